Source: an optimization exercise on an open RTL-to-GDS flow (aim: small area). Production flows keep margins and buffers that such runs may drop.
RTL that was checked went through simulation tests only; none was proved equivalent to the original.
Order is by start time. A run may have started before the one above it ended, and the first run may already hold edits.
Not every run is shown, and edits may drop behaviour that the tests do not exercise.
Only the layout flow was run in runs 1 to 3, 6 to 9, 11, 13 and 23; the RTL was not checked for function there.

--- flow/design.v ---
module mini_fir_mac (
    input             clk,
    input             rst_n,
    input      [ 7:0] i_data,
    input      [ 7:0] i_coeff,
    input      [18:0] i_prev,
    output reg [18:0] o_next    
);
localparam MPY_BITS = 8+8;
localparam ACCU_BITS = MPY_BITS + 3;
wire [MPY_BITS-1:0] mult;
wire [ACCU_BITS-1:0] adder;
assign mult  = i_data * i_coeff;
assign adder = i_prev + {{(ACCU_BITS-MPY_BITS){1'b0}}, mult[MPY_BITS-1:0]};
always @(posedge clk or negedge rst_n) begin
    if(~rst_n) 
        o_next <= 'd0;
    else
        o_next <= adder;
end
endmodule
module mini_fir_dp (
    input        clk,
    input        rst_n,
    input  [7:0] i_coeff_00,
    input  [7:0] i_coeff_01,
    input  [7:0] i_coeff_02,
    input  [7:0] i_coeff_03,
    input  [7:0] i_coeff_04,
    input  [7:0] i_coeff_05,
    input  [7:0] i_coeff_06,
    input  [7:0] i_din,
    output reg [7:0] o_dout
);
wire [18:0] tmp_00;
wire [18:0] tmp_01;
wire [18:0] tmp_02;
wire [18:0] tmp_03;
wire [18:0] tmp_04;
wire [18:0] tmp_05;
wire [18:0] tmp_06;
mini_fir_mac u_mac_00 (.clk (clk), .rst_n (rst_n), .i_data ( i_din), .i_coeff(i_coeff_00), .i_prev( 19'd0), .o_next(tmp_00));
mini_fir_mac u_mac_01 (.clk (clk), .rst_n (rst_n), .i_data ( i_din), .i_coeff(i_coeff_01), .i_prev(tmp_00), .o_next(tmp_01));
mini_fir_mac u_mac_02 (.clk (clk), .rst_n (rst_n), .i_data ( i_din), .i_coeff(i_coeff_02), .i_prev(tmp_01), .o_next(tmp_02));
mini_fir_mac u_mac_03 (.clk (clk), .rst_n (rst_n), .i_data ( i_din), .i_coeff(i_coeff_03), .i_prev(tmp_02), .o_next(tmp_03));
mini_fir_mac u_mac_04 (.clk (clk), .rst_n (rst_n), .i_data ( i_din), .i_coeff(i_coeff_04), .i_prev(tmp_03), .o_next(tmp_04));
mini_fir_mac u_mac_05 (.clk (clk), .rst_n (rst_n), .i_data ( i_din), .i_coeff(i_coeff_05), .i_prev(tmp_04), .o_next(tmp_05));
mini_fir_mac u_mac_06 (.clk (clk), .rst_n (rst_n), .i_data ( i_din), .i_coeff(i_coeff_06), .i_prev(tmp_05), .o_next(tmp_06));
wire [10:0] shift_nbits = tmp_06>>8;
wire [7:0]  clip_out = (|shift_nbits[10:8]) ? 8'hff : shift_nbits[7:0];
always @(posedge clk or negedge rst_n) begin
    if(~rst_n) begin
        o_dout <= 'd0;
    end
    else begin
        o_dout <= clip_out;
    end
end
endmodule
module mini_fir_ctrl (    
    input        clk,
    input        rst_n,
    input  [3:0] i_addr,
    input  [7:0] i_data_wr,
    input        i_wr,
    input        i_rd,
    output     [7:0] o_data_rd,
    output reg [7:0] o_fir_ctrl,
    output reg [7:0] o_coeff_00,
    output reg [7:0] o_coeff_01,
    output reg [7:0] o_coeff_02,
    output reg [7:0] o_coeff_03,
    output reg [7:0] o_coeff_04,
    output reg [7:0] o_coeff_05,
    output reg [7:0] o_coeff_06
);
localparam COEFF_00_ID = 4'h0;
localparam COEFF_01_ID = 4'h1;
localparam COEFF_02_ID = 4'h2;
localparam COEFF_03_ID = 4'h3;
localparam COEFF_04_ID = 4'h4;
localparam COEFF_05_ID = 4'h5;
localparam COEFF_06_ID = 4'h6;
localparam FIR_CTRL_ID = 4'hf;
always @(posedge clk or negedge rst_n) begin
    if(~rst_n) begin        
        o_coeff_00 <= 8'h00;
        o_coeff_01 <= 8'h00;
        o_coeff_02 <= 8'h00;
        o_coeff_03 <= 8'h00;
        o_coeff_04 <= 8'h00;
        o_coeff_05 <= 8'h00;
        o_coeff_06 <= 8'h00;
        o_fir_ctrl <= 8'h00;
    end
    else if(i_wr) begin
        case(i_addr[3:0])            
            COEFF_00_ID: o_coeff_00 <= i_data_wr; 
            COEFF_01_ID: o_coeff_01 <= i_data_wr; 
            COEFF_02_ID: o_coeff_02 <= i_data_wr; 
            COEFF_03_ID: o_coeff_03 <= i_data_wr; 
            COEFF_04_ID: o_coeff_04 <= i_data_wr; 
            COEFF_05_ID: o_coeff_05 <= i_data_wr; 
            COEFF_06_ID: o_coeff_06 <= i_data_wr; 
            FIR_CTRL_ID: o_fir_ctrl <= i_data_wr; 
            default ;
        endcase
    end
end
reg [7:0] reg_out_mux;
always @* begin
    case(i_addr[3:0])            
        COEFF_00_ID: reg_out_mux = o_coeff_00; 
        COEFF_01_ID: reg_out_mux = o_coeff_01; 
        COEFF_02_ID: reg_out_mux = o_coeff_02; 
        COEFF_03_ID: reg_out_mux = o_coeff_03; 
        COEFF_04_ID: reg_out_mux = o_coeff_04; 
        COEFF_05_ID: reg_out_mux = o_coeff_05; 
        COEFF_06_ID: reg_out_mux = o_coeff_06; 
        FIR_CTRL_ID: reg_out_mux = o_fir_ctrl;    
            default: reg_out_mux = 8'd0;     
    endcase
end
assign o_data_rd = i_rd ? reg_out_mux : 8'd0;
endmodule
module mini_fir #(
    parameter NUM = 1
)(    
    input        clk,
    input        rst_n,
    input  [3:0] i_addr,
    input  [7:0] i_data_wr,
    input        i_wr,
    input        i_rd,
    output [7:0] o_data_rd,
    input  [7:0] i_din,
    output reg [7:0] o_dout
);
wire [7:0] fir_ctrl;
wire [7:0] coeff_00;
wire [7:0] coeff_01;
wire [7:0] coeff_02;
wire [7:0] coeff_03;
wire [7:0] coeff_04;
wire [7:0] coeff_05;
wire [7:0] coeff_06;
wire fir_enable;
assign fir_enable = fir_ctrl[0];
wire [8*(NUM+1)-1 :0] fir_temp;
genvar i;
mini_fir_ctrl u_fir_ctrl (    
    .clk         ( clk        ),
    .rst_n       ( rst_n      ),
    .i_addr      ( i_addr     ),
    .i_data_wr   ( i_data_wr  ),
    .i_wr        ( i_wr       ),
    .i_rd        ( i_rd       ),
    .o_data_rd   ( o_data_rd  ),
    .o_fir_ctrl  (   fir_ctrl ),
    .o_coeff_00  (   coeff_00 ),
    .o_coeff_01  (   coeff_01 ),
    .o_coeff_02  (   coeff_02 ),
    .o_coeff_03  (   coeff_03 ),
    .o_coeff_04  (   coeff_04 ),
    .o_coeff_05  (   coeff_05 ),
    .o_coeff_06  (   coeff_06 )
);
assign fir_temp[7:0] = i_din;
generate
for(i=0; i< NUM; i=i+1) begin: loop_fir_dp
    mini_fir_dp u_fir_dp(
        .clk         ( clk        ),
        .rst_n       ( rst_n      ),
        .i_coeff_00  (   coeff_00 ),
        .i_coeff_01  (   coeff_01 ),
        .i_coeff_02  (   coeff_02 ),
        .i_coeff_03  (   coeff_03 ),
        .i_coeff_04  (   coeff_04 ),
        .i_coeff_05  (   coeff_05 ),
        .i_coeff_06  (   coeff_06 ),
        .i_din       ( fir_temp[    i*8+:8] ),
        .o_dout      ( fir_temp[(i+1)*8+:8] )
    );
    end
endgenerate
always @(posedge clk or negedge rst_n) begin
    if(~rst_n) begin
        o_dout <= 'd0;
    end
    else if(fir_enable) begin
        o_dout <= fir_temp[8*NUM+:8];
    end
    else begin
        o_dout <= i_din;
    end
end
endmodule
--- flow/run.sh ---
#!/bin/bash
# synth_recipe.tcl (not shown) runs the flow's synth.tcl, then flattens the netlist and writes it again
# the make line also repeats each setting of config.mk as NAME=value (left out here)
make -C /OpenROAD-flow-scripts/flow DESIGN_CONFIG=/design/flow/config.mk WORK_HOME=/design/flow/orfs CLKGATE_MAP_FILE= SYNTH_SCRIPT=/design/flow/synth_recipe.tcl finish
--- flow/constraint.sdc ---
create_clock -name core_clock -period 5.5 [get_ports {clk}]
set_input_delay 1.1000 -clock core_clock [delete_from_list [all_inputs] [get_ports {clk}]]
set_output_delay 1.1000 -clock core_clock [all_outputs]
set_load 0.01 [all_outputs]
--- flow/config.mk ---
export PLATFORM = sky130hd
export DESIGN_NAME = mini_fir
export DESIGN_NICKNAME = mini_fir
export VERILOG_FILES = /design/flow/design.v
export SDC_FILE = /design/flow/constraint.sdc
export NUM_CORES = 4
export LEC_CHECK = 0
export CAP_MARGIN = 20
export CORE_MARGIN = 2
export CORE_UTILIZATION = 40
export SLEW_MARGIN = 20
==> impl_metrics.prom, run 1 <==
# TYPE chip_impl_metric gauge
chip_impl_metric{name="post_drt_wl_per_cell",unit="um"} 16.11
chip_impl_metric{name="globalRouteOverflowTotal",unit=""} 0
chip_impl_info{name="start_kind",value="input pin"} 1
chip_impl_metric{name="drt_first_iter_violations",unit=""} 854
chip_impl_metric{name="detail_route.drc_violations",unit=""} 0
chip_impl_metric{name="setup-violations-final",unit=""} 0
chip_impl_metric{name="syn_to_final_growth",unit="%"} 12.11
chip_impl_metric{name="num-fill-cells",unit=""} 5751
chip_impl_metric{name="post-route-min-period",unit="ps"} 5310
chip_impl_metric{name="ant_nets",unit=""} 0
chip_impl_metric{name="gp_routability_congestion",unit=""} 0.8464
chip_impl_metric{name="syn-instance-count",unit=""} 2553
chip_impl_info{name="cp-end-kind",value="flip-flop"} 1
chip_impl_metric{name="core",unit="sq um"} 60130
chip_impl_metric{name="initial_utilization",unit="%"} 40.37
chip_impl_metric{name="critPathMaxFanout",unit=""} 14
chip_impl_info{name="cts_tree",value="built"} 1
chip_impl_metric{name="post_synthesis_async_set_or_reset_flop_share",unit="%"} 100.0
chip_impl_metric{name="clk_transition_reported_paths",unit="ps"} 80
chip_impl_metric{name="port_buffers",unit=""} 39
chip_impl_metric{name="cts_buffers",unit=""} 17
chip_impl_info{name="layout.cells.most_common",value="inv_1"} 1
chip_impl_info{name="crit_type",value="input pin to flip-flop"} 1
chip_impl_metric{name="regToRegSetupSlack",unit="ps"} 820
chip_impl_metric{name="place_hpwl",unit="um"} 44940
chip_impl_info{name="critical_path.reg2reg.endpoint",value="loop_fir_dp[0].u_fir_dp.u_mac_05.o_next[18]$_DFF_PN0_"} 1
chip_impl_metric{name="worst_slew_pin_slew",unit="ps"} 1138
chip_impl_metric{name="cts-root-to-sink-buffers",unit=""} 2
chip_impl_metric{name="hold_viol_final",unit=""} 0
chip_impl_metric{name="netlist-cell-type-count",unit=""} 64
chip_impl_metric{name="first_global_vias",unit=""} 18490
chip_impl_info{name="final_cell_mix",value="inv_1 (636), fa_1 (336), ha_1 (272), and2_1 (263), nand2_1 (210)"} 1
chip_impl_metric{name="postSynthRegisterBits",unit=""} 199
chip_impl_info{name="worst_setup_path_endpoint",value="loop_fir_dp[0].u_fir_dp.u_mac_01.o_next[16]$_DFF_PN0_"} 1
chip_impl_metric{name="grt_first_pass_wirelength",unit="um"} 95720
chip_impl_metric{name="rows",unit=""} 90
chip_impl_metric{name="num_io_pins",unit=""} 40
chip_impl_info{name="rsz_0062_raised_after_global_routing",value="false"} 1
chip_impl_metric{name="worst_ep_arrival_time",unit="ps"} 5690
chip_impl_metric{name="max_freq",unit="MHz"} 188.3
chip_impl_metric{name="tns",unit="ps"} 0
chip_impl_metric{name="htreeDepth",unit=""} 4
chip_impl_metric{name="num-nets-final",unit=""} 3309
chip_impl_metric{name="gr-usage-all-layers",unit="%"} 19.36
chip_impl_metric{name="hold_buffers",unit=""} 0
chip_impl_metric{name="postCtsSetupBuffers",unit=""} 0
chip_impl_metric{name="design.die.area",unit="sq um"} 62680
chip_impl_metric{name="routed_wl",unit="um"} 55970
chip_impl_metric{name="ys_seq_area_share",unit="%"} 20.51
chip_impl_metric{name="antenna_found_initial",unit=""} 1
chip_impl_metric{name="final_max_slew_viol_count",unit=""} 0
chip_impl_metric{name="cts.sink_count",unit=""} 199
chip_impl_info{name="synth_ff_type",value="dfrtp_1"} 1
chip_impl_info{name="r2r-start",value="u_fir_ctrl.o_coeff_05[2]$_DFFE_PN0P_"} 1
chip_impl_metric{name="post_route_cells_drive_above_1_share",unit="%"} 11.08
chip_impl_metric{name="largest_net_degree_at_the_start_of_global_routing",unit=""} 171
chip_impl_metric{name="maxCapViolCount",unit=""} 0
chip_impl_metric{name="clock-skew-final",unit="ps"} 12.67
chip_impl_info{name="status",value="finished clean"} 1
chip_impl_info{name="worst_hold_path_type",value="flip-flop to flip-flop"} 1
chip_impl_metric{name="route.vias.total",unit=""} 16930
chip_impl_metric{name="worst_r2r_path_depth",unit=""} 17
chip_impl_info{name="clock-root-buffer",value="clkbuf_16"} 1
chip_impl_metric{name="die_h",unit="um"} 250.4
chip_impl_metric{name="drt_pass1_iterations",unit=""} 7
chip_impl_metric{name="syn_avg_cell_area",unit="sq um"} 9.509
chip_impl_metric{name="total_number_of_yosys_warnings",unit=""} 4
chip_impl_metric{name="cts_repair_resize_count",unit=""} 0
chip_impl_info{name="crit_path_from",value="i_din[3]"} 1
chip_impl_metric{name="worst_ep_required_time",unit="ps"} 5880
chip_impl_metric{name="floorplan.die.width",unit="um"} 250.4
chip_impl_metric{name="period_share",unit="%"} 96.55
chip_impl_metric{name="mappedNetlistArea",unit="sq um"} 24280
chip_impl_metric{name="synth_edf_count",unit=""} 0
chip_impl_metric{name="vias_per_cell",unit=""} 4.873
chip_impl_metric{name="insertion_delay",unit="ps"} 500
chip_impl_metric{name="worst_relative_slew_slack",unit="%"} 24.12
==> cells in the mapped netlist, drive strengths merged (26+ instances only) <==
master	number	share of area [%]
a21oi	72	1.5
and2	263	6.8
clkbuf	98	1.5
dfrtp	199	21
fa	336	28
ha	272	14
inv	636	9.8
mux2	74	3.4
nand2	210	3.2
nor2	45	0.70
o21a	26	0.80
o21ai	40	0.82
xnor2	64	2.3
==> worst min-delay path by stage <==
stage | slack [ps] | from | depth (start not counted) | end
CTS | 430 | loop_fir_dp[0].u_fir_dp.u_mac_06.o_next[11]$_DFF_PN0_ | 1 | loop_fir_dp[0].u_fir_dp.o_dout[3]$_DFF_PN0_
floorplan | 410 | loop_fir_dp[0].u_fir_dp.u_mac_06.o_next[8]$_DFF_PN0_ | 1 | loop_fir_dp[0].u_fir_dp.o_dout[0]$_DFF_PN0_
global placement | 410 | loop_fir_dp[0].u_fir_dp.u_mac_06.o_next[13]$_DFF_PN0_ | 1 | loop_fir_dp[0].u_fir_dp.o_dout[5]$_DFF_PN0_
global route | 450 | loop_fir_dp[0].u_fir_dp.u_mac_06.o_next[11]$_DFF_PN0_ | 1 | loop_fir_dp[0].u_fir_dp.o_dout[3]$_DFF_PN0_
detailed placement | 410 | loop_fir_dp[0].u_fir_dp.u_mac_06.o_next[11]$_DFF_PN0_ | 1 | loop_fir_dp[0].u_fir_dp.o_dout[3]$_DFF_PN0_
finish | 430 | loop_fir_dp[0].u_fir_dp.u_mac_06.o_next[11]$_DFF_PN0_ | 1 | loop_fir_dp[0].u_fir_dp.o_dout[3]$_DFF_PN0_
==> per-layer routing <==
layer	GRT usage (%)	part of all wire, %
met3	2.941	3.8
met4	5.133	1.9
met2	31.71	47
met5	0	0
met1	26.84	48
==> cell type report <==
cell class | count | area, sq um | share of cell area, %
Tap cell | 782 | 978.4 | 3.595
Antenna cell | 3 | 7.507 | 0.02758
Clock inverter | 13 | 136.4 | 0.5011
Multi-Input combinational cell | 1612 | 16500 | 60.62
Clock buffer | 19 | 442.9 | 1.627
Sequential cell | 199 | 4980 | 18.30
Timing Repair Buffer | 211 | 1787 | 6.565
Inverter | 636 | 2387 | 8.771
==> cells by family (layout without fill, tap and decap cells) <==
logic type / after synthesis / in the layout / synth area share, %
fa+ha+maj: 608 / 608 / 41.73
flops: 199 / 199 / 20.51
buf+inv: 742 / 879 / 11.53
xor+xnor: 81 / 81 / 2.922
simple gates: 609 / 609 / 13.10
other cells: 0 / 3 / 0
compound gates: 229 / 229 / 6.226
mux: 85 / 85 / 3.989
==> stage by stage <==
stage / worst slack (ps) / hold slack [ps] / util [%] / cell area (sq um) / instances
floorplan: 62.31 / 408.4 / - / 24280 / 2553
global placement: -245.3 / 410.2 / 44.27 / 26620 / 3439
global route: 5.838 / 452.1 / 45.25 / 27210 / 3473
CTS: 251.3 / 432.3 / 45.24 / 27200 / 3472
finish: 189.8 / 430.1 / 45.26 / 27220 / 3475
detailed placement: -238.9 / 414.8 / 44.28 / 26630 / 3440
==> registers in the layout, indices dropped and copies added, names as in the netlist, 11 cells and up <==
name / count
loop_fir_dp.u_fir_dp.u_mac_00.o_next: 16
loop_fir_dp.u_fir_dp.u_mac_03.o_next: 19
loop_fir_dp.u_fir_dp.u_mac_04.o_next: 19
loop_fir_dp.u_fir_dp.u_mac_02.o_next: 18
loop_fir_dp.u_fir_dp.u_mac_01.o_next: 17
loop_fir_dp.u_fir_dp.u_mac_05.o_next: 19
loop_fir_dp.u_fir_dp.u_mac_06.o_next: 11
==> worst max-delay path: stages <==
cell and delay [ps]:
buf_2 410, buf_12 220, buf_12 120, and2_1 150
fa_1 460, fa_1 460, fa_1 490, inv_1 50
fa_1 510, inv_1 50, ha_1 290, and2_1 180
a221oi_1 360, a31oi_1 170, a21o_1 210, a21oi_1 160
xor2_1 280
Power of run 1 is not shown: the default activity estimate is doubtful for this run.
==> run 2: changes to the inputs <==
==> flow/design.v (replaced) <==
module mini_fir_mac (
    input  [7:0]  i_c0, i_c1, i_c2, i_c3, i_c4, i_c5, i_c6,
    input  [7:0]  i_x0, i_x1, i_x2, i_x3, i_x4, i_x5, i_x6,
    output [18:0] o_sum
);
assign o_sum = i_c0 * i_x0 + i_c1 * i_x1 + i_c2 * i_x2 + i_c3 * i_x3
             + i_c4 * i_x4 + i_c5 * i_x5 + i_c6 * i_x6;
endmodule
module mini_fir_dp (
    input        clk,
    input  [7:0] i_coeff_00,
    input  [7:0] i_coeff_01,
    input  [7:0] i_coeff_02,
    input  [7:0] i_coeff_03,
    input  [7:0] i_coeff_04,
    input  [7:0] i_coeff_05,
    input  [7:0] i_coeff_06,
    input  [7:0] i_din,
    output reg [7:0] o_dout
);
reg [55:0] x_d;
always @(posedge clk)
    x_d <= {x_d[47:0], i_din};
wire [18:0] sum;
mini_fir_mac u_mac (
    .i_c0(i_coeff_00), .i_c1(i_coeff_01), .i_c2(i_coeff_02), .i_c3(i_coeff_03),
    .i_c4(i_coeff_04), .i_c5(i_coeff_05), .i_c6(i_coeff_06),
    .i_x0(x_d[55:48]), .i_x1(x_d[47:40]), .i_x2(x_d[39:32]), .i_x3(x_d[31:24]),
    .i_x4(x_d[23:16]), .i_x5(x_d[15:8]), .i_x6(x_d[7:0]),
    .o_sum(sum)
);
always @(posedge clk)
    o_dout <= (|sum[18:16]) ? 8'hff : sum[15:8];
endmodule
module mini_fir_ctrl (
    input        clk,
    input        rst_n,
    input  [3:0] i_addr,
    input  [7:0] i_data_wr,
    input        i_wr,
    input        i_rd,
    output     [7:0] o_data_rd,
    output reg [7:0] o_fir_ctrl,
    output reg [7:0] o_coeff_00,
    output reg [7:0] o_coeff_01,
    output reg [7:0] o_coeff_02,
    output reg [7:0] o_coeff_03,
    output reg [7:0] o_coeff_04,
    output reg [7:0] o_coeff_05,
    output reg [7:0] o_coeff_06
);
always @(posedge clk or negedge rst_n) begin
    if (~rst_n) begin
        o_coeff_00 <= 8'h00;
        o_coeff_01 <= 8'h00;
        o_coeff_02 <= 8'h00;
        o_coeff_03 <= 8'h00;
        o_coeff_04 <= 8'h00;
        o_coeff_05 <= 8'h00;
        o_coeff_06 <= 8'h00;
        o_fir_ctrl <= 8'h00;
    end else if (i_wr) begin
        case (i_addr)
            4'h0: o_coeff_00 <= i_data_wr;
            4'h1: o_coeff_01 <= i_data_wr;
            4'h2: o_coeff_02 <= i_data_wr;
            4'h3: o_coeff_03 <= i_data_wr;
            4'h4: o_coeff_04 <= i_data_wr;
            4'h5: o_coeff_05 <= i_data_wr;
            4'h6: o_coeff_06 <= i_data_wr;
            4'hf: o_fir_ctrl <= i_data_wr;
            default: ;
        endcase
    end
end
reg [7:0] reg_out_mux;
always @* begin
    case (i_addr)
        4'h0: reg_out_mux = o_coeff_00;
        4'h1: reg_out_mux = o_coeff_01;
        4'h2: reg_out_mux = o_coeff_02;
        4'h3: reg_out_mux = o_coeff_03;
        4'h4: reg_out_mux = o_coeff_04;
        4'h5: reg_out_mux = o_coeff_05;
        4'h6: reg_out_mux = o_coeff_06;
        4'hf: reg_out_mux = o_fir_ctrl;
        default: reg_out_mux = 8'd0;
    endcase
end
assign o_data_rd = i_rd ? reg_out_mux : 8'd0;
endmodule
module mini_fir #(
    parameter NUM = 1
)(
    input        clk,
    input        rst_n,
    input  [3:0] i_addr,
    input  [7:0] i_data_wr,
    input        i_wr,
    input        i_rd,
    output [7:0] o_data_rd,
    input  [7:0] i_din,
    output reg [7:0] o_dout
);
wire [7:0] fir_ctrl;
wire [7:0] coeff_00, coeff_01, coeff_02, coeff_03, coeff_04, coeff_05, coeff_06;
wire [7:0] fir_out;
mini_fir_ctrl u_fir_ctrl (
    .clk        (clk),
    .rst_n      (rst_n),
    .i_addr     (i_addr),
    .i_data_wr  (i_data_wr),
    .i_wr       (i_wr),
    .i_rd       (i_rd),
    .o_data_rd  (o_data_rd),
    .o_fir_ctrl (fir_ctrl),
    .o_coeff_00 (coeff_00),
    .o_coeff_01 (coeff_01),
    .o_coeff_02 (coeff_02),
    .o_coeff_03 (coeff_03),
    .o_coeff_04 (coeff_04),
    .o_coeff_05 (coeff_05),
    .o_coeff_06 (coeff_06)
);
mini_fir_dp u_fir_dp (
    .clk        (clk),
    .i_coeff_00 (coeff_00),
    .i_coeff_01 (coeff_01),
    .i_coeff_02 (coeff_02),
    .i_coeff_03 (coeff_03),
    .i_coeff_04 (coeff_04),
    .i_coeff_05 (coeff_05),
    .i_coeff_06 (coeff_06),
    .i_din      (i_din),
    .o_dout     (fir_out)
);
always @(posedge clk or negedge rst_n) begin
    if (~rst_n)
        o_dout <= 8'd0;
    else if (fir_ctrl[0])
        o_dout <= fir_out;
    else
        o_dout <= i_din;
end
endmodule
==> impl_metrics.prom, run 2 <==
# TYPE chip_impl_metric gauge
chip_impl_info{name="status",value="complete, but fails checks"} 1
chip_impl_info{name="so.violations",value="setup timing"} 1
chip_impl_info{name="top_register",value="u_fir_dp.x_d"} 1
chip_impl_metric{name="ys_seq_area_share",unit="%"} 15.08
chip_impl_info{name="synth_top_family_by_area",value="adder cells"} 1
chip_impl_metric{name="num_io_pins",unit=""} 40
chip_impl_info{name="timing.critical_path.mode_cell",value="fa_1"} 1
chip_impl_metric{name="post-route-min-period",unit="ps"} 9173
chip_impl_metric{name="worst_relative_slew_slack",unit="%"} 46.06
chip_impl_metric{name="total_number_of_yosys_warnings",unit=""} 3
chip_impl_metric{name="syn_to_final_growth",unit="%"} 18.57
chip_impl_metric{name="yosys.area_share.xor_xnor",unit="%"} 1.010
chip_impl_metric{name="ant_nets",unit=""} 0
chip_impl_metric{name="cts_buffers",unit=""} 17
chip_impl_metric{name="compound_gate_portion_of_the_synthesized_area",unit="%"} 3.371
chip_impl_info{name="final_cell_mix",value="inv_1 (471), fa_1 (392), and2_1 (249), buf_4 (238), nand2_1 (203)"} 1
chip_impl_metric{name="routed_wl",unit="um"} 58610
chip_impl_info{name="synth_most_common_cell",value="inv_1"} 1
chip_impl_metric{name="mappedNetlistArea",unit="sq um"} 20450
chip_impl_metric{name="worst_ep_arrival_time",unit="ps"} 9530
chip_impl_metric{name="timing.hold.ws",unit="ps"} 472.4
chip_impl_metric{name="die_h",unit="um"} 230.1
chip_impl_metric{name="syn-instance-count",unit=""} 2020
chip_impl_info{name="clock-root-buffer",value="clkbuf_16"} 1
chip_impl_metric{name="cts-root-to-sink-buffers",unit=""} 2
chip_impl_info{name="cp-end-kind",value="flip-flop"} 1
chip_impl_metric{name="drt_pass1_iterations",unit=""} 6
chip_impl_info{name="worst_hold_path_type",value="flip-flop to flip-flop"} 1
chip_impl_metric{name="floorplan.die.width",unit="um"} 230.1
chip_impl_metric{name="rows",unit=""} 82
chip_impl_info{name="cpLargestDelayFamily",value="adder cells"} 1
chip_impl_metric{name="gr-usage-all-layers",unit="%"} 23.77
chip_impl_metric{name="insertion_delay",unit="ps"} 490
chip_impl_info{name="layout.cells.most_common",value="inv_1"} 1
chip_impl_metric{name="final_max_slew_viol_count",unit=""} 0
chip_impl_metric{name="netlist.area_leader.share",unit="%"} 39.26
chip_impl_metric{name="first_global_vias",unit=""} 15930
chip_impl_metric{name="post_drt_wl_per_cell",unit="um"} 19.89
chip_impl_metric{name="max_ffs_per_register",unit=""} 56
chip_impl_metric{name="largest_net_degree_at_the_start_of_global_routing",unit=""} 39
chip_impl_info{name="synth_ff_type",value="dfrtp_1"} 1
chip_impl_metric{name="cts.sink_count",unit=""} 136
chip_impl_metric{name="place_hpwl",unit="um"} 50430
chip_impl_info{name="rsz_0062_raised_after_global_routing",value="true"} 1
chip_impl_info{name="crit_type",value="flip-flop to flip-flop"} 1
chip_impl_metric{name="detail_route.drc_violations",unit=""} 0
chip_impl_metric{name="antenna_cells",unit=""} 0
chip_impl_metric{name="critPathMaxStageDelay",unit="ps"} 530
chip_impl_metric{name="period_share",unit="%"} 166.8
chip_impl_metric{name="multi_input_area",unit="sq um"} 15670
chip_impl_metric{name="setup-violations-final",unit=""} 8
chip_impl_metric{name="max_freq",unit="MHz"} 109.0
chip_impl_metric{name="worst_ep_required_time",unit="ps"} 5860
chip_impl_metric{name="hold_buffers",unit=""} 0
chip_impl_metric{name="worst_slew_pin_slew",unit="ps"} 806.6
chip_impl_metric{name="core",unit="sq um"} 50270
chip_impl_metric{name="globalRouteOverflowTotal",unit=""} 0
chip_impl_metric{name="num-nets-final",unit=""} 2898
chip_impl_metric{name="area.sequential",unit="sq um"} 3097
chip_impl_metric{name="gp_routability_congestion",unit=""} 0.9239
chip_impl_metric{name="route.vias.total",unit=""} 14420
chip_impl_metric{name="maxCapViolCount",unit=""} 0
chip_impl_metric{name="post_synthesis_async_set_or_reset_flop_share",unit="%"} 52.94
chip_impl_metric{name="grt_first_pass_wirelength",unit="um"} 94180
chip_impl_metric{name="clock-skew-final",unit="ps"} 10.53
chip_impl_metric{name="num-fill-cells",unit=""} 4694
chip_impl_metric{name="post_route_cells_drive_above_1_share",unit="%"} 19.31
chip_impl_metric{name="clk_transition_reported_paths",unit="ps"} 70
chip_impl_info{name="synth_top_area_cell",value="fa_1"} 1
chip_impl_info{name="cell_at_the_slowest_stage_of_the_critical_path",value="fa_2"} 1
chip_impl_metric{name="syn_avg_cell_area",unit="sq um"} 10.12
chip_impl_metric{name="critPathMaxFanout",unit=""} 8
chip_impl_info{name="cts_tree",value="built"} 1
chip_impl_metric{name="port_buffers",unit=""} 39
chip_impl_metric{name="htreeDepth",unit=""} 4
chip_impl_metric{name="hold_viol_final",unit=""} 0
chip_impl_metric{name="design.die.area",unit="sq um"} 52950
chip_impl_metric{name="fin_ws",unit="ps"} -3673
chip_impl_metric{name="synthSimpleGateAreaFrac",unit="%"} 14.02
chip_impl_metric{name="initial_utilization",unit="%"} 40.67
chip_impl_metric{name="cp_num_buf_inv",unit=""} 7
chip_impl_metric{name="drt_first_iter_violations",unit=""} 1007
chip_impl_info{name="netlist_top_cells_count",value="inv_1 (480), fa_1 (401), and2_1 (251), ha_1 (212), nand2_1 (207)"} 1
chip_impl_metric{name="vias_per_cell",unit=""} 4.895
chip_impl_metric{name="netlist-cell-type-count",unit=""} 72
chip_impl_metric{name="postSynthRegisterBits",unit=""} 136
chip_impl_metric{name="synthMuxAreaShare",unit="%"} 4.283
chip_impl_metric{name="synth_edf_count",unit=""} 0
chip_impl_info{name="start_kind",value="flip-flop"} 1
chip_impl_metric{name="synthAdderAreaFrac",unit="%"} 52.23
chip_impl_info{name="synthTopCellsByArea",value="fa_1 (39%), ha_1 (13%), dfrtp_1 (8.8%)"} 1
chip_impl_metric{name="antenna_found_initial",unit=""} 3
==> run 2: cell count changes after synthesis, moves of 12 or more <==
cell / delta
a21o_1: -14
a21oi_1: -49
and2_1: -12
clkbuf_1: -47
dfrtp_1: -127
dfxtp_1: +64
fa_1: +65
ha_1: -60
inv_1: -156
nand2b_1: -12
nor2_1: -21
o21a_1: -25
o21ai_0: -26
xnor2_1: -51
==> run 2: area by class of cell <==
class	count	area share, %
clock buffers	21	1.899
flip-flops and latches	136	12.77
repair buffers	281	9.315
multi-input cells	1345	64.65
clock inverters	11	0.4696
well taps	672	3.468
inverters	480	7.431
==> run 2: layer usage <==
metal	share of wire [%]	GRT usage, %
met5	0	0
met4	3.4	8.931
met1	45	32.85
met2	47	37.85
met3	4.6	3.509
==> run 2: kinds of logic (layout without fill, tap and decap cells) <==
family                   count (synthesis)  in the layout
adder cells (fa/ha/maj)                613            613
AND/OR/NAND/NOR                        543            543
buffers and inverters                  539            793
flip-flops                             136            136
AO/OA/AOI/OAI                           90             90
multiplexers                            78             78
XOR/XNOR                                21             21
==> run 2: repair_timing <==
action	4_1_cts	5_1_grt
buffers inserted	0	5
gates resized for setup	14	31
setup endpoints to repair	8	8
pin swaps	5	34
==> run 2: path summary, 6_finish.rpt <==
| kind | start | depth (start not counted) | slack (ps) | to |
|---|---|---|---|---|
| setup / recovery | u_fir_ctrl.o_coeff_00[4]$_DFFE_PN0P_ | 32 | -3670 | u_fir_dp.o_dout[6]$_SDFF_PP1_ |
| hold / removal | u_fir_dp.o_dout[2]$_SDFF_PP1_ | 1 | 470 | o_dout[2]$_DFF_PN0_ |
| setup reg to reg | u_fir_ctrl.o_coeff_00[4]$_DFFE_PN0P_ | 32 | -3670 | u_fir_dp.o_dout[6]$_SDFF_PP1_ |
| hold reg to reg | u_fir_dp.o_dout[2]$_SDFF_PP1_ | 1 | 470 | o_dout[2]$_DFF_PN0_ |
| max in group asynchronous | rst_n | 2 | 3820 | u_fir_ctrl.o_fir_ctrl[1]$_DFFE_PN0P_ |
| min in group asynchronous | rst_n | 1 | 630 | u_fir_ctrl.o_coeff_03[1]$_DFFE_PN0P_ |
==> run 2: through the flow <==
step / instance area [sq um] / util [%] / setup TNS [ps] / std cells / setup WS [ps]
after floorplan: 20660 / - / -25070 / 2020 / -3141
after global placement: 23460 / 46.66 / -28840 / 2909 / -3612
after detailed placement: 23460 / 46.66 / -29480 / 2909 / -3711
after CTS: 24100 / 47.93 / -29190 / 2941 / -3676
after global routing: 24250 / 48.23 / -31820 / 2946 / -3984
final: 24250 / 48.23 / -29250 / 2946 / -3673
==> run 2: worst reg2reg max path: cells and delay by family, from the launching register on <==
kind / cells / cell delay, ps
flops: 1 / 440
compound gates: 3 / 510
fa+ha+maj: 14 / 6560
simple gates: 6 / 890
xor+xnor: 2 / 310
buf+inv: 7 / 330
Power of run 2 is not shown: default switching activity piles up to over one toggle a cycle in this logic, so the estimate is an artifact.
==> run 3: changes to the inputs <==
--- a/flow/design.v
+++ b/flow/design.v
@@ -1,10 +1,1024 @@
 module mini_fir_mac (
-    input  [7:0]  i_c0, i_c1, i_c2, i_c3, i_c4, i_c5, i_c6,
-    input  [7:0]  i_x0, i_x1, i_x2, i_x3, i_x4, i_x5, i_x6,
-    output [18:0] o_sum
+    input [7:0] i_c0, input [7:0] i_c1, input [7:0] i_c2, input [7:0] i_c3, input [7:0] i_c4, input [7:0] i_c5, input [7:0] i_c6,
+    input [7:0] i_x0, input [7:0] i_x1, input [7:0] i_x2, input [7:0] i_x3, input [7:0] i_x4, input [7:0] i_x5, input [7:0] i_x6,
+    output [10:0] o_sum
 );
-assign o_sum = i_c0 * i_x0 + i_c1 * i_x1 + i_c2 * i_x2 + i_c3 * i_x3
-             + i_c4 * i_x4 + i_c5 * i_x5 + i_c6 * i_x6;
+wire p0_0_0, p0_0_1, p0_0_2, p0_0_3, p0_0_4, p0_0_5, p0_0_6, p0_0_7, p0_1_0, p0_1_1, p0_1_2, p0_1_3;
+wire p0_1_4, p0_1_5, p0_1_6, p0_1_7, p0_2_0, p0_2_1, p0_2_2, p0_2_3, p0_2_4, p0_2_5, p0_2_6, p0_2_7;
+wire p0_3_0, p0_3_1, p0_3_2, p0_3_3, p0_3_4, p0_3_5, p0_3_6, p0_3_7, p0_4_0, p0_4_1, p0_4_2, p0_4_3;
+wire p0_4_4, p0_4_5, p0_4_6, p0_4_7, p0_5_0, p0_5_1, p0_5_2, p0_5_3, p0_5_4, p0_5_5, p0_5_6, p0_5_7;
+wire p0_6_0, p0_6_1, p0_6_2, p0_6_3, p0_6_4, p0_6_5, p0_6_6, p0_6_7, p0_7_0, p0_7_1, p0_7_2, p0_7_3;
+wire p0_7_4, p0_7_5, p0_7_6, p0_7_7, p1_0_0, p1_0_1, p1_0_2, p1_0_3, p1_0_4, p1_0_5, p1_0_6, p1_0_7;
+wire p1_1_0, p1_1_1, p1_1_2, p1_1_3, p1_1_4, p1_1_5, p1_1_6, p1_1_7, p1_2_0, p1_2_1, p1_2_2, p1_2_3;
+wire p1_2_4, p1_2_5, p1_2_6, p1_2_7, p1_3_0, p1_3_1, p1_3_2, p1_3_3, p1_3_4, p1_3_5, p1_3_6, p1_3_7;
+wire p1_4_0, p1_4_1, p1_4_2, p1_4_3, p1_4_4, p1_4_5, p1_4_6, p1_4_7, p1_5_0, p1_5_1, p1_5_2, p1_5_3;
+wire p1_5_4, p1_5_5, p1_5_6, p1_5_7, p1_6_0, p1_6_1, p1_6_2, p1_6_3, p1_6_4, p1_6_5, p1_6_6, p1_6_7;
+wire p1_7_0, p1_7_1, p1_7_2, p1_7_3, p1_7_4, p1_7_5, p1_7_6, p1_7_7, p2_0_0, p2_0_1, p2_0_2, p2_0_3;
+wire p2_0_4, p2_0_5, p2_0_6, p2_0_7, p2_1_0, p2_1_1, p2_1_2, p2_1_3, p2_1_4, p2_1_5, p2_1_6, p2_1_7;
+wire p2_2_0, p2_2_1, p2_2_2, p2_2_3, p2_2_4, p2_2_5, p2_2_6, p2_2_7, p2_3_0, p2_3_1, p2_3_2, p2_3_3;
+wire p2_3_4, p2_3_5, p2_3_6, p2_3_7, p2_4_0, p2_4_1, p2_4_2, p2_4_3, p2_4_4, p2_4_5, p2_4_6, p2_4_7;
+wire p2_5_0, p2_5_1, p2_5_2, p2_5_3, p2_5_4, p2_5_5, p2_5_6, p2_5_7, p2_6_0, p2_6_1, p2_6_2, p2_6_3;
+wire p2_6_4, p2_6_5, p2_6_6, p2_6_7, p2_7_0, p2_7_1, p2_7_2, p2_7_3, p2_7_4, p2_7_5, p2_7_6, p2_7_7;
+wire p3_0_0, p3_0_1, p3_0_2, p3_0_3, p3_0_4, p3_0_5, p3_0_6, p3_0_7, p3_1_0, p3_1_1, p3_1_2, p3_1_3;
+wire p3_1_4, p3_1_5, p3_1_6, p3_1_7, p3_2_0, p3_2_1, p3_2_2, p3_2_3, p3_2_4, p3_2_5, p3_2_6, p3_2_7;
+wire p3_3_0, p3_3_1, p3_3_2, p3_3_3, p3_3_4, p3_3_5, p3_3_6, p3_3_7, p3_4_0, p3_4_1, p3_4_2, p3_4_3;
+wire p3_4_4, p3_4_5, p3_4_6, p3_4_7, p3_5_0, p3_5_1, p3_5_2, p3_5_3, p3_5_4, p3_5_5, p3_5_6, p3_5_7;
+wire p3_6_0, p3_6_1, p3_6_2, p3_6_3, p3_6_4, p3_6_5, p3_6_6, p3_6_7, p3_7_0, p3_7_1, p3_7_2, p3_7_3;
+wire p3_7_4, p3_7_5, p3_7_6, p3_7_7, p4_0_0, p4_0_1, p4_0_2, p4_0_3, p4_0_4, p4_0_5, p4_0_6, p4_0_7;
+wire p4_1_0, p4_1_1, p4_1_2, p4_1_3, p4_1_4, p4_1_5, p4_1_6, p4_1_7, p4_2_0, p4_2_1, p4_2_2, p4_2_3;
+wire p4_2_4, p4_2_5, p4_2_6, p4_2_7, p4_3_0, p4_3_1, p4_3_2, p4_3_3, p4_3_4, p4_3_5, p4_3_6, p4_3_7;
+wire p4_4_0, p4_4_1, p4_4_2, p4_4_3, p4_4_4, p4_4_5, p4_4_6, p4_4_7, p4_5_0, p4_5_1, p4_5_2, p4_5_3;
+wire p4_5_4, p4_5_5, p4_5_6, p4_5_7, p4_6_0, p4_6_1, p4_6_2, p4_6_3, p4_6_4, p4_6_5, p4_6_6, p4_6_7;
+wire p4_7_0, p4_7_1, p4_7_2, p4_7_3, p4_7_4, p4_7_5, p4_7_6, p4_7_7, p5_0_0, p5_0_1, p5_0_2, p5_0_3;
+wire p5_0_4, p5_0_5, p5_0_6, p5_0_7, p5_1_0, p5_1_1, p5_1_2, p5_1_3, p5_1_4, p5_1_5, p5_1_6, p5_1_7;
+wire p5_2_0, p5_2_1, p5_2_2, p5_2_3, p5_2_4, p5_2_5, p5_2_6, p5_2_7, p5_3_0, p5_3_1, p5_3_2, p5_3_3;
+wire p5_3_4, p5_3_5, p5_3_6, p5_3_7, p5_4_0, p5_4_1, p5_4_2, p5_4_3, p5_4_4, p5_4_5, p5_4_6, p5_4_7;
+wire p5_5_0, p5_5_1, p5_5_2, p5_5_3, p5_5_4, p5_5_5, p5_5_6, p5_5_7, p5_6_0, p5_6_1, p5_6_2, p5_6_3;
+wire p5_6_4, p5_6_5, p5_6_6, p5_6_7, p5_7_0, p5_7_1, p5_7_2, p5_7_3, p5_7_4, p5_7_5, p5_7_6, p5_7_7;
+wire p6_0_0, p6_0_1, p6_0_2, p6_0_3, p6_0_4, p6_0_5, p6_0_6, p6_0_7, p6_1_0, p6_1_1, p6_1_2, p6_1_3;
+wire p6_1_4, p6_1_5, p6_1_6, p6_1_7, p6_2_0, p6_2_1, p6_2_2, p6_2_3, p6_2_4, p6_2_5, p6_2_6, p6_2_7;
+wire p6_3_0, p6_3_1, p6_3_2, p6_3_3, p6_3_4, p6_3_5, p6_3_6, p6_3_7, p6_4_0, p6_4_1, p6_4_2, p6_4_3;
+wire p6_4_4, p6_4_5, p6_4_6, p6_4_7, p6_5_0, p6_5_1, p6_5_2, p6_5_3, p6_5_4, p6_5_5, p6_5_6, p6_5_7;
+wire p6_6_0, p6_6_1, p6_6_2, p6_6_3, p6_6_4, p6_6_5, p6_6_6, p6_6_7, p6_7_0, p6_7_1, p6_7_2, p6_7_3;
+wire p6_7_4, p6_7_5, p6_7_6, p6_7_7, fs0, fc0, fs1, fc1, fs2, fc2, hs0, hc0;
+wire fs3, fc3, fs4, fc4, fs5, fc5, fs6, fc6, fs7, fc7, fs8, fc8;
+wire fs9, fc9, fs10, fc10, fs11, fc11, fs12, fc12, fs13, fc13, fs14, fc14;
+wire fs15, fc15, fs16, fc16, fs17, fc17, fs18, fc18, fs19, fc19, fs20, fc20;
+wire fs21, fc21, fs22, fc22, fs23, fc23, fs24, fc24, fs25, fc25, fs26, fc26;
+wire hs1, hc1, fs27, fc27, fs28, fc28, fs29, fc29, fs30, fc30, fs31, fc31;
+wire fs32, fc32, fs33, fc33, fs34, fc34, fs35, fc35, fs36, fc36, fs37, fc37;
+wire fs38, fc38, fs39, fc39, fs40, fc40, fs41, fc41, fs42, fc42, fs43, fc43;
+wire fs44, fc44, fs45, fc45, fs46, fc46, hs2, hc2, fs47, fc47, fs48, fc48;
+wire fs49, fc49, fs50, fc50, fs51, fc51, fs52, fc52, fs53, fc53, fs54, fc54;
+wire fs55, fc55, fs56, fc56, fs57, fc57, fs58, fc58, fs59, fc59, fs60, fc60;
+wire fs61, fc61, fs62, fc62, fs63, fc63, fs64, fc64, fs65, fc65, fs66, fc66;
+wire fs67, fc67, fs68, fc68, fs69, fc69, fs70, fc70, fs71, fc71, fs72, fc72;
+wire hs3, hc3, fs73, fc73, fs74, fc74, fs75, fc75, fs76, fc76, fs77, fc77;
+wire fs78, fc78, fs79, fc79, fs80, fc80, fs81, fc81, fs82, fc82, fs83, fc83;
+wire fs84, fc84, fs85, fc85, fs86, fc86, fs87, fc87, fs88, fc88, fs89, fc89;
+wire fs90, fc90, fs91, fc91, fs92, fc92, fs93, fc93, fs94, fc94, fs95, fc95;
+wire fs96, fc96, fs97, fc97, fs98, fc98, hs4, hc4, fs99, fc99, fs100, fc100;
+wire fs101, fc101, fs102, fc102, fs103, fc103, fs104, fc104, hs5, hc5, fs105, fc105;
+wire fs106, fc106, fs107, fc107, fs108, fc108, fs109, fc109, fs110, fc110, fs111, fc111;
+wire fs112, fc112, fs113, fc113, fs114, fc114, fs115, fc115, fs116, fc116, fs117, fc117;
+wire fs118, fc118, fs119, fc119, fs120, fc120, fs121, fc121, fs122, fc122, fs123, fc123;
+wire fs124, fc124, fs125, fc125, fs126, fc126, fs127, fc127, fs128, fc128, fs129, fc129;
+wire fs130, fc130, fs131, fc131, fs132, fc132, fs133, fc133, hs6, hc6, fs134, fc134;
+wire fs135, fc135, fs136, fc136, fs137, fc137, fs138, fc138, fs139, fc139, fs140, fc140;
+wire fs141, fc141, fs142, fc142, fs143, fc143, fs144, fc144, fs145, fc145, fs146, fc146;
+wire fs147, fc147, fs148, fc148, fs149, fc149, fs150, fc150, fs151, fc151, fs152, fc152;
+wire fs153, fc153, fs154, fc154, fs155, fc155, fs156, fc156, fs157, fc157, fs158, fc158;
+wire fs159, fc159, fs160, fc160, fs161, fc161, fs162, fc162, fs163, fc163, fs164, fc164;
+wire fs165, fc165, fs166, fc166, fs167, fc167, fs168, fc168, fs169, fc169, fs170, fc170;
+wire fs171, fc171, fs172, fc172, fs173, fc173, fs174, fc174, fs175, fc175, fs176, fc176;
+wire fs177, fc177, fs178, fc178, fs179, fc179, fs180, fc180, fs181, fc181, fs182, fc182;
+wire fs183, fc183, fs184, fc184, fs185, fc185, fs186, fc186, fs187, fc187, fs188, fc188;
+wire fs189, fc189, hs7, hc7, fs190, fc190, fs191, fc191, fs192, fc192, hs8, hc8;
+wire fs193, fc193, fs194, fc194, fs195, fc195, fs196, fc196, fs197, fc197, fs198, fc198;
+wire fs199, fc199, fs200, fc200, fs201, fc201, fs202, fc202, hs9, hc9, fs203, fc203;
+wire fs204, fc204, fs205, fc205, fs206, fc206, fs207, fc207, fs208, fc208, fs209, fc209;
+wire fs210, fc210, fs211, fc211, fs212, fc212, fs213, fc213, fs214, fc214, fs215, fc215;
+wire fs216, fc216, fs217, fc217, fs218, fc218, fs219, fc219, fs220, fc220, fs221, fc221;
+wire fs222, fc222, fs223, fc223, fs224, fc224, fs225, fc225, fs226, fc226, fs227, fc227;
+wire fs228, fc228, fs229, fc229, fs230, fc230, fs231, fc231, fs232, fc232, fs233, fc233;
+wire fs234, fc234, fs235, fc235, fs236, fc236, fs237, fc237, fs238, fc238, fs239, fc239;
+wire fs240, fc240, fs241, fc241, fs242, fc242, fs243, fc243, fs244, fc244, fs245, fc245;
+wire fs246, fc246, fs247, fc247, fs248, fc248, fs249, fc249, fs250, fc250, fs251, fc251;
+wire fs252, fc252, fs253, fc253, fs254, fc254, fs255, fc255, fs256, fc256, fs257, fc257;
+wire fs258, fc258, fs259, fc259, fs260, fc260, fs261, fc261, fs262, fc262, fs263, fc263;
+wire fs264, fc264, fs265, fc265, hs10, hc10, fs266, fc266, fs267, fc267, fs268, fc268;
+wire fs269, fc269, fs270, fc270, fs271, fc271, fs272, fc272, fs273, fc273, fs274, fc274;
+wire fs275, fc275, fs276, fc276, fs277, fc277, fs278, fc278, fs279, fc279, fs280, fc280;
+wire fs281, fc281, fs282, fc282, fs283, fc283, fs284, fc284, fs285, fc285, fs286, fc286;
+wire fs287, fc287, fs288, fc288, fs289, fc289, fs290, fc290, fs291, fc291, fs292, fc292;
+wire fs293, fc293, fs294, fc294, fs295, fc295, fs296, fc296, fs297, fc297, fs298, fc298;
+wire fs299, fc299, fs300, fc300, fs301, fc301, fs302, fc302, fs303, fc303, fs304, fc304;
+wire fs305, fc305, fs306, fc306, fs307, fc307, fs308, fc308, fs309, fc309, hs11, hc11;
+wire fs310, fc310, fs311, fc311, fs312, fc312, fs313, fc313, hs12, hc12, fs314, fc314;
+wire fs315, fc315, fs316, fc316, fs317, fc317, fs318, fc318, fs319, fc319, fs320, fc320;
+wire fs321, fc321, fs322, fc322, fs323, fc323, fs324, fc324, fs325, fc325, fs326, fc326;
+wire fs327, fc327, fs328, fc328, fs329, fc329, fs330, fc330, fs331, fc331, fs332, fc332;
+wire fs333, fc333, fs334, fc334, fs335, fc335, fs336, fc336, fs337, fc337, fs338, fc338;
+wire fs339, fc339, fs340, fc340, fs341, fc341, fs342, fc342, fs343, fc343, fs344, fc344;
+wire fs345, fc345, fs346, fc346, fs347, fc347, fs348, fc348, fs349, fc349, fs350, fc350;
+wire fs351, fc351, fs352, fc352, hs13, hc13, fs353, fc353, fs354, fc354, fs355, fc355;
+wire fs356, fc356, fs357, fc357, fs358, fc358, fs359, fc359, fs360, fc360, fs361, fc361;
+wire fs362, fc362, fs363, fc363, fs364, fc364, fs365, fc365, fs366, fc366, fs367, fc367;
+wire fs368, fc368, fs369, fc369, fs370, fc370, fs371, fc371, fs372, fc372, fs373, fc373;
+wire fs374, fc374, fs375, fc375, fs376, fc376, fs377, fc377, fs378, fc378, fs379, fc379;
+wire fs380, fc380, hs14, hc14, fs381, fc381, fs382, fc382, fs383, fc383, fs384, fc384;
+wire fs385, fc385, fs386, fc386, fs387, fc387, fs388, fc388, fs389, fc389, fs390, fc390;
+wire fs391, fc391, fs392, fc392, fs393, fc393, fs394, fc394, fs395, fc395, hs15, hc15;
+wire hs16, hc16, fs396, fc396, fs397, fc397, fs398, fc398, fs399, fc399, fs400, fc400;
+wire fs401, fc401, fs402, fc402, fs403, fc403, fs404, fc404, fs405, fc405, fs406, fc406;
+wire fs407, fc407, fs408, fc408, fs409, fc409, fs410, fc410, fs411, fc411, mh17, mc412;
+wire mc413, mc414, mc415, mc416, mc417, mc418, fs419, fc419, fs420, fc420, fs421, fc421;
+wire fs422, fc422, fs423, fc423, fs424, fc424, fs425, fc425, fs426, fc426, fs427, fc427;
+wire fs428, fc428;
+assign p0_0_0 = ~(i_c0[0] & i_x0[0]);
+assign p0_0_1 = ~(i_c0[0] & i_x0[1]);
+assign p0_0_2 = ~(i_c0[0] & i_x0[2]);
+assign p0_0_3 = ~(i_c0[0] & i_x0[3]);
+assign p0_0_4 = ~(i_c0[0] & i_x0[4]);
+assign p0_0_5 = ~(i_c0[0] & i_x0[5]);
+assign p0_0_6 = ~(i_c0[0] & i_x0[6]);
+assign p0_0_7 = ~(i_c0[0] & i_x0[7]);
+assign p0_1_0 = ~(i_c0[1] & i_x0[0]);
+assign p0_1_1 = ~(i_c0[1] & i_x0[1]);
+assign p0_1_2 = ~(i_c0[1] & i_x0[2]);
+assign p0_1_3 = ~(i_c0[1] & i_x0[3]);
+assign p0_1_4 = ~(i_c0[1] & i_x0[4]);
+assign p0_1_5 = ~(i_c0[1] & i_x0[5]);
+assign p0_1_6 = ~(i_c0[1] & i_x0[6]);
+assign p0_1_7 = ~(i_c0[1] & i_x0[7]);
+assign p0_2_0 = ~(i_c0[2] & i_x0[0]);
+assign p0_2_1 = ~(i_c0[2] & i_x0[1]);
+assign p0_2_2 = ~(i_c0[2] & i_x0[2]);
+assign p0_2_3 = ~(i_c0[2] & i_x0[3]);
+assign p0_2_4 = ~(i_c0[2] & i_x0[4]);
+assign p0_2_5 = ~(i_c0[2] & i_x0[5]);
+assign p0_2_6 = ~(i_c0[2] & i_x0[6]);
+assign p0_2_7 = ~(i_c0[2] & i_x0[7]);
+assign p0_3_0 = ~(i_c0[3] & i_x0[0]);
+assign p0_3_1 = ~(i_c0[3] & i_x0[1]);
+assign p0_3_2 = ~(i_c0[3] & i_x0[2]);
+assign p0_3_3 = ~(i_c0[3] & i_x0[3]);
+assign p0_3_4 = ~(i_c0[3] & i_x0[4]);
+assign p0_3_5 = ~(i_c0[3] & i_x0[5]);
+assign p0_3_6 = ~(i_c0[3] & i_x0[6]);
+assign p0_3_7 = ~(i_c0[3] & i_x0[7]);
+assign p0_4_0 = ~(i_c0[4] & i_x0[0]);
+assign p0_4_1 = ~(i_c0[4] & i_x0[1]);
+assign p0_4_2 = ~(i_c0[4] & i_x0[2]);
+assign p0_4_3 = ~(i_c0[4] & i_x0[3]);
+assign p0_4_4 = ~(i_c0[4] & i_x0[4]);
+assign p0_4_5 = ~(i_c0[4] & i_x0[5]);
+assign p0_4_6 = ~(i_c0[4] & i_x0[6]);
+assign p0_4_7 = ~(i_c0[4] & i_x0[7]);
+assign p0_5_0 = ~(i_c0[5] & i_x0[0]);
+assign p0_5_1 = ~(i_c0[5] & i_x0[1]);
+assign p0_5_2 = ~(i_c0[5] & i_x0[2]);
+assign p0_5_3 = ~(i_c0[5] & i_x0[3]);
+assign p0_5_4 = ~(i_c0[5] & i_x0[4]);
+assign p0_5_5 = ~(i_c0[5] & i_x0[5]);
+assign p0_5_6 = ~(i_c0[5] & i_x0[6]);
+assign p0_5_7 = ~(i_c0[5] & i_x0[7]);
+assign p0_6_0 = ~(i_c0[6] & i_x0[0]);
+assign p0_6_1 = ~(i_c0[6] & i_x0[1]);
+assign p0_6_2 = ~(i_c0[6] & i_x0[2]);
+assign p0_6_3 = ~(i_c0[6] & i_x0[3]);
+assign p0_6_4 = ~(i_c0[6] & i_x0[4]);
+assign p0_6_5 = ~(i_c0[6] & i_x0[5]);
+assign p0_6_6 = ~(i_c0[6] & i_x0[6]);
+assign p0_6_7 = ~(i_c0[6] & i_x0[7]);
+assign p0_7_0 = ~(i_c0[7] & i_x0[0]);
+assign p0_7_1 = ~(i_c0[7] & i_x0[1]);
+assign p0_7_2 = ~(i_c0[7] & i_x0[2]);
+assign p0_7_3 = ~(i_c0[7] & i_x0[3]);
+assign p0_7_4 = ~(i_c0[7] & i_x0[4]);
+assign p0_7_5 = ~(i_c0[7] & i_x0[5]);
+assign p0_7_6 = ~(i_c0[7] & i_x0[6]);
+assign p0_7_7 = ~(i_c0[7] & i_x0[7]);
+assign p1_0_0 = ~(i_c1[0] & i_x1[0]);
+assign p1_0_1 = ~(i_c1[0] & i_x1[1]);
+assign p1_0_2 = ~(i_c1[0] & i_x1[2]);
+assign p1_0_3 = ~(i_c1[0] & i_x1[3]);
+assign p1_0_4 = ~(i_c1[0] & i_x1[4]);
+assign p1_0_5 = ~(i_c1[0] & i_x1[5]);
+assign p1_0_6 = ~(i_c1[0] & i_x1[6]);
+assign p1_0_7 = ~(i_c1[0] & i_x1[7]);
+assign p1_1_0 = ~(i_c1[1] & i_x1[0]);
+assign p1_1_1 = ~(i_c1[1] & i_x1[1]);
+assign p1_1_2 = ~(i_c1[1] & i_x1[2]);
+assign p1_1_3 = ~(i_c1[1] & i_x1[3]);
+assign p1_1_4 = ~(i_c1[1] & i_x1[4]);
+assign p1_1_5 = ~(i_c1[1] & i_x1[5]);
+assign p1_1_6 = ~(i_c1[1] & i_x1[6]);
+assign p1_1_7 = ~(i_c1[1] & i_x1[7]);
+assign p1_2_0 = ~(i_c1[2] & i_x1[0]);
+assign p1_2_1 = ~(i_c1[2] & i_x1[1]);
+assign p1_2_2 = ~(i_c1[2] & i_x1[2]);
+assign p1_2_3 = ~(i_c1[2] & i_x1[3]);
+assign p1_2_4 = ~(i_c1[2] & i_x1[4]);
+assign p1_2_5 = ~(i_c1[2] & i_x1[5]);
+assign p1_2_6 = ~(i_c1[2] & i_x1[6]);
+assign p1_2_7 = ~(i_c1[2] & i_x1[7]);
+assign p1_3_0 = ~(i_c1[3] & i_x1[0]);
+assign p1_3_1 = ~(i_c1[3] & i_x1[1]);
+assign p1_3_2 = ~(i_c1[3] & i_x1[2]);
+assign p1_3_3 = ~(i_c1[3] & i_x1[3]);
+assign p1_3_4 = ~(i_c1[3] & i_x1[4]);
+assign p1_3_5 = ~(i_c1[3] & i_x1[5]);
+assign p1_3_6 = ~(i_c1[3] & i_x1[6]);
+assign p1_3_7 = ~(i_c1[3] & i_x1[7]);
+assign p1_4_0 = ~(i_c1[4] & i_x1[0]);
+assign p1_4_1 = ~(i_c1[4] & i_x1[1]);
+assign p1_4_2 = ~(i_c1[4] & i_x1[2]);
+assign p1_4_3 = ~(i_c1[4] & i_x1[3]);
+assign p1_4_4 = ~(i_c1[4] & i_x1[4]);
+assign p1_4_5 = ~(i_c1[4] & i_x1[5]);
+assign p1_4_6 = ~(i_c1[4] & i_x1[6]);
+assign p1_4_7 = ~(i_c1[4] & i_x1[7]);
+assign p1_5_0 = ~(i_c1[5] & i_x1[0]);
+assign p1_5_1 = ~(i_c1[5] & i_x1[1]);
+assign p1_5_2 = ~(i_c1[5] & i_x1[2]);
+assign p1_5_3 = ~(i_c1[5] & i_x1[3]);
+assign p1_5_4 = ~(i_c1[5] & i_x1[4]);
+assign p1_5_5 = ~(i_c1[5] & i_x1[5]);
+assign p1_5_6 = ~(i_c1[5] & i_x1[6]);
+assign p1_5_7 = ~(i_c1[5] & i_x1[7]);
+assign p1_6_0 = ~(i_c1[6] & i_x1[0]);
+assign p1_6_1 = ~(i_c1[6] & i_x1[1]);
+assign p1_6_2 = ~(i_c1[6] & i_x1[2]);
+assign p1_6_3 = ~(i_c1[6] & i_x1[3]);
+assign p1_6_4 = ~(i_c1[6] & i_x1[4]);
+assign p1_6_5 = ~(i_c1[6] & i_x1[5]);
+assign p1_6_6 = ~(i_c1[6] & i_x1[6]);
+assign p1_6_7 = ~(i_c1[6] & i_x1[7]);
+assign p1_7_0 = ~(i_c1[7] & i_x1[0]);
+assign p1_7_1 = ~(i_c1[7] & i_x1[1]);
+assign p1_7_2 = ~(i_c1[7] & i_x1[2]);
+assign p1_7_3 = ~(i_c1[7] & i_x1[3]);
+assign p1_7_4 = ~(i_c1[7] & i_x1[4]);
+assign p1_7_5 = ~(i_c1[7] & i_x1[5]);
+assign p1_7_6 = ~(i_c1[7] & i_x1[6]);
+assign p1_7_7 = ~(i_c1[7] & i_x1[7]);
+assign p2_0_0 = ~(i_c2[0] & i_x2[0]);
+assign p2_0_1 = ~(i_c2[0] & i_x2[1]);
+assign p2_0_2 = ~(i_c2[0] & i_x2[2]);
+assign p2_0_3 = ~(i_c2[0] & i_x2[3]);
+assign p2_0_4 = ~(i_c2[0] & i_x2[4]);
+assign p2_0_5 = ~(i_c2[0] & i_x2[5]);
+assign p2_0_6 = ~(i_c2[0] & i_x2[6]);
+assign p2_0_7 = ~(i_c2[0] & i_x2[7]);
+assign p2_1_0 = ~(i_c2[1] & i_x2[0]);
+assign p2_1_1 = ~(i_c2[1] & i_x2[1]);
+assign p2_1_2 = ~(i_c2[1] & i_x2[2]);
+assign p2_1_3 = ~(i_c2[1] & i_x2[3]);
+assign p2_1_4 = ~(i_c2[1] & i_x2[4]);
+assign p2_1_5 = ~(i_c2[1] & i_x2[5]);
+assign p2_1_6 = ~(i_c2[1] & i_x2[6]);
+assign p2_1_7 = ~(i_c2[1] & i_x2[7]);
+assign p2_2_0 = ~(i_c2[2] & i_x2[0]);
+assign p2_2_1 = ~(i_c2[2] & i_x2[1]);
+assign p2_2_2 = ~(i_c2[2] & i_x2[2]);
+assign p2_2_3 = ~(i_c2[2] & i_x2[3]);
+assign p2_2_4 = ~(i_c2[2] & i_x2[4]);
+assign p2_2_5 = ~(i_c2[2] & i_x2[5]);
+assign p2_2_6 = ~(i_c2[2] & i_x2[6]);
+assign p2_2_7 = ~(i_c2[2] & i_x2[7]);
+assign p2_3_0 = ~(i_c2[3] & i_x2[0]);
+assign p2_3_1 = ~(i_c2[3] & i_x2[1]);
+assign p2_3_2 = ~(i_c2[3] & i_x2[2]);
+assign p2_3_3 = ~(i_c2[3] & i_x2[3]);
+assign p2_3_4 = ~(i_c2[3] & i_x2[4]);
+assign p2_3_5 = ~(i_c2[3] & i_x2[5]);
+assign p2_3_6 = ~(i_c2[3] & i_x2[6]);
+assign p2_3_7 = ~(i_c2[3] & i_x2[7]);
+assign p2_4_0 = ~(i_c2[4] & i_x2[0]);
+assign p2_4_1 = ~(i_c2[4] & i_x2[1]);
+assign p2_4_2 = ~(i_c2[4] & i_x2[2]);
+assign p2_4_3 = ~(i_c2[4] & i_x2[3]);
+assign p2_4_4 = ~(i_c2[4] & i_x2[4]);
+assign p2_4_5 = ~(i_c2[4] & i_x2[5]);
+assign p2_4_6 = ~(i_c2[4] & i_x2[6]);
+assign p2_4_7 = ~(i_c2[4] & i_x2[7]);
+assign p2_5_0 = ~(i_c2[5] & i_x2[0]);
+assign p2_5_1 = ~(i_c2[5] & i_x2[1]);
+assign p2_5_2 = ~(i_c2[5] & i_x2[2]);
+assign p2_5_3 = ~(i_c2[5] & i_x2[3]);
+assign p2_5_4 = ~(i_c2[5] & i_x2[4]);
+assign p2_5_5 = ~(i_c2[5] & i_x2[5]);
+assign p2_5_6 = ~(i_c2[5] & i_x2[6]);
+assign p2_5_7 = ~(i_c2[5] & i_x2[7]);
+assign p2_6_0 = ~(i_c2[6] & i_x2[0]);
+assign p2_6_1 = ~(i_c2[6] & i_x2[1]);
+assign p2_6_2 = ~(i_c2[6] & i_x2[2]);
+assign p2_6_3 = ~(i_c2[6] & i_x2[3]);
+assign p2_6_4 = ~(i_c2[6] & i_x2[4]);
+assign p2_6_5 = ~(i_c2[6] & i_x2[5]);
+assign p2_6_6 = ~(i_c2[6] & i_x2[6]);
+assign p2_6_7 = ~(i_c2[6] & i_x2[7]);
+assign p2_7_0 = ~(i_c2[7] & i_x2[0]);
+assign p2_7_1 = ~(i_c2[7] & i_x2[1]);
+assign p2_7_2 = ~(i_c2[7] & i_x2[2]);
+assign p2_7_3 = ~(i_c2[7] & i_x2[3]);
+assign p2_7_4 = ~(i_c2[7] & i_x2[4]);
+assign p2_7_5 = ~(i_c2[7] & i_x2[5]);
+assign p2_7_6 = ~(i_c2[7] & i_x2[6]);
+assign p2_7_7 = ~(i_c2[7] & i_x2[7]);
+assign p3_0_0 = ~(i_c3[0] & i_x3[0]);
+assign p3_0_1 = ~(i_c3[0] & i_x3[1]);
+assign p3_0_2 = ~(i_c3[0] & i_x3[2]);
+assign p3_0_3 = ~(i_c3[0] & i_x3[3]);
+assign p3_0_4 = ~(i_c3[0] & i_x3[4]);
+assign p3_0_5 = ~(i_c3[0] & i_x3[5]);
+assign p3_0_6 = ~(i_c3[0] & i_x3[6]);
+assign p3_0_7 = ~(i_c3[0] & i_x3[7]);
+assign p3_1_0 = ~(i_c3[1] & i_x3[0]);
+assign p3_1_1 = ~(i_c3[1] & i_x3[1]);
+assign p3_1_2 = ~(i_c3[1] & i_x3[2]);
+assign p3_1_3 = ~(i_c3[1] & i_x3[3]);
+assign p3_1_4 = ~(i_c3[1] & i_x3[4]);
+assign p3_1_5 = ~(i_c3[1] & i_x3[5]);
+assign p3_1_6 = ~(i_c3[1] & i_x3[6]);
+assign p3_1_7 = ~(i_c3[1] & i_x3[7]);
+assign p3_2_0 = ~(i_c3[2] & i_x3[0]);
+assign p3_2_1 = ~(i_c3[2] & i_x3[1]);
+assign p3_2_2 = ~(i_c3[2] & i_x3[2]);
+assign p3_2_3 = ~(i_c3[2] & i_x3[3]);
+assign p3_2_4 = ~(i_c3[2] & i_x3[4]);
+assign p3_2_5 = ~(i_c3[2] & i_x3[5]);
+assign p3_2_6 = ~(i_c3[2] & i_x3[6]);
+assign p3_2_7 = ~(i_c3[2] & i_x3[7]);
+assign p3_3_0 = ~(i_c3[3] & i_x3[0]);
+assign p3_3_1 = ~(i_c3[3] & i_x3[1]);
+assign p3_3_2 = ~(i_c3[3] & i_x3[2]);
+assign p3_3_3 = ~(i_c3[3] & i_x3[3]);
+assign p3_3_4 = ~(i_c3[3] & i_x3[4]);
+assign p3_3_5 = ~(i_c3[3] & i_x3[5]);
+assign p3_3_6 = ~(i_c3[3] & i_x3[6]);
+assign p3_3_7 = ~(i_c3[3] & i_x3[7]);
+assign p3_4_0 = ~(i_c3[4] & i_x3[0]);
+assign p3_4_1 = ~(i_c3[4] & i_x3[1]);
+assign p3_4_2 = ~(i_c3[4] & i_x3[2]);
+assign p3_4_3 = ~(i_c3[4] & i_x3[3]);
+assign p3_4_4 = ~(i_c3[4] & i_x3[4]);
+assign p3_4_5 = ~(i_c3[4] & i_x3[5]);
+assign p3_4_6 = ~(i_c3[4] & i_x3[6]);
+assign p3_4_7 = ~(i_c3[4] & i_x3[7]);
+assign p3_5_0 = ~(i_c3[5] & i_x3[0]);
+assign p3_5_1 = ~(i_c3[5] & i_x3[1]);
+assign p3_5_2 = ~(i_c3[5] & i_x3[2]);
+assign p3_5_3 = ~(i_c3[5] & i_x3[3]);
+assign p3_5_4 = ~(i_c3[5] & i_x3[4]);
+assign p3_5_5 = ~(i_c3[5] & i_x3[5]);
+assign p3_5_6 = ~(i_c3[5] & i_x3[6]);
+assign p3_5_7 = ~(i_c3[5] & i_x3[7]);
+assign p3_6_0 = ~(i_c3[6] & i_x3[0]);
+assign p3_6_1 = ~(i_c3[6] & i_x3[1]);
+assign p3_6_2 = ~(i_c3[6] & i_x3[2]);
+assign p3_6_3 = ~(i_c3[6] & i_x3[3]);
+assign p3_6_4 = ~(i_c3[6] & i_x3[4]);
+assign p3_6_5 = ~(i_c3[6] & i_x3[5]);
+assign p3_6_6 = ~(i_c3[6] & i_x3[6]);
+assign p3_6_7 = ~(i_c3[6] & i_x3[7]);
+assign p3_7_0 = ~(i_c3[7] & i_x3[0]);
+assign p3_7_1 = ~(i_c3[7] & i_x3[1]);
+assign p3_7_2 = ~(i_c3[7] & i_x3[2]);
+assign p3_7_3 = ~(i_c3[7] & i_x3[3]);
+assign p3_7_4 = ~(i_c3[7] & i_x3[4]);
+assign p3_7_5 = ~(i_c3[7] & i_x3[5]);
+assign p3_7_6 = ~(i_c3[7] & i_x3[6]);
+assign p3_7_7 = ~(i_c3[7] & i_x3[7]);
+assign p4_0_0 = ~(i_c4[0] & i_x4[0]);
+assign p4_0_1 = ~(i_c4[0] & i_x4[1]);
+assign p4_0_2 = ~(i_c4[0] & i_x4[2]);
+assign p4_0_3 = ~(i_c4[0] & i_x4[3]);
+assign p4_0_4 = ~(i_c4[0] & i_x4[4]);
+assign p4_0_5 = ~(i_c4[0] & i_x4[5]);
+assign p4_0_6 = ~(i_c4[0] & i_x4[6]);
+assign p4_0_7 = ~(i_c4[0] & i_x4[7]);
+assign p4_1_0 = ~(i_c4[1] & i_x4[0]);
+assign p4_1_1 = ~(i_c4[1] & i_x4[1]);
+assign p4_1_2 = ~(i_c4[1] & i_x4[2]);
+assign p4_1_3 = ~(i_c4[1] & i_x4[3]);
+assign p4_1_4 = ~(i_c4[1] & i_x4[4]);
+assign p4_1_5 = ~(i_c4[1] & i_x4[5]);
+assign p4_1_6 = ~(i_c4[1] & i_x4[6]);
+assign p4_1_7 = ~(i_c4[1] & i_x4[7]);
+assign p4_2_0 = ~(i_c4[2] & i_x4[0]);
+assign p4_2_1 = ~(i_c4[2] & i_x4[1]);
+assign p4_2_2 = ~(i_c4[2] & i_x4[2]);
+assign p4_2_3 = ~(i_c4[2] & i_x4[3]);
+assign p4_2_4 = ~(i_c4[2] & i_x4[4]);
+assign p4_2_5 = ~(i_c4[2] & i_x4[5]);
+assign p4_2_6 = ~(i_c4[2] & i_x4[6]);
+assign p4_2_7 = ~(i_c4[2] & i_x4[7]);
+assign p4_3_0 = ~(i_c4[3] & i_x4[0]);
+assign p4_3_1 = ~(i_c4[3] & i_x4[1]);
+assign p4_3_2 = ~(i_c4[3] & i_x4[2]);
+assign p4_3_3 = ~(i_c4[3] & i_x4[3]);
+assign p4_3_4 = ~(i_c4[3] & i_x4[4]);
+assign p4_3_5 = ~(i_c4[3] & i_x4[5]);
+assign p4_3_6 = ~(i_c4[3] & i_x4[6]);
+assign p4_3_7 = ~(i_c4[3] & i_x4[7]);
+assign p4_4_0 = ~(i_c4[4] & i_x4[0]);
+assign p4_4_1 = ~(i_c4[4] & i_x4[1]);
+assign p4_4_2 = ~(i_c4[4] & i_x4[2]);
+assign p4_4_3 = ~(i_c4[4] & i_x4[3]);
+assign p4_4_4 = ~(i_c4[4] & i_x4[4]);
+assign p4_4_5 = ~(i_c4[4] & i_x4[5]);
+assign p4_4_6 = ~(i_c4[4] & i_x4[6]);
+assign p4_4_7 = ~(i_c4[4] & i_x4[7]);
+assign p4_5_0 = ~(i_c4[5] & i_x4[0]);
+assign p4_5_1 = ~(i_c4[5] & i_x4[1]);
+assign p4_5_2 = ~(i_c4[5] & i_x4[2]);
+assign p4_5_3 = ~(i_c4[5] & i_x4[3]);
+assign p4_5_4 = ~(i_c4[5] & i_x4[4]);
+assign p4_5_5 = ~(i_c4[5] & i_x4[5]);
+assign p4_5_6 = ~(i_c4[5] & i_x4[6]);
+assign p4_5_7 = ~(i_c4[5] & i_x4[7]);
+assign p4_6_0 = ~(i_c4[6] & i_x4[0]);
+assign p4_6_1 = ~(i_c4[6] & i_x4[1]);
+assign p4_6_2 = ~(i_c4[6] & i_x4[2]);
+assign p4_6_3 = ~(i_c4[6] & i_x4[3]);
+assign p4_6_4 = ~(i_c4[6] & i_x4[4]);
+assign p4_6_5 = ~(i_c4[6] & i_x4[5]);
+assign p4_6_6 = ~(i_c4[6] & i_x4[6]);
+assign p4_6_7 = ~(i_c4[6] & i_x4[7]);
+assign p4_7_0 = ~(i_c4[7] & i_x4[0]);
+assign p4_7_1 = ~(i_c4[7] & i_x4[1]);
+assign p4_7_2 = ~(i_c4[7] & i_x4[2]);
+assign p4_7_3 = ~(i_c4[7] & i_x4[3]);
+assign p4_7_4 = ~(i_c4[7] & i_x4[4]);
+assign p4_7_5 = ~(i_c4[7] & i_x4[5]);
+assign p4_7_6 = ~(i_c4[7] & i_x4[6]);
+assign p4_7_7 = ~(i_c4[7] & i_x4[7]);
+assign p5_0_0 = ~(i_c5[0] & i_x5[0]);
+assign p5_0_1 = ~(i_c5[0] & i_x5[1]);
+assign p5_0_2 = ~(i_c5[0] & i_x5[2]);
+assign p5_0_3 = ~(i_c5[0] & i_x5[3]);
+assign p5_0_4 = ~(i_c5[0] & i_x5[4]);
+assign p5_0_5 = ~(i_c5[0] & i_x5[5]);
+assign p5_0_6 = ~(i_c5[0] & i_x5[6]);
+assign p5_0_7 = ~(i_c5[0] & i_x5[7]);
+assign p5_1_0 = ~(i_c5[1] & i_x5[0]);
+assign p5_1_1 = ~(i_c5[1] & i_x5[1]);
+assign p5_1_2 = ~(i_c5[1] & i_x5[2]);
+assign p5_1_3 = ~(i_c5[1] & i_x5[3]);
+assign p5_1_4 = ~(i_c5[1] & i_x5[4]);
+assign p5_1_5 = ~(i_c5[1] & i_x5[5]);
+assign p5_1_6 = ~(i_c5[1] & i_x5[6]);
+assign p5_1_7 = ~(i_c5[1] & i_x5[7]);
+assign p5_2_0 = ~(i_c5[2] & i_x5[0]);
+assign p5_2_1 = ~(i_c5[2] & i_x5[1]);
+assign p5_2_2 = ~(i_c5[2] & i_x5[2]);
+assign p5_2_3 = ~(i_c5[2] & i_x5[3]);
+assign p5_2_4 = ~(i_c5[2] & i_x5[4]);
+assign p5_2_5 = ~(i_c5[2] & i_x5[5]);
+assign p5_2_6 = ~(i_c5[2] & i_x5[6]);
+assign p5_2_7 = ~(i_c5[2] & i_x5[7]);
+assign p5_3_0 = ~(i_c5[3] & i_x5[0]);
+assign p5_3_1 = ~(i_c5[3] & i_x5[1]);
+assign p5_3_2 = ~(i_c5[3] & i_x5[2]);
+assign p5_3_3 = ~(i_c5[3] & i_x5[3]);
+assign p5_3_4 = ~(i_c5[3] & i_x5[4]);
+assign p5_3_5 = ~(i_c5[3] & i_x5[5]);
+assign p5_3_6 = ~(i_c5[3] & i_x5[6]);
+assign p5_3_7 = ~(i_c5[3] & i_x5[7]);
+assign p5_4_0 = ~(i_c5[4] & i_x5[0]);
+assign p5_4_1 = ~(i_c5[4] & i_x5[1]);
+assign p5_4_2 = ~(i_c5[4] & i_x5[2]);
+assign p5_4_3 = ~(i_c5[4] & i_x5[3]);
+assign p5_4_4 = ~(i_c5[4] & i_x5[4]);
+assign p5_4_5 = ~(i_c5[4] & i_x5[5]);
+assign p5_4_6 = ~(i_c5[4] & i_x5[6]);
+assign p5_4_7 = ~(i_c5[4] & i_x5[7]);
+assign p5_5_0 = ~(i_c5[5] & i_x5[0]);
+assign p5_5_1 = ~(i_c5[5] & i_x5[1]);
+assign p5_5_2 = ~(i_c5[5] & i_x5[2]);
+assign p5_5_3 = ~(i_c5[5] & i_x5[3]);
+assign p5_5_4 = ~(i_c5[5] & i_x5[4]);
+assign p5_5_5 = ~(i_c5[5] & i_x5[5]);
+assign p5_5_6 = ~(i_c5[5] & i_x5[6]);
+assign p5_5_7 = ~(i_c5[5] & i_x5[7]);
+assign p5_6_0 = ~(i_c5[6] & i_x5[0]);
+assign p5_6_1 = ~(i_c5[6] & i_x5[1]);
+assign p5_6_2 = ~(i_c5[6] & i_x5[2]);
+assign p5_6_3 = ~(i_c5[6] & i_x5[3]);
+assign p5_6_4 = ~(i_c5[6] & i_x5[4]);
+assign p5_6_5 = ~(i_c5[6] & i_x5[5]);
+assign p5_6_6 = ~(i_c5[6] & i_x5[6]);
+assign p5_6_7 = ~(i_c5[6] & i_x5[7]);
+assign p5_7_0 = ~(i_c5[7] & i_x5[0]);
+assign p5_7_1 = ~(i_c5[7] & i_x5[1]);
+assign p5_7_2 = ~(i_c5[7] & i_x5[2]);
+assign p5_7_3 = ~(i_c5[7] & i_x5[3]);
+assign p5_7_4 = ~(i_c5[7] & i_x5[4]);
+assign p5_7_5 = ~(i_c5[7] & i_x5[5]);
+assign p5_7_6 = ~(i_c5[7] & i_x5[6]);
+assign p5_7_7 = ~(i_c5[7] & i_x5[7]);
+assign p6_0_0 = ~(i_c6[0] & i_x6[0]);
+assign p6_0_1 = ~(i_c6[0] & i_x6[1]);
+assign p6_0_2 = ~(i_c6[0] & i_x6[2]);
+assign p6_0_3 = ~(i_c6[0] & i_x6[3]);
+assign p6_0_4 = ~(i_c6[0] & i_x6[4]);
+assign p6_0_5 = ~(i_c6[0] & i_x6[5]);
+assign p6_0_6 = ~(i_c6[0] & i_x6[6]);
+assign p6_0_7 = ~(i_c6[0] & i_x6[7]);
+assign p6_1_0 = ~(i_c6[1] & i_x6[0]);
+assign p6_1_1 = ~(i_c6[1] & i_x6[1]);
+assign p6_1_2 = ~(i_c6[1] & i_x6[2]);
+assign p6_1_3 = ~(i_c6[1] & i_x6[3]);
+assign p6_1_4 = ~(i_c6[1] & i_x6[4]);
+assign p6_1_5 = ~(i_c6[1] & i_x6[5]);
+assign p6_1_6 = ~(i_c6[1] & i_x6[6]);
+assign p6_1_7 = ~(i_c6[1] & i_x6[7]);
+assign p6_2_0 = ~(i_c6[2] & i_x6[0]);
+assign p6_2_1 = ~(i_c6[2] & i_x6[1]);
+assign p6_2_2 = ~(i_c6[2] & i_x6[2]);
+assign p6_2_3 = ~(i_c6[2] & i_x6[3]);
+assign p6_2_4 = ~(i_c6[2] & i_x6[4]);
+assign p6_2_5 = ~(i_c6[2] & i_x6[5]);
+assign p6_2_6 = ~(i_c6[2] & i_x6[6]);
+assign p6_2_7 = ~(i_c6[2] & i_x6[7]);
+assign p6_3_0 = ~(i_c6[3] & i_x6[0]);
+assign p6_3_1 = ~(i_c6[3] & i_x6[1]);
+assign p6_3_2 = ~(i_c6[3] & i_x6[2]);
+assign p6_3_3 = ~(i_c6[3] & i_x6[3]);
+assign p6_3_4 = ~(i_c6[3] & i_x6[4]);
+assign p6_3_5 = ~(i_c6[3] & i_x6[5]);
+assign p6_3_6 = ~(i_c6[3] & i_x6[6]);
+assign p6_3_7 = ~(i_c6[3] & i_x6[7]);
+assign p6_4_0 = ~(i_c6[4] & i_x6[0]);
+assign p6_4_1 = ~(i_c6[4] & i_x6[1]);
+assign p6_4_2 = ~(i_c6[4] & i_x6[2]);
+assign p6_4_3 = ~(i_c6[4] & i_x6[3]);
+assign p6_4_4 = ~(i_c6[4] & i_x6[4]);
+assign p6_4_5 = ~(i_c6[4] & i_x6[5]);
+assign p6_4_6 = ~(i_c6[4] & i_x6[6]);
+assign p6_4_7 = ~(i_c6[4] & i_x6[7]);
+assign p6_5_0 = ~(i_c6[5] & i_x6[0]);
+assign p6_5_1 = ~(i_c6[5] & i_x6[1]);
+assign p6_5_2 = ~(i_c6[5] & i_x6[2]);
+assign p6_5_3 = ~(i_c6[5] & i_x6[3]);
+assign p6_5_4 = ~(i_c6[5] & i_x6[4]);
+assign p6_5_5 = ~(i_c6[5] & i_x6[5]);
+assign p6_5_6 = ~(i_c6[5] & i_x6[6]);
+assign p6_5_7 = ~(i_c6[5] & i_x6[7]);
+assign p6_6_0 = ~(i_c6[6] & i_x6[0]);
+assign p6_6_1 = ~(i_c6[6] & i_x6[1]);
+assign p6_6_2 = ~(i_c6[6] & i_x6[2]);
+assign p6_6_3 = ~(i_c6[6] & i_x6[3]);
+assign p6_6_4 = ~(i_c6[6] & i_x6[4]);
+assign p6_6_5 = ~(i_c6[6] & i_x6[5]);
+assign p6_6_6 = ~(i_c6[6] & i_x6[6]);
+assign p6_6_7 = ~(i_c6[6] & i_x6[7]);
+assign p6_7_0 = ~(i_c6[7] & i_x6[0]);
+assign p6_7_1 = ~(i_c6[7] & i_x6[1]);
+assign p6_7_2 = ~(i_c6[7] & i_x6[2]);
+assign p6_7_3 = ~(i_c6[7] & i_x6[3]);
+assign p6_7_4 = ~(i_c6[7] & i_x6[4]);
+assign p6_7_5 = ~(i_c6[7] & i_x6[5]);
+assign p6_7_6 = ~(i_c6[7] & i_x6[6]);
+assign p6_7_7 = ~(i_c6[7] & i_x6[7]);
+mini_fir_fa u_fa0 (.a(p0_0_6), .b(p0_1_5), .c(p0_2_4), .s(fs0), .co(fc0));
+mini_fir_fa u_fa1 (.a(p0_3_3), .b(p0_4_2), .c(p0_5_1), .s(fs1), .co(fc1));
+mini_fir_fa u_fa2 (.a(p0_6_0), .b(p1_0_6), .c(p1_1_5), .s(fs2), .co(fc2));
+mini_fir_iha u_ha0 (.a(p1_2_4), .b(p1_3_3), .s(hs0), .co(hc0));
+mini_fir_fa u_fa3 (.a(p0_0_7), .b(p0_1_6), .c(p0_2_5), .s(fs3), .co(fc3));
+mini_fir_fa u_fa4 (.a(p0_3_4), .b(p0_4_3), .c(p0_5_2), .s(fs4), .co(fc4));
+mini_fir_fa u_fa5 (.a(p0_6_1), .b(p0_7_0), .c(p1_0_7), .s(fs5), .co(fc5));
+mini_fir_fa u_fa6 (.a(p1_1_6), .b(p1_2_5), .c(p1_3_4), .s(fs6), .co(fc6));
+mini_fir_fa u_fa7 (.a(p1_4_3), .b(p1_5_2), .c(p1_6_1), .s(fs7), .co(fc7));
+mini_fir_fa u_fa8 (.a(p1_7_0), .b(p2_0_7), .c(p2_1_6), .s(fs8), .co(fc8));
+mini_fir_fa u_fa9 (.a(p2_2_5), .b(p2_3_4), .c(p2_4_3), .s(fs9), .co(fc9));
+mini_fir_fa u_fa10 (.a(p2_5_2), .b(p2_6_1), .c(p2_7_0), .s(fs10), .co(fc10));
+mini_fir_fa u_fa11 (.a(p3_0_7), .b(p3_1_6), .c(p3_2_5), .s(fs11), .co(fc11));
+mini_fir_fa u_fa12 (.a(p0_1_7), .b(p0_2_6), .c(p0_3_5), .s(fs12), .co(fc12));
+mini_fir_fa u_fa13 (.a(p0_4_4), .b(p0_5_3), .c(p0_6_2), .s(fs13), .co(fc13));
+mini_fir_fa u_fa14 (.a(p0_7_1), .b(p1_1_7), .c(p1_2_6), .s(fs14), .co(fc14));
+mini_fir_fa u_fa15 (.a(p1_3_5), .b(p1_4_4), .c(p1_5_3), .s(fs15), .co(fc15));
+mini_fir_fa u_fa16 (.a(p1_6_2), .b(p1_7_1), .c(p2_1_7), .s(fs16), .co(fc16));
+mini_fir_fa u_fa17 (.a(p2_2_6), .b(p2_3_5), .c(p2_4_4), .s(fs17), .co(fc17));
+mini_fir_fa u_fa18 (.a(p2_5_3), .b(p2_6_2), .c(p2_7_1), .s(fs18), .co(fc18));
+mini_fir_fa u_fa19 (.a(p3_1_7), .b(p3_2_6), .c(p3_3_5), .s(fs19), .co(fc19));
+mini_fir_fa u_fa20 (.a(p0_2_7), .b(p0_3_6), .c(p0_4_5), .s(fs20), .co(fc20));
+mini_fir_fa u_fa21 (.a(p0_5_4), .b(p0_6_3), .c(p0_7_2), .s(fs21), .co(fc21));
+mini_fir_fa u_fa22 (.a(p1_2_7), .b(p1_3_6), .c(p1_4_5), .s(fs22), .co(fc22));
+mini_fir_fa u_fa23 (.a(p1_5_4), .b(p1_6_3), .c(p1_7_2), .s(fs23), .co(fc23));
+mini_fir_fa u_fa24 (.a(p0_0_4), .b(p0_1_3), .c(p0_2_2), .s(fs24), .co(fc24));
+mini_fir_fa u_fa25 (.a(p0_3_1), .b(p0_4_0), .c(p1_0_4), .s(fs25), .co(fc25));
+mini_fir_fa u_fa26 (.a(p1_1_3), .b(p1_2_2), .c(p1_3_1), .s(fs26), .co(fc26));
+mini_fir_iha u_ha1 (.a(p1_4_0), .b(p2_0_4), .s(hs1), .co(hc1));
+mini_fir_fa u_fa27 (.a(p0_0_5), .b(p0_1_4), .c(p0_2_3), .s(fs27), .co(fc27));
+mini_fir_fa u_fa28 (.a(p0_3_2), .b(p0_4_1), .c(p0_5_0), .s(fs28), .co(fc28));
+mini_fir_fa u_fa29 (.a(p1_0_5), .b(p1_1_4), .c(p1_2_3), .s(fs29), .co(fc29));
+mini_fir_fa u_fa30 (.a(p1_3_2), .b(p1_4_1), .c(p1_5_0), .s(fs30), .co(fc30));
+mini_fir_fa u_fa31 (.a(p2_0_5), .b(p2_1_4), .c(p2_2_3), .s(fs31), .co(fc31));
+mini_fir_fa u_fa32 (.a(p2_3_2), .b(p2_4_1), .c(p2_5_0), .s(fs32), .co(fc32));
+mini_fir_fa u_fa33 (.a(p3_0_5), .b(p3_1_4), .c(p3_2_3), .s(fs33), .co(fc33));
+mini_fir_fa u_fa34 (.a(p3_3_2), .b(p3_4_1), .c(p3_5_0), .s(fs34), .co(fc34));
+mini_fir_fa u_fa35 (.a(p4_0_5), .b(p4_1_4), .c(p4_2_3), .s(fs35), .co(fc35));
+mini_fir_fa u_fa36 (.a(p1_4_2), .b(p1_5_1), .c(p1_6_0), .s(fs36), .co(fc36));
+mini_fir_fa u_fa37 (.a(p2_0_6), .b(p2_1_5), .c(p2_2_4), .s(fs37), .co(fc37));
+mini_fir_fa u_fa38 (.a(p2_3_3), .b(p2_4_2), .c(p2_5_1), .s(fs38), .co(fc38));
+mini_fir_fa u_fa39 (.a(p2_6_0), .b(p3_0_6), .c(p3_1_5), .s(fs39), .co(fc39));
+mini_fir_fa u_fa40 (.a(p3_2_4), .b(p3_3_3), .c(p3_4_2), .s(fs40), .co(fc40));
+mini_fir_fa u_fa41 (.a(p3_5_1), .b(p3_6_0), .c(p4_0_6), .s(fs41), .co(fc41));
+mini_fir_fa u_fa42 (.a(p4_1_5), .b(p4_2_4), .c(p4_3_3), .s(fs42), .co(fc42));
+mini_fir_fa u_fa43 (.a(p4_4_2), .b(p4_5_1), .c(p4_6_0), .s(fs43), .co(fc43));
+mini_fir_fa u_fa44 (.a(p5_0_6), .b(p5_1_5), .c(p5_2_4), .s(fs44), .co(fc44));
+mini_fir_fa u_fa45 (.a(p5_3_3), .b(p5_4_2), .c(p5_5_1), .s(fs45), .co(fc45));
+mini_fir_fa u_fa46 (.a(p5_6_0), .b(p6_0_6), .c(p6_1_5), .s(fs46), .co(fc46));
+mini_fir_iha u_ha2 (.a(p6_2_4), .b(p6_3_3), .s(hs2), .co(hc2));
+mini_fir_fa u_fa47 (.a(p3_3_4), .b(p3_4_3), .c(p3_5_2), .s(fs47), .co(fc47));
+mini_fir_fa u_fa48 (.a(p3_6_1), .b(p3_7_0), .c(p4_0_7), .s(fs48), .co(fc48));
+mini_fir_fa u_fa49 (.a(p4_1_6), .b(p4_2_5), .c(p4_3_4), .s(fs49), .co(fc49));
+mini_fir_fa u_fa50 (.a(p4_4_3), .b(p4_5_2), .c(p4_6_1), .s(fs50), .co(fc50));
+mini_fir_fa u_fa51 (.a(p4_7_0), .b(p5_0_7), .c(p5_1_6), .s(fs51), .co(fc51));
+mini_fir_fa u_fa52 (.a(p5_2_5), .b(p5_3_4), .c(p5_4_3), .s(fs52), .co(fc52));
+mini_fir_fa u_fa53 (.a(p5_5_2), .b(p5_6_1), .c(p5_7_0), .s(fs53), .co(fc53));
+mini_fir_fa u_fa54 (.a(p6_0_7), .b(p6_1_6), .c(p6_2_5), .s(fs54), .co(fc54));
+mini_fir_fa u_fa55 (.a(p6_3_4), .b(p6_4_3), .c(p6_5_2), .s(fs55), .co(fc55));
+mini_fir_fa u_fa56 (.a(p6_6_1), .b(p6_7_0), .c(hc0), .s(fs56), .co(fc56));
+mini_fir_fa u_fa57 (.a(fc0), .b(fc1), .c(fc2), .s(fs57), .co(fc57));
+mini_fir_fa u_fa58 (.a(fs10), .b(fs11), .c(fs3), .s(fs58), .co(fc58));
+mini_fir_fa u_fa59 (.a(fs4), .b(fs5), .c(fs6), .s(fs59), .co(fc59));
+mini_fir_fa u_fa60 (.a(p3_4_4), .b(p3_5_3), .c(p3_6_2), .s(fs60), .co(fc60));
+mini_fir_fa u_fa61 (.a(p3_7_1), .b(p4_1_7), .c(p4_2_6), .s(fs61), .co(fc61));
+mini_fir_fa u_fa62 (.a(p4_3_5), .b(p4_4_4), .c(p4_5_3), .s(fs62), .co(fc62));
+mini_fir_fa u_fa63 (.a(p4_6_2), .b(p4_7_1), .c(p5_1_7), .s(fs63), .co(fc63));
+mini_fir_fa u_fa64 (.a(p5_2_6), .b(p5_3_5), .c(p5_4_4), .s(fs64), .co(fc64));
+mini_fir_fa u_fa65 (.a(p5_5_3), .b(p5_6_2), .c(p5_7_1), .s(fs65), .co(fc65));
+mini_fir_fa u_fa66 (.a(p6_1_7), .b(p6_2_6), .c(p6_3_5), .s(fs66), .co(fc66));
+mini_fir_fa u_fa67 (.a(p6_4_4), .b(p6_5_3), .c(p6_6_2), .s(fs67), .co(fc67));
+mini_fir_fa u_fa68 (.a(p6_7_1), .b(fc10), .c(fc11), .s(fs68), .co(fc68));
+mini_fir_fa u_fa69 (.a(fc3), .b(fc4), .c(fc5), .s(fs69), .co(fc69));
+mini_fir_fa u_fa70 (.a(fc6), .b(fc7), .c(fc8), .s(fs70), .co(fc70));
+mini_fir_fa u_fa71 (.a(fc9), .b(fs12), .c(fs13), .s(fs71), .co(fc71));
+mini_fir_fa u_fa72 (.a(fs14), .b(fs15), .c(fs16), .s(fs72), .co(fc72));
+mini_fir_iha u_ha3 (.a(fs17), .b(fs18), .s(hs3), .co(hc3));
+mini_fir_fa u_fa73 (.a(p2_2_7), .b(p2_3_6), .c(p2_4_5), .s(fs73), .co(fc73));
+mini_fir_fa u_fa74 (.a(p2_5_4), .b(p2_6_3), .c(p2_7_2), .s(fs74), .co(fc74));
+mini_fir_fa u_fa75 (.a(p3_2_7), .b(p3_3_6), .c(p3_4_5), .s(fs75), .co(fc75));
+mini_fir_fa u_fa76 (.a(p3_5_4), .b(p3_6_3), .c(p3_7_2), .s(fs76), .co(fc76));
+mini_fir_fa u_fa77 (.a(p4_2_7), .b(p4_3_6), .c(p4_4_5), .s(fs77), .co(fc77));
+mini_fir_fa u_fa78 (.a(p4_5_4), .b(p4_6_3), .c(p4_7_2), .s(fs78), .co(fc78));
+mini_fir_fa u_fa79 (.a(p5_2_7), .b(p5_3_6), .c(p5_4_5), .s(fs79), .co(fc79));
+mini_fir_fa u_fa80 (.a(p5_5_4), .b(p5_6_3), .c(p5_7_2), .s(fs80), .co(fc80));
+mini_fir_fa u_fa81 (.a(p6_2_7), .b(p6_3_6), .c(p6_4_5), .s(fs81), .co(fc81));
+mini_fir_fa u_fa82 (.a(p6_5_4), .b(p6_6_3), .c(p6_7_2), .s(fs82), .co(fc82));
+mini_fir_fa u_fa83 (.a(fc12), .b(fc13), .c(fc14), .s(fs83), .co(fc83));
+mini_fir_fa u_fa84 (.a(fc15), .b(fc16), .c(fc17), .s(fs84), .co(fc84));
+mini_fir_fa u_fa85 (.a(fc18), .b(fc19), .c(fs20), .s(fs85), .co(fc85));
+mini_fir_fa u_fa86 (.a(fs21), .b(fs22), .c(fs23), .s(fs86), .co(fc86));
+mini_fir_fa u_fa87 (.a(p0_3_7), .b(p0_4_6), .c(p0_5_5), .s(fs87), .co(fc87));
+mini_fir_fa u_fa88 (.a(p0_6_4), .b(p0_7_3), .c(p1_3_7), .s(fs88), .co(fc88));
+mini_fir_fa u_fa89 (.a(p1_4_6), .b(p1_5_5), .c(p1_6_4), .s(fs89), .co(fc89));
+mini_fir_fa u_fa90 (.a(p1_7_3), .b(p2_3_7), .c(p2_4_6), .s(fs90), .co(fc90));
+mini_fir_fa u_fa91 (.a(p2_5_5), .b(p2_6_4), .c(p2_7_3), .s(fs91), .co(fc91));
+mini_fir_fa u_fa92 (.a(p3_3_7), .b(p3_4_6), .c(p3_5_5), .s(fs92), .co(fc92));
+mini_fir_fa u_fa93 (.a(p3_6_4), .b(p3_7_3), .c(p4_3_7), .s(fs93), .co(fc93));
+mini_fir_fa u_fa94 (.a(p4_4_6), .b(p4_5_5), .c(p4_6_4), .s(fs94), .co(fc94));
+mini_fir_fa u_fa95 (.a(p4_7_3), .b(p5_3_7), .c(p5_4_6), .s(fs95), .co(fc95));
+mini_fir_fa u_fa96 (.a(p5_5_5), .b(p5_6_4), .c(p5_7_3), .s(fs96), .co(fc96));
+mini_fir_fa u_fa97 (.a(p6_3_7), .b(p6_4_6), .c(p6_5_5), .s(fs97), .co(fc97));
+mini_fir_fa u_fa98 (.a(p6_6_4), .b(p6_7_3), .c(fc20), .s(fs98), .co(fc98));
+mini_fir_iha u_ha4 (.a(fc21), .b(fc22), .s(hs4), .co(hc4));
+mini_fir_fa u_fa99 (.a(p0_4_7), .b(p0_5_6), .c(p0_6_5), .s(fs99), .co(fc99));
+mini_fir_fa u_fa100 (.a(p0_7_4), .b(p1_4_7), .c(p1_5_6), .s(fs100), .co(fc100));
+mini_fir_fa u_fa101 (.a(p1_6_5), .b(p1_7_4), .c(p2_4_7), .s(fs101), .co(fc101));
+mini_fir_fa u_fa102 (.a(p2_5_6), .b(p2_6_5), .c(p2_7_4), .s(fs102), .co(fc102));
+mini_fir_fa u_fa103 (.a(p3_4_7), .b(p3_5_6), .c(p3_6_5), .s(fs103), .co(fc103));
+mini_fir_fa u_fa104 (.a(p3_7_4), .b(p4_4_7), .c(p4_5_6), .s(fs104), .co(fc104));
+mini_fir_iha u_ha5 (.a(p4_6_5), .b(p4_7_4), .s(hs5), .co(hc5));
+mini_fir_fa u_fa105 (.a(p0_0_2), .b(p0_1_1), .c(p0_2_0), .s(fs105), .co(fc105));
+mini_fir_fa u_fa106 (.a(p0_0_3), .b(p0_1_2), .c(p0_2_1), .s(fs106), .co(fc106));
+mini_fir_fa u_fa107 (.a(p0_3_0), .b(p1_0_3), .c(p1_1_2), .s(fs107), .co(fc107));
+mini_fir_fa u_fa108 (.a(p1_2_1), .b(p1_3_0), .c(p2_0_3), .s(fs108), .co(fc108));
+mini_fir_fa u_fa109 (.a(p2_1_2), .b(p2_2_1), .c(p2_3_0), .s(fs109), .co(fc109));
+mini_fir_fa u_fa110 (.a(p3_0_3), .b(p3_1_2), .c(p3_2_1), .s(fs110), .co(fc110));
+mini_fir_fa u_fa111 (.a(p2_1_3), .b(p2_2_2), .c(p2_3_1), .s(fs111), .co(fc111));
+mini_fir_fa u_fa112 (.a(p2_4_0), .b(p3_0_4), .c(p3_1_3), .s(fs112), .co(fc112));
+mini_fir_fa u_fa113 (.a(p3_2_2), .b(p3_3_1), .c(p3_4_0), .s(fs113), .co(fc113));
+mini_fir_fa u_fa114 (.a(p4_0_4), .b(p4_1_3), .c(p4_2_2), .s(fs114), .co(fc114));
+mini_fir_fa u_fa115 (.a(p4_3_1), .b(p4_4_0), .c(p5_0_4), .s(fs115), .co(fc115));
+mini_fir_fa u_fa116 (.a(p5_1_3), .b(p5_2_2), .c(p5_3_1), .s(fs116), .co(fc116));
+mini_fir_fa u_fa117 (.a(p5_4_0), .b(p6_0_4), .c(p6_1_3), .s(fs117), .co(fc117));
+mini_fir_fa u_fa118 (.a(p4_3_2), .b(p4_4_1), .c(p4_5_0), .s(fs118), .co(fc118));
+mini_fir_fa u_fa119 (.a(p5_0_5), .b(p5_1_4), .c(p5_2_3), .s(fs119), .co(fc119));
+mini_fir_fa u_fa120 (.a(p5_3_2), .b(p5_4_1), .c(p5_5_0), .s(fs120), .co(fc120));
+mini_fir_fa u_fa121 (.a(p6_0_5), .b(p6_1_4), .c(p6_2_3), .s(fs121), .co(fc121));
+mini_fir_fa u_fa122 (.a(p6_3_2), .b(p6_4_1), .c(p6_5_0), .s(fs122), .co(fc122));
+mini_fir_fa u_fa123 (.a(hc1), .b(fc24), .c(fc25), .s(fs123), .co(fc123));
+mini_fir_fa u_fa124 (.a(fc26), .b(fs27), .c(fs28), .s(fs124), .co(fc124));
+mini_fir_fa u_fa125 (.a(fs29), .b(fs30), .c(fs31), .s(fs125), .co(fc125));
+mini_fir_fa u_fa126 (.a(p6_4_2), .b(p6_5_1), .c(p6_6_0), .s(fs126), .co(fc126));
+mini_fir_fa u_fa127 (.a(hs0), .b(hs2), .c(fc27), .s(fs127), .co(fc127));
+mini_fir_fa u_fa128 (.a(fc28), .b(fc29), .c(fc30), .s(fs128), .co(fc128));
+mini_fir_fa u_fa129 (.a(fc31), .b(fc32), .c(fc33), .s(fs129), .co(fc129));
+mini_fir_fa u_fa130 (.a(fc34), .b(fc35), .c(fs0), .s(fs130), .co(fc130));
+mini_fir_fa u_fa131 (.a(fs1), .b(fs2), .c(fs36), .s(fs131), .co(fc131));
+mini_fir_fa u_fa132 (.a(fs37), .b(fs38), .c(fs39), .s(fs132), .co(fc132));
+mini_fir_fa u_fa133 (.a(fs40), .b(fs41), .c(fs42), .s(fs133), .co(fc133));
+mini_fir_iha u_ha6 (.a(fs43), .b(fs44), .s(hs6), .co(hc6));
+mini_fir_fa u_fa134 (.a(hc2), .b(fc36), .c(fc37), .s(fs134), .co(fc134));
+mini_fir_fa u_fa135 (.a(fc38), .b(fc39), .c(fc40), .s(fs135), .co(fc135));
+mini_fir_fa u_fa136 (.a(fc41), .b(fc42), .c(fc43), .s(fs136), .co(fc136));
+mini_fir_fa u_fa137 (.a(fc44), .b(fc45), .c(fc46), .s(fs137), .co(fc137));
+mini_fir_fa u_fa138 (.a(fs47), .b(fs48), .c(fs49), .s(fs138), .co(fc138));
+mini_fir_fa u_fa139 (.a(fs50), .b(fs51), .c(fs52), .s(fs139), .co(fc139));
+mini_fir_fa u_fa140 (.a(fs53), .b(fs54), .c(fs55), .s(fs140), .co(fc140));
+mini_fir_fa u_fa141 (.a(fs7), .b(fs8), .c(fs9), .s(fs141), .co(fc141));
+mini_fir_fa u_fa142 (.a(fs56), .b(fs57), .c(fs58), .s(fs142), .co(fc142));
+mini_fir_fa u_fa143 (.a(fc47), .b(fc48), .c(fc49), .s(fs143), .co(fc143));
+mini_fir_fa u_fa144 (.a(fc50), .b(fc51), .c(fc52), .s(fs144), .co(fc144));
+mini_fir_fa u_fa145 (.a(fc53), .b(fc54), .c(fc55), .s(fs145), .co(fc145));
+mini_fir_fa u_fa146 (.a(fs19), .b(fs60), .c(fs61), .s(fs146), .co(fc146));
+mini_fir_fa u_fa147 (.a(fs62), .b(fs63), .c(fs64), .s(fs147), .co(fc147));
+mini_fir_fa u_fa148 (.a(fs65), .b(fs66), .c(fs67), .s(fs148), .co(fc148));
+mini_fir_fa u_fa149 (.a(fc56), .b(hs3), .c(fc57), .s(fs149), .co(fc149));
+mini_fir_fa u_fa150 (.a(fc58), .b(fc59), .c(fs68), .s(fs150), .co(fc150));
+mini_fir_fa u_fa151 (.a(fs69), .b(fs70), .c(fs71), .s(fs151), .co(fc151));
+mini_fir_fa u_fa152 (.a(fc60), .b(fc61), .c(fc62), .s(fs152), .co(fc152));
+mini_fir_fa u_fa153 (.a(fc63), .b(fc64), .c(fc65), .s(fs153), .co(fc153));
+mini_fir_fa u_fa154 (.a(fc66), .b(fc67), .c(fs73), .s(fs154), .co(fc154));
+mini_fir_fa u_fa155 (.a(fs74), .b(fs75), .c(fs76), .s(fs155), .co(fc155));
+mini_fir_fa u_fa156 (.a(fs77), .b(fs78), .c(fs79), .s(fs156), .co(fc156));
+mini_fir_fa u_fa157 (.a(fs80), .b(fs81), .c(fs82), .s(fs157), .co(fc157));
+mini_fir_fa u_fa158 (.a(hc3), .b(fc68), .c(fc69), .s(fs158), .co(fc158));
+mini_fir_fa u_fa159 (.a(fc70), .b(fc71), .c(fc72), .s(fs159), .co(fc159));
+mini_fir_fa u_fa160 (.a(fs83), .b(fs84), .c(fs85), .s(fs160), .co(fc160));
+mini_fir_fa u_fa161 (.a(fc23), .b(fc73), .c(fc74), .s(fs161), .co(fc161));
+mini_fir_fa u_fa162 (.a(fc75), .b(fc76), .c(fc77), .s(fs162), .co(fc162));
+mini_fir_fa u_fa163 (.a(fc78), .b(fc79), .c(fc80), .s(fs163), .co(fc163));
+mini_fir_fa u_fa164 (.a(fc81), .b(fc82), .c(fs87), .s(fs164), .co(fc164));
+mini_fir_fa u_fa165 (.a(fs88), .b(fs89), .c(fs90), .s(fs165), .co(fc165));
+mini_fir_fa u_fa166 (.a(fs91), .b(fs92), .c(fs93), .s(fs166), .co(fc166));
+mini_fir_fa u_fa167 (.a(fs94), .b(fs95), .c(fs96), .s(fs167), .co(fc167));
+mini_fir_fa u_fa168 (.a(fs97), .b(hs4), .c(fc83), .s(fs168), .co(fc168));
+mini_fir_fa u_fa169 (.a(fc84), .b(fc85), .c(fc86), .s(fs169), .co(fc169));
+mini_fir_fa u_fa170 (.a(p5_4_7), .b(p5_5_6), .c(p5_6_5), .s(fs170), .co(fc170));
+mini_fir_fa u_fa171 (.a(p5_7_4), .b(p6_4_7), .c(p6_5_6), .s(fs171), .co(fc171));
+mini_fir_fa u_fa172 (.a(p6_6_5), .b(p6_7_4), .c(hs5), .s(fs172), .co(fc172));
+mini_fir_fa u_fa173 (.a(fc87), .b(fc88), .c(fc89), .s(fs173), .co(fc173));
+mini_fir_fa u_fa174 (.a(fc90), .b(fc91), .c(fc92), .s(fs174), .co(fc174));
+mini_fir_fa u_fa175 (.a(fc93), .b(fc94), .c(fc95), .s(fs175), .co(fc175));
+mini_fir_fa u_fa176 (.a(fc96), .b(fc97), .c(fs100), .s(fs176), .co(fc176));
+mini_fir_fa u_fa177 (.a(fs101), .b(fs102), .c(fs103), .s(fs177), .co(fc177));
+mini_fir_fa u_fa178 (.a(fs104), .b(fs99), .c(hc4), .s(fs178), .co(fc178));
+mini_fir_fa u_fa179 (.a(p0_5_7), .b(p0_6_6), .c(p0_7_5), .s(fs179), .co(fc179));
+mini_fir_fa u_fa180 (.a(p1_5_7), .b(p1_6_6), .c(p1_7_5), .s(fs180), .co(fc180));
+mini_fir_fa u_fa181 (.a(p2_5_7), .b(p2_6_6), .c(p2_7_5), .s(fs181), .co(fc181));
+mini_fir_fa u_fa182 (.a(p3_5_7), .b(p3_6_6), .c(p3_7_5), .s(fs182), .co(fc182));
+mini_fir_fa u_fa183 (.a(p4_5_7), .b(p4_6_6), .c(p4_7_5), .s(fs183), .co(fc183));
+mini_fir_fa u_fa184 (.a(p5_5_7), .b(p5_6_6), .c(p5_7_5), .s(fs184), .co(fc184));
+mini_fir_fa u_fa185 (.a(p6_5_7), .b(p6_6_6), .c(p6_7_5), .s(fs185), .co(fc185));
+mini_fir_fa u_fa186 (.a(hc5), .b(fc100), .c(fc101), .s(fs186), .co(fc186));
+mini_fir_fa u_fa187 (.a(fc102), .b(fc103), .c(fc104), .s(fs187), .co(fc187));
+mini_fir_fa u_fa188 (.a(p0_6_7), .b(p0_7_6), .c(p1_6_7), .s(fs188), .co(fc188));
+mini_fir_fa u_fa189 (.a(p1_7_6), .b(p2_6_7), .c(p2_7_6), .s(fs189), .co(fc189));
+mini_fir_iha u_ha7 (.a(p0_0_1), .b(p0_1_0), .s(hs7), .co(hc7));
+mini_fir_fa u_fa190 (.a(p1_0_2), .b(p1_1_1), .c(p1_2_0), .s(fs190), .co(fc190));
+mini_fir_fa u_fa191 (.a(p2_0_2), .b(p2_1_1), .c(p2_2_0), .s(fs191), .co(fc191));
+mini_fir_fa u_fa192 (.a(p3_0_2), .b(p3_1_1), .c(p3_2_0), .s(fs192), .co(fc192));
+mini_fir_iha u_ha8 (.a(p4_0_2), .b(p4_1_1), .s(hs8), .co(hc8));
+mini_fir_fa u_fa193 (.a(p3_3_0), .b(p4_0_3), .c(p4_1_2), .s(fs193), .co(fc193));
+mini_fir_fa u_fa194 (.a(p4_2_1), .b(p4_3_0), .c(p5_0_3), .s(fs194), .co(fc194));
+mini_fir_fa u_fa195 (.a(p5_1_2), .b(p5_2_1), .c(p5_3_0), .s(fs195), .co(fc195));
+mini_fir_fa u_fa196 (.a(p6_0_3), .b(p6_1_2), .c(p6_2_1), .s(fs196), .co(fc196));
+mini_fir_fa u_fa197 (.a(p6_3_0), .b(fc105), .c(fs106), .s(fs197), .co(fc197));
+mini_fir_fa u_fa198 (.a(p6_2_2), .b(p6_3_1), .c(p6_4_0), .s(fs198), .co(fc198));
+mini_fir_fa u_fa199 (.a(hs1), .b(fc106), .c(fc107), .s(fs199), .co(fc199));
+mini_fir_fa u_fa200 (.a(fc108), .b(fc109), .c(fc110), .s(fs200), .co(fc200));
+mini_fir_fa u_fa201 (.a(fs111), .b(fs112), .c(fs113), .s(fs201), .co(fc201));
+mini_fir_fa u_fa202 (.a(fs114), .b(fs115), .c(fs116), .s(fs202), .co(fc202));
+mini_fir_iha u_ha9 (.a(fs117), .b(fs24), .s(hs9), .co(hc9));
+mini_fir_fa u_fa203 (.a(fc111), .b(fc112), .c(fc113), .s(fs203), .co(fc203));
+mini_fir_fa u_fa204 (.a(fc114), .b(fc115), .c(fc116), .s(fs204), .co(fc204));
+mini_fir_fa u_fa205 (.a(fc117), .b(fs118), .c(fs119), .s(fs205), .co(fc205));
+mini_fir_fa u_fa206 (.a(fs120), .b(fs121), .c(fs122), .s(fs206), .co(fc206));
+mini_fir_fa u_fa207 (.a(fs32), .b(fs33), .c(fs34), .s(fs207), .co(fc207));
+mini_fir_fa u_fa208 (.a(fs35), .b(fs123), .c(fs124), .s(fs208), .co(fc208));
+mini_fir_fa u_fa209 (.a(fc118), .b(fc119), .c(fc120), .s(fs209), .co(fc209));
+mini_fir_fa u_fa210 (.a(fc121), .b(fc122), .c(fs126), .s(fs210), .co(fc210));
+mini_fir_fa u_fa211 (.a(fs45), .b(fs46), .c(hs6), .s(fs211), .co(fc211));
+mini_fir_fa u_fa212 (.a(fc123), .b(fc124), .c(fc125), .s(fs212), .co(fc212));
+mini_fir_fa u_fa213 (.a(fs127), .b(fs128), .c(fs129), .s(fs213), .co(fc213));
+mini_fir_fa u_fa214 (.a(fs130), .b(fs131), .c(fs132), .s(fs214), .co(fc214));
+mini_fir_fa u_fa215 (.a(fc126), .b(hc6), .c(fc127), .s(fs215), .co(fc215));
+mini_fir_fa u_fa216 (.a(fc128), .b(fc129), .c(fc130), .s(fs216), .co(fc216));
+mini_fir_fa u_fa217 (.a(fc131), .b(fc132), .c(fc133), .s(fs217), .co(fc217));
+mini_fir_fa u_fa218 (.a(fs134), .b(fs135), .c(fs136), .s(fs218), .co(fc218));
+mini_fir_fa u_fa219 (.a(fs137), .b(fs138), .c(fs139), .s(fs219), .co(fc219));
+mini_fir_fa u_fa220 (.a(fs140), .b(fs141), .c(fs59), .s(fs220), .co(fc220));
+mini_fir_fa u_fa221 (.a(fc134), .b(fc135), .c(fc136), .s(fs221), .co(fc221));
+mini_fir_fa u_fa222 (.a(fc137), .b(fc138), .c(fc139), .s(fs222), .co(fc222));
+mini_fir_fa u_fa223 (.a(fc140), .b(fc141), .c(fs143), .s(fs223), .co(fc223));
+mini_fir_fa u_fa224 (.a(fs144), .b(fs145), .c(fs146), .s(fs224), .co(fc224));
+mini_fir_fa u_fa225 (.a(fs147), .b(fs148), .c(fs72), .s(fs225), .co(fc225));
+mini_fir_fa u_fa226 (.a(fc142), .b(fs149), .c(fs150), .s(fs226), .co(fc226));
+mini_fir_fa u_fa227 (.a(fc143), .b(fc144), .c(fc145), .s(fs227), .co(fc227));
+mini_fir_fa u_fa228 (.a(fc146), .b(fc147), .c(fc148), .s(fs228), .co(fc228));
+mini_fir_fa u_fa229 (.a(fs152), .b(fs153), .c(fs154), .s(fs229), .co(fc229));
+mini_fir_fa u_fa230 (.a(fs155), .b(fs156), .c(fs157), .s(fs230), .co(fc230));
+mini_fir_fa u_fa231 (.a(fs86), .b(fc149), .c(fc150), .s(fs231), .co(fc231));
+mini_fir_fa u_fa232 (.a(fc151), .b(fs158), .c(fs159), .s(fs232), .co(fc232));
+mini_fir_fa u_fa233 (.a(fc152), .b(fc153), .c(fc154), .s(fs233), .co(fc233));
+mini_fir_fa u_fa234 (.a(fc155), .b(fc156), .c(fc157), .s(fs234), .co(fc234));
+mini_fir_fa u_fa235 (.a(fs161), .b(fs162), .c(fs163), .s(fs235), .co(fc235));
+mini_fir_fa u_fa236 (.a(fs164), .b(fs165), .c(fs166), .s(fs236), .co(fc236));
+mini_fir_fa u_fa237 (.a(fs167), .b(fs98), .c(fc158), .s(fs237), .co(fc237));
+mini_fir_fa u_fa238 (.a(fc159), .b(fc160), .c(fs168), .s(fs238), .co(fc238));
+mini_fir_fa u_fa239 (.a(fs170), .b(fs171), .c(fs172), .s(fs239), .co(fc239));
+mini_fir_fa u_fa240 (.a(fc161), .b(fc162), .c(fc163), .s(fs240), .co(fc240));
+mini_fir_fa u_fa241 (.a(fc164), .b(fc165), .c(fc166), .s(fs241), .co(fc241));
+mini_fir_fa u_fa242 (.a(fc167), .b(fc98), .c(fs173), .s(fs242), .co(fc242));
+mini_fir_fa u_fa243 (.a(fs174), .b(fs175), .c(fs176), .s(fs243), .co(fc243));
+mini_fir_fa u_fa244 (.a(fs177), .b(fs178), .c(fc168), .s(fs244), .co(fc244));
+mini_fir_fa u_fa245 (.a(fc170), .b(fc171), .c(fc99), .s(fs245), .co(fc245));
+mini_fir_fa u_fa246 (.a(fs179), .b(fs180), .c(fs181), .s(fs246), .co(fc246));
+mini_fir_fa u_fa247 (.a(fs182), .b(fs183), .c(fs184), .s(fs247), .co(fc247));
+mini_fir_fa u_fa248 (.a(fs185), .b(fc172), .c(fc173), .s(fs248), .co(fc248));
+mini_fir_fa u_fa249 (.a(fc174), .b(fc175), .c(fc176), .s(fs249), .co(fc249));
+mini_fir_fa u_fa250 (.a(fc177), .b(fs186), .c(fs187), .s(fs250), .co(fc250));
+mini_fir_fa u_fa251 (.a(p3_6_7), .b(p3_7_6), .c(p4_6_7), .s(fs251), .co(fc251));
+mini_fir_fa u_fa252 (.a(p4_7_6), .b(p5_6_7), .c(p5_7_6), .s(fs252), .co(fc252));
+mini_fir_fa u_fa253 (.a(p6_6_7), .b(p6_7_6), .c(fc179), .s(fs253), .co(fc253));
+mini_fir_fa u_fa254 (.a(fc180), .b(fc181), .c(fc182), .s(fs254), .co(fc254));
+mini_fir_fa u_fa255 (.a(fc183), .b(fc184), .c(fc185), .s(fs255), .co(fc255));
+mini_fir_fa u_fa256 (.a(fs188), .b(fs189), .c(fc186), .s(fs256), .co(fc256));
+mini_fir_fa u_fa257 (.a(p0_7_7), .b(p1_7_7), .c(p2_7_7), .s(fs257), .co(fc257));
+mini_fir_fa u_fa258 (.a(p1_0_1), .b(p1_1_0), .c(p2_0_1), .s(fs258), .co(fc258));
+mini_fir_fa u_fa259 (.a(p2_1_0), .b(p3_0_1), .c(p3_1_0), .s(fs259), .co(fc259));
+mini_fir_fa u_fa260 (.a(p4_2_0), .b(p5_0_2), .c(p5_1_1), .s(fs260), .co(fc260));
+mini_fir_fa u_fa261 (.a(p5_2_0), .b(p6_0_2), .c(p6_1_1), .s(fs261), .co(fc261));
+mini_fir_fa u_fa262 (.a(p6_2_0), .b(hc7), .c(hs8), .s(fs262), .co(fc262));
+mini_fir_fa u_fa263 (.a(hc8), .b(fc190), .c(fc191), .s(fs263), .co(fc263));
+mini_fir_fa u_fa264 (.a(fc192), .b(fs107), .c(fs108), .s(fs264), .co(fc264));
+mini_fir_fa u_fa265 (.a(fs109), .b(fs110), .c(fs193), .s(fs265), .co(fc265));
+mini_fir_iha u_ha10 (.a(fs194), .b(fs195), .s(hs10), .co(hc10));
+mini_fir_fa u_fa266 (.a(fc193), .b(fc194), .c(fc195), .s(fs266), .co(fc266));
+mini_fir_fa u_fa267 (.a(fc196), .b(fs198), .c(fs25), .s(fs267), .co(fc267));
+mini_fir_fa u_fa268 (.a(fs26), .b(hs9), .c(fc197), .s(fs268), .co(fc268));
+mini_fir_fa u_fa269 (.a(fs199), .b(fs200), .c(fs201), .s(fs269), .co(fc269));
+mini_fir_fa u_fa270 (.a(fc198), .b(hc9), .c(fc199), .s(fs270), .co(fc270));
+mini_fir_fa u_fa271 (.a(fc200), .b(fc201), .c(fc202), .s(fs271), .co(fc271));
+mini_fir_fa u_fa272 (.a(fs125), .b(fs203), .c(fs204), .s(fs272), .co(fc272));
+mini_fir_fa u_fa273 (.a(fs205), .b(fs206), .c(fs207), .s(fs273), .co(fc273));
+mini_fir_fa u_fa274 (.a(fc203), .b(fc204), .c(fc205), .s(fs274), .co(fc274));
+mini_fir_fa u_fa275 (.a(fc206), .b(fc207), .c(fs133), .s(fs275), .co(fc275));
+mini_fir_fa u_fa276 (.a(fs209), .b(fs210), .c(fs211), .s(fs276), .co(fc276));
+mini_fir_fa u_fa277 (.a(fc208), .b(fs212), .c(fs213), .s(fs277), .co(fc277));
+mini_fir_fa u_fa278 (.a(fc209), .b(fc210), .c(fc211), .s(fs278), .co(fc278));
+mini_fir_fa u_fa279 (.a(fc212), .b(fc213), .c(fc214), .s(fs279), .co(fc279));
+mini_fir_fa u_fa280 (.a(fs142), .b(fs215), .c(fs216), .s(fs280), .co(fc280));
+mini_fir_fa u_fa281 (.a(fs217), .b(fs218), .c(fs219), .s(fs281), .co(fc281));
+mini_fir_fa u_fa282 (.a(fc215), .b(fc216), .c(fc217), .s(fs282), .co(fc282));
+mini_fir_fa u_fa283 (.a(fc218), .b(fc219), .c(fc220), .s(fs283), .co(fc283));
+mini_fir_fa u_fa284 (.a(fs151), .b(fs221), .c(fs222), .s(fs284), .co(fc284));
+mini_fir_fa u_fa285 (.a(fs223), .b(fs224), .c(fs225), .s(fs285), .co(fc285));
+mini_fir_fa u_fa286 (.a(fc221), .b(fc222), .c(fc223), .s(fs286), .co(fc286));
+mini_fir_fa u_fa287 (.a(fc224), .b(fc225), .c(fs160), .s(fs287), .co(fc287));
+mini_fir_fa u_fa288 (.a(fs227), .b(fs228), .c(fs229), .s(fs288), .co(fc288));
+mini_fir_fa u_fa289 (.a(fs230), .b(fc226), .c(fs231), .s(fs289), .co(fc289));
+mini_fir_fa u_fa290 (.a(fc227), .b(fc228), .c(fc229), .s(fs290), .co(fc290));
+mini_fir_fa u_fa291 (.a(fc230), .b(fs169), .c(fs233), .s(fs291), .co(fc291));
+mini_fir_fa u_fa292 (.a(fs234), .b(fs235), .c(fs236), .s(fs292), .co(fc292));
+mini_fir_fa u_fa293 (.a(fc231), .b(fc232), .c(fs237), .s(fs293), .co(fc293));
+mini_fir_fa u_fa294 (.a(fs239), .b(fc169), .c(fc233), .s(fs294), .co(fc294));
+mini_fir_fa u_fa295 (.a(fc234), .b(fc235), .c(fc236), .s(fs295), .co(fc295));
+mini_fir_fa u_fa296 (.a(fs240), .b(fs241), .c(fs242), .s(fs296), .co(fc296));
+mini_fir_fa u_fa297 (.a(fs243), .b(fc237), .c(fc238), .s(fs297), .co(fc297));
+mini_fir_fa u_fa298 (.a(fs245), .b(fs246), .c(fs247), .s(fs298), .co(fc298));
+mini_fir_fa u_fa299 (.a(fc178), .b(fc239), .c(fc240), .s(fs299), .co(fc299));
+mini_fir_fa u_fa300 (.a(fc241), .b(fc242), .c(fc243), .s(fs300), .co(fc300));
+mini_fir_fa u_fa301 (.a(fs248), .b(fs249), .c(fs250), .s(fs301), .co(fc301));
+mini_fir_fa u_fa302 (.a(fs251), .b(fs252), .c(fc187), .s(fs302), .co(fc302));
+mini_fir_fa u_fa303 (.a(fc245), .b(fc246), .c(fc247), .s(fs303), .co(fc303));
+mini_fir_fa u_fa304 (.a(fs253), .b(fs254), .c(fs255), .s(fs304), .co(fc304));
+mini_fir_fa u_fa305 (.a(fc248), .b(fc249), .c(fc250), .s(fs305), .co(fc305));
+mini_fir_fa u_fa306 (.a(p3_7_7), .b(p4_7_7), .c(p5_7_7), .s(fs306), .co(fc306));
+mini_fir_fa u_fa307 (.a(p6_7_7), .b(fc188), .c(fc189), .s(fs307), .co(fc307));
+mini_fir_fa u_fa308 (.a(fc251), .b(fc252), .c(fs257), .s(fs308), .co(fc308));
+mini_fir_fa u_fa309 (.a(fc253), .b(fc254), .c(fc255), .s(fs309), .co(fc309));
+mini_fir_iha u_ha11 (.a(p0_0_0), .b(p1_0_0), .s(hs11), .co(hc11));
+mini_fir_fa u_fa310 (.a(p4_0_1), .b(p4_1_0), .c(p5_0_1), .s(fs310), .co(fc310));
+mini_fir_fa u_fa311 (.a(p5_1_0), .b(p6_0_1), .c(p6_1_0), .s(fs311), .co(fc311));
+mini_fir_fa u_fa312 (.a(fc258), .b(fc259), .c(fs105), .s(fs312), .co(fc312));
+mini_fir_fa u_fa313 (.a(fs190), .b(fs191), .c(fs192), .s(fs313), .co(fc313));
+mini_fir_iha u_ha12 (.a(fs260), .b(fs261), .s(hs12), .co(hc12));
+mini_fir_fa u_fa314 (.a(fc260), .b(fc261), .c(fs196), .s(fs314), .co(fc314));
+mini_fir_fa u_fa315 (.a(fc262), .b(hs10), .c(fs197), .s(fs315), .co(fc315));
+mini_fir_fa u_fa316 (.a(fs263), .b(fs264), .c(fs265), .s(fs316), .co(fc316));
+mini_fir_fa u_fa317 (.a(hc10), .b(fc263), .c(fc264), .s(fs317), .co(fc317));
+mini_fir_fa u_fa318 (.a(fc265), .b(fs202), .c(fs266), .s(fs318), .co(fc318));
+mini_fir_fa u_fa319 (.a(fs267), .b(fs268), .c(fs269), .s(fs319), .co(fc319));
+mini_fir_fa u_fa320 (.a(fc266), .b(fc267), .c(fc268), .s(fs320), .co(fc320));
+mini_fir_fa u_fa321 (.a(fc269), .b(fs208), .c(fs270), .s(fs321), .co(fc321));
+mini_fir_fa u_fa322 (.a(fs271), .b(fs272), .c(fs273), .s(fs322), .co(fc322));
+mini_fir_fa u_fa323 (.a(fc270), .b(fc271), .c(fc272), .s(fs323), .co(fc323));
+mini_fir_fa u_fa324 (.a(fc273), .b(fs214), .c(fs274), .s(fs324), .co(fc324));
+mini_fir_fa u_fa325 (.a(fs275), .b(fs276), .c(fs277), .s(fs325), .co(fc325));
+mini_fir_fa u_fa326 (.a(fc274), .b(fc275), .c(fs220), .s(fs326), .co(fc326));
+mini_fir_fa u_fa327 (.a(fc276), .b(fs278), .c(fc277), .s(fs327), .co(fc327));
+mini_fir_fa u_fa328 (.a(fs279), .b(fs280), .c(fs281), .s(fs328), .co(fc328));
+mini_fir_fa u_fa329 (.a(fc278), .b(fc279), .c(fc280), .s(fs329), .co(fc329));
+mini_fir_fa u_fa330 (.a(fc281), .b(fs226), .c(fs282), .s(fs330), .co(fc330));
+mini_fir_fa u_fa331 (.a(fs283), .b(fs284), .c(fs285), .s(fs331), .co(fc331));
+mini_fir_fa u_fa332 (.a(fc282), .b(fc283), .c(fc284), .s(fs332), .co(fc332));
+mini_fir_fa u_fa333 (.a(fc285), .b(fs232), .c(fs286), .s(fs333), .co(fc333));
+mini_fir_fa u_fa334 (.a(fs287), .b(fs288), .c(fs289), .s(fs334), .co(fc334));
+mini_fir_fa u_fa335 (.a(fc286), .b(fc287), .c(fc288), .s(fs335), .co(fc335));
+mini_fir_fa u_fa336 (.a(fs238), .b(fs290), .c(fs291), .s(fs336), .co(fc336));
+mini_fir_fa u_fa337 (.a(fs292), .b(fc289), .c(fs293), .s(fs337), .co(fc337));
+mini_fir_fa u_fa338 (.a(fc290), .b(fc291), .c(fc292), .s(fs338), .co(fc338));
+mini_fir_fa u_fa339 (.a(fs244), .b(fs294), .c(fs295), .s(fs339), .co(fc339));
+mini_fir_fa u_fa340 (.a(fs296), .b(fc293), .c(fs297), .s(fs340), .co(fc340));
+mini_fir_fa u_fa341 (.a(fs298), .b(fc244), .c(fc294), .s(fs341), .co(fc341));
+mini_fir_fa u_fa342 (.a(fc295), .b(fc296), .c(fs299), .s(fs342), .co(fc342));
+mini_fir_fa u_fa343 (.a(fs300), .b(fs301), .c(fc297), .s(fs343), .co(fc343));
+mini_fir_fa u_fa344 (.a(fc298), .b(fs256), .c(fs302), .s(fs344), .co(fc344));
+mini_fir_fa u_fa345 (.a(fs303), .b(fs304), .c(fc299), .s(fs345), .co(fc345));
+mini_fir_fa u_fa346 (.a(fc300), .b(fc301), .c(fs305), .s(fs346), .co(fc346));
+mini_fir_fa u_fa347 (.a(fs306), .b(fs307), .c(fs308), .s(fs347), .co(fc347));
+mini_fir_fa u_fa348 (.a(fc256), .b(fc302), .c(fc303), .s(fs348), .co(fc348));
+mini_fir_fa u_fa349 (.a(fc304), .b(fs309), .c(fc305), .s(fs349), .co(fc349));
+mini_fir_fa u_fa350 (.a(fc257), .b(fc306), .c(fc307), .s(fs350), .co(fc350));
+mini_fir_fa u_fa351 (.a(p2_0_0), .b(p3_0_0), .c(p4_0_0), .s(fs351), .co(fc351));
+mini_fir_fa u_fa352 (.a(hc11), .b(hs7), .c(fs258), .s(fs352), .co(fc352));
+mini_fir_iha u_ha13 (.a(fs259), .b(fs310), .s(hs13), .co(hc13));
+mini_fir_fa u_fa353 (.a(fc310), .b(fc311), .c(fs262), .s(fs353), .co(fc353));
+mini_fir_fa u_fa354 (.a(hs12), .b(fs312), .c(fs313), .s(fs354), .co(fc354));
+mini_fir_fa u_fa355 (.a(hc12), .b(fc312), .c(fc313), .s(fs355), .co(fc355));
+mini_fir_fa u_fa356 (.a(fs314), .b(fs315), .c(fs316), .s(fs356), .co(fc356));
+mini_fir_fa u_fa357 (.a(fc314), .b(fc315), .c(fc316), .s(fs357), .co(fc357));
+mini_fir_fa u_fa358 (.a(fs317), .b(fs318), .c(fs319), .s(fs358), .co(fc358));
+mini_fir_fa u_fa359 (.a(fc317), .b(fc318), .c(fc319), .s(fs359), .co(fc359));
+mini_fir_fa u_fa360 (.a(fs320), .b(fs321), .c(fs322), .s(fs360), .co(fc360));
+mini_fir_fa u_fa361 (.a(fc320), .b(fc321), .c(fc322), .s(fs361), .co(fc361));
+mini_fir_fa u_fa362 (.a(fs323), .b(fs324), .c(fs325), .s(fs362), .co(fc362));
+mini_fir_fa u_fa363 (.a(fc323), .b(fc324), .c(fs326), .s(fs363), .co(fc363));
+mini_fir_fa u_fa364 (.a(fc325), .b(fs327), .c(fs328), .s(fs364), .co(fc364));
+mini_fir_fa u_fa365 (.a(fc326), .b(fc327), .c(fc328), .s(fs365), .co(fc365));
+mini_fir_fa u_fa366 (.a(fs329), .b(fs330), .c(fs331), .s(fs366), .co(fc366));
+mini_fir_fa u_fa367 (.a(fc329), .b(fc330), .c(fc331), .s(fs367), .co(fc367));
+mini_fir_fa u_fa368 (.a(fs332), .b(fs333), .c(fs334), .s(fs368), .co(fc368));
+mini_fir_fa u_fa369 (.a(fc332), .b(fc333), .c(fs335), .s(fs369), .co(fc369));
+mini_fir_fa u_fa370 (.a(fs336), .b(fc334), .c(fs337), .s(fs370), .co(fc370));
+mini_fir_fa u_fa371 (.a(fc335), .b(fc336), .c(fs338), .s(fs371), .co(fc371));
+mini_fir_fa u_fa372 (.a(fs339), .b(fc337), .c(fs340), .s(fs372), .co(fc372));
+mini_fir_fa u_fa373 (.a(fc338), .b(fc339), .c(fs341), .s(fs373), .co(fc373));
+mini_fir_fa u_fa374 (.a(fs342), .b(fc340), .c(fs343), .s(fs374), .co(fc374));
+mini_fir_fa u_fa375 (.a(fs344), .b(fc341), .c(fc342), .s(fs375), .co(fc375));
+mini_fir_fa u_fa376 (.a(fs345), .b(fs346), .c(fc343), .s(fs376), .co(fc376));
+mini_fir_fa u_fa377 (.a(fs347), .b(fc344), .c(fs348), .s(fs377), .co(fc377));
+mini_fir_fa u_fa378 (.a(fc345), .b(fc346), .c(fs349), .s(fs378), .co(fc378));
+mini_fir_fa u_fa379 (.a(fc308), .b(fc309), .c(fc347), .s(fs379), .co(fc379));
+mini_fir_fa u_fa380 (.a(fs350), .b(fc348), .c(fc349), .s(fs380), .co(fc380));
+mini_fir_iha u_ha14 (.a(p5_0_0), .b(p6_0_0), .s(hs14), .co(hc14));
+mini_fir_fa u_fa381 (.a(fc351), .b(fs311), .c(hs13), .s(fs381), .co(fc381));
+mini_fir_fa u_fa382 (.a(hc13), .b(fc352), .c(fs353), .s(fs382), .co(fc382));
+mini_fir_fa u_fa383 (.a(fc353), .b(fc354), .c(fs355), .s(fs383), .co(fc383));
+mini_fir_fa u_fa384 (.a(fc355), .b(fc356), .c(fs357), .s(fs384), .co(fc384));
+mini_fir_fa u_fa385 (.a(fc357), .b(fc358), .c(fs359), .s(fs385), .co(fc385));
+mini_fir_fa u_fa386 (.a(fc359), .b(fc360), .c(fs361), .s(fs386), .co(fc386));
+mini_fir_fa u_fa387 (.a(fc361), .b(fs363), .c(fc362), .s(fs387), .co(fc387));
+mini_fir_fa u_fa388 (.a(fc363), .b(fc364), .c(fs365), .s(fs388), .co(fc388));
+mini_fir_fa u_fa389 (.a(fc365), .b(fc366), .c(fs367), .s(fs389), .co(fc389));
+mini_fir_fa u_fa390 (.a(fc367), .b(fs369), .c(fc368), .s(fs390), .co(fc390));
+mini_fir_fa u_fa391 (.a(fc369), .b(fs371), .c(fc370), .s(fs391), .co(fc391));
+mini_fir_fa u_fa392 (.a(fc371), .b(fs373), .c(fc372), .s(fs392), .co(fc392));
+mini_fir_fa u_fa393 (.a(fc373), .b(fs375), .c(fc374), .s(fs393), .co(fc393));
+mini_fir_fa u_fa394 (.a(fs377), .b(fc375), .c(fs378), .s(fs394), .co(fc394));
+mini_fir_fa u_fa395 (.a(fs379), .b(fc377), .c(fc378), .s(fs395), .co(fc395));
+mini_fir_iha u_ha15 (.a(fc350), .b(fc379), .s(hs15), .co(hc15));
+mini_fir_iha u_ha16 (.a(hs11), .b(hs14), .s(hs16), .co(hc16));
+mini_fir_fa u_fa396 (.a(hc14), .b(fs352), .c(fs381), .s(fs396), .co(fc396));
+mini_fir_fa u_fa397 (.a(fc381), .b(fs354), .c(fs382), .s(fs397), .co(fc397));
+mini_fir_fa u_fa398 (.a(fc382), .b(fs356), .c(fs383), .s(fs398), .co(fc398));
+mini_fir_fa u_fa399 (.a(fc383), .b(fs358), .c(fs384), .s(fs399), .co(fc399));
+mini_fir_fa u_fa400 (.a(fc384), .b(fs360), .c(fs385), .s(fs400), .co(fc400));
+mini_fir_fa u_fa401 (.a(fc385), .b(fs362), .c(fs386), .s(fs401), .co(fc401));
+mini_fir_fa u_fa402 (.a(fc386), .b(fs364), .c(fs387), .s(fs402), .co(fc402));
+mini_fir_fa u_fa403 (.a(fs366), .b(fc387), .c(fs388), .s(fs403), .co(fc403));
+mini_fir_fa u_fa404 (.a(fc388), .b(fs368), .c(fs389), .s(fs404), .co(fc404));
+mini_fir_fa u_fa405 (.a(fc389), .b(fs370), .c(fs390), .s(fs405), .co(fc405));
+mini_fir_fa u_fa406 (.a(fs372), .b(fc390), .c(fs391), .s(fs406), .co(fc406));
+mini_fir_fa u_fa407 (.a(fs374), .b(fc391), .c(fs392), .s(fs407), .co(fc407));
+mini_fir_fa u_fa408 (.a(fs376), .b(fc392), .c(fs393), .s(fs408), .co(fc408));
+mini_fir_fa u_fa409 (.a(fc376), .b(fs394), .c(fc393), .s(fs409), .co(fc409));
+mini_fir_fa u_fa410 (.a(fs380), .b(fc394), .c(fs395), .s(fs410), .co(fc410));
+mini_fir_fa u_fa411 (.a(hs15), .b(fc380), .c(fc395), .s(fs411), .co(fc411));
+assign mh17 = hs16 | fs351;
+assign mc412 = (hc16 & fs396) | (mh17 & (hc16 | fs396));
+assign mc413 = (fc396 & fs397) | (mc412 & (fc396 | fs397));
+assign mc414 = (fc397 & fs398) | (mc413 & (fc397 | fs398));
+assign mc415 = (fc398 & fs399) | (mc414 & (fc398 | fs399));
+assign mc416 = (fc399 & fs400) | (mc415 & (fc399 | fs400));
+assign mc417 = (fc400 & fs401) | (mc416 & (fc400 | fs401));
+assign mc418 = (fc401 & fs402) | (mc417 & (fc401 | fs402));
+mini_fir_fa u_fa419 (.a(fc402), .b(fs403), .c(mc418), .s(fs419), .co(fc419));
+mini_fir_fa u_fa420 (.a(fc403), .b(fs404), .c(fc419), .s(fs420), .co(fc420));
+mini_fir_fa u_fa421 (.a(fc404), .b(fs405), .c(fc420), .s(fs421), .co(fc421));
+mini_fir_fa u_fa422 (.a(fc405), .b(fs406), .c(fc421), .s(fs422), .co(fc422));
+mini_fir_fa u_fa423 (.a(fc406), .b(fs407), .c(fc422), .s(fs423), .co(fc423));
+mini_fir_fa u_fa424 (.a(fc407), .b(fs408), .c(fc423), .s(fs424), .co(fc424));
+mini_fir_fa u_fa425 (.a(fc408), .b(fs409), .c(fc424), .s(fs425), .co(fc425));
+mini_fir_fa u_fa426 (.a(fc409), .b(fs410), .c(fc425), .s(fs426), .co(fc426));
+mini_fir_fa u_fa427 (.a(fc410), .b(fs411), .c(fc426), .s(fs427), .co(fc427));
+mini_fir_fa u_fa428 (.a(fc411), .b(hc15), .c(fc427), .s(fs428), .co(fc428));
+assign o_sum = ~{fc428, fs428, fs427, fs426, fs425, fs424, fs423, fs422, fs421, fs420, fs419};
+endmodule
+module mini_fir_fa (input a, input b, input c, output s, output co);
+assign s  = a ^ b ^ c;
+assign co = (a & b) | (c & (a ^ b));
+endmodule
+module mini_fir_iha (input a, input b, output s, output co);
+assign s  = ~(a ^ b);
+assign co = a | b;
 endmodule
 module mini_fir_dp (
     input        clk,
@@ -21,7 +1035,7 @@
 reg [55:0] x_d;
 always @(posedge clk)
     x_d <= {x_d[47:0], i_din};
-wire [18:0] sum;
+wire [10:0] sum;
 mini_fir_mac u_mac (
     .i_c0(i_coeff_00), .i_c1(i_coeff_01), .i_c2(i_coeff_02), .i_c3(i_coeff_03),
     .i_c4(i_coeff_04), .i_c5(i_coeff_05), .i_c6(i_coeff_06),
@@ -30,7 +1044,7 @@
     .o_sum(sum)
 );
 always @(posedge clk)
-    o_dout <= (|sum[18:16]) ? 8'hff : sum[15:8];
+    o_dout <= (|sum[10:8]) ? 8'hff : sum[7:0];
 endmodule
 module mini_fir_ctrl (
     input        clk,
--- a/flow/config.mk
+++ b/flow/config.mk
@@ -5,7 +5,9 @@
 export SDC_FILE = /design/flow/constraint.sdc
 export NUM_CORES = 4
 export LEC_CHECK = 0
+export ABC_AREA = 1
 export CAP_MARGIN = 20
 export CORE_MARGIN = 2
 export CORE_UTILIZATION = 40
 export SLEW_MARGIN = 20
+export SYNTH_HIERARCHICAL = 1
==> impl_metrics.prom, run 3 <==
# TYPE chip_impl_metric gauge
chip_impl_metric{name="final_max_slew_viol_count",unit=""} 0
chip_impl_metric{name="syn_avg_cell_area",unit="sq um"} 9.983
chip_impl_metric{name="cts-root-to-sink-buffers",unit=""} 2
chip_impl_info{name="timing.critical_path.mode_cell",value="fa_2"} 1
chip_impl_metric{name="clock-skew-final",unit="ps"} 11.19
chip_impl_info{name="cts_tree",value="built"} 1
chip_impl_metric{name="syn_to_final_growth",unit="%"} 16.98
chip_impl_info{name="r2r-start",value="u_fir_ctrl.o_coeff_06[3]$_DFFE_PN0P_"} 1
chip_impl_metric{name="die_h",unit="um"} 202.8
chip_impl_metric{name="insertion_delay",unit="ps"} 450
chip_impl_metric{name="gr-usage-all-layers",unit="%"} 26.89
chip_impl_metric{name="post-route-min-period",unit="ps"} 8753
chip_impl_metric{name="post_route_cells_drive_above_1_share",unit="%"} 16.74
chip_impl_info{name="so.violations",value="setup timing"} 1
chip_impl_metric{name="synth_edf_count",unit=""} 0
chip_impl_metric{name="hold_path_depth",unit=""} 2
chip_impl_metric{name="drt_first_iter_violations",unit=""} 1113
chip_impl_metric{name="cts.sink_count",unit=""} 136
chip_impl_info{name="synthTopCellsByArea",value="fa_1 (53%), nand2_1 (14%), dfrtp_1 (11%)"} 1
chip_impl_info{name="layout.cells.most_common",value="nand2_1"} 1
chip_impl_info{name="clock-root-buffer",value="clkbuf_16"} 1
chip_impl_metric{name="port_buffers",unit=""} 39
chip_impl_metric{name="ant_nets",unit=""} 0
chip_impl_info{name="final_cell_mix",value="nand2_1 (587), fa_1 (395), buf_4 (171), inv_1 (105)"} 1
chip_impl_metric{name="mappedNetlistArea",unit="sq um"} 15800
chip_impl_metric{name="period_share",unit="%"} 159.1
chip_impl_metric{name="worst_slew_pin_slew",unit="ps"} 804.4
chip_impl_info{name="synth_top_area_cell",value="fa_1"} 1
chip_impl_metric{name="route.vias.total",unit=""} 11530
chip_impl_metric{name="postSynthRegisterBits",unit=""} 136
chip_impl_metric{name="netlist.area_leader.share",unit="%"} 53.46
chip_impl_metric{name="ys_seq_area_share",unit="%"} 19.51
chip_impl_metric{name="num-fill-cells",unit=""} 3610
chip_impl_info{name="critical_path.reg2reg.endpoint",value="u_fir_dp.o_dout[3]$_SDFF_PP1_"} 1
chip_impl_metric{name="grt_first_pass_wirelength",unit="um"} 79180
chip_impl_metric{name="num_io_pins",unit=""} 40
chip_impl_metric{name="gp_routability_congestion",unit=""} 0.9765
chip_impl_metric{name="regToRegSetupSlack",unit="ps"} -3250
chip_impl_metric{name="post_drt_wl_per_cell",unit="um"} 23.12
chip_impl_metric{name="maxCapViolCount",unit=""} 0
chip_impl_metric{name="num-nets-final",unit=""} 2158
chip_impl_metric{name="largest_net_degree_at_the_start_of_global_routing",unit=""} 51
chip_impl_metric{name="post_synthesis_async_set_or_reset_flop_share",unit="%"} 52.94
chip_impl_info{name="cp-end-kind",value="flip-flop"} 1
chip_impl_metric{name="globalRouteOverflowTotal",unit=""} 0
chip_impl_metric{name="worst_relative_slew_slack",unit="%"} 46.37
chip_impl_metric{name="design.die.area",unit="sq um"} 41110
chip_impl_metric{name="clk_transition_reported_paths",unit="ps"} 60
chip_impl_metric{name="total_number_of_yosys_warnings",unit=""} 9
chip_impl_metric{name="max_ffs_per_register",unit=""} 56
chip_impl_metric{name="area.sequential",unit="sq um"} 3103
chip_impl_metric{name="critPathMaxFanout",unit=""} 9
chip_impl_info{name="start_kind",value="flip-flop"} 1
chip_impl_metric{name="stdcell_area",unit="sq um"} 18490
chip_impl_metric{name="cts_buffers",unit=""} 17
chip_impl_metric{name="initial_utilization",unit="%"} 40.70
chip_impl_metric{name="worst_r2r_path_depth",unit=""} 25
chip_impl_info{name="hold_start",value="u_fir_dp.o_dout[7]$_SDFF_PP1_"} 1
chip_impl_metric{name="max_freq",unit="MHz"} 114.3
chip_impl_info{name="netlist_top_cells_count",value="nand2_1 (594), fa_1 (422), clkbuf_1 (113), inv_1 (108), dfrtp_1 (72)"} 1
chip_impl_metric{name="antenna_cells",unit=""} 0
chip_impl_metric{name="core",unit="sq um"} 38830
chip_impl_metric{name="dpl-instance-area",unit="sq um"} 17790
chip_impl_metric{name="first_global_vias",unit=""} 12670
chip_impl_metric{name="vias_per_cell",unit=""} 5.181
chip_impl_info{name="crit_type",value="flip-flop to flip-flop"} 1
chip_impl_metric{name="detail_route.drc_violations",unit=""} 0
chip_impl_metric{name="setup-violations-final",unit=""} 8
chip_impl_info{name="cell_at_the_slowest_stage_of_the_critical_path",value="fa_1"} 1
chip_impl_metric{name="drt_pass1_iterations",unit=""} 5
chip_impl_info{name="synth_most_common_cell",value="nand2_1"} 1
chip_impl_metric{name="htreeDepth",unit=""} 4
chip_impl_info{name="synth_ff_type",value="dfrtp_1"} 1
chip_impl_metric{name="tns",unit="ps"} -25930
chip_impl_metric{name="netlist-cell-type-count",unit=""} 23
chip_impl_metric{name="routed_wl",unit="um"} 51470
chip_impl_info{name="min_delay_worst_endpoint",value="o_dout[7]$_DFF_PN0_"} 1
chip_impl_metric{name="syn-instance-count",unit=""} 1583
chip_impl_metric{name="antenna_found_initial",unit=""} 0
chip_impl_info{name="status",value="complete, but fails checks"} 1
chip_impl_metric{name="hold_viol_final",unit=""} 0
chip_impl_metric{name="floorplan.die.width",unit="um"} 202.8
chip_impl_info{name="worst_hold_path_type",value="flip-flop to flip-flop"} 1
chip_impl_metric{name="rows",unit=""} 72
chip_impl_metric{name="worst_ep_arrival_time",unit="ps"} 9080
chip_impl_info{name="top_register",value="u_fir_dp.x_d"} 1
chip_impl_metric{name="place_hpwl",unit="um"} 43600
chip_impl_metric{name="multi_input_area",unit="sq um"} 11910
chip_impl_metric{name="fin_ws",unit="ps"} -3253
chip_impl_metric{name="critPathMaxStageDelay",unit="ps"} 640
chip_impl_info{name="rsz_0062_raised_after_global_routing",value="true"} 1
chip_impl_metric{name="worst_ep_required_time",unit="ps"} 5830
-- run 3: final cells by class --
class | instances | share of cell area [%]
Inverter | 110 | 2.234
Clock inverter | 13 | 0.6565
Multi-Input combinational cell | 1207 | 64.43
Tap cell | 518 | 3.506
Sequential cell | 136 | 16.79
Clock buffer | 19 | 2.396
Timing Repair Buffer | 223 | 9.997
-- run 3: per-layer routing --
metal,up-vias,GRT usage [%],wire (um)
met2,519,42.82,24740
li1,4937,-,-
met5,-,0,0
met4,0,11.44,2285
met3,99,4.799,3672
met1,5978,36.47,20780
-- run 3: cell families after synthesis --
kind of cell,synth area share [%]
adder cells (fa/ha/maj),54.81
buffers and inverters,5.883
flip-flops,19.51
AND/OR/NAND/NOR,17.40
AO/OA/AOI/OAI,2.399
-- run 3: worst max-delay path by stage --
stage | from | to | slack, ps | cells past startpoint
after floorplan | u_fir_ctrl.o_coeff_02[0]$_DFFE_PN0P_ | u_fir_dp.o_dout[1]$_SDFF_PP1_ | -2950 | 26
after CTS | u_fir_ctrl.o_coeff_00[4]$_DFFE_PN0P_ | u_fir_dp.o_dout[1]$_SDFF_PP1_ | -3260 | 25
after global placement | u_fir_ctrl.o_coeff_06[2]$_DFFE_PN0P_ | u_fir_dp.o_dout[1]$_SDFF_PP1_ | -3250 | 27
after detailed placement | u_fir_ctrl.o_coeff_00[0]$_DFFE_PN0P_ | u_fir_dp.o_dout[1]$_SDFF_PP1_ | -3350 | 23
final | u_fir_ctrl.o_coeff_06[3]$_DFFE_PN0P_ | u_fir_dp.o_dout[3]$_SDFF_PP1_ | -3250 | 25
after global routing | u_fir_ctrl.o_coeff_02[5]$_DFFE_PN0P_ | u_fir_dp.o_dout[4]$_SDFF_PP1_ | -3450 | 25
-- run 3: worst max-delay path: cells and delay by family (launching register included) --
| family | cells | cell delay [ps] |
|---|---|---|
| adders and majority gates | 17 | 7220 |
| buffers and inverters | 2 | 230 |
| DFF | 1 | 380 |
| and+or+nand+nor | 6 | 770 |
-- run 3: timing repair --
action	4_1_cts	5_1_grt
hold buffers	0	0
pin swaps	6	12
setup buffers	2	1
endpoints found under the setup margin	8	8
gates resized for setup	22	22
-- run 3: per-module statistics from Yosys (local to each module, per instance) --
| module | flops+latches | cells | copies in the design | area, sq um |
|---|---|---|---|---|
| mini_fir_ctrl | 64 | 358 | 1 | 2940 |
| mini_fir_mac | 0 | 602 | 1 | 2275 |
| mini_fir_dp | 64 | 82 | 1 | 1366 |
| mini_fir | 8 | 34 | 1 | 305.3 |
| mini_fir_iha | 0 | 5 | 17 | 27.53 |
| mini_fir_fa | 0 | 1 | 422 | 20.02 |
-- run 3: through the flow --
stage | util, % | hold slack, ps | cells | setup slack [ps]
4_1_cts | 47.46 | 426.3 | 2225 | -3262
3_3_place_gp | 45.81 | 415.8 | 2191 | -3254
2_1_floorplan | - | 329.0 | 1583 | -2949
6_report | 47.61 | 424.6 | 2226 | -3253
3_5_place_dp | 45.81 | 415.7 | 2191 | -3352
5_1_grt | 47.61 | 470.1 | 2226 | -3454
Power of run 3 is left out for the same reason.
==> run 4: changes to the inputs <==
--- a/flow/design.v
+++ b/flow/design.v
@@ -1,7 +1,9 @@
 module mini_fir_mac (
     input [7:0] i_c0, input [7:0] i_c1, input [7:0] i_c2, input [7:0] i_c3, input [7:0] i_c4, input [7:0] i_c5, input [7:0] i_c6,
     input [7:0] i_x0, input [7:0] i_x1, input [7:0] i_x2, input [7:0] i_x3, input [7:0] i_x4, input [7:0] i_x5, input [7:0] i_x6,
-    output [10:0] o_sum
+    output [9:0] o_a_n,
+    output [9:0] o_b_n,
+    output o_c_n
 );
 wire p0_0_0, p0_0_1, p0_0_2, p0_0_3, p0_0_4, p0_0_5, p0_0_6, p0_0_7, p0_1_0, p0_1_1, p0_1_2, p0_1_3;
 wire p0_1_4, p0_1_5, p0_1_6, p0_1_7, p0_2_0, p0_2_1, p0_2_2, p0_2_3, p0_2_4, p0_2_5, p0_2_6, p0_2_7;
@@ -111,10 +113,8 @@
 wire fs391, fc391, fs392, fc392, fs393, fc393, fs394, fc394, fs395, fc395, hs15, hc15;
 wire hs16, hc16, fs396, fc396, fs397, fc397, fs398, fc398, fs399, fc399, fs400, fc400;
 wire fs401, fc401, fs402, fc402, fs403, fc403, fs404, fc404, fs405, fc405, fs406, fc406;
-wire fs407, fc407, fs408, fc408, fs409, fc409, fs410, fc410, fs411, fc411, mh17, mc412;
-wire mc413, mc414, mc415, mc416, mc417, mc418, fs419, fc419, fs420, fc420, fs421, fc421;
-wire fs422, fc422, fs423, fc423, fs424, fc424, fs425, fc425, fs426, fc426, fs427, fc427;
-wire fs428, fc428;
+wire fs407, fc407, fs408, fc408, fs409, fc409, fs410, fc410, fs411, fc411, mc0, mc1;
+wire mc2, mc3, mc4, mc5, mc6, mc7;
 assign p0_0_0 = ~(i_c0[0] & i_x0[0]);
 assign p0_0_1 = ~(i_c0[0] & i_x0[1]);
 assign p0_0_2 = ~(i_c0[0] & i_x0[2]);
@@ -992,25 +992,34 @@
 mini_fir_fa u_fa409 (.a(fc376), .b(fs394), .c(fc393), .s(fs409), .co(fc409));
 mini_fir_fa u_fa410 (.a(fs380), .b(fc394), .c(fs395), .s(fs410), .co(fc410));
 mini_fir_fa u_fa411 (.a(hs15), .b(fc380), .c(fc395), .s(fs411), .co(fc411));
-assign mh17 = hs16 | fs351;
-assign mc412 = (hc16 & fs396) | (mh17 & (hc16 | fs396));
-assign mc413 = (fc396 & fs397) | (mc412 & (fc396 | fs397));
-assign mc414 = (fc397 & fs398) | (mc413 & (fc397 | fs398));
-assign mc415 = (fc398 & fs399) | (mc414 & (fc398 | fs399));
-assign mc416 = (fc399 & fs400) | (mc415 & (fc399 | fs400));
-assign mc417 = (fc400 & fs401) | (mc416 & (fc400 | fs401));
-assign mc418 = (fc401 & fs402) | (mc417 & (fc401 | fs402));
-mini_fir_fa u_fa419 (.a(fc402), .b(fs403), .c(mc418), .s(fs419), .co(fc419));
-mini_fir_fa u_fa420 (.a(fc403), .b(fs404), .c(fc419), .s(fs420), .co(fc420));
-mini_fir_fa u_fa421 (.a(fc404), .b(fs405), .c(fc420), .s(fs421), .co(fc421));
-mini_fir_fa u_fa422 (.a(fc405), .b(fs406), .c(fc421), .s(fs422), .co(fc422));
-mini_fir_fa u_fa423 (.a(fc406), .b(fs407), .c(fc422), .s(fs423), .co(fc423));
-mini_fir_fa u_fa424 (.a(fc407), .b(fs408), .c(fc423), .s(fs424), .co(fc424));
-mini_fir_fa u_fa425 (.a(fc408), .b(fs409), .c(fc424), .s(fs425), .co(fc425));
-mini_fir_fa u_fa426 (.a(fc409), .b(fs410), .c(fc425), .s(fs426), .co(fc426));
-mini_fir_fa u_fa427 (.a(fc410), .b(fs411), .c(fc426), .s(fs427), .co(fc427));
-mini_fir_fa u_fa428 (.a(fc411), .b(hc15), .c(fc427), .s(fs428), .co(fc428));
-assign o_sum = ~{fc428, fs428, fs427, fs426, fs425, fs424, fs423, fs422, fs421, fs420, fs419};
+assign mc0 = hs16 | fs351;
+assign mc1 = (hc16 & fs396) | (mc0 & (hc16 | fs396));
+assign mc2 = (fc396 & fs397) | (mc1 & (fc396 | fs397));
+assign mc3 = (fc397 & fs398) | (mc2 & (fc397 | fs398));
+assign mc4 = (fc398 & fs399) | (mc3 & (fc398 | fs399));
+assign mc5 = (fc399 & fs400) | (mc4 & (fc399 | fs400));
+assign mc6 = (fc400 & fs401) | (mc5 & (fc400 | fs401));
+assign mc7 = (fc401 & fs402) | (mc6 & (fc401 | fs402));
+assign o_a_n = {fc411, fc410, fc409, fc408, fc407, fc406, fc405, fc404, fc403, fc402};
+assign o_b_n = {hc15, fs411, fs410, fs409, fs408, fs407, fs406, fs405, fs404, fs403};
+assign o_c_n = mc7;
+endmodule
+module mini_fir_cpa (
+    input  [9:0] i_a_n,
+    input  [9:0] i_b_n,
+    input         i_c_n,
+    output [10:0] o_sum
+);
+wire [10:0] c_n;
+wire [9:0] s_n;
+assign c_n[0] = i_c_n;
+genvar i;
+generate
+    for (i = 0; i < 10; i = i + 1) begin : g_rip
+        mini_fir_fa u_fa (.a(i_a_n[i]), .b(i_b_n[i]), .c(c_n[i]), .s(s_n[i]), .co(c_n[i+1]));
+    end
+endgenerate
+assign o_sum = ~{c_n[10], s_n};
 endmodule
 module mini_fir_fa (input a, input b, input c, output s, output co);
 assign s  = a ^ b ^ c;
@@ -1030,21 +1039,30 @@
     input  [7:0] i_coeff_05,
     input  [7:0] i_coeff_06,
     input  [7:0] i_din,
-    output reg [7:0] o_dout
+    output [7:0] o_dout
 );
 reg [55:0] x_d;
 always @(posedge clk)
     x_d <= {x_d[47:0], i_din};
-wire [10:0] sum;
+wire [9:0] a_n, b_n;
+wire       c_n;
 mini_fir_mac u_mac (
     .i_c0(i_coeff_00), .i_c1(i_coeff_01), .i_c2(i_coeff_02), .i_c3(i_coeff_03),
     .i_c4(i_coeff_04), .i_c5(i_coeff_05), .i_c6(i_coeff_06),
     .i_x0(x_d[55:48]), .i_x1(x_d[47:40]), .i_x2(x_d[39:32]), .i_x3(x_d[31:24]),
     .i_x4(x_d[23:16]), .i_x5(x_d[15:8]), .i_x6(x_d[7:0]),
-    .o_sum(sum)
+    .o_a_n(a_n), .o_b_n(b_n), .o_c_n(c_n)
 );
-always @(posedge clk)
-    o_dout <= (|sum[10:8]) ? 8'hff : sum[7:0];
+reg [9:0] sa_n, sb_n;
+reg       sc_n;
+always @(posedge clk) begin
+    sa_n <= a_n;
+    sb_n <= b_n;
+    sc_n <= c_n;
+end
+wire [10:0] sum;
+mini_fir_cpa u_cpa (.i_a_n(sa_n), .i_b_n(sb_n), .i_c_n(sc_n), .o_sum(sum));
+assign o_dout = (|sum[10:8]) ? 8'hff : sum[7:0];
 endmodule
 module mini_fir_ctrl (
     input        clk,
==> impl_metrics.prom, run 4 <==
# TYPE chip_impl_metric gauge
chip_impl_info{name="rsz_0062_raised_after_global_routing",value="false"} 1
chip_impl_metric{name="syn-instance-count",unit=""} 1619
chip_impl_info{name="crit_type",value="flip-flop to flip-flop"} 1
chip_impl_metric{name="cp_num_buf_inv",unit=""} 0
chip_impl_metric{name="period_share",unit="%"} 94.62
chip_impl_metric{name="fin_ws",unit="ps"} 296.1
chip_impl_info{name="critical_path.reg2reg.endpoint",value="u_fir_dp.sb_n[3]$_DFF_P_"} 1
chip_impl_info{name="synth_most_common_cell",value="nand2_1"} 1
chip_impl_metric{name="ys_seq_area_share",unit="%"} 20.61
chip_impl_metric{name="port_buffers",unit=""} 39
chip_impl_metric{name="setup-violations-final",unit=""} 0
chip_impl_metric{name="worst_ep_required_time",unit="ps"} 5800
chip_impl_metric{name="cts_buffers",unit=""} 17
chip_impl_metric{name="routed_wl",unit="um"} 52010
chip_impl_metric{name="grt_first_pass_wirelength",unit="um"} 79060
chip_impl_info{name="status",value="finished clean"} 1
chip_impl_metric{name="post_drt_wl_per_cell",unit="um"} 23.97
chip_impl_metric{name="htreeDepth",unit=""} 4
chip_impl_metric{name="core",unit="sq um"} 39910
chip_impl_metric{name="ant_nets",unit=""} 0
chip_impl_info{name="worst_hold_path_type",value="flip-flop to flip-flop"} 1
chip_impl_info{name="start_kind",value="flip-flop"} 1
chip_impl_metric{name="gp_routability_congestion",unit=""} 0.9738
chip_impl_info{name="timing.critical_path.mode_cell",value="fa_1"} 1
chip_impl_metric{name="syn_avg_cell_area",unit="sq um"} 10.02
chip_impl_metric{name="first_global_vias",unit=""} 12550
chip_impl_metric{name="num-nets-final",unit=""} 2095
chip_impl_metric{name="tns",unit="ps"} 0
chip_impl_metric{name="antenna_found_initial",unit=""} 1
chip_impl_info{name="cell_at_the_slowest_stage_of_the_critical_path",value="fa_1"} 1
chip_impl_info{name="clock-root-buffer",value="clkbuf_16"} 1
chip_impl_metric{name="cts_repair_resize_count",unit=""} 0
chip_impl_metric{name="total_number_of_yosys_warnings",unit=""} 9
chip_impl_metric{name="clock-skew-final",unit="ps"} 16.42
chip_impl_metric{name="post-route-min-period",unit="ps"} 5204
chip_impl_metric{name="hold_buffers",unit=""} 0
chip_impl_info{name="netlist_top_cells_count",value="nand2_1 (595), fa_1 (422), clkbuf_1 (113), inv_1 (111), dfxtp_1 (77)"} 1
chip_impl_metric{name="synth_edf_count",unit=""} 0
chip_impl_info{name="final_cell_mix",value="nand2_1 (595), fa_1 (422), inv_1 (111), buf_4 (105), dfxtp_1 (77)"} 1
chip_impl_info{name="cts_tree",value="built"} 1
chip_impl_info{name="layout.cells.most_common",value="nand2_1"} 1
chip_impl_metric{name="regToRegSetupSlack",unit="ps"} 300
chip_impl_metric{name="insertion_delay",unit="ps"} 430
chip_impl_info{name="hold_start",value="u_fir_dp.x_d[12]$_DFF_P_"} 1
chip_impl_metric{name="worst_ep_arrival_time",unit="ps"} 5510
chip_impl_info{name="layout_top_registers",value="u_fir_dp.x_d x56, u_fir_dp.sa_n x10, u_fir_dp.sb_n x10"} 1
chip_impl_info{name="cpLargestDelayFamily",value="adder cells"} 1
chip_impl_metric{name="vias_per_cell",unit=""} 5.242
chip_impl_metric{name="postSynthRegisterBits",unit=""} 149
chip_impl_info{name="cp-end-kind",value="flip-flop"} 1
chip_impl_metric{name="worst_slew_pin_slew",unit="ps"} 797.5
chip_impl_metric{name="hold_viol_final",unit=""} 0
chip_impl_metric{name="pre_cts_slack",unit="ps"} 295.1
chip_impl_metric{name="num_io_pins",unit=""} 40
chip_impl_info{name="top_register",value="u_fir_dp.x_d"} 1
chip_impl_metric{name="drt_pass1_iterations",unit=""} 8
chip_impl_metric{name="maxCapViolCount",unit=""} 0
chip_impl_metric{name="worst_r2r_path_depth",unit=""} 10
chip_impl_info{name="r2r-start",value="u_fir_ctrl.o_coeff_00[3]$_DFFE_PN0P_"} 1
chip_impl_metric{name="detail_route.drc_violations",unit=""} 0
chip_impl_info{name="min_delay_worst_endpoint",value="u_fir_dp.x_d[20]$_DFF_P_"} 1
chip_impl_info{name="synthTopCellsByArea",value="fa_1 (52%), nand2_1 (14%), dfrtp_1 (11%)"} 1
chip_impl_metric{name="clk_transition_reported_paths",unit="ps"} 70
chip_impl_metric{name="final_max_slew_viol_count",unit=""} 0
chip_impl_metric{name="syn_to_final_growth",unit="%"} 10.65
chip_impl_metric{name="route.vias.total",unit=""} 11380
chip_impl_metric{name="cts.sink_count",unit=""} 149
chip_impl_metric{name="mappedNetlistArea",unit="sq um"} 16220
chip_impl_info{name="synth_top_area_cell",value="fa_1"} 1
chip_impl_metric{name="post_route_cells_drive_above_1_share",unit="%"} 8.936
chip_impl_metric{name="initial_utilization",unit="%"} 40.64
chip_impl_metric{name="largest_net_degree_at_the_start_of_global_routing",unit=""} 73
chip_impl_metric{name="cts-root-to-sink-buffers",unit=""} 2
chip_impl_info{name="synth_ff_type",value="dfxtp_1"} 1
chip_impl_metric{name="floorplan.die.width",unit="um"} 205.4
chip_impl_metric{name="post_synthesis_async_set_or_reset_flop_share",unit="%"} 48.32
chip_impl_metric{name="globalRouteOverflowTotal",unit=""} 0
chip_impl_metric{name="drt_first_iter_violations",unit=""} 993
chip_impl_metric{name="hold_path_depth",unit=""} 0
chip_impl_metric{name="antenna_cells",unit=""} 0
chip_impl_metric{name="design.die.area",unit="sq um"} 42170
chip_impl_metric{name="die_h",unit="um"} 205.4
chip_impl_metric{name="worst_relative_slew_slack",unit="%"} 46.78
chip_impl_metric{name="critPathMaxFanout",unit=""} 10
chip_impl_metric{name="place_hpwl",unit="um"} 44400
chip_impl_metric{name="max_freq",unit="MHz"} 192.2
chip_impl_info{name="critical_path.cell_chain",value="nand2_1 -> fa_1 -> fa_1 -> fa_1 -> fa_1 -> fa_1 -> fa_1 -> fa_1 -> fa_1 -> fa_1"} 1
chip_impl_metric{name="critPathMaxStageDelay",unit="ps"} 590
chip_impl_metric{name="gr-usage-all-layers",unit="%"} 26.44
chip_impl_metric{name="rows",unit=""} 73
chip_impl_metric{name="max_ffs_per_register",unit=""} 56
chip_impl_metric{name="netlist.area_leader.share",unit="%"} 52.09
chip_impl_metric{name="postCtsSetupBuffers",unit=""} 0
chip_impl_metric{name="netlist-cell-type-count",unit=""} 22
==> run 4: worst max-delay path by stage <==
stage	startpoint	to	slack (ps)	depth (start not counted)
final	u_fir_ctrl.o_coeff_00[3]$_DFFE_PN0P_	u_fir_dp.sb_n[3]$_DFF_P_	300	10
after global routing	u_fir_ctrl.o_coeff_02[2]$_DFFE_PN0P_	u_fir_dp.sb_n[3]$_DFF_P_	140	10
after CTS	u_fir_dp.sc_n$_DFF_P_	o_dout[2]$_DFF_PN0_	290	15
after detailed placement	u_fir_dp.sc_n$_DFF_P_	o_dout[2]$_DFF_PN0_	300	15
after global placement	u_fir_dp.sc_n$_DFF_P_	o_dout[0]$_DFF_PN0_	350	15
after floorplan	u_fir_ctrl.o_coeff_00[0]$_DFFE_PN0P_	u_fir_dp.sb_n[3]$_DFF_P_	510	12
==> run 4: logic make-up (layout without fill, tap and decap cells) <==
| family | after synthesis | in the layout | share of synthesized area, % |
|---|---|---|---|
| AO/OA/AOI/OAI | 77 | 77 | 2.399 |
| AND/OR/NAND/NOR | 691 | 691 | 16.86 |
| buffers and inverters | 263 | 289 | 6.727 |
| adder cells (fa/ha/maj) | 439 | 439 | 53.40 |
| flip-flops | 149 | 149 | 20.61 |
==> run 4: layer usage <==
layer  share of wire [%]  wire length (um)  vias to the layer above  GRT usage (%)
li1                    -                 -                     4822              -
met3                 7.4              3861                      144          5.432
met1                  39             20070                     5874          33.95
met4                 7.5              3880                        2          16.86
met5               0.035                18                        -              0
met2                  46             24170                      534          41.05
==> run 4: per-module statistics from Yosys, one instance, submodules excluded <==
module	times used	flip-flops and latches
mini_fir_mac	1	0
mini_fir_ctrl	1	64
mini_fir	1	8
mini_fir_fa	422	0
mini_fir_dp	1	77
mini_fir_cpa	1	0
mini_fir_iha	17	0
==> run 4: through the flow <==
stage	hold WS (ps)	instance area (sq um)	util, %	instances
floorplan	329.0	16220	-	1619
global placement	427.6	17390	43.56	2138
detailed placement	426.3	17390	43.56	2138
CTS	442.6	17940	44.95	2170
global route	457.3	17950	44.96	2170
finish	450.9	17950	44.96	2170
==> run 4: final cells by class <==
type                       count  area (sq um)
multi-input combinational   1207         11790
clock inverter                12         120.1
tap                          525         656.9
sequential                   149          3343
clock buffer                  20         436.7
timing repair buffer         144          1180
inverter                     113         424.2
fill                        3759         21970
==> run 4: worst register-to-register path: stages, from the launching register on <==
cell and delay [ps]:
dfrtp_1 580, nand2_1 160, fa_1 480, fa_1 540, fa_1 480, fa_1 490
fa_1 590, fa_1 440, fa_1 390, fa_1 520, fa_1 410
Power of run 4 is not shown: the default activity estimate is doubtful for this run.
==> run 5: changes to the inputs <==
--- a/flow/config.mk
+++ b/flow/config.mk
@@ -8,6 +8,7 @@
 export ABC_AREA = 1
 export CAP_MARGIN = 20
 export CORE_MARGIN = 2
-export CORE_UTILIZATION = 40
+export CORE_UTILIZATION = 65
+export GPL_TIMING_DRIVEN = 0
 export SLEW_MARGIN = 20
 export SYNTH_HIERARCHICAL = 1
==> impl_metrics.prom, run 5 <==
# TYPE chip_impl_metric gauge
chip_impl_metric{name="worst_slew_pin_slew",unit="ps"} 881.4
chip_impl_metric{name="routed_wl",unit="um"} 48690
chip_impl_info{name="status",value="finished clean"} 1
chip_impl_metric{name="die_h",unit="um"} 162.0
chip_impl_info{name="synthTopCellsByArea",value="fa_1 (52%), nand2_1 (14%), dfrtp_1 (11%)"} 1
chip_impl_metric{name="ys_seq_area_share",unit="%"} 20.61
chip_impl_metric{name="cts_buffers",unit=""} 17
chip_impl_metric{name="worst_ep_arrival_time",unit="ps"} 5750
chip_impl_info{name="cpLargestDelayFamily",value="adder cells"} 1
chip_impl_metric{name="mappedNetlistArea",unit="sq um"} 16220
chip_impl_metric{name="total_number_of_yosys_warnings",unit=""} 9
chip_impl_info{name="critical_path.cell_chain",value="buf_1 -> nand2_1 -> fa_1 -> inv_1 -> ha_1 -> inv_1 -> fa_1 -> fa_1 -> fa_1 -> fa_1 -> fa_1 -> fa_1 -> fa_1 -> buf_4"} 1
chip_impl_metric{name="vias_per_cell",unit=""} 6.017
chip_impl_info{name="start_kind",value="flip-flop"} 1
chip_impl_metric{name="drt_pass1_iterations",unit=""} 6
chip_impl_metric{name="worst_relative_slew_slack",unit="%"} 41.24
chip_impl_metric{name="floorplan.die.width",unit="um"} 162.0
chip_impl_metric{name="critPathMaxFanout",unit=""} 8
chip_impl_info{name="globalRoute.busiestLayer",value="met2"} 1
chip_impl_metric{name="ant_nets",unit=""} 0
chip_impl_metric{name="max_freq",unit="MHz"} 184.6
chip_impl_metric{name="detail_route.drc_violations",unit=""} 0
chip_impl_metric{name="setup-violations-final",unit=""} 0
chip_impl_info{name="crit_type",value="flip-flop to flip-flop"} 1
chip_impl_info{name="layout_top_registers",value="u_fir_dp.x_d x56, u_fir_dp.sa_n x10, u_fir_dp.sb_n x10"} 1
chip_impl_metric{name="syn_avg_cell_area",unit="sq um"} 10.02
chip_impl_metric{name="clk_transition_reported_paths",unit="ps"} 80
chip_impl_metric{name="post_synthesis_async_set_or_reset_flop_share",unit="%"} 48.32
chip_impl_metric{name="first_global_vias",unit=""} 13340
chip_impl_metric{name="gp_routability_congestion",unit=""} 1.000
chip_impl_info{name="final_cell_mix",value="nand2_1 (595), fa_1 (422), inv_1 (111), dfxtp_1 (77), dfrtp_1 (71)"} 1
chip_impl_metric{name="gr-usage-met3",unit="%"} 10.60
chip_impl_metric{name="gr-usage-met2",unit="%"} 61.43
chip_impl_metric{name="post_route_cells_drive_above_1_share",unit="%"} 6.341
chip_impl_metric{name="initial_utilization",unit="%"} 66.50
chip_impl_info{name="rsz_0062_raised_after_global_routing",value="false"} 1
chip_impl_metric{name="grtUsageMet1",unit="%"} 52.43
chip_impl_metric{name="cts-root-to-sink-buffers",unit=""} 2
chip_impl_metric{name="dpl-instance-area",unit="sq um"} 17030
chip_impl_metric{name="htreeDepth",unit=""} 4
chip_impl_metric{name="syn-instance-count",unit=""} 1619
chip_impl_info{name="top_register",value="u_fir_dp.x_d"} 1
chip_impl_metric{name="period_share",unit="%"} 98.49
chip_impl_metric{name="post-route-min-period",unit="ps"} 5417
chip_impl_metric{name="cts.sink_count",unit=""} 149
chip_impl_info{name="cts_tree",value="built"} 1
chip_impl_metric{name="critPathMaxStageDelay",unit="ps"} 620
chip_impl_metric{name="drt_first_iter_violations",unit=""} 1411
chip_impl_metric{name="worst_ep_required_time",unit="ps"} 5840
chip_impl_metric{name="route.vias.total",unit=""} 11910
chip_impl_metric{name="postCtsSetupBuffers",unit=""} 0
chip_impl_metric{name="antenna_cells",unit=""} 0
chip_impl_metric{name="gr-usage-all-layers",unit="%"} 40.14
chip_impl_metric{name="insertion_delay",unit="ps"} 450
chip_impl_info{name="timing.critical_path.mode_cell",value="fa_1"} 1
chip_impl_metric{name="netlist-cell-type-count",unit=""} 22
chip_impl_info{name="worst_hold_path_type",value="flip-flop to flip-flop"} 1
chip_impl_info{name="synth_top_area_cell",value="fa_1"} 1
chip_impl_metric{name="core",unit="sq um"} 24390
chip_impl_metric{name="num-nets-final",unit=""} 2106
chip_impl_metric{name="max_ffs_per_register",unit=""} 56
chip_impl_metric{name="syn_to_final_growth",unit="%"} 8.223
chip_impl_info{name="layout.cells.most_common",value="nand2_1"} 1
chip_impl_metric{name="cp_num_buf_inv",unit=""} 4
chip_impl_metric{name="clock-skew-final",unit="ps"} 19.50
chip_impl_info{name="clock-root-buffer",value="clkbuf_16"} 1
chip_impl_metric{name="port_buffers",unit=""} 38
chip_impl_metric{name="place_hpwl",unit="um"} 39370
chip_impl_info{name="netlist_top_cells_count",value="nand2_1 (595), fa_1 (422), clkbuf_1 (113), inv_1 (111), dfxtp_1 (77)"} 1
chip_impl_metric{name="postSynthRegisterBits",unit=""} 149
chip_impl_metric{name="design.die.area",unit="sq um"} 26230
chip_impl_metric{name="maxCapViolCount",unit=""} 0
chip_impl_metric{name="final_max_slew_viol_count",unit=""} 0
chip_impl_info{name="synth_ff_type",value="dfxtp_1"} 1
chip_impl_metric{name="hold_viol_final",unit=""} 0
chip_impl_metric{name="netlist.area_leader.share",unit="%"} 52.09
chip_impl_info{name="synth_most_common_cell",value="nand2_1"} 1
chip_impl_metric{name="rows",unit=""} 57
chip_impl_info{name="cp-end-kind",value="flip-flop"} 1
chip_impl_info{name="cell_at_the_slowest_stage_of_the_critical_path",value="fa_1"} 1
chip_impl_metric{name="hold_buffers",unit=""} 0
chip_impl_metric{name="antenna_found_initial",unit=""} 0
chip_impl_metric{name="synth_edf_count",unit=""} 0
chip_impl_metric{name="globalRouteOverflowTotal",unit=""} 0
chip_impl_metric{name="stdcell_area",unit="sq um"} 17550
chip_impl_metric{name="num_io_pins",unit=""} 40
chip_impl_metric{name="largest_net_degree_at_the_start_of_global_routing",unit=""} 48
chip_impl_metric{name="grt_first_pass_wirelength",unit="um"} 75490
chip_impl_metric{name="post_drt_wl_per_cell",unit="um"} 24.59
==> run 5: cell counts after synthesis <==
No cell type changed its count.
==> run 5: per-stage QoR <==
| step | setup slack [ps] | TNS [ps] | cells | utilization, % | hold WS, ps |
|---|---|---|---|---|---|
| 3_3_place_gp | 17.26 | 0 | 1981 | 69.72 | 332.2 |
| 2_1_floorplan | 506.8 | 0 | 1619 | - | 329.0 |
| 4_1_cts | 4.172 | 0 | 2003 | 72.24 | 348.2 |
| 5_1_grt | 2.822 | 0 | 1980 | 71.97 | 358.3 |
| 3_5_place_dp | -82.99 | -167.7 | 1982 | 69.82 | 335.7 |
| 6_report | 82.96 | 0 | 1980 | 71.97 | 346.2 |
==> run 5: kinds of logic (layout without fill, tap and decap cells) <==
logic type,after synthesis,count (layout),share of synthesized area [%]
AOI/OAI and AO/OA,77,77,2.399
adders and majority gates,439,439,53.40
buffers and inverters,263,300,6.727
DFF,149,149,20.61
and+or+nand+nor,691,691,16.86
==> run 5: worst paths after layout <==
kind | depth (start not counted) | startpoint | slack (ps) | to
min in group asynchronous | 1 | rst_n | 580 | o_dout[4]$_DFF_PN0_
max in group asynchronous | 2 | rst_n | 4310 | u_fir_ctrl.o_coeff_01[4]$_DFFE_PN0P_
min reg2reg | 0 | u_fir_dp.x_d[14]$_DFF_P_ | 350 | u_fir_dp.x_d[22]$_DFF_P_
min | 0 | u_fir_dp.x_d[14]$_DFF_P_ | 350 | u_fir_dp.x_d[22]$_DFF_P_
max reg2reg | 14 | u_fir_dp.x_d[38]$_DFF_P_ | 80 | u_fir_dp.sb_n[3]$_DFF_P_
max | 14 | u_fir_dp.x_d[38]$_DFF_P_ | 80 | u_fir_dp.sb_n[3]$_DFF_P_
==> run 5: layer usage <==
| metal | vias to the layer above | wire [um] |
|---|---|---|
| met4 | 0 | 3465 |
| met3 | 204 | 5338 |
| met1 | 6057 | 17250 |
| met2 | 809 | 22640 |
| li1 | 4844 | - |
| met5 | - | 0 |
==> run 5: cell type report <==
class	instances	area [sq um]
flip-flops and latches	149	3344
clock inverters	15	193.9
plain buffers	116	569.3
inverters	113	424.2
fillers	1892	6838
repair buffers	39	405.4
multi-input cells	1207	11790
well taps	324	405.4
clock buffers	17	425.4
==> run 5: repair_timing <==
item | CTS | global route
resized for setup | 9 | 33
pin swaps | 0 | 0
endpoints found under the setup margin | 4 | 9
==> run 5: Yosys stat by module, one instance, submodules excluded <==
module | flops+latches | cell area [sq um] | times used | cells
mini_fir_dp | 77 | 1627 | 1 | 95
mini_fir_fa | 0 | 20.02 | 422 | 1
mini_fir_cpa | 0 | 41.29 | 1 | 11
mini_fir | 8 | 305.3 | 1 | 34
mini_fir_iha | 0 | 27.53 | 17 | 5
mini_fir_mac | 0 | 2390 | 1 | 614
mini_fir_ctrl | 64 | 2940 | 1 | 358
Power of run 5 is not shown: default switching activity piles up to over one toggle a cycle in this logic, so the estimate is an artifact.
==> run 6: changes to the inputs <==
==> flow/design.v (replaced) <==
module mini_fir_mac (
    input [7:0] i_c0, input [7:0] i_c1, input [7:0] i_c2, input [7:0] i_c3, input [7:0] i_c4, input [7:0] i_c5, input [7:0] i_c6,
    input [7:0] i_x0, input [7:0] i_x1, input [7:0] i_x2, input [7:0] i_x3, input [7:0] i_x4, input [7:0] i_x5, input [7:0] i_x6,
    output [9:0] o_a_n,
    output [9:0] o_b_n,
    output o_c_n
);
wire p0_0_0, p0_0_1, p0_0_2, p0_0_3, p0_0_4, p0_0_5, p0_0_6, p0_0_7, p0_1_0, p0_1_1, p0_1_2, p0_1_3;
wire p0_1_4, p0_1_5, p0_1_6, p0_1_7, p0_2_0, p0_2_1, p0_2_2, p0_2_3, p0_2_4, p0_2_5, p0_2_6, p0_2_7;
wire p0_3_0, p0_3_1, p0_3_2, p0_3_3, p0_3_4, p0_3_5, p0_3_6, p0_3_7, p0_4_0, p0_4_1, p0_4_2, p0_4_3;
wire p0_4_4, p0_4_5, p0_4_6, p0_4_7, p0_5_0, p0_5_1, p0_5_2, p0_5_3, p0_5_4, p0_5_5, p0_5_6, p0_5_7;
wire p0_6_0, p0_6_1, p0_6_2, p0_6_3, p0_6_4, p0_6_5, p0_6_6, p0_6_7, p0_7_0, p0_7_1, p0_7_2, p0_7_3;
wire p0_7_4, p0_7_5, p0_7_6, p0_7_7, p1_0_0, p1_0_1, p1_0_2, p1_0_3, p1_0_4, p1_0_5, p1_0_6, p1_0_7;
wire p1_1_0, p1_1_1, p1_1_2, p1_1_3, p1_1_4, p1_1_5, p1_1_6, p1_1_7, p1_2_0, p1_2_1, p1_2_2, p1_2_3;
wire p1_2_4, p1_2_5, p1_2_6, p1_2_7, p1_3_0, p1_3_1, p1_3_2, p1_3_3, p1_3_4, p1_3_5, p1_3_6, p1_3_7;
wire p1_4_0, p1_4_1, p1_4_2, p1_4_3, p1_4_4, p1_4_5, p1_4_6, p1_4_7, p1_5_0, p1_5_1, p1_5_2, p1_5_3;
wire p1_5_4, p1_5_5, p1_5_6, p1_5_7, p1_6_0, p1_6_1, p1_6_2, p1_6_3, p1_6_4, p1_6_5, p1_6_6, p1_6_7;
wire p1_7_0, p1_7_1, p1_7_2, p1_7_3, p1_7_4, p1_7_5, p1_7_6, p1_7_7, p2_0_0, p2_0_1, p2_0_2, p2_0_3;
wire p2_0_4, p2_0_5, p2_0_6, p2_0_7, p2_1_0, p2_1_1, p2_1_2, p2_1_3, p2_1_4, p2_1_5, p2_1_6, p2_1_7;
wire p2_2_0, p2_2_1, p2_2_2, p2_2_3, p2_2_4, p2_2_5, p2_2_6, p2_2_7, p2_3_0, p2_3_1, p2_3_2, p2_3_3;
wire p2_3_4, p2_3_5, p2_3_6, p2_3_7, p2_4_0, p2_4_1, p2_4_2, p2_4_3, p2_4_4, p2_4_5, p2_4_6, p2_4_7;
wire p2_5_0, p2_5_1, p2_5_2, p2_5_3, p2_5_4, p2_5_5, p2_5_6, p2_5_7, p2_6_0, p2_6_1, p2_6_2, p2_6_3;
wire p2_6_4, p2_6_5, p2_6_6, p2_6_7, p2_7_0, p2_7_1, p2_7_2, p2_7_3, p2_7_4, p2_7_5, p2_7_6, p2_7_7;
wire p3_0_0, p3_0_1, p3_0_2, p3_0_3, p3_0_4, p3_0_5, p3_0_6, p3_0_7, p3_1_0, p3_1_1, p3_1_2, p3_1_3;
wire p3_1_4, p3_1_5, p3_1_6, p3_1_7, p3_2_0, p3_2_1, p3_2_2, p3_2_3, p3_2_4, p3_2_5, p3_2_6, p3_2_7;
wire p3_3_0, p3_3_1, p3_3_2, p3_3_3, p3_3_4, p3_3_5, p3_3_6, p3_3_7, p3_4_0, p3_4_1, p3_4_2, p3_4_3;
wire p3_4_4, p3_4_5, p3_4_6, p3_4_7, p3_5_0, p3_5_1, p3_5_2, p3_5_3, p3_5_4, p3_5_5, p3_5_6, p3_5_7;
wire p3_6_0, p3_6_1, p3_6_2, p3_6_3, p3_6_4, p3_6_5, p3_6_6, p3_6_7, p3_7_0, p3_7_1, p3_7_2, p3_7_3;
wire p3_7_4, p3_7_5, p3_7_6, p3_7_7, p4_0_0, p4_0_1, p4_0_2, p4_0_3, p4_0_4, p4_0_5, p4_0_6, p4_0_7;
wire p4_1_0, p4_1_1, p4_1_2, p4_1_3, p4_1_4, p4_1_5, p4_1_6, p4_1_7, p4_2_0, p4_2_1, p4_2_2, p4_2_3;
wire p4_2_4, p4_2_5, p4_2_6, p4_2_7, p4_3_0, p4_3_1, p4_3_2, p4_3_3, p4_3_4, p4_3_5, p4_3_6, p4_3_7;
wire p4_4_0, p4_4_1, p4_4_2, p4_4_3, p4_4_4, p4_4_5, p4_4_6, p4_4_7, p4_5_0, p4_5_1, p4_5_2, p4_5_3;
wire p4_5_4, p4_5_5, p4_5_6, p4_5_7, p4_6_0, p4_6_1, p4_6_2, p4_6_3, p4_6_4, p4_6_5, p4_6_6, p4_6_7;
wire p4_7_0, p4_7_1, p4_7_2, p4_7_3, p4_7_4, p4_7_5, p4_7_6, p4_7_7, p5_0_0, p5_0_1, p5_0_2, p5_0_3;
wire p5_0_4, p5_0_5, p5_0_6, p5_0_7, p5_1_0, p5_1_1, p5_1_2, p5_1_3, p5_1_4, p5_1_5, p5_1_6, p5_1_7;
wire p5_2_0, p5_2_1, p5_2_2, p5_2_3, p5_2_4, p5_2_5, p5_2_6, p5_2_7, p5_3_0, p5_3_1, p5_3_2, p5_3_3;
wire p5_3_4, p5_3_5, p5_3_6, p5_3_7, p5_4_0, p5_4_1, p5_4_2, p5_4_3, p5_4_4, p5_4_5, p5_4_6, p5_4_7;
wire p5_5_0, p5_5_1, p5_5_2, p5_5_3, p5_5_4, p5_5_5, p5_5_6, p5_5_7, p5_6_0, p5_6_1, p5_6_2, p5_6_3;
wire p5_6_4, p5_6_5, p5_6_6, p5_6_7, p5_7_0, p5_7_1, p5_7_2, p5_7_3, p5_7_4, p5_7_5, p5_7_6, p5_7_7;
wire p6_0_0, p6_0_1, p6_0_2, p6_0_3, p6_0_4, p6_0_5, p6_0_6, p6_0_7, p6_1_0, p6_1_1, p6_1_2, p6_1_3;
wire p6_1_4, p6_1_5, p6_1_6, p6_1_7, p6_2_0, p6_2_1, p6_2_2, p6_2_3, p6_2_4, p6_2_5, p6_2_6, p6_2_7;
wire p6_3_0, p6_3_1, p6_3_2, p6_3_3, p6_3_4, p6_3_5, p6_3_6, p6_3_7, p6_4_0, p6_4_1, p6_4_2, p6_4_3;
wire p6_4_4, p6_4_5, p6_4_6, p6_4_7, p6_5_0, p6_5_1, p6_5_2, p6_5_3, p6_5_4, p6_5_5, p6_5_6, p6_5_7;
wire p6_6_0, p6_6_1, p6_6_2, p6_6_3, p6_6_4, p6_6_5, p6_6_6, p6_6_7, p6_7_0, p6_7_1, p6_7_2, p6_7_3;
wire p6_7_4, p6_7_5, p6_7_6, p6_7_7, fs0, fc0, fs1, fc1, fs2, fc2, fs3, fc3;
wire fs4, fc4, fs5, fc5, fs6, fc6, fs7, fc7, fs8, fc8, fs9, fc9;
wire fs10, fc10, fs11, fc11, fs12, fc12, fs13, fc13, fs14, fc14, fs15, fc15;
wire fs16, fc16, fs17, fc17, fs18, fc18, fs19, fc19, fs20, fc20, fs21, fc21;
wire fs22, fc22, fs23, fc23, fs24, fc24, fs25, fc25, fs26, fc26, fs27, fc27;
wire fs28, fc28, fs29, fc29, fs30, fc30, fs31, fc31, fs32, fc32, fs33, fc33;
wire fs34, fc34, fs35, fc35, fs36, fc36, fs37, fc37, fs38, fc38, fs39, fc39;
wire fs40, fc40, fs41, fc41, fs42, fc42, fs43, fc43, fs44, fc44, fs45, fc45;
wire fs46, fc46, fs47, fc47, fs48, fc48, fs49, fc49, fs50, fc50, fs51, fc51;
wire fs52, fc52, fs53, fc53, fs54, fc54, fs55, fc55, fs56, fc56, fs57, fc57;
wire fs58, fc58, fs59, fc59, fs60, fc60, fs61, fc61, fs62, fc62, fs63, fc63;
wire fs64, fc64, fs65, fc65, fs66, fc66, fs67, fc67, fs68, fc68, fs69, fc69;
wire fs70, fc70, fs71, fc71, fs72, fc72, fs73, fc73, fs74, fc74, fs75, fc75;
wire fs76, fc76, fs77, fc77, fs78, fc78, fs79, fc79, fs80, fc80, fs81, fc81;
wire fs82, fc82, fs83, fc83, fs84, fc84, fs85, fc85, fs86, fc86, fs87, fc87;
wire fs88, fc88, fs89, fc89, fs90, fc90, fs91, fc91, fs92, fc92, fs93, fc93;
wire fs94, fc94, fs95, fc95, fs96, fc96, fs97, fc97, fs98, fc98, fs99, fc99;
wire fs100, fc100, fs101, fc101, fs102, fc102, fs103, fc103, fs104, fc104, fs105, fc105;
wire fs106, fc106, fs107, fc107, fs108, fc108, fs109, fc109, fs110, fc110, fs111, fc111;
wire fs112, fc112, fs113, fc113, fs114, fc114, fs115, fc115, fs116, fc116, fs117, fc117;
wire fs118, fc118, fs119, fc119, fs120, fc120, fs121, fc121, fs122, fc122, fs123, fc123;
wire fs124, fc124, fs125, fc125, fs126, fc126, fs127, fc127, fs128, fc128, fs129, fc129;
wire fs130, fc130, fs131, fc131, fs132, fc132, fs133, fc133, fs134, fc134, fs135, fc135;
wire fs136, fc136, fs137, fc137, fs138, fc138, fs139, fc139, fs140, fc140, fs141, fc141;
wire fs142, fc142, fs143, fc143, fs144, fc144, fs145, fc145, fs146, fc146, fs147, fc147;
wire fs148, fc148, fs149, fc149, fs150, fc150, fs151, fc151, fs152, fc152, fs153, fc153;
wire fs154, fc154, fs155, fc155, fs156, fc156, fs157, fc157, fs158, fc158, fs159, fc159;
wire fs160, fc160, fs161, fc161, fs162, fc162, fs163, fc163, fs164, fc164, fs165, fc165;
wire fs166, fc166, fs167, fc167, fs168, fc168, fs169, fc169, fs170, fc170, fs171, fc171;
wire fs172, fc172, fs173, fc173, fs174, fc174, fs175, fc175, fs176, fc176, fs177, fc177;
wire fs178, fc178, fs179, fc179, fs180, fc180, fs181, fc181, fs182, fc182, fs183, fc183;
wire fs184, fc184, fs185, fc185, fs186, fc186, fs187, fc187, fs188, fc188, fs189, fc189;
wire fs190, fc190, fs191, fc191, fs192, fc192, fs193, fc193, fs194, fc194, fs195, fc195;
wire fs196, fc196, fs197, fc197, fs198, fc198, fs199, fc199, fs200, fc200, fs201, fc201;
wire fs202, fc202, fs203, fc203, fs204, fc204, fs205, fc205, fs206, fc206, fs207, fc207;
wire fs208, fc208, fs209, fc209, fs210, fc210, fs211, fc211, fs212, fc212, fs213, fc213;
wire fs214, fc214, fs215, fc215, fs216, fc216, fs217, fc217, fs218, fc218, fs219, fc219;
wire fs220, fc220, fs221, fc221, fs222, fc222, fs223, fc223, fs224, fc224, fs225, fc225;
wire fs226, fc226, fs227, fc227, fs228, fc228, fs229, fc229, fs230, fc230, fs231, fc231;
wire fs232, fc232, fs233, fc233, fs234, fc234, fs235, fc235, fs236, fc236, fs237, fc237;
wire fs238, fc238, fs239, fc239, fs240, fc240, fs241, fc241, fs242, fc242, fs243, fc243;
wire fs244, fc244, fs245, fc245, fs246, fc246, fs247, fc247, fs248, fc248, fs249, fc249;
wire fs250, fc250, fs251, fc251, fs252, fc252, fs253, fc253, fs254, fc254, fs255, fc255;
wire fs256, fc256, fs257, fc257, fs258, fc258, fs259, fc259, fs260, fc260, fs261, fc261;
wire fs262, fc262, fs263, fc263, fs264, fc264, fs265, fc265, fs266, fc266, fs267, fc267;
wire fs268, fc268, fs269, fc269, fs270, fc270, fs271, fc271, fs272, fc272, fs273, fc273;
wire fs274, fc274, fs275, fc275, fs276, fc276, fs277, fc277, fs278, fc278, fs279, fc279;
wire fs280, fc280, fs281, fc281, fs282, fc282, fs283, fc283, fs284, fc284, fs285, fc285;
wire fs286, fc286, fs287, fc287, fs288, fc288, fs289, fc289, fs290, fc290, fs291, fc291;
wire fs292, fc292, fs293, fc293, fs294, fc294, fs295, fc295, fs296, fc296, fs297, fc297;
wire fs298, fc298, fs299, fc299, fs300, fc300, fs301, fc301, fs302, fc302, fs303, fc303;
wire fs304, fc304, fs305, fc305, fs306, fc306, fs307, fc307, fs308, fc308, fs309, fc309;
wire fs310, fc310, fs311, fc311, fs312, fc312, fs313, fc313, fs314, fc314, fs315, fc315;
wire fs316, fc316, fs317, fc317, fs318, fc318, fs319, fc319, fs320, fc320, fs321, fc321;
wire fs322, fc322, fs323, fc323, fs324, fc324, fs325, fc325, fs326, fc326, fs327, fc327;
wire fs328, fc328, fs329, fc329, fs330, fc330, hs0, hc0, fs331, fc331, fs332, fc332;
wire hs1, hc1, fs333, fc333, fs334, fc334, hs2, hc2, fs335, fc335, fs336, fc336;
wire hs3, hc3, fs337, fc337, fs338, fc338, fs339, fc339, fs340, fc340, fs341, fc341;
wire hs4, hc4, fs342, fc342, fs343, fc343, hs5, hc5, fs344, fc344, fs345, fc345;
wire fs346, fc346, fs347, fc347, fs348, fc348, fs349, fc349, fs350, fc350, fs351, fc351;
wire fs352, fc352, fs353, fc353, fs354, fc354, fs355, fc355, fs356, fc356, fs357, fc357;
wire fs358, fc358, fs359, fc359, fs360, fc360, hs6, hc6, fs361, fc361, fs362, fc362;
wire fs363, fc363, fs364, fc364, fs365, fc365, fs366, fc366, fs367, fc367, fs368, fc368;
wire fs369, fc369, fs370, fc370, fs371, fc371, fs372, fc372, fs373, fc373, fs374, fc374;
wire fs375, fc375, fs376, fc376, fs377, fc377, fs378, fc378, fs379, fc379, fs380, fc380;
wire fs381, fc381, fs382, fc382, fs383, fc383, fs384, fc384, fs385, fc385, fs386, fc386;
wire fs387, fc387, fs388, fc388, fs389, fc389, fs390, fc390, fs391, fc391, fs392, fc392;
wire fs393, fc393, fs394, fc394, fs395, fc395, fs396, fc396, fs397, fc397, fs398, fc398;
wire fs399, fc399, hs7, hc7, hs8, hc8, fs400, fc400, fs401, fc401, fs402, fc402;
wire fs403, fc403, fs404, fc404, fs405, fc405, fs406, fc406, fs407, fc407, fs408, fc408;
wire fs409, fc409, fs410, fc410, fs411, fc411, fs412, fc412, hs9, hc9, mc0, mc1;
wire mc2, mc3, mc4, mc5, mc6;
assign p0_0_0 = ~(i_c0[0] & i_x0[0]);
assign p0_0_1 = ~(i_c0[0] & i_x0[1]);
assign p0_0_2 = ~(i_c0[0] & i_x0[2]);
assign p0_0_3 = ~(i_c0[0] & i_x0[3]);
assign p0_0_4 = ~(i_c0[0] & i_x0[4]);
assign p0_0_5 = ~(i_c0[0] & i_x0[5]);
assign p0_0_6 = ~(i_c0[0] & i_x0[6]);
assign p0_0_7 = ~(i_c0[0] & i_x0[7]);
assign p0_1_0 = ~(i_c0[1] & i_x0[0]);
assign p0_1_1 = ~(i_c0[1] & i_x0[1]);
assign p0_1_2 = ~(i_c0[1] & i_x0[2]);
assign p0_1_3 = ~(i_c0[1] & i_x0[3]);
assign p0_1_4 = ~(i_c0[1] & i_x0[4]);
assign p0_1_5 = ~(i_c0[1] & i_x0[5]);
assign p0_1_6 = ~(i_c0[1] & i_x0[6]);
assign p0_1_7 = ~(i_c0[1] & i_x0[7]);
assign p0_2_0 = ~(i_c0[2] & i_x0[0]);
assign p0_2_1 = ~(i_c0[2] & i_x0[1]);
assign p0_2_2 = ~(i_c0[2] & i_x0[2]);
assign p0_2_3 = ~(i_c0[2] & i_x0[3]);
assign p0_2_4 = ~(i_c0[2] & i_x0[4]);
assign p0_2_5 = ~(i_c0[2] & i_x0[5]);
assign p0_2_6 = ~(i_c0[2] & i_x0[6]);
assign p0_2_7 = ~(i_c0[2] & i_x0[7]);
assign p0_3_0 = ~(i_c0[3] & i_x0[0]);
assign p0_3_1 = ~(i_c0[3] & i_x0[1]);
assign p0_3_2 = ~(i_c0[3] & i_x0[2]);
assign p0_3_3 = ~(i_c0[3] & i_x0[3]);
assign p0_3_4 = ~(i_c0[3] & i_x0[4]);
assign p0_3_5 = ~(i_c0[3] & i_x0[5]);
assign p0_3_6 = ~(i_c0[3] & i_x0[6]);
assign p0_3_7 = ~(i_c0[3] & i_x0[7]);
assign p0_4_0 = ~(i_c0[4] & i_x0[0]);
assign p0_4_1 = ~(i_c0[4] & i_x0[1]);
assign p0_4_2 = ~(i_c0[4] & i_x0[2]);
assign p0_4_3 = ~(i_c0[4] & i_x0[3]);
assign p0_4_4 = ~(i_c0[4] & i_x0[4]);
assign p0_4_5 = ~(i_c0[4] & i_x0[5]);
assign p0_4_6 = ~(i_c0[4] & i_x0[6]);
assign p0_4_7 = ~(i_c0[4] & i_x0[7]);
assign p0_5_0 = ~(i_c0[5] & i_x0[0]);
assign p0_5_1 = ~(i_c0[5] & i_x0[1]);
assign p0_5_2 = ~(i_c0[5] & i_x0[2]);
assign p0_5_3 = ~(i_c0[5] & i_x0[3]);
assign p0_5_4 = ~(i_c0[5] & i_x0[4]);
assign p0_5_5 = ~(i_c0[5] & i_x0[5]);
assign p0_5_6 = ~(i_c0[5] & i_x0[6]);
assign p0_5_7 = ~(i_c0[5] & i_x0[7]);
assign p0_6_0 = ~(i_c0[6] & i_x0[0]);
assign p0_6_1 = ~(i_c0[6] & i_x0[1]);
assign p0_6_2 = ~(i_c0[6] & i_x0[2]);
assign p0_6_3 = ~(i_c0[6] & i_x0[3]);
assign p0_6_4 = ~(i_c0[6] & i_x0[4]);
assign p0_6_5 = ~(i_c0[6] & i_x0[5]);
assign p0_6_6 = ~(i_c0[6] & i_x0[6]);
assign p0_6_7 = ~(i_c0[6] & i_x0[7]);
assign p0_7_0 = ~(i_c0[7] & i_x0[0]);
assign p0_7_1 = ~(i_c0[7] & i_x0[1]);
assign p0_7_2 = ~(i_c0[7] & i_x0[2]);
assign p0_7_3 = ~(i_c0[7] & i_x0[3]);
assign p0_7_4 = ~(i_c0[7] & i_x0[4]);
assign p0_7_5 = ~(i_c0[7] & i_x0[5]);
assign p0_7_6 = ~(i_c0[7] & i_x0[6]);
assign p0_7_7 = ~(i_c0[7] & i_x0[7]);
assign p1_0_0 = ~(i_c1[0] & i_x1[0]);
assign p1_0_1 = ~(i_c1[0] & i_x1[1]);
assign p1_0_2 = ~(i_c1[0] & i_x1[2]);
assign p1_0_3 = ~(i_c1[0] & i_x1[3]);
assign p1_0_4 = ~(i_c1[0] & i_x1[4]);
assign p1_0_5 = ~(i_c1[0] & i_x1[5]);
assign p1_0_6 = ~(i_c1[0] & i_x1[6]);
assign p1_0_7 = ~(i_c1[0] & i_x1[7]);
assign p1_1_0 = ~(i_c1[1] & i_x1[0]);
assign p1_1_1 = ~(i_c1[1] & i_x1[1]);
assign p1_1_2 = ~(i_c1[1] & i_x1[2]);
assign p1_1_3 = ~(i_c1[1] & i_x1[3]);
assign p1_1_4 = ~(i_c1[1] & i_x1[4]);
assign p1_1_5 = ~(i_c1[1] & i_x1[5]);
assign p1_1_6 = ~(i_c1[1] & i_x1[6]);
assign p1_1_7 = ~(i_c1[1] & i_x1[7]);
assign p1_2_0 = ~(i_c1[2] & i_x1[0]);
assign p1_2_1 = ~(i_c1[2] & i_x1[1]);
assign p1_2_2 = ~(i_c1[2] & i_x1[2]);
assign p1_2_3 = ~(i_c1[2] & i_x1[3]);
assign p1_2_4 = ~(i_c1[2] & i_x1[4]);
assign p1_2_5 = ~(i_c1[2] & i_x1[5]);
assign p1_2_6 = ~(i_c1[2] & i_x1[6]);
assign p1_2_7 = ~(i_c1[2] & i_x1[7]);
assign p1_3_0 = ~(i_c1[3] & i_x1[0]);
assign p1_3_1 = ~(i_c1[3] & i_x1[1]);
assign p1_3_2 = ~(i_c1[3] & i_x1[2]);
assign p1_3_3 = ~(i_c1[3] & i_x1[3]);
assign p1_3_4 = ~(i_c1[3] & i_x1[4]);
assign p1_3_5 = ~(i_c1[3] & i_x1[5]);
assign p1_3_6 = ~(i_c1[3] & i_x1[6]);
assign p1_3_7 = ~(i_c1[3] & i_x1[7]);
assign p1_4_0 = ~(i_c1[4] & i_x1[0]);
assign p1_4_1 = ~(i_c1[4] & i_x1[1]);
assign p1_4_2 = ~(i_c1[4] & i_x1[2]);
assign p1_4_3 = ~(i_c1[4] & i_x1[3]);
assign p1_4_4 = ~(i_c1[4] & i_x1[4]);
assign p1_4_5 = ~(i_c1[4] & i_x1[5]);
assign p1_4_6 = ~(i_c1[4] & i_x1[6]);
assign p1_4_7 = ~(i_c1[4] & i_x1[7]);
assign p1_5_0 = ~(i_c1[5] & i_x1[0]);
assign p1_5_1 = ~(i_c1[5] & i_x1[1]);
assign p1_5_2 = ~(i_c1[5] & i_x1[2]);
assign p1_5_3 = ~(i_c1[5] & i_x1[3]);
assign p1_5_4 = ~(i_c1[5] & i_x1[4]);
assign p1_5_5 = ~(i_c1[5] & i_x1[5]);
assign p1_5_6 = ~(i_c1[5] & i_x1[6]);
assign p1_5_7 = ~(i_c1[5] & i_x1[7]);
assign p1_6_0 = ~(i_c1[6] & i_x1[0]);
assign p1_6_1 = ~(i_c1[6] & i_x1[1]);
assign p1_6_2 = ~(i_c1[6] & i_x1[2]);
assign p1_6_3 = ~(i_c1[6] & i_x1[3]);
assign p1_6_4 = ~(i_c1[6] & i_x1[4]);
assign p1_6_5 = ~(i_c1[6] & i_x1[5]);
assign p1_6_6 = ~(i_c1[6] & i_x1[6]);
assign p1_6_7 = ~(i_c1[6] & i_x1[7]);
assign p1_7_0 = ~(i_c1[7] & i_x1[0]);
assign p1_7_1 = ~(i_c1[7] & i_x1[1]);
assign p1_7_2 = ~(i_c1[7] & i_x1[2]);
assign p1_7_3 = ~(i_c1[7] & i_x1[3]);
assign p1_7_4 = ~(i_c1[7] & i_x1[4]);
assign p1_7_5 = ~(i_c1[7] & i_x1[5]);
assign p1_7_6 = ~(i_c1[7] & i_x1[6]);
assign p1_7_7 = ~(i_c1[7] & i_x1[7]);
assign p2_0_0 = ~(i_c2[0] & i_x2[0]);
assign p2_0_1 = ~(i_c2[0] & i_x2[1]);
assign p2_0_2 = ~(i_c2[0] & i_x2[2]);
assign p2_0_3 = ~(i_c2[0] & i_x2[3]);
assign p2_0_4 = ~(i_c2[0] & i_x2[4]);
assign p2_0_5 = ~(i_c2[0] & i_x2[5]);
assign p2_0_6 = ~(i_c2[0] & i_x2[6]);
assign p2_0_7 = ~(i_c2[0] & i_x2[7]);
assign p2_1_0 = ~(i_c2[1] & i_x2[0]);
assign p2_1_1 = ~(i_c2[1] & i_x2[1]);
assign p2_1_2 = ~(i_c2[1] & i_x2[2]);
assign p2_1_3 = ~(i_c2[1] & i_x2[3]);
assign p2_1_4 = ~(i_c2[1] & i_x2[4]);
assign p2_1_5 = ~(i_c2[1] & i_x2[5]);
assign p2_1_6 = ~(i_c2[1] & i_x2[6]);
assign p2_1_7 = ~(i_c2[1] & i_x2[7]);
assign p2_2_0 = ~(i_c2[2] & i_x2[0]);
assign p2_2_1 = ~(i_c2[2] & i_x2[1]);
assign p2_2_2 = ~(i_c2[2] & i_x2[2]);
assign p2_2_3 = ~(i_c2[2] & i_x2[3]);
assign p2_2_4 = ~(i_c2[2] & i_x2[4]);
assign p2_2_5 = ~(i_c2[2] & i_x2[5]);
assign p2_2_6 = ~(i_c2[2] & i_x2[6]);
assign p2_2_7 = ~(i_c2[2] & i_x2[7]);
assign p2_3_0 = ~(i_c2[3] & i_x2[0]);
assign p2_3_1 = ~(i_c2[3] & i_x2[1]);
assign p2_3_2 = ~(i_c2[3] & i_x2[2]);
assign p2_3_3 = ~(i_c2[3] & i_x2[3]);
assign p2_3_4 = ~(i_c2[3] & i_x2[4]);
assign p2_3_5 = ~(i_c2[3] & i_x2[5]);
assign p2_3_6 = ~(i_c2[3] & i_x2[6]);
assign p2_3_7 = ~(i_c2[3] & i_x2[7]);
assign p2_4_0 = ~(i_c2[4] & i_x2[0]);
assign p2_4_1 = ~(i_c2[4] & i_x2[1]);
assign p2_4_2 = ~(i_c2[4] & i_x2[2]);
assign p2_4_3 = ~(i_c2[4] & i_x2[3]);
assign p2_4_4 = ~(i_c2[4] & i_x2[4]);
assign p2_4_5 = ~(i_c2[4] & i_x2[5]);
assign p2_4_6 = ~(i_c2[4] & i_x2[6]);
assign p2_4_7 = ~(i_c2[4] & i_x2[7]);
assign p2_5_0 = ~(i_c2[5] & i_x2[0]);
assign p2_5_1 = ~(i_c2[5] & i_x2[1]);
assign p2_5_2 = ~(i_c2[5] & i_x2[2]);
assign p2_5_3 = ~(i_c2[5] & i_x2[3]);
assign p2_5_4 = ~(i_c2[5] & i_x2[4]);
assign p2_5_5 = ~(i_c2[5] & i_x2[5]);
assign p2_5_6 = ~(i_c2[5] & i_x2[6]);
assign p2_5_7 = ~(i_c2[5] & i_x2[7]);
assign p2_6_0 = ~(i_c2[6] & i_x2[0]);
assign p2_6_1 = ~(i_c2[6] & i_x2[1]);
assign p2_6_2 = ~(i_c2[6] & i_x2[2]);
assign p2_6_3 = ~(i_c2[6] & i_x2[3]);
assign p2_6_4 = ~(i_c2[6] & i_x2[4]);
assign p2_6_5 = ~(i_c2[6] & i_x2[5]);
assign p2_6_6 = ~(i_c2[6] & i_x2[6]);
assign p2_6_7 = ~(i_c2[6] & i_x2[7]);
assign p2_7_0 = ~(i_c2[7] & i_x2[0]);
assign p2_7_1 = ~(i_c2[7] & i_x2[1]);
assign p2_7_2 = ~(i_c2[7] & i_x2[2]);
assign p2_7_3 = ~(i_c2[7] & i_x2[3]);
assign p2_7_4 = ~(i_c2[7] & i_x2[4]);
assign p2_7_5 = ~(i_c2[7] & i_x2[5]);
assign p2_7_6 = ~(i_c2[7] & i_x2[6]);
assign p2_7_7 = ~(i_c2[7] & i_x2[7]);
assign p3_0_0 = ~(i_c3[0] & i_x3[0]);
assign p3_0_1 = ~(i_c3[0] & i_x3[1]);
assign p3_0_2 = ~(i_c3[0] & i_x3[2]);
assign p3_0_3 = ~(i_c3[0] & i_x3[3]);
assign p3_0_4 = ~(i_c3[0] & i_x3[4]);
assign p3_0_5 = ~(i_c3[0] & i_x3[5]);
assign p3_0_6 = ~(i_c3[0] & i_x3[6]);
assign p3_0_7 = ~(i_c3[0] & i_x3[7]);
assign p3_1_0 = ~(i_c3[1] & i_x3[0]);
assign p3_1_1 = ~(i_c3[1] & i_x3[1]);
assign p3_1_2 = ~(i_c3[1] & i_x3[2]);
assign p3_1_3 = ~(i_c3[1] & i_x3[3]);
assign p3_1_4 = ~(i_c3[1] & i_x3[4]);
assign p3_1_5 = ~(i_c3[1] & i_x3[5]);
assign p3_1_6 = ~(i_c3[1] & i_x3[6]);
assign p3_1_7 = ~(i_c3[1] & i_x3[7]);
assign p3_2_0 = ~(i_c3[2] & i_x3[0]);
assign p3_2_1 = ~(i_c3[2] & i_x3[1]);
assign p3_2_2 = ~(i_c3[2] & i_x3[2]);
assign p3_2_3 = ~(i_c3[2] & i_x3[3]);
assign p3_2_4 = ~(i_c3[2] & i_x3[4]);
assign p3_2_5 = ~(i_c3[2] & i_x3[5]);
assign p3_2_6 = ~(i_c3[2] & i_x3[6]);
assign p3_2_7 = ~(i_c3[2] & i_x3[7]);
assign p3_3_0 = ~(i_c3[3] & i_x3[0]);
assign p3_3_1 = ~(i_c3[3] & i_x3[1]);
assign p3_3_2 = ~(i_c3[3] & i_x3[2]);
assign p3_3_3 = ~(i_c3[3] & i_x3[3]);
assign p3_3_4 = ~(i_c3[3] & i_x3[4]);
assign p3_3_5 = ~(i_c3[3] & i_x3[5]);
assign p3_3_6 = ~(i_c3[3] & i_x3[6]);
assign p3_3_7 = ~(i_c3[3] & i_x3[7]);
assign p3_4_0 = ~(i_c3[4] & i_x3[0]);
assign p3_4_1 = ~(i_c3[4] & i_x3[1]);
assign p3_4_2 = ~(i_c3[4] & i_x3[2]);
assign p3_4_3 = ~(i_c3[4] & i_x3[3]);
assign p3_4_4 = ~(i_c3[4] & i_x3[4]);
assign p3_4_5 = ~(i_c3[4] & i_x3[5]);
assign p3_4_6 = ~(i_c3[4] & i_x3[6]);
assign p3_4_7 = ~(i_c3[4] & i_x3[7]);
assign p3_5_0 = ~(i_c3[5] & i_x3[0]);
assign p3_5_1 = ~(i_c3[5] & i_x3[1]);
assign p3_5_2 = ~(i_c3[5] & i_x3[2]);
assign p3_5_3 = ~(i_c3[5] & i_x3[3]);
assign p3_5_4 = ~(i_c3[5] & i_x3[4]);
assign p3_5_5 = ~(i_c3[5] & i_x3[5]);
assign p3_5_6 = ~(i_c3[5] & i_x3[6]);
assign p3_5_7 = ~(i_c3[5] & i_x3[7]);
assign p3_6_0 = ~(i_c3[6] & i_x3[0]);
assign p3_6_1 = ~(i_c3[6] & i_x3[1]);
assign p3_6_2 = ~(i_c3[6] & i_x3[2]);
assign p3_6_3 = ~(i_c3[6] & i_x3[3]);
assign p3_6_4 = ~(i_c3[6] & i_x3[4]);
assign p3_6_5 = ~(i_c3[6] & i_x3[5]);
assign p3_6_6 = ~(i_c3[6] & i_x3[6]);
assign p3_6_7 = ~(i_c3[6] & i_x3[7]);
assign p3_7_0 = ~(i_c3[7] & i_x3[0]);
assign p3_7_1 = ~(i_c3[7] & i_x3[1]);
assign p3_7_2 = ~(i_c3[7] & i_x3[2]);
assign p3_7_3 = ~(i_c3[7] & i_x3[3]);
assign p3_7_4 = ~(i_c3[7] & i_x3[4]);
assign p3_7_5 = ~(i_c3[7] & i_x3[5]);
assign p3_7_6 = ~(i_c3[7] & i_x3[6]);
assign p3_7_7 = ~(i_c3[7] & i_x3[7]);
assign p4_0_0 = ~(i_c4[0] & i_x4[0]);
assign p4_0_1 = ~(i_c4[0] & i_x4[1]);
assign p4_0_2 = ~(i_c4[0] & i_x4[2]);
assign p4_0_3 = ~(i_c4[0] & i_x4[3]);
assign p4_0_4 = ~(i_c4[0] & i_x4[4]);
assign p4_0_5 = ~(i_c4[0] & i_x4[5]);
assign p4_0_6 = ~(i_c4[0] & i_x4[6]);
assign p4_0_7 = ~(i_c4[0] & i_x4[7]);
assign p4_1_0 = ~(i_c4[1] & i_x4[0]);
assign p4_1_1 = ~(i_c4[1] & i_x4[1]);
assign p4_1_2 = ~(i_c4[1] & i_x4[2]);
assign p4_1_3 = ~(i_c4[1] & i_x4[3]);
assign p4_1_4 = ~(i_c4[1] & i_x4[4]);
assign p4_1_5 = ~(i_c4[1] & i_x4[5]);
assign p4_1_6 = ~(i_c4[1] & i_x4[6]);
assign p4_1_7 = ~(i_c4[1] & i_x4[7]);
assign p4_2_0 = ~(i_c4[2] & i_x4[0]);
assign p4_2_1 = ~(i_c4[2] & i_x4[1]);
assign p4_2_2 = ~(i_c4[2] & i_x4[2]);
assign p4_2_3 = ~(i_c4[2] & i_x4[3]);
assign p4_2_4 = ~(i_c4[2] & i_x4[4]);
assign p4_2_5 = ~(i_c4[2] & i_x4[5]);
assign p4_2_6 = ~(i_c4[2] & i_x4[6]);
assign p4_2_7 = ~(i_c4[2] & i_x4[7]);
assign p4_3_0 = ~(i_c4[3] & i_x4[0]);
assign p4_3_1 = ~(i_c4[3] & i_x4[1]);
assign p4_3_2 = ~(i_c4[3] & i_x4[2]);
assign p4_3_3 = ~(i_c4[3] & i_x4[3]);
assign p4_3_4 = ~(i_c4[3] & i_x4[4]);
assign p4_3_5 = ~(i_c4[3] & i_x4[5]);
assign p4_3_6 = ~(i_c4[3] & i_x4[6]);
assign p4_3_7 = ~(i_c4[3] & i_x4[7]);
assign p4_4_0 = ~(i_c4[4] & i_x4[0]);
assign p4_4_1 = ~(i_c4[4] & i_x4[1]);
assign p4_4_2 = ~(i_c4[4] & i_x4[2]);
assign p4_4_3 = ~(i_c4[4] & i_x4[3]);
assign p4_4_4 = ~(i_c4[4] & i_x4[4]);
assign p4_4_5 = ~(i_c4[4] & i_x4[5]);
assign p4_4_6 = ~(i_c4[4] & i_x4[6]);
assign p4_4_7 = ~(i_c4[4] & i_x4[7]);
assign p4_5_0 = ~(i_c4[5] & i_x4[0]);
assign p4_5_1 = ~(i_c4[5] & i_x4[1]);
assign p4_5_2 = ~(i_c4[5] & i_x4[2]);
assign p4_5_3 = ~(i_c4[5] & i_x4[3]);
assign p4_5_4 = ~(i_c4[5] & i_x4[4]);
assign p4_5_5 = ~(i_c4[5] & i_x4[5]);
assign p4_5_6 = ~(i_c4[5] & i_x4[6]);
assign p4_5_7 = ~(i_c4[5] & i_x4[7]);
assign p4_6_0 = ~(i_c4[6] & i_x4[0]);
assign p4_6_1 = ~(i_c4[6] & i_x4[1]);
assign p4_6_2 = ~(i_c4[6] & i_x4[2]);
assign p4_6_3 = ~(i_c4[6] & i_x4[3]);
assign p4_6_4 = ~(i_c4[6] & i_x4[4]);
assign p4_6_5 = ~(i_c4[6] & i_x4[5]);
assign p4_6_6 = ~(i_c4[6] & i_x4[6]);
assign p4_6_7 = ~(i_c4[6] & i_x4[7]);
assign p4_7_0 = ~(i_c4[7] & i_x4[0]);
assign p4_7_1 = ~(i_c4[7] & i_x4[1]);
assign p4_7_2 = ~(i_c4[7] & i_x4[2]);
assign p4_7_3 = ~(i_c4[7] & i_x4[3]);
assign p4_7_4 = ~(i_c4[7] & i_x4[4]);
assign p4_7_5 = ~(i_c4[7] & i_x4[5]);
assign p4_7_6 = ~(i_c4[7] & i_x4[6]);
assign p4_7_7 = ~(i_c4[7] & i_x4[7]);
assign p5_0_0 = ~(i_c5[0] & i_x5[0]);
assign p5_0_1 = ~(i_c5[0] & i_x5[1]);
assign p5_0_2 = ~(i_c5[0] & i_x5[2]);
assign p5_0_3 = ~(i_c5[0] & i_x5[3]);
assign p5_0_4 = ~(i_c5[0] & i_x5[4]);
assign p5_0_5 = ~(i_c5[0] & i_x5[5]);
assign p5_0_6 = ~(i_c5[0] & i_x5[6]);
assign p5_0_7 = ~(i_c5[0] & i_x5[7]);
assign p5_1_0 = ~(i_c5[1] & i_x5[0]);
assign p5_1_1 = ~(i_c5[1] & i_x5[1]);
assign p5_1_2 = ~(i_c5[1] & i_x5[2]);
assign p5_1_3 = ~(i_c5[1] & i_x5[3]);
assign p5_1_4 = ~(i_c5[1] & i_x5[4]);
assign p5_1_5 = ~(i_c5[1] & i_x5[5]);
assign p5_1_6 = ~(i_c5[1] & i_x5[6]);
assign p5_1_7 = ~(i_c5[1] & i_x5[7]);
assign p5_2_0 = ~(i_c5[2] & i_x5[0]);
assign p5_2_1 = ~(i_c5[2] & i_x5[1]);
assign p5_2_2 = ~(i_c5[2] & i_x5[2]);
assign p5_2_3 = ~(i_c5[2] & i_x5[3]);
assign p5_2_4 = ~(i_c5[2] & i_x5[4]);
assign p5_2_5 = ~(i_c5[2] & i_x5[5]);
assign p5_2_6 = ~(i_c5[2] & i_x5[6]);
assign p5_2_7 = ~(i_c5[2] & i_x5[7]);
assign p5_3_0 = ~(i_c5[3] & i_x5[0]);
assign p5_3_1 = ~(i_c5[3] & i_x5[1]);
assign p5_3_2 = ~(i_c5[3] & i_x5[2]);
assign p5_3_3 = ~(i_c5[3] & i_x5[3]);
assign p5_3_4 = ~(i_c5[3] & i_x5[4]);
assign p5_3_5 = ~(i_c5[3] & i_x5[5]);
assign p5_3_6 = ~(i_c5[3] & i_x5[6]);
assign p5_3_7 = ~(i_c5[3] & i_x5[7]);
assign p5_4_0 = ~(i_c5[4] & i_x5[0]);
assign p5_4_1 = ~(i_c5[4] & i_x5[1]);
assign p5_4_2 = ~(i_c5[4] & i_x5[2]);
assign p5_4_3 = ~(i_c5[4] & i_x5[3]);
assign p5_4_4 = ~(i_c5[4] & i_x5[4]);
assign p5_4_5 = ~(i_c5[4] & i_x5[5]);
assign p5_4_6 = ~(i_c5[4] & i_x5[6]);
assign p5_4_7 = ~(i_c5[4] & i_x5[7]);
assign p5_5_0 = ~(i_c5[5] & i_x5[0]);
assign p5_5_1 = ~(i_c5[5] & i_x5[1]);
assign p5_5_2 = ~(i_c5[5] & i_x5[2]);
assign p5_5_3 = ~(i_c5[5] & i_x5[3]);
assign p5_5_4 = ~(i_c5[5] & i_x5[4]);
assign p5_5_5 = ~(i_c5[5] & i_x5[5]);
assign p5_5_6 = ~(i_c5[5] & i_x5[6]);
assign p5_5_7 = ~(i_c5[5] & i_x5[7]);
assign p5_6_0 = ~(i_c5[6] & i_x5[0]);
assign p5_6_1 = ~(i_c5[6] & i_x5[1]);
assign p5_6_2 = ~(i_c5[6] & i_x5[2]);
assign p5_6_3 = ~(i_c5[6] & i_x5[3]);
assign p5_6_4 = ~(i_c5[6] & i_x5[4]);
assign p5_6_5 = ~(i_c5[6] & i_x5[5]);
assign p5_6_6 = ~(i_c5[6] & i_x5[6]);
assign p5_6_7 = ~(i_c5[6] & i_x5[7]);
assign p5_7_0 = ~(i_c5[7] & i_x5[0]);
assign p5_7_1 = ~(i_c5[7] & i_x5[1]);
assign p5_7_2 = ~(i_c5[7] & i_x5[2]);
assign p5_7_3 = ~(i_c5[7] & i_x5[3]);
assign p5_7_4 = ~(i_c5[7] & i_x5[4]);
assign p5_7_5 = ~(i_c5[7] & i_x5[5]);
assign p5_7_6 = ~(i_c5[7] & i_x5[6]);
assign p5_7_7 = ~(i_c5[7] & i_x5[7]);
assign p6_0_0 = ~(i_c6[0] & i_x6[0]);
assign p6_0_1 = ~(i_c6[0] & i_x6[1]);
assign p6_0_2 = ~(i_c6[0] & i_x6[2]);
assign p6_0_3 = ~(i_c6[0] & i_x6[3]);
assign p6_0_4 = ~(i_c6[0] & i_x6[4]);
assign p6_0_5 = ~(i_c6[0] & i_x6[5]);
assign p6_0_6 = ~(i_c6[0] & i_x6[6]);
assign p6_0_7 = ~(i_c6[0] & i_x6[7]);
assign p6_1_0 = ~(i_c6[1] & i_x6[0]);
assign p6_1_1 = ~(i_c6[1] & i_x6[1]);
assign p6_1_2 = ~(i_c6[1] & i_x6[2]);
assign p6_1_3 = ~(i_c6[1] & i_x6[3]);
assign p6_1_4 = ~(i_c6[1] & i_x6[4]);
assign p6_1_5 = ~(i_c6[1] & i_x6[5]);
assign p6_1_6 = ~(i_c6[1] & i_x6[6]);
assign p6_1_7 = ~(i_c6[1] & i_x6[7]);
assign p6_2_0 = ~(i_c6[2] & i_x6[0]);
assign p6_2_1 = ~(i_c6[2] & i_x6[1]);
assign p6_2_2 = ~(i_c6[2] & i_x6[2]);
assign p6_2_3 = ~(i_c6[2] & i_x6[3]);
assign p6_2_4 = ~(i_c6[2] & i_x6[4]);
assign p6_2_5 = ~(i_c6[2] & i_x6[5]);
assign p6_2_6 = ~(i_c6[2] & i_x6[6]);
assign p6_2_7 = ~(i_c6[2] & i_x6[7]);
assign p6_3_0 = ~(i_c6[3] & i_x6[0]);
assign p6_3_1 = ~(i_c6[3] & i_x6[1]);
assign p6_3_2 = ~(i_c6[3] & i_x6[2]);
assign p6_3_3 = ~(i_c6[3] & i_x6[3]);
assign p6_3_4 = ~(i_c6[3] & i_x6[4]);
assign p6_3_5 = ~(i_c6[3] & i_x6[5]);
assign p6_3_6 = ~(i_c6[3] & i_x6[6]);
assign p6_3_7 = ~(i_c6[3] & i_x6[7]);
assign p6_4_0 = ~(i_c6[4] & i_x6[0]);
assign p6_4_1 = ~(i_c6[4] & i_x6[1]);
assign p6_4_2 = ~(i_c6[4] & i_x6[2]);
assign p6_4_3 = ~(i_c6[4] & i_x6[3]);
assign p6_4_4 = ~(i_c6[4] & i_x6[4]);
assign p6_4_5 = ~(i_c6[4] & i_x6[5]);
assign p6_4_6 = ~(i_c6[4] & i_x6[6]);
assign p6_4_7 = ~(i_c6[4] & i_x6[7]);
assign p6_5_0 = ~(i_c6[5] & i_x6[0]);
assign p6_5_1 = ~(i_c6[5] & i_x6[1]);
assign p6_5_2 = ~(i_c6[5] & i_x6[2]);
assign p6_5_3 = ~(i_c6[5] & i_x6[3]);
assign p6_5_4 = ~(i_c6[5] & i_x6[4]);
assign p6_5_5 = ~(i_c6[5] & i_x6[5]);
assign p6_5_6 = ~(i_c6[5] & i_x6[6]);
assign p6_5_7 = ~(i_c6[5] & i_x6[7]);
assign p6_6_0 = ~(i_c6[6] & i_x6[0]);
assign p6_6_1 = ~(i_c6[6] & i_x6[1]);
assign p6_6_2 = ~(i_c6[6] & i_x6[2]);
assign p6_6_3 = ~(i_c6[6] & i_x6[3]);
assign p6_6_4 = ~(i_c6[6] & i_x6[4]);
assign p6_6_5 = ~(i_c6[6] & i_x6[5]);
assign p6_6_6 = ~(i_c6[6] & i_x6[6]);
assign p6_6_7 = ~(i_c6[6] & i_x6[7]);
assign p6_7_0 = ~(i_c6[7] & i_x6[0]);
assign p6_7_1 = ~(i_c6[7] & i_x6[1]);
assign p6_7_2 = ~(i_c6[7] & i_x6[2]);
assign p6_7_3 = ~(i_c6[7] & i_x6[3]);
assign p6_7_4 = ~(i_c6[7] & i_x6[4]);
assign p6_7_5 = ~(i_c6[7] & i_x6[5]);
assign p6_7_6 = ~(i_c6[7] & i_x6[6]);
assign p6_7_7 = ~(i_c6[7] & i_x6[7]);
mini_fir_fa u_fa0 (.a(p0_0_6), .b(p0_1_5), .c(p0_2_4), .s(fs0), .co(fc0));
mini_fir_fa u_fa1 (.a(p0_3_3), .b(p0_4_2), .c(p0_5_1), .s(fs1), .co(fc1));
mini_fir_fa u_fa2 (.a(p0_6_0), .b(p1_0_6), .c(p1_1_5), .s(fs2), .co(fc2));
mini_fir_fa u_fa3 (.a(p1_2_4), .b(p1_3_3), .c(p1_4_2), .s(fs3), .co(fc3));
mini_fir_fa u_fa4 (.a(p0_0_7), .b(p0_1_6), .c(p0_2_5), .s(fs4), .co(fc4));
mini_fir_fa u_fa5 (.a(p0_3_4), .b(p0_4_3), .c(p0_5_2), .s(fs5), .co(fc5));
mini_fir_fa u_fa6 (.a(p0_6_1), .b(p0_7_0), .c(p1_0_7), .s(fs6), .co(fc6));
mini_fir_fa u_fa7 (.a(p1_1_6), .b(p1_2_5), .c(p1_3_4), .s(fs7), .co(fc7));
mini_fir_fa u_fa8 (.a(p1_4_3), .b(p1_5_2), .c(p1_6_1), .s(fs8), .co(fc8));
mini_fir_fa u_fa9 (.a(p1_7_0), .b(p2_0_7), .c(p2_1_6), .s(fs9), .co(fc9));
mini_fir_fa u_fa10 (.a(p2_2_5), .b(p2_3_4), .c(p2_4_3), .s(fs10), .co(fc10));
mini_fir_fa u_fa11 (.a(p2_5_2), .b(p2_6_1), .c(p2_7_0), .s(fs11), .co(fc11));
mini_fir_fa u_fa12 (.a(p3_0_7), .b(p3_1_6), .c(p3_2_5), .s(fs12), .co(fc12));
mini_fir_fa u_fa13 (.a(p0_1_7), .b(p0_2_6), .c(p0_3_5), .s(fs13), .co(fc13));
mini_fir_fa u_fa14 (.a(p0_4_4), .b(p0_5_3), .c(p0_6_2), .s(fs14), .co(fc14));
mini_fir_fa u_fa15 (.a(p0_7_1), .b(p1_1_7), .c(p1_2_6), .s(fs15), .co(fc15));
mini_fir_fa u_fa16 (.a(p1_3_5), .b(p1_4_4), .c(p1_5_3), .s(fs16), .co(fc16));
mini_fir_fa u_fa17 (.a(p1_6_2), .b(p1_7_1), .c(p2_1_7), .s(fs17), .co(fc17));
mini_fir_fa u_fa18 (.a(p2_2_6), .b(p2_3_5), .c(p2_4_4), .s(fs18), .co(fc18));
mini_fir_fa u_fa19 (.a(p2_5_3), .b(p2_6_2), .c(p2_7_1), .s(fs19), .co(fc19));
mini_fir_fa u_fa20 (.a(p3_1_7), .b(p3_2_6), .c(p3_3_5), .s(fs20), .co(fc20));
mini_fir_fa u_fa21 (.a(p0_2_7), .b(p0_3_6), .c(p0_4_5), .s(fs21), .co(fc21));
mini_fir_fa u_fa22 (.a(p0_5_4), .b(p0_6_3), .c(p0_7_2), .s(fs22), .co(fc22));
mini_fir_fa u_fa23 (.a(p1_2_7), .b(p1_3_6), .c(p1_4_5), .s(fs23), .co(fc23));
mini_fir_fa u_fa24 (.a(p1_5_4), .b(p1_6_3), .c(p1_7_2), .s(fs24), .co(fc24));
mini_fir_fa u_fa25 (.a(p0_0_4), .b(p0_1_3), .c(p0_2_2), .s(fs25), .co(fc25));
mini_fir_fa u_fa26 (.a(p0_3_1), .b(p0_4_0), .c(p1_0_4), .s(fs26), .co(fc26));
mini_fir_fa u_fa27 (.a(p1_1_3), .b(p1_2_2), .c(p1_3_1), .s(fs27), .co(fc27));
mini_fir_fa u_fa28 (.a(p1_4_0), .b(p2_0_4), .c(p2_1_3), .s(fs28), .co(fc28));
mini_fir_fa u_fa29 (.a(p0_0_5), .b(p0_1_4), .c(p0_2_3), .s(fs29), .co(fc29));
mini_fir_fa u_fa30 (.a(p0_3_2), .b(p0_4_1), .c(p0_5_0), .s(fs30), .co(fc30));
mini_fir_fa u_fa31 (.a(p1_0_5), .b(p1_1_4), .c(p1_2_3), .s(fs31), .co(fc31));
mini_fir_fa u_fa32 (.a(p1_3_2), .b(p1_4_1), .c(p1_5_0), .s(fs32), .co(fc32));
mini_fir_fa u_fa33 (.a(p2_0_5), .b(p2_1_4), .c(p2_2_3), .s(fs33), .co(fc33));
mini_fir_fa u_fa34 (.a(p2_3_2), .b(p2_4_1), .c(p2_5_0), .s(fs34), .co(fc34));
mini_fir_fa u_fa35 (.a(p3_0_5), .b(p3_1_4), .c(p3_2_3), .s(fs35), .co(fc35));
mini_fir_fa u_fa36 (.a(p3_3_2), .b(p3_4_1), .c(p3_5_0), .s(fs36), .co(fc36));
mini_fir_fa u_fa37 (.a(p4_0_5), .b(p4_1_4), .c(p4_2_3), .s(fs37), .co(fc37));
mini_fir_fa u_fa38 (.a(p1_5_1), .b(p1_6_0), .c(p2_0_6), .s(fs38), .co(fc38));
mini_fir_fa u_fa39 (.a(p2_1_5), .b(p2_2_4), .c(p2_3_3), .s(fs39), .co(fc39));
mini_fir_fa u_fa40 (.a(p2_4_2), .b(p2_5_1), .c(p2_6_0), .s(fs40), .co(fc40));
mini_fir_fa u_fa41 (.a(p3_0_6), .b(p3_1_5), .c(p3_2_4), .s(fs41), .co(fc41));
mini_fir_fa u_fa42 (.a(p3_3_3), .b(p3_4_2), .c(p3_5_1), .s(fs42), .co(fc42));
mini_fir_fa u_fa43 (.a(p3_6_0), .b(p4_0_6), .c(p4_1_5), .s(fs43), .co(fc43));
mini_fir_fa u_fa44 (.a(p4_2_4), .b(p4_3_3), .c(p4_4_2), .s(fs44), .co(fc44));
mini_fir_fa u_fa45 (.a(p4_5_1), .b(p4_6_0), .c(p5_0_6), .s(fs45), .co(fc45));
mini_fir_fa u_fa46 (.a(p5_1_5), .b(p5_2_4), .c(p5_3_3), .s(fs46), .co(fc46));
mini_fir_fa u_fa47 (.a(p5_4_2), .b(p5_5_1), .c(p5_6_0), .s(fs47), .co(fc47));
mini_fir_fa u_fa48 (.a(p6_0_6), .b(p6_1_5), .c(p6_2_4), .s(fs48), .co(fc48));
mini_fir_fa u_fa49 (.a(p3_3_4), .b(p3_4_3), .c(p3_5_2), .s(fs49), .co(fc49));
mini_fir_fa u_fa50 (.a(p3_6_1), .b(p3_7_0), .c(p4_0_7), .s(fs50), .co(fc50));
mini_fir_fa u_fa51 (.a(p4_1_6), .b(p4_2_5), .c(p4_3_4), .s(fs51), .co(fc51));
mini_fir_fa u_fa52 (.a(p4_4_3), .b(p4_5_2), .c(p4_6_1), .s(fs52), .co(fc52));
mini_fir_fa u_fa53 (.a(p4_7_0), .b(p5_0_7), .c(p5_1_6), .s(fs53), .co(fc53));
mini_fir_fa u_fa54 (.a(p5_2_5), .b(p5_3_4), .c(p5_4_3), .s(fs54), .co(fc54));
mini_fir_fa u_fa55 (.a(p5_5_2), .b(p5_6_1), .c(p5_7_0), .s(fs55), .co(fc55));
mini_fir_fa u_fa56 (.a(p6_0_7), .b(p6_1_6), .c(p6_2_5), .s(fs56), .co(fc56));
mini_fir_fa u_fa57 (.a(p6_3_4), .b(p6_4_3), .c(p6_5_2), .s(fs57), .co(fc57));
mini_fir_fa u_fa58 (.a(p6_6_1), .b(p6_7_0), .c(fc0), .s(fs58), .co(fc58));
mini_fir_fa u_fa59 (.a(fc1), .b(fc2), .c(fc3), .s(fs59), .co(fc59));
mini_fir_fa u_fa60 (.a(fs10), .b(fs11), .c(fs12), .s(fs60), .co(fc60));
mini_fir_fa u_fa61 (.a(fs4), .b(fs5), .c(fs6), .s(fs61), .co(fc61));
mini_fir_fa u_fa62 (.a(p3_4_4), .b(p3_5_3), .c(p3_6_2), .s(fs62), .co(fc62));
mini_fir_fa u_fa63 (.a(p3_7_1), .b(p4_1_7), .c(p4_2_6), .s(fs63), .co(fc63));
mini_fir_fa u_fa64 (.a(p4_3_5), .b(p4_4_4), .c(p4_5_3), .s(fs64), .co(fc64));
mini_fir_fa u_fa65 (.a(p4_6_2), .b(p4_7_1), .c(p5_1_7), .s(fs65), .co(fc65));
mini_fir_fa u_fa66 (.a(p5_2_6), .b(p5_3_5), .c(p5_4_4), .s(fs66), .co(fc66));
mini_fir_fa u_fa67 (.a(p5_5_3), .b(p5_6_2), .c(p5_7_1), .s(fs67), .co(fc67));
mini_fir_fa u_fa68 (.a(p6_1_7), .b(p6_2_6), .c(p6_3_5), .s(fs68), .co(fc68));
mini_fir_fa u_fa69 (.a(p6_4_4), .b(p6_5_3), .c(p6_6_2), .s(fs69), .co(fc69));
mini_fir_fa u_fa70 (.a(p6_7_1), .b(fc10), .c(fc11), .s(fs70), .co(fc70));
mini_fir_fa u_fa71 (.a(fc12), .b(fc4), .c(fc5), .s(fs71), .co(fc71));
mini_fir_fa u_fa72 (.a(fc6), .b(fc7), .c(fc8), .s(fs72), .co(fc72));
mini_fir_fa u_fa73 (.a(fc9), .b(fs13), .c(fs14), .s(fs73), .co(fc73));
mini_fir_fa u_fa74 (.a(fs15), .b(fs16), .c(fs17), .s(fs74), .co(fc74));
mini_fir_fa u_fa75 (.a(fs18), .b(fs19), .c(fs20), .s(fs75), .co(fc75));
mini_fir_fa u_fa76 (.a(p2_2_7), .b(p2_3_6), .c(p2_4_5), .s(fs76), .co(fc76));
mini_fir_fa u_fa77 (.a(p2_5_4), .b(p2_6_3), .c(p2_7_2), .s(fs77), .co(fc77));
mini_fir_fa u_fa78 (.a(p3_2_7), .b(p3_3_6), .c(p3_4_5), .s(fs78), .co(fc78));
mini_fir_fa u_fa79 (.a(p3_5_4), .b(p3_6_3), .c(p3_7_2), .s(fs79), .co(fc79));
mini_fir_fa u_fa80 (.a(p4_2_7), .b(p4_3_6), .c(p4_4_5), .s(fs80), .co(fc80));
mini_fir_fa u_fa81 (.a(p4_5_4), .b(p4_6_3), .c(p4_7_2), .s(fs81), .co(fc81));
mini_fir_fa u_fa82 (.a(p5_2_7), .b(p5_3_6), .c(p5_4_5), .s(fs82), .co(fc82));
mini_fir_fa u_fa83 (.a(p5_5_4), .b(p5_6_3), .c(p5_7_2), .s(fs83), .co(fc83));
mini_fir_fa u_fa84 (.a(p6_2_7), .b(p6_3_6), .c(p6_4_5), .s(fs84), .co(fc84));
mini_fir_fa u_fa85 (.a(p6_5_4), .b(p6_6_3), .c(p6_7_2), .s(fs85), .co(fc85));
mini_fir_fa u_fa86 (.a(fc13), .b(fc14), .c(fc15), .s(fs86), .co(fc86));
mini_fir_fa u_fa87 (.a(fc16), .b(fc17), .c(fc18), .s(fs87), .co(fc87));
mini_fir_fa u_fa88 (.a(fc19), .b(fc20), .c(fs21), .s(fs88), .co(fc88));
mini_fir_fa u_fa89 (.a(fs22), .b(fs23), .c(fs24), .s(fs89), .co(fc89));
mini_fir_fa u_fa90 (.a(p0_3_7), .b(p0_4_6), .c(p0_5_5), .s(fs90), .co(fc90));
mini_fir_fa u_fa91 (.a(p0_6_4), .b(p0_7_3), .c(p1_3_7), .s(fs91), .co(fc91));
mini_fir_fa u_fa92 (.a(p1_4_6), .b(p1_5_5), .c(p1_6_4), .s(fs92), .co(fc92));
mini_fir_fa u_fa93 (.a(p1_7_3), .b(p2_3_7), .c(p2_4_6), .s(fs93), .co(fc93));
mini_fir_fa u_fa94 (.a(p2_5_5), .b(p2_6_4), .c(p2_7_3), .s(fs94), .co(fc94));
mini_fir_fa u_fa95 (.a(p3_3_7), .b(p3_4_6), .c(p3_5_5), .s(fs95), .co(fc95));
mini_fir_fa u_fa96 (.a(p3_6_4), .b(p3_7_3), .c(p4_3_7), .s(fs96), .co(fc96));
mini_fir_fa u_fa97 (.a(p4_4_6), .b(p4_5_5), .c(p4_6_4), .s(fs97), .co(fc97));
mini_fir_fa u_fa98 (.a(p4_7_3), .b(p5_3_7), .c(p5_4_6), .s(fs98), .co(fc98));
mini_fir_fa u_fa99 (.a(p5_5_5), .b(p5_6_4), .c(p5_7_3), .s(fs99), .co(fc99));
mini_fir_fa u_fa100 (.a(p6_3_7), .b(p6_4_6), .c(p6_5_5), .s(fs100), .co(fc100));
mini_fir_fa u_fa101 (.a(p6_6_4), .b(p6_7_3), .c(fc21), .s(fs101), .co(fc101));
mini_fir_fa u_fa102 (.a(fc22), .b(fc23), .c(fc24), .s(fs102), .co(fc102));
mini_fir_fa u_fa103 (.a(p0_4_7), .b(p0_5_6), .c(p0_6_5), .s(fs103), .co(fc103));
mini_fir_fa u_fa104 (.a(p0_7_4), .b(p1_4_7), .c(p1_5_6), .s(fs104), .co(fc104));
mini_fir_fa u_fa105 (.a(p1_6_5), .b(p1_7_4), .c(p2_4_7), .s(fs105), .co(fc105));
mini_fir_fa u_fa106 (.a(p2_5_6), .b(p2_6_5), .c(p2_7_4), .s(fs106), .co(fc106));
mini_fir_fa u_fa107 (.a(p3_4_7), .b(p3_5_6), .c(p3_6_5), .s(fs107), .co(fc107));
mini_fir_fa u_fa108 (.a(p3_7_4), .b(p4_4_7), .c(p4_5_6), .s(fs108), .co(fc108));
mini_fir_fa u_fa109 (.a(p4_6_5), .b(p4_7_4), .c(p5_4_7), .s(fs109), .co(fc109));
mini_fir_fa u_fa110 (.a(p0_0_2), .b(p0_1_1), .c(p0_2_0), .s(fs110), .co(fc110));
mini_fir_fa u_fa111 (.a(p0_0_3), .b(p0_1_2), .c(p0_2_1), .s(fs111), .co(fc111));
mini_fir_fa u_fa112 (.a(p0_3_0), .b(p1_0_3), .c(p1_1_2), .s(fs112), .co(fc112));
mini_fir_fa u_fa113 (.a(p1_2_1), .b(p1_3_0), .c(p2_0_3), .s(fs113), .co(fc113));
mini_fir_fa u_fa114 (.a(p2_1_2), .b(p2_2_1), .c(p2_3_0), .s(fs114), .co(fc114));
mini_fir_fa u_fa115 (.a(p3_0_3), .b(p3_1_2), .c(p3_2_1), .s(fs115), .co(fc115));
mini_fir_fa u_fa116 (.a(p2_2_2), .b(p2_3_1), .c(p2_4_0), .s(fs116), .co(fc116));
mini_fir_fa u_fa117 (.a(p3_0_4), .b(p3_1_3), .c(p3_2_2), .s(fs117), .co(fc117));
mini_fir_fa u_fa118 (.a(p3_3_1), .b(p3_4_0), .c(p4_0_4), .s(fs118), .co(fc118));
mini_fir_fa u_fa119 (.a(p4_1_3), .b(p4_2_2), .c(p4_3_1), .s(fs119), .co(fc119));
mini_fir_fa u_fa120 (.a(p4_4_0), .b(p5_0_4), .c(p5_1_3), .s(fs120), .co(fc120));
mini_fir_fa u_fa121 (.a(p5_2_2), .b(p5_3_1), .c(p5_4_0), .s(fs121), .co(fc121));
mini_fir_fa u_fa122 (.a(p6_0_4), .b(p6_1_3), .c(p6_2_2), .s(fs122), .co(fc122));
mini_fir_fa u_fa123 (.a(p4_3_2), .b(p4_4_1), .c(p4_5_0), .s(fs123), .co(fc123));
mini_fir_fa u_fa124 (.a(p5_0_5), .b(p5_1_4), .c(p5_2_3), .s(fs124), .co(fc124));
mini_fir_fa u_fa125 (.a(p5_3_2), .b(p5_4_1), .c(p5_5_0), .s(fs125), .co(fc125));
mini_fir_fa u_fa126 (.a(p6_0_5), .b(p6_1_4), .c(p6_2_3), .s(fs126), .co(fc126));
mini_fir_fa u_fa127 (.a(p6_3_2), .b(p6_4_1), .c(p6_5_0), .s(fs127), .co(fc127));
mini_fir_fa u_fa128 (.a(fc25), .b(fc26), .c(fc27), .s(fs128), .co(fc128));
mini_fir_fa u_fa129 (.a(fc28), .b(fs29), .c(fs30), .s(fs129), .co(fc129));
mini_fir_fa u_fa130 (.a(fs31), .b(fs32), .c(fs33), .s(fs130), .co(fc130));
mini_fir_fa u_fa131 (.a(p6_3_3), .b(p6_4_2), .c(p6_5_1), .s(fs131), .co(fc131));
mini_fir_fa u_fa132 (.a(p6_6_0), .b(fc29), .c(fc30), .s(fs132), .co(fc132));
mini_fir_fa u_fa133 (.a(fc31), .b(fc32), .c(fc33), .s(fs133), .co(fc133));
mini_fir_fa u_fa134 (.a(fc34), .b(fc35), .c(fc36), .s(fs134), .co(fc134));
mini_fir_fa u_fa135 (.a(fc37), .b(fs0), .c(fs1), .s(fs135), .co(fc135));
mini_fir_fa u_fa136 (.a(fs2), .b(fs3), .c(fs38), .s(fs136), .co(fc136));
mini_fir_fa u_fa137 (.a(fs39), .b(fs40), .c(fs41), .s(fs137), .co(fc137));
mini_fir_fa u_fa138 (.a(fs42), .b(fs43), .c(fs44), .s(fs138), .co(fc138));
mini_fir_fa u_fa139 (.a(fs45), .b(fs46), .c(fs47), .s(fs139), .co(fc139));
mini_fir_fa u_fa140 (.a(fc38), .b(fc39), .c(fc40), .s(fs140), .co(fc140));
mini_fir_fa u_fa141 (.a(fc41), .b(fc42), .c(fc43), .s(fs141), .co(fc141));
mini_fir_fa u_fa142 (.a(fc44), .b(fc45), .c(fc46), .s(fs142), .co(fc142));
mini_fir_fa u_fa143 (.a(fc47), .b(fc48), .c(fs49), .s(fs143), .co(fc143));
mini_fir_fa u_fa144 (.a(fs50), .b(fs51), .c(fs52), .s(fs144), .co(fc144));
mini_fir_fa u_fa145 (.a(fs53), .b(fs54), .c(fs55), .s(fs145), .co(fc145));
mini_fir_fa u_fa146 (.a(fs56), .b(fs57), .c(fs7), .s(fs146), .co(fc146));
mini_fir_fa u_fa147 (.a(fs8), .b(fs9), .c(fs58), .s(fs147), .co(fc147));
mini_fir_fa u_fa148 (.a(fs59), .b(fs60), .c(fs61), .s(fs148), .co(fc148));
mini_fir_fa u_fa149 (.a(fc49), .b(fc50), .c(fc51), .s(fs149), .co(fc149));
mini_fir_fa u_fa150 (.a(fc52), .b(fc53), .c(fc54), .s(fs150), .co(fc150));
mini_fir_fa u_fa151 (.a(fc55), .b(fc56), .c(fc57), .s(fs151), .co(fc151));
mini_fir_fa u_fa152 (.a(fs62), .b(fs63), .c(fs64), .s(fs152), .co(fc152));
mini_fir_fa u_fa153 (.a(fs65), .b(fs66), .c(fs67), .s(fs153), .co(fc153));
mini_fir_fa u_fa154 (.a(fs68), .b(fs69), .c(fc58), .s(fs154), .co(fc154));
mini_fir_fa u_fa155 (.a(fc59), .b(fc60), .c(fc61), .s(fs155), .co(fc155));
mini_fir_fa u_fa156 (.a(fs70), .b(fs71), .c(fs72), .s(fs156), .co(fc156));
mini_fir_fa u_fa157 (.a(fs73), .b(fs74), .c(fs75), .s(fs157), .co(fc157));
mini_fir_fa u_fa158 (.a(fc62), .b(fc63), .c(fc64), .s(fs158), .co(fc158));
mini_fir_fa u_fa159 (.a(fc65), .b(fc66), .c(fc67), .s(fs159), .co(fc159));
mini_fir_fa u_fa160 (.a(fc68), .b(fc69), .c(fs76), .s(fs160), .co(fc160));
mini_fir_fa u_fa161 (.a(fs77), .b(fs78), .c(fs79), .s(fs161), .co(fc161));
mini_fir_fa u_fa162 (.a(fs80), .b(fs81), .c(fs82), .s(fs162), .co(fc162));
mini_fir_fa u_fa163 (.a(fs83), .b(fs84), .c(fs85), .s(fs163), .co(fc163));
mini_fir_fa u_fa164 (.a(fc70), .b(fc71), .c(fc72), .s(fs164), .co(fc164));
mini_fir_fa u_fa165 (.a(fc73), .b(fc74), .c(fc75), .s(fs165), .co(fc165));
mini_fir_fa u_fa166 (.a(fs86), .b(fs87), .c(fs88), .s(fs166), .co(fc166));
mini_fir_fa u_fa167 (.a(fc76), .b(fc77), .c(fc78), .s(fs167), .co(fc167));
mini_fir_fa u_fa168 (.a(fc79), .b(fc80), .c(fc81), .s(fs168), .co(fc168));
mini_fir_fa u_fa169 (.a(fc82), .b(fc83), .c(fc84), .s(fs169), .co(fc169));
mini_fir_fa u_fa170 (.a(fc85), .b(fs100), .c(fs90), .s(fs170), .co(fc170));
mini_fir_fa u_fa171 (.a(fs91), .b(fs92), .c(fs93), .s(fs171), .co(fc171));
mini_fir_fa u_fa172 (.a(fs94), .b(fs95), .c(fs96), .s(fs172), .co(fc172));
mini_fir_fa u_fa173 (.a(fs97), .b(fs98), .c(fs99), .s(fs173), .co(fc173));
mini_fir_fa u_fa174 (.a(fc86), .b(fc87), .c(fc88), .s(fs174), .co(fc174));
mini_fir_fa u_fa175 (.a(fc89), .b(fs101), .c(fs102), .s(fs175), .co(fc175));
mini_fir_fa u_fa176 (.a(p5_5_6), .b(p5_6_5), .c(p5_7_4), .s(fs176), .co(fc176));
mini_fir_fa u_fa177 (.a(p6_4_7), .b(p6_5_6), .c(p6_6_5), .s(fs177), .co(fc177));
mini_fir_fa u_fa178 (.a(p6_7_4), .b(fc100), .c(fc90), .s(fs178), .co(fc178));
mini_fir_fa u_fa179 (.a(fc91), .b(fc92), .c(fc93), .s(fs179), .co(fc179));
mini_fir_fa u_fa180 (.a(fc94), .b(fc95), .c(fc96), .s(fs180), .co(fc180));
mini_fir_fa u_fa181 (.a(fc97), .b(fc98), .c(fc99), .s(fs181), .co(fc181));
mini_fir_fa u_fa182 (.a(fs103), .b(fs104), .c(fs105), .s(fs182), .co(fc182));
mini_fir_fa u_fa183 (.a(fs106), .b(fs107), .c(fs108), .s(fs183), .co(fc183));
mini_fir_fa u_fa184 (.a(fs109), .b(fc101), .c(fc102), .s(fs184), .co(fc184));
mini_fir_fa u_fa185 (.a(p0_5_7), .b(p0_6_6), .c(p0_7_5), .s(fs185), .co(fc185));
mini_fir_fa u_fa186 (.a(p1_5_7), .b(p1_6_6), .c(p1_7_5), .s(fs186), .co(fc186));
mini_fir_fa u_fa187 (.a(p2_5_7), .b(p2_6_6), .c(p2_7_5), .s(fs187), .co(fc187));
mini_fir_fa u_fa188 (.a(p3_5_7), .b(p3_6_6), .c(p3_7_5), .s(fs188), .co(fc188));
mini_fir_fa u_fa189 (.a(p4_5_7), .b(p4_6_6), .c(p4_7_5), .s(fs189), .co(fc189));
mini_fir_fa u_fa190 (.a(p5_5_7), .b(p5_6_6), .c(p5_7_5), .s(fs190), .co(fc190));
mini_fir_fa u_fa191 (.a(p6_5_7), .b(p6_6_6), .c(p6_7_5), .s(fs191), .co(fc191));
mini_fir_fa u_fa192 (.a(fc103), .b(fc104), .c(fc105), .s(fs192), .co(fc192));
mini_fir_fa u_fa193 (.a(fc106), .b(fc107), .c(fc108), .s(fs193), .co(fc193));
mini_fir_fa u_fa194 (.a(p0_6_7), .b(p0_7_6), .c(p1_6_7), .s(fs194), .co(fc194));
mini_fir_fa u_fa195 (.a(p1_7_6), .b(p2_6_7), .c(p2_7_6), .s(fs195), .co(fc195));
mini_fir_fa u_fa196 (.a(p0_0_1), .b(p0_1_0), .c(p1_0_1), .s(fs196), .co(fc196));
mini_fir_fa u_fa197 (.a(p1_0_2), .b(p1_1_1), .c(p1_2_0), .s(fs197), .co(fc197));
mini_fir_fa u_fa198 (.a(p2_0_2), .b(p2_1_1), .c(p2_2_0), .s(fs198), .co(fc198));
mini_fir_fa u_fa199 (.a(p3_0_2), .b(p3_1_1), .c(p3_2_0), .s(fs199), .co(fc199));
mini_fir_fa u_fa200 (.a(p4_0_2), .b(p4_1_1), .c(p4_2_0), .s(fs200), .co(fc200));
mini_fir_fa u_fa201 (.a(p3_3_0), .b(p4_0_3), .c(p4_1_2), .s(fs201), .co(fc201));
mini_fir_fa u_fa202 (.a(p4_2_1), .b(p4_3_0), .c(p5_0_3), .s(fs202), .co(fc202));
mini_fir_fa u_fa203 (.a(p5_1_2), .b(p5_2_1), .c(p5_3_0), .s(fs203), .co(fc203));
mini_fir_fa u_fa204 (.a(p6_0_3), .b(p6_1_2), .c(p6_2_1), .s(fs204), .co(fc204));
mini_fir_fa u_fa205 (.a(p6_3_0), .b(fc110), .c(fs111), .s(fs205), .co(fc205));
mini_fir_fa u_fa206 (.a(p6_3_1), .b(p6_4_0), .c(fc111), .s(fs206), .co(fc206));
mini_fir_fa u_fa207 (.a(fc112), .b(fc113), .c(fc114), .s(fs207), .co(fc207));
mini_fir_fa u_fa208 (.a(fc115), .b(fs116), .c(fs117), .s(fs208), .co(fc208));
mini_fir_fa u_fa209 (.a(fs118), .b(fs119), .c(fs120), .s(fs209), .co(fc209));
mini_fir_fa u_fa210 (.a(fs121), .b(fs122), .c(fs25), .s(fs210), .co(fc210));
mini_fir_fa u_fa211 (.a(fc116), .b(fc117), .c(fc118), .s(fs211), .co(fc211));
mini_fir_fa u_fa212 (.a(fc119), .b(fc120), .c(fc121), .s(fs212), .co(fc212));
mini_fir_fa u_fa213 (.a(fc122), .b(fs123), .c(fs124), .s(fs213), .co(fc213));
mini_fir_fa u_fa214 (.a(fs125), .b(fs126), .c(fs127), .s(fs214), .co(fc214));
mini_fir_fa u_fa215 (.a(fs34), .b(fs35), .c(fs36), .s(fs215), .co(fc215));
mini_fir_fa u_fa216 (.a(fs37), .b(fs128), .c(fs129), .s(fs216), .co(fc216));
mini_fir_fa u_fa217 (.a(fc123), .b(fc124), .c(fc125), .s(fs217), .co(fc217));
mini_fir_fa u_fa218 (.a(fc126), .b(fc127), .c(fs131), .s(fs218), .co(fc218));
mini_fir_fa u_fa219 (.a(fs48), .b(fc128), .c(fc129), .s(fs219), .co(fc219));
mini_fir_fa u_fa220 (.a(fc130), .b(fs132), .c(fs133), .s(fs220), .co(fc220));
mini_fir_fa u_fa221 (.a(fs134), .b(fs135), .c(fs136), .s(fs221), .co(fc221));
mini_fir_fa u_fa222 (.a(fs137), .b(fs138), .c(fs139), .s(fs222), .co(fc222));
mini_fir_fa u_fa223 (.a(fc131), .b(fc132), .c(fc133), .s(fs223), .co(fc223));
mini_fir_fa u_fa224 (.a(fc134), .b(fc135), .c(fc136), .s(fs224), .co(fc224));
mini_fir_fa u_fa225 (.a(fc137), .b(fc138), .c(fc139), .s(fs225), .co(fc225));
mini_fir_fa u_fa226 (.a(fs140), .b(fs141), .c(fs142), .s(fs226), .co(fc226));
mini_fir_fa u_fa227 (.a(fs143), .b(fs144), .c(fs145), .s(fs227), .co(fc227));
mini_fir_fa u_fa228 (.a(fs146), .b(fs147), .c(fs148), .s(fs228), .co(fc228));
mini_fir_fa u_fa229 (.a(fc140), .b(fc141), .c(fc142), .s(fs229), .co(fc229));
mini_fir_fa u_fa230 (.a(fc143), .b(fc144), .c(fc145), .s(fs230), .co(fc230));
mini_fir_fa u_fa231 (.a(fc146), .b(fs149), .c(fs150), .s(fs231), .co(fc231));
mini_fir_fa u_fa232 (.a(fs151), .b(fs152), .c(fs153), .s(fs232), .co(fc232));
mini_fir_fa u_fa233 (.a(fc147), .b(fc148), .c(fs154), .s(fs233), .co(fc233));
mini_fir_fa u_fa234 (.a(fs155), .b(fs156), .c(fs157), .s(fs234), .co(fc234));
mini_fir_fa u_fa235 (.a(fc149), .b(fc150), .c(fc151), .s(fs235), .co(fc235));
mini_fir_fa u_fa236 (.a(fc152), .b(fc153), .c(fs158), .s(fs236), .co(fc236));
mini_fir_fa u_fa237 (.a(fs159), .b(fs160), .c(fs161), .s(fs237), .co(fc237));
mini_fir_fa u_fa238 (.a(fs162), .b(fs163), .c(fs89), .s(fs238), .co(fc238));
mini_fir_fa u_fa239 (.a(fc154), .b(fc155), .c(fc156), .s(fs239), .co(fc239));
mini_fir_fa u_fa240 (.a(fc157), .b(fs164), .c(fs165), .s(fs240), .co(fc240));
mini_fir_fa u_fa241 (.a(fc158), .b(fc159), .c(fc160), .s(fs241), .co(fc241));
mini_fir_fa u_fa242 (.a(fc161), .b(fc162), .c(fc163), .s(fs242), .co(fc242));
mini_fir_fa u_fa243 (.a(fs167), .b(fs168), .c(fs169), .s(fs243), .co(fc243));
mini_fir_fa u_fa244 (.a(fs170), .b(fs171), .c(fs172), .s(fs244), .co(fc244));
mini_fir_fa u_fa245 (.a(fs173), .b(fc164), .c(fc165), .s(fs245), .co(fc245));
mini_fir_fa u_fa246 (.a(fc166), .b(fs174), .c(fs175), .s(fs246), .co(fc246));
mini_fir_fa u_fa247 (.a(fs176), .b(fs177), .c(fc167), .s(fs247), .co(fc247));
mini_fir_fa u_fa248 (.a(fc168), .b(fc169), .c(fc170), .s(fs248), .co(fc248));
mini_fir_fa u_fa249 (.a(fc171), .b(fc172), .c(fc173), .s(fs249), .co(fc249));
mini_fir_fa u_fa250 (.a(fs178), .b(fs179), .c(fs180), .s(fs250), .co(fc250));
mini_fir_fa u_fa251 (.a(fs181), .b(fs182), .c(fs183), .s(fs251), .co(fc251));
mini_fir_fa u_fa252 (.a(fc174), .b(fc175), .c(fs184), .s(fs252), .co(fc252));
mini_fir_fa u_fa253 (.a(fc109), .b(fc176), .c(fc177), .s(fs253), .co(fc253));
mini_fir_fa u_fa254 (.a(fs185), .b(fs186), .c(fs187), .s(fs254), .co(fc254));
mini_fir_fa u_fa255 (.a(fs188), .b(fs189), .c(fs190), .s(fs255), .co(fc255));
mini_fir_fa u_fa256 (.a(fs191), .b(fc178), .c(fc179), .s(fs256), .co(fc256));
mini_fir_fa u_fa257 (.a(fc180), .b(fc181), .c(fc182), .s(fs257), .co(fc257));
mini_fir_fa u_fa258 (.a(fc183), .b(fs192), .c(fs193), .s(fs258), .co(fc258));
mini_fir_fa u_fa259 (.a(p3_6_7), .b(p3_7_6), .c(p4_6_7), .s(fs259), .co(fc259));
mini_fir_fa u_fa260 (.a(p4_7_6), .b(p5_6_7), .c(p5_7_6), .s(fs260), .co(fc260));
mini_fir_fa u_fa261 (.a(p6_6_7), .b(p6_7_6), .c(fc185), .s(fs261), .co(fc261));
mini_fir_fa u_fa262 (.a(fc186), .b(fc187), .c(fc188), .s(fs262), .co(fc262));
mini_fir_fa u_fa263 (.a(fc189), .b(fc190), .c(fc191), .s(fs263), .co(fc263));
mini_fir_fa u_fa264 (.a(fs194), .b(fs195), .c(fc192), .s(fs264), .co(fc264));
mini_fir_fa u_fa265 (.a(p0_7_7), .b(p1_7_7), .c(p2_7_7), .s(fs265), .co(fc265));
mini_fir_fa u_fa266 (.a(p1_1_0), .b(p2_0_1), .c(p2_1_0), .s(fs266), .co(fc266));
mini_fir_fa u_fa267 (.a(p3_0_1), .b(p3_1_0), .c(p4_0_1), .s(fs267), .co(fc267));
mini_fir_fa u_fa268 (.a(p5_0_2), .b(p5_1_1), .c(p5_2_0), .s(fs268), .co(fc268));
mini_fir_fa u_fa269 (.a(p6_0_2), .b(p6_1_1), .c(p6_2_0), .s(fs269), .co(fc269));
mini_fir_fa u_fa270 (.a(fc196), .b(fs110), .c(fs197), .s(fs270), .co(fc270));
mini_fir_fa u_fa271 (.a(fc197), .b(fc198), .c(fc199), .s(fs271), .co(fc271));
mini_fir_fa u_fa272 (.a(fc200), .b(fs112), .c(fs113), .s(fs272), .co(fc272));
mini_fir_fa u_fa273 (.a(fs114), .b(fs115), .c(fs201), .s(fs273), .co(fc273));
mini_fir_fa u_fa274 (.a(fs202), .b(fs203), .c(fs204), .s(fs274), .co(fc274));
mini_fir_fa u_fa275 (.a(fc201), .b(fc202), .c(fc203), .s(fs275), .co(fc275));
mini_fir_fa u_fa276 (.a(fc204), .b(fs26), .c(fs27), .s(fs276), .co(fc276));
mini_fir_fa u_fa277 (.a(fs28), .b(fc205), .c(fs206), .s(fs277), .co(fc277));
mini_fir_fa u_fa278 (.a(fs207), .b(fs208), .c(fs209), .s(fs278), .co(fc278));
mini_fir_fa u_fa279 (.a(fc206), .b(fc207), .c(fc208), .s(fs279), .co(fc279));
mini_fir_fa u_fa280 (.a(fc209), .b(fc210), .c(fs130), .s(fs280), .co(fc280));
mini_fir_fa u_fa281 (.a(fs211), .b(fs212), .c(fs213), .s(fs281), .co(fc281));
mini_fir_fa u_fa282 (.a(fs214), .b(fs215), .c(fs216), .s(fs282), .co(fc282));
mini_fir_fa u_fa283 (.a(fc211), .b(fc212), .c(fc213), .s(fs283), .co(fc283));
mini_fir_fa u_fa284 (.a(fc214), .b(fc215), .c(fs217), .s(fs284), .co(fc284));
mini_fir_fa u_fa285 (.a(fs218), .b(fc216), .c(fs219), .s(fs285), .co(fc285));
mini_fir_fa u_fa286 (.a(fs220), .b(fs221), .c(fs222), .s(fs286), .co(fc286));
mini_fir_fa u_fa287 (.a(fc217), .b(fc218), .c(fc219), .s(fs287), .co(fc287));
mini_fir_fa u_fa288 (.a(fc220), .b(fc221), .c(fc222), .s(fs288), .co(fc288));
mini_fir_fa u_fa289 (.a(fs223), .b(fs224), .c(fs225), .s(fs289), .co(fc289));
mini_fir_fa u_fa290 (.a(fs226), .b(fs227), .c(fs228), .s(fs290), .co(fc290));
mini_fir_fa u_fa291 (.a(fc223), .b(fc224), .c(fc225), .s(fs291), .co(fc291));
mini_fir_fa u_fa292 (.a(fc226), .b(fc227), .c(fs229), .s(fs292), .co(fc292));
mini_fir_fa u_fa293 (.a(fs230), .b(fs231), .c(fs232), .s(fs293), .co(fc293));
mini_fir_fa u_fa294 (.a(fc228), .b(fs233), .c(fs234), .s(fs294), .co(fc294));
mini_fir_fa u_fa295 (.a(fc229), .b(fc230), .c(fc231), .s(fs295), .co(fc295));
mini_fir_fa u_fa296 (.a(fc232), .b(fs166), .c(fs235), .s(fs296), .co(fc296));
mini_fir_fa u_fa297 (.a(fs236), .b(fs237), .c(fs238), .s(fs297), .co(fc297));
mini_fir_fa u_fa298 (.a(fc233), .b(fc234), .c(fs239), .s(fs298), .co(fc298));
mini_fir_fa u_fa299 (.a(fc235), .b(fc236), .c(fc237), .s(fs299), .co(fc299));
mini_fir_fa u_fa300 (.a(fc238), .b(fs241), .c(fs242), .s(fs300), .co(fc300));
mini_fir_fa u_fa301 (.a(fs243), .b(fs244), .c(fc239), .s(fs301), .co(fc301));
mini_fir_fa u_fa302 (.a(fc240), .b(fs245), .c(fs246), .s(fs302), .co(fc302));
mini_fir_fa u_fa303 (.a(fc241), .b(fc242), .c(fc243), .s(fs303), .co(fc303));
mini_fir_fa u_fa304 (.a(fc244), .b(fs247), .c(fs248), .s(fs304), .co(fc304));
mini_fir_fa u_fa305 (.a(fs249), .b(fs250), .c(fs251), .s(fs305), .co(fc305));
mini_fir_fa u_fa306 (.a(fc245), .b(fc246), .c(fs252), .s(fs306), .co(fc306));
mini_fir_fa u_fa307 (.a(fs253), .b(fs254), .c(fs255), .s(fs307), .co(fc307));
mini_fir_fa u_fa308 (.a(fc184), .b(fc247), .c(fc248), .s(fs308), .co(fc308));
mini_fir_fa u_fa309 (.a(fc249), .b(fc250), .c(fc251), .s(fs309), .co(fc309));
mini_fir_fa u_fa310 (.a(fs256), .b(fs257), .c(fs258), .s(fs310), .co(fc310));
mini_fir_fa u_fa311 (.a(fs259), .b(fs260), .c(fc193), .s(fs311), .co(fc311));
mini_fir_fa u_fa312 (.a(fc253), .b(fc254), .c(fc255), .s(fs312), .co(fc312));
mini_fir_fa u_fa313 (.a(fs261), .b(fs262), .c(fs263), .s(fs313), .co(fc313));
mini_fir_fa u_fa314 (.a(fc256), .b(fc257), .c(fc258), .s(fs314), .co(fc314));
mini_fir_fa u_fa315 (.a(p3_7_7), .b(p4_7_7), .c(p5_7_7), .s(fs315), .co(fc315));
mini_fir_fa u_fa316 (.a(p6_7_7), .b(fc194), .c(fc195), .s(fs316), .co(fc316));
mini_fir_fa u_fa317 (.a(fc259), .b(fc260), .c(fs265), .s(fs317), .co(fc317));
mini_fir_fa u_fa318 (.a(fc261), .b(fc262), .c(fc263), .s(fs318), .co(fc318));
mini_fir_fa u_fa319 (.a(p0_0_0), .b(p1_0_0), .c(p2_0_0), .s(fs319), .co(fc319));
mini_fir_fa u_fa320 (.a(p4_1_0), .b(p5_0_1), .c(p5_1_0), .s(fs320), .co(fc320));
mini_fir_fa u_fa321 (.a(p6_0_1), .b(p6_1_0), .c(fs196), .s(fs321), .co(fc321));
mini_fir_fa u_fa322 (.a(fc266), .b(fc267), .c(fs198), .s(fs322), .co(fc322));
mini_fir_fa u_fa323 (.a(fs199), .b(fs200), .c(fs268), .s(fs323), .co(fc323));
mini_fir_fa u_fa324 (.a(fc268), .b(fc269), .c(fc270), .s(fs324), .co(fc324));
mini_fir_fa u_fa325 (.a(fs205), .b(fs271), .c(fs272), .s(fs325), .co(fc325));
mini_fir_fa u_fa326 (.a(fc271), .b(fc272), .c(fc273), .s(fs326), .co(fc326));
mini_fir_fa u_fa327 (.a(fc274), .b(fs210), .c(fs275), .s(fs327), .co(fc327));
mini_fir_fa u_fa328 (.a(fs276), .b(fs277), .c(fs278), .s(fs328), .co(fc328));
mini_fir_fa u_fa329 (.a(fc275), .b(fc276), .c(fc277), .s(fs329), .co(fc329));
mini_fir_fa u_fa330 (.a(fc278), .b(fs279), .c(fs280), .s(fs330), .co(fc330));
mini_fir_iha u_ha0 (.a(fs281), .b(fs282), .s(hs0), .co(hc0));
mini_fir_fa u_fa331 (.a(fc279), .b(fc280), .c(fc281), .s(fs331), .co(fc331));
mini_fir_fa u_fa332 (.a(fs283), .b(fs284), .c(fc282), .s(fs332), .co(fc332));
mini_fir_iha u_ha1 (.a(fs285), .b(fs286), .s(hs1), .co(hc1));
mini_fir_fa u_fa333 (.a(fc283), .b(fc284), .c(fc285), .s(fs333), .co(fc333));
mini_fir_fa u_fa334 (.a(fc286), .b(fs287), .c(fs288), .s(fs334), .co(fc334));
mini_fir_iha u_ha2 (.a(fs289), .b(fs290), .s(hs2), .co(hc2));
mini_fir_fa u_fa335 (.a(fc287), .b(fc288), .c(fc289), .s(fs335), .co(fc335));
mini_fir_fa u_fa336 (.a(fs291), .b(fs292), .c(fs293), .s(fs336), .co(fc336));
mini_fir_iha u_ha3 (.a(fc290), .b(fs294), .s(hs3), .co(hc3));
mini_fir_fa u_fa337 (.a(fc291), .b(fc292), .c(fc293), .s(fs337), .co(fc337));
mini_fir_fa u_fa338 (.a(fs240), .b(fs295), .c(fs296), .s(fs338), .co(fc338));
mini_fir_fa u_fa339 (.a(fs297), .b(fc294), .c(fs298), .s(fs339), .co(fc339));
mini_fir_fa u_fa340 (.a(fc295), .b(fc296), .c(fc297), .s(fs340), .co(fc340));
mini_fir_fa u_fa341 (.a(fs299), .b(fs300), .c(fc298), .s(fs341), .co(fc341));
mini_fir_iha u_ha4 (.a(fs301), .b(fs302), .s(hs4), .co(hc4));
mini_fir_fa u_fa342 (.a(fc299), .b(fc300), .c(fs303), .s(fs342), .co(fc342));
mini_fir_fa u_fa343 (.a(fs304), .b(fs305), .c(fc301), .s(fs343), .co(fc343));
mini_fir_iha u_ha5 (.a(fc302), .b(fs306), .s(hs5), .co(hc5));
mini_fir_fa u_fa344 (.a(fs307), .b(fc252), .c(fc303), .s(fs344), .co(fc344));
mini_fir_fa u_fa345 (.a(fc304), .b(fc305), .c(fs308), .s(fs345), .co(fc345));
mini_fir_fa u_fa346 (.a(fs309), .b(fs310), .c(fc306), .s(fs346), .co(fc346));
mini_fir_fa u_fa347 (.a(fc307), .b(fs264), .c(fs311), .s(fs347), .co(fc347));
mini_fir_fa u_fa348 (.a(fs312), .b(fs313), .c(fc308), .s(fs348), .co(fc348));
mini_fir_fa u_fa349 (.a(fc309), .b(fc310), .c(fs314), .s(fs349), .co(fc349));
mini_fir_fa u_fa350 (.a(fs315), .b(fs316), .c(fs317), .s(fs350), .co(fc350));
mini_fir_fa u_fa351 (.a(fc264), .b(fc311), .c(fc312), .s(fs351), .co(fc351));
mini_fir_fa u_fa352 (.a(fc313), .b(fs318), .c(fc314), .s(fs352), .co(fc352));
mini_fir_fa u_fa353 (.a(fc265), .b(fc315), .c(fc316), .s(fs353), .co(fc353));
mini_fir_fa u_fa354 (.a(p3_0_0), .b(p4_0_0), .c(p5_0_0), .s(fs354), .co(fc354));
mini_fir_fa u_fa355 (.a(fc319), .b(fs266), .c(fs267), .s(fs355), .co(fc355));
mini_fir_fa u_fa356 (.a(fc320), .b(fs269), .c(fc321), .s(fs356), .co(fc356));
mini_fir_fa u_fa357 (.a(fs270), .b(fs322), .c(fs323), .s(fs357), .co(fc357));
mini_fir_fa u_fa358 (.a(fc322), .b(fc323), .c(fs273), .s(fs358), .co(fc358));
mini_fir_fa u_fa359 (.a(fs274), .b(fs324), .c(fs325), .s(fs359), .co(fc359));
mini_fir_fa u_fa360 (.a(fc324), .b(fc325), .c(fs326), .s(fs360), .co(fc360));
mini_fir_iha u_ha6 (.a(fs327), .b(fs328), .s(hs6), .co(hc6));
mini_fir_fa u_fa361 (.a(fc326), .b(fc327), .c(fc328), .s(fs361), .co(fc361));
mini_fir_fa u_fa362 (.a(fs329), .b(fs330), .c(hs0), .s(fs362), .co(fc362));
mini_fir_fa u_fa363 (.a(fc329), .b(fc330), .c(fs331), .s(fs363), .co(fc363));
mini_fir_fa u_fa364 (.a(hc0), .b(hs1), .c(fs332), .s(fs364), .co(fc364));
mini_fir_fa u_fa365 (.a(fc331), .b(hc1), .c(fc332), .s(fs365), .co(fc365));
mini_fir_fa u_fa366 (.a(fs333), .b(fs334), .c(hs2), .s(fs366), .co(fc366));
mini_fir_fa u_fa367 (.a(fc333), .b(fc334), .c(fs335), .s(fs367), .co(fc367));
mini_fir_fa u_fa368 (.a(fs336), .b(hc2), .c(hs3), .s(fs368), .co(fc368));
mini_fir_fa u_fa369 (.a(fc335), .b(fc336), .c(fs337), .s(fs369), .co(fc369));
mini_fir_fa u_fa370 (.a(fs338), .b(hc3), .c(fs339), .s(fs370), .co(fc370));
mini_fir_fa u_fa371 (.a(fc337), .b(fc338), .c(fs340), .s(fs371), .co(fc371));
mini_fir_fa u_fa372 (.a(hs4), .b(fc339), .c(fs341), .s(fs372), .co(fc372));
mini_fir_fa u_fa373 (.a(fc340), .b(fs342), .c(hc4), .s(fs373), .co(fc373));
mini_fir_fa u_fa374 (.a(hs5), .b(fc341), .c(fs343), .s(fs374), .co(fc374));
mini_fir_fa u_fa375 (.a(fc342), .b(fs344), .c(fs345), .s(fs375), .co(fc375));
mini_fir_fa u_fa376 (.a(hc5), .b(fc343), .c(fs346), .s(fs376), .co(fc376));
mini_fir_fa u_fa377 (.a(fs347), .b(fc344), .c(fc345), .s(fs377), .co(fc377));
mini_fir_fa u_fa378 (.a(fs348), .b(fs349), .c(fc346), .s(fs378), .co(fc378));
mini_fir_fa u_fa379 (.a(fs350), .b(fc347), .c(fs351), .s(fs379), .co(fc379));
mini_fir_fa u_fa380 (.a(fc348), .b(fc349), .c(fs352), .s(fs380), .co(fc380));
mini_fir_fa u_fa381 (.a(fc317), .b(fc318), .c(fc350), .s(fs381), .co(fc381));
mini_fir_fa u_fa382 (.a(fs353), .b(fc351), .c(fc352), .s(fs382), .co(fc382));
mini_fir_fa u_fa383 (.a(fc354), .b(fs320), .c(fs321), .s(fs383), .co(fc383));
mini_fir_fa u_fa384 (.a(fc355), .b(fs356), .c(fs357), .s(fs384), .co(fc384));
mini_fir_fa u_fa385 (.a(fc356), .b(fc357), .c(fs358), .s(fs385), .co(fc385));
mini_fir_fa u_fa386 (.a(fc358), .b(fc359), .c(fs360), .s(fs386), .co(fc386));
mini_fir_fa u_fa387 (.a(fc360), .b(hc6), .c(fs361), .s(fs387), .co(fc387));
mini_fir_fa u_fa388 (.a(fc361), .b(fs363), .c(fc362), .s(fs388), .co(fc388));
mini_fir_fa u_fa389 (.a(fc363), .b(fc364), .c(fs365), .s(fs389), .co(fc389));
mini_fir_fa u_fa390 (.a(fc365), .b(fs367), .c(fc366), .s(fs390), .co(fc390));
mini_fir_fa u_fa391 (.a(fc367), .b(fs369), .c(fc368), .s(fs391), .co(fc391));
mini_fir_fa u_fa392 (.a(fc369), .b(fs371), .c(fc370), .s(fs392), .co(fc392));
mini_fir_fa u_fa393 (.a(fc371), .b(fs373), .c(fc372), .s(fs393), .co(fc393));
mini_fir_fa u_fa394 (.a(fs375), .b(fc373), .c(fc374), .s(fs394), .co(fc394));
mini_fir_fa u_fa395 (.a(fc375), .b(fs377), .c(fc376), .s(fs395), .co(fc395));
mini_fir_fa u_fa396 (.a(fs379), .b(fc377), .c(fs380), .s(fs396), .co(fc396));
mini_fir_fa u_fa397 (.a(fs381), .b(fc379), .c(fc380), .s(fs397), .co(fc397));
mini_fir_fa u_fa398 (.a(fc353), .b(fc381), .c(fc382), .s(fs398), .co(fc398));
mini_fir_fa u_fa399 (.a(p6_0_0), .b(fs319), .c(fs354), .s(fs399), .co(fc399));
mini_fir_iha u_ha7 (.a(fs355), .b(fs383), .s(hs7), .co(hc7));
mini_fir_iha u_ha8 (.a(fc383), .b(fs384), .s(hs8), .co(hc8));
mini_fir_fa u_fa400 (.a(fc384), .b(fs359), .c(fs385), .s(fs400), .co(fc400));
mini_fir_fa u_fa401 (.a(fc385), .b(hs6), .c(fs386), .s(fs401), .co(fc401));
mini_fir_fa u_fa402 (.a(fc386), .b(fs362), .c(fs387), .s(fs402), .co(fc402));
mini_fir_fa u_fa403 (.a(fc387), .b(fs364), .c(fs388), .s(fs403), .co(fc403));
mini_fir_fa u_fa404 (.a(fc388), .b(fs366), .c(fs389), .s(fs404), .co(fc404));
mini_fir_fa u_fa405 (.a(fs368), .b(fc389), .c(fs390), .s(fs405), .co(fc405));
mini_fir_fa u_fa406 (.a(fs370), .b(fc390), .c(fs391), .s(fs406), .co(fc406));
mini_fir_fa u_fa407 (.a(fs372), .b(fc391), .c(fs392), .s(fs407), .co(fc407));
mini_fir_fa u_fa408 (.a(fs374), .b(fc392), .c(fs393), .s(fs408), .co(fc408));
mini_fir_fa u_fa409 (.a(fs376), .b(fc393), .c(fs394), .s(fs409), .co(fc409));
mini_fir_fa u_fa410 (.a(fs378), .b(fc394), .c(fs395), .s(fs410), .co(fc410));
mini_fir_fa u_fa411 (.a(fc378), .b(fs396), .c(fc395), .s(fs411), .co(fc411));
mini_fir_fa u_fa412 (.a(fs382), .b(fc396), .c(fs397), .s(fs412), .co(fc412));
mini_fir_iha u_ha9 (.a(fc397), .b(fs398), .s(hs9), .co(hc9));
assign mc0 = fc399 | hs7;
assign mc1 = (hc7 & hs8) | (mc0 & (hc7 | hs8));
assign mc2 = (hc8 & fs400) | (mc1 & (hc8 | fs400));
assign mc3 = (fc400 & fs401) | (mc2 & (fc400 | fs401));
assign mc4 = (fc401 & fs402) | (mc3 & (fc401 | fs402));
assign mc5 = (fc402 & fs403) | (mc4 & (fc402 | fs403));
assign mc6 = (fc403 & fs404) | (mc5 & (fc403 | fs404));
assign o_a_n = {hc9, fc412, fc411, fc410, fc409, fc408, fc407, fc406, fc405, fc404};
assign o_b_n = {fc398, hs9, fs412, fs411, fs410, fs409, fs408, fs407, fs406, fs405};
assign o_c_n = mc6;
endmodule
module mini_fir_cpa (
    input  [9:0] i_a_n,
    input  [9:0] i_b_n,
    input         i_c_n,
    output [10:0] o_sum
);
wire [10:0] c_n;
wire [9:0] s_n;
assign c_n[0] = i_c_n;
genvar i;
generate
    for (i = 0; i < 10; i = i + 1) begin : g_rip
        mini_fir_fa u_fa (.a(i_a_n[i]), .b(i_b_n[i]), .c(c_n[i]), .s(s_n[i]), .co(c_n[i+1]));
    end
endgenerate
assign o_sum = ~{c_n[10], s_n};
endmodule
module mini_fir_fa (input a, input b, input c, output s, output co);
assign s  = a ^ b ^ c;
assign co = (a & b) | (c & (a ^ b));
endmodule
module mini_fir_iha (input a, input b, output s, output co);
mini_fir_xnor2 u_s (.a(a), .b(b), .y(s));
mini_fir_or2 u_co (.a(a), .b(b), .y(co));
endmodule
module mini_fir_xnor2 (input a, input b, output y);
assign y = ~(a ^ b);
endmodule
module mini_fir_or2 (input a, input b, output y);
assign y = a | b;
endmodule
module mini_fir_dp (
    input        clk,
    input  [7:0] i_coeff_00,
    input  [7:0] i_coeff_01,
    input  [7:0] i_coeff_02,
    input  [7:0] i_coeff_03,
    input  [7:0] i_coeff_04,
    input  [7:0] i_coeff_05,
    input  [7:0] i_coeff_06,
    input  [7:0] i_din,
    output [7:0] o_dout
);
reg [55:0] x_d;
always @(posedge clk)
    x_d <= {x_d[47:0], i_din};
wire [9:0] a_n, b_n;
wire       c_n;
mini_fir_mac u_mac (
    .i_c0(i_coeff_00), .i_c1(i_coeff_01), .i_c2(i_coeff_02), .i_c3(i_coeff_03),
    .i_c4(i_coeff_04), .i_c5(i_coeff_05), .i_c6(i_coeff_06),
    .i_x0(x_d[55:48]), .i_x1(x_d[47:40]), .i_x2(x_d[39:32]), .i_x3(x_d[31:24]),
    .i_x4(x_d[23:16]), .i_x5(x_d[15:8]), .i_x6(x_d[7:0]),
    .o_a_n(a_n), .o_b_n(b_n), .o_c_n(c_n)
);
reg [9:0] sa_n, sb_n;
reg       sc_n;
always @(posedge clk) begin
    sa_n <= a_n;
    sb_n <= b_n;
    sc_n <= c_n;
end
wire [10:0] sum;
mini_fir_cpa u_cpa (.i_a_n(sa_n), .i_b_n(sb_n), .i_c_n(sc_n), .o_sum(sum));
assign o_dout = (|sum[10:8]) ? 8'hff : sum[7:0];
endmodule
module mini_fir_ctrl (
    input        clk,
    input        rst_n,
    input  [3:0] i_addr,
    input  [7:0] i_data_wr,
    input        i_wr,
    input        i_rd,
    output     [7:0] o_data_rd,
    output reg [7:0] o_fir_ctrl,
    output reg [7:0] o_coeff_00,
    output reg [7:0] o_coeff_01,
    output reg [7:0] o_coeff_02,
    output reg [7:0] o_coeff_03,
    output reg [7:0] o_coeff_04,
    output reg [7:0] o_coeff_05,
    output reg [7:0] o_coeff_06
);
always @(posedge clk or negedge rst_n) begin
    if (~rst_n) begin
        o_coeff_00 <= 8'h00;
        o_coeff_01 <= 8'h00;
        o_coeff_02 <= 8'h00;
        o_coeff_03 <= 8'h00;
        o_coeff_04 <= 8'h00;
        o_coeff_05 <= 8'h00;
        o_coeff_06 <= 8'h00;
        o_fir_ctrl <= 8'h00;
    end else if (i_wr) begin
        case (i_addr)
            4'h0: o_coeff_00 <= i_data_wr;
            4'h1: o_coeff_01 <= i_data_wr;
            4'h2: o_coeff_02 <= i_data_wr;
            4'h3: o_coeff_03 <= i_data_wr;
            4'h4: o_coeff_04 <= i_data_wr;
            4'h5: o_coeff_05 <= i_data_wr;
            4'h6: o_coeff_06 <= i_data_wr;
            4'hf: o_fir_ctrl <= i_data_wr;
            default: ;
        endcase
    end
end
reg [7:0] reg_out_mux;
always @* begin
    case (i_addr)
        4'h0: reg_out_mux = o_coeff_00;
        4'h1: reg_out_mux = o_coeff_01;
        4'h2: reg_out_mux = o_coeff_02;
        4'h3: reg_out_mux = o_coeff_03;
        4'h4: reg_out_mux = o_coeff_04;
        4'h5: reg_out_mux = o_coeff_05;
        4'h6: reg_out_mux = o_coeff_06;
        4'hf: reg_out_mux = o_fir_ctrl;
        default: reg_out_mux = 8'd0;
    endcase
end
assign o_data_rd = i_rd ? reg_out_mux : 8'd0;
endmodule
module mini_fir #(
    parameter NUM = 1
)(
    input        clk,
    input        rst_n,
    input  [3:0] i_addr,
    input  [7:0] i_data_wr,
    input        i_wr,
    input        i_rd,
    output [7:0] o_data_rd,
    input  [7:0] i_din,
    output reg [7:0] o_dout
);
wire [7:0] fir_ctrl;
wire [7:0] coeff_00, coeff_01, coeff_02, coeff_03, coeff_04, coeff_05, coeff_06;
wire [7:0] fir_out;
mini_fir_ctrl u_fir_ctrl (
    .clk        (clk),
    .rst_n      (rst_n),
    .i_addr     (i_addr),
    .i_data_wr  (i_data_wr),
    .i_wr       (i_wr),
    .i_rd       (i_rd),
    .o_data_rd  (o_data_rd),
    .o_fir_ctrl (fir_ctrl),
    .o_coeff_00 (coeff_00),
    .o_coeff_01 (coeff_01),
    .o_coeff_02 (coeff_02),
    .o_coeff_03 (coeff_03),
    .o_coeff_04 (coeff_04),
    .o_coeff_05 (coeff_05),
    .o_coeff_06 (coeff_06)
);
mini_fir_dp u_fir_dp (
    .clk        (clk),
    .i_coeff_00 (coeff_00),
    .i_coeff_01 (coeff_01),
    .i_coeff_02 (coeff_02),
    .i_coeff_03 (coeff_03),
    .i_coeff_04 (coeff_04),
    .i_coeff_05 (coeff_05),
    .i_coeff_06 (coeff_06),
    .i_din      (i_din),
    .o_dout     (fir_out)
);
always @(posedge clk or negedge rst_n) begin
    if (~rst_n)
        o_dout <= 8'd0;
    else if (fir_ctrl[0])
        o_dout <= fir_out;
    else
        o_dout <= i_din;
end
endmodule
--- a/flow/config.mk
+++ b/flow/config.mk
@@ -9,6 +9,7 @@
 export CAP_MARGIN = 20
 export CORE_MARGIN = 2
 export CORE_UTILIZATION = 65
+export CTS_BUF_LIST = sky130_fd_sc_hd__clkbuf_4 sky130_fd_sc_hd__clkbuf_16
 export GPL_TIMING_DRIVEN = 0
 export SLEW_MARGIN = 20
 export SYNTH_HIERARCHICAL = 1
==> impl_metrics.prom, run 6 <==
# TYPE chip_impl_metric gauge
chip_impl_info{name="worst_hold_path_type",value="flip-flop to flip-flop"} 1
chip_impl_metric{name="dpl-instance-area",unit="sq um"} 16840
chip_impl_info{name="layout_top_registers",value="u_fir_dp.x_d x56, u_fir_dp.sa_n x10, u_fir_dp.sb_n x10"} 1
chip_impl_metric{name="num_io_pins",unit=""} 40
chip_impl_metric{name="drt_pass1_iterations",unit=""} 8
chip_impl_info{name="clock-root-buffer",value="clkbuf_16"} 1
chip_impl_info{name="top_register",value="u_fir_dp.x_d"} 1
chip_impl_metric{name="clk_transition_reported_paths",unit="ps"} 90
chip_impl_info{name="min_delay_worst_endpoint",value="u_fir_dp.x_d[26]$_DFF_P_"} 1
chip_impl_metric{name="hold_viol_final",unit=""} 0
chip_impl_info{name="r2r-start",value="u_fir_ctrl.o_coeff_02[6]$_DFFE_PN0P_"} 1
chip_impl_metric{name="worst_r2r_path_depth",unit=""} 11
chip_impl_metric{name="port_buffers",unit=""} 38
chip_impl_info{name="cpLargestDelayFamily",value="adder cells"} 1
chip_impl_info{name="synth_most_common_cell",value="nand2_1"} 1
chip_impl_info{name="cts_tree",value="built"} 1
chip_impl_metric{name="vias_per_cell",unit=""} 6.126
chip_impl_metric{name="max_ffs_per_register",unit=""} 56
chip_impl_metric{name="initial_utilization",unit="%"} 66.14
chip_impl_info{name="critical_path.cell_chain",value="nand2_1 -> fa_1 -> fa_1 -> fa_1 -> fa_1 -> fa_1 -> fa_1 -> fa_1 -> fa_1 -> fa_1 -> buf_4"} 1
chip_impl_metric{name="floorplan.die.width",unit="um"} 161.1
chip_impl_metric{name="postCtsSetupBuffers",unit=""} 0
chip_impl_metric{name="routed_wl",unit="um"} 48270
chip_impl_metric{name="synth_edf_count",unit=""} 0
chip_impl_metric{name="period_share",unit="%"} 97.99
chip_impl_metric{name="cts_buffers",unit=""} 17
chip_impl_metric{name="timing.hold.ws",unit="ps"} 350.0
chip_impl_metric{name="mappedNetlistArea",unit="sq um"} 16040
chip_impl_metric{name="hold_buffers",unit=""} 0
chip_impl_metric{name="antenna_cells",unit=""} 0
chip_impl_info{name="start_kind",value="flip-flop"} 1
chip_impl_metric{name="place_hpwl",unit="um"} 38950
chip_impl_metric{name="design.die.area",unit="sq um"} 25950
chip_impl_info{name="netlist_top_cells_count",value="nand2_1 (631), fa_1 (423), clkbuf_1 (113), dfxtp_1 (77), inv_1 (76)"} 1
chip_impl_metric{name="worst_slew_pin_slew",unit="ps"} 837.1
chip_impl_metric{name="final_max_slew_viol_count",unit=""} 0
chip_impl_metric{name="detail_route.drc_violations",unit=""} 0
chip_impl_info{name="crit_type",value="flip-flop to flip-flop"} 1
chip_impl_metric{name="core",unit="sq um"} 24250
chip_impl_metric{name="post_route_cells_drive_above_1_share",unit="%"} 7.711
chip_impl_metric{name="globalRouteOverflowTotal",unit=""} 0
chip_impl_metric{name="num-nets-final",unit=""} 2055
chip_impl_metric{name="total_number_of_yosys_warnings",unit=""} 9
chip_impl_metric{name="netlist.area_leader.share",unit="%"} 52.80
chip_impl_metric{name="cp_num_buf_inv",unit=""} 1
chip_impl_info{name="status",value="finished clean"} 1
chip_impl_metric{name="cts-root-to-sink-buffers",unit=""} 2
chip_impl_metric{name="route.vias.total",unit=""} 11920
chip_impl_metric{name="ant_nets",unit=""} 0
chip_impl_info{name="cp-end-kind",value="flip-flop"} 1
chip_impl_metric{name="syn-instance-count",unit=""} 1607
chip_impl_metric{name="largest_net_degree_at_the_start_of_global_routing",unit=""} 44
chip_impl_metric{name="maxCapViolCount",unit=""} 0
chip_impl_metric{name="netlist-cell-type-count",unit=""} 21
chip_impl_metric{name="critPathMaxStageDelay",unit="ps"} 670
chip_impl_metric{name="setup-violations-final",unit=""} 0
chip_impl_metric{name="cts_repair_resize_count",unit=""} 1
chip_impl_info{name="hold_start",value="u_fir_dp.x_d[18]$_DFF_P_"} 1
chip_impl_metric{name="gp_routability_congestion",unit=""} 0.9806
chip_impl_metric{name="post_synthesis_async_set_or_reset_flop_share",unit="%"} 48.32
chip_impl_metric{name="htreeDepth",unit=""} 4
chip_impl_metric{name="gr-usage-all-layers",unit="%"} 40.05
chip_impl_metric{name="die_h",unit="um"} 161.1
chip_impl_info{name="timing.critical_path.mode_cell",value="fa_1"} 1
chip_impl_info{name="synth_ff_type",value="dfxtp_1"} 1
chip_impl_metric{name="hold_path_depth",unit=""} 0
chip_impl_metric{name="stdcell_area",unit="sq um"} 17300
chip_impl_metric{name="post-route-min-period",unit="ps"} 5389
chip_impl_metric{name="max_freq",unit="MHz"} 185.6
chip_impl_metric{name="first_global_vias",unit=""} 13240
chip_impl_info{name="synth_top_area_cell",value="fa_1"} 1
chip_impl_info{name="critical_path.reg2reg.endpoint",value="u_fir_dp.sb_n[2]$_DFF_P_"} 1
chip_impl_metric{name="critPathMaxFanout",unit=""} 10
chip_impl_metric{name="clock-skew-final",unit="ps"} 15.26
chip_impl_metric{name="rows",unit=""} 57
chip_impl_metric{name="regToRegSetupSlack",unit="ps"} 110
chip_impl_info{name="cell_at_the_slowest_stage_of_the_critical_path",value="dfrtp_1"} 1
chip_impl_metric{name="ys_seq_area_share",unit="%"} 20.85
chip_impl_metric{name="worst_relative_slew_slack",unit="%"} 44.20
chip_impl_metric{name="post_drt_wl_per_cell",unit="um"} 24.82
chip_impl_metric{name="syn_avg_cell_area",unit="sq um"} 9.980
chip_impl_info{name="synthTopCellsByArea",value="fa_1 (53%), nand2_1 (15%), dfrtp_1 (11%)"} 1
chip_impl_metric{name="syn_to_final_growth",unit="%"} 7.887
chip_impl_metric{name="worst_ep_required_time",unit="ps"} 5850
chip_impl_metric{name="grt_first_pass_wirelength",unit="um"} 75270
chip_impl_metric{name="postSynthRegisterBits",unit=""} 149
chip_impl_info{name="final_cell_mix",value="nand2_1 (631), fa_1 (423), dfxtp_1 (77), inv_1 (76), nand3_1 (67)"} 1
chip_impl_info{name="layout.cells.most_common",value="nand2_1"} 1
chip_impl_metric{name="drt_first_iter_violations",unit=""} 1504
chip_impl_metric{name="worst_ep_arrival_time",unit="ps"} 5740
chip_impl_metric{name="post_layout_utilization_of_the_core",unit="%"} 71.36
chip_impl_metric{name="insertion_delay",unit="ps"} 450
chip_impl_metric{name="antenna_found_initial",unit=""} 0
chip_impl_metric{name="cts.sink_count",unit=""} 149
-- run 6: cell count changes after synthesis, sizes merged --
cell,before,now
fa,422,423
o21ai,66,65
or2,0,1
nand2,595,631
o22a,1,0
ha,17,0
inv,112,77
nor2,25,29
-- run 6: logic make-up (layout without fill, tap and decap cells) --
group	after synthesis	in the layout	share of synthesized area (%)
flip-flops	149	149	20.85
buffers and inverters	228	242	5.984
AO/OA/AOI/OAI	75	75	2.340
adder cells (fa/ha/maj)	423	423	52.80
AND/OR/NAND/NOR	732	732	18.03
-- run 6: final cells by class --
| class | count | area (sq um) |
|---|---|---|
| sequential | 149 | 3358 |
| fill | 1871 | 6945 |
| clock buffer | 17 | 425.4 |
| multi-input combinational | 1230 | 11740 |
| inverter | 78 | 292.8 |
| timing repair buffer | 39 | 397.9 |
| buffer | 93 | 494.2 |
| tap | 324 | 405.4 |
| clock inverter | 15 | 193.9 |
-- run 6: routing by layer --
layer	GRT usage, %	vias to the layer above	wire length [um]
li1	-	4779	-
met1	53.42	6018	17020
met2	61.65	885	22490
met3	8.988	234	5365
met4	23.30	0	3398
met5	0	-	0
-- run 6: Yosys stat by module (local to each module, per instance), excerpt --
module          cell area, sq um  flops+latches  cells inside
mini_fir_cpa               41.29              0            11
mini_fir_fa                20.02              0             1
mini_fir_dp                 1627             77            95
mini_fir_xnor2             18.77              0             5
mini_fir_mac                2356              0           606
mini_fir_or2               11.26              0             3
mini_fir                   305.3              8            34
mini_fir_ctrl               2940             64           358
-- run 6: worst max path at each step --
stage | start | end | slack, ps | cells past startpoint
final | u_fir_ctrl.o_coeff_02[6]$_DFFE_PN0P_ | u_fir_dp.sb_n[2]$_DFF_P_ | 110 | 11
after global routing | u_fir_ctrl.o_coeff_00[6]$_DFFE_PN0P_ | u_fir_dp.sb_n[2]$_DFF_P_ | -1 | 11
after CTS | u_fir_ctrl.o_coeff_05[1]$_DFFE_PN0P_ | u_fir_dp.sc_n$_DFF_P_ | 1 | 16
after detailed placement | u_fir_ctrl.o_coeff_00[5]$_DFFE_PN0P_ | u_fir_dp.sb_n[2]$_DFF_P_ | -50 | 12
after global placement | u_fir_ctrl.o_coeff_00[7]$_DFFE_PN0P_ | u_fir_dp.sb_n[2]$_DFF_P_ | 7 | 12
after floorplan | u_fir_ctrl.o_coeff_00[1]$_DFFE_PN0P_ | u_fir_dp.sb_n[2]$_DFF_P_ | 460 | 12
-- run 6: through the flow --
step	worst slack, ps	TNS (ps)	std cells
2_1_floorplan	461.2	0	1607
3_3_place_gp	6.568	0	1969
3_5_place_dp	-54.73	-106.7	1970
4_1_cts	1.040	0	1991
5_1_grt	-1.169	-1.169	1945
6_report	110.8	0	1945
-- run 6: worst reg2reg max path, delay by kind of cell (launching register included) --
family / cells / cell delay (ps)
adder cells (fa/ha/maj): 9 / 4330
buffers and inverters: 1 / 140
flip-flops: 1 / 670
AND/OR/NAND/NOR: 1 / 180
Power of run 6 is left out for the same reason.
==> run 7: changes to the inputs <==
--- a/flow/config.mk
+++ b/flow/config.mk
@@ -9,7 +9,7 @@
 export CAP_MARGIN = 20
 export CORE_MARGIN = 2
 export CORE_UTILIZATION = 65
-export CTS_BUF_LIST = sky130_fd_sc_hd__clkbuf_4 sky130_fd_sc_hd__clkbuf_16
+export CTS_BUF_LIST = sky130_fd_sc_hd__clkbuf_8
 export GPL_TIMING_DRIVEN = 0
 export SLEW_MARGIN = 20
 export SYNTH_HIERARCHICAL = 1
==> impl_metrics.prom, run 7 <==
# TYPE chip_impl_metric gauge
chip_impl_metric{name="globalRouteOverflowTotal",unit=""} 0
chip_impl_metric{name="postCtsSetupBuffers",unit=""} 0
chip_impl_metric{name="setup-violations-final",unit=""} 0
chip_impl_info{name="top_register",value="u_fir_dp.x_d"} 1
chip_impl_info{name="timing.critical_path.mode_cell",value="fa_1"} 1
chip_impl_metric{name="clock-skew-final",unit="ps"} 29.98
chip_impl_metric{name="total_number_of_yosys_warnings",unit=""} 9
chip_impl_metric{name="period_share",unit="%"} 97.82
chip_impl_metric{name="critPathMaxFanout",unit=""} 8
chip_impl_info{name="r2r-start",value="u_fir_ctrl.o_coeff_06[6]$_DFFE_PN0P_"} 1
chip_impl_metric{name="route.vias.total",unit=""} 11830
chip_impl_metric{name="drt_first_iter_violations",unit=""} 1390
chip_impl_info{name="clock-root-buffer",value="clkbuf_8"} 1
chip_impl_metric{name="instances_no_fill",unit=""} 1949
chip_impl_metric{name="worst_ep_arrival_time",unit="ps"} 5800
chip_impl_info{name="netlist_top_cells_count",value="nand2_1 (631), fa_1 (423), clkbuf_1 (113), dfxtp_1 (77), inv_1 (76)"} 1
chip_impl_metric{name="clk_transition_reported_paths",unit="ps"} 130
chip_impl_info{name="worst_hold_path_type",value="flip-flop to flip-flop"} 1
chip_impl_metric{name="first_global_vias",unit=""} 13110
chip_impl_metric{name="place_hpwl",unit="um"} 38950
chip_impl_metric{name="detail_route.drc_violations",unit=""} 0
chip_impl_info{name="critical_path.cell_chain",value="clkbuf_1 -> nand2_1 -> fa_1 -> fa_1 -> fa_1 -> fa_1 -> fa_1 -> fa_1 -> fa_1 -> fa_1 -> buf_4"} 1
chip_impl_info{name="layout.cells.most_common",value="nand2_1"} 1
chip_impl_metric{name="ant_nets",unit=""} 0
chip_impl_info{name="cts_tree",value="built"} 1
chip_impl_info{name="crit_path_from",value="u_fir_ctrl.o_coeff_06[6]$_DFFE_PN0P_"} 1
chip_impl_metric{name="core",unit="sq um"} 24250
chip_impl_metric{name="syn-instance-count",unit=""} 1607
chip_impl_metric{name="maxCapViolCount",unit=""} 0
chip_impl_info{name="critical_path.reg2reg.endpoint",value="u_fir_dp.sb_n[2]$_DFF_P_"} 1
chip_impl_metric{name="vias_per_cell",unit=""} 6.071
chip_impl_metric{name="post_drt_wl_per_cell",unit="um"} 24.40
chip_impl_metric{name="final_max_slew_viol_count",unit=""} 0
chip_impl_info{name="cell_at_the_slowest_stage_of_the_critical_path",value="clkbuf_1"} 1
chip_impl_metric{name="hold_viol_final",unit=""} 0
chip_impl_metric{name="grt_first_pass_wirelength",unit="um"} 74620
chip_impl_metric{name="drt_pass1_iterations",unit=""} 9
chip_impl_metric{name="post_synthesis_async_set_or_reset_flop_share",unit="%"} 48.32
chip_impl_metric{name="syn_to_final_growth",unit="%"} 6.749
chip_impl_info{name="synthTopCellsByArea",value="fa_1 (53%), nand2_1 (15%), dfrtp_1 (11%)"} 1
chip_impl_metric{name="fin_ws",unit="ps"} 119.9
chip_impl_metric{name="place.detailed.instances",unit=""} 1970
chip_impl_metric{name="worst_relative_slew_slack",unit="%"} 44.53
chip_impl_metric{name="num-fill-cells",unit=""} 1892
chip_impl_metric{name="worst_ep_required_time",unit="ps"} 5920
chip_impl_metric{name="ys_seq_area_share",unit="%"} 20.85
chip_impl_metric{name="die_h",unit="um"} 161.1
chip_impl_metric{name="hold_buffers",unit=""} 0
chip_impl_metric{name="floorplan.die.width",unit="um"} 161.1
chip_impl_metric{name="rows",unit=""} 57
chip_impl_metric{name="antenna_found_initial",unit=""} 1
chip_impl_info{name="rsz_0062_raised_after_global_routing",value="true"} 1
chip_impl_info{name="worst_setup_path_endpoint",value="u_fir_dp.sb_n[2]$_DFF_P_"} 1
chip_impl_info{name="cp-end-kind",value="flip-flop"} 1
chip_impl_metric{name="max_ffs_per_register",unit=""} 56
chip_impl_metric{name="regToRegSetupSlack",unit="ps"} 120
chip_impl_metric{name="netlist-cell-type-count",unit=""} 21
chip_impl_info{name="synth_most_common_cell",value="nand2_1"} 1
chip_impl_metric{name="cts.sink_count",unit=""} 149
chip_impl_metric{name="critPathMaxStageDelay",unit="ps"} 640
chip_impl_metric{name="gr-usage-all-layers",unit="%"} 39.63
chip_impl_metric{name="max_freq",unit="MHz"} 185.9
chip_impl_metric{name="cts_buffers",unit=""} 17
chip_impl_info{name="status",value="finished clean"} 1
chip_impl_metric{name="netlist.area_leader.share",unit="%"} 52.80
chip_impl_metric{name="mappedNetlistArea",unit="sq um"} 16040
chip_impl_metric{name="initial_utilization",unit="%"} 66.14
chip_impl_info{name="synth_top_area_cell",value="fa_1"} 1
chip_impl_metric{name="antenna_cells",unit=""} 0
chip_impl_info{name="layout_top_registers",value="u_fir_dp.x_d x56, u_fir_dp.sa_n x10, u_fir_dp.sb_n x10"} 1
chip_impl_metric{name="num_io_pins",unit=""} 40
chip_impl_metric{name="postSynthRegisterBits",unit=""} 149
chip_impl_metric{name="pre_cts_slack",unit="ps"} -54.73
chip_impl_metric{name="syn_avg_cell_area",unit="sq um"} 9.980
chip_impl_metric{name="largest_net_degree_at_the_start_of_global_routing",unit=""} 44
chip_impl_metric{name="num-nets-final",unit=""} 2059
chip_impl_metric{name="htreeDepth",unit=""} 4
chip_impl_metric{name="routed_wl",unit="um"} 47550
chip_impl_metric{name="design.die.area",unit="sq um"} 25950
chip_impl_info{name="start_kind",value="flip-flop"} 1
chip_impl_metric{name="worst_r2r_path_depth",unit=""} 11
chip_impl_info{name="synth_ff_type",value="dfxtp_1"} 1
chip_impl_metric{name="synth_edf_count",unit=""} 0
chip_impl_info{name="final_cell_mix",value="nand2_1 (631), fa_1 (423), dfxtp_1 (77), inv_1 (76), nand3_1 (67)"} 1
chip_impl_metric{name="insertion_delay",unit="ps"} 500
chip_impl_metric{name="worst_slew_pin_slew",unit="ps"} 832.1
chip_impl_metric{name="cts-root-to-sink-buffers",unit=""} 2
chip_impl_metric{name="gp_routability_congestion",unit=""} 0.9806
chip_impl_info{name="crit_type",value="flip-flop to flip-flop"} 1
chip_impl_metric{name="post-route-min-period",unit="ps"} 5380
chip_impl_metric{name="post_route_cells_drive_above_1_share",unit="%"} 7.385
chip_impl_metric{name="port_buffers",unit=""} 38
[run 7: changes by cell type in the layout (fill, tap and decap cells not counted), sizes merged]
| cell | delta |
|---|---|
| clkbuf | +5 |
| buf | -1 |
[run 7: routing by layer]
layer / global-route usage [%] / share of wire [%] / vias to the layer above
met3: 9.605 / 11 / 198
met1: 52.62 / 35 / 6018
met5: 0 / 0 / -
met2: 61.88 / 47 / 834
li1: - / - / 4782
met4: 20.62 / 6.3 / 0
[run 7: worst max-delay path: cells and delay by family, from the launching register on]
| kind | cells | cell delay, ps |
|---|---|---|
| buf+inv | 2 | 780 |
| flops | 1 | 400 |
| fa+ha+maj | 8 | 3950 |
| simple gates | 1 | 190 |
[run 7: worst min path at each step]
| stage | from | slack [ps] | cells after the start | end |
|---|---|---|---|---|
| finish | u_fir_dp.x_d[18]$_DFF_P_ | 350 | 0 | u_fir_dp.x_d[26]$_DFF_P_ |
| global route | u_fir_dp.x_d[40]$_DFF_P_ | 360 | 0 | u_fir_dp.x_d[48]$_DFF_P_ |
| CTS | u_fir_dp.x_d[18]$_DFF_P_ | 350 | 0 | u_fir_dp.x_d[26]$_DFF_P_ |
| detailed placement | u_fir_dp.x_d[12]$_DFF_P_ | 340 | 0 | u_fir_dp.x_d[20]$_DFF_P_ |
| global placement | u_fir_dp.x_d[42]$_DFF_P_ | 330 | 0 | u_fir_dp.x_d[50]$_DFF_P_ |
| floorplan | u_fir_dp.x_d[2]$_DFF_P_ | 330 | 0 | u_fir_dp.x_d[10]$_DFF_P_ |
[run 7: layout make-up]
cell class                      instances  area [sq um]  share of cell area [%]
Buffer                                 97         509.2                   2.974
Sequential cell                       149          3352                   19.58
Clock buffer                           17         234.0                   1.367
Inverter                               78         292.8                   1.710
Multi-Input combinational cell       1230         11740                   68.54
Timing Repair Buffer                   39         397.9                   2.324
Tap cell                              324         405.4                   2.368
Clock inverter                         15         193.9                   1.133
[run 7: kinds of logic after synthesis]
logic type | after synthesis | synth area share [%]
buffers and inverters | 228 | 5.984
AO/OA/AOI/OAI | 75 | 2.340
adder cells (fa/ha/maj) | 423 | 52.80
flip-flops | 149 | 20.85
AND/OR/NAND/NOR | 732 | 18.03
[run 7: stage by stage]
stage	cell area [sq um]	util, %	hold WS (ps)	setup TNS (ps)
6_report	17120	70.60	350.6	0
5_1_grt	17120	70.60	360.7	-19.62
2_1_floorplan	16040	-	329.0	0
4_1_cts	17240	71.09	354.8	0
3_3_place_gp	16820	69.38	331.7	0
3_5_place_dp	16840	69.45	335.5	-106.7
[run 7: modules after synthesis (local to each module, per instance), a selection]
module,copies in the design,flip-flops and latches,cells,cell area [sq um]
mini_fir_or2,10,0,3,11.26
mini_fir_mac,1,0,606,2356
mini_fir_ctrl,1,64,358,2940
mini_fir_cpa,1,0,11,41.29
mini_fir_dp,1,77,95,1627
mini_fir,1,8,34,305.3
mini_fir_xnor2,10,0,5,18.77
mini_fir_fa,423,0,1,20.02
[run 7: what timing repair did]
action	4_1_cts	5_1_grt
pin swaps	0	0
resized for setup	3	65
setup endpoints to repair	4	10
Power of run 7 is left out for the same reason.
==> run 8: changes to the inputs <==
--- a/flow/config.mk
+++ b/flow/config.mk
@@ -10,6 +10,7 @@
 export CORE_MARGIN = 2
 export CORE_UTILIZATION = 65
 export CTS_BUF_LIST = sky130_fd_sc_hd__clkbuf_8
+export CTS_CLUSTER_SIZE = 10
 export GPL_TIMING_DRIVEN = 0
 export SLEW_MARGIN = 20
 export SYNTH_HIERARCHICAL = 1
==> impl_metrics.prom, run 8 <==
# TYPE chip_impl_metric gauge
chip_impl_info{name="status",value="finished clean"} 1
chip_impl_metric{name="synthAdderAreaFrac",unit="%"} 52.80
chip_impl_info{name="synth_top_area_cell",value="fa_1"} 1
chip_impl_metric{name="largest_net_degree_at_the_start_of_global_routing",unit=""} 44
chip_impl_metric{name="place.detailed.instances",unit=""} 1970
chip_impl_metric{name="postSynthRegisterBits",unit=""} 149
chip_impl_metric{name="htreeDepth",unit=""} 4
chip_impl_metric{name="syn_avg_cell_area",unit="sq um"} 9.980
chip_impl_metric{name="fin_ws",unit="ps"} 119.9
chip_impl_info{name="clock-root-buffer",value="clkbuf_8"} 1
chip_impl_metric{name="grtUsageMet1",unit="%"} 52.62
chip_impl_metric{name="worst_r2r_path_depth",unit=""} 11
chip_impl_metric{name="design.die.area",unit="sq um"} 25950
chip_impl_metric{name="gp_routability_congestion",unit=""} 0.9806
chip_impl_info{name="synth_ff_type",value="dfxtp_1"} 1
chip_impl_metric{name="netlist-cell-type-count",unit=""} 21
chip_impl_metric{name="post_synthesis_async_set_or_reset_flop_share",unit="%"} 48.32
chip_impl_metric{name="critPathMaxFanout",unit=""} 8
chip_impl_metric{name="ant_nets",unit=""} 0
chip_impl_info{name="netlist_top_cells_count",value="nand2_1 (631), fa_1 (423), clkbuf_1 (113), dfxtp_1 (77), inv_1 (76)"} 1
chip_impl_metric{name="clk_transition_reported_paths",unit="ps"} 130
chip_impl_metric{name="yosys.area_share.xor_xnor",unit="%"} 0
chip_impl_metric{name="die_h",unit="um"} 161.1
chip_impl_info{name="layout.cells.most_common",value="nand2_1"} 1
chip_impl_info{name="cp-end-kind",value="flip-flop"} 1
chip_impl_metric{name="hold_viol_final",unit=""} 0
chip_impl_metric{name="max_freq",unit="MHz"} 185.9
chip_impl_info{name="critical_path.reg2reg.endpoint",value="u_fir_dp.sb_n[2]$_DFF_P_"} 1
chip_impl_metric{name="num-nets-final",unit=""} 2059
chip_impl_info{name="timing.critical_path.mode_cell",value="fa_1"} 1
chip_impl_metric{name="port_buffers",unit=""} 38
chip_impl_metric{name="detail_route.drc_violations",unit=""} 0
chip_impl_metric{name="total_number_of_yosys_warnings",unit=""} 9
chip_impl_metric{name="ys_seq_area_share",unit="%"} 20.85
chip_impl_metric{name="clock-skew-final",unit="ps"} 29.98
chip_impl_metric{name="core",unit="sq um"} 24250
chip_impl_metric{name="post-route-min-period",unit="ps"} 5380
chip_impl_metric{name="drt_pass1_iterations",unit=""} 9
chip_impl_metric{name="cts.sink_count",unit=""} 149
chip_impl_info{name="synth_most_common_cell",value="nand2_1"} 1
chip_impl_info{name="synth_top_family_by_area",value="adder cells"} 1
chip_impl_metric{name="drt_first_iter_violations",unit=""} 1390
chip_impl_metric{name="critPathMaxStageDelay",unit="ps"} 640
chip_impl_metric{name="worst_ep_arrival_time",unit="ps"} 5800
chip_impl_metric{name="pre_cts_slack",unit="ps"} -54.73
chip_impl_metric{name="post_drt_wl_per_cell",unit="um"} 24.40
chip_impl_metric{name="hold_path_depth",unit=""} 0
chip_impl_info{name="top_register",value="u_fir_dp.x_d"} 1
chip_impl_metric{name="vias_per_cell",unit=""} 6.071
chip_impl_info{name="cell_at_the_slowest_stage_of_the_critical_path",value="clkbuf_1"} 1
chip_impl_metric{name="worst_relative_slew_slack",unit="%"} 44.53
chip_impl_metric{name="post_route_cells_drive_above_1_share",unit="%"} 7.385
chip_impl_metric{name="regToRegSetupSlack",unit="ps"} 120
chip_impl_metric{name="num-fill-cells",unit=""} 1892
chip_impl_metric{name="worst_ep_required_time",unit="ps"} 5920
chip_impl_metric{name="cts-root-to-sink-buffers",unit=""} 2
chip_impl_metric{name="synthSimpleGateAreaFrac",unit="%"} 18.03
chip_impl_info{name="start_kind",value="flip-flop"} 1
chip_impl_info{name="min_delay_worst_endpoint",value="u_fir_dp.x_d[26]$_DFF_P_"} 1
chip_impl_info{name="cts_tree",value="built"} 1
chip_impl_metric{name="first_global_vias",unit=""} 13110
chip_impl_info{name="hold_start",value="u_fir_dp.x_d[18]$_DFF_P_"} 1
chip_impl_metric{name="netlist.area_leader.share",unit="%"} 52.80
chip_impl_metric{name="maxCapViolCount",unit=""} 0
chip_impl_info{name="globalRoute.busiestLayer",value="met2"} 1
chip_impl_metric{name="setup-violations-final",unit=""} 0
chip_impl_metric{name="mappedNetlistArea",unit="sq um"} 16040
chip_impl_info{name="layout_top_registers",value="u_fir_dp.x_d x56, u_fir_dp.sa_n x10, u_fir_dp.sb_n x10"} 1
chip_impl_info{name="critical_path.cell_chain",value="clkbuf_1 -> nand2_1 -> fa_1 -> fa_1 -> fa_1 -> fa_1 -> fa_1 -> fa_1 -> fa_1 -> fa_1 -> buf_4"} 1
chip_impl_metric{name="num_io_pins",unit=""} 40
chip_impl_info{name="rsz_0062_raised_after_global_routing",value="true"} 1
chip_impl_metric{name="floorplan.die.width",unit="um"} 161.1
chip_impl_metric{name="synth_edf_count",unit=""} 0
chip_impl_metric{name="syn_to_final_growth",unit="%"} 6.749
chip_impl_metric{name="rows",unit=""} 57
chip_impl_metric{name="antenna_cells",unit=""} 0
chip_impl_metric{name="final_max_slew_viol_count",unit=""} 0
chip_impl_metric{name="gr-usage-met2",unit="%"} 61.88
chip_impl_metric{name="gr-usage-met3",unit="%"} 9.605
chip_impl_metric{name="globalRouteOverflowTotal",unit=""} 0
chip_impl_metric{name="syn-instance-count",unit=""} 1607
chip_impl_info{name="worst_hold_path_type",value="flip-flop to flip-flop"} 1
chip_impl_info{name="crit_type",value="flip-flop to flip-flop"} 1
chip_impl_metric{name="antenna_found_initial",unit=""} 1
chip_impl_info{name="r2r-start",value="u_fir_ctrl.o_coeff_06[6]$_DFFE_PN0P_"} 1
chip_impl_metric{name="synthMuxAreaShare",unit="%"} 0
chip_impl_metric{name="grt_first_pass_wirelength",unit="um"} 74620
chip_impl_metric{name="initial_utilization",unit="%"} 66.14
chip_impl_metric{name="route.vias.total",unit=""} 11830
chip_impl_metric{name="cts_buffers",unit=""} 17
chip_impl_metric{name="insertion_delay",unit="ps"} 500
chip_impl_metric{name="instances_no_fill",unit=""} 1949
chip_impl_metric{name="worst_slew_pin_slew",unit="ps"} 832.1
chip_impl_metric{name="postCtsSetupBuffers",unit=""} 0
chip_impl_metric{name="cts_repair_resize_count",unit=""} 3
chip_impl_metric{name="period_share",unit="%"} 97.82
chip_impl_metric{name="compound_gate_portion_of_the_synthesized_area",unit="%"} 2.340
chip_impl_metric{name="routed_wl",unit="um"} 47550
chip_impl_metric{name="place_hpwl",unit="um"} 38950
chip_impl_metric{name="max_ffs_per_register",unit=""} 56
chip_impl_metric{name="hold_buffers",unit=""} 0
chip_impl_info{name="final_cell_mix",value="nand2_1 (631), fa_1 (423), dfxtp_1 (77), inv_1 (76), nand3_1 (67)"} 1
chip_impl_metric{name="gr-usage-all-layers",unit="%"} 39.63
chip_impl_info{name="synthTopCellsByArea",value="fa_1 (53%), nand2_1 (15%), dfrtp_1 (11%)"} 1
-- run 8: critical path: cells and delay by family (launching register included) --
family | cells | cell delay (ps)
adders and majority gates | 8 | 3950
buffers and inverters | 2 | 780
DFF | 1 | 400
and+or+nand+nor | 1 | 190
-- run 8: area by class of cell --
cell class                 instances  area [sq um]  area share [%]
clock inverter                    15         193.9           1.133
buffer                            97         509.2           2.974
tap                              324         405.4           2.368
timing repair buffer              39         397.9           2.324
multi-input combinational       1230         11740           68.54
inverter                          78         292.8           1.710
clock buffer                      17         234.0           1.367
sequential                       149          3352           19.58
-- run 8: how the worst max path moves through the flow --
stage / startpoint / to / cells past startpoint / slack (ps)
floorplan: u_fir_ctrl.o_coeff_00[1]$_DFFE_PN0P_ / u_fir_dp.sb_n[2]$_DFF_P_ / 12 / 460
global placement: u_fir_ctrl.o_coeff_00[7]$_DFFE_PN0P_ / u_fir_dp.sb_n[2]$_DFF_P_ / 12 / 7
detailed placement: u_fir_ctrl.o_coeff_00[5]$_DFFE_PN0P_ / u_fir_dp.sb_n[2]$_DFF_P_ / 12 / -50
CTS: u_fir_dp.x_d[24]$_DFF_P_ / u_fir_dp.sc_n$_DFF_P_ / 16 / 1
global route: u_fir_dp.x_d[14]$_DFF_P_ / u_fir_dp.sc_n$_DFF_P_ / 16 / -20
finish: u_fir_ctrl.o_coeff_06[6]$_DFFE_PN0P_ / u_fir_dp.sb_n[2]$_DFF_P_ / 11 / 120
-- run 8: layer usage --
layer  up-vias  routed length (um)
met4         0                3011
met1      6018               16810
met3       198                5326
met5         -                   0
met2       834               22410
li1       4782                   -
-- run 8: through the flow --
step	TNS [ps]	cell area (sq um)	hold slack, ps	utilization (%)
after floorplan	0	16040	329.0	-
after global placement	0	16820	331.7	69.38
after detailed placement	-106.7	16840	335.5	69.45
after CTS	0	17240	354.8	71.09
after global routing	-19.62	17120	360.7	70.60
final	0	17120	350.6	70.60
-- run 8: cell families after synthesis --
| logic type | count (synthesis) |
|---|---|
| compound gates | 75 |
| fa+ha+maj | 423 |
| simple gates | 732 |
| flops | 149 |
| buf+inv | 228 |
-- run 8: per-module statistics from Yosys, one instance, submodules excluded, a selection --
module	copies in the design	cells
mini_fir_mac	1	606
mini_fir_xnor2	10	5
mini_fir_ctrl	1	358
mini_fir_or2	10	3
mini_fir	1	34
mini_fir_cpa	1	11
mini_fir_dp	1	95
mini_fir_fa	423	1
Power of run 8 is left out for the same reason.
==> run 9: changes to the inputs <==
--- a/flow/design.v
+++ b/flow/design.v
@@ -893,25 +893,25 @@
 mini_fir_fa u_fa328 (.a(fs276), .b(fs277), .c(fs278), .s(fs328), .co(fc328));
 mini_fir_fa u_fa329 (.a(fc275), .b(fc276), .c(fc277), .s(fs329), .co(fc329));
 mini_fir_fa u_fa330 (.a(fc278), .b(fs279), .c(fs280), .s(fs330), .co(fc330));
-mini_fir_iha u_ha0 (.a(fs281), .b(fs282), .s(hs0), .co(hc0));
+mini_fir_fa u_ha0 (.a(fs281), .b(fs282), .c(1'b1), .s(hs0), .co(hc0));
 mini_fir_fa u_fa331 (.a(fc279), .b(fc280), .c(fc281), .s(fs331), .co(fc331));
 mini_fir_fa u_fa332 (.a(fs283), .b(fs284), .c(fc282), .s(fs332), .co(fc332));
-mini_fir_iha u_ha1 (.a(fs285), .b(fs286), .s(hs1), .co(hc1));
+mini_fir_fa u_ha1 (.a(fs285), .b(fs286), .c(1'b1), .s(hs1), .co(hc1));
 mini_fir_fa u_fa333 (.a(fc283), .b(fc284), .c(fc285), .s(fs333), .co(fc333));
 mini_fir_fa u_fa334 (.a(fc286), .b(fs287), .c(fs288), .s(fs334), .co(fc334));
-mini_fir_iha u_ha2 (.a(fs289), .b(fs290), .s(hs2), .co(hc2));
+mini_fir_fa u_ha2 (.a(fs289), .b(fs290), .c(1'b1), .s(hs2), .co(hc2));
 mini_fir_fa u_fa335 (.a(fc287), .b(fc288), .c(fc289), .s(fs335), .co(fc335));
 mini_fir_fa u_fa336 (.a(fs291), .b(fs292), .c(fs293), .s(fs336), .co(fc336));
-mini_fir_iha u_ha3 (.a(fc290), .b(fs294), .s(hs3), .co(hc3));
+mini_fir_fa u_ha3 (.a(fc290), .b(fs294), .c(1'b1), .s(hs3), .co(hc3));
 mini_fir_fa u_fa337 (.a(fc291), .b(fc292), .c(fc293), .s(fs337), .co(fc337));
 mini_fir_fa u_fa338 (.a(fs240), .b(fs295), .c(fs296), .s(fs338), .co(fc338));
 mini_fir_fa u_fa339 (.a(fs297), .b(fc294), .c(fs298), .s(fs339), .co(fc339));
 mini_fir_fa u_fa340 (.a(fc295), .b(fc296), .c(fc297), .s(fs340), .co(fc340));
 mini_fir_fa u_fa341 (.a(fs299), .b(fs300), .c(fc298), .s(fs341), .co(fc341));
-mini_fir_iha u_ha4 (.a(fs301), .b(fs302), .s(hs4), .co(hc4));
+mini_fir_fa u_ha4 (.a(fs301), .b(fs302), .c(1'b1), .s(hs4), .co(hc4));
 mini_fir_fa u_fa342 (.a(fc299), .b(fc300), .c(fs303), .s(fs342), .co(fc342));
 mini_fir_fa u_fa343 (.a(fs304), .b(fs305), .c(fc301), .s(fs343), .co(fc343));
-mini_fir_iha u_ha5 (.a(fc302), .b(fs306), .s(hs5), .co(hc5));
+mini_fir_fa u_ha5 (.a(fc302), .b(fs306), .c(1'b1), .s(hs5), .co(hc5));
 mini_fir_fa u_fa344 (.a(fs307), .b(fc252), .c(fc303), .s(fs344), .co(fc344));
 mini_fir_fa u_fa345 (.a(fc304), .b(fc305), .c(fs308), .s(fs345), .co(fc345));
 mini_fir_fa u_fa346 (.a(fs309), .b(fs310), .c(fc306), .s(fs346), .co(fc346));
@@ -929,7 +929,7 @@
 mini_fir_fa u_fa358 (.a(fc322), .b(fc323), .c(fs273), .s(fs358), .co(fc358));
 mini_fir_fa u_fa359 (.a(fs274), .b(fs324), .c(fs325), .s(fs359), .co(fc359));
 mini_fir_fa u_fa360 (.a(fc324), .b(fc325), .c(fs326), .s(fs360), .co(fc360));
-mini_fir_iha u_ha6 (.a(fs327), .b(fs328), .s(hs6), .co(hc6));
+mini_fir_fa u_ha6 (.a(fs327), .b(fs328), .c(1'b1), .s(hs6), .co(hc6));
 mini_fir_fa u_fa361 (.a(fc326), .b(fc327), .c(fc328), .s(fs361), .co(fc361));
 mini_fir_fa u_fa362 (.a(fs329), .b(fs330), .c(hs0), .s(fs362), .co(fc362));
 mini_fir_fa u_fa363 (.a(fc329), .b(fc330), .c(fs331), .s(fs363), .co(fc363));
@@ -969,8 +969,8 @@
 mini_fir_fa u_fa397 (.a(fs381), .b(fc379), .c(fc380), .s(fs397), .co(fc397));
 mini_fir_fa u_fa398 (.a(fc353), .b(fc381), .c(fc382), .s(fs398), .co(fc398));
 mini_fir_fa u_fa399 (.a(p6_0_0), .b(fs319), .c(fs354), .s(fs399), .co(fc399));
-mini_fir_iha u_ha7 (.a(fs355), .b(fs383), .s(hs7), .co(hc7));
-mini_fir_iha u_ha8 (.a(fc383), .b(fs384), .s(hs8), .co(hc8));
+mini_fir_fa u_ha7 (.a(fs355), .b(fs383), .c(1'b1), .s(hs7), .co(hc7));
+mini_fir_fa u_ha8 (.a(fc383), .b(fs384), .c(1'b1), .s(hs8), .co(hc8));
 mini_fir_fa u_fa400 (.a(fc384), .b(fs359), .c(fs385), .s(fs400), .co(fc400));
 mini_fir_fa u_fa401 (.a(fc385), .b(hs6), .c(fs386), .s(fs401), .co(fc401));
 mini_fir_fa u_fa402 (.a(fc386), .b(fs362), .c(fs387), .s(fs402), .co(fc402));
@@ -984,7 +984,7 @@
 mini_fir_fa u_fa410 (.a(fs378), .b(fc394), .c(fs395), .s(fs410), .co(fc410));
 mini_fir_fa u_fa411 (.a(fc378), .b(fs396), .c(fc395), .s(fs411), .co(fc411));
 mini_fir_fa u_fa412 (.a(fs382), .b(fc396), .c(fs397), .s(fs412), .co(fc412));
-mini_fir_iha u_ha9 (.a(fc397), .b(fs398), .s(hs9), .co(hc9));
+mini_fir_fa u_ha9 (.a(fc397), .b(fs398), .c(1'b1), .s(hs9), .co(hc9));
 assign mc0 = fc399 | hs7;
 assign mc1 = (hc7 & hs8) | (mc0 & (hc7 | hs8));
 assign mc2 = (hc8 & fs400) | (mc1 & (hc8 | fs400));
--- a/flow/config.mk
+++ b/flow/config.mk
@@ -10,7 +10,7 @@
 export CORE_MARGIN = 2
 export CORE_UTILIZATION = 65
 export CTS_BUF_LIST = sky130_fd_sc_hd__clkbuf_8
-export CTS_CLUSTER_SIZE = 10
+export CTS_CLUSTER_DIAMETER = 30
 export GPL_TIMING_DRIVEN = 0
 export SLEW_MARGIN = 20
 export SYNTH_HIERARCHICAL = 1
==> impl_metrics.prom, run 9 <==
# TYPE chip_impl_metric gauge
chip_impl_info{name="clock-root-buffer",value="clkbuf_8"} 1
chip_impl_metric{name="syn_to_final_growth",unit="%"} 7.966
chip_impl_metric{name="detail_route.drc_violations",unit=""} 0
chip_impl_metric{name="post_synthesis_async_set_or_reset_flop_share",unit="%"} 48.32
chip_impl_metric{name="num-nets-final",unit=""} 2016
chip_impl_info{name="netlist_top_cells_count",value="nand2_1 (591), fa_1 (433), clkbuf_1 (113), dfxtp_1 (77), dfrtp_1 (72)"} 1
chip_impl_metric{name="post_route_cells_drive_above_1_share",unit="%"} 11.26
chip_impl_metric{name="syn_avg_cell_area",unit="sq um"} 10.37
chip_impl_metric{name="insertion_delay",unit="ps"} 490
chip_impl_info{name="top_register",value="u_fir_dp.x_d"} 1
chip_impl_metric{name="synth_edf_count",unit=""} 0
chip_impl_metric{name="place_hpwl",unit="um"} 38960
chip_impl_metric{name="first_global_vias",unit=""} 12620
chip_impl_metric{name="clk_transition_reported_paths",unit="ps"} 100
chip_impl_metric{name="post_layout_utilization_of_the_core",unit="%"} 71.19
chip_impl_metric{name="vias_per_cell",unit=""} 6.066
chip_impl_metric{name="grtUsageMet1",unit="%"} 53.92
chip_impl_info{name="layout_top_registers",value="u_fir_dp.x_d x56, u_fir_dp.sa_n x10, u_fir_dp.sb_n x10"} 1
chip_impl_metric{name="total_number_of_yosys_warnings",unit=""} 9
chip_impl_metric{name="floorplan.die.width",unit="um"} 160.6
chip_impl_metric{name="netlist-cell-type-count",unit=""} 22
chip_impl_metric{name="setup-violations-final",unit=""} 0
chip_impl_metric{name="worst_ep_required_time",unit="ps"} 5910
chip_impl_metric{name="period_share",unit="%"} 98.49
chip_impl_metric{name="worst_slew_pin_slew",unit="ps"} 838.6
chip_impl_metric{name="gr-usage-met2",unit="%"} 61.70
chip_impl_info{name="synth_ff_type",value="dfxtp_1"} 1
chip_impl_metric{name="pre_cts_slack",unit="ps"} -462.9
chip_impl_metric{name="fin_ws",unit="ps"} 83.19
chip_impl_metric{name="htreeDepth",unit=""} 4
chip_impl_metric{name="post_drt_wl_per_cell",unit="um"} 25.40
chip_impl_metric{name="gp_routability_congestion",unit=""} 0.9793
chip_impl_metric{name="drt_pass1_iterations",unit=""} 5
chip_impl_metric{name="gr-usage-all-layers",unit="%"} 40.21
chip_impl_metric{name="routed_wl",unit="um"} 48160
chip_impl_metric{name="worst_ep_arrival_time",unit="ps"} 5830
chip_impl_metric{name="gr-usage-met3",unit="%"} 10.23
chip_impl_metric{name="largest_net_degree_at_the_start_of_global_routing",unit=""} 54
chip_impl_metric{name="final_max_slew_viol_count",unit=""} 0
chip_impl_info{name="final_cell_mix",value="nand2_1 (591), fa_1 (430), dfxtp_1 (73), nand3_1 (67), o21ai_0 (64)"} 1
chip_impl_info{name="status",value="finished clean"} 1
chip_impl_info{name="cp-end-kind",value="flip-flop"} 1
chip_impl_metric{name="maxCapViolCount",unit=""} 0
chip_impl_metric{name="port_buffers",unit=""} 38
chip_impl_metric{name="core",unit="sq um"} 24180
chip_impl_metric{name="cts-root-to-sink-buffers",unit=""} 2
chip_impl_info{name="cts_tree",value="built"} 1
chip_impl_info{name="worst_hold_path_type",value="flip-flop to flip-flop"} 1
chip_impl_metric{name="critPathMaxFanout",unit=""} 10
chip_impl_metric{name="cts.sink_count",unit=""} 149
chip_impl_metric{name="antenna_found_initial",unit=""} 0
chip_impl_metric{name="die_h",unit="um"} 160.6
chip_impl_metric{name="hold_viol_final",unit=""} 0
chip_impl_metric{name="clock-skew-final",unit="ps"} 21.12
chip_impl_metric{name="max_freq",unit="MHz"} 184.6
chip_impl_metric{name="initial_utilization",unit="%"} 65.94
chip_impl_info{name="start_kind",value="flip-flop"} 1
chip_impl_metric{name="grt_first_pass_wirelength",unit="um"} 74740
chip_impl_metric{name="rows",unit=""} 57
chip_impl_metric{name="ant_nets",unit=""} 0
chip_impl_metric{name="max_ffs_per_register",unit=""} 56
chip_impl_metric{name="syn-instance-count",unit=""} 1538
chip_impl_info{name="globalRoute.busiestLayer",value="met2"} 1
chip_impl_metric{name="mappedNetlistArea",unit="sq um"} 15940
chip_impl_metric{name="num-fill-cells",unit=""} 1818
chip_impl_info{name="synthTopCellsByArea",value="fa_1 (54%), nand2_1 (14%), dfrtp_1 (11%)"} 1
chip_impl_info{name="crit_type",value="flip-flop to flip-flop"} 1
chip_impl_metric{name="hold_buffers",unit=""} 0
chip_impl_metric{name="netlist.area_leader.share",unit="%"} 54.38
chip_impl_info{name="layout.cells.most_common",value="nand2_1"} 1
chip_impl_info{name="synth_top_area_cell",value="fa_1"} 1
chip_impl_metric{name="antenna_cells",unit=""} 0
chip_impl_metric{name="post-route-min-period",unit="ps"} 5417
chip_impl_metric{name="drt_first_iter_violations",unit=""} 1364
chip_impl_metric{name="num_io_pins",unit=""} 40
chip_impl_metric{name="design.die.area",unit="sq um"} 25790
chip_impl_metric{name="hold_path_depth",unit=""} 0
chip_impl_metric{name="postSynthRegisterBits",unit=""} 149
chip_impl_metric{name="cts_buffers",unit=""} 17
chip_impl_metric{name="ys_seq_area_share",unit="%"} 20.97
chip_impl_metric{name="globalRouteOverflowTotal",unit=""} 0
chip_impl_info{name="synth_most_common_cell",value="nand2_1"} 1
chip_impl_metric{name="worst_relative_slew_slack",unit="%"} 44.09
chip_impl_metric{name="worst_r2r_path_depth",unit=""} 13
chip_impl_metric{name="route.vias.total",unit=""} 11500
## run 9: cell count changes in the layout (fill, tap and decap cells not counted), moves of 13 or more
cell	before	now
buf_4	23	37
clkbuf_1	29	16
dfrtp_1	65	35
dfrtp_2	7	37
inv_1	76	36
nand2_1	631	591
## run 9: path summary, 6_finish.rpt
| check | from | end | slack [ps] |
|---|---|---|---|
| hold reg to reg | u_fir_dp.x_d[16]$_DFF_P_ | u_fir_dp.x_d[24]$_DFF_P_ | 350 |
| min in group asynchronous | rst_n | o_dout[6]$_DFF_PN0_ | 500 |
| setup reg to reg | u_fir_ctrl.o_coeff_04[3]$_DFFE_PN0P_ | u_fir_dp.sc_n$_DFF_P_ | 80 |
| hold / removal | u_fir_dp.x_d[16]$_DFF_P_ | u_fir_dp.x_d[24]$_DFF_P_ | 350 |
| max in group asynchronous | rst_n | u_fir_ctrl.o_coeff_01[1]$_DFFE_PN0P_ | 4370 |
| setup / recovery | u_fir_ctrl.o_coeff_04[3]$_DFFE_PN0P_ | u_fir_dp.sc_n$_DFF_P_ | 80 |
## run 9: worst max-delay path, stage by stage, from the launching register on
cell and delay [ps]:
dfrtp_1 780, nand2_1 170, fa_1 550, fa_1 430
fa_1 540, fa_1 440, fa_1 510, fa_1 430
fa_1 480, fa_2 590, nand2_1 70, o21ai_0 90
inv_1 100, a21oi_4 160
## run 9: layer usage
metal  vias up  part of all wire [%]  wire length (um)
li1       4639                     -                 -
met1      5827                    36             17260
met2       832                    47             22600
met3       204                    11              5411
met4         0                   6.0              2889
met5         -                     0                 0
## run 9: modules after synthesis (local to each module, per instance)
module,cells,times used
mini_fir_ctrl,358,1
mini_fir_mac,607,1
mini_fir_dp,95,1
mini_fir,34,1
mini_fir_cpa,11,1
mini_fir_fa,1,433
## run 9: per-stage QoR
step / cell area (sq um) / instances / TNS [ps] / hold slack, ps
4_1_cts: 17040 / 1886 / 0 / 339.4
3_3_place_gp: 16760 / 1909 / -1477 / 332.1
2_1_floorplan: 15980 / 1547 / 0 / 329.0
3_5_place_dp: 16790 / 1910 / -2160 / 334.0
5_1_grt: 17210 / 1896 / -17.33 / 354.6
6_report: 17210 / 1896 / 0 / 348.9
## run 9: timing repair
action                                  in CTS  in global routing
resized for setup                           44                 75
pin swaps                                    0                  1
setup buffers                                0                 14
endpoints found under the setup margin      13                  8
## run 9: kinds of logic (layout without fill, tap and decap cells)
group	after synthesis	count (layout)	synth area share (%)
adder cells (fa/ha/maj)	433	433	54.38
buffers and inverters	188	213	5.078
AO/OA/AOI/OAI	75	75	2.355
other	1	10	0.02352
flip-flops	149	149	20.97
AND/OR/NAND/NOR	692	692	17.20
## run 9: cell type report
cell class	count	area, sq um	area share, %
Sequential cell	149	3395	19.72
Timing Repair Buffer	53	510.5	2.966
Clock inverter	14	152.6	0.8869
Clock buffer	18	247.7	1.439
Tap cell	324	405.4	2.355
Inverter	38	142.6	0.8287
Multi-Input combinational cell	1210	11840	68.80
Buffer	90	516.7	3.002
Power of run 9 is left out for the same reason.
==> run 10: changes to the inputs <==
--- a/flow/design.v
+++ b/flow/design.v
@@ -112,8 +112,9 @@
 wire fs393, fc393, fs394, fc394, fs395, fc395, fs396, fc396, fs397, fc397, fs398, fc398;
 wire fs399, fc399, hs7, hc7, hs8, hc8, fs400, fc400, fs401, fc401, fs402, fc402;
 wire fs403, fc403, fs404, fc404, fs405, fc405, fs406, fc406, fs407, fc407, fs408, fc408;
-wire fs409, fc409, fs410, fc410, fs411, fc411, fs412, fc412, hs9, hc9, mc0, mc1;
-wire mc2, mc3, mc4, mc5, mc6;
+wire fs409, fc409, fs410, fc410, fs411, fc411, fs412, fc412, hs9, hc9, lg0, lp0;
+wire lg1, lp1, lg2, lp2, lg3, lp3, lg4, lp4, lg5, lp5, lg6, lp6;
+wire lg7, lp7, lc1, lc2, lc3, lc4, lgg, lpp, lcout_n;
 assign p0_0_0 = ~(i_c0[0] & i_x0[0]);
 assign p0_0_1 = ~(i_c0[0] & i_x0[1]);
 assign p0_0_2 = ~(i_c0[0] & i_x0[2]);
@@ -985,16 +986,32 @@
 mini_fir_fa u_fa411 (.a(fc378), .b(fs396), .c(fc395), .s(fs411), .co(fc411));
 mini_fir_fa u_fa412 (.a(fs382), .b(fc396), .c(fs397), .s(fs412), .co(fc412));
 mini_fir_fa u_ha9 (.a(fc397), .b(fs398), .c(1'b1), .s(hs9), .co(hc9));
-assign mc0 = fc399 | hs7;
-assign mc1 = (hc7 & hs8) | (mc0 & (hc7 | hs8));
-assign mc2 = (hc8 & fs400) | (mc1 & (hc8 | fs400));
-assign mc3 = (fc400 & fs401) | (mc2 & (fc400 | fs401));
-assign mc4 = (fc401 & fs402) | (mc3 & (fc401 | fs402));
-assign mc5 = (fc402 & fs403) | (mc4 & (fc402 | fs403));
-assign mc6 = (fc403 & fs404) | (mc5 & (fc403 | fs404));
+assign lg0 = 1'b0;
+assign lp0 = ~fs399;
+assign lg1 = (~fc399 & ~hs7);
+assign lp1 = (~fc399 | ~hs7);
+assign lg2 = (~hc7 & ~hs8);
+assign lp2 = (~hc7 | ~hs8);
+assign lg3 = (~hc8 & ~fs400);
+assign lp3 = (~hc8 | ~fs400);
+assign lg4 = (~fc400 & ~fs401);
+assign lp4 = (~fc400 | ~fs401);
+assign lg5 = (~fc401 & ~fs402);
+assign lp5 = (~fc401 | ~fs402);
+assign lg6 = (~fc402 & ~fs403);
+assign lp6 = (~fc402 | ~fs403);
+assign lg7 = (~fc403 & ~fs404);
+assign lp7 = (~fc403 | ~fs404);
+assign lc1 = lg0;
+assign lc2 = lg1 | (lp1 & lc1);
+assign lc3 = lg2 | (lp2 & lc2);
+assign lc4 = lg3 | (lp3 & lc3);
+assign lgg = (lg4 & lp5 & lp6 & lp7) | (lg5 & lp6 & lp7) | (lg6 & lp7) | (lg7);
+assign lpp = lp4 & lp5 & lp6 & lp7;
+assign lcout_n = ~(lgg | (lpp & lc4));
 assign o_a_n = {hc9, fc412, fc411, fc410, fc409, fc408, fc407, fc406, fc405, fc404};
 assign o_b_n = {fc398, hs9, fs412, fs411, fs410, fs409, fs408, fs407, fs406, fs405};
-assign o_c_n = mc6;
+assign o_c_n = lcout_n;
 endmodule
 module mini_fir_cpa (
     input  [9:0] i_a_n,
==> impl_metrics.prom, run 10 <==
# TYPE chip_impl_metric gauge
chip_impl_metric{name="max_freq",unit="MHz"} 184.7
chip_impl_metric{name="worst_relative_slew_slack",unit="%"} 45.29
chip_impl_metric{name="first_global_vias",unit=""} 12700
chip_impl_info{name="cell_at_the_slowest_stage_of_the_critical_path",value="fa_1"} 1
chip_impl_metric{name="stdcell_area",unit="sq um"} 17210
chip_impl_metric{name="compound_gate_portion_of_the_synthesized_area",unit="%"} 2.289
chip_impl_info{name="cts_tree",value="built"} 1
chip_impl_metric{name="rows",unit=""} 57
chip_impl_info{name="critical_path.cell_chain",value="nand2_1 -> fa_1 -> fa_1 -> fa_1 -> fa_1 -> fa_1 -> fa_1 -> fa_1 -> fa_1 -> nand2_1 -> nand2_1 -> inv_1 -> nand2_1 -> nand2_1 -> nor2_4"} 1
chip_impl_metric{name="cts.sink_count",unit=""} 149
chip_impl_metric{name="post_synthesis_async_set_or_reset_flop_share",unit="%"} 48.32
chip_impl_info{name="worst_hold_path_type",value="flip-flop to flip-flop"} 1
chip_impl_metric{name="dpl-instance-area",unit="sq um"} 16800
chip_impl_metric{name="mappedNetlistArea",unit="sq um"} 15960
chip_impl_metric{name="routed_wl",unit="um"} 48870
chip_impl_metric{name="gp_routability_congestion",unit=""} 0.9924
chip_impl_metric{name="design.die.area",unit="sq um"} 25830
chip_impl_metric{name="num-nets-final",unit=""} 2015
chip_impl_metric{name="netlist.area_leader.share",unit="%"} 54.30
chip_impl_metric{name="yosys.area_share.xor_xnor",unit="%"} 0
chip_impl_info{name="layout_top_registers",value="u_fir_dp.x_d x56, u_fir_dp.sa_n x10, u_fir_dp.sb_n x10"} 1
chip_impl_metric{name="critPathMaxFanout",unit=""} 10
chip_impl_metric{name="timing.hold.ws",unit="ps"} 332.3
chip_impl_metric{name="drt_pass1_iterations",unit=""} 7
chip_impl_metric{name="globalRouteOverflowTotal",unit=""} 0
chip_impl_info{name="layout.cells.most_common",value="nand2_1"} 1
chip_impl_metric{name="period_share",unit="%"} 98.42
chip_impl_info{name="start_kind",value="flip-flop"} 1
chip_impl_metric{name="setup-violations-final",unit=""} 0
chip_impl_info{name="synth_top_area_cell",value="fa_1"} 1
chip_impl_info{name="cpLargestDelayFamily",value="adder cells"} 1
chip_impl_metric{name="grt_first_pass_wirelength",unit="um"} 75360
chip_impl_metric{name="antenna_found_initial",unit=""} 0
chip_impl_metric{name="total_number_of_yosys_warnings",unit=""} 9
chip_impl_metric{name="synth_edf_count",unit=""} 0
chip_impl_metric{name="maxCapViolCount",unit=""} 0
chip_impl_metric{name="hold_viol_final",unit=""} 0
chip_impl_info{name="netlist_top_cells_count",value="nand2_1 (595), fa_1 (433), clkbuf_1 (114), dfxtp_1 (77), dfrtp_1 (72)"} 1
chip_impl_metric{name="detail_route.drc_violations",unit=""} 0
chip_impl_metric{name="post_route_cells_drive_above_1_share",unit="%"} 11.46
chip_impl_metric{name="largest_net_degree_at_the_start_of_global_routing",unit=""} 44
chip_impl_metric{name="ant_nets",unit=""} 0
chip_impl_metric{name="cts-root-to-sink-buffers",unit=""} 2
chip_impl_metric{name="syn-instance-count",unit=""} 1543
chip_impl_metric{name="netlist-cell-type-count",unit=""} 24
chip_impl_metric{name="drt_first_iter_violations",unit=""} 1337
chip_impl_metric{name="post-route-min-period",unit="ps"} 5413
chip_impl_info{name="synth_ff_type",value="dfxtp_1"} 1
chip_impl_info{name="final_cell_mix",value="nand2_1 (595), fa_1 (433), dfxtp_1 (68), nand3_1 (67), o21ai_0 (63)"} 1
chip_impl_info{name="synth_most_common_cell",value="nand2_1"} 1
chip_impl_metric{name="num-fill-cells",unit=""} 1850
chip_impl_metric{name="die_h",unit="um"} 160.7
chip_impl_metric{name="critPathMaxStageDelay",unit="ps"} 610
chip_impl_metric{name="gr-usage-all-layers",unit="%"} 40.62
chip_impl_metric{name="syn_to_final_growth",unit="%"} 7.791
chip_impl_metric{name="cp_num_buf_inv",unit=""} 1
chip_impl_info{name="cp-end-kind",value="flip-flop"} 1
chip_impl_info{name="timing.critical_path.mode_cell",value="fa_1"} 1
chip_impl_info{name="synth_top_family_by_area",value="adder cells"} 1
chip_impl_metric{name="num_io_pins",unit=""} 40
chip_impl_metric{name="vias_per_cell",unit=""} 6.140
chip_impl_metric{name="floorplan.die.width",unit="um"} 160.7
chip_impl_metric{name="port_buffers",unit=""} 38
chip_impl_metric{name="synthMuxAreaShare",unit="%"} 0
chip_impl_metric{name="max_ffs_per_register",unit=""} 56
chip_impl_info{name="status",value="finished clean"} 1
chip_impl_metric{name="cts_buffers",unit=""} 17
chip_impl_metric{name="place_hpwl",unit="um"} 38790
chip_impl_metric{name="worst_ep_arrival_time",unit="ps"} 5820
chip_impl_metric{name="pre_cts_slack",unit="ps"} -432.4
chip_impl_info{name="rsz_0062_raised_after_global_routing",value="false"} 1
chip_impl_metric{name="fin_ws",unit="ps"} 86.88
chip_impl_metric{name="insertion_delay",unit="ps"} 490
chip_impl_metric{name="core",unit="sq um"} 24250
chip_impl_metric{name="postSynthRegisterBits",unit=""} 149
chip_impl_info{name="synthTopCellsByArea",value="fa_1 (54%), nand2_1 (14%), dfrtp_1 (11%)"} 1
chip_impl_metric{name="htreeDepth",unit=""} 4
chip_impl_info{name="clock-root-buffer",value="clkbuf_8"} 1
chip_impl_metric{name="post_drt_wl_per_cell",unit="um"} 25.79
chip_impl_metric{name="worst_ep_required_time",unit="ps"} 5910
chip_impl_metric{name="synthAdderAreaFrac",unit="%"} 54.30
chip_impl_metric{name="initial_utilization",unit="%"} 65.83
chip_impl_metric{name="clock-skew-final",unit="ps"} 22.49
chip_impl_metric{name="worst_slew_pin_slew",unit="ps"} 820.6
chip_impl_metric{name="final_max_slew_viol_count",unit=""} 0
chip_impl_metric{name="ys_seq_area_share",unit="%"} 20.94
chip_impl_metric{name="syn_avg_cell_area",unit="sq um"} 10.35
chip_impl_metric{name="route.vias.total",unit=""} 11640
chip_impl_metric{name="synthSimpleGateAreaFrac",unit="%"} 17.32
chip_impl_info{name="crit_type",value="flip-flop to flip-flop"} 1
chip_impl_metric{name="clk_transition_reported_paths",unit="ps"} 120
chip_impl_info{name="top_register",value="u_fir_dp.x_d"} 1
chip_impl_metric{name="tns",unit="ps"} 0
chip_impl_metric{name="antenna_cells",unit=""} 0
-- run 10: worst paths after layout --
path | startpoint | to | slack (ps) | depth (start not counted)
max | u_fir_ctrl.o_coeff_00[6]$_DFFE_PN0P_ | u_fir_dp.sc_n$_DFF_P_ | 90 | 15
min | u_fir_dp.x_d[40]$_DFF_P_ | u_fir_dp.x_d[48]$_DFF_P_ | 330 | 0
max reg2reg | u_fir_ctrl.o_coeff_00[6]$_DFFE_PN0P_ | u_fir_dp.sc_n$_DFF_P_ | 90 | 15
min reg2reg | u_fir_dp.x_d[40]$_DFF_P_ | u_fir_dp.x_d[48]$_DFF_P_ | 330 | 0
max in group asynchronous | rst_n | u_fir_ctrl.o_coeff_00[1]$_DFFE_PN0P_ | 4300 | 2
min in group asynchronous | rst_n | o_dout[6]$_DFF_PN0_ | 550 | 1
-- run 10: layout make-up --
cell class	instances	area [sq um]	area share (%)
well taps	324	405.4	2.356
repair buffers	45	455.4	2.647
inverters	40	150.1	0.8726
flip-flops and latches	149	3415	19.84
clock buffers	17	234.0	1.360
plain buffers	92	521.8	3.032
clock inverters	15	177.7	1.033
multi-input cells	1213	11850	68.86
-- run 10: logic make-up (layout without fill, tap and decap cells) --
family	Yosys count	after routing
AND/OR/NAND/NOR	697	697
adder cells (fa/ha/maj)	433	433
buffers and inverters	190	209
flip-flops	149	149
AO/OA/AOI/OAI	73	73
other	1	10
-- run 10: what timing repair did --
| item | 4_1_cts | 5_1_grt |
|---|---|---|
| hold buffers | 0 | 0 |
| setup buffers | 0 | 6 |
| setup endpoints to repair | 14 | 10 |
| resized for setup | 73 | 51 |
| gates cloned | 0 | 0 |
-- run 10: worst register-to-register path, cell delays in order, from the launching register on --
cell     delay (ps)
dfrtp_2         550
nand2_1         140
fa_1            610
fa_1            460
fa_1            480
fa_1            560
fa_1            450
fa_1            580
fa_1            460
fa_1            590
nand2_1         100
nand2_1          70
inv_1            40
nand2_1          50
nand2_1          80
nor2_4          150
-- run 10: per-layer routing --
| layer | wire length, um | global-route usage, % | share of wire (%) |
|---|---|---|---|
| met3 | 5747 | 12.27 | 12 |
| met5 | 0 | 0 | 0 |
| met1 | 17410 | 52.93 | 36 |
| met2 | 22750 | 63.21 | 47 |
| met4 | 2969 | 20.21 | 6.1 |
-- run 10: stage by stage --
step | cells | utilization [%]
6_report | 1895 | 70.96
2_1_floorplan | 1552 | -
3_5_place_dp | 1915 | 69.28
4_1_cts | 1889 | 70.50
5_1_grt | 1895 | 70.96
3_3_place_gp | 1914 | 69.21
-- run 10: modules after synthesis, one instance, submodules excluded --
module | cell area, sq um | flops+latches | times used | cells inside
mini_fir_ctrl | 2940 | 64 | 1 | 358
mini_fir_mac | 2381 | 0 | 1 | 612
mini_fir_dp | 1627 | 77 | 1 | 95
mini_fir | 305.3 | 8 | 1 | 34
mini_fir_cpa | 41.29 | 0 | 1 | 11
mini_fir_fa | 20.02 | 0 | 433 | 1
Power of run 10 is left out for the same reason.
==> run 11: changes to the inputs <==
--- a/flow/design.v
+++ b/flow/design.v
@@ -109,12 +109,10 @@
 wire fs375, fc375, fs376, fc376, fs377, fc377, fs378, fc378, fs379, fc379, fs380, fc380;
 wire fs381, fc381, fs382, fc382, fs383, fc383, fs384, fc384, fs385, fc385, fs386, fc386;
 wire fs387, fc387, fs388, fc388, fs389, fc389, fs390, fc390, fs391, fc391, fs392, fc392;
-wire fs393, fc393, fs394, fc394, fs395, fc395, fs396, fc396, fs397, fc397, fs398, fc398;
-wire fs399, fc399, hs7, hc7, hs8, hc8, fs400, fc400, fs401, fc401, fs402, fc402;
-wire fs403, fc403, fs404, fc404, fs405, fc405, fs406, fc406, fs407, fc407, fs408, fc408;
-wire fs409, fc409, fs410, fc410, fs411, fc411, fs412, fc412, hs9, hc9, lg0, lp0;
-wire lg1, lp1, lg2, lp2, lg3, lp3, lg4, lp4, lg5, lp5, lg6, lp6;
-wire lg7, lp7, lc1, lc2, lc3, lc4, lgg, lpp, lcout_n;
+wire fs393, fc393, fs394, fc394, fs395, fc395, fs396, fc396, fs397, fc397, fs398, fs399;
+wire fc399, hs7, hc7, hs8, hc8, fs400, fc400, fs401, fc401, fs402, fc402, fs403;
+wire fc403, fs404, lg0, lp0, lg1, lp1, lg2, lp2, lg3, lp3, lg4, lp4;
+wire lg5, lp5, lg6, lp6, lg7, lp7, lc1, lc2, lc3, lc4, lgg, lpp;
 assign p0_0_0 = ~(i_c0[0] & i_x0[0]);
 assign p0_0_1 = ~(i_c0[0] & i_x0[1]);
 assign p0_0_2 = ~(i_c0[0] & i_x0[2]);
@@ -968,7 +966,7 @@
 mini_fir_fa u_fa395 (.a(fc375), .b(fs377), .c(fc376), .s(fs395), .co(fc395));
 mini_fir_fa u_fa396 (.a(fs379), .b(fc377), .c(fs380), .s(fs396), .co(fc396));
 mini_fir_fa u_fa397 (.a(fs381), .b(fc379), .c(fc380), .s(fs397), .co(fc397));
-mini_fir_fa u_fa398 (.a(fc353), .b(fc381), .c(fc382), .s(fs398), .co(fc398));
+mini_fir_fa u_fa398 (.a(fc353), .b(fc381), .c(fc382), .s(fs398), .co(o_b_n[9]));
 mini_fir_fa u_fa399 (.a(p6_0_0), .b(fs319), .c(fs354), .s(fs399), .co(fc399));
 mini_fir_fa u_ha7 (.a(fs355), .b(fs383), .c(1'b1), .s(hs7), .co(hc7));
 mini_fir_fa u_ha8 (.a(fc383), .b(fs384), .c(1'b1), .s(hs8), .co(hc8));
@@ -976,16 +974,16 @@
 mini_fir_fa u_fa401 (.a(fc385), .b(hs6), .c(fs386), .s(fs401), .co(fc401));
 mini_fir_fa u_fa402 (.a(fc386), .b(fs362), .c(fs387), .s(fs402), .co(fc402));
 mini_fir_fa u_fa403 (.a(fc387), .b(fs364), .c(fs388), .s(fs403), .co(fc403));
-mini_fir_fa u_fa404 (.a(fc388), .b(fs366), .c(fs389), .s(fs404), .co(fc404));
-mini_fir_fa u_fa405 (.a(fs368), .b(fc389), .c(fs390), .s(fs405), .co(fc405));
-mini_fir_fa u_fa406 (.a(fs370), .b(fc390), .c(fs391), .s(fs406), .co(fc406));
-mini_fir_fa u_fa407 (.a(fs372), .b(fc391), .c(fs392), .s(fs407), .co(fc407));
-mini_fir_fa u_fa408 (.a(fs374), .b(fc392), .c(fs393), .s(fs408), .co(fc408));
-mini_fir_fa u_fa409 (.a(fs376), .b(fc393), .c(fs394), .s(fs409), .co(fc409));
-mini_fir_fa u_fa410 (.a(fs378), .b(fc394), .c(fs395), .s(fs410), .co(fc410));
-mini_fir_fa u_fa411 (.a(fc378), .b(fs396), .c(fc395), .s(fs411), .co(fc411));
-mini_fir_fa u_fa412 (.a(fs382), .b(fc396), .c(fs397), .s(fs412), .co(fc412));
-mini_fir_fa u_ha9 (.a(fc397), .b(fs398), .c(1'b1), .s(hs9), .co(hc9));
+mini_fir_fa u_fa404 (.a(fc388), .b(fs366), .c(fs389), .s(fs404), .co(o_a_n[0]));
+mini_fir_fa u_fa405 (.a(fs368), .b(fc389), .c(fs390), .s(o_b_n[0]), .co(o_a_n[1]));
+mini_fir_fa u_fa406 (.a(fs370), .b(fc390), .c(fs391), .s(o_b_n[1]), .co(o_a_n[2]));
+mini_fir_fa u_fa407 (.a(fs372), .b(fc391), .c(fs392), .s(o_b_n[2]), .co(o_a_n[3]));
+mini_fir_fa u_fa408 (.a(fs374), .b(fc392), .c(fs393), .s(o_b_n[3]), .co(o_a_n[4]));
+mini_fir_fa u_fa409 (.a(fs376), .b(fc393), .c(fs394), .s(o_b_n[4]), .co(o_a_n[5]));
+mini_fir_fa u_fa410 (.a(fs378), .b(fc394), .c(fs395), .s(o_b_n[5]), .co(o_a_n[6]));
+mini_fir_fa u_fa411 (.a(fc378), .b(fs396), .c(fc395), .s(o_b_n[6]), .co(o_a_n[7]));
+mini_fir_fa u_fa412 (.a(fs382), .b(fc396), .c(fs397), .s(o_b_n[7]), .co(o_a_n[8]));
+mini_fir_fa u_ha9 (.a(fc397), .b(fs398), .c(1'b1), .s(o_b_n[8]), .co(o_a_n[9]));
 assign lg0 = 1'b0;
 assign lp0 = ~fs399;
 assign lg1 = (~fc399 & ~hs7);
@@ -1008,10 +1006,7 @@
 assign lc4 = lg3 | (lp3 & lc3);
 assign lgg = (lg4 & lp5 & lp6 & lp7) | (lg5 & lp6 & lp7) | (lg6 & lp7) | (lg7);
 assign lpp = lp4 & lp5 & lp6 & lp7;
-assign lcout_n = ~(lgg | (lpp & lc4));
-assign o_a_n = {hc9, fc412, fc411, fc410, fc409, fc408, fc407, fc406, fc405, fc404};
-assign o_b_n = {fc398, hs9, fs412, fs411, fs410, fs409, fs408, fs407, fs406, fs405};
-assign o_c_n = lcout_n;
+assign o_c_n = ~(lgg | (lpp & lc4));
 endmodule
 module mini_fir_cpa (
     input  [9:0] i_a_n,
==> flow/flow/run.sh (new file) <==
#!/bin/bash
# The standard layout, except that the port buffers are the smallest buffer
# (sky130_fd_sc_hd__buf_1) instead of ORFS's default choice.
set -euo pipefail
bash standard.sh "BUFFER_PORTS_ARGS=-buffer_cell sky130_fd_sc_hd__buf_1" finish > standard.log 2>&1
==> flow/standard.sh (new file) <==
#!/bin/bash
# synth_recipe.tcl (not shown) runs the flow's synth.tcl, then flattens the netlist and writes it again
# the make line also repeats each setting of config.mk as NAME=value (left out here)
make -C /OpenROAD-flow-scripts/flow DESIGN_CONFIG=/design/flow/config.mk WORK_HOME=/design/flow/orfs CLKGATE_MAP_FILE= SYNTH_SCRIPT=/design/flow/synth_recipe.tcl "${@:-finish}"
removed: flow/run.sh
==> impl_metrics.prom, run 11 <==
# TYPE chip_impl_metric gauge
chip_impl_metric{name="max_ffs_per_register",unit=""} 56
chip_impl_metric{name="first_global_vias",unit=""} 12810
chip_impl_metric{name="gp_routability_congestion",unit=""} 0.9839
chip_impl_metric{name="post-route-min-period",unit="ps"} 5361
chip_impl_metric{name="cts-root-to-sink-buffers",unit=""} 2
chip_impl_metric{name="worst_r2r_path_depth",unit=""} 14
chip_impl_metric{name="post_drt_wl_per_cell",unit="um"} 25.69
chip_impl_info{name="r2r-start",value="u_fir_dp.x_d[21]$_DFF_P_"} 1
chip_impl_metric{name="cts.sink_count",unit=""} 149
chip_impl_metric{name="detail_route.drc_violations",unit=""} 0
chip_impl_metric{name="drt_pass1_iterations",unit=""} 6
chip_impl_info{name="critical_path.cell_chain",value="buf_4 -> nand2_1 -> fa_1 -> fa_1 -> fa_1 -> fa_1 -> fa_1 -> fa_1 -> fa_1 -> fa_2 -> nand2_1 -> nand4_1 -> a21oi_1 -> nor2_4"} 1
chip_impl_metric{name="worst_ep_arrival_time",unit="ps"} 5730
chip_impl_metric{name="mappedNetlistArea",unit="sq um"} 15810
chip_impl_info{name="synthTopCellsByArea",value="fa_1 (55%), nand2_1 (14%), dfrtp_1 (11%)"} 1
chip_impl_info{name="rsz_0062_raised_after_global_routing",value="false"} 1
chip_impl_metric{name="critPathMaxFanout",unit=""} 8
chip_impl_metric{name="initial_utilization",unit="%"} 65.60
chip_impl_metric{name="cp_num_buf_inv",unit=""} 1
chip_impl_info{name="cp-end-kind",value="flip-flop"} 1
chip_impl_info{name="layout.cells.most_common",value="nand2_1"} 1
chip_impl_metric{name="multi_input_area",unit="sq um"} 11860
chip_impl_info{name="layout_top_registers",value="u_fir_dp.x_d x56, u_fir_dp.sa_n x10, u_fir_dp.sb_n x10"} 1
chip_impl_info{name="critical_path.reg2reg.endpoint",value="u_fir_dp.sc_n$_DFF_P_"} 1
chip_impl_metric{name="setup-violations-final",unit=""} 0
chip_impl_metric{name="netlist-cell-type-count",unit=""} 24
chip_impl_metric{name="drt_first_iter_violations",unit=""} 1518
chip_impl_info{name="crit_path_from",value="u_fir_dp.x_d[21]$_DFF_P_"} 1
chip_impl_metric{name="regToRegSetupSlack",unit="ps"} 140
chip_impl_metric{name="syn-instance-count",unit=""} 1523
chip_impl_metric{name="ys_seq_area_share",unit="%"} 21.14
chip_impl_metric{name="tns",unit="ps"} 0
chip_impl_info{name="worst_setup_path_endpoint",value="u_fir_dp.sc_n$_DFF_P_"} 1
chip_impl_info{name="synth_most_common_cell",value="nand2_1"} 1
chip_impl_metric{name="area.sequential",unit="sq um"} 3433
chip_impl_metric{name="gr-usage-all-layers",unit="%"} 40.59
chip_impl_metric{name="worst_ep_required_time",unit="ps"} 5870
chip_impl_info{name="clock-root-buffer",value="clkbuf_8"} 1
chip_impl_metric{name="post_route_cells_drive_above_1_share",unit="%"} 12.52
chip_impl_metric{name="antenna_cells",unit=""} 0
chip_impl_metric{name="port_buffers",unit=""} 38
chip_impl_metric{name="max_freq",unit="MHz"} 186.5
chip_impl_info{name="final_cell_mix",value="nand2_1 (593), fa_1 (430), nand3_1 (67), dfxtp_1 (65), o21ai_0 (63)"} 1
chip_impl_metric{name="route.vias.total",unit=""} 11730
chip_impl_info{name="cts_tree",value="built"} 1
chip_impl_metric{name="maxCapViolCount",unit=""} 0
chip_impl_metric{name="synth_edf_count",unit=""} 0
chip_impl_info{name="cell_at_the_slowest_stage_of_the_critical_path",value="fa_1"} 1
chip_impl_metric{name="rows",unit=""} 57
chip_impl_metric{name="ant_nets",unit=""} 0
chip_impl_metric{name="num_io_pins",unit=""} 40
chip_impl_metric{name="worst_slew_pin_slew",unit="ps"} 783.7
chip_impl_metric{name="worstSetupPathDepth",unit=""} 14
chip_impl_metric{name="insertion_delay",unit="ps"} 500
chip_impl_info{name="status",value="finished clean"} 1
chip_impl_metric{name="floorplan.die.width",unit="um"} 160.0
chip_impl_info{name="synth_ff_type",value="dfxtp_1"} 1
chip_impl_metric{name="syn_avg_cell_area",unit="sq um"} 10.38
chip_impl_metric{name="postSynthRegisterBits",unit=""} 149
chip_impl_metric{name="total_number_of_yosys_warnings",unit=""} 9
chip_impl_metric{name="grt_first_pass_wirelength",unit="um"} 74990
chip_impl_info{name="top_register",value="u_fir_dp.x_d"} 1
chip_impl_metric{name="routed_wl",unit="um"} 48730
chip_impl_info{name="netlist_top_cells_count",value="nand2_1 (595), fa_1 (433), clkbuf_1 (114), dfxtp_1 (77), dfrtp_1 (72)"} 1
chip_impl_metric{name="fin_ws",unit="ps"} 138.8
chip_impl_metric{name="antenna_found_initial",unit=""} 0
chip_impl_metric{name="period_share",unit="%"} 97.48
chip_impl_info{name="timing.critical_path.mode_cell",value="fa_1"} 1
chip_impl_metric{name="place_hpwl",unit="um"} 39070
chip_impl_metric{name="clock-skew-final",unit="ps"} 24.41
chip_impl_metric{name="final_max_slew_viol_count",unit=""} 0
chip_impl_info{name="synth_top_area_cell",value="fa_1"} 1
chip_impl_metric{name="hold_buffers",unit=""} 0
chip_impl_metric{name="num-fill-cells",unit=""} 1902
chip_impl_metric{name="hold_viol_final",unit=""} 0
chip_impl_metric{name="largest_net_degree_at_the_start_of_global_routing",unit=""} 28
chip_impl_info{name="start_kind",value="flip-flop"} 1
chip_impl_info{name="crit_type",value="flip-flop to flip-flop"} 1
chip_impl_metric{name="netlist.area_leader.share",unit="%"} 54.82
chip_impl_info{name="cpLargestDelayFamily",value="adder cells"} 1
chip_impl_metric{name="cts_buffers",unit=""} 17
chip_impl_metric{name="worst_relative_slew_slack",unit="%"} 47.75
chip_impl_metric{name="htreeDepth",unit=""} 4
chip_impl_metric{name="critPathMaxStageDelay",unit="ps"} 580
chip_impl_metric{name="globalRouteOverflowTotal",unit=""} 0
chip_impl_metric{name="die_h",unit="um"} 160.0
chip_impl_metric{name="num-nets-final",unit=""} 2017
chip_impl_metric{name="design.die.area",unit="sq um"} 25590
chip_impl_metric{name="vias_per_cell",unit=""} 6.183
chip_impl_metric{name="post_synthesis_async_set_or_reset_flop_share",unit="%"} 48.32
chip_impl_info{name="worst_hold_path_type",value="flip-flop to flip-flop"} 1
chip_impl_metric{name="core",unit="sq um"} 24110
chip_impl_metric{name="pre_cts_slack",unit="ps"} -487.1
chip_impl_metric{name="syn_to_final_growth",unit="%"} 8.427
chip_impl_metric{name="clk_transition_reported_paths",unit="ps"} 120
## run 11: Yosys stat by module (local to each module, per instance)
module	times used	area (sq um)	cells inside
mini_fir_ctrl	1	2940	358
mini_fir_mac	1	2231	592
mini_fir_dp	1	1627	95
mini_fir	1	305.3	34
mini_fir_cpa	1	41.29	11
mini_fir_fa	433	20.02	1
## run 11: area by class of cell
| cell class | instances | area share (%) |
|---|---|---|
| plain buffers | 69 | 2.379 |
| clock buffers | 17 | 1.365 |
| clock inverters | 15 | 1.219 |
| inverters | 40 | 0.8757 |
| multi-input cells | 1213 | 69.15 |
| flip-flops and latches | 149 | 20.02 |
| well taps | 324 | 2.364 |
| repair buffers | 70 | 2.620 |
## run 11: cells by family (layout without fill, tap and decap cells)
kind of cell	Yosys count	in the layout	share of synthesized area [%]
simple gates	697	697	17.49
other cells	1	10	0.02372
flops	149	149	21.14
compound gates	73	73	2.310
fa+ha+maj	433	433	54.82
buf+inv	170	211	4.217
## run 11: metrics by stage
step | cells | instance area (sq um) | utilization, % | hold WS, ps
2_1_floorplan | 1532 | 15850 | - | 329.0
3_3_place_gp | 1894 | 16390 | 68.01 | 329.6
3_5_place_dp | 1897 | 16470 | 68.33 | 337.7
4_1_cts | 1871 | 16790 | 69.65 | 347.8
5_1_grt | 1897 | 17150 | 71.13 | 352.7
6_report | 1897 | 17150 | 71.13 | 345.7
## run 11: layer usage
metal / up-vias / global-route usage (%) / wire [um]
met5: - / 0 / 0
met4: 0 / 22.15 / 3024
met3: 220 / 12.44 / 5517
met2: 838 / 63.56 / 23040
met1: 6034 / 51.48 / 17150
li1: 4637 / - / -
## run 11: worst reg2reg max path: stages, from the launching register on
cell     delay, ps
dfxtp_1        410
buf_4          210
nand2_1        140
fa_1           500
fa_1           580
fa_1           450
fa_1           550
fa_1           450
fa_1           430
fa_1           540
fa_2           470
nand2_1        110
nand4_1         90
a21oi_1        230
nor2_4          80
## run 11: worst min-delay path by stage
stage / from / end / slack [ps] / depth (start not counted)
floorplan: u_fir_dp.x_d[2]$_DFF_P_ / u_fir_dp.x_d[10]$_DFF_P_ / 330 / 0
global placement: u_fir_dp.x_d[45]$_DFF_P_ / u_fir_dp.x_d[53]$_DFF_P_ / 330 / 0
detailed placement: u_fir_dp.x_d[11]$_DFF_P_ / u_fir_dp.x_d[19]$_DFF_P_ / 340 / 0
CTS: u_fir_dp.x_d[11]$_DFF_P_ / u_fir_dp.x_d[19]$_DFF_P_ / 350 / 0
global route: u_fir_dp.x_d[14]$_DFF_P_ / u_fir_dp.x_d[22]$_DFF_P_ / 350 / 0
finish: u_fir_dp.x_d[14]$_DFF_P_ / u_fir_dp.x_d[22]$_DFF_P_ / 350 / 0
## run 11: what timing repair did
action | 4_1_cts | 5_1_grt
resized for setup | 67 | 109
setup buffers | 0 | 29
setup endpoints to repair | 9 | 3
pin swaps | 0 | 1
Power of run 11 is left out for the same reason.
==> run 12: changes to the inputs <==
==> flow/design.v: back to that of run 10 <==
==> impl_metrics.prom, run 12 <==
# TYPE chip_impl_metric gauge
chip_impl_metric{name="worst_ep_required_time",unit="ps"} 5870
chip_impl_metric{name="rows",unit=""} 57
chip_impl_info{name="top_register",value="u_fir_dp.x_d"} 1
chip_impl_info{name="netlist_top_cells_count",value="nand2_1 (595), fa_1 (433), clkbuf_1 (114), dfxtp_1 (77), dfrtp_1 (72)"} 1
chip_impl_metric{name="tns",unit="ps"} 0
chip_impl_metric{name="insertion_delay",unit="ps"} 480
chip_impl_metric{name="globalRouteOverflowTotal",unit=""} 0
chip_impl_metric{name="ant_nets",unit=""} 0
chip_impl_metric{name="worst_slew_pin_slew",unit="ps"} 818.2
chip_impl_metric{name="syn_to_final_growth",unit="%"} 6.592
chip_impl_metric{name="design.die.area",unit="sq um"} 25830
chip_impl_info{name="synth_top_area_cell",value="fa_1"} 1
chip_impl_metric{name="hold_viol_final",unit=""} 0
chip_impl_metric{name="detail_route.drc_violations",unit=""} 0
chip_impl_metric{name="cts.sink_count",unit=""} 149
chip_impl_metric{name="first_global_vias",unit=""} 12930
chip_impl_metric{name="max_ffs_per_register",unit=""} 56
chip_impl_info{name="start_kind",value="flip-flop"} 1
chip_impl_metric{name="syn_avg_cell_area",unit="sq um"} 10.35
chip_impl_info{name="r2r-start",value="u_fir_ctrl.o_coeff_06[5]$_DFFE_PN0P_"} 1
chip_impl_metric{name="post_layout_utilization_of_the_core",unit="%"} 70.17
chip_impl_metric{name="critPathMaxFanout",unit=""} 8
chip_impl_metric{name="routed_wl",unit="um"} 47990
chip_impl_metric{name="port_buffers",unit=""} 38
chip_impl_metric{name="worst_r2r_path_depth",unit=""} 11
chip_impl_metric{name="hold_buffers",unit=""} 0
chip_impl_info{name="crit_type",value="flip-flop to flip-flop"} 1
chip_impl_metric{name="core",unit="sq um"} 24250
chip_impl_info{name="layout_top_registers",value="u_fir_dp.x_d x56, u_fir_dp.sa_n x10, u_fir_dp.sb_n x10"} 1
chip_impl_metric{name="antenna_cells",unit=""} 0
chip_impl_metric{name="floorplan.die.width",unit="um"} 160.7
chip_impl_metric{name="die_h",unit="um"} 160.7
chip_impl_metric{name="num_io_pins",unit=""} 40
chip_impl_metric{name="cts_buffers",unit=""} 17
chip_impl_metric{name="mappedNetlistArea",unit="sq um"} 15960
chip_impl_metric{name="post-route-min-period",unit="ps"} 5393
chip_impl_metric{name="route.vias.total",unit=""} 11610
chip_impl_metric{name="ys_seq_area_share",unit="%"} 20.94
chip_impl_metric{name="gp_routability_congestion",unit=""} 0.9929
chip_impl_metric{name="max_freq",unit="MHz"} 185.4
chip_impl_metric{name="vias_per_cell",unit=""} 6.121
chip_impl_metric{name="post_route_cells_drive_above_1_share",unit="%"} 11.70
chip_impl_metric{name="clock-skew-final",unit="ps"} 20.31
chip_impl_metric{name="clk_transition_reported_paths",unit="ps"} 100
chip_impl_metric{name="total_number_of_yosys_warnings",unit=""} 9
chip_impl_metric{name="post_synthesis_async_set_or_reset_flop_share",unit="%"} 48.32
chip_impl_metric{name="period_share",unit="%"} 98.05
chip_impl_info{name="synth_ff_type",value="dfxtp_1"} 1
chip_impl_metric{name="initial_utilization",unit="%"} 65.83
chip_impl_info{name="worst_hold_path_type",value="flip-flop to flip-flop"} 1
chip_impl_metric{name="num-nets-final",unit=""} 2016
chip_impl_metric{name="worst_ep_arrival_time",unit="ps"} 5760
chip_impl_info{name="cp-end-kind",value="flip-flop"} 1
chip_impl_metric{name="final_max_slew_viol_count",unit=""} 0
chip_impl_metric{name="largest_net_degree_at_the_start_of_global_routing",unit=""} 28
chip_impl_metric{name="gr-usage-all-layers",unit="%"} 40.45
chip_impl_metric{name="netlist.area_leader.share",unit="%"} 54.30
chip_impl_metric{name="synth_edf_count",unit=""} 0
chip_impl_metric{name="drt_first_iter_violations",unit=""} 1280
chip_impl_metric{name="postSynthRegisterBits",unit=""} 149
chip_impl_metric{name="setup-violations-final",unit=""} 0
chip_impl_metric{name="regToRegSetupSlack",unit="ps"} 110
chip_impl_metric{name="netlist-cell-type-count",unit=""} 24
chip_impl_metric{name="worst_relative_slew_slack",unit="%"} 45.45
chip_impl_metric{name="drt_pass1_iterations",unit=""} 6
chip_impl_metric{name="hold_path_depth",unit=""} 0
chip_impl_metric{name="maxCapViolCount",unit=""} 0
chip_impl_info{name="min_delay_worst_endpoint",value="u_fir_dp.x_d[50]$_DFF_P_"} 1
chip_impl_metric{name="antenna_found_initial",unit=""} 0
chip_impl_metric{name="grt_first_pass_wirelength",unit="um"} 75350
chip_impl_info{name="synth_most_common_cell",value="nand2_1"} 1
chip_impl_metric{name="post_drt_wl_per_cell",unit="um"} 25.31
chip_impl_info{name="hold_start",value="u_fir_dp.x_d[42]$_DFF_P_"} 1
chip_impl_info{name="final_cell_mix",value="nand2_1 (595), fa_1 (432), dfxtp_1 (68), nand3_1 (67), o21ai_0 (63)"} 1
chip_impl_info{name="status",value="finished clean"} 1
chip_impl_metric{name="syn-instance-count",unit=""} 1543
chip_impl_info{name="critical_path.reg2reg.endpoint",value="u_fir_dp.sb_n[3]$_DFF_P_"} 1
chip_impl_info{name="clock-root-buffer",value="clkbuf_8"} 1
chip_impl_metric{name="place_hpwl",unit="um"} 38660
chip_impl_info{name="layout.cells.most_common",value="nand2_1"} 1
chip_impl_metric{name="cts-root-to-sink-buffers",unit=""} 2
chip_impl_info{name="synthTopCellsByArea",value="fa_1 (54%), nand2_1 (14%), dfrtp_1 (11%)"} 1
chip_impl_metric{name="htreeDepth",unit=""} 4
chip_impl_info{name="cts_tree",value="built"} 1
[run 12: how the worst max path moves through the flow]
stage / startpoint / endpoint / slack (ps) / cells after the start
floorplan: u_fir_ctrl.o_coeff_00[1]$_DFFE_PN0P_ / u_fir_dp.sb_n[3]$_DFF_P_ / 330 / 12
global placement: u_fir_ctrl.o_coeff_02[2]$_DFFE_PN0P_ / u_fir_dp.sc_n$_DFF_P_ / -460 / 16
detailed placement: u_fir_ctrl.o_coeff_02[2]$_DFFE_PN0P_ / u_fir_dp.sc_n$_DFF_P_ / -510 / 16
CTS: u_fir_ctrl.o_coeff_03[2]$_DFFE_PN0P_ / u_fir_dp.sc_n$_DFF_P_ / 0.8 / 15
global route: u_fir_dp.x_d[25]$_DFF_P_ / u_fir_dp.sc_n$_DFF_P_ / -1 / 16
finish: u_fir_ctrl.o_coeff_06[5]$_DFFE_PN0P_ / u_fir_dp.sb_n[3]$_DFF_P_ / 110 / 11
[run 12: critical path: stages, from the launching register on]
cell and delay, ps:
dfrtp_1 430, clkbuf_1 540, nand2_1 180, fa_1 500, fa_1 530, fa_1 610, fa_1 470, fa_1 530
fa_1 440, fa_1 510, fa_1 410, buf_4 140
[run 12: logic make-up after synthesis]
| group | synth area share, % |
|---|---|
| AND/OR/NAND/NOR | 17.32 |
| flip-flops | 20.94 |
| buffers and inverters | 5.118 |
| adder cells (fa/ha/maj) | 54.30 |
| other | 0.02349 |
| AO/OA/AOI/OAI | 2.289 |
[run 12: cell type report]
cell class                      count  area, sq um
Clock inverter                     15        165.2
Sequential cell                   149         3421
Tap cell                          324        405.4
Inverter                           40        150.1
Multi-Input combinational cell   1213        11850
Clock buffer                       17        234.0
Timing Repair Buffer               47        264.0
Fill cell                        1874         7233
Buffer                             91        525.5
[run 12: per-layer routing]
layer / global-route usage [%] / share of wire [%]
met5: 0 / 0
met4: 21.19 / 6.3
met3: 13.38 / 12
met2: 61.78 / 46
met1: 52.51 / 36
[run 12: timing repair]
action | in CTS | in global routing
gates resized for setup | 51 | 92
endpoints found under the hold margin | 0 | 0
pin swaps | 0 | 2
buffers inserted | 0 | 6
endpoints found under the setup margin | 14 | 13
[run 12: metrics by stage]
| stage | cells | setup slack (ps) | hold WS (ps) | cell area [sq um] |
|---|---|---|---|---|
| after floorplan | 1552 | 328.3 | 329.0 | 16000 |
| after global placement | 1914 | -455.4 | 330.7 | 16540 |
| after detailed placement | 1917 | -511.6 | 334.0 | 16620 |
| after CTS | 1896 | 0.7860 | 347.8 | 16890 |
| after global routing | 1896 | -1.448 | 354.2 | 17020 |
| final | 1896 | 107.1 | 339.0 | 17020 |
[run 12: Yosys stat by module (local to each module, per instance)]
module / copies in the design / flip-flops and latches / cell area [sq um]
mini_fir: 1 / 8 / 305.3
mini_fir_ctrl: 1 / 64 / 2940
mini_fir_cpa: 1 / 0 / 41.29
mini_fir_mac: 1 / 0 / 2381
mini_fir_fa: 433 / 0 / 20.02
mini_fir_dp: 1 / 77 / 1627
Power of run 12 is left out for the same reason.
==> run 13: too many edits to list; what changed since run 12 <==
flow/design.v: 1192 -> 1190 lines; modules unchanged: 8
  mini_fir_mac: edited, 1015 -> 1010 lines, shown in part
  mini_fir_pp: new, 3 lines
==> module mini_fir_mac as of run 13, first 21 of 1010 lines <==
module mini_fir_mac (
    input [7:0] i_c0, input [7:0] i_c1, input [7:0] i_c2, input [7:0] i_c3, input [7:0] i_c4, input [7:0] i_c5, input [7:0] i_c6,
    input [7:0] i_x0, input [7:0] i_x1, input [7:0] i_x2, input [7:0] i_x3, input [7:0] i_x4, input [7:0] i_x5, input [7:0] i_x6,
    output [9:0] o_a_n,
    output [9:0] o_b_n,
    output o_c_n
);
wire p0_0_0, p0_0_1, p0_0_2, p0_0_3, p0_0_4, p0_0_5, p0_0_6, p0_0_7, p0_1_0, p0_1_1, p0_1_2, p0_1_3;
wire p0_1_4, p0_1_5, p0_1_6, p0_1_7, p0_2_0, p0_2_1, p0_2_2, p0_2_3, p0_2_4, p0_2_5, p0_2_6, p0_2_7;
wire p0_3_0, p0_3_1, p0_3_2, p0_3_3, p0_3_4, p0_3_5, p0_3_6, p0_3_7, p0_4_0, p0_4_1, p0_4_2, p0_4_3;
wire p0_4_4, p0_4_5, p0_4_6, p0_4_7, p0_5_0, p0_5_1, p0_5_2, p0_5_3, p0_5_4, p0_5_5, p0_5_6, p0_5_7;
wire p0_6_0, p0_6_1, p0_6_2, p0_6_3, p0_6_4, p0_6_5, p0_6_6, p0_6_7, p0_7_0, p0_7_1, p0_7_2, p0_7_3;
wire p0_7_4, p0_7_5, p0_7_6, p0_7_7, p1_0_0, p1_0_1, p1_0_2, p1_0_3, p1_0_4, p1_0_5, p1_0_6, p1_0_7;
wire p1_1_0, p1_1_1, p1_1_2, p1_1_3, p1_1_4, p1_1_5, p1_1_6, p1_1_7, p1_2_0, p1_2_1, p1_2_2, p1_2_3;
wire p1_2_4, p1_2_5, p1_2_6, p1_2_7, p1_3_0, p1_3_1, p1_3_2, p1_3_3, p1_3_4, p1_3_5, p1_3_6, p1_3_7;
wire p1_4_0, p1_4_1, p1_4_2, p1_4_3, p1_4_4, p1_4_5, p1_4_6, p1_4_7, p1_5_0, p1_5_1, p1_5_2, p1_5_3;
wire p1_5_4, p1_5_5, p1_5_6, p1_5_7, p1_6_0, p1_6_1, p1_6_2, p1_6_3, p1_6_4, p1_6_5, p1_6_6, p1_6_7;
wire p1_7_0, p1_7_1, p1_7_2, p1_7_3, p1_7_4, p1_7_5, p1_7_6, p1_7_7, p2_0_0, p2_0_1, p2_0_2, p2_0_3;
wire p2_0_4, p2_0_5, p2_0_6, p2_0_7, p2_1_0, p2_1_1, p2_1_2, p2_1_3, p2_1_4, p2_1_5, p2_1_6, p2_1_7;
wire p2_2_0, p2_2_1, p2_2_2, p2_2_3, p2_2_4, p2_2_5, p2_2_6, p2_2_7, p2_3_0, p2_3_1, p2_3_2, p2_3_3;
wire p2_3_4, p2_3_5, p2_3_6, p2_3_7, p2_4_0, p2_4_1, p2_4_2, p2_4_3, p2_4_4, p2_4_5, p2_4_6, p2_4_7;
==> module mini_fir_pp as of run 13 <==
module mini_fir_pp (input a, input b, output y);
assign y = ~(a & b);
endmodule
==> impl_metrics.prom, run 13 <==
# TYPE chip_impl_metric gauge
chip_impl_metric{name="mappedNetlistArea",unit="sq um"} 15390
chip_impl_metric{name="worstSetupPathDepth",unit=""} 15
chip_impl_info{name="worst_hold_path_type",value="flip-flop to flip-flop"} 1
chip_impl_metric{name="post_route_cells_drive_above_1_share",unit="%"} 12.96
chip_impl_metric{name="instances_no_fill",unit=""} 1863
chip_impl_info{name="cell_at_the_slowest_stage_of_the_critical_path",value="fa_2"} 1
chip_impl_metric{name="worst_slew_pin_slew",unit="ps"} 774.2
chip_impl_metric{name="post_synthesis_async_set_or_reset_flop_share",unit="%"} 48.32
chip_impl_info{name="cp-end-kind",value="flip-flop"} 1
chip_impl_metric{name="postSynthRegisterBits",unit=""} 149
chip_impl_info{name="crit_path_from",value="u_fir_dp.x_d[33]$_DFF_P_"} 1
chip_impl_info{name="top_register",value="u_fir_dp.x_d"} 1
chip_impl_info{name="cpLargestDelayFamily",value="adder cells"} 1
chip_impl_info{name="synthTopCellsByArea",value="fa_1 (56%), nand2_1 (15%), dfrtp_1 (12%)"} 1
chip_impl_metric{name="critPathMaxFanout",unit=""} 9
chip_impl_metric{name="gr-usage-all-layers",unit="%"} 43.08
chip_impl_metric{name="worst_r2r_path_depth",unit=""} 15
chip_impl_metric{name="syn_avg_cell_area",unit="sq um"} 10.91
chip_impl_metric{name="setup-violations-final",unit=""} 0
chip_impl_metric{name="num_io_pins",unit=""} 40
chip_impl_metric{name="cp_num_buf_inv",unit=""} 1
chip_impl_metric{name="max_freq",unit="MHz"} 184.9
chip_impl_info{name="crit_type",value="flip-flop to flip-flop"} 1
chip_impl_info{name="layout_top_registers",value="u_fir_dp.x_d x56, u_fir_dp.sa_n x10, u_fir_dp.sb_n x10"} 1
chip_impl_info{name="r2r-start",value="u_fir_dp.x_d[33]$_DFF_P_"} 1
chip_impl_metric{name="core",unit="sq um"} 23330
chip_impl_metric{name="yosys.area_share.xor_xnor",unit="%"} 0
chip_impl_metric{name="cts-root-to-sink-buffers",unit=""} 2
chip_impl_metric{name="maxCapViolCount",unit=""} 0
chip_impl_metric{name="die_h",unit="um"} 157.9
chip_impl_metric{name="ys_seq_area_share",unit="%"} 21.72
chip_impl_metric{name="globalRouteOverflowTotal",unit=""} 0
chip_impl_metric{name="num-nets-final",unit=""} 1987
chip_impl_metric{name="hold_buffers",unit=""} 0
chip_impl_metric{name="critPathMaxStageDelay",unit="ps"} 650
chip_impl_metric{name="synthMuxAreaShare",unit="%"} 0
chip_impl_metric{name="ant_nets",unit=""} 0
chip_impl_metric{name="worst_relative_slew_slack",unit="%"} 48.38
chip_impl_metric{name="vias_per_cell",unit=""} 6.262
chip_impl_metric{name="period_share",unit="%"} 98.32
chip_impl_metric{name="worst_ep_arrival_time",unit="ps"} 5820
chip_impl_info{name="synth_ff_type",value="dfxtp_1"} 1
chip_impl_info{name="synth_top_family_by_area",value="adder cells"} 1
chip_impl_metric{name="drt_pass1_iterations",unit=""} 7
chip_impl_info{name="start_kind",value="flip-flop"} 1
chip_impl_metric{name="max_ffs_per_register",unit=""} 56
chip_impl_metric{name="place_hpwl",unit="um"} 37340
chip_impl_info{name="final_cell_mix",value="nand2_1 (594), fa_1 (431), nand3_1 (67), o21ai_0 (63), buf_4 (50)"} 1
chip_impl_metric{name="floorplan.die.width",unit="um"} 157.9
chip_impl_info{name="rsz_0062_raised_after_global_routing",value="true"} 1
chip_impl_metric{name="insertion_delay",unit="ps"} 480
chip_impl_metric{name="antenna_found_initial",unit=""} 1
chip_impl_metric{name="clk_transition_reported_paths",unit="ps"} 120
chip_impl_info{name="cts_tree",value="built"} 1
chip_impl_metric{name="synthAdderAreaFrac",unit="%"} 56.32
chip_impl_metric{name="initial_utilization",unit="%"} 65.97
chip_impl_metric{name="largest_net_degree_at_the_start_of_global_routing",unit=""} 29
chip_impl_metric{name="post_drt_wl_per_cell",unit="um"} 26.96
chip_impl_metric{name="cts.sink_count",unit=""} 149
chip_impl_metric{name="gp_routability_congestion",unit=""} 0.9910
chip_impl_metric{name="route.vias.total",unit=""} 11670
chip_impl_metric{name="regToRegSetupSlack",unit="ps"} 90
chip_impl_metric{name="netlist-cell-type-count",unit=""} 23
chip_impl_metric{name="design.die.area",unit="sq um"} 24930
chip_impl_metric{name="post-route-min-period",unit="ps"} 5408
chip_impl_metric{name="routed_wl",unit="um"} 50230
chip_impl_info{name="worst_setup_path_endpoint",value="u_fir_dp.sc_n$_DFF_P_"} 1
chip_impl_metric{name="drt_first_iter_violations",unit=""} 1415
chip_impl_metric{name="total_number_of_yosys_warnings",unit=""} 9
chip_impl_metric{name="cts_buffers",unit=""} 17
chip_impl_info{name="synth_most_common_cell",value="nand2_1"} 1
chip_impl_metric{name="hold_viol_final",unit=""} 0
chip_impl_metric{name="syn-instance-count",unit=""} 1411
chip_impl_metric{name="syn_to_final_growth",unit="%"} 10.37
chip_impl_metric{name="netlist.area_leader.share",unit="%"} 56.32
chip_impl_metric{name="synthSimpleGateAreaFrac",unit="%"} 17.96
chip_impl_info{name="synth_top_area_cell",value="fa_1"} 1
chip_impl_info{name="timing.critical_path.mode_cell",value="fa_1"} 1
chip_impl_metric{name="grt_first_pass_wirelength",unit="um"} 74300
chip_impl_metric{name="synth_edf_count",unit=""} 0
chip_impl_info{name="critical_path.cell_chain",value="nand2_1 -> fa_1 -> fa_1 -> fa_1 -> fa_2 -> fa_1 -> fa_1 -> fa_1 -> fa_2 -> nand2_1 -> nand2_1 -> inv_1 -> nand2_1 -> nand2_1 -> nor2_4"} 1
chip_impl_info{name="layout.cells.most_common",value="nand2_1"} 1
chip_impl_metric{name="clock-skew-final",unit="ps"} 17.81
chip_impl_info{name="critical_path.reg2reg.endpoint",value="u_fir_dp.sc_n$_DFF_P_"} 1
chip_impl_metric{name="worst_ep_required_time",unit="ps"} 5910
chip_impl_metric{name="port_buffers",unit=""} 38
chip_impl_info{name="hold_start",value="u_fir_dp.x_d[41]$_DFF_P_"} 1
chip_impl_info{name="status",value="finished clean"} 1
chip_impl_metric{name="first_global_vias",unit=""} 12440
chip_impl_metric{name="compound_gate_portion_of_the_synthesized_area",unit="%"} 2.374
chip_impl_metric{name="htreeDepth",unit=""} 4
chip_impl_metric{name="final_max_slew_viol_count",unit=""} 0
chip_impl_info{name="clock-root-buffer",value="clkbuf_8"} 1
chip_impl_metric{name="place.detailed.instances",unit=""} 1779
chip_impl_info{name="netlist_top_cells_count",value="nand2_1 (595), fa_1 (433), dfxtp_1 (77), dfrtp_1 (72), nand3_1 (67)"} 1
chip_impl_metric{name="detail_route.drc_violations",unit=""} 0
chip_impl_metric{name="rows",unit=""} 56
run 13: logic make-up (layout without fill, tap and decap cells):
family | Yosys count | after routing
compound gates | 73 | 73
fa+ha+maj | 433 | 433
other cells | 1 | 11
buf+inv | 58 | 181
flops | 149 | 149
simple gates | 697 | 697
run 13: per-layer routing:
| layer | GRT usage (%) | up-vias | part of all wire (%) |
|---|---|---|---|
| met5 | 0 | - | 0 |
| met4 | 24.16 | 0 | 6.4 |
| met3 | 15.90 | 211 | 14 |
| met2 | 60.70 | 920 | 44 |
| met1 | 58.52 | 5956 | 35 |
| li1 | - | 4579 | - |
run 13: cell type report:
type | instances | area, sq um
clock buffers | 17 | 234.0
well taps | 319 | 399.1
inverters | 40 | 150.1
repair buffers | 91 | 596.8
diodes | 1 | 2.502
multi-input cells | 1213 | 11860
clock inverters | 15 | 193.9
plain buffers | 18 | 96.34
fillers | 1688 | 6344
flip-flops and latches | 149 | 3461
run 13: how the worst min path moves through the flow:
stage | slack (ps) | to | cells after the start
after global placement | 470 | u_fir_ctrl.o_fir_ctrl[3]$_DFFE_PN0P_ | 2
after floorplan | 420 | u_fir_dp.x_d[10]$_DFF_P_ | 0
final | 430 | u_fir_dp.x_d[49]$_DFF_P_ | 0
after global routing | 440 | u_fir_dp.x_d[49]$_DFF_P_ | 0
after detailed placement | 480 | u_fir_ctrl.o_fir_ctrl[3]$_DFFE_PN0P_ | 2
after CTS | 460 | u_fir_dp.x_d[39]$_DFF_P_ | 0
run 13: timing repair:
action	in CTS	in global routing
resized for setup	42	52
setup buffers	17	34
setup endpoints to repair	1	2
pin swaps	0	1
run 13: modules after synthesis, one instance, submodules excluded:
module | times used | flops+latches
mini_fir_ctrl | 1 | 64
mini_fir_dp | 1 | 77
mini_fir_pp | 448 | 0
mini_fir_fa | 433 | 0
mini_fir | 1 | 8
mini_fir_cpa | 1 | 0
mini_fir_mac | 1 | 0
run 13: through the flow:
step	setup TNS (ps)	setup slack, ps	instance area [sq um]	utilization [%]	hold WS, ps
after global placement	-141.3	-141.3	15970	68.44	466.4
after global routing	0	10.28	16990	72.81	435.3
final	0	92.13	16990	72.81	433.6
after floorplan	0	626.7	15430	-	423.6
after detailed placement	-197.8	-197.8	16020	68.65	478.4
after CTS	0	3.152	16640	71.31	464.7
Power of run 13 is left out for the same reason.
==> run 14: changes to the inputs <==
--- a/flow/design.v
+++ b/flow/design.v
@@ -1094,6 +1094,36 @@
     output reg [7:0] o_coeff_05,
     output reg [7:0] o_coeff_06
 );
+wire [7:0] hit;
+assign hit[0] = (i_addr == 4'h0);
+assign hit[1] = (i_addr == 4'h1);
+assign hit[2] = (i_addr == 4'h2);
+assign hit[3] = (i_addr == 4'h3);
+assign hit[4] = (i_addr == 4'h4);
+assign hit[5] = (i_addr == 4'h5);
+assign hit[6] = (i_addr == 4'h6);
+assign hit[7] = (i_addr == 4'hf);
+wire [7:0] we_n = ~({8{i_wr}} & hit);
+wire [7:0] rd   = {8{i_rd}} & hit;
+wire [7:0] d_n  = ~i_data_wr;
+wire [63:0] q = {o_fir_ctrl, o_coeff_06, o_coeff_05, o_coeff_04,
+                 o_coeff_03, o_coeff_02, o_coeff_01, o_coeff_00};
+wire [63:0] nxt;
+genvar k, b;
+generate
+    for (k = 0; k < 8; k = k + 1) begin : g_reg
+        for (b = 0; b < 8; b = b + 1) begin : g_bit
+            mini_fir_hold u_hold (.d_n(d_n[b]), .we_n(we_n[k]), .q(q[8*k+b]), .y(nxt[8*k+b]));
+        end
+    end
+    for (b = 0; b < 8; b = b + 1) begin : g_rd
+        mini_fir_rdbit u_rd (
+            .sel(rd),
+            .d({q[56+b], q[48+b], q[40+b], q[32+b], q[24+b], q[16+b], q[8+b], q[b]}),
+            .y(o_data_rd[b])
+        );
+    end
+endgenerate
 always @(posedge clk or negedge rst_n) begin
     if (~rst_n) begin
         o_coeff_00 <= 8'h00;
@@ -1104,35 +1134,28 @@
         o_coeff_05 <= 8'h00;
         o_coeff_06 <= 8'h00;
         o_fir_ctrl <= 8'h00;
-    end else if (i_wr) begin
-        case (i_addr)
-            4'h0: o_coeff_00 <= i_data_wr;
-            4'h1: o_coeff_01 <= i_data_wr;
-            4'h2: o_coeff_02 <= i_data_wr;
-            4'h3: o_coeff_03 <= i_data_wr;
-            4'h4: o_coeff_04 <= i_data_wr;
-            4'h5: o_coeff_05 <= i_data_wr;
-            4'h6: o_coeff_06 <= i_data_wr;
-            4'hf: o_fir_ctrl <= i_data_wr;
-            default: ;
-        endcase
+    end else begin
+        {o_fir_ctrl, o_coeff_06, o_coeff_05, o_coeff_04,
+         o_coeff_03, o_coeff_02, o_coeff_01, o_coeff_00} <= nxt;
     end
 end
-reg [7:0] reg_out_mux;
-always @* begin
-    case (i_addr)
-        4'h0: reg_out_mux = o_coeff_00;
-        4'h1: reg_out_mux = o_coeff_01;
-        4'h2: reg_out_mux = o_coeff_02;
-        4'h3: reg_out_mux = o_coeff_03;
-        4'h4: reg_out_mux = o_coeff_04;
-        4'h5: reg_out_mux = o_coeff_05;
-        4'h6: reg_out_mux = o_coeff_06;
-        4'hf: reg_out_mux = o_fir_ctrl;
-        default: reg_out_mux = 8'd0;
-    endcase
-end
-assign o_data_rd = i_rd ? reg_out_mux : 8'd0;
+endmodule
+module mini_fir_hold (input d_n, input we_n, input q, output y);
+assign y = ~((d_n | we_n) & ~(we_n & q));
+endmodule
+module mini_fir_rdbit (input [7:0] sel, input [7:0] d, output y);
+wire [3:0] t_n;
+mini_fir_aoi22 u_t0 (.a(sel[0]), .b(d[0]), .c(sel[1]), .d(d[1]), .y(t_n[0]));
+mini_fir_aoi22 u_t1 (.a(sel[2]), .b(d[2]), .c(sel[3]), .d(d[3]), .y(t_n[1]));
+mini_fir_aoi22 u_t2 (.a(sel[4]), .b(d[4]), .c(sel[5]), .d(d[5]), .y(t_n[2]));
+mini_fir_aoi22 u_t3 (.a(sel[6]), .b(d[6]), .c(sel[7]), .d(d[7]), .y(t_n[3]));
+mini_fir_nand4 u_or (.a(t_n[0]), .b(t_n[1]), .c(t_n[2]), .d(t_n[3]), .y(y));
+endmodule
+module mini_fir_aoi22 (input a, input b, input c, input d, output y);
+assign y = ~((a & b) | (c & d));
+endmodule
+module mini_fir_nand4 (input a, input b, input c, input d, output y);
+assign y = ~(a & b & c & d);
 endmodule
 module mini_fir #(
     parameter NUM = 1
==> impl_metrics.prom, run 14 <==
# TYPE chip_impl_metric gauge
chip_impl_info{name="status",value="finished clean"} 1
chip_impl_metric{name="max_ffs_per_register",unit=""} 56
chip_impl_info{name="synth_most_common_cell",value="nand2_1"} 1
chip_impl_metric{name="place.detailed.instances",unit=""} 1825
chip_impl_metric{name="critPathMaxFanout",unit=""} 10
chip_impl_metric{name="period_share",unit="%"} 98.65
chip_impl_info{name="synth_ff_type",value="dfxtp_1"} 1
chip_impl_metric{name="syn_to_final_growth",unit="%"} 10.17
chip_impl_metric{name="area.sequential",unit="sq um"} 3468
chip_impl_metric{name="ant_nets",unit=""} 0
chip_impl_info{name="clock-root-buffer",value="clkbuf_8"} 1
chip_impl_metric{name="netlist.area_leader.share",unit="%"} 56.13
chip_impl_metric{name="design.die.area",unit="sq um"} 25010
chip_impl_metric{name="gr-usage-all-layers",unit="%"} 40.39
chip_impl_metric{name="hold_path_depth",unit=""} 0
chip_impl_metric{name="worst_relative_slew_slack",unit="%"} 32.48
chip_impl_metric{name="instances_no_fill",unit=""} 1909
chip_impl_metric{name="routed_wl",unit="um"} 46970
chip_impl_info{name="layout_top_registers",value="u_fir_dp.x_d x56, u_fir_dp.sa_n x10, u_fir_dp.sb_n x10"} 1
chip_impl_metric{name="total_number_of_yosys_warnings",unit=""} 9
chip_impl_metric{name="post_synthesis_async_set_or_reset_flop_share",unit="%"} 48.32
chip_impl_metric{name="maxCapViolCount",unit=""} 0
chip_impl_metric{name="synth_edf_count",unit=""} 0
chip_impl_metric{name="ys_seq_area_share",unit="%"} 21.65
chip_impl_metric{name="post-route-min-period",unit="ps"} 5426
chip_impl_metric{name="post_route_cells_drive_above_1_share",unit="%"} 11.64
chip_impl_metric{name="worst_r2r_path_depth",unit=""} 15
chip_impl_metric{name="die_h",unit="um"} 158.1
chip_impl_metric{name="htreeDepth",unit=""} 4
chip_impl_metric{name="core",unit="sq um"} 23400
chip_impl_metric{name="tns",unit="ps"} 0
chip_impl_metric{name="setup-violations-final",unit=""} 0
chip_impl_metric{name="netlist-cell-type-count",unit=""} 19
chip_impl_metric{name="cts.sink_count",unit=""} 149
chip_impl_metric{name="globalRouteOverflowTotal",unit=""} 0
chip_impl_metric{name="initial_utilization",unit="%"} 65.99
chip_impl_metric{name="drt_pass1_iterations",unit=""} 5
chip_impl_metric{name="worst_ep_arrival_time",unit="ps"} 5840
chip_impl_metric{name="place_hpwl",unit="um"} 35860
chip_impl_metric{name="clock-skew-final",unit="ps"} 30.44
chip_impl_metric{name="num-fill-cells",unit=""} 1787
chip_impl_metric{name="antenna_found_initial",unit=""} 1
chip_impl_metric{name="vias_per_cell",unit=""} 6.009
chip_impl_metric{name="floorplan.die.width",unit="um"} 158.1
chip_impl_metric{name="max_freq",unit="MHz"} 184.3
chip_impl_metric{name="regToRegSetupSlack",unit="ps"} 70
chip_impl_metric{name="post_drt_wl_per_cell",unit="um"} 24.61
chip_impl_info{name="hold_start",value="u_fir_dp.x_d[40]$_DFF_P_"} 1
chip_impl_metric{name="port_buffers",unit=""} 38
chip_impl_metric{name="pre_cts_slack",unit="ps"} -191.1
chip_impl_metric{name="worst_ep_required_time",unit="ps"} 5920
chip_impl_metric{name="largest_net_degree_at_the_start_of_global_routing",unit=""} 30
chip_impl_metric{name="mappedNetlistArea",unit="sq um"} 15440
chip_impl_metric{name="fin_ws",unit="ps"} 74.46
chip_impl_info{name="layout.cells.most_common",value="nand2_1"} 1
chip_impl_metric{name="drt_first_iter_violations",unit=""} 1126
chip_impl_info{name="crit_type",value="flip-flop to flip-flop"} 1
chip_impl_metric{name="postSynthRegisterBits",unit=""} 149
chip_impl_info{name="critical_path.reg2reg.endpoint",value="u_fir_dp.sc_n$_DFF_P_"} 1
chip_impl_metric{name="multi_input_area",unit="sq um"} 11810
chip_impl_metric{name="rows",unit=""} 56
chip_impl_info{name="rsz_0062_raised_after_global_routing",value="true"} 1
chip_impl_info{name="start_kind",value="flip-flop"} 1
chip_impl_info{name="netlist_top_cells_count",value="nand2_1 (681), fa_1 (433), inv_1 (86), dfxtp_1 (77), dfrtp_1 (72)"} 1
chip_impl_info{name="cp-end-kind",value="flip-flop"} 1
chip_impl_info{name="cts_tree",value="built"} 1
chip_impl_info{name="min_delay_worst_endpoint",value="u_fir_dp.x_d[48]$_DFF_P_"} 1
chip_impl_metric{name="detail_route.drc_violations",unit=""} 0
chip_impl_info{name="top_register",value="u_fir_dp.x_d"} 1
chip_impl_info{name="synthTopCellsByArea",value="fa_1 (56%), nand2_1 (17%), dfrtp_1 (12%)"} 1
chip_impl_metric{name="num-nets-final",unit=""} 2033
chip_impl_metric{name="final_max_slew_viol_count",unit=""} 0
chip_impl_metric{name="route.vias.total",unit=""} 11470
chip_impl_info{name="final_cell_mix",value="nand2_1 (678), fa_1 (431), inv_1 (86), o21ai_1 (64), buf_4 (42)"} 1
chip_impl_metric{name="timing.hold.ws",unit="ps"} 441.0
chip_impl_info{name="synth_top_area_cell",value="fa_1"} 1
chip_impl_info{name="r2r-start",value="u_fir_ctrl.o_coeff_03[2]$_DFF_PN0_"} 1
chip_impl_metric{name="insertion_delay",unit="ps"} 490
chip_impl_metric{name="grt_first_pass_wirelength",unit="um"} 70500
chip_impl_metric{name="hold_viol_final",unit=""} 0
chip_impl_metric{name="hold_buffers",unit=""} 0
chip_impl_metric{name="syn_avg_cell_area",unit="sq um"} 10.60
chip_impl_metric{name="num_io_pins",unit=""} 40
chip_impl_metric{name="worst_slew_pin_slew",unit="ps"} 1005
chip_impl_metric{name="clk_transition_reported_paths",unit="ps"} 120
chip_impl_metric{name="gp_routability_congestion",unit=""} 1.000
chip_impl_metric{name="cts-root-to-sink-buffers",unit=""} 2
chip_impl_metric{name="first_global_vias",unit=""} 12080
chip_impl_metric{name="syn-instance-count",unit=""} 1457
chip_impl_info{name="worst_hold_path_type",value="flip-flop to flip-flop"} 1
chip_impl_metric{name="cts_buffers",unit=""} 17
==> run 14: changes by cell type in the layout (fill, tap and decap cells not counted), sizes merged <==
cell,delta
nor3,+1
nand3,-56
clkinv,-3
nor2,-10
nand4,+1
nand2,+86
inv,+51
buf,-16
a21oi,-8
==> run 14: metal layers <==
metal  vias up  track usage, %  routed length [um]
li1       4648               -                   -
met3       230           11.69                5555
met5         -               0                   0
met2       792           61.01               21490
met1      5802           52.71               16530
met4         0           24.02                3390
==> run 14: cells by family (layout without fill, tap and decap cells) <==
kind of cell,Yosys count,after routing,share of synthesized area [%]
adders and majority gates,433,433,56.13
buffers and inverters,90,213,2.236
AOI/OAI and AO/OA,65,65,2.107
DFF,149,149,21.65
and+or+nand+nor,719,719,17.85
other,1,11,0.02428
==> run 14: timing repair <==
action | in CTS | in global routing
pin swaps | 0 | 8
endpoints found under the setup margin | 1 | 1
buffers inserted | 0 | 51
resized for setup | 45 | 54
cloned | 0 | 0
==> run 14: metrics by stage <==
step / cell area (sq um) / utilization [%]
floorplan: 15480 / -
global placement: 16020 / 68.45
detailed placement: 16070 / 68.65
CTS: 16550 / 70.71
global route: 17010 / 72.69
finish: 17010 / 72.70
==> run 14: final cells by class <==
type	count	area share (%)
antenna	1	0.01471
buffer	2	0.08825
clock buffer	17	1.375
clock inverter	15	1.111
inverter	88	1.942
multi-input combinational	1227	69.41
sequential	149	20.39
tap	319	2.346
timing repair buffer	91	3.332
==> run 14: how the worst max path moves through the flow <==
stage | start | endpoint | slack, ps
finish | u_fir_ctrl.o_coeff_03[2]$_DFF_PN0_ | u_fir_dp.sc_n$_DFF_P_ | 70
global route | u_fir_ctrl.o_coeff_02[4]$_DFF_PN0_ | u_fir_dp.sc_n$_DFF_P_ | -120
CTS | u_fir_ctrl.o_coeff_02[5]$_DFF_PN0_ | u_fir_dp.sc_n$_DFF_P_ | 40
detailed placement | u_fir_ctrl.o_coeff_02[2]$_DFF_PN0_ | u_fir_dp.sc_n$_DFF_P_ | -190
global placement | u_fir_ctrl.o_coeff_02[2]$_DFF_PN0_ | u_fir_dp.sc_n$_DFF_P_ | -140
floorplan | u_fir_ctrl.o_coeff_02[2]$_DFF_PN0_ | u_fir_dp.sc_n$_DFF_P_ | 630
==> run 14: worst max-delay path: stages (launching register included) <==
cell and delay, ps:
dfrtp_2 590, nand2_1 120, fa_1 510, fa_1 430
fa_1 490, fa_1 590, fa_1 450, fa_1 540
fa_1 450, fa_2 700, nand2_2 100, nand2_1 80
inv_1 40, nand2_1 50, nand2_1 70, nor2_4 140
==> run 14: modules after synthesis, one instance, submodules excluded, excerpt <==
module / flops+latches / cells inside / copies in the design
mini_fir: 8 / 34 / 1
mini_fir_aoi22: 0 / 4 / 32
mini_fir_cpa: 0 / 11 / 1
mini_fir_ctrl: 64 / 108 / 1
mini_fir_dp: 77 / 95 / 1
mini_fir_fa: 0 / 1 / 433
mini_fir_hold: 0 / 2 / 64
mini_fir_mac: 0 / 32 / 1
mini_fir_nand4: 0 / 5 / 8
mini_fir_pp: 0 / 1 / 448
Power of run 14 is left out for the same reason.
==> run 15: changes to the inputs <==
--- a/flow/config.mk
+++ b/flow/config.mk
@@ -5,7 +5,6 @@
 export SDC_FILE = /design/flow/constraint.sdc
 export NUM_CORES = 4
 export LEC_CHECK = 0
-export ABC_AREA = 1
 export CAP_MARGIN = 20
 export CORE_MARGIN = 2
 export CORE_UTILIZATION = 65
==> impl_metrics.prom, run 15 <==
# TYPE chip_impl_metric gauge
chip_impl_info{name="status",value="finished clean"} 1
chip_impl_metric{name="place_hpwl",unit="um"} 35600
chip_impl_metric{name="num_io_pins",unit=""} 40
chip_impl_metric{name="design.die.area",unit="sq um"} 24630
chip_impl_metric{name="core",unit="sq um"} 22780
chip_impl_info{name="final_cell_mix",value="nand2_1 (520), fa_1 (428), o21ai_1 (65), dfxtp_1 (55), dfrtp_2 (37)"} 1
chip_impl_metric{name="port_buffers",unit=""} 37
chip_impl_info{name="clock-root-buffer",value="clkbuf_8"} 1
chip_impl_metric{name="ant_nets",unit=""} 0
chip_impl_info{name="synthTopCellsByArea",value="fa_1 (57%), nand2_1 (13%), dfrtp_1 (12%)"} 1
chip_impl_metric{name="post_synthesis_async_set_or_reset_flop_share",unit="%"} 48.32
chip_impl_info{name="synth_top_family_by_area",value="adder cells"} 1
chip_impl_info{name="cts_tree",value="built"} 1
chip_impl_metric{name="setup-violations-final",unit=""} 0
chip_impl_metric{name="die_h",unit="um"} 157.0
chip_impl_metric{name="insertion_delay",unit="ps"} 480
chip_impl_metric{name="period_share",unit="%"} 97.26
chip_impl_metric{name="largest_net_degree_at_the_start_of_global_routing",unit=""} 28
chip_impl_metric{name="netlist-cell-type-count",unit=""} 30
chip_impl_metric{name="critPathMaxFanout",unit=""} 7
chip_impl_info{name="crit_type",value="flip-flop to flip-flop"} 1
chip_impl_metric{name="synthAdderAreaFrac",unit="%"} 57.08
chip_impl_metric{name="clk_transition_reported_paths",unit="ps"} 110
chip_impl_metric{name="route.vias.total",unit=""} 10650
chip_impl_metric{name="yosys.area_share.xor_xnor",unit="%"} 0
chip_impl_metric{name="first_global_vias",unit=""} 11720
chip_impl_info{name="top_register",value="u_fir_dp.x_d"} 1
chip_impl_metric{name="synthMuxAreaShare",unit="%"} 0.7899
chip_impl_metric{name="floorplan.die.width",unit="um"} 157.0
chip_impl_metric{name="fin_ws",unit="ps"} 150.7
chip_impl_metric{name="worst_relative_slew_slack",unit="%"} 30.21
chip_impl_metric{name="synthSimpleGateAreaFrac",unit="%"} 14.37
chip_impl_info{name="layout.cells.most_common",value="nand2_1"} 1
chip_impl_info{name="worst_hold_path_type",value="input pin to asynchronous set/reset pin"} 1
chip_impl_metric{name="syn_avg_cell_area",unit="sq um"} 11.92
chip_impl_metric{name="initial_utilization",unit="%"} 66.76
chip_impl_metric{name="drt_first_iter_violations",unit=""} 1102
chip_impl_metric{name="final_max_slew_viol_count",unit=""} 0
chip_impl_metric{name="tns",unit="ps"} 0
chip_impl_metric{name="num-nets-final",unit=""} 1814
chip_impl_info{name="netlist_top_cells_count",value="nand2_1 (520), fa_1 (433), dfxtp_1 (77), dfrtp_1 (72), o21ai_1 (65)"} 1
chip_impl_metric{name="post-route-min-period",unit="ps"} 5349
chip_impl_metric{name="clock-skew-final",unit="ps"} 31.99
chip_impl_info{name="synth_ff_type",value="dfxtp_1"} 1
chip_impl_metric{name="htreeDepth",unit=""} 4
chip_impl_metric{name="gp_routability_congestion",unit=""} 1.004
chip_impl_info{name="synth_most_common_cell",value="nand2_1"} 1
chip_impl_info{name="crit_path_from",value="u_fir_ctrl.o_coeff_00[3]$_DFF_PN0_"} 1
chip_impl_metric{name="grt_first_pass_wirelength",unit="um"} 70040
chip_impl_metric{name="worst_r2r_path_depth",unit=""} 11
chip_impl_info{name="cp-end-kind",value="flip-flop"} 1
chip_impl_metric{name="synth_edf_count",unit=""} 0
chip_impl_metric{name="hold_buffers",unit=""} 0
chip_impl_metric{name="post_route_cells_drive_above_1_share",unit="%"} 11.90
chip_impl_metric{name="gr-usage-all-layers",unit="%"} 40.78
chip_impl_info{name="r2r-start",value="u_fir_ctrl.o_coeff_00[3]$_DFF_PN0_"} 1
chip_impl_metric{name="vias_per_cell",unit=""} 6.322
chip_impl_metric{name="netlist.area_leader.share",unit="%"} 57.00
chip_impl_info{name="layout_top_registers",value="u_fir_dp.x_d x56, u_fir_dp.sa_n x10, u_fir_dp.sb_n x10"} 1
chip_impl_metric{name="max_freq",unit="MHz"} 186.9
chip_impl_metric{name="cts.sink_count",unit=""} 149
chip_impl_metric{name="syn-instance-count",unit=""} 1276
chip_impl_metric{name="hold_viol_final",unit=""} 0
chip_impl_metric{name="rows",unit=""} 55
chip_impl_metric{name="cts_buffers",unit=""} 17
chip_impl_info{name="synth_top_area_cell",value="fa_1"} 1
chip_impl_info{name="rsz_0062_raised_after_global_routing",value="false"} 1
chip_impl_metric{name="globalRouteOverflowTotal",unit=""} 0
chip_impl_info{name="critical_path.reg2reg.endpoint",value="u_fir_dp.sb_n[0]$_DFF_P_"} 1
chip_impl_metric{name="antenna_found_initial",unit=""} 2
chip_impl_metric{name="worst_ep_arrival_time",unit="ps"} 5710
chip_impl_metric{name="worst_ep_required_time",unit="ps"} 5860
chip_impl_metric{name="syn_to_final_growth",unit="%"} 8.236
chip_impl_metric{name="postSynthRegisterBits",unit=""} 149
chip_impl_metric{name="worst_slew_pin_slew",unit="ps"} 1043
chip_impl_info{name="start_kind",value="flip-flop"} 1
chip_impl_metric{name="post_drt_wl_per_cell",unit="um"} 27.43
chip_impl_metric{name="regToRegSetupSlack",unit="ps"} 150
chip_impl_metric{name="cts-root-to-sink-buffers",unit=""} 2
chip_impl_metric{name="mappedNetlistArea",unit="sq um"} 15210
chip_impl_info{name="worst_setup_path_endpoint",value="u_fir_dp.sb_n[0]$_DFF_P_"} 1
chip_impl_metric{name="ys_seq_area_share",unit="%"} 21.98
chip_impl_metric{name="compound_gate_portion_of_the_synthesized_area",unit="%"} 5.060
chip_impl_metric{name="routed_wl",unit="um"} 46220
chip_impl_metric{name="maxCapViolCount",unit=""} 0
chip_impl_metric{name="pre_cts_slack",unit="ps"} -83.74
chip_impl_metric{name="max_ffs_per_register",unit=""} 56
chip_impl_metric{name="drt_pass1_iterations",unit=""} 5
chip_impl_metric{name="total_number_of_yosys_warnings",unit=""} 9
chip_impl_metric{name="detail_route.drc_violations",unit=""} 0
run 15: cell count changes after synthesis, moves of 3 or more:
cell     delta
a22oi_2    +32
inv_1      -65
nor2_1      -5
nand3_1    -14
nand4_1     +7
mux2_4      +8
nand2_1   -161
nor2_4      -3
or4_1       +8
run 15: how the worst min path moves through the flow:
stage / start / to
6_report: rst_n / o_dout[1]$_DFF_PN0_
4_1_cts: rst_n / o_dout[1]$_DFF_PN0_
3_3_place_gp: u_fir_ctrl.o_fir_ctrl[3]$_DFF_PN0_ / u_fir_ctrl.o_fir_ctrl[3]$_DFF_PN0_
5_1_grt: rst_n / o_dout[1]$_DFF_PN0_
2_1_floorplan: u_fir_dp.x_d[2]$_DFF_P_ / u_fir_dp.x_d[10]$_DFF_P_
3_5_place_dp: u_fir_ctrl.o_fir_ctrl[3]$_DFF_PN0_ / u_fir_ctrl.o_fir_ctrl[3]$_DFF_PN0_
run 15: area by class of cell:
cell class,count,area [sq um]
buffer,3,26.28
fill,1621,6319
timing repair buffer,53,302.8
multi-input combinational,1112,11810
antenna,2,5.005
clock inverter,15,193.9
clock buffer,17,234.0
tap,313,391.6
sequential,149,3417
inverter,21,78.83
run 15: critical path, stage by stage, from the launching register on:
cell and delay, ps:
dfrtp_2 480, buf_4 180, nand2_1 80, fa_1 570
fa_1 460, fa_1 550, fa_1 480, fa_1 540
fa_2 510, fa_1 410, fa_1 550, fa_1 410
run 15: metal layers:
| layer | GRT usage [%] | vias up | share of wire, % |
|---|---|---|---|
| li1 | - | 4208 | - |
| met1 | 54.78 | 5533 | 36 |
| met2 | 60.96 | 733 | 46 |
| met3 | 10.35 | 178 | 11 |
| met4 | 24.73 | 0 | 7.0 |
| met5 | 0 | - | 0 |
run 15: cell families (layout without fill, tap and decap cells):
group           Yosys count  count (layout)
fa+ha+maj               434             434
other cells               1              12
compound gates          103             103
buf+inv                  24             109
flops                   149             149
mux                       8               8
simple gates            557             557
run 15: through the flow:
step,std cells,utilization (%),instance area (sq um),hold WS [ps]
floorplan,1285,-,15240,423.6
global placement,1635,69.24,15770,488.0
detailed placement,1639,69.60,15850,495.1
CTS,1671,71.54,16290,392.5
global route,1683,72.24,16450,392.7
finish,1685,72.26,16460,412.5
run 15: what timing repair did:
action / CTS / global route
setup endpoints to repair: 9 / 13
buffers inserted: 0 / 12
gates resized for setup: 11 / 54
pin swaps: 0 / 3
run 15: per-module statistics from Yosys (local to each module, per instance), excerpt:
module	cell area, sq um	cells inside
mini_fir_fa	20.02	1
mini_fir_dp	1602	85
mini_fir_hold	8.758	2
mini_fir	331.6	17
mini_fir_pp	3.754	1
mini_fir_ctrl	1800	103
mini_fir_nand4	6.256	1
mini_fir_cpa	41.29	11
mini_fir_aoi22	12.51	1
Power of run 15 is left out for the same reason.
==> run 16: changes to the inputs <==
--- a/flow/design.v
+++ b/flow/design.v
@@ -1012,18 +1012,19 @@
     input  [9:0] i_a_n,
     input  [9:0] i_b_n,
     input         i_c_n,
-    output [10:0] o_sum
+    output [10:0] o_sum_n
 );
-wire [10:0] c_n;
-wire [9:0] s_n;
-assign c_n[0] = i_c_n;
-genvar i;
-generate
-    for (i = 0; i < 10; i = i + 1) begin : g_rip
-        mini_fir_fa u_fa (.a(i_a_n[i]), .b(i_b_n[i]), .c(c_n[i]), .s(s_n[i]), .co(c_n[i+1]));
-    end
-endgenerate
-assign o_sum = ~{c_n[10], s_n};
+wire [9:1] c_n;
+mini_fir_fa u_fa0 (.a(i_a_n[0]), .b(i_b_n[0]), .c(i_c_n), .s(o_sum_n[0]), .co(c_n[1]));
+mini_fir_fa u_fa1 (.a(i_a_n[1]), .b(i_b_n[1]), .c(c_n[1]), .s(o_sum_n[1]), .co(c_n[2]));
+mini_fir_fa u_fa2 (.a(i_a_n[2]), .b(i_b_n[2]), .c(c_n[2]), .s(o_sum_n[2]), .co(c_n[3]));
+mini_fir_fa u_fa3 (.a(i_a_n[3]), .b(i_b_n[3]), .c(c_n[3]), .s(o_sum_n[3]), .co(c_n[4]));
+mini_fir_fa u_fa4 (.a(i_a_n[4]), .b(i_b_n[4]), .c(c_n[4]), .s(o_sum_n[4]), .co(c_n[5]));
+mini_fir_fa u_fa5 (.a(i_a_n[5]), .b(i_b_n[5]), .c(c_n[5]), .s(o_sum_n[5]), .co(c_n[6]));
+mini_fir_fa u_fa6 (.a(i_a_n[6]), .b(i_b_n[6]), .c(c_n[6]), .s(o_sum_n[6]), .co(c_n[7]));
+mini_fir_fa u_fa7 (.a(i_a_n[7]), .b(i_b_n[7]), .c(c_n[7]), .s(o_sum_n[7]), .co(c_n[8]));
+mini_fir_fa u_fa8 (.a(i_a_n[8]), .b(i_b_n[8]), .c(c_n[8]), .s(o_sum_n[8]), .co(c_n[9]));
+mini_fir_fa u_fa9 (.a(i_a_n[9]), .b(i_b_n[9]), .c(c_n[9]), .s(o_sum_n[9]), .co(o_sum_n[10]));
 endmodule
 module mini_fir_pp (input a, input b, output y);
 assign y = ~(a & b);
@@ -1052,7 +1053,8 @@
     input  [7:0] i_coeff_05,
     input  [7:0] i_coeff_06,
     input  [7:0] i_din,
-    output [7:0] o_dout
+    output [7:0] o_sum_n,     
+    output       o_ok         
 );
 reg [55:0] x_d;
 always @(posedge clk)
@@ -1073,9 +1075,10 @@
     sb_n <= b_n;
     sc_n <= c_n;
 end
-wire [10:0] sum;
-mini_fir_cpa u_cpa (.i_a_n(sa_n), .i_b_n(sb_n), .i_c_n(sc_n), .o_sum(sum));
-assign o_dout = (|sum[10:8]) ? 8'hff : sum[7:0];
+wire [10:0] sum_n;
+mini_fir_cpa u_cpa (.i_a_n(sa_n), .i_b_n(sb_n), .i_c_n(sc_n), .o_sum_n(sum_n));
+assign o_sum_n = sum_n[7:0];
+assign o_ok    = &sum_n[10:8];
 endmodule
 module mini_fir_ctrl (
     input        clk,
@@ -1144,18 +1147,20 @@
 assign y = ~((d_n | we_n) & ~(we_n & q));
 endmodule
 module mini_fir_rdbit (input [7:0] sel, input [7:0] d, output y);
-wire [3:0] t_n;
-mini_fir_aoi22 u_t0 (.a(sel[0]), .b(d[0]), .c(sel[1]), .d(d[1]), .y(t_n[0]));
-mini_fir_aoi22 u_t1 (.a(sel[2]), .b(d[2]), .c(sel[3]), .d(d[3]), .y(t_n[1]));
-mini_fir_aoi22 u_t2 (.a(sel[4]), .b(d[4]), .c(sel[5]), .d(d[5]), .y(t_n[2]));
-mini_fir_aoi22 u_t3 (.a(sel[6]), .b(d[6]), .c(sel[7]), .d(d[7]), .y(t_n[3]));
-mini_fir_nand4 u_or (.a(t_n[0]), .b(t_n[1]), .c(t_n[2]), .d(t_n[3]), .y(y));
+wire [2:0] t_n;
+mini_fir_aoi222 u_t0 (.a(sel[0]), .b(d[0]), .c(sel[1]), .d(d[1]), .e(sel[2]), .f(d[2]), .y(t_n[0]));
+mini_fir_aoi222 u_t1 (.a(sel[3]), .b(d[3]), .c(sel[4]), .d(d[4]), .e(sel[5]), .f(d[5]), .y(t_n[1]));
+mini_fir_aoi22 u_t2 (.a(sel[6]), .b(d[6]), .c(sel[7]), .d(d[7]), .y(t_n[2]));
+mini_fir_nand3 u_or (.a(t_n[0]), .b(t_n[1]), .c(t_n[2]), .y(y));
+endmodule
+module mini_fir_aoi222 (input a, input b, input c, input d, input e, input f, output y);
+assign y = ~((a & b) | (c & d) | (e & f));
 endmodule
 module mini_fir_aoi22 (input a, input b, input c, input d, output y);
 assign y = ~((a & b) | (c & d));
 endmodule
-module mini_fir_nand4 (input a, input b, input c, input d, output y);
-assign y = ~(a & b & c & d);
+module mini_fir_nand3 (input a, input b, input c, output y);
+assign y = ~(a & b & c);
 endmodule
 module mini_fir #(
     parameter NUM = 1
@@ -1172,7 +1177,8 @@
 );
 wire [7:0] fir_ctrl;
 wire [7:0] coeff_00, coeff_01, coeff_02, coeff_03, coeff_04, coeff_05, coeff_06;
-wire [7:0] fir_out;
+wire [7:0] sum_n;
+wire       ok;
 mini_fir_ctrl u_fir_ctrl (
     .clk        (clk),
     .rst_n      (rst_n),
@@ -1200,14 +1206,28 @@
     .i_coeff_05 (coeff_05),
     .i_coeff_06 (coeff_06),
     .i_din      (i_din),
-    .o_dout     (fir_out)
+    .o_sum_n    (sum_n),
+    .o_ok       (ok)
 );
+wire [7:0] dout_nxt, filt;
+wire       en_n = ~fir_ctrl[0];
+genvar b;
+generate
+    for (b = 0; b < 8; b = b + 1) begin : g_out
+        mini_fir_a21oi u_filt (.a1(ok), .a2(sum_n[b]), .b1(en_n), .y(filt[b]));
+        mini_fir_a21o  u_mux  (.a1(en_n), .a2(i_din[b]), .b1(filt[b]), .x(dout_nxt[b]));
+    end
+endgenerate
 always @(posedge clk or negedge rst_n) begin
     if (~rst_n)
         o_dout <= 8'd0;
-    else if (fir_ctrl[0])
-        o_dout <= fir_out;
     else
-        o_dout <= i_din;
+        o_dout <= dout_nxt;
 end
 endmodule
+module mini_fir_a21oi (input a1, input a2, input b1, output y);
+assign y = ~((a1 & a2) | b1);
+endmodule
+module mini_fir_a21o (input a1, input a2, input b1, output x);
+assign x = (a1 & a2) | b1;
+endmodule
--- a/flow/config.mk
+++ b/flow/config.mk
@@ -7,7 +7,7 @@
 export LEC_CHECK = 0
 export CAP_MARGIN = 20
 export CORE_MARGIN = 2
-export CORE_UTILIZATION = 65
+export CORE_UTILIZATION = 72
 export CTS_BUF_LIST = sky130_fd_sc_hd__clkbuf_8
 export CTS_CLUSTER_DIAMETER = 30
 export GPL_TIMING_DRIVEN = 0
==> impl_metrics.prom, run 16 <==
# TYPE chip_impl_metric gauge
chip_impl_info{name="start_kind",value="flip-flop"} 1
chip_impl_metric{name="floorplan.die.width",unit="um"} 148.2
chip_impl_metric{name="clk_transition_reported_paths",unit="ps"} 100
chip_impl_info{name="synth_ff_type",value="dfxtp_1"} 1
chip_impl_metric{name="syn_to_final_growth",unit="%"} 8.362
chip_impl_metric{name="ant_nets",unit=""} 0
chip_impl_metric{name="grt_first_pass_wirelength",unit="um"} 73010
chip_impl_metric{name="antenna_found_initial",unit=""} 0
chip_impl_metric{name="post_route_cells_drive_above_1_share",unit="%"} 10.31
chip_impl_metric{name="ys_seq_area_share",unit="%"} 22.34
chip_impl_metric{name="hold_viol_final",unit=""} 0
chip_impl_metric{name="post_synthesis_async_set_or_reset_flop_share",unit="%"} 48.32
chip_impl_info{name="clock-root-buffer",value="clkbuf_8"} 1
chip_impl_info{name="cts_tree",value="built"} 1
chip_impl_metric{name="mappedNetlistArea",unit="sq um"} 14960
chip_impl_info{name="layout.cells.most_common",value="nand2_1"} 1
chip_impl_metric{name="synth_edf_count",unit=""} 0
chip_impl_metric{name="rows",unit=""} 52
chip_impl_info{name="synth_top_area_cell",value="fa_1"} 1
chip_impl_info{name="synthTopCellsByArea",value="fa_1 (58%), nand2_1 (13%), dfrtp_1 (12%)"} 1
chip_impl_metric{name="critPathMaxFanout",unit=""} 9
chip_impl_info{name="layout_top_registers",value="u_fir_dp.x_d x56, u_fir_dp.sa_n x10, u_fir_dp.sb_n x10"} 1
chip_impl_info{name="crit_type",value="flip-flop to flip-flop"} 1
chip_impl_metric{name="max_freq",unit="MHz"} 183.9
chip_impl_metric{name="syn-instance-count",unit=""} 1258
chip_impl_metric{name="gr-usage-all-layers",unit="%"} 47.14
chip_impl_metric{name="syn_avg_cell_area",unit="sq um"} 11.90
chip_impl_metric{name="gp_routability_congestion",unit=""} 1.073
chip_impl_metric{name="initial_utilization",unit="%"} 73.72
chip_impl_metric{name="core",unit="sq um"} 20300
chip_impl_metric{name="num-fill-cells",unit=""} 1206
chip_impl_metric{name="worst_ep_required_time",unit="ps"} 5870
chip_impl_info{name="synth_most_common_cell",value="nand2_1"} 1
chip_impl_info{name="netlist_top_cells_count",value="nand2_1 (520), fa_1 (433), dfxtp_1 (77), dfrtp_1 (72), o21ai_1 (65)"} 1
chip_impl_info{name="worst_hold_path_type",value="flip-flop to flip-flop"} 1
chip_impl_metric{name="num_io_pins",unit=""} 40
chip_impl_metric{name="worst_relative_slew_slack",unit="%"} 41.58
chip_impl_info{name="final_cell_mix",value="nand2_1 (520), fa_1 (433), o21ai_1 (65), dfxtp_1 (52), dfrtp_1 (38)"} 1
chip_impl_info{name="top_register",value="u_fir_dp.x_d"} 1
chip_impl_metric{name="design.die.area",unit="sq um"} 21950
chip_impl_info{name="cp-end-kind",value="flip-flop"} 1
chip_impl_metric{name="worst_slew_pin_slew",unit="ps"} 873.1
chip_impl_metric{name="htreeDepth",unit=""} 4
chip_impl_metric{name="timing.hold.ws",unit="ps"} 458.4
chip_impl_metric{name="maxCapViolCount",unit=""} 0
chip_impl_metric{name="cts.sink_count",unit=""} 149
chip_impl_info{name="status",value="finished clean"} 1
chip_impl_metric{name="routed_wl",unit="um"} 48580
chip_impl_metric{name="regToRegSetupSlack",unit="ps"} 60
chip_impl_metric{name="netlist-cell-type-count",unit=""} 30
chip_impl_metric{name="largest_net_degree_at_the_start_of_global_routing",unit=""} 35
chip_impl_metric{name="detail_route.drc_violations",unit=""} 0
chip_impl_metric{name="route.vias.total",unit=""} 11330
chip_impl_metric{name="cts-root-to-sink-buffers",unit=""} 2
chip_impl_metric{name="port_buffers",unit=""} 37
chip_impl_metric{name="postSynthRegisterBits",unit=""} 149
chip_impl_metric{name="clock-skew-final",unit="ps"} 23.29
chip_impl_metric{name="drt_pass1_iterations",unit=""} 9
chip_impl_metric{name="insertion_delay",unit="ps"} 490
chip_impl_metric{name="num-nets-final",unit=""} 1802
chip_impl_metric{name="cts_buffers",unit=""} 17
chip_impl_metric{name="max_ffs_per_register",unit=""} 56
chip_impl_metric{name="place_hpwl",unit="um"} 35450
chip_impl_metric{name="globalRouteOverflowTotal",unit=""} 0
chip_impl_metric{name="worst_ep_arrival_time",unit="ps"} 5810
chip_impl_metric{name="total_number_of_yosys_warnings",unit=""} 9
chip_impl_metric{name="final_max_slew_viol_count",unit=""} 0
chip_impl_metric{name="first_global_vias",unit=""} 12540
chip_impl_metric{name="vias_per_cell",unit=""} 6.952
chip_impl_metric{name="setup-violations-final",unit=""} 0
chip_impl_metric{name="drt_first_iter_violations",unit=""} 1734
chip_impl_metric{name="post-route-min-period",unit="ps"} 5437
chip_impl_metric{name="die_h",unit="um"} 148.2
chip_impl_metric{name="post_drt_wl_per_cell",unit="um"} 29.81
chip_impl_metric{name="netlist.area_leader.share",unit="%"} 57.93
chip_impl_metric{name="period_share",unit="%"} 98.86
run 16: final cells by class:
type                       count  area, sq um  area share (%)
sequential                   149         3422           21.10
multi-input combinational   1105        11610           71.60
clock buffer                  17        234.0           1.443
antenna                        2        5.005         0.03086
timing repair buffer          59        342.8           2.114
inverter                      11        41.29          0.2546
buffer                         2        15.01         0.09259
clock inverter                15        207.7           1.281
tap                          270        337.8           2.083
run 16: final timing paths:
path	end	cells after the start	start
max in group asynchronous	u_fir_ctrl.o_coeff_01[0]$_DFF_PN0_	3	rst_n
setup / recovery	u_fir_dp.sc_n$_DFF_P_	12	u_fir_dp.x_d[37]$_DFF_P_
setup reg to reg	u_fir_dp.sc_n$_DFF_P_	12	u_fir_dp.x_d[37]$_DFF_P_
min in group asynchronous	o_dout[6]$_DFF_PN0_	1	rst_n
hold reg to reg	u_fir_dp.x_d[52]$_DFF_P_	0	u_fir_dp.x_d[44]$_DFF_P_
hold / removal	u_fir_dp.x_d[52]$_DFF_P_	0	u_fir_dp.x_d[44]$_DFF_P_
run 16: through the flow:
step                      TNS [ps]  cells  worst slack, ps  utilization (%)  instance area, sq um
final                            0   1630            62.57            79.88                 16220
after global placement      -27.15   1574           -27.15            76.23                 15470
after floorplan                  0   1267            505.9                -                 15000
after detailed placement    -986.9   1576           -141.4            76.44                 15520
after global routing        -7.214   1628           -7.214            79.86                 16210
after CTS                        0   1608            2.446            78.64                 15960
run 16: critical path, cell delays in order, from the launching register on:
cell and delay [ps]:
dfxtp_1 660, nand2_1 180, fa_1 550, fa_1 560, fa_1 600, fa_1 440, fa_1 550, fa_1 470
fa_1 510, nor2_1 120, a21oi_1 50, a22o_2 310, maj3_2 340
run 16: Yosys stat by module, one instance, submodules excluded, excerpt:
module	cell area, sq um	flip-flops and latches
mini_fir_nand3	5.005	0
mini_fir_a21oi	8.758	0
mini_fir_pp	3.754	0
mini_fir_a21o	7.507	0
mini_fir_ctrl	1800	64
mini_fir_aoi22	12.51	0
mini_fir_hold	8.758	0
mini_fir	203.9	8
mini_fir_dp	1548	77
run 16: per-layer routing:
metal / vias to the layer above / share of wire (%) / wire (um) / GRT usage [%]
met4: 0 / 9.4 / 4591 / 30.19
met1: 5617 / 31 / 14850 / 58.75
met5: - / 0 / 0 / 0
met2: 1150 / 44 / 21490 / 70.05
met3: 405 / 16 / 7654 / 18.50
li1: 4160 / - / - / -
run 16: what timing repair did:
item | CTS | global route
endpoints found under the setup margin | 9 | 12
buffers inserted | 0 | 20
hold buffers | 0 | 0
gates resized for setup | 4 | 60
run 16: logic make-up (layout without fill, tap and decap cells):
kind of cell	Yosys count	in the layout	share of synthesized area [%]
compound gates	111	111	5.075
fa+ha+maj	434	434	58.00
buf+inv	13	104	0.3762
flops	149	149	22.34
other cells	1	12	0.02506
simple gates	550	550	14.18
Power of run 16 is left out for the same reason.
==> run 17: changes to the inputs <==
--- a/flow/config.mk
+++ b/flow/config.mk
@@ -7,7 +7,7 @@
 export LEC_CHECK = 0
 export CAP_MARGIN = 20
 export CORE_MARGIN = 2
-export CORE_UTILIZATION = 72
+export CORE_UTILIZATION = 65
 export CTS_BUF_LIST = sky130_fd_sc_hd__clkbuf_8
 export CTS_CLUSTER_DIAMETER = 30
 export GPL_TIMING_DRIVEN = 0
==> impl_metrics.prom, run 17 <==
# TYPE chip_impl_metric gauge
chip_impl_info{name="top_register",value="u_fir_dp.x_d"} 1
chip_impl_metric{name="max_freq",unit="MHz"} 185.7
chip_impl_info{name="start_kind",value="flip-flop"} 1
chip_impl_metric{name="num-fill-cells",unit=""} 1636
chip_impl_info{name="critical_path.cell_chain",value="nand2_1 -> fa_1 -> fa_1 -> fa_1 -> fa_1 -> fa_1 -> fa_1 -> fa_1 -> fa_1 -> nor2_1 -> a21oi_1 -> a22o_1 -> maj3_2"} 1
chip_impl_info{name="timing.critical_path.mode_cell",value="fa_1"} 1
chip_impl_metric{name="cts-root-to-sink-buffers",unit=""} 2
chip_impl_metric{name="globalRouteOverflowTotal",unit=""} 0
chip_impl_metric{name="fin_ws",unit="ps"} 115.8
chip_impl_metric{name="detail_route.drc_violations",unit=""} 0
chip_impl_metric{name="post-route-min-period",unit="ps"} 5384
chip_impl_metric{name="vias_per_cell",unit=""} 6.424
chip_impl_info{name="r2r-start",value="u_fir_dp.x_d[35]$_DFF_P_"} 1
chip_impl_info{name="cts_tree",value="built"} 1
chip_impl_metric{name="core",unit="sq um"} 22640
chip_impl_metric{name="total_number_of_yosys_warnings",unit=""} 9
chip_impl_metric{name="post_route_cells_drive_above_1_share",unit="%"} 6.194
chip_impl_metric{name="post_layout_utilization_of_the_core",unit="%"} 70.73
chip_impl_metric{name="cts_buffers",unit=""} 17
chip_impl_metric{name="drt_pass1_iterations",unit=""} 5
chip_impl_metric{name="ys_seq_area_share",unit="%"} 22.34
chip_impl_metric{name="gr-usage-all-layers",unit="%"} 39.85
chip_impl_metric{name="port_buffers",unit=""} 37
chip_impl_info{name="clock-root-buffer",value="clkbuf_8"} 1
chip_impl_info{name="layout_top_registers",value="u_fir_dp.x_d x56, u_fir_dp.sa_n x10, u_fir_dp.sb_n x10"} 1
chip_impl_metric{name="clock-skew-final",unit="ps"} 29.51
chip_impl_metric{name="floorplan.die.width",unit="um"} 155.7
chip_impl_info{name="status",value="finished clean"} 1
chip_impl_metric{name="dpl-instance-area",unit="sq um"} 15530
chip_impl_info{name="crit_type",value="flip-flop to flip-flop"} 1
chip_impl_metric{name="routed_wl",unit="um"} 44280
chip_impl_metric{name="worst_ep_arrival_time",unit="ps"} 5760
chip_impl_metric{name="timing.hold.ws",unit="ps"} 465.9
chip_impl_metric{name="place_hpwl",unit="um"} 34290
chip_impl_metric{name="hold_path_depth",unit=""} 0
chip_impl_metric{name="max_ffs_per_register",unit=""} 56
chip_impl_metric{name="hold_buffers",unit=""} 0
chip_impl_metric{name="design.die.area",unit="sq um"} 24250
chip_impl_metric{name="worst_ep_required_time",unit="ps"} 5870
chip_impl_metric{name="antenna_found_initial",unit=""} 0
chip_impl_info{name="cp-end-kind",value="flip-flop"} 1
chip_impl_metric{name="regToRegSetupSlack",unit="ps"} 120
chip_impl_metric{name="pre_cts_slack",unit="ps"} -8.477
chip_impl_metric{name="final_max_slew_viol_count",unit=""} 0
chip_impl_metric{name="maxCapViolCount",unit=""} 0
chip_impl_info{name="min_delay_worst_endpoint",value="u_fir_dp.x_d[51]$_DFF_P_"} 1
chip_impl_info{name="synth_ff_type",value="dfxtp_1"} 1
chip_impl_metric{name="grt_first_pass_wirelength",unit="um"} 68380
chip_impl_info{name="hold_start",value="u_fir_dp.x_d[43]$_DFF_P_"} 1
chip_impl_metric{name="insertion_delay",unit="ps"} 490
chip_impl_metric{name="netlist.area_leader.share",unit="%"} 57.93
chip_impl_metric{name="syn_avg_cell_area",unit="sq um"} 11.90
chip_impl_info{name="worst_hold_path_type",value="flip-flop to flip-flop"} 1
chip_impl_metric{name="worst_relative_slew_slack",unit="%"} 42.80
chip_impl_metric{name="setup-violations-final",unit=""} 0
chip_impl_metric{name="synth_edf_count",unit=""} 0
chip_impl_metric{name="rows",unit=""} 55
chip_impl_metric{name="htreeDepth",unit=""} 4
chip_impl_metric{name="post_drt_wl_per_cell",unit="um"} 27.23
chip_impl_metric{name="first_global_vias",unit=""} 11680
chip_impl_metric{name="mappedNetlistArea",unit="sq um"} 14960
chip_impl_metric{name="syn-instance-count",unit=""} 1258
chip_impl_metric{name="postSynthRegisterBits",unit=""} 149
chip_impl_metric{name="drt_first_iter_violations",unit=""} 1211
chip_impl_info{name="synthTopCellsByArea",value="fa_1 (58%), nand2_1 (13%), dfrtp_1 (12%)"} 1
chip_impl_metric{name="route.vias.total",unit=""} 10450
chip_impl_metric{name="clk_transition_reported_paths",unit="ps"} 110
chip_impl_info{name="final_cell_mix",value="nand2_1 (520), fa_1 (433), dfxtp_1 (70), o21ai_1 (65), dfrtp_1 (58)"} 1
chip_impl_info{name="rsz_0062_raised_after_global_routing",value="false"} 1
chip_impl_metric{name="syn_to_final_growth",unit="%"} 7.007
chip_impl_metric{name="die_h",unit="um"} 155.7
chip_impl_metric{name="post_synthesis_async_set_or_reset_flop_share",unit="%"} 48.32
chip_impl_metric{name="stdcell_area",unit="sq um"} 16010
chip_impl_info{name="cell_at_the_slowest_stage_of_the_critical_path",value="dfxtp_1"} 1
chip_impl_metric{name="period_share",unit="%"} 97.90
chip_impl_metric{name="worst_r2r_path_depth",unit=""} 13
chip_impl_metric{name="cts.sink_count",unit=""} 149
chip_impl_metric{name="num-nets-final",unit=""} 1784
chip_impl_info{name="layout.cells.most_common",value="nand2_1"} 1
chip_impl_metric{name="largest_net_degree_at_the_start_of_global_routing",unit=""} 33
chip_impl_metric{name="netlist-cell-type-count",unit=""} 30
chip_impl_metric{name="hold_viol_final",unit=""} 0
chip_impl_info{name="netlist_top_cells_count",value="nand2_1 (520), fa_1 (433), dfxtp_1 (77), dfrtp_1 (72), o21ai_1 (65)"} 1
chip_impl_info{name="synth_top_area_cell",value="fa_1"} 1
chip_impl_metric{name="gp_routability_congestion",unit=""} 1.019
chip_impl_metric{name="initial_utilization",unit="%"} 66.10
chip_impl_info{name="synth_most_common_cell",value="nand2_1"} 1
chip_impl_metric{name="critPathMaxStageDelay",unit="ps"} 660
chip_impl_metric{name="num_io_pins",unit=""} 40
chip_impl_metric{name="ant_nets",unit=""} 0
chip_impl_metric{name="critPathMaxFanout",unit=""} 9
chip_impl_info{name="critical_path.reg2reg.endpoint",value="u_fir_dp.sc_n$_DFF_P_"} 1
chip_impl_metric{name="worst_slew_pin_slew",unit="ps"} 854.9
[run 17: critical path: cells and delay by family (launching register included)]
kind | cells | cell delay (ps)
fa+ha+maj | 9 | 4110
flops | 1 | 660
compound gates | 2 | 270
simple gates | 2 | 250
[run 17: layer usage]
metal  up-vias  GRT usage, %  wire (um)  part of all wire, %
met4         0         20.93       3061                  6.9
met2       769         61.63      20510                   46
met1      5339         52.95      15900                   36
met3       204         10.17       4802                   11
li1       4133             -          -                    -
met5         -         1.449          0                    0
[run 17: cell families after synthesis]
family | synth area share [%]
and+or+nand+nor | 14.18
adders and majority gates | 58.00
DFF | 22.34
AOI/OAI and AO/OA | 5.075
buffers and inverters | 0.3762
other | 0.02506
[run 17: repair_timing]
action | CTS | global route
cloned | 0 | 0
buffers inserted | 0 | 2
gates resized for setup | 1 | 21
endpoints found under the setup margin | 7 | 2
[run 17: modules after synthesis (local to each module, per instance), excerpt]
| module | cell area, sq um | cells | flip-flops and latches | copies in the design |
|---|---|---|---|---|
| mini_fir | 203.9 | 9 | 8 | 1 |
| mini_fir_fa | 20.02 | 1 | 0 | 433 |
| mini_fir_hold | 8.758 | 2 | 0 | 64 |
| mini_fir_mac | 71.32 | 11 | 0 | 1 |
| mini_fir_nand3 | 5.005 | 1 | 0 | 8 |
| mini_fir_aoi222 | 10.01 | 1 | 0 | 16 |
| mini_fir_dp | 1548 | 78 | 77 | 1 |
[run 17: per-stage QoR]
stage / TNS, ps / std cells
4_1_cts: 0 / 1623
6_report: 0 / 1626
2_1_floorplan: 0 / 1267
3_5_place_dp: -8.477 / 1591
5_1_grt: 0 / 1625
3_3_place_gp: 0 / 1589
[run 17: worst max path at each step]
| stage | start | slack, ps | endpoint |
|---|---|---|---|
| global placement | u_fir_ctrl.o_coeff_00[3]$_DFF_PN0_ | 10 | u_fir_dp.sc_n$_DFF_P_ |
| detailed placement | u_fir_dp.sa_n[0]$_DFF_P_ | -8 | o_dout[3]$_DFF_PN0_ |
| CTS | u_fir_ctrl.o_coeff_00[3]$_DFF_PN0_ | 3 | u_fir_dp.sc_n$_DFF_P_ |
| global route | u_fir_ctrl.o_coeff_04[4]$_DFF_PN0_ | 5 | u_fir_dp.sc_n$_DFF_P_ |
| finish | u_fir_dp.x_d[35]$_DFF_P_ | 120 | u_fir_dp.sc_n$_DFF_P_ |
| floorplan | u_fir_ctrl.o_coeff_00[0]$_DFF_PN0_ | 510 | u_fir_dp.sc_n$_DFF_P_ |
[run 17: final cells by class]
cell class / count / area (sq um) / area share (%)
diodes: 1 / 2.502 / 0.01563
plain buffers: 2 / 15.01 / 0.09376
clock buffers: 17 / 234.0 / 1.461
clock inverters: 15 / 193.9 / 1.211
inverters: 11 / 41.29 / 0.2579
multi-input cells: 1105 / 11600 / 72.47
flip-flops and latches: 149 / 3369 / 21.04
well taps: 285 / 356.6 / 2.227
repair buffers: 41 / 195.2 / 1.219
Power of run 17 is left out for the same reason.
==> run 18: changes to the inputs <==
==> flow/flow/run.sh (replaced) <==
#!/bin/bash
# The standard layout, with two changes:
# - the port buffers are the smallest buffer (sky130_fd_sc_hd__buf_1) instead
#   of ORFS's default choice;
# - clock tree synthesis adds no dummy loads to balance the tree's leaves
#   (the other CTS arguments are the ones ORFS builds from config.mk).
set -euo pipefail
bash standard.sh \
  "BUFFER_PORTS_ARGS=-buffer_cell sky130_fd_sc_hd__buf_1" \
  "CTS_ARGS=-sink_clustering_enable -repair_clock_nets -sink_clustering_max_diameter 30 -buf_list sky130_fd_sc_hd__clkbuf_8 -dont_use_dummy_load" \
  finish > standard.log 2>&1
==> impl_metrics.prom, run 18 <==
# TYPE chip_impl_metric gauge
chip_impl_info{name="status",value="finished clean"} 1
chip_impl_metric{name="worstSetupPathDepth",unit=""} 13
chip_impl_metric{name="hold_viol_final",unit=""} 0
chip_impl_info{name="globalRoute.busiestLayer",value="met2"} 1
chip_impl_metric{name="floorplan.die.width",unit="um"} 155.7
chip_impl_metric{name="ant_nets",unit=""} 0
chip_impl_metric{name="max_ffs_per_register",unit=""} 56
chip_impl_info{name="synthTopCellsByArea",value="fa_1 (58%), nand2_1 (13%), dfrtp_1 (12%)"} 1
chip_impl_metric{name="synth_edf_count",unit=""} 0
chip_impl_metric{name="postSynthRegisterBits",unit=""} 149
chip_impl_info{name="top_register",value="u_fir_dp.x_d"} 1
chip_impl_info{name="start_kind",value="flip-flop"} 1
chip_impl_metric{name="setup-violations-final",unit=""} 0
chip_impl_metric{name="synthSimpleGateAreaFrac",unit="%"} 14.18
chip_impl_metric{name="synthAdderAreaFrac",unit="%"} 58.00
chip_impl_info{name="r2r-start",value="u_fir_dp.x_d[44]$_DFF_P_"} 1
chip_impl_metric{name="drt_first_iter_violations",unit=""} 1050
chip_impl_metric{name="gr-usage-met3",unit="%"} 10.86
chip_impl_metric{name="vias_per_cell",unit=""} 6.453
chip_impl_metric{name="ys_seq_area_share",unit="%"} 22.34
chip_impl_metric{name="worst_slew_pin_slew",unit="ps"} 872.1
chip_impl_metric{name="num_io_pins",unit=""} 40
chip_impl_metric{name="cts.sink_count",unit=""} 149
chip_impl_metric{name="post_synthesis_async_set_or_reset_flop_share",unit="%"} 48.32
chip_impl_metric{name="mappedNetlistArea",unit="sq um"} 14960
chip_impl_metric{name="cts-root-to-sink-buffers",unit=""} 2
chip_impl_metric{name="design.die.area",unit="sq um"} 24250
chip_impl_metric{name="syn-instance-count",unit=""} 1258
chip_impl_metric{name="routed_wl",unit="um"} 43940
chip_impl_metric{name="core",unit="sq um"} 22640
chip_impl_metric{name="worst_r2r_path_depth",unit=""} 13
chip_impl_metric{name="gp_routability_congestion",unit=""} 1.019
chip_impl_info{name="cts_tree",value="built"} 1
chip_impl_metric{name="cts_buffers",unit=""} 17
chip_impl_metric{name="globalRouteOverflowTotal",unit=""} 0
chip_impl_metric{name="worst_ep_required_time",unit="ps"} 5840
chip_impl_info{name="clock-root-buffer",value="clkbuf_8"} 1
chip_impl_info{name="synth_top_family_by_area",value="adder cells"} 1
chip_impl_metric{name="antenna_cells",unit=""} 0
chip_impl_info{name="cell_at_the_slowest_stage_of_the_critical_path",value="dfxtp_1"} 1
chip_impl_metric{name="yosys.area_share.xor_xnor",unit="%"} 0
chip_impl_metric{name="critPathMaxFanout",unit=""} 9
chip_impl_metric{name="post_drt_wl_per_cell",unit="um"} 27.29
chip_impl_info{name="synth_ff_type",value="dfxtp_1"} 1
chip_impl_metric{name="worst_ep_arrival_time",unit="ps"} 5720
chip_impl_info{name="synth_most_common_cell",value="nand2_1"} 1
chip_impl_info{name="worst_setup_path_endpoint",value="u_fir_dp.sc_n$_DFF_P_"} 1
chip_impl_metric{name="netlist.area_leader.share",unit="%"} 57.93
chip_impl_metric{name="place.detailed.instances",unit=""} 1591
chip_impl_metric{name="first_global_vias",unit=""} 11620
chip_impl_metric{name="instances_no_fill",unit=""} 1610
chip_impl_metric{name="total_number_of_yosys_warnings",unit=""} 9
chip_impl_metric{name="detail_route.drc_violations",unit=""} 0
chip_impl_info{name="netlist_top_cells_count",value="nand2_1 (520), fa_1 (433), dfxtp_1 (77), dfrtp_1 (72), o21ai_1 (65)"} 1
chip_impl_metric{name="gr-usage-all-layers",unit="%"} 39.80
chip_impl_metric{name="worst_relative_slew_slack",unit="%"} 41.64
chip_impl_metric{name="rows",unit=""} 55
chip_impl_metric{name="pre_cts_slack",unit="ps"} -8.477
chip_impl_metric{name="maxCapViolCount",unit=""} 0
chip_impl_info{name="layout_top_registers",value="u_fir_dp.x_d x56, u_fir_dp.sa_n x10, u_fir_dp.sb_n x10"} 1
chip_impl_info{name="layout.cells.most_common",value="nand2_1"} 1
chip_impl_metric{name="insertion_delay",unit="ps"} 480
chip_impl_metric{name="synthMuxAreaShare",unit="%"} 0
chip_impl_metric{name="route.vias.total",unit=""} 10390
chip_impl_metric{name="drt_pass1_iterations",unit=""} 8
chip_impl_info{name="crit_path_from",value="u_fir_dp.x_d[44]$_DFF_P_"} 1
chip_impl_metric{name="syn_to_final_growth",unit="%"} 5.694
chip_impl_metric{name="fin_ws",unit="ps"} 119.4
chip_impl_metric{name="post_route_cells_drive_above_1_share",unit="%"} 5.132
chip_impl_metric{name="place_hpwl",unit="um"} 34290
chip_impl_metric{name="critPathMaxStageDelay",unit="ps"} 600
chip_impl_info{name="critical_path.reg2reg.endpoint",value="u_fir_dp.sc_n$_DFF_P_"} 1
chip_impl_info{name="worst_hold_path_type",value="flip-flop to flip-flop"} 1
chip_impl_metric{name="grt_first_pass_wirelength",unit="um"} 68220
chip_impl_info{name="cpLargestDelayFamily",value="adder cells"} 1
chip_impl_info{name="final_cell_mix",value="nand2_1 (520), fa_1 (433), dfxtp_1 (72), o21ai_1 (65), dfrtp_1 (56)"} 1
chip_impl_metric{name="regToRegSetupSlack",unit="ps"} 120
chip_impl_metric{name="post-route-min-period",unit="ps"} 5381
chip_impl_metric{name="die_h",unit="um"} 155.7
chip_impl_metric{name="gr-usage-met2",unit="%"} 60.94
chip_impl_metric{name="period_share",unit="%"} 97.83
chip_impl_metric{name="largest_net_degree_at_the_start_of_global_routing",unit=""} 33
chip_impl_metric{name="syn_avg_cell_area",unit="sq um"} 11.90
chip_impl_metric{name="compound_gate_portion_of_the_synthesized_area",unit="%"} 5.075
chip_impl_metric{name="cp_num_buf_inv",unit=""} 0
chip_impl_info{name="critical_path.cell_chain",value="nand2_1 -> fa_1 -> fa_1 -> fa_1 -> fa_1 -> fa_1 -> fa_1 -> fa_1 -> fa_1 -> nor2_1 -> a21oi_1 -> a22o_1 -> maj3_2"} 1
chip_impl_metric{name="htreeDepth",unit=""} 4
chip_impl_metric{name="grtUsageMet1",unit="%"} 52.57
chip_impl_metric{name="clock-skew-final",unit="ps"} 55.81
chip_impl_metric{name="initial_utilization",unit="%"} 66.10
chip_impl_metric{name="final_max_slew_viol_count",unit=""} 0
chip_impl_info{name="cp-end-kind",value="flip-flop"} 1
chip_impl_metric{name="antenna_found_initial",unit=""} 0
chip_impl_metric{name="hold_buffers",unit=""} 0
chip_impl_metric{name="netlist-cell-type-count",unit=""} 30
chip_impl_info{name="crit_type",value="flip-flop to flip-flop"} 1
chip_impl_info{name="timing.critical_path.mode_cell",value="fa_1"} 1
chip_impl_info{name="synth_top_area_cell",value="fa_1"} 1
chip_impl_metric{name="clk_transition_reported_paths",unit="ps"} 90
chip_impl_metric{name="num-nets-final",unit=""} 1784
chip_impl_metric{name="max_freq",unit="MHz"} 185.9
chip_impl_metric{name="port_buffers",unit=""} 37
==> run 18: changes by cell type in the layout (fill, tap and decap cells not counted) <==
cell      previous run  this run
inv_12               1         0
diode_2              1         0
dfrtp_2             14        16
dfxtp_2              7         5
clkinv_8             6         0
inv_6                2         0
inv_8                4         0
dfxtp_1             70        72
clkinv_4             2         0
dfrtp_1             58        56
==> run 18: cell type report <==
class                           count  area [sq um]
Tap cell                          285         356.6
Sequential cell                   149          3369
Buffer                              2         15.01
Multi-Input combinational cell   1105         11600
Inverter                           11         41.29
Fill cell                        1677          6824
Clock buffer                       17         234.0
Timing Repair Buffer               41         195.2
==> run 18: worst min-delay path by stage <==
stage,start,endpoint,cells after the start
after floorplan,u_fir_dp.x_d[2]$_DFF_P_,u_fir_dp.x_d[10]$_DFF_P_,0
after global placement,u_fir_ctrl.o_fir_ctrl[7]$_DFF_PN0_,u_fir_ctrl.o_fir_ctrl[7]$_DFF_PN0_,2
after detailed placement,u_fir_ctrl.o_fir_ctrl[7]$_DFF_PN0_,u_fir_ctrl.o_fir_ctrl[7]$_DFF_PN0_,2
after CTS,u_fir_dp.x_d[47]$_DFF_P_,u_fir_dp.x_d[55]$_DFF_P_,0
after global routing,u_fir_dp.x_d[40]$_DFF_P_,u_fir_dp.x_d[48]$_DFF_P_,0
final,u_fir_dp.x_d[40]$_DFF_P_,u_fir_dp.x_d[48]$_DFF_P_,0
==> run 18: worst register-to-register path, stage by stage, from the launching register on <==
cell and delay [ps]:
dfxtp_1 600, nand2_1 130, fa_1 420, fa_1 520
fa_1 590, fa_1 470, fa_1 490, fa_1 390
fa_1 510, fa_1 440, nor2_1 120, a21oi_1 50
a22o_1 220, maj3_2 320
==> run 18: logic make-up (layout without fill, tap and decap cells) <==
kind of cell	count (synthesis)	count (layout)
adders and majority gates	434	434
buffers and inverters	13	71
and+or+nand+nor	550	550
DFF	149	149
other	1	10
AOI/OAI and AO/OA	111	111
==> run 18: routing by layer <==
metal / up-vias / share of wire (%)
met5: - / 0
met4: 0 / 7.1
met3: 211 / 11
met2: 772 / 46
met1: 5293 / 36
li1: 4113 / -
==> run 18: what timing repair did <==
| item | 4_1_cts | 5_1_grt |
|---|---|---|
| buffers inserted | 0 | 2 |
| endpoints found under the setup margin | 8 | 3 |
| gates resized for setup | 3 | 19 |
==> run 18: through the flow <==
stage	hold WS, ps	util, %	instance area (sq um)	TNS (ps)
2_1_floorplan	423.6	-	15000	0
3_3_place_gp	490.0	68.43	15490	0
3_5_place_dp	494.7	68.62	15530	-8.477
4_1_cts	510.9	69.67	15770	0
5_1_grt	468.1	69.86	15820	-1.660
6_report	469.3	69.86	15820	0
==> run 18: Yosys stat by module, one instance, submodules excluded, a selection <==
| module | copies in the design | flip-flops and latches | cells inside |
|---|---|---|---|
| mini_fir | 1 | 8 | 9 |
| mini_fir_a21o | 8 | 0 | 1 |
| mini_fir_a21oi | 8 | 0 | 1 |
| mini_fir_aoi22 | 8 | 0 | 1 |
| mini_fir_aoi222 | 16 | 0 | 1 |
| mini_fir_ctrl | 1 | 64 | 103 |
| mini_fir_dp | 1 | 77 | 78 |
| mini_fir_fa | 433 | 0 | 1 |
| mini_fir_hold | 64 | 0 | 2 |
| mini_fir_mac | 1 | 0 | 11 |
| mini_fir_nand3 | 8 | 0 | 1 |
| mini_fir_pp | 448 | 0 | 1 |
Power of run 18 is left out for the same reason.
==> run 19: changes to the inputs <==
--- a/flow/design.v
+++ b/flow/design.v
@@ -892,25 +892,25 @@
 mini_fir_fa u_fa328 (.a(fs276), .b(fs277), .c(fs278), .s(fs328), .co(fc328));
 mini_fir_fa u_fa329 (.a(fc275), .b(fc276), .c(fc277), .s(fs329), .co(fc329));
 mini_fir_fa u_fa330 (.a(fc278), .b(fs279), .c(fs280), .s(fs330), .co(fc330));
-mini_fir_fa u_ha0 (.a(fs281), .b(fs282), .c(1'b1), .s(hs0), .co(hc0));
+mini_fir_iha u_ha0 (.a(fs281), .b(fs282), .s(hs0), .co(hc0));
 mini_fir_fa u_fa331 (.a(fc279), .b(fc280), .c(fc281), .s(fs331), .co(fc331));
 mini_fir_fa u_fa332 (.a(fs283), .b(fs284), .c(fc282), .s(fs332), .co(fc332));
-mini_fir_fa u_ha1 (.a(fs285), .b(fs286), .c(1'b1), .s(hs1), .co(hc1));
+mini_fir_iha u_ha1 (.a(fs285), .b(fs286), .s(hs1), .co(hc1));
 mini_fir_fa u_fa333 (.a(fc283), .b(fc284), .c(fs287), .s(fs333), .co(fc333));
 mini_fir_fa u_fa334 (.a(fc285), .b(fc286), .c(fs288), .s(fs334), .co(fc334));
-mini_fir_fa u_ha2 (.a(fs289), .b(fs290), .c(1'b1), .s(hs2), .co(hc2));
+mini_fir_iha u_ha2 (.a(fs289), .b(fs290), .s(hs2), .co(hc2));
 mini_fir_fa u_fa335 (.a(fc287), .b(fs291), .c(fc288), .s(fs335), .co(fc335));
 mini_fir_fa u_fa336 (.a(fc289), .b(fs292), .c(fs293), .s(fs336), .co(fc336));
-mini_fir_fa u_ha3 (.a(fc290), .b(fs294), .c(1'b1), .s(hs3), .co(hc3));
+mini_fir_iha u_ha3 (.a(fc290), .b(fs294), .s(hs3), .co(hc3));
 mini_fir_fa u_fa337 (.a(fc291), .b(fs295), .c(fc292), .s(fs337), .co(fc337));
 mini_fir_fa u_fa338 (.a(fc293), .b(fs240), .c(fs296), .s(fs338), .co(fc338));
 mini_fir_fa u_fa339 (.a(fs297), .b(fc294), .c(fs298), .s(fs339), .co(fc339));
 mini_fir_fa u_fa340 (.a(fc295), .b(fc296), .c(fc297), .s(fs340), .co(fc340));
 mini_fir_fa u_fa341 (.a(fs299), .b(fs300), .c(fs301), .s(fs341), .co(fc341));
-mini_fir_fa u_ha4 (.a(fc298), .b(fs302), .c(1'b1), .s(hs4), .co(hc4));
+mini_fir_iha u_ha4 (.a(fc298), .b(fs302), .s(hs4), .co(hc4));
 mini_fir_fa u_fa342 (.a(fs303), .b(fc299), .c(fc300), .s(fs342), .co(fc342));
 mini_fir_fa u_fa343 (.a(fs304), .b(fc301), .c(fs305), .s(fs343), .co(fc343));
-mini_fir_fa u_ha5 (.a(fc302), .b(fs306), .c(1'b1), .s(hs5), .co(hc5));
+mini_fir_iha u_ha5 (.a(fc302), .b(fs306), .s(hs5), .co(hc5));
 mini_fir_fa u_fa344 (.a(fs307), .b(fc252), .c(fc303), .s(fs344), .co(fc344));
 mini_fir_fa u_fa345 (.a(fs308), .b(fs309), .c(fc304), .s(fs345), .co(fc345));
 mini_fir_fa u_fa346 (.a(fc305), .b(fs310), .c(fc306), .s(fs346), .co(fc346));
@@ -928,7 +928,7 @@
 mini_fir_fa u_fa358 (.a(fc322), .b(fc323), .c(fs273), .s(fs358), .co(fc358));
 mini_fir_fa u_fa359 (.a(fs274), .b(fs324), .c(fs325), .s(fs359), .co(fc359));
 mini_fir_fa u_fa360 (.a(fc324), .b(fc325), .c(fs326), .s(fs360), .co(fc360));
-mini_fir_fa u_ha6 (.a(fs327), .b(fs328), .c(1'b1), .s(hs6), .co(hc6));
+mini_fir_iha u_ha6 (.a(fs327), .b(fs328), .s(hs6), .co(hc6));
 mini_fir_fa u_fa361 (.a(fc326), .b(fc327), .c(fs329), .s(fs361), .co(fc361));
 mini_fir_fa u_fa362 (.a(fc328), .b(fs330), .c(hs0), .s(fs362), .co(fc362));
 mini_fir_fa u_fa363 (.a(fc329), .b(fc330), .c(fs331), .s(fs363), .co(fc363));
@@ -968,8 +968,8 @@
 mini_fir_fa u_fa397 (.a(fs381), .b(fc379), .c(fs382), .s(fs397), .co(fc397));
 mini_fir_fa u_fa398 (.a(fc353), .b(fc381), .c(fc382), .s(fs398), .co(o_b_n[9]));
 mini_fir_fa u_fa399 (.a(p6_0_0), .b(fs319), .c(fs354), .s(fs399), .co(fc399));
-mini_fir_fa u_ha7 (.a(fs355), .b(fs383), .c(1'b1), .s(hs7), .co(hc7));
-mini_fir_fa u_ha8 (.a(fc383), .b(fs384), .c(1'b1), .s(hs8), .co(hc8));
+mini_fir_iha u_ha7 (.a(fs355), .b(fs383), .s(hs7), .co(hc7));
+mini_fir_iha u_ha8 (.a(fc383), .b(fs384), .s(hs8), .co(hc8));
 mini_fir_fa u_fa400 (.a(fc384), .b(fs359), .c(fs385), .s(fs400), .co(fc400));
 mini_fir_fa u_fa401 (.a(fc385), .b(fs386), .c(hs6), .s(fs401), .co(fc401));
 mini_fir_fa u_fa402 (.a(fc386), .b(fs387), .c(fs362), .s(fs402), .co(fc402));
@@ -983,7 +983,7 @@
 mini_fir_fa u_fa410 (.a(fs378), .b(fc394), .c(fs395), .s(o_b_n[5]), .co(o_a_n[6]));
 mini_fir_fa u_fa411 (.a(fc378), .b(fs396), .c(fc395), .s(o_b_n[6]), .co(o_a_n[7]));
 mini_fir_fa u_fa412 (.a(fc380), .b(fs397), .c(fc396), .s(o_b_n[7]), .co(o_a_n[8]));
-mini_fir_fa u_ha9 (.a(fc397), .b(fs398), .c(1'b1), .s(o_b_n[8]), .co(o_a_n[9]));
+mini_fir_iha u_ha9 (.a(fc397), .b(fs398), .s(o_b_n[8]), .co(o_a_n[9]));
 assign lg0 = 1'b0;
 assign lp0 = ~fs399;
 assign lg1 = (~fc399 & ~hs7);
--- a/flow/config.mk
+++ b/flow/config.mk
@@ -5,11 +5,11 @@
 export SDC_FILE = /design/flow/constraint.sdc
 export NUM_CORES = 4
 export LEC_CHECK = 0
-export CAP_MARGIN = 20
+export CAP_MARGIN = 5
 export CORE_MARGIN = 2
 export CORE_UTILIZATION = 65
 export CTS_BUF_LIST = sky130_fd_sc_hd__clkbuf_8
 export CTS_CLUSTER_DIAMETER = 30
 export GPL_TIMING_DRIVEN = 0
-export SLEW_MARGIN = 20
+export SLEW_MARGIN = 5
 export SYNTH_HIERARCHICAL = 1
==> impl_metrics.prom, run 19 <==
# TYPE chip_impl_metric gauge
chip_impl_info{name="status",value="finished clean"} 1
chip_impl_info{name="synthTopCellsByArea",value="fa_1 (57%), nand2_1 (13%), dfrtp_1 (12%)"} 1
chip_impl_metric{name="design.die.area",unit="sq um"} 24170
chip_impl_metric{name="worst_ep_required_time",unit="ps"} 5810
chip_impl_metric{name="ant_nets",unit=""} 0
chip_impl_info{name="timing.critical_path.mode_cell",value="fa_1"} 1
chip_impl_metric{name="cts-root-to-sink-buffers",unit=""} 2
chip_impl_info{name="synth_ff_type",value="dfxtp_1"} 1
chip_impl_metric{name="clk_transition_reported_paths",unit="ps"} 120
chip_impl_metric{name="gp_routability_congestion",unit=""} 1.012
chip_impl_metric{name="ys_seq_area_share",unit="%"} 22.42
chip_impl_metric{name="num-nets-final",unit=""} 1772
chip_impl_metric{name="route.vias.total",unit=""} 10440
chip_impl_metric{name="cp_num_buf_inv",unit=""} 0
chip_impl_metric{name="post-route-min-period",unit="ps"} 5347
chip_impl_info{name="cell_at_the_slowest_stage_of_the_critical_path",value="dfrtp_1"} 1
chip_impl_info{name="cts_tree",value="built"} 1
chip_impl_metric{name="rows",unit=""} 55
chip_impl_info{name="synth_most_common_cell",value="nand2_1"} 1
chip_impl_metric{name="period_share",unit="%"} 97.21
chip_impl_info{name="rsz_0062_raised_after_global_routing",value="false"} 1
chip_impl_metric{name="tns",unit="ps"} 0
chip_impl_info{name="worst_hold_path_type",value="input pin to asynchronous set/reset pin"} 1
chip_impl_metric{name="worst_relative_slew_slack",unit="%"} 15.17
chip_impl_metric{name="routed_wl",unit="um"} 44500
chip_impl_info{name="final_cell_mix",value="nand2_1 (520), fa_1 (423), dfxtp_1 (77), dfrtp_1 (72), o21ai_1 (65)"} 1
chip_impl_metric{name="worst_ep_arrival_time",unit="ps"} 5660
chip_impl_metric{name="largest_net_degree_at_the_start_of_global_routing",unit=""} 41
chip_impl_metric{name="synth_edf_count",unit=""} 0
chip_impl_metric{name="gr-usage-all-layers",unit="%"} 39.88
chip_impl_info{name="start_kind",value="flip-flop"} 1
chip_impl_metric{name="vias_per_cell",unit=""} 6.494
chip_impl_metric{name="floorplan.die.width",unit="um"} 155.5
chip_impl_metric{name="drt_first_iter_violations",unit=""} 1173
chip_impl_metric{name="max_ffs_per_register",unit=""} 56
chip_impl_metric{name="globalRouteOverflowTotal",unit=""} 0
chip_impl_metric{name="post_route_cells_drive_above_1_share",unit="%"} 3.326
chip_impl_metric{name="postSynthRegisterBits",unit=""} 149
chip_impl_metric{name="post_synthesis_async_set_or_reset_flop_share",unit="%"} 48.32
chip_impl_info{name="netlist_top_cells_count",value="nand2_1 (520), fa_1 (423), dfxtp_1 (77), dfrtp_1 (72), o21ai_1 (65)"} 1
chip_impl_metric{name="final_max_slew_viol_count",unit=""} 0
chip_impl_metric{name="syn_avg_cell_area",unit="sq um"} 11.77
chip_impl_info{name="critical_path.cell_chain",value="nand2_1 -> fa_1 -> fa_1 -> fa_1 -> fa_1 -> fa_1 -> fa_1 -> fa_1 -> fa_1 -> fa_1"} 1
chip_impl_metric{name="num_io_pins",unit=""} 40
chip_impl_metric{name="place_hpwl",unit="um"} 34640
chip_impl_metric{name="syn-instance-count",unit=""} 1267
chip_impl_metric{name="critPathMaxStageDelay",unit="ps"} 660
chip_impl_metric{name="clock-skew-final",unit="ps"} 41.17
chip_impl_metric{name="grt_first_pass_wirelength",unit="um"} 68210
chip_impl_info{name="layout.cells.most_common",value="nand2_1"} 1
chip_impl_metric{name="cts_buffers",unit=""} 17
chip_impl_info{name="clock-root-buffer",value="clkbuf_8"} 1
chip_impl_metric{name="worst_slew_pin_slew",unit="ps"} 1263
chip_impl_metric{name="cts.sink_count",unit=""} 149
chip_impl_metric{name="setup-violations-final",unit=""} 0
chip_impl_info{name="crit_type",value="flip-flop to flip-flop"} 1
chip_impl_metric{name="total_number_of_yosys_warnings",unit=""} 9
chip_impl_metric{name="post_drt_wl_per_cell",unit="um"} 27.67
chip_impl_info{name="top_register",value="u_fir_dp.x_d"} 1
chip_impl_metric{name="antenna_cells",unit=""} 0
chip_impl_metric{name="max_freq",unit="MHz"} 187.0
chip_impl_metric{name="critPathMaxFanout",unit=""} 10
chip_impl_metric{name="hold_viol_final",unit=""} 0
chip_impl_metric{name="initial_utilization",unit="%"} 66.06
chip_impl_metric{name="htreeDepth",unit=""} 4
chip_impl_metric{name="port_buffers",unit=""} 37
chip_impl_info{name="cpLargestDelayFamily",value="adder cells"} 1
chip_impl_metric{name="detail_route.drc_violations",unit=""} 0
chip_impl_metric{name="netlist.area_leader.share",unit="%"} 56.79
chip_impl_metric{name="maxCapViolCount",unit=""} 0
chip_impl_info{name="layout_top_registers",value="u_fir_dp.x_d x56, u_fir_dp.sa_n x10, u_fir_dp.sb_n x10"} 1
chip_impl_info{name="synth_top_area_cell",value="fa_1"} 1
chip_impl_metric{name="insertion_delay",unit="ps"} 450
chip_impl_metric{name="syn_to_final_growth",unit="%"} 5.203
chip_impl_info{name="cp-end-kind",value="flip-flop"} 1
chip_impl_metric{name="num-fill-cells",unit=""} 1713
chip_impl_metric{name="core",unit="sq um"} 22570
chip_impl_metric{name="die_h",unit="um"} 155.5
chip_impl_metric{name="first_global_vias",unit=""} 11520
chip_impl_metric{name="mappedNetlistArea",unit="sq um"} 14910
chip_impl_metric{name="antenna_found_initial",unit=""} 0
chip_impl_metric{name="drt_pass1_iterations",unit=""} 6
chip_impl_metric{name="netlist-cell-type-count",unit=""} 31
chip_impl_metric{name="hold_buffers",unit=""} 0
run 19: cells by family after synthesis:
| group | count (synthesis) | share of synthesized area [%] |
|---|---|---|
| AND/OR/NAND/NOR | 560 | 14.65 |
| adder cells (fa/ha/maj) | 424 | 56.87 |
| flip-flops | 149 | 22.42 |
| AO/OA/AOI/OAI | 111 | 5.094 |
| buffers and inverters | 13 | 0.3776 |
| XOR/XNOR | 10 | 0.5874 |
run 19: final timing paths:
| kind | start | to | slack [ps] | cells past startpoint |
|---|---|---|---|---|
| setup / recovery | u_fir_ctrl.o_coeff_00[3]$_DFF_PN0_ | u_fir_dp.sb_n[3]$_DFF_P_ | 150 | 10 |
| hold / removal | rst_n | o_dout[0]$_DFF_PN0_ | 450 | 1 |
| setup reg to reg | u_fir_ctrl.o_coeff_00[3]$_DFF_PN0_ | u_fir_dp.sb_n[3]$_DFF_P_ | 150 | 10 |
| hold reg to reg | u_fir_ctrl.o_fir_ctrl[6]$_DFF_PN0_ | u_fir_ctrl.o_fir_ctrl[6]$_DFF_PN0_ | 520 | 2 |
| max in group asynchronous | rst_n | u_fir_ctrl.o_coeff_03[0]$_DFF_PN0_ | 4330 | 3 |
| min in group core_clock | u_fir_ctrl.o_fir_ctrl[6]$_DFF_PN0_ | u_fir_ctrl.o_fir_ctrl[6]$_DFF_PN0_ | 520 | 2 |
run 19: metrics by stage:
stage               hold WS, ps  cell area [sq um]  std cells  setup WS (ps)  util [%]
floorplan                 423.6              14910       1267          517.0         -
global placement          488.4              15410       1589         -1.337     68.25
detailed placement        494.8              15450       1591         -82.32     68.44
CTS                       432.2              15680       1608          97.51     69.48
global route              421.3              15690       1608          34.73     69.50
finish                    453.1              15690       1608          153.4     69.50
run 19: final cells by class:
cell class	count	area (sq um)	share of cell area [%]
multi-input cells	1105	11520	73.41
flip-flops and latches	149	3343	21.31
well taps	285	356.6	2.273
clock buffers	17	234.0	1.492
repair buffers	39	180.2	1.149
inverters	11	41.29	0.2632
plain buffers	2	15.01	0.09572
run 19: layer usage:
metal / part of all wire, % / vias to the layer above / global-route usage (%)
met1: 35 / 5367 / 52.52
met2: 46 / 767 / 61.76
met4: 6.6 / 0 / 21.19
li1: - / 4124 / -
met5: 0 / - / 0
met3: 12 / 184 / 10.75
run 19: repair_timing:
action,CTS,global route
buffers inserted,0,0
endpoints found under the setup margin,8,2
resized for setup,1,1
run 19: modules after synthesis (local to each module, per instance), a selection:
| module | flip-flops and latches | cells inside |
|---|---|---|
| mini_fir_dp | 77 | 78 |
| mini_fir | 8 | 9 |
| mini_fir_fa | 0 | 1 |
| mini_fir_aoi22 | 0 | 1 |
| mini_fir_aoi222 | 0 | 1 |
| mini_fir_hold | 0 | 2 |
| mini_fir_a21oi | 0 | 1 |
| mini_fir_a21o | 0 | 1 |
| mini_fir_or2 | 0 | 1 |
| mini_fir_pp | 0 | 1 |
Power of run 19 is left out for the same reason.
==> run 20: changes to the inputs <==
--- a/flow/config.mk
+++ b/flow/config.mk
@@ -5,11 +5,12 @@
 export SDC_FILE = /design/flow/constraint.sdc
 export NUM_CORES = 4
 export LEC_CHECK = 0
-export CAP_MARGIN = 5
+export CAP_MARGIN = 20
 export CORE_MARGIN = 2
 export CORE_UTILIZATION = 65
 export CTS_BUF_LIST = sky130_fd_sc_hd__clkbuf_8
 export CTS_CLUSTER_DIAMETER = 30
 export GPL_TIMING_DRIVEN = 0
-export SLEW_MARGIN = 5
+export PLACE_DENSITY = 0.75
+export SLEW_MARGIN = 20
 export SYNTH_HIERARCHICAL = 1
==> impl_metrics.prom, run 20 <==
# TYPE chip_impl_metric gauge
chip_impl_info{name="status",value="finished clean"} 1
chip_impl_metric{name="tns",unit="ps"} 0
chip_impl_metric{name="hold_buffers",unit=""} 0
chip_impl_info{name="cp-end-kind",value="flip-flop"} 1
chip_impl_metric{name="post_layout_utilization_of_the_core",unit="%"} 69.52
chip_impl_info{name="crit_type",value="flip-flop to flip-flop"} 1
chip_impl_metric{name="critPathMaxStageDelay",unit="ps"} 700
chip_impl_metric{name="drt_first_iter_violations",unit=""} 1122
chip_impl_info{name="synthTopCellsByArea",value="fa_1 (57%), nand2_1 (13%), dfrtp_1 (12%)"} 1
chip_impl_metric{name="postCtsSetupBuffers",unit=""} 0
chip_impl_metric{name="gr-usage-all-layers",unit="%"} 40.00
chip_impl_info{name="start_kind",value="flip-flop"} 1
chip_impl_info{name="final_cell_mix",value="nand2_1 (520), fa_1 (423), dfxtp_1 (77), dfrtp_1 (70), o21ai_1 (65)"} 1
chip_impl_info{name="timing.critical_path.mode_cell",value="fa_1"} 1
chip_impl_metric{name="die_h",unit="um"} 155.5
chip_impl_metric{name="setup-violations-final",unit=""} 0
chip_impl_metric{name="netlist.area_leader.share",unit="%"} 56.79
chip_impl_metric{name="dpl-instance-area",unit="sq um"} 15450
chip_impl_metric{name="antenna_found_initial",unit=""} 0
chip_impl_metric{name="vias_per_cell",unit=""} 6.584
chip_impl_metric{name="max_freq",unit="MHz"} 185.6
chip_impl_metric{name="maxCapViolCount",unit=""} 0
chip_impl_metric{name="design.die.area",unit="sq um"} 24170
chip_impl_metric{name="syn_avg_cell_area",unit="sq um"} 11.77
chip_impl_metric{name="postSynthRegisterBits",unit=""} 149
chip_impl_metric{name="netlist-cell-type-count",unit=""} 31
chip_impl_metric{name="cts_repair_resize_count",unit=""} 0
chip_impl_metric{name="cp_num_buf_inv",unit=""} 0
chip_impl_metric{name="post-route-min-period",unit="ps"} 5387
chip_impl_metric{name="gp_routability_congestion",unit=""} 0.9887
chip_impl_metric{name="insertion_delay",unit="ps"} 470
chip_impl_metric{name="critPathMaxFanout",unit=""} 10
chip_impl_metric{name="final_max_slew_viol_count",unit=""} 0
chip_impl_metric{name="first_global_vias",unit=""} 11780
chip_impl_metric{name="initial_utilization",unit="%"} 66.06
chip_impl_metric{name="route.vias.total",unit=""} 10590
chip_impl_metric{name="hold_viol_final",unit=""} 0
chip_impl_metric{name="synth_edf_count",unit=""} 0
chip_impl_metric{name="ys_seq_area_share",unit="%"} 22.42
chip_impl_metric{name="num-nets-final",unit=""} 1772
chip_impl_metric{name="timing.hold.ws",unit="ps"} 500.7
chip_impl_metric{name="period_share",unit="%"} 97.95
chip_impl_metric{name="worst_relative_slew_slack",unit="%"} 45.33
chip_impl_info{name="synth_top_area_cell",value="fa_1"} 1
chip_impl_info{name="layout_top_registers",value="u_fir_dp.x_d x56, u_fir_dp.sa_n x10, u_fir_dp.sb_n x10"} 1
chip_impl_info{name="cts_tree",value="built"} 1
chip_impl_metric{name="max_ffs_per_register",unit=""} 56
chip_impl_metric{name="place_hpwl",unit="um"} 34860
chip_impl_metric{name="mappedNetlistArea",unit="sq um"} 14910
chip_impl_info{name="cpLargestDelayFamily",value="adder cells"} 1
chip_impl_info{name="critical_path.cell_chain",value="nand2_1 -> fa_1 -> fa_1 -> fa_1 -> fa_1 -> fa_1 -> fa_1 -> fa_1 -> fa_1 -> fa_1"} 1
chip_impl_metric{name="drt_pass1_iterations",unit=""} 9
chip_impl_metric{name="post_synthesis_async_set_or_reset_flop_share",unit="%"} 48.32
chip_impl_metric{name="ant_nets",unit=""} 0
chip_impl_metric{name="num_io_pins",unit=""} 40
chip_impl_info{name="clock-root-buffer",value="clkbuf_8"} 1
chip_impl_metric{name="worst_ep_required_time",unit="ps"} 5820
chip_impl_metric{name="cts_buffers",unit=""} 17
chip_impl_info{name="netlist_top_cells_count",value="nand2_1 (520), fa_1 (423), dfxtp_1 (77), dfrtp_1 (72), o21ai_1 (65)"} 1
chip_impl_metric{name="clock-skew-final",unit="ps"} 41.78
chip_impl_metric{name="globalRouteOverflowTotal",unit=""} 0
chip_impl_metric{name="post_route_cells_drive_above_1_share",unit="%"} 3.553
chip_impl_metric{name="core",unit="sq um"} 22570
chip_impl_metric{name="largest_net_degree_at_the_start_of_global_routing",unit=""} 34
chip_impl_metric{name="port_buffers",unit=""} 37
chip_impl_info{name="synth_ff_type",value="dfxtp_1"} 1
chip_impl_metric{name="clk_transition_reported_paths",unit="ps"} 110
chip_impl_info{name="worst_hold_path_type",value="input pin to asynchronous set/reset pin"} 1
chip_impl_metric{name="syn_to_final_growth",unit="%"} 5.245
chip_impl_info{name="cell_at_the_slowest_stage_of_the_critical_path",value="dfrtp_1"} 1
chip_impl_metric{name="syn-instance-count",unit=""} 1267
chip_impl_metric{name="cts.sink_count",unit=""} 149
chip_impl_metric{name="worst_slew_pin_slew",unit="ps"} 817.0
chip_impl_metric{name="detail_route.drc_violations",unit=""} 0
chip_impl_metric{name="worst_ep_arrival_time",unit="ps"} 5710
chip_impl_info{name="layout.cells.most_common",value="nand2_1"} 1
chip_impl_metric{name="cts-root-to-sink-buffers",unit=""} 2
chip_impl_metric{name="grt_first_pass_wirelength",unit="um"} 68480
chip_impl_metric{name="post_drt_wl_per_cell",unit="um"} 27.79
chip_impl_metric{name="routed_wl",unit="um"} 44720
chip_impl_metric{name="num-fill-cells",unit=""} 1691
chip_impl_info{name="top_register",value="u_fir_dp.x_d"} 1
chip_impl_info{name="synth_most_common_cell",value="nand2_1"} 1
chip_impl_metric{name="stdcell_area",unit="sq um"} 15690
chip_impl_metric{name="floorplan.die.width",unit="um"} 155.5
chip_impl_metric{name="total_number_of_yosys_warnings",unit=""} 9
chip_impl_metric{name="rows",unit=""} 55
chip_impl_metric{name="htreeDepth",unit=""} 4
## run 20: cell count changes in the layout (fill, tap and decap cells not counted)
| cell | before | now |
|---|---|---|
| dfrtp_1 | 72 | 70 |
| dfrtp_2 | 0 | 2 |
| and3_2 | 0 | 1 |
| and3_4 | 1 | 0 |
| diode_2 | 0 | 1 |
| nor3_1 | 1 | 0 |
| nor3_2 | 1 | 2 |
## run 20: logic make-up after synthesis
| logic type | count (synthesis) | synth area share (%) |
|---|---|---|
| XOR/XNOR | 10 | 0.5874 |
| flip-flops | 149 | 22.42 |
| AND/OR/NAND/NOR | 560 | 14.65 |
| adder cells (fa/ha/maj) | 424 | 56.87 |
| AO/OA/AOI/OAI | 111 | 5.094 |
| buffers and inverters | 13 | 0.3776 |
## run 20: modules after synthesis (local to each module, per instance), a selection
module	cell area, sq um	cells	flip-flops and latches
mini_fir_ctrl	1800	103	64
mini_fir_dp	1548	78	77
mini_fir	203.9	9	8
mini_fir_mac	67.56	10	0
mini_fir_fa	20.02	1	0
mini_fir_aoi22	12.51	1	0
mini_fir_aoi222	10.01	1	0
mini_fir_a21oi	8.758	1	0
mini_fir_hold	8.758	2	0
mini_fir_xnor2	8.758	1	0
mini_fir_a21o	7.507	1	0
mini_fir_or2	6.256	1	0
mini_fir_nand3	5.005	1	0
mini_fir_pp	3.754	1	0
## run 20: metrics by stage
stage,worst slack [ps],instances
6_report,112.7,1609
5_1_grt,-1.235,1608
4_1_cts,7.128,1608
3_5_place_dp,14.58,1591
3_3_place_gp,62.24,1589
2_1_floorplan,517.0,1267
## run 20: cell type report
| type | count | area, sq um | area share, % |
|---|---|---|---|
| diodes | 1 | 2.502 | 0.01595 |
| repair buffers | 39 | 180.2 | 1.148 |
| multi-input cells | 1105 | 11520 | 73.39 |
| flip-flops and latches | 149 | 3346 | 21.32 |
| plain buffers | 2 | 15.01 | 0.09568 |
| clock buffers | 17 | 234.0 | 1.491 |
| inverters | 11 | 41.29 | 0.2631 |
| well taps | 285 | 356.6 | 2.272 |
## run 20: worst paths after layout
kind / cells past startpoint / startpoint / slack (ps) / to
setup reg to reg: 10 / u_fir_ctrl.o_coeff_00[7]$_DFF_PN0_ / 110 / u_fir_dp.sb_n[2]$_DFF_P_
setup / recovery: 10 / u_fir_ctrl.o_coeff_00[7]$_DFF_PN0_ / 110 / u_fir_dp.sb_n[2]$_DFF_P_
hold / removal: 1 / rst_n / 500 / o_dout[7]$_DFF_PN0_
hold reg to reg: 2 / u_fir_ctrl.o_fir_ctrl[2]$_DFF_PN0_ / 530 / u_fir_ctrl.o_fir_ctrl[2]$_DFF_PN0_
max in group asynchronous: 3 / rst_n / 4240 / u_fir_ctrl.o_coeff_00[1]$_DFF_PN0_
min in group core_clock: 2 / u_fir_ctrl.o_fir_ctrl[2]$_DFF_PN0_ / 530 / u_fir_ctrl.o_fir_ctrl[2]$_DFF_PN0_
## run 20: worst register-to-register path: stages, from the launching register on
cell     delay [ps]
dfrtp_1         700
nand2_1         160
fa_1            520
fa_1            540
fa_1            550
fa_1            440
fa_1            450
fa_1            530
fa_1            420
fa_1            510
fa_1            410
## run 20: layer usage
layer / global-route usage, % / up-vias / wire length, um
met1: 53.58 / 5431 / 15670
met5: 0 / - / 0
met2: 61.72 / 820 / 20890
met4: 22.02 / 0 / 2960
met3: 9.443 / 212 / 5201
li1: - / 4130 / -
Power of run 20 is left out for the same reason.
==> run 21: changes to the inputs <==
--- a/flow/config.mk
+++ b/flow/config.mk
@@ -11,6 +11,5 @@
 export CTS_BUF_LIST = sky130_fd_sc_hd__clkbuf_8
 export CTS_CLUSTER_DIAMETER = 30
 export GPL_TIMING_DRIVEN = 0
-export PLACE_DENSITY = 0.75
 export SLEW_MARGIN = 20
 export SYNTH_HIERARCHICAL = 1
==> impl_metrics.prom, run 21 <==
# TYPE chip_impl_metric gauge
chip_impl_info{name="layout_top_registers",value="u_fir_dp.x_d x56, u_fir_dp.sa_n x10, u_fir_dp.sb_n x10"} 1
chip_impl_info{name="cts_tree",value="built"} 1
chip_impl_metric{name="postSynthRegisterBits",unit=""} 149
chip_impl_metric{name="drt_pass1_iterations",unit=""} 9
chip_impl_metric{name="place_hpwl",unit="um"} 34780
chip_impl_metric{name="synth_edf_count",unit=""} 0
chip_impl_info{name="cp-end-kind",value="flip-flop"} 1
chip_impl_info{name="top_register",value="u_fir_dp.x_d"} 1
chip_impl_info{name="synth_most_common_cell",value="nand2_1"} 1
chip_impl_metric{name="design.die.area",unit="sq um"} 24170
chip_impl_metric{name="num-fill-cells",unit=""} 1720
chip_impl_metric{name="area.sequential",unit="sq um"} 3343
chip_impl_metric{name="cts_buffers",unit=""} 17
chip_impl_metric{name="max_ffs_per_register",unit=""} 56
chip_impl_metric{name="core",unit="sq um"} 22570
chip_impl_metric{name="grt_first_pass_wirelength",unit="um"} 68740
chip_impl_metric{name="post_drt_wl_per_cell",unit="um"} 27.67
chip_impl_metric{name="gr-usage-all-layers",unit="%"} 40.16
chip_impl_metric{name="worst_relative_slew_slack",unit="%"} 41.43
chip_impl_metric{name="antenna_found_initial",unit=""} 0
chip_impl_metric{name="critPathMaxFanout",unit=""} 10
chip_impl_metric{name="routed_wl",unit="um"} 44510
chip_impl_metric{name="post_synthesis_async_set_or_reset_flop_share",unit="%"} 48.32
chip_impl_metric{name="insertion_delay",unit="ps"} 470
chip_impl_metric{name="die_h",unit="um"} 155.5
chip_impl_metric{name="num-nets-final",unit=""} 1773
chip_impl_info{name="rsz_0062_raised_after_global_routing",value="false"} 1
chip_impl_info{name="worst_hold_path_type",value="flip-flop to flip-flop"} 1
chip_impl_info{name="final_cell_mix",value="nand2_1 (520), fa_1 (423), dfxtp_1 (77), dfrtp_1 (72), o21ai_1 (65)"} 1
chip_impl_metric{name="critPathMaxStageDelay",unit="ps"} 700
chip_impl_metric{name="final_max_slew_viol_count",unit=""} 0
chip_impl_metric{name="port_buffers",unit=""} 37
chip_impl_metric{name="netlist-cell-type-count",unit=""} 31
chip_impl_metric{name="worst_ep_arrival_time",unit="ps"} 5670
chip_impl_info{name="cell_at_the_slowest_stage_of_the_critical_path",value="dfrtp_1"} 1
chip_impl_metric{name="fin_ws",unit="ps"} 151.7
chip_impl_info{name="synth_top_area_cell",value="fa_1"} 1
chip_impl_metric{name="worst_ep_required_time",unit="ps"} 5820
chip_impl_metric{name="detail_route.drc_violations",unit=""} 0
chip_impl_metric{name="period_share",unit="%"} 97.24
chip_impl_metric{name="cts-root-to-sink-buffers",unit=""} 2
chip_impl_metric{name="max_freq",unit="MHz"} 187.0
chip_impl_info{name="cpLargestDelayFamily",value="adder cells"} 1
chip_impl_info{name="critical_path.cell_chain",value="nand2_1 -> fa_1 -> fa_1 -> fa_1 -> fa_1 -> fa_1 -> fa_1 -> fa_1 -> fa_1 -> fa_1"} 1
chip_impl_metric{name="largest_net_degree_at_the_start_of_global_routing",unit=""} 30
chip_impl_info{name="timing.critical_path.mode_cell",value="fa_1"} 1
chip_impl_metric{name="globalRouteOverflowTotal",unit=""} 0
chip_impl_metric{name="mappedNetlistArea",unit="sq um"} 14910
chip_impl_metric{name="syn_avg_cell_area",unit="sq um"} 11.77
chip_impl_metric{name="worst_slew_pin_slew",unit="ps"} 875.3
chip_impl_metric{name="gp_routability_congestion",unit=""} 1.012
chip_impl_metric{name="rows",unit=""} 55
chip_impl_metric{name="initial_utilization",unit="%"} 66.06
chip_impl_metric{name="floorplan.die.width",unit="um"} 155.5
chip_impl_info{name="synth_ff_type",value="dfxtp_1"} 1
chip_impl_metric{name="post_route_cells_drive_above_1_share",unit="%"} 3.399
chip_impl_metric{name="route.vias.total",unit=""} 10420
chip_impl_metric{name="hold_path_depth",unit=""} 2
chip_impl_info{name="synthTopCellsByArea",value="fa_1 (57%), nand2_1 (13%), dfrtp_1 (12%)"} 1
chip_impl_metric{name="hold_viol_final",unit=""} 0
chip_impl_metric{name="clock-skew-final",unit="ps"} 35.55
chip_impl_metric{name="cp_num_buf_inv",unit=""} 0
chip_impl_metric{name="worstSetupPathDepth",unit=""} 10
chip_impl_metric{name="antenna_cells",unit=""} 0
chip_impl_info{name="start_kind",value="flip-flop"} 1
chip_impl_metric{name="vias_per_cell",unit=""} 6.473
chip_impl_metric{name="postCtsSetupBuffers",unit=""} 0
chip_impl_metric{name="netlist.area_leader.share",unit="%"} 56.79
chip_impl_info{name="layout.cells.most_common",value="nand2_1"} 1
chip_impl_metric{name="syn_to_final_growth",unit="%"} 5.236
chip_impl_metric{name="num_io_pins",unit=""} 40
chip_impl_metric{name="worst_r2r_path_depth",unit=""} 10
chip_impl_info{name="clock-root-buffer",value="clkbuf_8"} 1
chip_impl_metric{name="syn-instance-count",unit=""} 1267
chip_impl_metric{name="ys_seq_area_share",unit="%"} 22.42
chip_impl_metric{name="clk_transition_reported_paths",unit="ps"} 120
chip_impl_metric{name="drt_first_iter_violations",unit=""} 1160
chip_impl_metric{name="pre_cts_slack",unit="ps"} -85.52
chip_impl_metric{name="htreeDepth",unit=""} 4
chip_impl_metric{name="setup-violations-final",unit=""} 0
chip_impl_info{name="status",value="finished clean"} 1
chip_impl_metric{name="total_number_of_yosys_warnings",unit=""} 9
chip_impl_metric{name="post-route-min-period",unit="ps"} 5348
chip_impl_metric{name="hold_buffers",unit=""} 0
chip_impl_info{name="crit_type",value="flip-flop to flip-flop"} 1
chip_impl_metric{name="maxCapViolCount",unit=""} 0
chip_impl_metric{name="multi_input_area",unit="sq um"} 11520
chip_impl_metric{name="first_global_vias",unit=""} 11670
chip_impl_metric{name="ant_nets",unit=""} 0
chip_impl_info{name="netlist_top_cells_count",value="nand2_1 (520), fa_1 (423), dfxtp_1 (77), dfrtp_1 (72), o21ai_1 (65)"} 1
chip_impl_metric{name="cts.sink_count",unit=""} 149
-- run 21: cell count changes in the layout (fill, tap and decap cells not counted), sizes merged --
cell | previous run | this run
buf | 41 | 42
diode | 1 | 0
-- run 21: final timing paths --
kind / start / end / slack [ps]
setup / recovery: u_fir_ctrl.o_coeff_02[2]$_DFF_PN0_ / u_fir_dp.sb_n[3]$_DFF_P_ / 150
hold / removal: u_fir_ctrl.o_fir_ctrl[7]$_DFF_PN0_ / u_fir_ctrl.o_fir_ctrl[7]$_DFF_PN0_ / 520
setup reg to reg: u_fir_ctrl.o_coeff_02[2]$_DFF_PN0_ / u_fir_dp.sb_n[3]$_DFF_P_ / 150
hold reg to reg: u_fir_ctrl.o_fir_ctrl[7]$_DFF_PN0_ / u_fir_ctrl.o_fir_ctrl[7]$_DFF_PN0_ / 520
max in group asynchronous: rst_n / u_fir_ctrl.o_coeff_05[0]$_DFF_PN0_ / 4030
min in group asynchronous: rst_n / u_fir_ctrl.o_coeff_06[7]$_DFF_PN0_ / 640
-- run 21: per-layer routing --
layer | global-route usage [%] | part of all wire [%]
met5 | 0 | 0
met4 | 21.63 | 6.3
met3 | 10.86 | 12
met2 | 61.95 | 47
met1 | 52.98 | 35
-- run 21: layout make-up --
cell class,instances,area share (%)
multi-input combinational,1105,73.39
timing repair buffer,40,1.180
clock buffer,17,1.491
tap,285,2.273
inverter,11,0.2631
buffer,2,0.09569
sequential,149,21.31
-- run 21: timing repair --
| item | CTS | global route |
|---|---|---|
| gates resized for setup | 1 | 1 |
| setup endpoints to repair | 8 | 2 |
| pin swaps | 0 | 0 |
-- run 21: logic make-up after synthesis --
group | Yosys count | share of synthesized area (%)
AO/OA/AOI/OAI | 111 | 5.094
XOR/XNOR | 10 | 0.5874
AND/OR/NAND/NOR | 560 | 14.65
adder cells (fa/ha/maj) | 424 | 56.87
buffers and inverters | 13 | 0.3776
flip-flops | 149 | 22.42
-- run 21: per-stage QoR --
stage          TNS (ps)  area [sq um]  hold slack, ps  utilization [%]  instances
2_1_floorplan         0         14910           423.6                -       1267
3_3_place_gp     -1.337         15410           488.4            68.25       1589
3_5_place_dp     -622.1         15450           494.7            68.46       1592
4_1_cts               0         15690           521.5            69.50       1609
5_1_grt               0         15690           541.2            69.52       1609
6_report              0         15690           517.2            69.52       1609
-- run 21: Yosys stat by module, one instance, submodules excluded, excerpt --
module	copies in the design	flops+latches	cells	cell area [sq um]
mini_fir_hold	64	0	2	8.758
mini_fir_nand3	8	0	1	5.005
mini_fir	1	8	9	203.9
mini_fir_a21o	8	0	1	7.507
mini_fir_aoi222	16	0	1	10.01
mini_fir_a21oi	8	0	1	8.758
mini_fir_xnor2	10	0	1	8.758
mini_fir_dp	1	77	78	1548
mini_fir_mac	1	0	10	67.56
mini_fir_aoi22	8	0	1	12.51
mini_fir_pp	448	0	1	3.754
mini_fir_ctrl	1	64	103	1800
mini_fir_fa	423	0	1	20.02
mini_fir_or2	10	0	1	6.256
-- run 21: tightest hold or removal path: cells and delay by family (launching register included) --
kind | cells | cell delay [ps]
AOI/OAI and AO/OA | 1 | 60
DFF | 1 | 380
and+or+nand+nor | 1 | 50
Power of run 21 is left out for the same reason.
==> run 22: changes to the inputs <==
--- a/flow/design.v
+++ b/flow/design.v
@@ -1147,20 +1147,21 @@
 assign y = ~((d_n | we_n) & ~(we_n & q));
 endmodule
 module mini_fir_rdbit (input [7:0] sel, input [7:0] d, output y);
-wire [2:0] t_n;
+wire [1:0] t_n;
+wire       u;
 mini_fir_aoi222 u_t0 (.a(sel[0]), .b(d[0]), .c(sel[1]), .d(d[1]), .e(sel[2]), .f(d[2]), .y(t_n[0]));
 mini_fir_aoi222 u_t1 (.a(sel[3]), .b(d[3]), .c(sel[4]), .d(d[4]), .e(sel[5]), .f(d[5]), .y(t_n[1]));
-mini_fir_aoi22 u_t2 (.a(sel[6]), .b(d[6]), .c(sel[7]), .d(d[7]), .y(t_n[2]));
-mini_fir_nand3 u_or (.a(t_n[0]), .b(t_n[1]), .c(t_n[2]), .y(y));
+mini_fir_nand2 u_u (.a(t_n[0]), .b(t_n[1]), .y(u));
+mini_fir_a221o u_y (.a1(sel[6]), .a2(d[6]), .b1(sel[7]), .b2(d[7]), .c1(u), .x(y));
 endmodule
 module mini_fir_aoi222 (input a, input b, input c, input d, input e, input f, output y);
 assign y = ~((a & b) | (c & d) | (e & f));
 endmodule
-module mini_fir_aoi22 (input a, input b, input c, input d, output y);
-assign y = ~((a & b) | (c & d));
+module mini_fir_nand2 (input a, input b, output y);
+assign y = ~(a & b);
 endmodule
-module mini_fir_nand3 (input a, input b, input c, output y);
-assign y = ~(a & b & c);
+module mini_fir_a221o (input a1, input a2, input b1, input b2, input c1, output x);
+assign x = (a1 & a2) | (b1 & b2) | c1;
 endmodule
 module mini_fir #(
     parameter NUM = 1
@@ -1214,8 +1215,8 @@
 genvar b;
 generate
     for (b = 0; b < 8; b = b + 1) begin : g_out
-        mini_fir_a21oi u_filt (.a1(ok), .a2(sum_n[b]), .b1(en_n), .y(filt[b]));
-        mini_fir_a21o  u_mux  (.a1(en_n), .a2(i_din[b]), .b1(filt[b]), .x(dout_nxt[b]));
+        mini_fir_nand2 u_filt (.a(ok), .b(sum_n[b]), .y(filt[b]));
+        mini_fir_a22o  u_mux  (.a1(fir_ctrl[0]), .a2(filt[b]), .b1(en_n), .b2(i_din[b]), .x(dout_nxt[b]));
     end
 endgenerate
 always @(posedge clk or negedge rst_n) begin
@@ -1225,9 +1226,6 @@
         o_dout <= dout_nxt;
 end
 endmodule
-module mini_fir_a21oi (input a1, input a2, input b1, output y);
-assign y = ~((a1 & a2) | b1);
-endmodule
-module mini_fir_a21o (input a1, input a2, input b1, output x);
-assign x = (a1 & a2) | b1;
+module mini_fir_a22o (input a1, input a2, input b1, input b2, output x);
+assign x = (a1 & a2) | (b1 & b2);
 endmodule
==> impl_metrics.prom, run 22 <==
# TYPE chip_impl_metric gauge
chip_impl_metric{name="core",unit="sq um"} 22500
chip_impl_info{name="critical_path.reg2reg.endpoint",value="u_fir_dp.sb_n[2]$_DFF_P_"} 1
chip_impl_metric{name="cts_buffers",unit=""} 17
chip_impl_metric{name="grt_first_pass_wirelength",unit="um"} 67630
chip_impl_metric{name="antenna_cells",unit=""} 0
chip_impl_metric{name="first_global_vias",unit=""} 11380
chip_impl_metric{name="ant_nets",unit=""} 0
chip_impl_info{name="start_kind",value="flip-flop"} 1
chip_impl_metric{name="clk_transition_reported_paths",unit="ps"} 110
chip_impl_metric{name="port_buffers",unit=""} 37
chip_impl_metric{name="setup-violations-final",unit=""} 0
chip_impl_metric{name="multi_input_area",unit="sq um"} 11460
chip_impl_metric{name="syn_to_final_growth",unit="%"} 5.283
chip_impl_metric{name="worst_ep_arrival_time",unit="ps"} 5710
chip_impl_info{name="layout_top_registers",value="u_fir_dp.x_d x56, u_fir_dp.sa_n x10, u_fir_dp.sb_n x10"} 1
chip_impl_metric{name="critPathMaxFanout",unit=""} 10
chip_impl_metric{name="final_max_slew_viol_count",unit=""} 0
chip_impl_metric{name="gp_routability_congestion",unit=""} 1.013
chip_impl_metric{name="synthAdderAreaFrac",unit="%"} 57.10
chip_impl_metric{name="post_drt_wl_per_cell",unit="um"} 27.70
chip_impl_metric{name="num_io_pins",unit=""} 40
chip_impl_metric{name="floorplan.die.width",unit="um"} 155.2
chip_impl_metric{name="worst_ep_required_time",unit="ps"} 5820
chip_impl_metric{name="hold_buffers",unit=""} 0
chip_impl_info{name="worst_hold_path_type",value="flip-flop to flip-flop"} 1
chip_impl_metric{name="worst_r2r_path_depth",unit=""} 10
chip_impl_info{name="synth_most_common_cell",value="nand2_1"} 1
chip_impl_metric{name="num-fill-cells",unit=""} 1702
chip_impl_metric{name="num-nets-final",unit=""} 1772
chip_impl_metric{name="netlist.area_leader.share",unit="%"} 57.02
chip_impl_metric{name="max_ffs_per_register",unit=""} 56
chip_impl_info{name="top_register",value="u_fir_dp.x_d"} 1
chip_impl_info{name="synthTopCellsByArea",value="fa_1 (57%), nand2_1 (14%), dfrtp_1 (12%)"} 1
chip_impl_metric{name="synthSimpleGateAreaFrac",unit="%"} 14.85
chip_impl_metric{name="die_h",unit="um"} 155.2
chip_impl_metric{name="routed_wl",unit="um"} 44540
chip_impl_metric{name="gr-usage-all-layers",unit="%"} 39.79
chip_impl_info{name="cts_tree",value="built"} 1
chip_impl_info{name="clock-root-buffer",value="clkbuf_8"} 1
chip_impl_metric{name="clock-skew-final",unit="ps"} 36.02
chip_impl_metric{name="worst_slew_pin_slew",unit="ps"} 820.7
chip_impl_metric{name="insertion_delay",unit="ps"} 470
chip_impl_metric{name="compound_gate_portion_of_the_synthesized_area",unit="%"} 4.575
chip_impl_info{name="crit_path_from",value="u_fir_ctrl.o_coeff_00[5]$_DFF_PN0_"} 1
chip_impl_metric{name="antenna_found_initial",unit=""} 0
chip_impl_metric{name="rows",unit=""} 55
chip_impl_metric{name="tns",unit="ps"} 0
chip_impl_metric{name="maxCapViolCount",unit=""} 0
chip_impl_metric{name="mappedNetlistArea",unit="sq um"} 14850
chip_impl_info{name="r2r-start",value="u_fir_ctrl.o_coeff_00[5]$_DFF_PN0_"} 1
chip_impl_metric{name="post_route_cells_drive_above_1_share",unit="%"} 2.192
chip_impl_info{name="synth_top_family_by_area",value="adder cells"} 1
chip_impl_metric{name="worst_relative_slew_slack",unit="%"} 45.28
chip_impl_metric{name="syn-instance-count",unit=""} 1267
chip_impl_metric{name="netlist-cell-type-count",unit=""} 29
chip_impl_metric{name="post-route-min-period",unit="ps"} 5391
chip_impl_info{name="netlist_top_cells_count",value="nand2_1 (536), fa_1 (423), dfxtp_1 (77), dfrtp_1 (72), o21ai_1 (65)"} 1
chip_impl_metric{name="syn_avg_cell_area",unit="sq um"} 11.72
chip_impl_info{name="synth_top_area_cell",value="fa_1"} 1
chip_impl_metric{name="max_freq",unit="MHz"} 185.5
chip_impl_metric{name="total_number_of_yosys_warnings",unit=""} 9
chip_impl_metric{name="yosys.area_share.xor_xnor",unit="%"} 0.5898
chip_impl_metric{name="cts-root-to-sink-buffers",unit=""} 2
chip_impl_metric{name="route.vias.total",unit=""} 10410
chip_impl_metric{name="drt_pass1_iterations",unit=""} 6
chip_impl_metric{name="postCtsSetupBuffers",unit=""} 0
chip_impl_metric{name="initial_utilization",unit="%"} 65.99
chip_impl_metric{name="drt_first_iter_violations",unit=""} 1256
chip_impl_metric{name="cts_repair_resize_count",unit=""} 0
chip_impl_metric{name="largest_net_degree_at_the_start_of_global_routing",unit=""} 29
chip_impl_info{name="rsz_0062_raised_after_global_routing",value="false"} 1
chip_impl_info{name="hold_start",value="u_fir_ctrl.o_fir_ctrl[4]$_DFF_PN0_"} 1
chip_impl_info{name="final_cell_mix",value="nand2_1 (536), fa_1 (423), dfxtp_1 (77), dfrtp_1 (72), o21ai_1 (65)"} 1
chip_impl_metric{name="place_hpwl",unit="um"} 34810
chip_impl_metric{name="period_share",unit="%"} 98.01
chip_impl_metric{name="vias_per_cell",unit=""} 6.472
chip_impl_info{name="status",value="finished clean"} 1
chip_impl_metric{name="hold_viol_final",unit=""} 0
chip_impl_metric{name="hold_path_depth",unit=""} 2
chip_impl_metric{name="detail_route.drc_violations",unit=""} 0
chip_impl_metric{name="cts.sink_count",unit=""} 149
chip_impl_info{name="min_delay_worst_endpoint",value="u_fir_ctrl.o_fir_ctrl[4]$_DFF_PN0_"} 1
chip_impl_info{name="crit_type",value="flip-flop to flip-flop"} 1
chip_impl_metric{name="area.sequential",unit="sq um"} 3343
chip_impl_metric{name="postSynthRegisterBits",unit=""} 149
chip_impl_metric{name="synthMuxAreaShare",unit="%"} 0
chip_impl_info{name="synth_ff_type",value="dfxtp_1"} 1
chip_impl_info{name="cp-end-kind",value="flip-flop"} 1
chip_impl_metric{name="ys_seq_area_share",unit="%"} 22.51
chip_impl_metric{name="synth_edf_count",unit=""} 0
chip_impl_metric{name="post_synthesis_async_set_or_reset_flop_share",unit="%"} 48.32
chip_impl_metric{name="design.die.area",unit="sq um"} 24070
chip_impl_metric{name="globalRouteOverflowTotal",unit=""} 0
chip_impl_metric{name="htreeDepth",unit=""} 4
chip_impl_info{name="layout.cells.most_common",value="nand2_1"} 1
chip_impl_metric{name="regToRegSetupSlack",unit="ps"} 110
-- run 22: per-module statistics from Yosys, one instance, submodules excluded, excerpt --
module	cell area (sq um)	times used
mini_fir_a221o	10.01	8
mini_fir_pp	3.754	448
mini_fir_nand2	3.754	16
mini_fir	203.9	1
mini_fir_hold	8.758	64
mini_fir_mac	67.56	1
mini_fir_or2	6.256	10
mini_fir_aoi222	10.01	16
mini_fir_ctrl	1800	1
mini_fir_dp	1548	1
-- run 22: area by class of cell --
cell class / count / share of cell area [%]
Multi-Input combinational cell: 1105 / 73.28
Sequential cell: 149 / 21.38
Tap cell: 285 / 2.281
Inverter: 11 / 0.2641
Buffer: 2 / 0.09603
Timing Repair Buffer: 39 / 1.200
Clock buffer: 17 / 1.496
-- run 22: worst max-delay path: stages (launching register included) --
cell	delay (ps)
dfrtp_1	730
nand2_1	160
fa_1	550
fa_1	440
fa_1	610
fa_1	470
fa_1	420
fa_1	520
fa_1	420
fa_1	500
fa_1	400
-- run 22: logic make-up after synthesis --
family / after synthesis
fa+ha+maj: 424
xor+xnor: 10
simple gates: 568
flops: 149
compound gates: 103
buf+inv: 13
-- run 22: stage by stage --
| stage | hold WS, ps | worst slack [ps] | util [%] | cells | area, sq um |
|---|---|---|---|---|---|
| floorplan | 423.6 | 635.5 | - | 1267 | 14850 |
| global placement | 470.3 | 185.8 | 68.20 | 1589 | 15350 |
| detailed placement | 477.4 | 115.3 | 68.43 | 1591 | 15400 |
| CTS | 503.6 | 129.6 | 69.47 | 1608 | 15630 |
| global route | 538.3 | 32.56 | 69.48 | 1608 | 15640 |
| finish | 500.5 | 109.3 | 69.48 | 1608 | 15640 |
-- run 22: worst max-delay path by stage --
stage,endpoint,slack [ps],cells after the start
3_3_place_gp,o_dout[2]$_DFF_PN0_,190,13
2_1_floorplan,o_dout[0]$_DFF_PN0_,640,13
4_1_cts,o_dout[2]$_DFF_PN0_,130,13
5_1_grt,u_fir_dp.sb_n[2]$_DFF_P_,30,10
6_report,u_fir_dp.sb_n[2]$_DFF_P_,110,10
3_5_place_dp,o_dout[2]$_DFF_PN0_,120,13
-- run 22: routing by layer --
metal / vias to the layer above / routed length [um] / global-route usage [%]
met4: 0 / 2659 / 20.28
met3: 166 / 5044 / 10.89
met1: 5395 / 16010 / 52.96
met5: - / 0 / 0.6211
li1: 4140 / - / -
met2: 706 / 20830 / 61.38
Power of run 22 is left out for the same reason.
==> run 23: changes to the inputs <==
--- a/flow/design.v
+++ b/flow/design.v
@@ -1,9 +1,10 @@
 module mini_fir_mac (
     input [7:0] i_c0, input [7:0] i_c1, input [7:0] i_c2, input [7:0] i_c3, input [7:0] i_c4, input [7:0] i_c5, input [7:0] i_c6,
     input [7:0] i_x0, input [7:0] i_x1, input [7:0] i_x2, input [7:0] i_x3, input [7:0] i_x4, input [7:0] i_x5, input [7:0] i_x6,
-    output [9:0] o_a_n,
-    output [9:0] o_b_n,
-    output o_c_n
+    output [7:0] o_a_n,
+    output [7:0] o_b_n,
+    output o_c_n,
+    output o_hz
 );
 wire p0_0_0, p0_0_1, p0_0_2, p0_0_3, p0_0_4, p0_0_5, p0_0_6, p0_0_7, p0_1_0, p0_1_1, p0_1_2, p0_1_3;
 wire p0_1_4, p0_1_5, p0_1_6, p0_1_7, p0_2_0, p0_2_1, p0_2_2, p0_2_3, p0_2_4, p0_2_5, p0_2_6, p0_2_7;
@@ -109,10 +110,11 @@
 wire fs375, fc375, fs376, fc376, fs377, fc377, fs378, fc378, fs379, fc379, fs380, fc380;
 wire fs381, fc381, fs382, fc382, fs383, fc383, fs384, fc384, fs385, fc385, fs386, fc386;
 wire fs387, fc387, fs388, fc388, fs389, fc389, fs390, fc390, fs391, fc391, fs392, fc392;
-wire fs393, fc393, fs394, fc394, fs395, fc395, fs396, fc396, fs397, fc397, fs398, fs399;
-wire fc399, hs7, hc7, hs8, hc8, fs400, fc400, fs401, fc401, fs402, fc402, fs403;
-wire fc403, fs404, lg0, lp0, lg1, lp1, lg2, lp2, lg3, lp3, lg4, lp4;
-wire lg5, lp5, lg6, lp6, lg7, lp7, lc1, lc2, lc3, lc4, lgg, lpp;
+wire fs393, fc393, fs394, fc394, fs395, fc395, fs396, fc396, fs397, fc397, fs398, fc398;
+wire fs399, fc399, hs7, hc7, hs8, hc8, fs400, fc400, fs401, fc401, fs402, fc402;
+wire fs403, fc403, fs404, fc412, hs9, hc9, lg0, lp0, lg1, lp1, lg2, lp2;
+wire lg3, lp3, lg4, lp4, lg5, lp5, lg6, lp6, lg7, lp7, lc1, lc2;
+wire lc3, lc4, lgg, lpp;
 mini_fir_pp u_p0_0_0 (.a(i_c0[0]), .b(i_x0[0]), .y(p0_0_0));
 mini_fir_pp u_p0_0_1 (.a(i_c0[0]), .b(i_x0[1]), .y(p0_0_1));
 mini_fir_pp u_p0_0_2 (.a(i_c0[0]), .b(i_x0[2]), .y(p0_0_2));
@@ -966,7 +968,7 @@
 mini_fir_fa u_fa395 (.a(fs377), .b(fc375), .c(fc376), .s(fs395), .co(fc395));
 mini_fir_fa u_fa396 (.a(fs379), .b(fc377), .c(fs380), .s(fs396), .co(fc396));
 mini_fir_fa u_fa397 (.a(fs381), .b(fc379), .c(fs382), .s(fs397), .co(fc397));
-mini_fir_fa u_fa398 (.a(fc353), .b(fc381), .c(fc382), .s(fs398), .co(o_b_n[9]));
+mini_fir_fa u_fa398 (.a(fc353), .b(fc381), .c(fc382), .s(fs398), .co(fc398));
 mini_fir_fa u_fa399 (.a(p6_0_0), .b(fs319), .c(fs354), .s(fs399), .co(fc399));
 mini_fir_iha u_ha7 (.a(fs355), .b(fs383), .s(hs7), .co(hc7));
 mini_fir_iha u_ha8 (.a(fc383), .b(fs384), .s(hs8), .co(hc8));
@@ -982,8 +984,8 @@
 mini_fir_fa u_fa409 (.a(fs376), .b(fc393), .c(fs394), .s(o_b_n[4]), .co(o_a_n[5]));
 mini_fir_fa u_fa410 (.a(fs378), .b(fc394), .c(fs395), .s(o_b_n[5]), .co(o_a_n[6]));
 mini_fir_fa u_fa411 (.a(fc378), .b(fs396), .c(fc395), .s(o_b_n[6]), .co(o_a_n[7]));
-mini_fir_fa u_fa412 (.a(fc380), .b(fs397), .c(fc396), .s(o_b_n[7]), .co(o_a_n[8]));
-mini_fir_iha u_ha9 (.a(fc397), .b(fs398), .s(o_b_n[8]), .co(o_a_n[9]));
+mini_fir_fa u_fa412 (.a(fc380), .b(fs397), .c(fc396), .s(o_b_n[7]), .co(fc412));
+mini_fir_iha u_ha9 (.a(fc397), .b(fs398), .s(hs9), .co(hc9));
 assign lg0 = 1'b0;
 assign lp0 = ~fs399;
 assign lg1 = (~fc399 & ~hs7);
@@ -1007,14 +1009,15 @@
 assign lgg = (lg4 & lp5 & lp6 & lp7) | (lg5 & lp6 & lp7) | (lg6 & lp7) | (lg7);
 assign lpp = lp4 & lp5 & lp6 & lp7;
 assign o_c_n = ~(lgg | (lpp & lc4));
+assign o_hz = fc412 & hs9 & hc9 & fc398;
 endmodule
 module mini_fir_cpa (
-    input  [9:0] i_a_n,
-    input  [9:0] i_b_n,
+    input  [7:0] i_a_n,
+    input  [7:0] i_b_n,
     input         i_c_n,
-    output [10:0] o_sum_n
+    output [8:0] o_sum_n
 );
-wire [9:1] c_n;
+wire [7:1] c_n;
 mini_fir_fa u_fa0 (.a(i_a_n[0]), .b(i_b_n[0]), .c(i_c_n), .s(o_sum_n[0]), .co(c_n[1]));
 mini_fir_fa u_fa1 (.a(i_a_n[1]), .b(i_b_n[1]), .c(c_n[1]), .s(o_sum_n[1]), .co(c_n[2]));
 mini_fir_fa u_fa2 (.a(i_a_n[2]), .b(i_b_n[2]), .c(c_n[2]), .s(o_sum_n[2]), .co(c_n[3]));
@@ -1022,9 +1025,7 @@
 mini_fir_fa u_fa4 (.a(i_a_n[4]), .b(i_b_n[4]), .c(c_n[4]), .s(o_sum_n[4]), .co(c_n[5]));
 mini_fir_fa u_fa5 (.a(i_a_n[5]), .b(i_b_n[5]), .c(c_n[5]), .s(o_sum_n[5]), .co(c_n[6]));
 mini_fir_fa u_fa6 (.a(i_a_n[6]), .b(i_b_n[6]), .c(c_n[6]), .s(o_sum_n[6]), .co(c_n[7]));
-mini_fir_fa u_fa7 (.a(i_a_n[7]), .b(i_b_n[7]), .c(c_n[7]), .s(o_sum_n[7]), .co(c_n[8]));
-mini_fir_fa u_fa8 (.a(i_a_n[8]), .b(i_b_n[8]), .c(c_n[8]), .s(o_sum_n[8]), .co(c_n[9]));
-mini_fir_fa u_fa9 (.a(i_a_n[9]), .b(i_b_n[9]), .c(c_n[9]), .s(o_sum_n[9]), .co(o_sum_n[10]));
+mini_fir_fa u_fa7 (.a(i_a_n[7]), .b(i_b_n[7]), .c(c_n[7]), .s(o_sum_n[7]), .co(o_sum_n[8]));
 endmodule
 module mini_fir_pp (input a, input b, output y);
 assign y = ~(a & b);
@@ -1059,26 +1060,27 @@
 reg [55:0] x_d;
 always @(posedge clk)
     x_d <= {x_d[47:0], i_din};
-wire [9:0] a_n, b_n;
-wire       c_n;
+wire [7:0] a_n, b_n;
+wire       c_n, hz;
 mini_fir_mac u_mac (
     .i_c0(i_coeff_00), .i_c1(i_coeff_01), .i_c2(i_coeff_02), .i_c3(i_coeff_03),
     .i_c4(i_coeff_04), .i_c5(i_coeff_05), .i_c6(i_coeff_06),
     .i_x0(x_d[55:48]), .i_x1(x_d[47:40]), .i_x2(x_d[39:32]), .i_x3(x_d[31:24]),
     .i_x4(x_d[23:16]), .i_x5(x_d[15:8]), .i_x6(x_d[7:0]),
-    .o_a_n(a_n), .o_b_n(b_n), .o_c_n(c_n)
+    .o_a_n(a_n), .o_b_n(b_n), .o_c_n(c_n), .o_hz(hz)
 );
-reg [9:0] sa_n, sb_n;
-reg       sc_n;
+reg [7:0] sa_n, sb_n;
+reg       sc_n, shz;
 always @(posedge clk) begin
     sa_n <= a_n;
     sb_n <= b_n;
     sc_n <= c_n;
+    shz  <= hz;
 end
-wire [10:0] sum_n;
+wire [8:0] sum_n;      
 mini_fir_cpa u_cpa (.i_a_n(sa_n), .i_b_n(sb_n), .i_c_n(sc_n), .o_sum_n(sum_n));
 assign o_sum_n = sum_n[7:0];
-assign o_ok    = &sum_n[10:8];
+assign o_ok    = shz & sum_n[8];
 endmodule
 module mini_fir_ctrl (
     input        clk,
==> impl_metrics.prom, run 23 <==
# TYPE chip_impl_metric gauge
chip_impl_info{name="timing.critical_path.mode_cell",value="fa_1"} 1
chip_impl_metric{name="critPathMaxStageDelay",unit="ps"} 670
chip_impl_info{name="rsz_0062_raised_after_global_routing",value="false"} 1
chip_impl_metric{name="routed_wl",unit="um"} 44940
chip_impl_metric{name="port_buffers",unit=""} 37
chip_impl_info{name="synth_top_area_cell",value="fa_1"} 1
chip_impl_metric{name="cts-root-to-sink-buffers",unit=""} 2
chip_impl_metric{name="grt_first_pass_wirelength",unit="um"} 69170
chip_impl_metric{name="pre_cts_slack",unit="ps"} 194.5
chip_impl_info{name="layout.cells.most_common",value="nand2_1"} 1
chip_impl_metric{name="clk_transition_reported_paths",unit="ps"} 110
chip_impl_metric{name="critPathMaxFanout",unit=""} 10
chip_impl_metric{name="netlist.area_leader.share",unit="%"} 57.10
chip_impl_info{name="netlist_top_cells_count",value="nand2_1 (536), fa_1 (421), dfxtp_1 (74), dfrtp_1 (72), o21ai_1 (65)"} 1
chip_impl_metric{name="final_max_slew_viol_count",unit=""} 0
chip_impl_metric{name="area.sequential",unit="sq um"} 3283
chip_impl_metric{name="cp_num_buf_inv",unit=""} 0
chip_impl_metric{name="num-nets-final",unit=""} 1767
chip_impl_metric{name="place.detailed.instances",unit=""} 1588
chip_impl_metric{name="insertion_delay",unit="ps"} 470
chip_impl_info{name="cell_at_the_slowest_stage_of_the_critical_path",value="dfrtp_1"} 1
chip_impl_info{name="cts_tree",value="built"} 1
chip_impl_metric{name="synth_edf_count",unit=""} 0
chip_impl_metric{name="hold_buffers",unit=""} 0
chip_impl_info{name="synth_ff_type",value="dfxtp_1"} 1
chip_impl_info{name="clock-root-buffer",value="clkbuf_8"} 1
chip_impl_metric{name="netlist-cell-type-count",unit=""} 30
chip_impl_metric{name="cts_buffers",unit=""} 17
chip_impl_metric{name="synthMuxAreaShare",unit="%"} 0
chip_impl_metric{name="syn_avg_cell_area",unit="sq um"} 11.69
chip_impl_metric{name="setup-violations-final",unit=""} 0
chip_impl_metric{name="syn_to_final_growth",unit="%"} 5.442
chip_impl_metric{name="worst_ep_required_time",unit="ps"} 5820
chip_impl_metric{name="rows",unit=""} 55
chip_impl_metric{name="mappedNetlistArea",unit="sq um"} 14760
chip_impl_metric{name="antenna_cells",unit=""} 0
chip_impl_metric{name="drt_pass1_iterations",unit=""} 7
chip_impl_metric{name="first_global_vias",unit=""} 11610
chip_impl_metric{name="ys_seq_area_share",unit="%"} 22.24
chip_impl_metric{name="postCtsSetupBuffers",unit=""} 0
chip_impl_metric{name="floorplan.die.width",unit="um"} 154.7
chip_impl_metric{name="post_drt_wl_per_cell",unit="um"} 28.00
chip_impl_metric{name="vias_per_cell",unit=""} 6.455
chip_impl_metric{name="hold_viol_final",unit=""} 0
chip_impl_metric{name="post_route_cells_drive_above_1_share",unit="%"} 2.197
chip_impl_info{name="critical_path.cell_chain",value="nand2_1 -> fa_1 -> fa_1 -> fa_1 -> fa_1 -> fa_1 -> fa_1 -> fa_1 -> fa_1 -> fa_1"} 1
chip_impl_metric{name="total_number_of_yosys_warnings",unit=""} 9
chip_impl_metric{name="post_synthesis_async_set_or_reset_flop_share",unit="%"} 49.32
chip_impl_metric{name="worst_relative_slew_slack",unit="%"} 44.40
chip_impl_metric{name="max_ffs_per_register",unit=""} 56
chip_impl_metric{name="detail_route.drc_violations",unit=""} 0
chip_impl_metric{name="instances_no_fill",unit=""} 1605
chip_impl_metric{name="syn-instance-count",unit=""} 1263
chip_impl_metric{name="multi_input_area",unit="sq um"} 11420
chip_impl_metric{name="num-fill-cells",unit=""} 1704
chip_impl_metric{name="largest_net_degree_at_the_start_of_global_routing",unit=""} 27
chip_impl_metric{name="route.vias.total",unit=""} 10360
chip_impl_metric{name="tns",unit="ps"} 0
chip_impl_metric{name="design.die.area",unit="sq um"} 23930
chip_impl_metric{name="drt_first_iter_violations",unit=""} 1194
chip_impl_metric{name="max_freq",unit="MHz"} 186.6
chip_impl_metric{name="cts.sink_count",unit=""} 146
chip_impl_metric{name="worst_slew_pin_slew",unit="ps"} 830.9
chip_impl_metric{name="worst_ep_arrival_time",unit="ps"} 5670
chip_impl_metric{name="core",unit="sq um"} 22430
chip_impl_metric{name="ant_nets",unit=""} 0
chip_impl_metric{name="fin_ws",unit="ps"} 141.3
chip_impl_metric{name="place_hpwl",unit="um"} 34910
chip_impl_metric{name="globalRouteOverflowTotal",unit=""} 0
chip_impl_metric{name="cts_repair_resize_count",unit=""} 0
chip_impl_info{name="final_cell_mix",value="nand2_1 (536), fa_1 (421), dfxtp_1 (74), dfrtp_1 (72), o21ai_1 (65)"} 1
chip_impl_info{name="start_kind",value="flip-flop"} 1
chip_impl_metric{name="yosys.area_share.xor_xnor",unit="%"} 0.5934
chip_impl_info{name="synth_top_family_by_area",value="adder cells"} 1
chip_impl_info{name="top_register",value="u_fir_dp.x_d"} 1
chip_impl_info{name="crit_type",value="flip-flop to flip-flop"} 1
chip_impl_metric{name="antenna_found_initial",unit=""} 1
chip_impl_metric{name="initial_utilization",unit="%"} 65.79
chip_impl_metric{name="post-route-min-period",unit="ps"} 5359
chip_impl_metric{name="die_h",unit="um"} 154.7
chip_impl_metric{name="maxCapViolCount",unit=""} 0
chip_impl_metric{name="num_io_pins",unit=""} 40
chip_impl_metric{name="htreeDepth",unit=""} 4
chip_impl_info{name="synthTopCellsByArea",value="fa_1 (57%), nand2_1 (14%), dfrtp_1 (12%)"} 1
chip_impl_metric{name="gp_routability_congestion",unit=""} 0.9899
chip_impl_info{name="cpLargestDelayFamily",value="adder cells"} 1
chip_impl_metric{name="postSynthRegisterBits",unit=""} 146
chip_impl_metric{name="synthSimpleGateAreaFrac",unit="%"} 15.00
chip_impl_metric{name="gr-usage-all-layers",unit="%"} 40.71
chip_impl_info{name="status",value="finished clean"} 1
chip_impl_info{name="worst_hold_path_type",value="input pin to asynchronous set/reset pin"} 1
chip_impl_info{name="cp-end-kind",value="flip-flop"} 1
chip_impl_info{name="synth_most_common_cell",value="nand2_1"} 1
chip_impl_metric{name="synthAdderAreaFrac",unit="%"} 57.18
chip_impl_metric{name="period_share",unit="%"} 97.43
chip_impl_metric{name="compound_gate_portion_of_the_synthesized_area",unit="%"} 4.603
chip_impl_metric{name="clock-skew-final",unit="ps"} 33.85
==> run 23: per-layer routing <==
layer  global-route usage [%]  wire, um
met1                    54.98     16250
met2                    62.33     20810
met3                    10.73      5138
met4                    20.72      2742
met5                        0         0
==> run 23: final timing paths <==
path,startpoint,to,slack [ps],depth (start not counted)
setup / recovery,u_fir_ctrl.o_coeff_00[7]$_DFF_PN0_,u_fir_dp.sb_n[3]$_DFF_P_,140,10
hold / removal,rst_n,o_dout[2]$_DFF_PN0_,440,1
setup reg to reg,u_fir_ctrl.o_coeff_00[7]$_DFF_PN0_,u_fir_dp.sb_n[3]$_DFF_P_,140,10
hold reg to reg,u_fir_ctrl.o_fir_ctrl[7]$_DFF_PN0_,u_fir_ctrl.o_fir_ctrl[7]$_DFF_PN0_,500,2
max in group asynchronous,rst_n,u_fir_ctrl.o_coeff_05[1]$_DFF_PN0_,4410,3
min in group core_clock,u_fir_ctrl.o_fir_ctrl[7]$_DFF_PN0_,u_fir_ctrl.o_fir_ctrl[7]$_DFF_PN0_,500,2
==> run 23: per-stage QoR <==
stage,utilization (%),hold slack [ps],instance area (sq um)
final,69.37,444.0,15560
after global routing,69.37,438.5,15560
after CTS,69.37,435.9,15560
after detailed placement,68.33,478.6,15330
after global placement,68.00,471.3,15250
after floorplan,-,423.6,14760
==> run 23: area by class of cell <==
class | count | area share (%)
Multi-Input combinational cell | 1104 | 73.41
Sequential cell | 146 | 21.10
Tap cell | 285 | 2.291
Clock buffer | 17 | 1.503
Timing Repair Buffer | 40 | 1.335
Inverter | 11 | 0.2653
Buffer | 2 | 0.09648
==> run 23: logic make-up after synthesis <==
group	Yosys count
fa+ha+maj	422
compound gates	103
flops	146
simple gates	569
buf+inv	13
xor+xnor	10
==> run 23: worst register-to-register path, stage by stage (launching register included) <==
cell and delay (ps):
dfrtp_1 670, nand2_1 160, fa_1 530, fa_1 540, fa_1 570, fa_1 460, fa_1 430, fa_1 520
fa_1 420, fa_1 420, fa_1 480
==> run 23: per-module statistics from Yosys (local to each module, per instance), a selection <==
module           cells  flops+latches  times used  area (sq um)
mini_fir_ctrl      103             64           1          1800
mini_fir_dp         75             74           1          1488
mini_fir             9              8           1         203.9
mini_fir_mac        11              0           1         76.32
mini_fir_fa          1              0         421         20.02
mini_fir_a221o       1              0           8         10.01
mini_fir_aoi222      1              0          16         10.01
mini_fir_a22o        1              0           8         8.758
mini_fir_hold        2              0          64         8.758
mini_fir_xnor2       1              0          10         8.758
mini_fir_or2         1              0          10         6.256
mini_fir_nand2       1              0          16         3.754
mini_fir_pp          1              0         448         3.754
Power of run 23 is left out for the same reason.
==> run 24: changes to the inputs <==
--- a/flow/design.v
+++ b/flow/design.v
@@ -111,10 +111,9 @@
 wire fs381, fc381, fs382, fc382, fs383, fc383, fs384, fc384, fs385, fc385, fs386, fc386;
 wire fs387, fc387, fs388, fc388, fs389, fc389, fs390, fc390, fs391, fc391, fs392, fc392;
 wire fs393, fc393, fs394, fc394, fs395, fc395, fs396, fc396, fs397, fc397, fs398, fc398;
-wire fs399, fc399, hs7, hc7, hs8, hc8, fs400, fc400, fs401, fc401, fs402, fc402;
-wire fs403, fc403, fs404, fc412, hs9, hc9, lg0, lp0, lg1, lp1, lg2, lp2;
-wire lg3, lp3, lg4, lp4, lg5, lp5, lg6, lp6, lg7, lp7, lc1, lc2;
-wire lc3, lc4, lgg, lpp;
+wire hs7, hc7, hs8, hc8, fs399, fc399, fs400, fc400, fs401, fc401, fs402, fc402;
+wire fs403, fc411, lg0, lp0, lg1, lp1, lg2, lp2, lg3, lp3, lg4, lp4;
+wire lg5, lp5, lg6, lp6, lg7, lp7, lc1, lc2, lc3, lc4, lgg, lpp;
 mini_fir_pp u_p0_0_0 (.a(i_c0[0]), .b(i_x0[0]), .y(p0_0_0));
 mini_fir_pp u_p0_0_1 (.a(i_c0[0]), .b(i_x0[1]), .y(p0_0_1));
 mini_fir_pp u_p0_0_2 (.a(i_c0[0]), .b(i_x0[2]), .y(p0_0_2));
@@ -968,40 +967,38 @@
 mini_fir_fa u_fa395 (.a(fs377), .b(fc375), .c(fc376), .s(fs395), .co(fc395));
 mini_fir_fa u_fa396 (.a(fs379), .b(fc377), .c(fs380), .s(fs396), .co(fc396));
 mini_fir_fa u_fa397 (.a(fs381), .b(fc379), .c(fs382), .s(fs397), .co(fc397));
-mini_fir_fa u_fa398 (.a(fc353), .b(fc381), .c(fc382), .s(fs398), .co(fc398));
-mini_fir_fa u_fa399 (.a(p6_0_0), .b(fs319), .c(fs354), .s(fs399), .co(fc399));
+mini_fir_fa u_fa398 (.a(p6_0_0), .b(fs319), .c(fs354), .s(fs398), .co(fc398));
 mini_fir_iha u_ha7 (.a(fs355), .b(fs383), .s(hs7), .co(hc7));
 mini_fir_iha u_ha8 (.a(fc383), .b(fs384), .s(hs8), .co(hc8));
-mini_fir_fa u_fa400 (.a(fc384), .b(fs359), .c(fs385), .s(fs400), .co(fc400));
-mini_fir_fa u_fa401 (.a(fc385), .b(fs386), .c(hs6), .s(fs401), .co(fc401));
-mini_fir_fa u_fa402 (.a(fc386), .b(fs387), .c(fs362), .s(fs402), .co(fc402));
-mini_fir_fa u_fa403 (.a(fc387), .b(fs364), .c(fs388), .s(fs403), .co(fc403));
-mini_fir_fa u_fa404 (.a(fc388), .b(fs389), .c(fs366), .s(fs404), .co(o_a_n[0]));
-mini_fir_fa u_fa405 (.a(fc389), .b(fs368), .c(fs390), .s(o_b_n[0]), .co(o_a_n[1]));
-mini_fir_fa u_fa406 (.a(fs370), .b(fc390), .c(fs391), .s(o_b_n[1]), .co(o_a_n[2]));
-mini_fir_fa u_fa407 (.a(fs372), .b(fc391), .c(fs392), .s(o_b_n[2]), .co(o_a_n[3]));
-mini_fir_fa u_fa408 (.a(fs374), .b(fc392), .c(fs393), .s(o_b_n[3]), .co(o_a_n[4]));
-mini_fir_fa u_fa409 (.a(fs376), .b(fc393), .c(fs394), .s(o_b_n[4]), .co(o_a_n[5]));
-mini_fir_fa u_fa410 (.a(fs378), .b(fc394), .c(fs395), .s(o_b_n[5]), .co(o_a_n[6]));
-mini_fir_fa u_fa411 (.a(fc378), .b(fs396), .c(fc395), .s(o_b_n[6]), .co(o_a_n[7]));
-mini_fir_fa u_fa412 (.a(fc380), .b(fs397), .c(fc396), .s(o_b_n[7]), .co(fc412));
-mini_fir_iha u_ha9 (.a(fc397), .b(fs398), .s(hs9), .co(hc9));
+mini_fir_fa u_fa399 (.a(fc384), .b(fs359), .c(fs385), .s(fs399), .co(fc399));
+mini_fir_fa u_fa400 (.a(fc385), .b(fs386), .c(hs6), .s(fs400), .co(fc400));
+mini_fir_fa u_fa401 (.a(fc386), .b(fs387), .c(fs362), .s(fs401), .co(fc401));
+mini_fir_fa u_fa402 (.a(fc387), .b(fs364), .c(fs388), .s(fs402), .co(fc402));
+mini_fir_fa u_fa403 (.a(fc388), .b(fs389), .c(fs366), .s(fs403), .co(o_a_n[0]));
+mini_fir_fa u_fa404 (.a(fc389), .b(fs368), .c(fs390), .s(o_b_n[0]), .co(o_a_n[1]));
+mini_fir_fa u_fa405 (.a(fs370), .b(fc390), .c(fs391), .s(o_b_n[1]), .co(o_a_n[2]));
+mini_fir_fa u_fa406 (.a(fs372), .b(fc391), .c(fs392), .s(o_b_n[2]), .co(o_a_n[3]));
+mini_fir_fa u_fa407 (.a(fs374), .b(fc392), .c(fs393), .s(o_b_n[3]), .co(o_a_n[4]));
+mini_fir_fa u_fa408 (.a(fs376), .b(fc393), .c(fs394), .s(o_b_n[4]), .co(o_a_n[5]));
+mini_fir_fa u_fa409 (.a(fs378), .b(fc394), .c(fs395), .s(o_b_n[5]), .co(o_a_n[6]));
+mini_fir_fa u_fa410 (.a(fc378), .b(fs396), .c(fc395), .s(o_b_n[6]), .co(o_a_n[7]));
+mini_fir_fa u_fa411 (.a(fc380), .b(fs397), .c(fc396), .s(o_b_n[7]), .co(fc411));
 assign lg0 = 1'b0;
-assign lp0 = ~fs399;
-assign lg1 = (~fc399 & ~hs7);
-assign lp1 = (~fc399 | ~hs7);
+assign lp0 = ~fs398;
+assign lg1 = (~fc398 & ~hs7);
+assign lp1 = (~fc398 | ~hs7);
 assign lg2 = (~hc7 & ~hs8);
 assign lp2 = (~hc7 | ~hs8);
-assign lg3 = (~hc8 & ~fs400);
-assign lp3 = (~hc8 | ~fs400);
-assign lg4 = (~fc400 & ~fs401);
-assign lp4 = (~fc400 | ~fs401);
-assign lg5 = (~fc401 & ~fs402);
-assign lp5 = (~fc401 | ~fs402);
-assign lg6 = (~fc402 & ~fs403);
-assign lp6 = (~fc402 | ~fs403);
-assign lg7 = (~fc403 & ~fs404);
-assign lp7 = (~fc403 | ~fs404);
+assign lg3 = (~hc8 & ~fs399);
+assign lp3 = (~hc8 | ~fs399);
+assign lg4 = (~fc399 & ~fs400);
+assign lp4 = (~fc399 | ~fs400);
+assign lg5 = (~fc400 & ~fs401);
+assign lp5 = (~fc400 | ~fs401);
+assign lg6 = (~fc401 & ~fs402);
+assign lp6 = (~fc401 | ~fs402);
+assign lg7 = (~fc402 & ~fs403);
+assign lp7 = (~fc402 | ~fs403);
 assign lc1 = lg0;
 assign lc2 = lg1 | (lp1 & lc1);
 assign lc3 = lg2 | (lp2 & lc2);
@@ -1009,7 +1006,7 @@
 assign lgg = (lg4 & lp5 & lp6 & lp7) | (lg5 & lp6 & lp7) | (lg6 & lp7) | (lg7);
 assign lpp = lp4 & lp5 & lp6 & lp7;
 assign o_c_n = ~(lgg | (lpp & lc4));
-assign o_hz = fc412 & hs9 & hc9 & fc398;
+assign o_hz = fc411 & fc353 & fc381 & fc382 & fc397;
 endmodule
 module mini_fir_cpa (
     input  [7:0] i_a_n,
==> impl_metrics.prom, run 24 <==
# TYPE chip_impl_metric gauge
chip_impl_info{name="status",value="finished clean"} 1
chip_impl_metric{name="num-nets-final",unit=""} 1764
chip_impl_info{name="cts_tree",value="built"} 1
chip_impl_metric{name="worst_ep_required_time",unit="ps"} 5800
chip_impl_metric{name="die_h",unit="um"} 154.5
chip_impl_metric{name="maxCapViolCount",unit=""} 0
chip_impl_metric{name="floorplan.die.width",unit="um"} 154.5
chip_impl_info{name="crit_path_from",value="u_fir_ctrl.o_coeff_02[5]$_DFF_PN0_"} 1
chip_impl_metric{name="max_ffs_per_register",unit=""} 56
chip_impl_metric{name="cts_buffers",unit=""} 17
chip_impl_metric{name="netlist.area_leader.share",unit="%"} 57.09
chip_impl_metric{name="largest_net_degree_at_the_start_of_global_routing",unit=""} 34
chip_impl_info{name="crit_type",value="flip-flop to flip-flop"} 1
chip_impl_metric{name="detail_route.drc_violations",unit=""} 0
chip_impl_metric{name="syn_to_final_growth",unit="%"} 5.293
chip_impl_metric{name="ant_nets",unit=""} 0
chip_impl_metric{name="antenna_found_initial",unit=""} 0
chip_impl_metric{name="netlist-cell-type-count",unit=""} 29
chip_impl_metric{name="timing.hold.ws",unit="ps"} 492.6
chip_impl_metric{name="max_freq",unit="MHz"} 187.3
chip_impl_metric{name="syn_avg_cell_area",unit="sq um"} 11.67
chip_impl_info{name="cp-end-kind",value="flip-flop"} 1
chip_impl_info{name="netlist_top_cells_count",value="nand2_1 (537), fa_1 (420), dfxtp_1 (74), dfrtp_1 (72), o21ai_1 (65)"} 1
chip_impl_metric{name="postSynthRegisterBits",unit=""} 146
chip_impl_metric{name="post_layout_utilization_of_the_core",unit="%"} 69.12
chip_impl_info{name="hold_start",value="u_fir_ctrl.o_fir_ctrl[3]$_DFF_PN0_"} 1
chip_impl_info{name="rsz_0062_raised_after_global_routing",value="false"} 1
chip_impl_info{name="top_register",value="u_fir_dp.x_d"} 1
chip_impl_metric{name="route.vias.total",unit=""} 10330
chip_impl_info{name="synthTopCellsByArea",value="fa_1 (57%), nand2_1 (14%), dfrtp_1 (12%)"} 1
chip_impl_metric{name="place_hpwl",unit="um"} 34540
chip_impl_metric{name="num_io_pins",unit=""} 40
chip_impl_metric{name="initial_utilization",unit="%"} 65.65
chip_impl_info{name="final_cell_mix",value="nand2_1 (537), fa_1 (420), dfxtp_1 (74), dfrtp_1 (71), o21ai_1 (65)"} 1
chip_impl_metric{name="insertion_delay",unit="ps"} 450
chip_impl_metric{name="hold_buffers",unit=""} 0
chip_impl_metric{name="htreeDepth",unit=""} 4
chip_impl_metric{name="port_buffers",unit=""} 37
chip_impl_metric{name="drt_pass1_iterations",unit=""} 6
chip_impl_metric{name="cts-root-to-sink-buffers",unit=""} 2
chip_impl_metric{name="design.die.area",unit="sq um"} 23880
chip_impl_metric{name="post-route-min-period",unit="ps"} 5339
chip_impl_metric{name="ys_seq_area_share",unit="%"} 22.29
chip_impl_metric{name="first_global_vias",unit=""} 11690
chip_impl_metric{name="gp_routability_congestion",unit=""} 1.011
chip_impl_metric{name="globalRouteOverflowTotal",unit=""} 0
chip_impl_metric{name="gr-usage-all-layers",unit="%"} 40.91
chip_impl_metric{name="syn-instance-count",unit=""} 1262
chip_impl_metric{name="grt_first_pass_wirelength",unit="um"} 69460
[run 24: worst paths after layout]
kind / endpoint / slack [ps] / cells after the start
max in group asynchronous: u_fir_ctrl.o_coeff_05[3]$_DFF_PN0_ / 4220 / 3
worst max-delay path: u_fir_dp.sb_n[2]$_DFF_P_ / 160 / 10
worst max register to register: u_fir_dp.sb_n[2]$_DFF_P_ / 160 / 10
min in group asynchronous: o_dout[6]$_DFF_PN0_ / 520 / 1
worst min-delay path: u_fir_ctrl.o_fir_ctrl[3]$_DFF_PN0_ / 490 / 2
worst min register to register: u_fir_ctrl.o_fir_ctrl[3]$_DFF_PN0_ / 490 / 2
[run 24: logic make-up (layout without fill, tap and decap cells)]
logic type / after synthesis / after routing / synth area share [%]
other cells: 0 / 1 / 0
compound gates: 103 / 103 / 4.613
buf+inv: 13 / 69 / 0.3823
fa+ha+maj: 421 / 421 / 57.17
simple gates: 570 / 570 / 15.01
xor+xnor: 9 / 9 / 0.5352
flops: 146 / 146 / 22.29
[run 24: stage by stage]
stage,instance area (sq um),setup WS (ps)
global placement,15220,219.6
floorplan,14730,665.0
finish,15510,160.9
global route,15500,0.1186
CTS,15500,163.0
detailed placement,15270,190.7
[run 24: Yosys stat by module (local to each module, per instance), excerpt]
module | cell area (sq um) | flip-flops and latches | cells
mini_fir_dp | 1488 | 74 | 75
mini_fir_a22o | 8.758 | 0 | 1
mini_fir_pp | 3.754 | 0 | 1
mini_fir_a221o | 10.01 | 0 | 1
mini_fir_aoi222 | 10.01 | 0 | 1
mini_fir_hold | 8.758 | 0 | 2
mini_fir | 203.9 | 8 | 9
mini_fir_mac | 80.08 | 0 | 13
[run 24: critical path, stage by stage, from the launching register on]
cell and delay, ps:
dfrtp_1 670, nand2_1 160, fa_1 600, fa_1 440
fa_1 540, fa_1 460, fa_1 430, fa_1 530
fa_1 420, fa_1 510, fa_1 420
[run 24: per-layer routing]
layer	up-vias	wire length, um	GRT usage (%)
li1	4117	-	-
met2	716	20890	63.10
met5	-	0	0
met1	5331	15990	56.02
met3	162	4934	9.891
met4	0	2522	19.80
[run 24: repair_timing]
| item | in CTS | in global routing |
|---|---|---|
| setup endpoints to repair | 0 | 2 |
| gates resized for setup | 0 | 1 |
| setup buffers | 0 | 0 |
[run 24: area by class of cell]
cell class | instances | share of cell area, %
Antenna cell | 1 | 0.01614
Buffer | 2 | 0.09682
Clock buffer | 17 | 1.509
Inverter | 11 | 0.2663
Multi-Input combinational cell | 1103 | 73.47
Sequential cell | 146 | 21.18
Tap cell | 285 | 2.299
Timing Repair Buffer | 39 | 1.162
Power of run 24 is left out for the same reason.

[what the ideal ports hide]
Ports are ideal in the flow. The routed layouts listed here were re-timed in OpenROAD.
Step 1 (the two cells are an assumption about what drives the block):
set clk [get_ports {clk}]
set_driving_cell -lib_cell sky130_fd_sc_hd__clkbuf_16 $clk
set_driving_cell -lib_cell sky130_fd_sc_hd__buf_2 [delete_from_list [all_inputs] $clk]
Step 2 times the ports against the registers' clock, not the clock port: input delays grow and output delays shrink by t, the midpoint of the rising clock arrivals with the driver on.
a / b / c = no drivers / after step 1 / after step 2; a / b = the first two.
run	t, ns	setup WS [ns]	hold WS [ns]	latest minus earliest clock arrival (ns)	pins driven straight from the clock port
run 1	0.544	0.190 / 0.210 / -0.335	0.430 / 0.430 / 0.430	0.013 / 0.013	1
run 2	0.540	-3.673 / -3.673 / -3.673	0.472 / 0.472 / 0.472	0.012 / 0.011	1
run 3	0.502	-3.253 / -3.253 / -3.253	0.425 / 0.425 / 0.425	0.018 / 0.017	1
run 4	0.480	0.296 / 0.296 / 0.296	0.451 / 0.451 / 0.451	0.016 / 0.016	1
run 5	0.494	0.083 / 0.083 / 0.083	0.346 / 0.346 / 0.346	0.020 / 0.020	1
run 6	0.488	0.111 / 0.111 / 0.111	0.350 / 0.350 / 0.350	0.017 / 0.017	1
run 7	0.534	0.120 / 0.120 / 0.120	0.351 / 0.351 / 0.351	0.030 / 0.030	1
run 8	0.534	0.120 / 0.120 / 0.120	0.351 / 0.351 / 0.351	0.030 / 0.030	1
run 9	0.528	0.083 / 0.083 / 0.083	0.349 / 0.349 / 0.349	0.022 / 0.021	1
run 10	0.528	0.087 / 0.087 / 0.087	0.332 / 0.332 / 0.332	0.025 / 0.025	1
run 11	0.538	0.139 / 0.139 / 0.139	0.346 / 0.346 / 0.346	0.025 / 0.024	1
run 12	0.522	0.107 / 0.107 / 0.107	0.339 / 0.339 / 0.339	0.020 / 0.021	1
run 13	0.516	0.092 / 0.092 / 0.092	0.434 / 0.434 / 0.434	0.024 / 0.024	1
run 14	0.520	0.074 / 0.074 / 0.074	0.441 / 0.441 / 0.441	0.031 / 0.031	1
run 15	0.513	0.151 / 0.151 / 0.151	0.413 / 0.390 / 0.457	0.032 / 0.032	1
run 16	0.524	0.063 / 0.063 / 0.063	0.458 / 0.458 / 0.458	0.024 / 0.024	1
run 17	0.516	0.116 / 0.116 / 0.116	0.466 / 0.466 / 0.466	0.030 / 0.029	1
run 18	0.490	0.119 / 0.119 / 0.119	0.469 / 0.469 / 0.469	0.066 / 0.065	1
run 19	0.491	0.153 / 0.153 / 0.153	0.453 / 0.430 / 0.517	0.060 / 0.060	1
run 20	0.499	0.113 / 0.113 / 0.113	0.501 / 0.473 / 0.528	0.054 / 0.054	1
run 21	0.495	0.152 / 0.152 / 0.152	0.517 / 0.517 / 0.517	0.054 / 0.054	1
run 22	0.493	0.109 / 0.109 / 0.109	0.501 / 0.501 / 0.501	0.046 / 0.047	1
run 23	0.497	0.141 / 0.141 / 0.141	0.444 / 0.420 / 0.499	0.044 / 0.044	1
run 24	0.485	0.161 / 0.161 / 0.161	0.493 / 0.493 / 0.493	0.053 / 0.053	1
With both steps, setup timing fails in run 1, where it was met with ideal ports. The setup slack of run 1, which loses most, moves by +0.020 ns with the drivers and by -0.525 ns with both steps.
